From an optimization exercise on the open Yosys and OpenROAD flow, aimed at small area; shortcuts taken in it are not production practice. RTL that was checked went through simulation tests only; none was proved equivalent to the original. Order is by start time. A run may have started before the one above it ended, and the first run may already hold edits. Some runs may be left out. An edit can pass the tests and still lose a function that they never use. Only the layout flow was run in runs 4 to 8, 10, 13 and 15; the RTL was not checked for function there.

<file path="design/flow/config.mk">
export PLATFORM = sky130hd
export DESIGN_NAME = seg_led_top
export DESIGN_NICKNAME = seg_led_top
export VERILOG_FILES = /design/flow/design.v
export SDC_FILE = /design/flow/constraint.sdc
export NUM_CORES = 4
export LEC_CHECK = 0
export CAP_MARGIN = 20
export CORE_MARGIN = 2
export CORE_UTILIZATION = 40
export SLEW_MARGIN = 20
</file>
<file path="design/flow/constraint.sdc">
create_clock -name core_clock -period 20.0 [get_ports {sys_clk}]
set_input_delay 4.0000 -clock core_clock [delete_from_list [all_inputs] [get_ports {sys_clk}]]
set_output_delay 4.0000 -clock core_clock [all_outputs]
set_load 0.01 [all_outputs]
</file>
<file path="design/flow/design.v">
module key_debounce(
    input clk,
    input rst_n,
    input key,
    output reg key_filtered
);
    parameter CNT_MAX = 20'd40;    
    reg [19:0] cnt;
    reg key_d0;
    reg key_d1;
    always @(posedge clk or negedge rst_n) begin
        if (!rst_n) begin
            key_d0 <= 1'b1;
            key_d1 <= 1'b1;
        end
        else begin
            key_d0 <= key;
            key_d1 <= key_d0;
        end
    end
    always @(posedge clk or negedge rst_n) begin
        if (!rst_n) begin
            cnt <= 20'd0;
        end
        else begin
            if (key_d1 != key_d0) begin  
                cnt <= CNT_MAX;
            end
            else begin   
                if (cnt > 20'd0) begin
                    cnt <= cnt - 1'b1;
                end
                else begin
                    cnt <= 20'd0;
                end
            end
        end
    end
    always @(posedge clk or negedge rst_n) begin
        if (!rst_n) begin
            key_filtered <= 1'b1;
        end
        else if (cnt == 20'd1) begin
            key_filtered <= key_d1;
        end
        else begin
            key_filtered <= key_filtered;
        end
    end
endmodule
module batch_debounce(
    input clk,
    input rst_n,
    input [3:0] keys,
    output [3:0] neg_keys_filtered
);
    reg [3:0] keys_filter_d0;
    wire [3:0] keys_filtered;
    assign neg_keys_filtered = (~keys_filtered) & keys_filter_d0;
    always @(posedge clk or negedge rst_n) begin
        if (!rst_n) begin
            keys_filter_d0 <= 4'b1111;
        end
        else begin
            keys_filter_d0 <= keys_filtered;
        end
    end
    key_debounce u_key_debounce1(
        .clk(clk), 
        .rst_n(rst_n),
        .key(keys[0]),
        .key_filtered(keys_filtered[0])
    );
    key_debounce u_key_debounce2(
        .clk(clk), 
        .rst_n(rst_n),
        .key(keys[1]),
        .key_filtered(keys_filtered[1])
    );
    key_debounce u_key_debounce3(
        .clk(clk), 
        .rst_n(rst_n),
        .key(keys[2]),
        .key_filtered(keys_filtered[2])
    );
    key_debounce u_key_debounce4(
        .clk(clk), 
        .rst_n(rst_n),
        .key(keys[3]),
        .key_filtered(keys_filtered[3])
    );
endmodule
module cnt2time(
    input clk,
    input rst_n,
    input [19:0] cnt_i,
    output reg [19:0] data
);
    reg [5:0] seconds;
    reg [5:0] minutes;
    reg [5:0] hours;
    always @(posedge clk or negedge rst_n) begin
        if (!rst_n) begin
            data <= 20'b0;
        end
        else begin
            seconds = cnt_i % 60;
            minutes = cnt_i / 60 % 60;
            hours = cnt_i / 3600 % 24;
            data <= hours * 10000 + minutes * 100 + seconds;
        end
    end
endmodule
module cntalm2time(
    input clk,
    input rst_n,
    input [19:0] cnt_i,
    output reg [19:0] data
);
    reg [5:0] seconds;
    reg [5:0] minutes;
    reg [5:0] hours;
    always @(posedge clk or negedge rst_n) begin
        if (!rst_n) begin
            data <= 20'b0;
        end
        else begin
            seconds = cnt_i % 60;
            minutes = cnt_i / 60 % 60;
            hours = cnt_i / 3600 % 25;
            data <= hours * 10000 + minutes * 100 + seconds;
        end
    end
endmodule
module alarm(
    input clk,
    input rst_n,
    input [2:0] sys_status,
    input [19:0] offset,
    input [3:0] neg_keys_filtered,
    input [19:0] cnt_i,  
    output reg [19:0] cnt_alm,
    output reg reach_alarm_time
);
    parameter S_ALARMTUNING = 3'd5;
    parameter K_CONFIRM = 4'b1000;
    parameter OFFSET_INIT = 20'h7ffff;   
    localparam ALARM_OFF = 20'd86_400;    
    localparam SEC_PER_DAY = 20'd86400;  
    reg [19:0] abs_offset;
    reg [19:0] cnt_tmp;
    always @(posedge clk or negedge rst_n) begin
        if (!rst_n) begin
            abs_offset <= 20'b0;
        end
        else begin
            if (sys_status == S_ALARMTUNING) begin
                if (offset < OFFSET_INIT) begin  
                    abs_offset <= OFFSET_INIT - offset;
                end
                else begin   
                    abs_offset <= offset - OFFSET_INIT;
                end
            end
        end
    end
    always @(posedge clk or negedge rst_n) begin
        if (!rst_n) begin
            cnt_alm <= ALARM_OFF;
        end
        else begin
            if (sys_status == S_ALARMTUNING) begin
                if (offset < OFFSET_INIT) begin  
                    if (cnt_tmp < abs_offset) begin
                        cnt_alm <= ALARM_OFF;
                    end
                    else begin
                        cnt_alm <= cnt_tmp - abs_offset;
                    end
                end
                else begin   
                    if (cnt_tmp + abs_offset > SEC_PER_DAY) begin
                        cnt_alm <= ALARM_OFF;
                    end
                    else begin
                        cnt_alm <= cnt_tmp + abs_offset;
                    end
                end
            end
            else begin
                cnt_alm <= cnt_tmp;
            end
        end
    end
    always @(posedge clk or negedge rst_n) begin
        if (!rst_n) begin
            cnt_tmp <= ALARM_OFF;
        end
        else begin
            if (sys_status == S_ALARMTUNING && neg_keys_filtered == K_CONFIRM) begin
                cnt_tmp <= cnt_alm;
            end
        end
    end
    always @(posedge clk or negedge rst_n) begin
        if (!rst_n) begin
            reach_alarm_time <= 20'b0;
        end
        else begin
            if (cnt_i == cnt_alm) begin
                reach_alarm_time <= 20'b1;
            end
            else begin
                reach_alarm_time <= 20'b0;
            end
        end
    end
endmodule
module count(
    input clk,
    input rst_n,
    input [2:0] sys_status,
    input [19:0] offset,
    input [3:0] neg_keys_filtered,
    output [19:0] data,
    output reg [5:0] point,
    output reg en,
    output reg sign,
    output [19:0] alarm_data,
    output reach_alarm_time
    );
    parameter MAX_NUM = 26'd500;  
    parameter S_INIT = 3'd0;
    parameter S_NORM = 3'd1;
    parameter S_TUNESEL = 3'd2;
    parameter S_TUNING  = 3'd3;
    parameter S_TUNEALARM = 3'd4;
    parameter S_ALARMTUNING = 3'd5;
    parameter S_ALARMING = 3'd6;
    parameter K_CONFIRM = 4'b1000;
    parameter OFFSET_INIT = 20'h7ffff;   
    localparam SEC_PER_DAY = 20'd86400;  
    localparam RUNNING  = 1'b1;
    localparam STOPPING = 1'b0;
    reg [19:0] cnt_i;
    reg [25:0] cnt_100ms;
    reg cnt_100ms_flag;
    reg run;
    reg [19:0] abs_offset;
    reg [19:0] cnt_j;
    wire [19:0] cnt_alm;
    always @(posedge clk or negedge rst_n) begin
        if (!rst_n) begin
            run <= STOPPING;
        end
        else begin
            case (sys_status)
                S_INIT:        run <= STOPPING;
                S_NORM:        run <= RUNNING;
                S_TUNESEL:     run <= STOPPING;
                S_TUNING:      run <= STOPPING;
                S_TUNEALARM:   run <= RUNNING;
                S_ALARMTUNING: run <= RUNNING;
                S_ALARMING:    run <= RUNNING;
                default:       run <= run;
            endcase
        end
    end
    always @(posedge clk or negedge rst_n) begin
        if (!rst_n) begin
            cnt_100ms <= 26'b0;
            cnt_100ms_flag <= 1'b0;
        end
        else if (cnt_100ms < MAX_NUM - 1'b1) begin
            cnt_100ms <= cnt_100ms + 1'b1;
            cnt_100ms_flag <= 1'b0;
        end
        else begin
            cnt_100ms <= 26'b0;
            cnt_100ms_flag <= 1'b1;
        end
    end
    always @(posedge clk or negedge rst_n) begin
        if (!rst_n) begin
            abs_offset <= 20'b0;
        end
        else begin
            if (sys_status == S_TUNING) begin
                if (offset < OFFSET_INIT) begin  
                    abs_offset <= OFFSET_INIT - offset;
                end
                else begin   
                    abs_offset <= offset - OFFSET_INIT;
                end
            end
        end
    end
    always @(posedge clk or negedge rst_n) begin
        if (!rst_n) begin
            cnt_i <= 20'b0;
        end
        else begin
            if (cnt_100ms_flag) begin
                if (cnt_i < SEC_PER_DAY) begin
                    if (run == 1'b1) begin
                        cnt_i <= cnt_i + 1'b1;
                    end
                    else begin
                        cnt_i <= cnt_i;
                    end
                end
                else begin
                    cnt_i <= 20'b0;
                end
            end
            if (sys_status == S_TUNING && neg_keys_filtered == K_CONFIRM) begin
                cnt_i <= cnt_j;
            end
        end
    end
    always @(posedge clk or negedge rst_n) begin
        if (!rst_n) begin
            cnt_j <= 20'b0;
        end
        else begin
            if (sys_status == S_TUNING) begin
                if (offset < OFFSET_INIT) begin  
                    if (cnt_i < abs_offset) begin
                        cnt_j <= cnt_j;
                    end
                    else begin
                        cnt_j <= cnt_i - abs_offset;
                    end
                end
                else begin   
                    if (cnt_i + abs_offset > SEC_PER_DAY) begin
                        cnt_j <= cnt_j;
                    end
                    else begin
                        cnt_j <= cnt_i + abs_offset;
                    end
                end
            end
            else begin
                cnt_j <= cnt_i;
            end
        end
    end
    cnt2time u_cnt2time (
        .clk(clk),
        .rst_n(rst_n), 
        .cnt_i(cnt_j),
        .data(data)
    );
    alarm #(
        .S_ALARMTUNING(S_ALARMTUNING),
        .K_CONFIRM(K_CONFIRM),
        .OFFSET_INIT(OFFSET_INIT)
    ) u_alarm (
        .clk(clk),
        .rst_n(rst_n),
        .sys_status (sys_status),
        .offset (offset),
        .neg_keys_filtered (neg_keys_filtered),
        .cnt_i(cnt_j),
        .cnt_alm (cnt_alm),
        .reach_alarm_time (reach_alarm_time)
    );
    cntalm2time u_cntalm2time (
        .clk(clk),
        .rst_n(rst_n), 
        .cnt_i(cnt_alm),
        .data(alarm_data)
    );
    always @(posedge clk or negedge rst_n) begin
        if (!rst_n) begin
            point <= 6'b010100;
            en <= 1'b0;
            sign <= 1'b0;
        end
        else begin
            point <= 6'b010100;
            en <= 1'b1;
            sign <= 1'b0;
        end
    end
endmodule
module tune_offset(
    input clk,
    input rst_n,
    input [2:0] sys_status,
    input [1:0] tune_status,
    input [3:0] neg_keys_filtered,
    output reg [19:0] offset
);
    parameter S_TUNING  = 3'd3;
    parameter S_ALARMTUNING = 3'd5;
    parameter T_NONE = 2'd0;
    parameter T_HOUR = 2'd3;
    parameter T_MINUTE = 2'd2;
    parameter T_SECOND = 2'd1;
    parameter MV_LEFT  = 4'b0010;
    parameter MV_RIGHT = 4'b0100;
    parameter OFFSET_INIT = 20'h7ffff;
    always @(posedge clk or negedge rst_n) begin
        if (!rst_n) begin
            offset <= OFFSET_INIT;
        end
        else begin
            if (sys_status == S_TUNING || sys_status == S_ALARMTUNING) begin
                case (tune_status)
                    T_HOUR: begin
                        if (neg_keys_filtered == MV_LEFT) begin
                            if (offset < 3600) begin
                                offset <= offset;
                            end
                            else begin
                                offset <= offset - 3600;
                            end
                        end
                        else if (neg_keys_filtered == MV_RIGHT) begin
                            if (offset > 20'hfffff - 3600) begin
                                offset <= offset;
                            end
                            else begin
                                offset <= offset + 3600;
                            end
                        end
                    end
                    T_MINUTE: begin
                        if (neg_keys_filtered == MV_LEFT) begin
                            if (offset < 60) begin
                                offset <= offset;
                            end
                            else begin
                                offset <= offset - 60;
                            end
                        end
                        else if (neg_keys_filtered == MV_RIGHT) begin
                            if (offset > 20'hfffff - 60) begin
                                offset <= offset;
                            end
                            else begin
                                offset <= offset + 60;
                            end
                        end
                    end
                    T_SECOND: begin
                        if (neg_keys_filtered == MV_LEFT) begin
                            if (offset < 1) begin
                                offset <= offset;
                            end
                            else begin
                                offset <= offset - 1;
                            end
                        end
                        else if (neg_keys_filtered == MV_RIGHT) begin
                            if (offset > 20'hfffff - 1) begin
                                offset <= offset;
                            end
                            else begin
                                offset <= offset + 1;
                            end
                        end
                    end
                    default: begin
                        offset <= OFFSET_INIT;
                    end
                endcase
            end
            else begin
                offset <= OFFSET_INIT;
            end
        end
    end
endmodule
module sys_status_mgr(
    input clk,
    input rst_n, 
    input [3:0] neg_keys_filtered,
    input reach_alarm_time,
    output reg [2:0] sys_status
);
    parameter S_INIT = 3'd0;
    parameter S_NORM = 3'd1;
    parameter S_TUNESEL = 3'd2;
    parameter S_TUNING  = 3'd3;
    parameter S_TUNEALARM = 3'd4;
    parameter S_ALARMTUNING = 3'd5;
    parameter S_ALARMING = 3'd6;
    parameter K_CONFIRM = 4'b1000;
    parameter K_CANCEL  = 4'b0001;
    always @(posedge clk or negedge rst_n) begin
        if (!rst_n) begin
            sys_status <= 3'd0;
        end
        else begin
            case (sys_status)
                S_INIT: begin
                    if (neg_keys_filtered == 4'b0000) begin
                        sys_status <= S_NORM;
                    end
                    else begin
                        sys_status <= sys_status;
                    end
                end
                S_NORM: begin
                    if (neg_keys_filtered == 4'b1000) begin
                        sys_status <= S_TUNESEL;
                    end
                    else if (neg_keys_filtered == 4'b0001) begin
                        sys_status <= S_TUNEALARM;
                    end
                    else if (reach_alarm_time == 1'b1) begin
                        sys_status <= S_ALARMING;
                    end
                    else begin
                        sys_status <= sys_status;
                    end
                end
                S_TUNESEL: begin
                    if (neg_keys_filtered == K_CANCEL) begin
                        sys_status <= S_NORM;
                    end
                    else if (neg_keys_filtered == K_CONFIRM) begin
                        sys_status <= S_TUNING;
                    end
                    else begin
                        sys_status <= sys_status;
                    end
                end
                S_TUNING: begin
                    if (neg_keys_filtered == K_CANCEL) begin
                        sys_status <= S_TUNESEL;
                    end
                    else if (neg_keys_filtered == K_CONFIRM) begin
                        sys_status <= S_TUNESEL;
                    end
                    else begin
                        sys_status <= sys_status;
                    end
                end
                S_TUNEALARM: begin
                    if (neg_keys_filtered == K_CONFIRM) begin
                        sys_status <= S_ALARMTUNING;
                    end
                    else if (neg_keys_filtered == K_CANCEL) begin
                        sys_status <= S_NORM;
                    end
                    else begin
                        sys_status <= sys_status;
                    end
                end
                S_ALARMTUNING: begin
                    if (neg_keys_filtered == K_CANCEL) begin
                        sys_status <= S_TUNEALARM;
                    end
                    else if (neg_keys_filtered == K_CONFIRM) begin
                        sys_status <= S_TUNEALARM;
                    end
                    else begin
                        sys_status <= sys_status;
                    end
                end
                S_ALARMING: begin
                    if (|neg_keys_filtered) begin
                        sys_status <= S_NORM;
                    end
                    else begin
                        sys_status <= sys_status;
                    end
                end
                default: sys_status <= S_NORM;
            endcase
        end
    end
endmodule
module tune_status_mgr(
    input clk,
    input rst_n,
    input [3:0] neg_keys_filtered,
    input [2:0] sys_status,
    output reg [1:0] tune_status
);
    parameter T_NONE = 2'd0;
    parameter T_HOUR = 2'd3;
    parameter T_MINUTE = 2'd2;
    parameter T_SECOND = 2'd1;
    parameter S_TUNESEL = 3'd2;
    parameter S_TUNING = 3'd3;
    parameter S_TUNEALARM = 3'd4;
    parameter S_ALARMTUNING = 3'd5;
    parameter MV_LEFT = 4'b0010;
    parameter MV_RIGHT = 4'b0100;
    always @(posedge clk or negedge rst_n) begin
        if (!rst_n) begin
            tune_status <= T_NONE;
        end
        else if (sys_status == S_TUNESEL || sys_status == S_TUNEALARM) begin
            case (tune_status)
                T_NONE: tune_status <= T_SECOND;
                T_SECOND: begin
                    if (neg_keys_filtered == MV_LEFT) begin
                        tune_status <= T_MINUTE;
                    end
                    else if (neg_keys_filtered == MV_RIGHT) begin
                        tune_status <= T_HOUR;
                    end
                    else begin
                        tune_status <= tune_status;
                    end
                end
                T_MINUTE: begin
                    if (neg_keys_filtered == MV_LEFT) begin
                        tune_status <= T_HOUR;
                    end
                    else if (neg_keys_filtered == MV_RIGHT) begin
                        tune_status <= T_SECOND;
                    end
                    else begin
                        tune_status <= tune_status;
                    end
                end
                T_HOUR: begin
                    if (neg_keys_filtered == MV_LEFT) begin
                        tune_status <= T_SECOND;
                    end
                    else if (neg_keys_filtered == MV_RIGHT) begin
                        tune_status <= T_MINUTE;
                    end
                    else begin
                        tune_status <= tune_status;
                    end
                end
                default: tune_status <= T_NONE;
            endcase
        end
        else if (sys_status == S_TUNING || sys_status == S_ALARMTUNING) begin
            tune_status <= tune_status;
        end
        else begin
            tune_status <= T_NONE;
        end
    end
endmodule
module binary2bcd(
    input wire sys_clk,
    input wire sys_rst_n,
    input wire [19:0] data,
    output reg [23:0] bcd_data
    );
    parameter CNT_SHIFT_NUM = 7'd20;
    reg [6:0] cnt_shift;
    reg [43:0] data_shift;
    reg shift_flag;
    always @(posedge sys_clk or negedge sys_rst_n) begin
        if (!sys_rst_n) begin
            cnt_shift <= 7'd0;
        end
        else if ((cnt_shift == CNT_SHIFT_NUM + 1) && (shift_flag)) begin
            cnt_shift <= 7'd0;
        end
        else if (shift_flag) begin
            cnt_shift <= cnt_shift + 1'b1;
        end
        else begin
            cnt_shift <= cnt_shift;
        end
    end
    always @(posedge sys_clk or negedge sys_rst_n) begin
        if (!sys_rst_n) begin
            data_shift <= 44'd0;
        end
        else if (cnt_shift == 7'd0) begin
            data_shift <= {24'b0, data};
        end
        else if ((cnt_shift <= CNT_SHIFT_NUM) && (!shift_flag)) begin
            data_shift[23:20] <= (data_shift[23:20] > 4)
            ? (data_shift[23:20] + 2'd3):(data_shift[23:20]);
            data_shift[27:24] <= (data_shift[27:24] > 4)
            ? (data_shift[27:24] + 2'd3):(data_shift[27:24]);
            data_shift[31:28] <= (data_shift[31:28] > 4)
            ? (data_shift[31:28] + 2'd3):(data_shift[31:28]);
            data_shift[35:32] <= (data_shift[35:32] > 4)
            ? (data_shift[35:32] + 2'd3):(data_shift[35:32]);
            data_shift[39:36] <= (data_shift[39:36] > 4)
            ? (data_shift[39:36] + 2'd3):(data_shift[39:36]);
            data_shift[43:40] <= (data_shift[43:40] > 4)
            ? (data_shift[43:40] + 2'd3):(data_shift[43:40]);
        end
        else if ((cnt_shift <= CNT_SHIFT_NUM) && (shift_flag)) begin
            data_shift <= data_shift << 1;
        end
        else begin
            data_shift <= data_shift;
        end
    end
    always @(posedge sys_clk or negedge sys_rst_n) begin
        if (!sys_rst_n) begin
            shift_flag <= 1'b0;
        end
        else begin
            shift_flag <= ~shift_flag;
        end
    end
    always @(posedge sys_clk or negedge sys_rst_n) begin
        if (!sys_rst_n) begin
            bcd_data <= 24'd0;
        end
        else if (cnt_shift == CNT_SHIFT_NUM + 1) begin
            bcd_data <= data_shift[43:20];
        end
        else begin
            bcd_data <= bcd_data;
        end
    end
endmodule
module seg_data_sel(
    input clk,
    input rst_n,
    input [2:0] sys_status,
    input [19:0] data,
    input [19:0] alarm_data,
    output reg [19:0] seg_data
);
    parameter S_TUNEALARM = 3'd4;
    parameter S_ALARMTUNING = 3'd5;
    always @(posedge clk or negedge rst_n) begin
        if (!rst_n) begin
            seg_data <= 20'd0;
        end
        else begin
            case (sys_status)
                S_TUNEALARM:    seg_data <= alarm_data;
                S_ALARMTUNING:  seg_data <= alarm_data;
                default: seg_data <= data;
            endcase
        end
    end
endmodule
module seg_led(
    input clk,
    input rst_n,
    input [19:0] data,
    input [5:0] point,
    input en,
    input sign,
    output reg [5:0] seg_sel,
    output reg [7:0] seg_led
    );
    localparam MAX_NUM = 4;  
    reg [23:0] bcd_data_t;
    reg [15:0] cnt_1ms;
    reg cnt_1ms_flag;
    reg [2:0] cnt_sel;
    reg [3:0] bcd_data_disp;
    reg dot_disp;
    wire [23:0] bcd_data;
    always @(posedge clk or negedge rst_n) begin
        if (!rst_n) begin
            bcd_data_t <= 24'b0;
        end
        else begin
            if (bcd_data[23:20] || point[5]) begin   
                bcd_data_t <= bcd_data;
            end
            else if (bcd_data[19:16] || point[4]) begin  
                bcd_data_t[19:0] <= bcd_data[19:0];
                if (sign) begin
                    bcd_data_t[23:20] <= 4'd11;
                end
                else begin
                    bcd_data_t[23:20] <= 4'd10;
                end
            end
            else if (bcd_data[15:12] || point[3]) begin  
                bcd_data_t[15:0] <= bcd_data[15:0];
                bcd_data_t[23:20] <= 4'd10;
                if (sign) begin
                    bcd_data_t[19:16] <= 4'd11;
                end
                else begin
                    bcd_data_t[19:16] <= 4'd10;
                end
            end
            else if (bcd_data[11:8] || point[2]) begin  
                bcd_data_t[11:0] <= bcd_data[11:0];
                bcd_data_t[23:16] <= {2{4'd10}};
                if (sign) begin
                    bcd_data_t[15:12] <= 4'd11;
                end
                else begin
                    bcd_data_t[15:12] <= 4'd10;
                end
            end
            else if (bcd_data[7:4] || point[1]) begin  
                bcd_data_t[7:0] <= bcd_data[7:0];
                bcd_data_t[23:12] <= {3{4'd10}};
                if (sign) begin
                    bcd_data_t[11:8] <= 4'd11;
                end
                else begin
                    bcd_data_t[11:8] <= 4'd10;
                end
            end
            else begin
                bcd_data_t[3:0] <= bcd_data[3:0];
                bcd_data_t[23:8] <= {4{4'd10}};
                if (sign) begin
                    bcd_data_t[7:4] <= 4'd11;
                end
                else begin
                    bcd_data_t[7:4] <= 4'd10;
                end
            end
        end
    end
    always @(posedge clk or negedge rst_n) begin
        if (!rst_n) begin
            cnt_1ms <= 13'b0;
            cnt_1ms_flag <= 1'b0;
        end
        else if (cnt_1ms < MAX_NUM - 1'b1) begin
            cnt_1ms <= cnt_1ms + 1;
            cnt_1ms_flag <= 1'b0;
        end
        else begin
            cnt_1ms <= 13'b0;
            cnt_1ms_flag <= 1'b1;
        end
    end
    always @(posedge clk or negedge rst_n) begin
        if (!rst_n) begin
            cnt_sel <= 3'b0;
        end
        else if (cnt_1ms_flag) begin
            if (cnt_sel < 3'd5) begin
                cnt_sel <= cnt_sel + 1'b1;
            end
            else begin
                cnt_sel <= 3'b0;
            end
        end
        else begin
            cnt_sel <= cnt_sel;
        end
    end
    always @(posedge clk or negedge rst_n) begin
        if (!rst_n) begin
            seg_sel <= 6'b111111;
            bcd_data_disp <= 4'b0;
            dot_disp <= 1'b1;
        end
        else begin
            if (en) begin
                case (cnt_sel)
                    3'd0 : begin
                        seg_sel <= 6'b111110;
                        bcd_data_disp <= bcd_data_t[3:0];
                        dot_disp <= ~point[0];
                    end
                    3'd1 : begin
                        seg_sel <= 6'b111101;
                        bcd_data_disp <= bcd_data_t[7:4];
                        dot_disp <= ~point[1];
                    end
                    3'd2 : begin
                        seg_sel <= 6'b111011;
                        bcd_data_disp <= bcd_data_t[11:8];
                        dot_disp <= ~point[2];
                    end
                    3'd3 : begin
                        seg_sel <= 6'b110111;
                        bcd_data_disp <= bcd_data_t[15:12];
                        dot_disp <= ~point[3];
                    end
                    3'd4 : begin
                        seg_sel <= 6'b101111;
                        bcd_data_disp <= bcd_data_t[19:16];
                        dot_disp <= ~point[4];
                    end
                    3'd5 : begin
                        seg_sel <= 6'b011111;
                        bcd_data_disp <= bcd_data_t[23:20];
                        dot_disp <= ~point[5];
                    end
                    default : begin
                        seg_sel <= 6'b111111;
                        bcd_data_disp <= 4'b0;
                        dot_disp <= 1;
                    end
                endcase 
            end
            else begin   
                seg_sel <= 6'b111111;
                bcd_data_disp <= 4'b0;
                dot_disp <= 1;
            end
        end
    end
    always @(posedge clk or negedge rst_n) begin
        if (!rst_n) begin
            seg_led <= 8'hff;
        end
        else begin
            case (bcd_data_disp)
                4'd0 : seg_led <= {dot_disp,7'b1000000};
                4'd1 : seg_led <= {dot_disp,7'b1111001};
                4'd2 : seg_led <= {dot_disp,7'b0100100};
                4'd3 : seg_led <= {dot_disp,7'b0110000};
                4'd4 : seg_led <= {dot_disp,7'b0011001};
                4'd5 : seg_led <= {dot_disp,7'b0010010};
                4'd6 : seg_led <= {dot_disp,7'b0000010};
                4'd7 : seg_led <= {dot_disp,7'b1111000};
                4'd8 : seg_led <= {dot_disp,7'b0000000};
                4'd9 : seg_led <= {dot_disp,7'b0010000};
                4'd10: seg_led <= {dot_disp,7'b1000000};   
                4'd11: seg_led <= 8'b10111111;   
                default : seg_led <= 8'hff;
            endcase
        end
    end
    binary2bcd u_binary2bcd (
        .sys_clk (clk),
        .sys_rst_n (rst_n),
        .data (data),
        .bcd_data (bcd_data)
    );
endmodule
module led_ctrl (
    input clk,
    input rst_n,
    input [2:0] sys_status,
    input [1:0] tune_status,
    output reg [3:0] leds
);
    parameter S_INIT = 3'd0;
    parameter S_NORM = 3'd1;
    parameter S_TUNESEL = 3'd2;
    parameter S_TUNING  = 3'd3;
    parameter S_TUNEALARM = 3'd4;
    parameter S_ALARMTUNING = 3'd5;
    parameter S_ALARMING = 3'd6;
    parameter T_NONE = 2'd0;
    parameter T_HOUR = 2'd3;
    parameter T_MINUTE = 2'd2;
    parameter T_SECOND = 2'd1;
    localparam MAX_NUM = 26'd500 >> 3;  
    reg [25:0] cnt;
    reg cnt_flag;
    always @(posedge clk or negedge rst_n) begin
        if (!rst_n) begin
            cnt <= 26'b0;
            cnt_flag <= 1'b0;
        end
        else if (cnt < MAX_NUM - 1'b1) begin
            cnt <= cnt + 1'b1;
        end
        else begin
            cnt <= 26'b0;
            cnt_flag <= ~cnt_flag;
        end
    end
    always @(posedge clk or negedge rst_n) begin
        if (!rst_n) begin
            leds <= 4'b0001;
        end
        else begin
            case (sys_status)
                S_INIT: leds <= 4'b0001;
                S_NORM: leds <= 4'b0010;
                S_TUNESEL: begin
                    case (tune_status)
                        T_SECOND: leds <= 4'b1100;
                        T_MINUTE: leds <= 4'b1010;
                        T_HOUR:   leds <= 4'b1001;
                        default:  leds <= 4'b1000;
                    endcase
                end
                S_TUNING: leds <= 4'b1111;
                S_TUNEALARM: begin
                    case (tune_status)
                        T_SECOND: leds <= 4'b1100;
                        T_MINUTE: leds <= 4'b1010;
                        T_HOUR:   leds <= 4'b1001;
                        default:  leds <= 4'b1000;
                    endcase
                end
                S_ALARMTUNING: leds <= 4'b1111;
                S_ALARMING: begin
                    if (cnt_flag) begin
                        leds <= 4'b1100;
                    end
                    else begin
                        leds <= 4'b0011;
                    end
                end
                default: leds <= leds;
            endcase
        end
    end
endmodule
module seg_led_top(
    input sys_clk,
    input sys_rst_n,
    input [3:0] keys,
    output [3:0] leds,
    output [5:0] seg_sel,
    output [7:0] seg_led
);
    wire [19:0] data;
    wire [5:0] point;
    wire en;
    wire sign;
    wire [19:0] alarm_data;
    wire reach_alarm_time;
    wire [19:0] seg_data;
    wire [3:0] neg_keys_filtered;
    wire [2:0] sys_status;
    wire [1:0] tune_status;
    wire [19:0] offset;
    parameter MAX_NUM = 26'd500;  
    parameter OFFSET_INIT = 20'h7ffff;   
    parameter S_INIT = 3'd0;
    parameter S_NORM = 3'd1;
    parameter S_TUNESEL = 3'd2;
    parameter S_TUNING  = 3'd3; 
    parameter S_TUNEALARM = 3'd4;
    parameter S_ALARMTUNING = 3'd5;
    parameter S_ALARMING = 3'd6;
    parameter T_NONE = 2'd0;
    parameter T_HOUR = 2'd3;
    parameter T_MINUTE = 2'd2;
    parameter T_SECOND = 2'd1;
    parameter MV_LEFT  = 4'b0010;
    parameter MV_RIGHT = 4'b0100;
    parameter K_CONFIRM = 4'b1000;
    parameter K_CANCEL  = 4'b0001;
    count #(
        .MAX_NUM(MAX_NUM),
        .S_INIT(S_INIT),
        .S_NORM(S_NORM),
        .S_TUNESEL(S_TUNESEL),
        .S_TUNING(S_TUNING),
        .OFFSET_INIT(OFFSET_INIT)
    ) u_count (
        .clk (sys_clk),
        .rst_n (sys_rst_n),
        .sys_status (sys_status),
        .offset (offset),
        .neg_keys_filtered (neg_keys_filtered),
        .data (data),
        .point (point),
        .en (en),
        .sign (sign),
        .alarm_data (alarm_data),
        .reach_alarm_time (reach_alarm_time)
    );
    tune_offset #(
        .S_TUNING(S_TUNING),
        .T_NONE(T_NONE),
        .T_HOUR(T_HOUR),
        .T_MINUTE(T_MINUTE), 
        .T_SECOND(T_SECOND),
        .MV_LEFT(MV_LEFT),
        .MV_RIGHT(MV_RIGHT),
        .OFFSET_INIT(OFFSET_INIT)
    ) u_tune_offset (
        .clk (sys_clk),
        .rst_n (sys_rst_n),
        .neg_keys_filtered (neg_keys_filtered),
        .sys_status (sys_status),
        .tune_status (tune_status),
        .offset (offset)
    );
    seg_data_sel #(
        .S_TUNEALARM(S_TUNEALARM),
        .S_ALARMTUNING(S_ALARMTUNING)
    ) u_seg_data_sel (
        .clk (sys_clk),
        .rst_n (sys_rst_n),
        .sys_status (sys_status),
        .data (data),
        .alarm_data (alarm_data),
        .seg_data (seg_data)
    );
    seg_led u_seg_led (
        .clk (sys_clk),
        .rst_n (sys_rst_n),
        .data (seg_data),
        .point (point),
        .en (en),
        .sign (sign),
        .seg_sel (seg_sel),
        .seg_led (seg_led)
    );
    batch_debounce u_batch_debounce (
        .clk (sys_clk),
        .rst_n (sys_rst_n),
        .keys (keys),
        .neg_keys_filtered(neg_keys_filtered)
    );
    sys_status_mgr #(
        .S_INIT(S_INIT),
        .S_NORM(S_NORM),
        .S_TUNESEL(S_TUNESEL),
        .S_TUNING(S_TUNING),
        .K_CONFIRM(K_CONFIRM),
        .K_CANCEL(K_CANCEL)
    ) u_sys_status_mgr (
        .clk (sys_clk),
        .rst_n (sys_rst_n),
        .neg_keys_filtered (neg_keys_filtered),
        .reach_alarm_time (reach_alarm_time),
        .sys_status(sys_status)
    );
    tune_status_mgr #(
        .T_NONE(T_NONE),
        .T_HOUR(T_HOUR),
        .T_MINUTE(T_MINUTE), 
        .T_SECOND(T_SECOND),
        .S_TUNESEL(S_TUNESEL),
        .S_TUNING(S_TUNING),
        .MV_LEFT(MV_LEFT),
        .MV_RIGHT(MV_RIGHT)
    ) u_tune_status_mgr (
        .clk (sys_clk),
        .rst_n (sys_rst_n),
        .neg_keys_filtered (neg_keys_filtered),
        .sys_status (sys_status),
        .tune_status (tune_status)
    );
    led_ctrl #(
        .S_INIT(S_INIT),
        .S_NORM(S_NORM),
        .S_TUNESEL(S_TUNESEL),
        .S_TUNING(S_TUNING),
        .T_NONE(T_NONE),
        .T_HOUR(T_HOUR),
        .T_MINUTE(T_MINUTE), 
        .T_SECOND(T_SECOND)
    ) u_led_ctrl (
        .clk (sys_clk),
        .rst_n (sys_rst_n),
        .sys_status (sys_status),
        .tune_status (tune_status),
        .leds (leds)
    );
endmodule
</file>
<file path="design/flow/run.sh">
#!/bin/bash
# synth_recipe.tcl (not shown) runs the flow's synth.tcl, then flattens the netlist and writes it again
# the make line also repeats each setting of config.mk as NAME=value (left out here)
make -C /OpenROAD-flow-scripts/flow DESIGN_CONFIG=/design/flow/config.mk WORK_HOME=/design/flow/orfs CLKGATE_MAP_FILE= SYNTH_SCRIPT=/design/flow/synth_recipe.tcl finish
</file>
==> run summary, run 1 <==
Static timing analysis puts the maximum clock frequency at 70.4 MHz. After layout, the worst path uses 71.0% of the clock period. At the end of routability-driven placement, the weighted congestion stood at 0.903. In the routed design, unresolved DRC markers number 0.

The number of cell instances on the worst register-to-register path is 51. The number of antenna violations at the first check in global routing was 0. Setup violations remaining at the end of the flow were counted as 0. The critical path class is register to register. The largest fanout of any net on the critical path was 21.

Between clock sinks in the finished design, the worst skew comes to 0.0295 ns. CTS built an H-tree with a depth of 2. Once the clock tree was built, the setup fixing pass inserted 0 buffers.

The HPWL after detailed placement is 69400 um. For the total inserted antenna cells, the log shows 0. The number of fill cells in the layout was 9331; the via count of the first global-routing pass was 30.6k. After clock tree synthesis, the clock-pin slew on the worst setup and hold paths is 0.07 ns. In this run the tightest slew margin relative to its limit is 34.1%. The detailed router placed 32.1k vias in this run. The path with the worst hold slack has its endpoint at u_batch_debounce.u_key_debounce1.key_d1. Counting distinct cell types in the post-synthesis netlist gives 126.

The total of flip-flops plus latches after synthesis works out to 501. The setup slack after layout was 5.80 ns. Data on the critical path is required at its endpoint by 20.47 ns. The minimum clock period came out at 14.20 ns. The routed design has 94900 um of wire. The detail route stage leaves a number of antenna-violating nets equal to 0. The share of cells above drive strength 1 is 8.35%, and the count of max-cap constraint violations is 0.

Most frequently used flop master after synthesis: dfrtp_1. The worst setup slack after placement came out at 5.87 ns. The post-cts hold buffer count was 0; the CTS buffer count was 55. The area added between synthesis and finish is 8.91%. The worst hold path begins at u_batch_debounce.u_key_debounce1.key_d0. The tree is rooted in a clkbuf_16. The clock latency at the later pin of the worst-skew pair is 0.63 ns, and the buffering stage count on the worst path with inverters included is 6. The cell count after synthesis came out at 4500.

The mean routed wirelength per cell works out to 16.5 um. Counting flops with an async set or reset pin after synthesis yields a share of 100%. The run gives 0 ns as the total negative setup slack.

TritonCTS built the clock tree. STA classifies the critical path endpoint as a register. The floorplan has 113 rows. The first global-routing pass estimated 159000 um of wire. For this configuration, the core starts out at a cell density of 40.4%. The cell depth of the worst min-delay path is 0, and the overall die width is 314 um. The largest single stage delay on the critical path is 0.71 ns.

After the last flow step, the layout net total stands at 4755. The slowest stage of the critical path is the or4_1 cell. The number of hold violations in the final report is 0, and the post-synthesis average cell area is 8.54 um^2. STA classifies the critical path startpoint as a register.

For the count of clock tree sinks, the log shows 501. The actual slew at the worst max-slew pin is 0.989 ns. Summing every instance area after synthesis gives 0.0384 mm^2. Before antenna repair, the detailed router went through 6 iterations.

Data arrival time of the critical path: 14.66 ns. Final max-slew violation count: 0. The largest net degree at the start of global routing was 141; the height of the die was 314 um. The cell family contributing the most delay on the critical path is compound AO/OA/AOI/OAI gates. The launching point of the worst reg2reg path was u_count.cnt_j[14].

The total routing resource utilization after global routing was 19.2%. Setup repair after global routing left no endpoint under its margin. The sequential-to-total area share from yosys stat came out at 32.8%. The worst min-delay path category is register to register. The tools report the endpoint of the most critical register-to-register path as u_count.u_cnt2time.data[18]. The number of buffers added on ports works out to 23. The area enclosed by the die boundary was 0.0985 mm^2; the count of flip-flops with a built-in enable after synthesis was 0. The region available for standard cell placement spans 0.0952 mm^2.

The per-cell via count in the routed design is 5.56. Post-CTS repair changed the size of 0 cells. The flow ran to the end and the layout has no timing, DRC or antenna violations. The total global routing overflow is 0, and the count of synthesis-stage warnings from yosys is 13. For flop-to-flop paths, the worst setup slack is 5.80 ns.

The count of routing violations after the opening detailed-route iteration was 2256. In this run the deepest clock path goes through 3 buffers. During I/O placement, the number of pins put on the boundary was 24.
==> cell families (layout without fill, tap and decap cells) <==
family                     after synthesis  in the layout  share of synthesized area [%]
DFF                                    501            501                           32.8
muxes                                  145            145                           4.06
AOI/OAI and AO/OA                     1241           1241                           21.4
other                                    2             51                         0.0196
adders and majority gates              305            305                           10.4
buffers and inverters                  461            415                           4.70
xor gates and xnor gates               348            348                           7.97
and+or+nand+nor                       1497           1497                           18.6
==> state kept, by name (all words and copies together) (netlist names), 24 cells and up <==
| name | flops |
|---|---|
| u_seg_led.bcd_data_t | 24 |
| u_seg_led.u_binary2bcd.data_shift | 44 |
| u_count.cnt_100ms | 26 |
| u_seg_led.u_binary2bcd.bcd_data | 24 |
| u_led_ctrl.cnt | 26 |
==> cells in the mapped netlist, types with 41 or more instances <==
| library cell | instances | area share, % |
|---|---|---|
| a21o_1 | 70 | 1.4 |
| a21oi_1 | 293 | 3.8 |
| a31oi_1 | 46 | 0.75 |
| and2_1 | 43 | 0.70 |
| and3_1 | 50 | 0.81 |
| clkbuf_1 | 158 | 1.5 |
| dfrtp_1 | 440 | 29 |
| dfstp_2 | 61 | 4.2 |
| ha_1 | 264 | 8.6 |
| inv_1 | 245 | 2.4 |
| mux2_2 | 74 | 2.2 |
| mux2i_1 | 68 | 1.8 |
| nand2_1 | 464 | 4.5 |
| nand3_1 | 104 | 1.4 |
| nand4_1 | 41 | 0.67 |
| nor2_1 | 401 | 3.9 |
| nor3_1 | 114 | 1.5 |
| nor4_1 | 55 | 0.90 |
| o21ai_0 | 325 | 4.2 |
| o21bai_1 | 77 | 1.5 |
| xnor2_1 | 252 | 5.7 |
| xor2_1 | 95 | 2.2 |
==> layout by cell type (no fill, tap or decap), drive strengths merged, types with 50 or more instances in the layout <==
cell,n
a21o,70
a21oi,299
and3,50
clkbuf,72
conb,51
dfrtp,440
dfstp,61
ha,264
inv,251
mux2,75
mux2i,70
nand2,465
nand3,106
nor2,402
nor3,117
nor4,58
o21ai,344
o21bai,77
xnor2,252
xor2,95
==> worst max-delay path by stage <==
| stage | startpoint | end | slack, ns | depth (start not counted) |
|---|---|---|---|---|
| floorplan | u_count.cnt_j[13] | u_count.u_cnt2time.data[18] | 8.53 | 53 |
| global placement | u_count.cnt_j[14] | u_count.u_cnt2time.data[18] | 6.22 | 51 |
| detailed placement | u_count.cnt_j[14] | u_count.u_cnt2time.data[18] | 5.87 | 51 |
| CTS | u_count.cnt_j[14] | u_count.u_cnt2time.data[19] | 5.87 | 50 |
| global route | u_count.cnt_j[14] | u_count.u_cnt2time.data[18] | 4.38 | 47 |
| finish | u_count.cnt_j[14] | u_count.u_cnt2time.data[18] | 5.80 | 51 |
==> through the flow <==
| stage | instance area (um^2) | hold WS [ns] | cells | utilization, % |
|---|---|---|---|---|
| after floorplan | 38600 | 0.350 | 4549 | - |
| after global placement | 39900 | 0.356 | 5665 | 41.9 |
| after detailed placement | 39900 | 0.360 | 5665 | 41.9 |
| after CTS | 41800 | 0.365 | 5768 | 44.0 |
| after global routing | 41800 | 0.376 | 5768 | 44.0 |
| final | 41800 | 0.369 | 5768 | 44.0 |
==> cell type report <==
class                   instances  area, um^2  area share, %
inverters                     253         952           2.28
clock inverters                31         395          0.945
multi-input cells            3587       24200           57.9
repair buffers                 59         518           1.24
well taps                    1265        1580           3.78
flip-flops and latches        501       12600           30.1
clock buffers                  72        1560           3.74
==> routing by layer <==
metal	up-vias	share of wire (%)	track usage, %
met2	638	47	31.7
met3	144	3.8	2.08
met4	0	3.2	6.57
met1	15361	46	26.3
li1	15912	-	-
met5	-	0	0
Power of run 1 is not shown: default switching activity piles up to over one toggle a cycle in this logic, so the estimate is an artifact.
==> inputs of run 2 (changes only) <==
==> design/flow/design.v (replaced) <==
module key_debounce(
    input clk,
    input rst_n,
    input key,
    output reg ev
);
    localparam [5:0] S40 = 6'b101000;
    localparam [5:0] S1  = 6'b100000;
    reg key_d0;
    reg key_d1;
    reg key_filtered;
    reg [5:0] lfsr;
    wire hit = (lfsr == S1);
    always @(posedge clk or negedge rst_n) begin
        if (!rst_n) begin
            key_d0 <= 1'b1;
            key_d1 <= 1'b1;
            key_filtered <= 1'b1;
            lfsr <= 6'd0;
            ev <= 1'b0;
        end
        else begin
            key_d0 <= key;
            key_d1 <= key_d0;
            lfsr <= (key_d1 != key_d0) ? S40 : {lfsr[4:0], lfsr[5] ^ lfsr[4]};
            if (hit)
                key_filtered <= key_d1;
            ev <= hit & key_filtered & ~key_d1;
        end
    end
endmodule
module seg_led_top(
    input sys_clk,
    input sys_rst_n,
    input [3:0] keys,
    output reg [3:0] leds,
    output reg [5:0] seg_sel,
    output reg [7:0] seg_led
);
    localparam [2:0] S_INIT        = 3'd0;
    localparam [2:0] S_NORM        = 3'd1;
    localparam [2:0] S_TUNESEL     = 3'd2;
    localparam [2:0] S_TUNING      = 3'd3;
    localparam [2:0] S_TUNEALARM   = 3'd4;
    localparam [2:0] S_ALARMTUNING = 3'd5;
    localparam [2:0] S_ALARMING    = 3'd6;
    localparam [1:0] T_NONE   = 2'd0;
    localparam [1:0] T_SECOND = 2'd1;
    localparam [1:0] T_MINUTE = 2'd2;
    localparam [1:0] T_HOUR   = 2'd3;
    localparam [16:0] MIDNIGHT = {5'd24, 6'd0, 6'd0};    
    wire clk = sys_clk;
    wire rst_n = sys_rst_n;
    function [19:0] fadd;
        input [19:0] a;
        input [19:0] b;
        reg [6:0] s;
        reg [6:0] m;
        reg c1, c2;
        begin
            s = {1'b0, a[5:0]} + {1'b0, b[5:0]};
            c1 = (s >= 7'd60);
            if (c1) s = s - 7'd60;
            m = {1'b0, a[11:6]} + {1'b0, b[11:6]} + {6'd0, c1};
            c2 = (m >= 7'd60);
            if (c2) m = m - 7'd60;
            fadd = {a[19:12] + b[19:12] + {7'd0, c2}, m[5:0], s[5:0]};
        end
    endfunction
    function [19:0] fsub;
        input [19:0] a;
        input [19:0] b;
        reg [6:0] s;
        reg [6:0] m;
        reg b1, b2;
        begin
            s = {1'b0, a[5:0]} - {1'b0, b[5:0]};
            b1 = s[6];
            if (b1) s = s + 7'd60;
            m = {1'b0, a[11:6]} - {1'b0, b[11:6]} - {6'd0, b1};
            b2 = m[6];
            if (b2) m = m + 7'd60;
            fsub = {a[19:12] - b[19:12] - {7'd0, b2}, m[5:0], s[5:0]};
        end
    endfunction
    function [16:0] finc;
        input [16:0] a;
        reg cs, cm;
        begin
            cs = (a[5:0] == 6'd59);
            cm = cs & (a[11:6] == 6'd59);
            finc[5:0]   = cs ? 6'd0 : a[5:0] + 6'd1;
            finc[11:6]  = cs ? (cm ? 6'd0 : a[11:6] + 6'd1) : a[11:6];
            finc[16:12] = cm ? a[16:12] + 5'd1 : a[16:12];
        end
    endfunction
    wire [3:0] ev;
    key_debounce u_key0 (.clk(clk), .rst_n(rst_n), .key(keys[0]), .ev(ev[0]));
    key_debounce u_key1 (.clk(clk), .rst_n(rst_n), .key(keys[1]), .ev(ev[1]));
    key_debounce u_key2 (.clk(clk), .rst_n(rst_n), .key(keys[2]), .ev(ev[2]));
    key_debounce u_key3 (.clk(clk), .rst_n(rst_n), .key(keys[3]), .ev(ev[3]));
    wire k_cancel  = (ev == 4'b0001);
    wire k_left    = (ev == 4'b0010);
    wire k_right   = (ev == 4'b0100);
    wire k_confirm = (ev == 4'b1000);
    wire k_any     = |ev;
    reg [2:0] st;
    reg [2:0] st_nx;
    reg [1:0] tune;
    reg run;
    reg reach;
    always @(*) begin
        st_nx = st;
        case (st)
            S_INIT:        if (!k_any) st_nx = S_NORM;
            S_NORM:        if (k_confirm) st_nx = S_TUNESEL;
                           else if (k_cancel) st_nx = S_TUNEALARM;
                           else if (reach) st_nx = S_ALARMING;
            S_TUNESEL:     if (k_cancel) st_nx = S_NORM;
                           else if (k_confirm) st_nx = S_TUNING;
            S_TUNING:      if (k_cancel | k_confirm) st_nx = S_TUNESEL;
            S_TUNEALARM:   if (k_confirm) st_nx = S_ALARMTUNING;
                           else if (k_cancel) st_nx = S_NORM;
            S_ALARMTUNING: if (k_cancel | k_confirm) st_nx = S_TUNEALARM;
            S_ALARMING:    if (k_any) st_nx = S_NORM;
            default:       st_nx = S_NORM;
        endcase
    end
    wire in_tuning = (st == S_TUNING);
    wire in_atuning = (st == S_ALARMTUNING);
    always @(posedge clk or negedge rst_n) begin
        if (!rst_n) begin
            st <= S_INIT;
            tune <= T_NONE;
            run <= 1'b0;
        end
        else begin
            st <= st_nx;
            if (st == S_TUNESEL || st == S_TUNEALARM) begin
                case (tune)
                    T_NONE:   tune <= T_SECOND;
                    T_SECOND: if (k_left) tune <= T_MINUTE; else if (k_right) tune <= T_HOUR;
                    T_MINUTE: if (k_left) tune <= T_HOUR;   else if (k_right) tune <= T_SECOND;
                    default:  if (k_left) tune <= T_SECOND; else if (k_right) tune <= T_MINUTE;
                endcase
            end
            else if (!(in_tuning || in_atuning))
                tune <= T_NONE;
            case (st)
                S_INIT, S_TUNESEL, S_TUNING: run <= 1'b0;
                S_NORM, S_TUNEALARM, S_ALARMTUNING, S_ALARMING: run <= 1'b1;
                default: run <= run;
            endcase
        end
    end
    reg [1:0] c4;
    reg [3:0] c11;
    reg [6:0] c125;
    reg [4:0] l31;
    reg blink;
    reg en;
    localparam [4:0] L30 = 5'b10000;    
    wire tick = (c4 == 2'd0) && (c125 == 7'd0);            
    wire p43  = (c4 == 2'd3) && (c11 == 4'd10);            
    wire p0   = (c4 == 2'd0) && (c11 == 4'd0) && en;       
    always @(posedge clk or negedge rst_n) begin
        if (!rst_n) begin
            c4 <= 2'd0;
            c11 <= 4'd0;
            c125 <= 7'd0;
            l31 <= 5'b00001;
            blink <= 1'b0;
            en <= 1'b0;
        end
        else begin
            c4 <= c4 + 2'd1;
            c11 <= (c11 == 4'd10) ? 4'd0 : c11 + 4'd1;
            c125 <= (c125 == 7'd124) ? 7'd0 : c125 + 7'd1;
            l31 <= {l31[3:0], l31[4] ^ l31[2]};
            if (c4[0] && l31 == L30)
                blink <= ~blink;
            en <= 1'b1;
        end
    end
    reg e_neg;
    reg [19:0] e_mag;
    reg [19:0] k_val;
    reg [19:0] sat_l;
    reg [19:0] sat_r;
    always @(*) begin
        case (tune)
            T_HOUR: begin
                k_val = {8'd1, 6'd0, 6'd0};
                sat_l = {8'd144, 6'd38, 6'd8};
                sat_r = {8'd144, 6'd38, 6'd9};
            end
            T_MINUTE: begin
                k_val = {8'd0, 6'd1, 6'd0};
                sat_l = {8'd145, 6'd37, 6'd8};
                sat_r = {8'd145, 6'd37, 6'd9};
            end
            default: begin
                k_val = {8'd0, 6'd0, 6'd1};
                sat_l = {8'd145, 6'd38, 6'd7};
                sat_r = {8'd145, 6'd38, 6'd8};
            end
        endcase
    end
    wire away = k_right ? ~e_neg : e_neg;
    wire mag_ge_k = (e_mag >= k_val);
    wire [19:0] mag_add = fadd(e_mag, k_val);
    wire [19:0] mag_sub = fsub(e_mag, k_val);
    wire [19:0] mag_neg = fsub(k_val, e_mag);
    wire hold_l = e_neg & (e_mag >= sat_l);
    wire hold_r = ~e_neg & (e_mag >= sat_r);
    always @(posedge clk or negedge rst_n) begin
        if (!rst_n) begin
            e_neg <= 1'b0;
            e_mag <= 20'd0;
        end
        else if ((in_tuning || in_atuning) && tune != T_NONE) begin
            if ((k_left && !hold_l) || (k_right && !hold_r)) begin
                if (away) begin
                    e_mag <= mag_add;
                end
                else if (mag_ge_k) begin
                    e_mag <= mag_sub;
                    if (mag_sub == 20'd0) e_neg <= 1'b0;
                end
                else begin
                    e_mag <= mag_neg;
                    e_neg <= ~e_neg;
                end
            end
        end
        else begin
            e_neg <= 1'b0;
            e_mag <= 20'd0;
        end
    end
    reg [17:0] abs_c;
    reg [17:0] abs_a;
    wire [17:0] mag_clamp = {|e_mag[19:17], e_mag[16:0]};
    always @(posedge clk or negedge rst_n) begin
        if (!rst_n) begin
            abs_c <= 18'd0;
            abs_a <= 18'd0;
        end
        else begin
            if (in_tuning) abs_c <= mag_clamp;
            if (in_atuning) abs_a <= mag_clamp;
        end
    end
    reg [16:0] cnt_i;
    reg [16:0] cnt_j;
    reg [16:0] cnt_tmp;
    reg [16:0] cnt_alm;
    wire [19:0] ti = {3'd0, cnt_i};
    wire [19:0] ac = {3'd0, abs_c[16:0]};
    wire [19:0] j_add = fadd(ti, ac);
    wire [19:0] j_sub = fsub(ti, ac);
    wire j_add_bad = abs_c[17] | (j_add > {3'd0, MIDNIGHT});
    wire j_sub_bad = abs_c[17] | (ti < ac);
    wire [19:0] ta = {3'd0, cnt_tmp};
    wire [19:0] aa = {3'd0, abs_a[16:0]};
    wire [19:0] a_add = fadd(ta, aa);
    wire [19:0] a_sub = fsub(ta, aa);
    wire a_add_bad = abs_a[17] | (a_add > {3'd0, MIDNIGHT});
    wire a_sub_bad = abs_a[17] | (ta < aa);
    always @(posedge clk or negedge rst_n) begin
        if (!rst_n) begin
            cnt_i <= 17'd0;
            cnt_j <= 17'd0;
            cnt_tmp <= MIDNIGHT;
            cnt_alm <= MIDNIGHT;
            reach <= 1'b0;
        end
        else begin
            if (tick) begin
                if (cnt_i != MIDNIGHT) begin
                    if (run) cnt_i <= finc(cnt_i);
                end
                else
                    cnt_i <= 17'd0;
            end
            if (in_tuning && k_confirm)
                cnt_i <= cnt_j;
            if (in_tuning) begin
                if (e_neg) begin
                    if (!j_sub_bad) cnt_j <= j_sub[16:0];
                end
                else begin
                    if (!j_add_bad) cnt_j <= j_add[16:0];
                end
            end
            else
                cnt_j <= cnt_i;
            if (in_atuning) begin
                if (e_neg)
                    cnt_alm <= a_sub_bad ? MIDNIGHT : a_sub[16:0];
                else
                    cnt_alm <= a_add_bad ? MIDNIGHT : a_add[16:0];
            end
            else
                cnt_alm <= cnt_tmp;
            if (in_atuning && k_confirm)
                cnt_tmp <= cnt_alm;
            reach <= (cnt_j == cnt_alm);
        end
    end
    reg [16:0] samp;
    reg [16:0] disp;
    wire alarm_next = (st_nx == S_TUNEALARM) || (st_nx == S_ALARMTUNING);
    wire [16:0] v = alarm_next ? cnt_alm : ((cnt_j == MIDNIGHT) ? 17'd0 : cnt_j);
    wire sel_s = ~seg_sel[0] | ~seg_sel[1];
    wire sel_m = ~seg_sel[2] | ~seg_sel[3];
    wire sel_h = ~seg_sel[4] | ~seg_sel[5];
    wire sel_tens = ~seg_sel[1] | ~seg_sel[3] | ~seg_sel[5];
    wire [5:0] fld = sel_s ? disp[5:0] : sel_m ? disp[11:6] : sel_h ? {1'b0, disp[16:12]} : 6'd0;
    wire [3:0] digit = sel_tens ? fld / 6'd10 : fld % 6'd10;
    wire dot = seg_sel[2] & seg_sel[4];
    reg [6:0] pat;
    always @(*) begin
        case (digit)
            4'd0: pat = 7'b1000000;
            4'd1: pat = 7'b1111001;
            4'd2: pat = 7'b0100100;
            4'd3: pat = 7'b0110000;
            4'd4: pat = 7'b0011001;
            4'd5: pat = 7'b0010010;
            4'd6: pat = 7'b0000010;
            4'd7: pat = 7'b1111000;
            4'd8: pat = 7'b0000000;
            default: pat = 7'b0010000;
        endcase
    end
    always @(posedge clk or negedge rst_n) begin
        if (!rst_n) begin
            samp <= 17'd0;
            disp <= 17'd0;
            seg_sel <= 6'b111111;
            seg_led <= 8'hff;
        end
        else begin
            if (p43) begin
                samp <= v;
                disp <= samp;
            end
            if (c4 == 2'd1)
                seg_sel <= {seg_sel[4:0], seg_sel[5] & ~(&seg_sel[4:0])};
            if (!p0)
                seg_led <= {dot, pat};
        end
    end
    always @(posedge clk or negedge rst_n) begin
        if (!rst_n) begin
            leds <= 4'b0001;
        end
        else begin
            case (st)
                S_INIT: leds <= 4'b0001;
                S_NORM: leds <= 4'b0010;
                S_TUNESEL, S_TUNEALARM: begin
                    case (tune)
                        T_SECOND: leds <= 4'b1100;
                        T_MINUTE: leds <= 4'b1010;
                        T_HOUR:   leds <= 4'b1001;
                        default:  leds <= 4'b1000;
                    endcase
                end
                S_TUNING, S_ALARMTUNING: leds <= 4'b1111;
                S_ALARMING: leds <= blink ? 4'b1100 : 4'b0011;
                default: leds <= leds;
            endcase
        end
    end
endmodule
==> run summary, run 2 <==
The detailed-placement wirelength estimate was 35700 um (was 69400 um); the count of unresolved DRC violations after routing was 0 (unchanged). The CTS buffer count came out at 29 (was 55). TritonCTS built the clock tree.

The total routing resource utilization after global routing is 20.4% (was 19.2%). The run gives 107 (was 141) as the largest net degree at the start of global routing. The run gives 0.0479 mm^2 (was 0.0985 mm^2) as the area enclosed by the die boundary.

The weighted congestion reported at the end of routability-driven placement is 0.897 (was 0.903), and the share of cells above drive strength 1 is 9.48% (was 8.35%). Worst-case hold path end point: u_key2.key_d1 (was u_batch_debounce.u_key_debounce1.key_d1). The tools report the count of different cell masters after synthesis as 98 (was 126).

Actual slew at the worst max-slew pin: 0.944 ns (was 0.989 ns). The family of cells with the greatest summed delay on the critical path was adder cells (was compound AO/OA/AOI/OAI gates). The height of the die is 219 um (was 314 um). The most frequently used flop master after synthesis is dfrtp_1 (unchanged). The largest area contributor in the netlist was dfrtp_1 (unchanged). Initial core utilization: 40.6% (was 40.4%).

The flow ran to the end and the layout has no timing, DRC or antenna violations. Minimum clock period: 7.56 ns (was 14.20 ns). For the post-cts repair resize count, the log shows 0 (unchanged). The mean routed wirelength per cell was 18.1 um (was 16.5 um); the total length of routed wires was 48200 um (was 94900 um).

The flip-flop count of the largest register, all copies and words added was 20 (was 44). The slowest stage cell on the critical path is o31ai_4 (was or4_1). The final max-slew violation count came out at 0 (unchanged). The setup clock skew after layout is 0.0189 ns (was 0.0295 ns). Number of fill cells in the layout: 4458 (was 9331). Via count of the first global-routing pass: 14.4k (was 30.6k).

The tools report the post-layout instance count excluding filler cells as 2667 (was 5768). The count of pins on the block boundary is 24 (unchanged), and the per-cell via count in the routed design is 5.60 (was 5.56). Top flop regs: e_mag (20), abs_a (18), abs_c (18) (was u_seg_led.u_binary2bcd.data_shift (44), u_count.cnt_100ms (26), u_led_ctrl.cnt (26)).

Top cells by area in the synthesized netlist: dfrtp_1, ha_1, dfstp_2, xnor2_1, o21ai_0 (was dfrtp_1, ha_1, xnor2_1, nand2_1, o21ai_0). The final clock period utilization by the worst path is 37.8% (was 71.0%), and the buffering stage count on the worst path with inverters included is 2 (was 6). The tools report the count of clock tree sinks as 244 (was 501). The logs give 0 ns (unchanged) for the total negative setup slack and 5 (was 6) for the first-pass iteration count of the detailed router. The tools report the clock latency at the later pin of the worst-skew pair as 0.57 ns (was 0.63 ns).

The count of final setup violators was 0 (unchanged). The number of placed instances, taps included came out at 2613 (was 5665). The register area came out at 0.00615 mm^2 (was 0.0126 mm^2).

The tools report the count of max-cap constraint violations as 0 (unchanged). The longest individual stage delay on the worst path came out at 0.51 ns (was 0.71 ns). For the sequential-to-total area share from yosys stat, the log shows 33.3% (was 32.8%).

The cell at the root of the clock tree is clkbuf_16 (unchanged). For the total inserted antenna cells, the log shows 0 (unchanged). Commonest non-fill, non-tap cells in the layout: dfrtp_1, ha_1, nand2_1, inv_1, nor2_1 (was nand2_1, dfrtp_1, nor2_1, o21ai_0, a21oi_1). The number of antenna violations at the first check in global routing was 2 (was 0). The area occupied by multi-input gates was 0.0114 mm^2 (was 0.0242 mm^2). Setup repair after global routing left no endpoint under its margin.

The critical path class is register to register (unchanged). The run gives 2054 (was 4500) as the synthesized netlist cell count. The number of buffers added on ports works out to 23 (unchanged). The netlist area before placement was 0.0185 mm^2 (was 0.0384 mm^2). Category of the worst setup path launch point: a register (unchanged). The post-layout net count was 2255 (was 4755); the critical path data required time was 20.42 ns (was 20.47 ns). The endpoint of the most critical register-to-register path is cnt_j[1] (was u_count.u_cnt2time.data[18]). Overall die width: 219 um (was 314 um). The tools report the launching point of the worst reg2reg path as cnt_i[2] (was u_count.cnt_j[14]). The total global routing overflow is 0 (unchanged). The post-synthesis average cell area came out at 8.99 um^2 (was 8.54 um^2). The run gives 0 (unchanged) as the number of setup buffers added after CTS. The largest fanout of any net on the critical path came out at 15 (was 21). The remaining number of nets flagged by the antenna check after routing is 0 (unchanged), and the count of flip-flops with a built-in enable after synthesis is 0 (unchanged). For the total number of vias, the log shows 14.9k (was 32.1k). The wire length of the first global-routing pass is 78200 um (was 159000 um), and the relative max-transition margin is 36.6% (was 34.1%). The register name with the most flops is e_mag (was u_seg_led.u_binary2bcd.data_shift).

Share of flip-flops with an asynchronous set or reset: 100% (unchanged). The data arrival time of the critical path is 7.98 ns (was 14.66 ns). The most common library cell in the layout ignoring fill and taps was dfrtp_1 (was nand2_1).

The number of hold violations in the final report was 0 (unchanged). The worst min-delay path category was register to register (unchanged). Reg-to-reg setup timing slack: 12.44 ns (was 5.80 ns). The kind of end point of the critical path is a register (unchanged). Top cell types by occurrence after synthesis: dfrtp_1, ha_1, nand2_1 (was nand2_1, dfrtp_1, nor2_1). The number of cell instances on the worst register-to-register path is 28 (was 51), and the count of routing violations after the opening detailed-route iteration is 1014 (was 2256). The logs give 1 (was 2) for the depth of the CTS H-tree and 132 MHz (was 70.4 MHz) for the maximum achievable frequency. The share of Yosys cell area claimed by the top area cell type is 28.7% (about the same). The area added between synthesis and finish was 9.43% (was 8.91%). The beginning of the worst hold path is u_key2.key_d0 (was u_batch_debounce.u_key_debounce1.key_d0). The post-cts hold buffer count is 0 (unchanged), and the row count is 78 (was 113). The most common cell in the synthesized netlist was dfrtp_1 (was nand2_1). The tools report the number of buffers on the longest clock path as 3 (unchanged). The CTS clock-pin slew for the worst setup and hold paths is 0.06 ns (was 0.07 ns), and the count of synthesis-stage warnings from yosys is 2 (was 13). The total of flip-flops plus latches after synthesis was 244 (was 501); the total core area was 0.0455 mm^2 (was 0.0952 mm^2). The cell depth of the worst min-delay path was 0 (unchanged).
[run 2: cell types whose count changed after synthesis, sizes merged, moves of 55 or more]
cell    delta
nor2     -249
xnor2    -164
nand3     -61
ha        -84
dfrtp    -228
inv       -80
a21o      -57
o21ai    -206
nor3      -79
o21bai    -59
a21oi    -169
nand2    -288
xor2      -55
clkbuf    -93
[run 2: layout make-up]
type / count / share of cell area [%]
Clock buffer: 39 / 4.03
Inverter: 169 / 3.14
Tap cell: 600 / 3.72
Clock inverter: 15 / 0.588
Sequential cell: 244 / 30.4
Multi-Input combinational cell: 1558 / 56.2
Timing Repair Buffer: 42 / 1.89
[run 2: routing by layer]
metal | vias to the layer above | wire length, um | track usage [%]
li1 | 7221 | - | -
met1 | 7294 | 22400 | 28.1
met2 | 323 | 22400 | 33.2
met3 | 94 | 2000 | 2.81
met4 | 2 | 1460 | 5.83
met5 | - | 18 | 0
[run 2: worst max path at each step]
stage / startpoint / end / slack, ns / cells past startpoint
after floorplan: cnt_i[2] / cnt_j[10] / 13.67 / 29
after global placement: cnt_i[2] / cnt_j[4] / 12.86 / 27
after detailed placement: cnt_i[2] / cnt_j[1] / 12.53 / 28
after CTS: cnt_i[2] / cnt_j[1] / 12.50 / 28
after global routing: cnt_i[2] / cnt_j[15] / 11.89 / 28
final: cnt_i[2] / cnt_j[1] / 12.44 / 28
[run 2: metrics by stage]
stage	util (%)	worst slack (ns)	hold slack (ns)	area (um^2)
after floorplan	-	13.67	0.347	18500
after global placement	42.4	12.86	0.359	19300
after detailed placement	42.4	12.53	0.361	19300
after CTS	44.4	12.50	0.372	20200
after global routing	44.4	11.89	0.375	20200
final	44.4	12.44	0.370	20200
[run 2: logic make-up (layout without fill, tap and decap cells)]
group	after synthesis	after routing	synth area share, %
AOI/OAI and AO/OA	502	502	17.7
DFF	244	244	33.3
xor gates and xnor gates	128	128	6.11
buffers and inverters	252	265	5.35
muxes	107	107	6.15
and+or+nand+nor	615	615	16.5
other	1	1	0.0203
adders and majority gates	205	205	14.9
Power of run 2 is not shown: the default activity estimate is doubtful for this run.
==> inputs of run 3 (changes only) <==
==> design/flow/design.v (replaced) <==
module key_debounce(
    input clk,
    input rst_n,
    input key,
    output reg ev
);
    localparam [5:0] S40 = 6'b101000;
    localparam [5:0] S1  = 6'b100000;
    reg key_d0;
    reg key_d1;
    reg key_filtered;
    reg [5:0] lfsr;
    wire hit = (lfsr == S1);
    always @(posedge clk or negedge rst_n) begin
        if (!rst_n) begin
            key_d0 <= 1'b1;
            key_d1 <= 1'b1;
            key_filtered <= 1'b1;
            lfsr <= 6'd0;
            ev <= 1'b0;
        end
        else begin
            key_d0 <= key;
            key_d1 <= key_d0;
            lfsr <= (key_d1 != key_d0) ? S40 : {lfsr[4:0], lfsr[5] ^ lfsr[4]};
            if (hit)
                key_filtered <= key_d1;
            ev <= hit & key_filtered & ~key_d1;
        end
    end
endmodule
module cnt2time(
    input clk,
    input rst_n,
    input in_tuning,
    input in_atuning,
    input [8:0] eh,
    input [5:0] em,
    input [5:0] es,
    output reg [17:0] abs_c,
    output reg [17:0] abs_a
);
    wire hi = ~eh[8] & (|eh[7:5]);
    wire lo = eh[8] & ~(&eh[7:5]);
    wire [5:0] hc = hi ? 6'd31 : lo ? 6'd32 : eh[5:0];
    wire [17:0] ec = {hc, em, es};
    always @(posedge clk or negedge rst_n) begin
        if (!rst_n) begin
            abs_c <= 18'd0;
            abs_a <= 18'd0;
        end
        else begin
            if (in_tuning) abs_c <= ec;
            if (in_atuning) abs_a <= ec;
        end
    end
endmodule
module alarm(
    input [16:0] x,
    input [17:0] a,
    input sub,
    output [16:0] r,
    output bad
);
    wire [4:0] xh = x[16:12];
    wire [5:0] xm = x[11:6];
    wire [5:0] xs = x[5:0];
    wire [7:0] ah = {{2{a[17]}}, a[17:12]};
    wire [5:0] am = a[11:6];
    wire [5:0] as = a[5:0];
    reg [6:0] s7;
    reg [6:0] m7;
    reg c1, c2;
    reg [7:0] rh;
    always @(*) begin
        if (!sub) begin
            s7 = {1'b0, xs} + {1'b0, as};
            c1 = (s7 >= 7'd60);
            if (c1) s7 = s7 - 7'd60;
            m7 = {1'b0, xm} + {1'b0, am} + {6'd0, c1};
            c2 = (m7 >= 7'd60);
            if (c2) m7 = m7 - 7'd60;
            rh = {3'd0, xh} + ah + {7'd0, c2};
        end
        else begin
            s7 = {1'b0, xs} - {1'b0, as};
            c1 = s7[6];
            if (c1) s7 = s7 + 7'd60;
            m7 = {1'b0, xm} - {1'b0, am} - {6'd0, c1};
            c2 = m7[6];
            if (c2) m7 = m7 + 7'd60;
            rh = {3'd0, xh} - ah - {7'd0, c2};
        end
    end
    assign r = {rh[4:0], m7[5:0], s7[5:0]};
    assign bad = rh[7] | (rh > 8'd24) | ((rh == 8'd24) & (|{m7[5:0], s7[5:0]}));
endmodule
module count(
    input clk,
    input rst_n,
    input tick,              
    input run,
    input in_tuning,
    input in_atuning,
    input k_confirm,
    input e_neg,             
    input [17:0] abs_c,      
    input [17:0] abs_a,      
    output reg [16:0] cnt_j,
    output reg [16:0] cnt_alm,
    output reg reach
);
    localparam [16:0] MIDNIGHT = {5'd24, 6'd0, 6'd0};
    reg [16:0] cnt_i;
    reg [16:0] cnt_tmp;
    wire [16:0] x = in_tuning ? cnt_i : cnt_tmp;
    wire [17:0] a = in_tuning ? abs_c : abs_a;
    wire [16:0] r;
    wire bad;
    alarm u_add (.x(x), .a(a), .sub(e_neg ^ a[17]), .r(r), .bad(bad));
    wire cs = (cnt_i[5:0] == 6'd59);
    wire cm = cs & (cnt_i[11:6] == 6'd59);
    wire [16:0] cnt_inc = {cm ? cnt_i[16:12] + 5'd1 : cnt_i[16:12],
                           cs ? (cm ? 6'd0 : cnt_i[11:6] + 6'd1) : cnt_i[11:6],
                           cs ? 6'd0 : cnt_i[5:0] + 6'd1};
    wire at_mid = (cnt_i[16:12] == 5'd24);
    always @(posedge clk or negedge rst_n) begin
        if (!rst_n) begin
            cnt_i <= 17'd0;
            cnt_j <= 17'd0;
            cnt_tmp <= MIDNIGHT;
            cnt_alm <= MIDNIGHT;
            reach <= 1'b0;
        end
        else begin
            if (in_tuning && k_confirm)
                cnt_i <= cnt_j;
            else if (tick) begin
                if (at_mid)
                    cnt_i <= 17'd0;
                else if (run)
                    cnt_i <= cnt_inc;
            end
            if (!in_tuning)
                cnt_j <= cnt_i;
            else if (!bad)
                cnt_j <= r;
            if (!in_atuning)
                cnt_alm <= cnt_tmp;
            else
                cnt_alm <= bad ? MIDNIGHT : r;
            if (in_atuning && k_confirm)
                cnt_tmp <= cnt_alm;
            reach <= (cnt_j == cnt_alm);
        end
    end
endmodule
module tune_offset(
    input clk,
    input rst_n,
    input active,            
    input [1:0] tune,        
    input k_left,
    input k_right,
    output reg [8:0] eh,
    output reg [5:0] em,
    output reg [5:0] es
);
    wire [20:0] e = {eh, em, es};
    reg [20:0] lim_l;
    reg [20:0] lim_r;
    always @(*) begin
        case (tune)
            2'd3: begin
                lim_l = {9'h16f, 6'd21, 6'd52};    
                lim_r = {9'd144, 6'd38, 6'd9};     
            end
            2'd2: begin
                lim_l = {9'h16e, 6'd22, 6'd52};    
                lim_r = {9'd145, 6'd37, 6'd9};     
            end
            default: begin
                lim_l = {9'h16e, 6'd21, 6'd53};    
                lim_r = {9'd145, 6'd38, 6'd8};     
            end
        endcase
    end
    wire hold_l = ({~e[20], e[19:0]} <= {~lim_l[20], lim_l[19:0]});
    wire hold_r = ({~e[20], e[19:0]} >= {~lim_r[20], lim_r[19:0]});
    wire step = (k_left & ~hold_l) | (k_right & ~hold_r);
    wire up = k_right;
    wire s_step = (tune == 2'd1);
    wire s_wrap = up ? (es == 6'd59) : (es == 6'd0);
    wire m_step = (tune == 2'd2) | (s_step & s_wrap);
    wire m_wrap = up ? (em == 6'd59) : (em == 6'd0);
    wire h_step = (tune == 2'd3) | (m_step & m_wrap);
    always @(posedge clk or negedge rst_n) begin
        if (!rst_n) begin
            eh <= 9'd0;
            em <= 6'd0;
            es <= 6'd0;
        end
        else if (!active || tune == 2'd0) begin
            eh <= 9'd0;
            em <= 6'd0;
            es <= 6'd0;
        end
        else if (step) begin
            if (s_step)
                es <= s_wrap ? (up ? 6'd0 : 6'd59) : (up ? es + 6'd1 : es - 6'd1);
            if (m_step)
                em <= m_wrap ? (up ? 6'd0 : 6'd59) : (up ? em + 6'd1 : em - 6'd1);
            if (h_step)
                eh <= up ? eh + 9'd1 : eh - 9'd1;
        end
    end
endmodule
module sys_status_mgr(
    input clk,
    input rst_n,
    input [3:0] ev,
    input reach,
    output reg [2:0] st,
    output reg [2:0] st_nx,
    output reg [1:0] tune,
    output reg run
);
    localparam [2:0] S_INIT        = 3'd0;
    localparam [2:0] S_NORM        = 3'd1;
    localparam [2:0] S_TUNESEL     = 3'd2;
    localparam [2:0] S_TUNING      = 3'd3;
    localparam [2:0] S_TUNEALARM   = 3'd4;
    localparam [2:0] S_ALARMTUNING = 3'd5;
    localparam [2:0] S_ALARMING    = 3'd6;
    wire k_cancel  = (ev == 4'b0001);
    wire k_left    = (ev == 4'b0010);
    wire k_right   = (ev == 4'b0100);
    wire k_confirm = (ev == 4'b1000);
    wire k_any     = |ev;
    always @(*) begin
        st_nx = st;
        case (st)
            S_INIT:        if (!k_any) st_nx = S_NORM;
            S_NORM:        if (k_confirm) st_nx = S_TUNESEL;
                           else if (k_cancel) st_nx = S_TUNEALARM;
                           else if (reach) st_nx = S_ALARMING;
            S_TUNESEL:     if (k_cancel) st_nx = S_NORM;
                           else if (k_confirm) st_nx = S_TUNING;
            S_TUNING:      if (k_cancel | k_confirm) st_nx = S_TUNESEL;
            S_TUNEALARM:   if (k_confirm) st_nx = S_ALARMTUNING;
                           else if (k_cancel) st_nx = S_NORM;
            S_ALARMTUNING: if (k_cancel | k_confirm) st_nx = S_TUNEALARM;
            S_ALARMING:    if (k_any) st_nx = S_NORM;
            default:       st_nx = S_NORM;
        endcase
    end
    always @(posedge clk or negedge rst_n) begin
        if (!rst_n) begin
            st <= S_INIT;
            tune <= 2'd0;
            run <= 1'b0;
        end
        else begin
            st <= st_nx;
            if (st == S_TUNESEL || st == S_TUNEALARM) begin
                case (tune)
                    2'd0: tune <= 2'd1;
                    2'd1: if (k_left) tune <= 2'd2; else if (k_right) tune <= 2'd3;
                    2'd2: if (k_left) tune <= 2'd3; else if (k_right) tune <= 2'd1;
                    default: if (k_left) tune <= 2'd1; else if (k_right) tune <= 2'd2;
                endcase
            end
            else if (!(st == S_TUNING || st == S_ALARMTUNING))
                tune <= 2'd0;
            case (st)
                S_INIT, S_TUNESEL, S_TUNING: run <= 1'b0;
                S_NORM, S_TUNEALARM, S_ALARMTUNING, S_ALARMING: run <= 1'b1;
                default: run <= run;
            endcase
        end
    end
endmodule
module binary2bcd(
    input clk,
    input rst_n,
    output tick,             
    output p43,              
    output p0,               
    output rot,              
    output reg blink         
);
    localparam [4:0] L30 = 5'b10000;    
    reg [1:0] c4;
    reg [3:0] c11;
    reg [6:0] c125;
    reg [4:0] l31;
    reg en;
    assign tick = (c4 == 2'd0) && (c125 == 7'd0);
    assign p43  = (c4 == 2'd3) && (c11 == 4'd10);
    assign p0   = (c4 == 2'd0) && (c11 == 4'd0) && en;
    assign rot  = (c4 == 2'd1);
    always @(posedge clk or negedge rst_n) begin
        if (!rst_n) begin
            c4 <= 2'd0;
            c11 <= 4'd0;
            c125 <= 7'd0;
            l31 <= 5'b00001;
            blink <= 1'b0;
            en <= 1'b0;
        end
        else begin
            c4 <= c4 + 2'd1;
            c11 <= (c11 == 4'd10) ? 4'd0 : c11 + 4'd1;
            c125 <= (c125 == 7'd124) ? 7'd0 : c125 + 7'd1;
            l31 <= {l31[3:0], l31[4] ^ l31[2]};
            if (c4[0] && l31 == L30)
                blink <= ~blink;
            en <= 1'b1;
        end
    end
endmodule
module seg_led(
    input clk,
    input rst_n,
    input p43,
    input p0,
    input rot,
    input alarm_next,
    input [16:0] cnt_j,
    input [16:0] cnt_alm,
    output reg [5:0] seg_sel,
    output reg [7:0] seg_led
);
    reg [16:0] samp;
    reg [16:0] disp;
    wire [4:0] jh = (cnt_j[16:12] == 5'd24) ? 5'd0 : cnt_j[16:12];
    wire [16:0] v = alarm_next ? cnt_alm : {jh, cnt_j[11:0]};
    wire sel_s = ~seg_sel[0] | ~seg_sel[1];
    wire sel_m = ~seg_sel[2] | ~seg_sel[3];
    wire sel_h = ~seg_sel[4] | ~seg_sel[5];
    wire sel_tens = ~seg_sel[1] | ~seg_sel[3] | ~seg_sel[5];
    wire [5:0] fld = sel_s ? disp[5:0] : sel_m ? disp[11:6] : sel_h ? {1'b0, disp[16:12]} : 6'd0;
    wire [3:0] digit = sel_tens ? fld / 6'd10 : fld % 6'd10;
    wire dot = seg_sel[2] & seg_sel[4];
    reg [6:0] pat;
    always @(*) begin
        case (digit)
            4'd0: pat = 7'b1000000;
            4'd1: pat = 7'b1111001;
            4'd2: pat = 7'b0100100;
            4'd3: pat = 7'b0110000;
            4'd4: pat = 7'b0011001;
            4'd5: pat = 7'b0010010;
            4'd6: pat = 7'b0000010;
            4'd7: pat = 7'b1111000;
            4'd8: pat = 7'b0000000;
            default: pat = 7'b0010000;
        endcase
    end
    always @(posedge clk or negedge rst_n) begin
        if (!rst_n) begin
            samp <= 17'd0;
            disp <= 17'd0;
            seg_sel <= 6'b111111;
            seg_led <= 8'hff;
        end
        else begin
            if (p43) begin
                samp <= v;
                disp <= samp;
            end
            if (rot)
                seg_sel <= {seg_sel[4:0], seg_sel[5] & ~(&seg_sel[4:0])};
            if (!p0)
                seg_led <= {dot, pat};
        end
    end
endmodule
module led_ctrl(
    input clk,
    input rst_n,
    input [2:0] st,
    input [1:0] tune,
    input blink,
    output reg [3:0] leds
);
    always @(posedge clk or negedge rst_n) begin
        if (!rst_n) begin
            leds <= 4'b0001;
        end
        else begin
            case (st)
                3'd0: leds <= 4'b0001;
                3'd1: leds <= 4'b0010;
                3'd2, 3'd4: begin
                    case (tune)
                        2'd1: leds <= 4'b1100;
                        2'd2: leds <= 4'b1010;
                        2'd3: leds <= 4'b1001;
                        default: leds <= 4'b1000;
                    endcase
                end
                3'd3, 3'd5: leds <= 4'b1111;
                3'd6: leds <= blink ? 4'b1100 : 4'b0011;
                default: leds <= leds;
            endcase
        end
    end
endmodule
module seg_led_top(
    input sys_clk,
    input sys_rst_n,
    input [3:0] keys,
    output [3:0] leds,
    output [5:0] seg_sel,
    output [7:0] seg_led
);
    wire clk = sys_clk;
    wire rst_n = sys_rst_n;
    wire [3:0] ev;
    key_debounce u_key0 (.clk(clk), .rst_n(rst_n), .key(keys[0]), .ev(ev[0]));
    key_debounce u_key1 (.clk(clk), .rst_n(rst_n), .key(keys[1]), .ev(ev[1]));
    key_debounce u_key2 (.clk(clk), .rst_n(rst_n), .key(keys[2]), .ev(ev[2]));
    key_debounce u_key3 (.clk(clk), .rst_n(rst_n), .key(keys[3]), .ev(ev[3]));
    wire k_left    = (ev == 4'b0010);
    wire k_right   = (ev == 4'b0100);
    wire k_confirm = (ev == 4'b1000);
    wire [2:0] st;
    wire [2:0] st_nx;
    wire [1:0] tune;
    wire run;
    wire reach;
    sys_status_mgr u_status (
        .clk(clk), .rst_n(rst_n), .ev(ev), .reach(reach),
        .st(st), .st_nx(st_nx), .tune(tune), .run(run)
    );
    wire in_tuning  = (st == 3'd3);
    wire in_atuning = (st == 3'd5);
    wire tick, p43, p0, rot, blink;
    binary2bcd u_time_base (
        .clk(clk), .rst_n(rst_n),
        .tick(tick), .p43(p43), .p0(p0), .rot(rot), .blink(blink)
    );
    wire [8:0] eh;
    wire [5:0] em;
    wire [5:0] es;
    tune_offset u_offset (
        .clk(clk), .rst_n(rst_n), .active(in_tuning | in_atuning), .tune(tune),
        .k_left(k_left), .k_right(k_right),
        .eh(eh), .em(em), .es(es)
    );
    wire [17:0] abs_c;
    wire [17:0] abs_a;
    cnt2time u_offsets (
        .clk(clk), .rst_n(rst_n), .in_tuning(in_tuning), .in_atuning(in_atuning),
        .eh(eh), .em(em), .es(es),
        .abs_c(abs_c), .abs_a(abs_a)
    );
    wire [16:0] cnt_j;
    wire [16:0] cnt_alm;
    count u_count (
        .clk(clk), .rst_n(rst_n), .tick(tick), .run(run),
        .in_tuning(in_tuning), .in_atuning(in_atuning), .k_confirm(k_confirm),
        .e_neg(eh[8]), .abs_c(abs_c), .abs_a(abs_a),
        .cnt_j(cnt_j), .cnt_alm(cnt_alm), .reach(reach)
    );
    seg_led u_display (
        .clk(clk), .rst_n(rst_n), .p43(p43), .p0(p0), .rot(rot),
        .alarm_next(st_nx == 3'd4 || st_nx == 3'd5),
        .cnt_j(cnt_j), .cnt_alm(cnt_alm),
        .seg_sel(seg_sel), .seg_led(seg_led)
    );
    led_ctrl u_leds (
        .clk(clk), .rst_n(rst_n), .st(st), .tune(tune), .blink(blink),
        .leds(leds)
    );
endmodule
==> run summary, run 3 <==
The height of the die was 201 um (was 219 um). The tools report the launching point of the worst reg2reg path as u_status.st[0] (was cnt_i[2]). The per-cell via count in the routed design is 5.50 (was 5.60).

The run finished with no timing, DRC or antenna violations. The logs give 0.0448 ns (was 0.0189 ns) for the setup clock skew after layout and 36.6% (about the same) for the relative max-transition margin. The run gives 28 (was 29) as the CTS buffer count. The weighted congestion reported at the end of routability-driven placement came out at 0.853 (was 0.897). For the total global routing overflow, the log shows 0 (unchanged). The post-layout net count came out at 1786 (was 2255).

Most frequently used flop master after synthesis: dfrtp_1 (unchanged). The tools report the count of routing violations after the opening detailed-route iteration as 881 (was 1014). The count of unresolved DRC violations after routing came out at 0 (unchanged). Slowest stage cell on the critical path: dfrtp_1 (was o31ai_4). The largest net degree at the start of global routing is 132 (was 107).

The count of max-cap constraint violations was 0 (unchanged). The final clock period utilization by the worst path was 44.5% (was 37.8%). The run gives 12.2k (was 14.9k) as the total number of vias. Setup repair after global routing left no endpoint under its margin. The critical path data required time came out at 20.42 ns (about the same).

The initial core utilization came out at 40.3% (was 40.6%). Share of flip-flops with an asynchronous set or reset: 100% (unchanged). The count of flip-flops with a built-in enable after synthesis is 0 (unchanged), and the post-cts hold buffer count is 0 (unchanged).

The minimum clock period was 8.90 ns (was 7.56 ns); the count of synthesis-stage warnings from yosys was 9 (was 2). Sequential-to-total area share from yosys stat: 39.7% (was 33.3%). Depth of the CTS H-tree: 1 (unchanged). Top flop regs: u_offsets.abs_a (18), u_offsets.abs_c (18) (was e_mag (20), abs_a (18), abs_c (18)). The tools report the cell at the root of the clock tree as clkbuf_16 (unchanged). The maximum achievable frequency came out at 112 MHz (was 132 MHz). The longest individual stage delay on the worst path is 0.72 ns (was 0.51 ns), and the post-layout instance count excluding filler cells is 2225 (was 2667). The via count of the first global-routing pass came out at 12.0k (was 14.4k).

The most common library cell in the layout ignoring fill and taps was nand2_1 (was dfrtp_1). The run gives 19.1% (was 20.4%) as the total routing resource utilization after global routing. Count of final setup violators: 0 (unchanged). The clock latency at the later pin of the worst-skew pair was 0.57 ns (about the same). The largest fanout of any net on the critical path was 49 (was 15); the total of flip-flops plus latches after synthesis was 244 (unchanged). The number of buffers added on ports is 23 (unchanged). The tools report the detailed-placement wirelength estimate as 27700 um (was 35700 um). The data arrival time of the critical path is 9.32 ns (was 7.98 ns), and the count of pins on the block boundary is 24 (unchanged).

The run gives 0 (unchanged) as the number of hold violations in the final report. The tools report the category of the worst setup path launch point as a register (unchanged). The area of all placed cells without fillers was 0.0171 mm^2 (was 0.0202 mm^2); the share of Yosys cell area claimed by the top area cell type was 34.3% (was 28.7%).

For the final max-slew violation count, the log shows 0 (unchanged). TritonCTS built the clock tree. The endpoint of the most critical register-to-register path was u_count.cnt_j[11] (was cnt_j[1]). The total negative setup slack is 0 ns (unchanged), and the area added between synthesis and finish is 10.9% (was 9.43%). Cell depth of the worst min-delay path: 0 (unchanged). Kind of end point of the critical path: a register (unchanged). Number of buffers on the longest clock path: 3 (unchanged). The overall die width came out at 201 um (was 219 um). For the placed instance area, the log shows 0.0161 mm^2 (was 0.0193 mm^2). Count of different cell masters after synthesis: 99 (was 98). The tools report the reg-to-reg setup timing slack as 11.10 ns (was 12.44 ns). The tools report the area enclosed by the die boundary as 0.0403 mm^2 (was 0.0479 mm^2).

The tools report the number of setup buffers added after CTS as 0 (unchanged). The post-synthesis average cell area came out at 9.16 um^2 (was 8.99 um^2). The number of placed instances, taps included was 2171 (was 2613). The share of cells above drive strength 1 was 12.0% (was 9.48%); the number of cell instances on the worst register-to-register path was 30 (was 28). The actual slew at the worst max-slew pin was 0.951 ns (was 0.944 ns); the remaining number of nets flagged by the antenna check after routing was 0 (unchanged).

The tools report the beginning of the worst hold path as u_key0.key_d0 (was u_key2.key_d0). The worst min-delay path category was register to register (unchanged). Most common cell in the synthesized netlist: nand2_1 (was dfrtp_1). The count of clock tree sinks was 244 (unchanged); the CTS clock-pin slew for the worst setup and hold paths was 0.06 ns (about the same).

The tools report the first-pass iteration count of the detailed router as 7 (was 5). Top cell types by occurrence after synthesis: nand2_1, dfrtp_1, nor2_1 (was dfrtp_1, ha_1, nand2_1). Top cells by area in the synthesized netlist: dfrtp_1, ha_1, nand2_1, dfstp_2, mux2_2 (was dfrtp_1, ha_1, dfstp_2, xnor2_1, o21ai_0). The row count is 72 (was 78).

The number of antenna violations at the first check in global routing was 0 (was 2). Commonest non-fill, non-tap cells in the layout: nand2_1, dfrtp_1, nor2_1, o21ai_0, inv_1 (was dfrtp_1, ha_1, nand2_1, inv_1, nor2_1). The post-cts repair resize count is 0 (unchanged). The largest area contributor in the netlist is dfrtp_1 (unchanged). The tools report the worst-case hold path end point as u_key0.key_d1 (was u_key2.key_d1). The wire length of the first global-routing pass was 63700 um (was 78200 um); the synthesized netlist cell count was 1689 (was 2054). For the total core area, the log shows 0.0384 mm^2 (was 0.0455 mm^2).

The critical path class was register to register (unchanged). The tools report the total length of routed wires as 38500 um (was 48200 um). The tools report the netlist area before placement as 0.0155 mm^2 (was 0.0185 mm^2).

The mean routed wirelength per cell is 17.3 um (was 18.1 um). The total inserted antenna cells is 0 (unchanged).
## run 3: cell families (layout without fill, tap and decap cells)
kind of cell    count (synthesis)  in the layout  synth area share [%]
fa+ha+maj                      96             96                  8.33
buf+inv                       163            181                  4.30
simple gates                  642            642                  20.5
mux                            96             96                  6.74
other cells                     1              1                0.0242
compound gates                385            385                  16.6
flops                         244            244                  39.7
xor+xnor                       62             62                  3.69
## run 3: how the worst max path moves through the flow
stage	endpoint	depth (start not counted)	startpoint	slack [ns]
3_5_place_dp	u_count.cnt_j[4]	30	u_status.st[0]	11.25
2_1_floorplan	u_count.cnt_j[10]	35	u_status.st[2]	12.42
3_3_place_gp	u_count.cnt_j[4]	30	u_status.st[0]	11.52
4_1_cts	u_count.cnt_j[11]	30	u_status.st[0]	11.15
6_report	u_count.cnt_j[11]	30	u_status.st[0]	11.10
5_1_grt	u_count.cnt_j[4]	30	u_status.st[0]	10.36
## run 3: per-stage QoR
| step | worst slack (ns) | hold WS, ns | utilization [%] |
|---|---|---|---|
| floorplan | 12.42 | 0.347 | - |
| global placement | 11.52 | 0.360 | 42.0 |
| detailed placement | 11.25 | 0.361 | 42.0 |
| CTS | 11.15 | 0.373 | 44.6 |
| global route | 10.36 | 0.377 | 44.7 |
| finish | 11.10 | 0.371 | 44.7 |
## run 3: area by class of cell
cell class,count,area [um^2]
tap,518,648
inverter,92,345
clock buffer,40,806
sequential,244,6150
multi-input combinational,1282,8670
timing repair buffer,37,364
fill,3793,21200
clock inverter,12,165
## run 3: worst max-delay path: cells and delay by family (launching register included)
family / cells / cell delay, ns
compound gates: 11 / 3.01
xor+xnor: 1 / 0.11
simple gates: 11 / 2.58
fa+ha+maj: 5 / 1.68
buf+inv: 2 / 0.61
flops: 1 / 0.72
## run 3: metal layers
metal  wire (um)  GRT usage (%)
met2       18100           31.4
met4         732           4.23
met3        1580           2.42
met5           0              0
met1       18100           27.0
Power of run 3 is not shown: the default activity estimate is doubtful for this run.
==> inputs of run 4 (changes only) <==
--- a/design/flow/design.v
+++ b/design/flow/design.v
@@ -62,38 +62,19 @@
     output [16:0] r,
     output bad
 );
-    wire [4:0] xh = x[16:12];
-    wire [5:0] xm = x[11:6];
-    wire [5:0] xs = x[5:0];
-    wire [7:0] ah = {{2{a[17]}}, a[17:12]};
-    wire [5:0] am = a[11:6];
-    wire [5:0] as = a[5:0];
-    reg [6:0] s7;
-    reg [6:0] m7;
-    reg c1, c2;
-    reg [7:0] rh;
-    always @(*) begin
-        if (!sub) begin
-            s7 = {1'b0, xs} + {1'b0, as};
-            c1 = (s7 >= 7'd60);
-            if (c1) s7 = s7 - 7'd60;
-            m7 = {1'b0, xm} + {1'b0, am} + {6'd0, c1};
-            c2 = (m7 >= 7'd60);
-            if (c2) m7 = m7 - 7'd60;
-            rh = {3'd0, xh} + ah + {7'd0, c2};
-        end
-        else begin
-            s7 = {1'b0, xs} - {1'b0, as};
-            c1 = s7[6];
-            if (c1) s7 = s7 + 7'd60;
-            m7 = {1'b0, xm} - {1'b0, am} - {6'd0, c1};
-            c2 = m7[6];
-            if (c2) m7 = m7 + 7'd60;
-            rh = {3'd0, xh} - ah - {7'd0, c2};
-        end
-    end
-    assign r = {rh[4:0], m7[5:0], s7[5:0]};
-    assign bad = rh[7] | (rh > 8'd24) | ((rh == 8'd24) & (|{m7[5:0], s7[5:0]}));
+    wire [6:0] ts = {1'b0, x[5:0]} + {1'b0, a[5:0] ^ {6{sub}}} + {6'd0, sub};
+    wire add_ovf_s = ts[6] | (&ts[5:2]);
+    wire fix_s = sub ? ~ts[6] : add_ovf_s;
+    wire cin_m = sub ? ts[6] : add_ovf_s;
+    wire [3:0] us = ts[5:2] + (fix_s ? {sub, sub, sub, 1'b1} : 4'd0);
+    wire [6:0] tm = {1'b0, x[11:6]} + {1'b0, a[11:6] ^ {6{sub}}} + {6'd0, cin_m};
+    wire add_ovf_m = tm[6] | (&tm[5:2]);
+    wire fix_m = sub ? ~tm[6] : add_ovf_m;
+    wire cin_h = sub ? tm[6] : add_ovf_m;
+    wire [3:0] um = tm[5:2] + (fix_m ? {sub, sub, sub, 1'b1} : 4'd0);
+    wire [7:0] rh = {3'd0, x[16:12]} + ({{2{a[17]}}, a[17:12]} ^ {8{sub}}) + {7'd0, cin_h};
+    assign r = {rh[4:0], um, tm[1:0], us, ts[1:0]};
+    assign bad = rh[7] | (rh[6:0] > 7'd24) | ((rh[6:0] == 7'd24) & (|{um, tm[1:0], us, ts[1:0]}));
 endmodule
 module count(
     input clk,
@@ -113,8 +94,8 @@
     localparam [16:0] MIDNIGHT = {5'd24, 6'd0, 6'd0};
     reg [16:0] cnt_i;
     reg [16:0] cnt_tmp;
-    wire [16:0] x = in_tuning ? cnt_i : cnt_tmp;
-    wire [17:0] a = in_tuning ? abs_c : abs_a;
+    wire [16:0] x = ({17{in_tuning}} & cnt_i) | ({17{in_atuning}} & cnt_tmp);
+    wire [17:0] a = ({18{in_tuning}} & abs_c) | ({18{in_atuning}} & abs_a);
     wire [16:0] r;
     wire bad;
     alarm u_add (.x(x), .a(a), .sub(e_neg ^ a[17]), .r(r), .bad(bad));
@@ -166,27 +147,29 @@
     output reg [5:0] em,
     output reg [5:0] es
 );
-    wire [20:0] e = {eh, em, es};
-    reg [20:0] lim_l;
-    reg [20:0] lim_r;
+    wire [11:0] ms = {em, es};
+    wire h_m146 = (eh == 9'h16e);    
+    wire h_m145 = (eh == 9'h16f);    
+    wire h_144  = (eh == 9'd144);
+    wire h_145  = (eh == 9'd145);
+    reg hold_l;
+    reg hold_r;
     always @(*) begin
         case (tune)
             2'd3: begin
-                lim_l = {9'h16f, 6'd21, 6'd52};    
-                lim_r = {9'd144, 6'd38, 6'd9};     
+                hold_l = h_m146 | (h_m145 & (ms <= {6'd21, 6'd52}));    
+                hold_r = h_145 | (h_144 & (ms >= {6'd38, 6'd9}));       
             end
             2'd2: begin
-                lim_l = {9'h16e, 6'd22, 6'd52};    
-                lim_r = {9'd145, 6'd37, 6'd9};     
+                hold_l = h_m146 & (ms <= {6'd22, 6'd52});               
+                hold_r = h_145 & (ms >= {6'd37, 6'd9});                 
             end
             default: begin
-                lim_l = {9'h16e, 6'd21, 6'd53};    
-                lim_r = {9'd145, 6'd38, 6'd8};     
+                hold_l = h_m146 & (ms <= {6'd21, 6'd53});               
+                hold_r = h_145 & (ms >= {6'd38, 6'd8});                 
             end
         endcase
     end
-    wire hold_l = ({~e[20], e[19:0]} <= {~lim_l[20], lim_l[19:0]});
-    wire hold_r = ({~e[20], e[19:0]} >= {~lim_r[20], lim_r[19:0]});
     wire step = (k_left & ~hold_l) | (k_right & ~hold_r);
     wire up = k_right;
     wire s_step = (tune == 2'd1);
@@ -194,6 +177,9 @@
     wire m_step = (tune == 2'd2) | (s_step & s_wrap);
     wire m_wrap = up ? (em == 6'd59) : (em == 6'd0);
     wire h_step = (tune == 2'd3) | (m_step & m_wrap);
+    wire [5:0] es_n = s_wrap ? {~up, ~up, ~up, 1'b0, ~up, ~up} : es + {{5{~up}}, 1'b1};
+    wire [5:0] em_n = m_wrap ? {~up, ~up, ~up, 1'b0, ~up, ~up} : em + {{5{~up}}, 1'b1};
+    wire [8:0] eh_n = eh + {{8{~up}}, 1'b1};
     always @(posedge clk or negedge rst_n) begin
         if (!rst_n) begin
             eh <= 9'd0;
@@ -206,12 +192,9 @@
             es <= 6'd0;
         end
         else if (step) begin
-            if (s_step)
-                es <= s_wrap ? (up ? 6'd0 : 6'd59) : (up ? es + 6'd1 : es - 6'd1);
-            if (m_step)
-                em <= m_wrap ? (up ? 6'd0 : 6'd59) : (up ? em + 6'd1 : em - 6'd1);
-            if (h_step)
-                eh <= up ? eh + 9'd1 : eh - 9'd1;
+            if (s_step) es <= es_n;
+            if (m_step) em <= em_n;
+            if (h_step) eh <= eh_n;
         end
     end
 endmodule
@@ -289,33 +272,34 @@
     output rot,              
     output reg blink         
 );
-    localparam [4:0] L30 = 5'b10000;    
+    localparam [3:0] C11_LAST  = 4'b0111;       
+    localparam [6:0] C125_LAST = 7'b1110000;    
+    localparam [4:0] L30       = 5'b10000;      
     reg [1:0] c4;
     reg [3:0] c11;
     reg [6:0] c125;
     reg [4:0] l31;
-    reg en;
-    assign tick = (c4 == 2'd0) && (c125 == 7'd0);
-    assign p43  = (c4 == 2'd3) && (c11 == 4'd10);
-    assign p0   = (c4 == 2'd0) && (c11 == 4'd0) && en;
+    wire c11_last = (c11 == C11_LAST);
+    wire c125_last = (c125 == C125_LAST);
+    assign tick = (c4 == 2'd0) && (c125 == 7'd1);
+    assign p43  = (c4 == 2'd3) && c11_last;
+    assign p0   = (c4 == 2'd0) && (c11 == 4'd1);
     assign rot  = (c4 == 2'd1);
     always @(posedge clk or negedge rst_n) begin
         if (!rst_n) begin
             c4 <= 2'd0;
-            c11 <= 4'd0;
-            c125 <= 7'd0;
+            c11 <= 4'd1;
+            c125 <= 7'd1;
             l31 <= 5'b00001;
             blink <= 1'b0;
-            en <= 1'b0;
         end
         else begin
             c4 <= c4 + 2'd1;
-            c11 <= (c11 == 4'd10) ? 4'd0 : c11 + 4'd1;
-            c125 <= (c125 == 7'd124) ? 7'd0 : c125 + 7'd1;
+            c11 <= c11_last ? 4'd1 : {c11[2:0], c11[3] ^ c11[2]};
+            c125 <= c125_last ? 7'd1 : {c125[5:0], c125[6] ^ c125[5]};
             l31 <= {l31[3:0], l31[4] ^ l31[2]};
             if (c4[0] && l31 == L30)
                 blink <= ~blink;
-            en <= 1'b1;
         end
     end
 endmodule
@@ -329,22 +313,24 @@
     input [16:0] cnt_j,
     input [16:0] cnt_alm,
     output reg [5:0] seg_sel,
-    output reg [7:0] seg_led
+    output [7:0] seg_led
 );
     reg [16:0] samp;
     reg [16:0] disp;
+    reg [3:0] dig;
+    reg dot;
     wire [4:0] jh = (cnt_j[16:12] == 5'd24) ? 5'd0 : cnt_j[16:12];
     wire [16:0] v = alarm_next ? cnt_alm : {jh, cnt_j[11:0]};
     wire sel_s = ~seg_sel[0] | ~seg_sel[1];
     wire sel_m = ~seg_sel[2] | ~seg_sel[3];
     wire sel_h = ~seg_sel[4] | ~seg_sel[5];
     wire sel_tens = ~seg_sel[1] | ~seg_sel[3] | ~seg_sel[5];
-    wire [5:0] fld = sel_s ? disp[5:0] : sel_m ? disp[11:6] : sel_h ? {1'b0, disp[16:12]} : 6'd0;
+    wire [5:0] fld = ({6{sel_s}} & disp[5:0]) | ({6{sel_m}} & disp[11:6]) | ({6{sel_h}} & {1'b0, disp[16:12]});
     wire [3:0] digit = sel_tens ? fld / 6'd10 : fld % 6'd10;
-    wire dot = seg_sel[2] & seg_sel[4];
+    wire started = ~(&seg_sel);      
     reg [6:0] pat;
     always @(*) begin
-        case (digit)
+        case (dig)
             4'd0: pat = 7'b1000000;
             4'd1: pat = 7'b1111001;
             4'd2: pat = 7'b0100100;
@@ -354,15 +340,18 @@
             4'd6: pat = 7'b0000010;
             4'd7: pat = 7'b1111000;
             4'd8: pat = 7'b0000000;
-            default: pat = 7'b0010000;
+            4'd9: pat = 7'b0010000;
+            default: pat = 7'b1111111;
         endcase
     end
+    assign seg_led = {dot, pat};
     always @(posedge clk or negedge rst_n) begin
         if (!rst_n) begin
             samp <= 17'd0;
             disp <= 17'd0;
             seg_sel <= 6'b111111;
-            seg_led <= 8'hff;
+            dig <= 4'hf;
+            dot <= 1'b1;
         end
         else begin
             if (p43) begin
@@ -370,9 +359,11 @@
                 disp <= samp;
             end
             if (rot)
-                seg_sel <= {seg_sel[4:0], seg_sel[5] & ~(&seg_sel[4:0])};
-            if (!p0)
-                seg_led <= {dot, pat};
+                seg_sel <= {seg_sel[4:0], seg_sel[5] & started};
+            if (!(p0 && started)) begin
+                dig <= digit;
+                dot <= seg_sel[2] & seg_sel[4];
+            end
         end
     end
 endmodule
--- a/design/flow/config.mk
+++ b/design/flow/config.mk
@@ -8,4 +8,5 @@
 export CAP_MARGIN = 20
 export CORE_MARGIN = 2
 export CORE_UTILIZATION = 40
+export CTS_BUF_LIST = sky130_fd_sc_hd__clkbuf_4
 export SLEW_MARGIN = 20
==> run summary, run 4 <==
Post-layout net count: 1497 (was 1786). The logs give 7 (unchanged) for the first-pass iteration count of the detailed router and 0.0150 mm^2 (was 0.0171 mm^2) for the area of all placed cells without fillers. The logs give 3 (unchanged) for the number of buffers on the longest clock path and 10.4k (was 12.2k) for the total number of vias.

The tools report the number of hold violations in the final report as 0 (unchanged). Top flop regs: u_offsets.abs_a (18), u_offsets.abs_c (18) (unchanged). For the weighted congestion reported at the end of routability-driven placement, the log shows 0.861 (was 0.853). The logs give 240 (was 244) for the count of clock tree sinks and 87 (was 99) for the count of different cell masters after synthesis.

The count of final setup violators came out at 0 (unchanged). The length of routed wiring on met1 was 14800 um (was 18100 um). Top cell types by occurrence after synthesis: dfrtp_1, nand2_1, o21ai_0 (was nand2_1, dfrtp_1, nor2_1).

Maximum achievable frequency: 117 MHz (was 112 MHz). The most common cell in the synthesized netlist was dfrtp_1 (was nand2_1). The area enclosed by the die boundary is 0.0351 mm^2 (was 0.0403 mm^2), and the per-cell via count in the routed design is 5.41 (was 5.50). The synthesized netlist cell count came out at 1385 (was 1689). The tools report the row count as 67 (was 72).

The count of flip-flops with a built-in enable after synthesis is 0 (unchanged). The count of max-cap constraint violations came out at 0 (unchanged). TritonCTS built the clock tree. The number of placed instances, taps included was 1800 (was 2171).

Longest individual stage delay on the worst path: 0.86 ns (was 0.72 ns). The total negative setup slack is 0 ns (unchanged). The run gives 724 (was 881) as the count of routing violations after the opening detailed-route iteration. The run gives 0 (unchanged) as the count of unresolved DRC violations after routing. The placed instance area came out at 0.0141 mm^2 (was 0.0161 mm^2). The mean routed wirelength per cell is 16.6 um (was 17.3 um). The tools report the total length of routed wires as 32000 um (was 38500 um). The final worst hold slack is 0.370 ns (was 0.371 ns). The length of routed met3 wiring was 1600 um (was 1580 um); the data arrival time of the critical path was 9.20 ns (was 9.32 ns). The total of flip-flops plus latches after synthesis was 240 (was 244); the minimum clock period was 8.58 ns (was 8.90 ns). The actual slew at the worst max-slew pin is 0.996 ns (was 0.951 ns). The logs give 24 (unchanged) for the count of pins on the block boundary and 0 (unchanged) for the number of setup buffers added after CTS.

The share of Yosys cell area claimed by the top area cell type came out at 38.9% (was 34.3%). Top cells by area in the synthesized netlist: dfrtp_1, dfstp_2, ha_1, nand2_1, mux2_2 (was dfrtp_1, ha_1, nand2_1, dfstp_2, mux2_2). For the critical path data required time, the log shows 20.61 ns (was 20.42 ns). The number of antenna violations at the first check in global routing was 1 (was 0). The total core area was 0.0333 mm^2 (was 0.0384 mm^2); the height of the die was 187 um (was 201 um). The tools report the kind of end point of the critical path as a register (unchanged). The tools report the wire length on met2 as 14900 um (was 18100 um).

The top layer used by detailed routing is met4 (unchanged). Worst min-delay path category: register to register (unchanged). Commonest non-fill, non-tap cells in the layout: dfrtp_1, nand2_1, clkbuf_4, o21ai_0, a21oi_1 (was nand2_1, dfrtp_1, nor2_1, o21ai_0, inv_1). The largest area contributor in the netlist was dfrtp_1 (unchanged). The post-layout instance count excluding filler cells is 1929 (was 2225). The sequential-to-total area share from yosys stat came out at 44.9% (was 39.7%).

The count of synthesis-stage warnings from yosys was 8 (was 9). Setup repair after global routing left no endpoint under its margin. The post-cts hold buffer count was 0 (unchanged); the CTS buffer count was 70 (was 28).

The tools report the depth of the CTS H-tree as 3 (was 1). The total routing resource utilization after global routing was 18.7% (was 19.1%). The overall die width works out to 187 um (was 201 um). Cell at the root of the clock tree: clkbuf_4 (was clkbuf_16). Total global routing overflow: 0 (unchanged).

Via count of the first global-routing pass: 10.2k (was 12.0k). Category of the worst setup path launch point: a register (unchanged). The clock latency at the later pin of the worst-skew pair was 0.71 ns (was 0.57 ns); the share of flip-flops with an asynchronous set or reset was 100% (unchanged). Number of buffers added on ports: 23 (unchanged). Counting stages on the worst path, the most repeated cell is fa_1. The tools report the wire length of the first global-routing pass as 53400 um (was 63700 um).

The most common library cell in the layout ignoring fill and taps was dfrtp_1 (was nand2_1). The run gives 0 (unchanged) as the final max-slew violation count. The largest fanout of any net on the critical path is 27 (was 49), and the relative max-transition margin is 33.2% (was 36.6%). The logs give 98 (was 132) for the largest net degree at the start of global routing and 0.0135 mm^2 (was 0.0155 mm^2) for the netlist area before placement. The area added between synthesis and finish works out to 11.9% (was 10.9%).

The slowest stage cell on the critical path is dfrtp_1 (unchanged). For the detailed-placement wirelength estimate, the log shows 22400 um (was 27700 um). The number of cell instances on the worst register-to-register path was 28 (was 30). The critical path class is register to register (unchanged). The initial core utilization came out at 40.4% (was 40.3%).

The final clock period utilization by the worst path is 42.9% (was 44.5%), and the setup clock skew after layout is 0.0576 ns (was 0.0448 ns). The cell depth of the worst min-delay path came out at 0 (unchanged). The share of cells above drive strength 1 works out to 15.9% (was 12.0%). CTS clock-pin slew for the worst setup and hold paths: 0.06 ns (about the same). The post-cts repair resize count came out at 0 (unchanged). The remaining number of nets flagged by the antenna check after routing came out at 0 (unchanged). The post-synthesis average cell area works out to 9.71 um^2 (was 9.16 um^2). The most frequently used flop master after synthesis was dfrtp_1 (unchanged).

The flow ran to the end and the layout has no timing, DRC or antenna violations.
[run 4: changes by cell type after synthesis, moves of 10 or more]
cell	before	now
inv_1	90	56
nor2_1	113	70
a21oi_1	89	72
a22oi_1	7	21
xor2_1	30	20
ha_1	83	56
a22o_1	2	24
nand2_1	263	186
xnor2_1	30	50
mux2_2	61	46
[run 4: logic make-up (layout without fill, tap and decap cells)]
logic type                 count (synthesis)  count (layout)  synth area share [%]
xor gates and xnor gates                  71              71                  4.73
and+or+nand+nor                          444             444                  16.3
other                                      0               1                     0
muxes                                     75              75                  6.01
DFF                                      240             240                  44.9
buffers and inverters                    124             219                  3.71
adders and majority gates                 67              67                  6.77
AOI/OAI and AO/OA                        364             364                  17.6
[run 4: worst paths after layout]
| check | startpoint | to | slack [ns] |
|---|---|---|---|
| worst max-delay path | u_status.st[2] | u_count.cnt_alm[3] | 11.42 |
| worst min-delay path | u_time_base.c125[1] | u_time_base.c125[2] | 0.37 |
| worst max register to register | u_status.st[2] | u_count.cnt_alm[3] | 11.42 |
| worst min register to register | u_time_base.c125[1] | u_time_base.c125[2] | 0.37 |
| max in group asynchronous | sys_rst_n | u_display.disp[2] | 15.39 |
| min in group asynchronous | sys_rst_n | u_time_base.c125[2] | 3.34 |
[run 4: final cells by class]
class                           count  area [um^2]
Fill cell                        3243        18200
Multi-Input combinational cell   1021         6930
Sequential cell                   240         6040
Clock buffer                      105          788
Tap cell                          448          561
Timing Repair Buffer               35          327
Inverter                           57          214
Clock inverter                     22          183
Antenna cell                        1         2.50
[run 4: worst max-delay path, delay by kind of cell (launching register included)]
kind                     cells  cell delay, ns
AO/OA/AOI/OAI                9            1.76
XOR/XNOR                     1            0.33
adder cells (fa/ha/maj)      5            2.10
flip-flops                   1            0.86
AND/OR/NAND/NOR             13            3.46
[run 4: routing by layer]
layer,vias up,GRT usage (%)
met1,5085,25.5
met2,250,29.4
met5,-,0
met3,51,3.92
met4,0,6.81
li1,5057,-
[run 4: per-stage QoR]
step	util [%]	worst slack, ns
final	45.2	11.42
after global routing	45.2	10.72
after CTS	45.2	11.41
after detailed placement	42.2	11.48
after global placement	42.2	11.64
after floorplan	-	12.59
Power of run 4 is not shown: the default activity estimate is doubtful for this run.
==> inputs of run 5 (changes only) <==
--- a/design/flow/config.mk
+++ b/design/flow/config.mk
@@ -8,5 +8,6 @@
 export CAP_MARGIN = 20
 export CORE_MARGIN = 2
 export CORE_UTILIZATION = 40
-export CTS_BUF_LIST = sky130_fd_sc_hd__clkbuf_4
+export CTS_BUF_LIST = sky130_fd_sc_hd__clkbuf_2 sky130_fd_sc_hd__clkbuf_4 sky130_fd_sc_hd__clkbuf_8
+export CTS_CLUSTER_SIZE = 40
 export SLEW_MARGIN = 20
==> run summary, run 5 <==
CTS clock-pin slew for the worst setup and hold paths: 0.06 ns (about the same). The actual slew at the worst max-slew pin was 0.987 ns (was 0.996 ns); the area added between synthesis and finish was 11.7% (was 11.9%). The area enclosed by the die boundary is 0.0351 mm^2 (unchanged). For the count of routing violations after the opening detailed-route iteration, the log shows 739 (was 724).

The relative max-transition margin came out at 33.7% (was 33.2%). Top cell types by occurrence after synthesis: dfrtp_1, nand2_1, o21ai_0 (unchanged). The post-cts repair resize count is 0 (unchanged).

Count of unresolved DRC violations after routing: 0 (unchanged). The tools report the number of hold violations in the final report as 0 (unchanged). The minimum clock period works out to 8.64 ns (was 8.58 ns).

Family of cells with the greatest summed delay on the critical path: simple AND/OR/NAND/NOR gates (unchanged). The post-cts hold buffer count was 0 (unchanged); the post-synthesis average cell area was 9.71 um^2 (unchanged). The via count of the first global-routing pass was 9967 (was 10.2k).

The logs give 116 MHz (was 117 MHz) for the maximum achievable frequency and 3 (unchanged) for the number of buffers on the longest clock path. The remaining number of nets flagged by the antenna check after routing was 0 (unchanged). The run finished with no timing, DRC or antenna violations.

Mean routed wirelength per cell: 17.0 um (was 16.6 um). The instance count on the critical path is 28 (unchanged), and the height of the die is 187 um (unchanged). The post-layout net count came out at 1469 (was 1497). The worst setup path endpoint is u_count.cnt_alm[8] (was u_count.cnt_alm[3]). The data arrival time of the critical path is 9.14 ns (was 9.20 ns). TritonCTS built the clock tree. The area of all placed cells without fillers is 0.0150 mm^2 (about the same).

The depth of the CTS H-tree was 2 (was 3); the total routing resource utilization after global routing was 18.5% (was 18.7%). For the critical path data required time, the log shows 20.50 ns (was 20.61 ns). The tools report the final design utilization as 45.1% (was 45.2%).

The worst min-delay path category is register to register (unchanged). The most frequently used flop master after synthesis was dfrtp_1 (unchanged). Most frequent cell on the critical path: fa_1 (unchanged). The launching point of the worst reg2reg path is u_status.st[2] (unchanged). For the wire length of the first global-routing pass, the log shows 53200 um (was 53400 um). The total length of routed wires came out at 32000 um (about the same). The number of buffers added on ports was 23 (unchanged); the final worst hold slack was 0.368 ns (was 0.370 ns). The most common cell in the synthesized netlist was dfrtp_1 (unchanged).

The largest net degree at the start of global routing was 98 (unchanged). The total of flip-flops plus latches after synthesis was 240 (unchanged). Top flop regs: u_offsets.abs_a (18), u_offsets.abs_c (18) (unchanged).

The logs give 0.0333 mm^2 (unchanged) for the total core area and 0.0135 mm^2 (unchanged) for the netlist area before placement. The detailed-placement wirelength estimate is 22400 um (unchanged). Critical path class: register to register (unchanged). The largest fanout of any net on the critical path works out to 27 (unchanged). The number of fill cells in the layout came out at 3227 (was 3243). The kind of end point of the critical path is a register (unchanged). Category of the worst setup path launch point: a register (unchanged). Synthesized netlist cell count: 1385 (unchanged). For the row count, the log shows 67 (unchanged). The reg-to-reg setup timing slack was 11.36 ns (was 11.42 ns). The final clock period utilization by the worst path was 43.2% (was 42.9%); the total inserted antenna cells was 0 (was 1). The per-cell via count in the routed design was 5.44 (was 5.41); the longest individual stage delay on the worst path was 0.87 ns (was 0.86 ns). The buffering stage count on the worst path with inverters included is 0 (unchanged), and the clock latency at the later pin of the worst-skew pair is 0.60 ns (was 0.71 ns). Count of synthesis-stage warnings from yosys: 8 (unchanged). Slowest stage cell on the critical path: dfrtp_1 (unchanged). The tools report the number of antenna violations at the first check in global routing as 0 (was 1). The share of cells above drive strength 1 is 13.8% (was 15.9%), and the number of cell instances on the worst register-to-register path is 28 (unchanged). For the number of setup buffers added after CTS, the log shows 0 (unchanged). The count of max-cap constraint violations was 0 (unchanged). The tools report the first element of the critical path as u_status.st[2] (unchanged).

The tools report the cell at the root of the clock tree as clkbuf_8 (was clkbuf_4). The total global routing overflow is 0 (unchanged), and the share of flip-flops with an asynchronous set or reset is 100% (unchanged). Setup repair after global routing left no endpoint under its margin. The logs give 44.9% (unchanged) for the sequential-to-total area share from yosys stat and 24 (unchanged) for the count of pins on the block boundary. The logs give 240 (unchanged) for the count of clock tree sinks and 5 (was 7) for the first-pass iteration count of the detailed router.

The CTS buffer count came out at 42 (was 70). Largest area contributor in the netlist: dfrtp_1 (unchanged). Commonest non-fill, non-tap cells in the layout: dfrtp_1, nand2_1, o21ai_0, a21oi_1, nor2_1 (was dfrtp_1, nand2_1, clkbuf_4, o21ai_0, a21oi_1).

The total number of vias came out at 10.2k (was 10.4k). The endpoint of the most critical register-to-register path was u_count.cnt_alm[8] (was u_count.cnt_alm[3]). The count of flip-flops with a built-in enable after synthesis is 0 (unchanged), and the setup clock skew after layout is 0.0455 ns (was 0.0576 ns). Top cells by area in the synthesized netlist: dfrtp_1, dfstp_2, ha_1, nand2_1, mux2_2 (unchanged). The overall die width is 187 um (unchanged).

The most common library cell in the layout ignoring fill and taps was dfrtp_1 (unchanged). The weighted congestion reported at the end of routability-driven placement came out at 0.861 (unchanged). The placed instance area was 0.0141 mm^2 (unchanged); the total negative setup slack was 0 ns (unchanged). The logs give 0 (unchanged) for the final max-slew violation count and 40.4% (unchanged) for the initial core utilization. Count of final setup violators: 0 (unchanged).

The share of Yosys cell area claimed by the top area cell type was 38.9% (unchanged); the count of different cell masters after synthesis was 87 (unchanged).
## run 5: how the worst min path moves through the flow
stage,start,end,slack (ns),cells after the start
floorplan,u_time_base.l31[3],u_time_base.l31[4],0.35,0
global placement,u_time_base.l31[1],u_time_base.l31[2],0.36,0
detailed placement,u_time_base.l31[3],u_time_base.l31[4],0.36,0
CTS,u_key3.key_d0,u_key3.key_d1,0.37,0
global route,u_key1.key_d0,u_key1.key_d1,0.38,0
finish,u_key0.key_d0,u_key0.key_d1,0.37,0
## run 5: area by class of cell
cell class / instances / area (um^2) / share of cell area (%)
sequential: 240 / 6040 / 40.2
multi-input combinational: 1021 / 6930 / 46.1
clock inverter: 6 / 83.8 / 0.558
tap: 448 / 561 / 3.73
inverter: 57 / 214 / 1.42
clock buffer: 70 / 870 / 5.79
timing repair buffer: 35 / 327 / 2.17
## run 5: per-stage QoR
stage               instances  setup slack [ns]
floorplan                1385             12.59
global placement         1800             11.64
detailed placement       1800             11.48
CTS                      1876             11.38
global route             1877             10.71
finish                   1877             11.36
## run 5: cells by family (layout without fill, tap and decap cells)
logic type                 after synthesis  count (layout)  synth area share, %
and+or+nand+nor                        444             444                 16.3
xor gates and xnor gates                71              71                 4.73
DFF                                    240             240                 44.9
AOI/OAI and AO/OA                      364             364                 17.6
adders and majority gates               67              67                 6.77
muxes                                   75              75                 6.01
buffers and inverters                  124             168                 3.71
## run 5: routing by layer
metal	GRT usage [%]	up-vias	share of wire, %
li1	-	4951	-
met1	26.2	5005	48
met2	29.3	195	46
met3	2.83	51	4.1
met4	5.60	0	2.2
met5	0	-	0
Power of run 5 is not shown: the default activity estimate is doubtful for this run.
==> inputs of run 6 (changes only) <==
--- a/design/flow/config.mk
+++ b/design/flow/config.mk
@@ -8,6 +8,7 @@
 export CAP_MARGIN = 20
 export CORE_MARGIN = 2
 export CORE_UTILIZATION = 40
-export CTS_BUF_LIST = sky130_fd_sc_hd__clkbuf_2 sky130_fd_sc_hd__clkbuf_4 sky130_fd_sc_hd__clkbuf_8
-export CTS_CLUSTER_SIZE = 40
+export CTS_BUF_LIST = sky130_fd_sc_hd__clkbuf_8 sky130_fd_sc_hd__clkbuf_16
+export CTS_CLUSTER_DIAMETER = 70
+export CTS_CLUSTER_SIZE = 16
 export SLEW_MARGIN = 20
==> run summary, run 6 <==
The cell depth of the worst min-delay path came out at 0 (unchanged). The per-cell via count in the routed design works out to 5.49 (was 5.44). The number of cell instances on the worst register-to-register path was 28 (unchanged). The most frequently used flop master after synthesis is dfrtp_1 (unchanged). The actual slew at the worst max-slew pin works out to 0.985 ns (was 0.987 ns).

For the register area, the log shows 0.00604 mm^2 (unchanged). Share of cells above drive strength 1: 10.9% (was 13.8%). The area enclosed by the die boundary is 0.0351 mm^2 (unchanged). The critical path data required time was 20.45 ns (was 20.50 ns). The kind of end point of the critical path was a register (unchanged). For the number of hold violations in the final report, the log shows 0 (unchanged).

The number of placed instances, taps included is 1800 (unchanged), and the synthesized netlist cell count is 1385 (unchanged). CTS clock-pin slew for the worst setup and hold paths: 0.08 ns (was 0.06 ns). The final max-slew violation count was 0 (unchanged). The setup clock skew after layout came out at 0.0324 ns (was 0.0455 ns). Commonest non-fill, non-tap cells in the layout: dfrtp_1, nand2_1, o21ai_0, a21oi_1, nor2_1 (unchanged).

Category of the worst setup path launch point: a register (unchanged). The number of buffers added on ports was 23 (unchanged); the placed instance area was 0.0141 mm^2 (unchanged). The post-synthesis average cell area is 9.71 um^2 (unchanged). The largest fanout of any net on the critical path is 27 (unchanged), and the CTS buffer count is 21 (was 42). Remaining number of nets flagged by the antenna check after routing: 0 (unchanged).

The height of the die was 187 um (unchanged); the via count of the first global-routing pass was 9746 (was 9967). Beginning of the worst hold path: u_key0.key_d0 (unchanged). The clock latency at the later pin of the worst-skew pair was 0.52 ns (was 0.60 ns); the area added between synthesis and finish was 9.53% (was 11.7%). TritonCTS built the clock tree.

The run gives 240 (unchanged) as the count of clock tree sinks. The run gives 40.4% (unchanged) as the initial core utilization. The run gives 8 (unchanged) as the count of synthesis-stage warnings from yosys. The flow ran to the end and the layout has no timing, DRC or antenna violations. For the sequential-to-total area share from yosys stat, the log shows 44.9% (unchanged). The tools report the total routing resource utilization after global routing as 18.1% (was 18.5%).

For the netlist area before placement, the log shows 0.0135 mm^2 (unchanged). For the weighted congestion reported at the end of routability-driven placement, the log shows 0.861 (unchanged). The row count is 67 (unchanged). The logs give 0 (unchanged) for the post-cts repair resize count and 0 (unchanged) for the total inserted antenna cells.

The maximum achievable frequency came out at 116 MHz (about the same). The most common library cell in the layout ignoring fill and taps is dfrtp_1 (unchanged). The wire length of the first global-routing pass was 52400 um (was 53200 um). The reg-to-reg setup timing slack is 11.40 ns (was 11.36 ns), and the overall die width is 187 um (unchanged). The longest individual stage delay on the worst path is 0.86 ns (was 0.87 ns). The largest net degree at the start of global routing came out at 98 (unchanged). The relative max-transition margin was 33.9% (was 33.7%).

The run gives 3 (unchanged) as the number of buffers on the longest clock path. The total core area is 0.0333 mm^2 (unchanged). The tools report the detailed-placement wirelength estimate as 22400 um (unchanged). The share of flip-flops with an asynchronous set or reset came out at 100% (unchanged).

The most frequent cell on the critical path is fa_1 (unchanged). The data arrival time of the critical path is 9.04 ns (was 9.14 ns), and the number of antenna violations at the first check in global routing is 0 (unchanged). The total negative setup slack is 0 ns (unchanged). For the setup slack after layout, the log shows 11.40 ns (was 11.36 ns).

The total of flip-flops plus latches after synthesis came out at 240 (unchanged). The worst min-delay path category is register to register (unchanged). The slowest stage cell on the critical path is dfrtp_1 (unchanged). The final clock period utilization by the worst path came out at 43.0% (was 43.2%).

The tools report the launching point of the worst reg2reg path as u_status.st[2] (unchanged). Mean routed wirelength per cell: 17.1 um (was 17.0 um). First element of the critical path: u_status.st[2] (unchanged). For the post-cts hold buffer count, the log shows 0 (unchanged).

Cell at the root of the clock tree: clkbuf_16 (was clkbuf_8). The share of Yosys cell area claimed by the top area cell type works out to 38.9% (unchanged). The logs give 10.1k (was 10.2k) for the total number of vias and 1839 (was 1877) for the post-layout instance count excluding filler cells. The count of final setup violators is 0 (unchanged), and the count of flip-flops with a built-in enable after synthesis is 0 (unchanged). The tools report the total global routing overflow as 0 (unchanged).

Top flop regs: u_offsets.abs_a (18), u_offsets.abs_c (18) (unchanged). The largest area contributor in the netlist is dfrtp_1 (unchanged). The count of different cell masters after synthesis was 87 (unchanged); the post-layout net count was 1448 (was 1469).

The number of setup buffers added after CTS was 0 (unchanged); the area occupied by multi-input gates was 0.00693 mm^2 (unchanged). The critical path class is register to register (unchanged). The count of unresolved DRC violations after routing is 0 (unchanged), and the first-pass iteration count of the detailed router is 5 (unchanged). The minimum clock period came out at 8.60 ns (was 8.64 ns). Top cells by area in the synthesized netlist: dfrtp_1, dfstp_2, ha_1, nand2_1, mux2_2 (unchanged).

The total length of routed wires is 31400 um (was 32000 um). The most common cell in the synthesized netlist is dfrtp_1 (unchanged). The number of fill cells in the layout is 3213 (was 3227).

The depth of the CTS H-tree is 1 (was 2). The endpoint of the most critical register-to-register path is u_count.cnt_alm[11] (was u_count.cnt_alm[8]). Top cell types by occurrence after synthesis: dfrtp_1, nand2_1, o21ai_0 (unchanged). The count of pins on the block boundary was 24 (unchanged).

The count of routing violations after the opening detailed-route iteration came out at 702 (was 739). Setup repair after global routing left no endpoint under its margin. For the count of max-cap constraint violations, the log shows 0 (unchanged). Worst setup slack after placement: 11.48 ns (unchanged).

The area of all placed cells without fillers was 0.0147 mm^2 (was 0.0150 mm^2). The tools report the worst-case hold path end point as u_key0.key_d1 (unchanged).
-- run 6: cell types whose count changed in the layout (fill, tap and decap cells not counted) --
cell / delta
clkinv_2: -1
clkbuf_16: +21
clkbuf_8: -52
bufinv_16: -1
inv_12: -1
clkinvlp_4: +1
inv_6: +2
clkbuf_4: -15
inv_8: -1
inv_1: +8
clkinv_8: +1
-- run 6: worst max-delay path by stage --
| stage | end | slack [ns] |
|---|---|---|
| 2_1_floorplan | u_count.cnt_j[1] | 12.59 |
| 3_3_place_gp | u_count.cnt_alm[8] | 11.64 |
| 3_5_place_dp | u_count.cnt_alm[0] | 11.48 |
| 4_1_cts | u_count.cnt_alm[12] | 11.39 |
| 5_1_grt | u_count.cnt_alm[12] | 10.69 |
| 6_report | u_count.cnt_alm[11] | 11.40 |
-- run 6: kinds of logic (layout without fill, tap and decap cells) --
group,after synthesis,after routing,share of synthesized area [%]
simple gates,444,444,16.3
compound gates,364,364,17.6
flops,240,240,44.9
buf+inv,124,130,3.71
mux,75,75,6.01
xor+xnor,71,71,4.73
fa+ha+maj,67,67,6.77
-- run 6: cell type report --
cell class                      count  area share [%]
Clock buffer                       24            3.85
Timing Repair Buffer               35            2.22
Tap cell                          448            3.81
Clock inverter                     14           0.629
Sequential cell                   240            41.0
Multi-Input combinational cell   1021            47.0
Inverter                           57            1.45
-- run 6: through the flow --
stage | hold slack [ns] | util (%)
finish | 0.368 | 44.3
global route | 0.376 | 44.3
CTS | 0.371 | 44.2
detailed placement | 0.360 | 42.2
global placement | 0.356 | 42.2
floorplan | 0.347 | -
-- run 6: metal layers --
metal | wire [um] | track usage [%] | part of all wire [%] | vias up
li1 | - | - | - | 4909
met1 | 14700 | 25.9 | 47 | 4926
met2 | 14400 | 28.9 | 46 | 221
met3 | 1510 | 2.70 | 4.8 | 37
met4 | 732 | 4.45 | 2.3 | 0
met5 | 0 | 0 | 0 | -
-- run 6: worst max-delay path: cells and delay by family (launching register included) --
kind / cells / cell delay, ns
xor gates and xnor gates: 1 / 0.33
AOI/OAI and AO/OA: 9 / 1.75
adders and majority gates: 5 / 2.09
DFF: 1 / 0.86
and+or+nand+nor: 13 / 3.48
Power of run 6 is not shown: the default activity estimate is doubtful for this run.
==> inputs of run 7 (changes only) <==
--- a/design/flow/config.mk
+++ b/design/flow/config.mk
@@ -8,7 +8,7 @@
 export CAP_MARGIN = 20
 export CORE_MARGIN = 2
 export CORE_UTILIZATION = 40
-export CTS_BUF_LIST = sky130_fd_sc_hd__clkbuf_8 sky130_fd_sc_hd__clkbuf_16
-export CTS_CLUSTER_DIAMETER = 70
-export CTS_CLUSTER_SIZE = 16
+export CTS_BUF_LIST = sky130_fd_sc_hd__clkbuf_16
+export CTS_CLUSTER_DIAMETER = 90
+export CTS_CLUSTER_SIZE = 20
 export SLEW_MARGIN = 20
==> run summary, run 7 <==
The number of hold violations in the final report is 0 (unchanged), and the row count is 67 (unchanged). Cell at the root of the clock tree: clkbuf_16 (unchanged). The number of antenna violations at the first check in global routing is 0 (unchanged), and the total global routing overflow is 0 (unchanged). Top cell types by occurrence after synthesis: dfrtp_1, nand2_1, o21ai_0 (unchanged). The number of buffers added on ports is 23 (unchanged). The tools report the count of different cell masters after synthesis as 87 (unchanged). For the synthesized netlist cell count, the log shows 1385 (unchanged).

The largest area contributor in the netlist is dfrtp_1 (unchanged). The CTS clock-pin slew for the worst setup and hold paths is 0.09 ns (was 0.08 ns). The run gives 0.0333 mm^2 (unchanged) as the total core area. The run gives 0 (unchanged) as the count of unresolved DRC violations after routing.

The height of the die is 187 um (unchanged). The beginning of the worst hold path was u_key1.key_d0 (was u_key0.key_d0). The wire length on met2 was 14600 um (was 14400 um). The count of clock tree sinks came out at 240 (unchanged). The detailed-placement wirelength estimate was 22400 um (unchanged).

The area added between synthesis and finish is 8.22% (was 9.53%), and the post-synthesis average cell area is 9.71 um^2 (unchanged). TritonCTS built the clock tree. The most frequently used flop master after synthesis was dfrtp_1 (unchanged). The netlist area before placement is 0.0135 mm^2 (unchanged), and the depth of the CTS H-tree is 1 (unchanged). The run gives 5 (unchanged) as the first-pass iteration count of the detailed router.

Most common cell in the synthesized netlist: dfrtp_1 (unchanged). The overall die width came out at 187 um (unchanged). The largest net degree at the start of global routing was 98 (unchanged); the count of pins on the block boundary was 24 (unchanged). The tools report the kind of end point of the critical path as a register (unchanged).

The sequential-to-total area share from yosys stat came out at 44.9% (unchanged). Setup repair after global routing left no endpoint under its margin. The top layer used by detailed routing is met4 (unchanged). For the count of final setup violators, the log shows 0 (unchanged). The run gives 0.0204 ns (was 0.0324 ns) as the setup clock skew after layout. The logs give 16 (was 21) for the CTS buffer count and 0.0351 mm^2 (unchanged) for the area enclosed by the die boundary. The total number of vias is 10.1k (about the same), and the minimum clock period is 8.61 ns (was 8.60 ns).

The critical path data required time was 20.44 ns (was 20.45 ns). The category of the worst setup path launch point is a register (unchanged). The share of cells above drive strength 1 works out to 10.1% (was 10.9%). The first element of the critical path is u_status.st[2] (unchanged). The most common library cell in the layout ignoring fill and taps was dfrtp_1 (unchanged). Launching point of the worst reg2reg path: u_status.st[2] (unchanged). The post-cts hold buffer count came out at 0 (unchanged).

The largest fanout of any net on the critical path works out to 27 (unchanged). The worst min-delay path category is register to register (unchanged). The longest individual stage delay on the worst path came out at 0.88 ns (was 0.86 ns).

The number of buffers on the longest clock path is 3 (unchanged), and the per-cell via count in the routed design is 5.53 (was 5.49). The logs give 0 ns (unchanged) for the total negative setup slack and 33.8% (was 33.9%) for the relative max-transition margin. The count of routing violations after the opening detailed-route iteration is 692 (was 702). The length of routed met3 wiring came out at 1480 um (was 1510 um). The weighted congestion reported at the end of routability-driven placement came out at 0.861 (unchanged).

The count of flip-flops with a built-in enable after synthesis works out to 0 (unchanged). Total of flip-flops plus latches after synthesis: 240 (unchanged). The run gives 14700 um (about the same) as the length of routed wiring on met1. The final clock period utilization by the worst path works out to 43.1% (was 43.0%).

The tools report the initial core utilization as 40.4% (unchanged). The actual slew at the worst max-slew pin was 0.986 ns (was 0.985 ns). The total inserted antenna cells is 0 (unchanged), and the wire length of the first global-routing pass is 52200 um (was 52400 um). The remaining number of nets flagged by the antenna check after routing is 0 (unchanged). For the count of max-cap constraint violations, the log shows 0 (unchanged).

Post-cts repair resize count: 0 (unchanged). For the via count of the first global-routing pass, the log shows 9743 (was 9746). The total length of routed wires is 31500 um (was 31400 um).

Commonest non-fill, non-tap cells in the layout: dfrtp_1, nand2_1, o21ai_0, a21oi_1, nor2_1 (unchanged). Number of setup buffers added after CTS: 0 (unchanged). The critical path class is register to register (unchanged).

For the final max-slew violation count, the log shows 0 (unchanged). Top cells by area in the synthesized netlist: dfrtp_1, dfstp_2, ha_1, nand2_1, mux2_2 (unchanged). The count of synthesis-stage warnings from yosys came out at 8 (unchanged).

The mean routed wirelength per cell is 17.2 um (was 17.1 um), and the data arrival time of the critical path is 9.05 ns (was 9.04 ns). The tools report the maximum achievable frequency as 116 MHz (about the same). The flow ran to the end and the layout has no timing, DRC or antenna violations. The most frequent cell on the critical path is fa_1 (unchanged). Post-layout net count: 1443 (was 1448). Top flop regs: u_offsets.abs_a (18), u_offsets.abs_c (18) (unchanged).

The clock latency at the later pin of the worst-skew pair was 0.51 ns (was 0.52 ns); the share of Yosys cell area claimed by the top area cell type was 38.9% (unchanged). For the total routing resource utilization after global routing, the log shows 18.0% (was 18.1%). The share of flip-flops with an asynchronous set or reset is 100% (unchanged).

The slowest stage cell on the critical path was dfrtp_1 (unchanged). The tools report the number of fill cells in the layout as 3244 (was 3213).
## run 7: cell counts after synthesis
No cell type changed its count.
## run 7: layer usage
layer	up-vias	track usage [%]
met5	-	0
met4	0	4.42
met3	36	2.70
met2	211	29.1
met1	4977	25.5
li1	4885	-
## run 7: final timing paths
check	endpoint	slack, ns	cells after the start
max	u_count.cnt_alm[11]	11.39	28
min	u_key1.key_d1	0.36	0
max reg2reg	u_count.cnt_alm[11]	11.39	28
min reg2reg	u_key1.key_d1	0.36	0
max in group asynchronous	u_key3.lfsr[2]	15.21	2
min in group asynchronous	u_display.samp[15]	3.52	1
## run 7: logic make-up (layout without fill, tap and decap cells)
| logic type | Yosys count | after routing | share of synthesized area (%) |
|---|---|---|---|
| adder cells (fa/ha/maj) | 67 | 67 | 6.77 |
| multiplexers | 75 | 75 | 6.01 |
| flip-flops | 240 | 240 | 44.9 |
| AND/OR/NAND/NOR | 444 | 444 | 16.3 |
| AO/OA/AOI/OAI | 364 | 364 | 17.6 |
| XOR/XNOR | 71 | 71 | 4.73 |
| buffers and inverters | 124 | 120 | 3.71 |
## run 7: layout make-up
cell class	count	area, um^2	share of cell area (%)
Timing Repair Buffer	35	327	2.24
Sequential cell	240	6040	41.5
Tap cell	448	561	3.85
Multi-Input combinational cell	1021	6930	47.6
Inverter	57	214	1.47
Clock inverter	11	58.8	0.404
Clock buffer	17	425	2.92
## run 7: metrics by stage
stage          instance area [um^2]  hold WS, ns  setup WS (ns)  cells  util (%)
2_1_floorplan                 13500        0.347          12.59   1385         -
3_3_place_gp                  14100        0.356          11.64   1800      42.2
3_5_place_dp                  14100        0.360          11.48   1800      42.2
4_1_cts                       14500        0.363          11.40   1828      43.7
5_1_grt                       14600        0.366          10.72   1829      43.7
6_report                      14600        0.364          11.39   1829      43.7
## run 7: worst max-delay path: cells and delay by family, from the launching register on
kind,cells,cell delay [ns]
simple gates,13,3.49
fa+ha+maj,5,2.09
compound gates,9,1.75
flops,1,0.88
xor+xnor,1,0.33
Power of run 7 is not shown: the default activity estimate is doubtful for this run.
==> inputs of run 8 (changes only) <==
--- a/design/flow/config.mk
+++ b/design/flow/config.mk
@@ -9,6 +9,6 @@
 export CORE_MARGIN = 2
 export CORE_UTILIZATION = 40
 export CTS_BUF_LIST = sky130_fd_sc_hd__clkbuf_16
-export CTS_CLUSTER_DIAMETER = 90
-export CTS_CLUSTER_SIZE = 20
+export CTS_CLUSTER_DIAMETER = 100
+export CTS_CLUSTER_SIZE = 24
 export SLEW_MARGIN = 20
==> run summary, run 8 <==
The number of setup buffers added after CTS was 0 (unchanged). The most frequently used flop master after synthesis is dfrtp_1 (unchanged). The critical path data required time was 20.42 ns (was 20.44 ns). Commonest non-fill, non-tap cells in the layout: dfrtp_1, nand2_1, o21ai_0, a21oi_1, nor2_1 (unchanged). The minimum clock period is 8.60 ns (was 8.61 ns), and the count of routing violations after the opening detailed-route iteration is 716 (was 692). The total of flip-flops plus latches after synthesis is 240 (unchanged), and the count of final setup violators is 0 (unchanged). Top cell types by occurrence after synthesis: dfrtp_1, nand2_1, o21ai_0 (unchanged). The critical path class is register to register (unchanged). The post-cts hold buffer count was 0 (unchanged). TritonCTS built the clock tree. Overall die width: 187 um (unchanged).

The run gives 9660 (was 9743) as the via count of the first global-routing pass. The tools report the post-layout instance count excluding filler cells as 1825 (was 1829). The share of flip-flops with an asynchronous set or reset works out to 100% (unchanged). The relative max-transition margin was 35.2% (was 33.8%); the total length of routed wires was 31300 um (was 31500 um). The largest net degree at the start of global routing was 98 (unchanged). The mean routed wirelength per cell works out to 17.2 um (about the same). The area added between synthesis and finish is 7.80% (was 8.22%), and the count of clock tree sinks is 240 (unchanged). Post-synthesis average cell area: 9.71 um^2 (unchanged). The category of the worst setup path launch point is a register (unchanged). The run finished with no timing, DRC or antenna violations.

The tools report the remaining number of nets flagged by the antenna check after routing as 0 (unchanged). Cell at the root of the clock tree: clkbuf_16 (unchanged). The height of the die came out at 187 um (unchanged). The clock latency at the later pin of the worst-skew pair is 0.50 ns (was 0.51 ns), and the total negative setup slack is 0 ns (unchanged).

The tools report the CTS buffer count as 14 (was 16). The count of max-cap constraint violations was 0 (unchanged); the count of flip-flops with a built-in enable after synthesis was 0 (unchanged). The run gives 10.0k (was 10.1k) as the total number of vias. The most common cell in the synthesized netlist was dfrtp_1 (unchanged). The longest individual stage delay on the worst path is 0.87 ns (was 0.88 ns). The number of buffers added on ports is 23 (unchanged). Per-cell via count in the routed design: 5.49 (was 5.53). The count of different cell masters after synthesis was 87 (unchanged); the CTS clock-pin slew for the worst setup and hold paths was 0.10 ns (was 0.09 ns). The post-layout net count is 1441 (was 1443). The data arrival time of the critical path is 9.02 ns (was 9.05 ns), and the first-pass iteration count of the detailed router is 5 (unchanged). The final clock period utilization by the worst path is 43.0% (was 43.1%). The logs give 0.00693 mm^2 (unchanged) for the area occupied by multi-input gates and 52100 um (was 52200 um) for the wire length of the first global-routing pass. The tools report the kind of end point of the critical path as a register (unchanged). The tools report the total routing resource utilization after global routing as 18.0% (about the same). For the count of synthesis-stage warnings from yosys, the log shows 8 (unchanged).

The share of Yosys cell area claimed by the top area cell type is 38.9% (unchanged), and the final max-slew violation count is 0 (unchanged). The run gives 44.9% (unchanged) as the sequential-to-total area share from yosys stat. The tools report the row count as 67 (unchanged).

The count of pins on the block boundary is 24 (unchanged), and the register area is 0.00604 mm^2 (unchanged). The tools report the depth of the CTS H-tree as 1 (unchanged). Actual slew at the worst max-slew pin: 0.966 ns (was 0.986 ns).

Worst min-delay path category: register to register (unchanged). The share of cells above drive strength 1 came out at 10.1% (about the same). Most frequent cell on the critical path: fa_1 (unchanged). The tools report the weighted congestion reported at the end of routability-driven placement as 0.861 (unchanged). The largest area contributor in the netlist was dfrtp_1 (unchanged).

The total global routing overflow came out at 0 (unchanged). The tools report the initial core utilization as 40.4% (unchanged). Setup repair after global routing left no endpoint under its margin. The logs give 0 (unchanged) for the count of unresolved DRC violations after routing and 3 (unchanged) for the number of buffers on the longest clock path.

The tools report the number of hold violations in the final report as 0 (unchanged). The detailed-placement wirelength estimate was 22400 um (unchanged); the number of antenna violations at the first check in global routing was 0 (unchanged). The setup clock skew after layout is 0.0314 ns (was 0.0204 ns), and the largest fanout of any net on the critical path is 27 (unchanged). The tools report the total core area as 0.0333 mm^2 (unchanged).

The number of fill cells in the layout was 3241 (was 3244); the synthesized netlist cell count was 1385 (unchanged). The run gives 0 (unchanged) as the post-cts repair resize count. Most common library cell in the layout ignoring fill and taps: dfrtp_1 (unchanged). The maximum achievable frequency was 116 MHz (about the same); the area enclosed by the die boundary was 0.0351 mm^2 (unchanged). Top cells by area in the synthesized netlist: dfrtp_1, dfstp_2, ha_1, nand2_1, mux2_2 (unchanged). The netlist area before placement was 0.0135 mm^2 (unchanged); the total inserted antenna cells was 0 (unchanged).

The slowest stage cell on the critical path is dfrtp_1 (unchanged). The number of placed instances, taps included was 1800 (unchanged). Top flop regs: u_offsets.abs_a (18), u_offsets.abs_c (18) (unchanged).
-- run 8: per-layer routing --
metal	GRT usage [%]	up-vias	share of wire, %
met3	2.38	35	4.7
met1	25.8	4911	47
met2	28.9	193	46
li1	-	4876	-
met4	4.66	0	2.6
met5	0	-	0
-- run 8: cell type report --
class	instances	share of cell area, %
clock buffer	15	2.59
tap	448	3.87
timing repair buffer	35	2.25
inverter	57	1.48
clock inverter	9	0.354
multi-input combinational	1021	47.8
sequential	240	41.7
-- run 8: kinds of logic (layout without fill, tap and decap cells) --
group,Yosys count,after routing,share of synthesized area [%]
and+or+nand+nor,444,444,16.3
AOI/OAI and AO/OA,364,364,17.6
DFF,240,240,44.9
buffers and inverters,124,116,3.71
muxes,75,75,6.01
xor gates and xnor gates,71,71,4.73
adders and majority gates,67,67,6.77
-- run 8: critical path: cells and delay by family, from the launching register on --
kind | cells | cell delay (ns)
and+or+nand+nor | 13 | 3.45
adders and majority gates | 5 | 2.09
AOI/OAI and AO/OA | 9 | 1.75
DFF | 1 | 0.87
xor gates and xnor gates | 1 | 0.33
-- run 8: through the flow --
step | worst slack (ns) | utilization [%] | hold slack, ns | instance area, um^2
3_5_place_dp | 11.48 | 42.2 | 0.360 | 14100
4_1_cts | 11.40 | 43.5 | 0.370 | 14500
2_1_floorplan | 12.59 | - | 0.347 | 13500
5_1_grt | 10.71 | 43.6 | 0.371 | 14500
3_3_place_gp | 11.64 | 42.2 | 0.356 | 14100
6_report | 11.40 | 43.6 | 0.369 | 14500
-- run 8: worst paths after layout --
kind | start | cells past startpoint | endpoint | slack [ns]
setup / recovery | u_status.st[2] | 28 | u_count.cnt_alm[13] | 11.40
hold / removal | u_key0.key_d0 | 0 | u_key0.key_d1 | 0.37
setup reg to reg | u_status.st[2] | 28 | u_count.cnt_alm[13] | 11.40
hold reg to reg | u_key0.key_d0 | 0 | u_key0.key_d1 | 0.37
max in group asynchronous | sys_rst_n | 2 | u_offsets.abs_a[0] | 15.21
min in group asynchronous | sys_rst_n | 1 | u_time_base.c125[2] | 3.51
Power of run 8 is not shown: the default activity estimate is doubtful for this run.
==> inputs of run 9 (changes only) <==
--- a/design/flow/design.v
+++ b/design/flow/design.v
@@ -11,18 +11,18 @@
     reg key_filtered;
     reg [5:0] lfsr;
     wire hit = (lfsr == S1);
+    always @(posedge clk)
+        lfsr <= (key_d1 != key_d0) ? S40 : {lfsr[4:0], lfsr[5] ^ lfsr[4]};
     always @(posedge clk or negedge rst_n) begin
         if (!rst_n) begin
             key_d0 <= 1'b1;
             key_d1 <= 1'b1;
             key_filtered <= 1'b1;
-            lfsr <= 6'd0;
             ev <= 1'b0;
         end
         else begin
             key_d0 <= key;
             key_d1 <= key_d0;
-            lfsr <= (key_d1 != key_d0) ? S40 : {lfsr[4:0], lfsr[5] ^ lfsr[4]};
             if (hit)
                 key_filtered <= key_d1;
             ev <= hit & key_filtered & ~key_d1;
@@ -111,7 +111,6 @@
             cnt_j <= 17'd0;
             cnt_tmp <= MIDNIGHT;
             cnt_alm <= MIDNIGHT;
-            reach <= 1'b0;
         end
         else begin
             if (in_tuning && k_confirm)
@@ -132,9 +131,10 @@
                 cnt_alm <= bad ? MIDNIGHT : r;
             if (in_atuning && k_confirm)
                 cnt_tmp <= cnt_alm;
-            reach <= (cnt_j == cnt_alm);
         end
     end
+    always @(posedge clk)
+        reach <= (cnt_j == cnt_alm);
 endmodule
 module tune_offset(
     input clk,
@@ -180,13 +180,8 @@
     wire [5:0] es_n = s_wrap ? {~up, ~up, ~up, 1'b0, ~up, ~up} : es + {{5{~up}}, 1'b1};
     wire [5:0] em_n = m_wrap ? {~up, ~up, ~up, 1'b0, ~up, ~up} : em + {{5{~up}}, 1'b1};
     wire [8:0] eh_n = eh + {{8{~up}}, 1'b1};
-    always @(posedge clk or negedge rst_n) begin
-        if (!rst_n) begin
-            eh <= 9'd0;
-            em <= 6'd0;
-            es <= 6'd0;
-        end
-        else if (!active || tune == 2'd0) begin
+    always @(posedge clk) begin
+        if (!active || tune == 2'd0) begin
             eh <= 9'd0;
             em <= 6'd0;
             es <= 6'd0;
@@ -240,11 +235,18 @@
     always @(posedge clk or negedge rst_n) begin
         if (!rst_n) begin
             st <= S_INIT;
-            tune <= 2'd0;
             run <= 1'b0;
         end
         else begin
             st <= st_nx;
+            case (st)
+                S_INIT, S_TUNESEL, S_TUNING: run <= 1'b0;
+                S_NORM, S_TUNEALARM, S_ALARMTUNING, S_ALARMING: run <= 1'b1;
+                default: run <= run;
+            endcase
+        end
+    end
+    always @(posedge clk) begin
             if (st == S_TUNESEL || st == S_TUNEALARM) begin
                 case (tune)
                     2'd0: tune <= 2'd1;
@@ -255,12 +257,6 @@
             end
             else if (!(st == S_TUNING || st == S_ALARMTUNING))
                 tune <= 2'd0;
-            case (st)
-                S_INIT, S_TUNESEL, S_TUNING: run <= 1'b0;
-                S_NORM, S_TUNEALARM, S_ALARMTUNING, S_ALARMING: run <= 1'b1;
-                default: run <= run;
-            endcase
-        end
     end
 endmodule
 module binary2bcd(
@@ -312,22 +308,24 @@
     input alarm_next,
     input [16:0] cnt_j,
     input [16:0] cnt_alm,
-    output reg [5:0] seg_sel,
+    output [5:0] seg_sel,
     output [7:0] seg_led
 );
+    reg [2:0] cs;
+    assign seg_sel = {cs != 3'd5, cs != 3'd4, cs != 3'd3, cs != 3'd2, cs != 3'd1, cs != 3'd0};
     reg [16:0] samp;
     reg [16:0] disp;
     reg [3:0] dig;
     reg dot;
     wire [4:0] jh = (cnt_j[16:12] == 5'd24) ? 5'd0 : cnt_j[16:12];
     wire [16:0] v = alarm_next ? cnt_alm : {jh, cnt_j[11:0]};
-    wire sel_s = ~seg_sel[0] | ~seg_sel[1];
-    wire sel_m = ~seg_sel[2] | ~seg_sel[3];
-    wire sel_h = ~seg_sel[4] | ~seg_sel[5];
-    wire sel_tens = ~seg_sel[1] | ~seg_sel[3] | ~seg_sel[5];
+    wire sel_s = ~cs[2] & ~cs[1];
+    wire sel_m = ~cs[2] & cs[1];
+    wire sel_h = cs[2] & ~cs[1];
+    wire sel_tens = cs[0];
     wire [5:0] fld = ({6{sel_s}} & disp[5:0]) | ({6{sel_m}} & disp[11:6]) | ({6{sel_h}} & {1'b0, disp[16:12]});
     wire [3:0] digit = sel_tens ? fld / 6'd10 : fld % 6'd10;
-    wire started = ~(&seg_sel);      
+    wire started = ~(&cs);           
     reg [6:0] pat;
     always @(*) begin
         case (dig)
@@ -349,7 +347,7 @@
         if (!rst_n) begin
             samp <= 17'd0;
             disp <= 17'd0;
-            seg_sel <= 6'b111111;
+            cs <= 3'd7;
             dig <= 4'hf;
             dot <= 1'b1;
         end
@@ -359,10 +357,10 @@
                 disp <= samp;
             end
             if (rot)
-                seg_sel <= {seg_sel[4:0], seg_sel[5] & started};
+                cs <= (cs[2] & cs[0]) ? 3'd0 : cs + 3'd1;
             if (!(p0 && started)) begin
                 dig <= digit;
-                dot <= seg_sel[2] & seg_sel[4];
+                dot <= ~(cs == 3'd2 || cs == 3'd4);
             end
         end
     end
==> run summary, run 9 <==
The largest fanout of any net on the critical path was 22 (was 27). The post-cts hold buffer count is 0 (unchanged). For the maximum achievable frequency, the log shows 115 MHz (was 116 MHz).

Top cells by area in the synthesized netlist: dfrtp_1, dfxtp_1, ha_1, dfstp_2, nand2_1 (was dfrtp_1, dfstp_2, ha_1, nand2_1, mux2_2). The run finished with no timing, DRC or antenna violations. The area added between synthesis and finish works out to 7.54% (was 7.80%). For the count of unresolved DRC violations after routing, the log shows 0 (unchanged).

The tools report the data arrival time of the critical path as 9.15 ns (was 9.02 ns). The tools report the CTS buffer count as 14 (unchanged). The total routing resource utilization after global routing is 18.3% (was 18.0%). The tools report the wire length of the first global-routing pass as 53000 um (was 52100 um). The setup slack after layout came out at 11.27 ns (was 11.40 ns).

The most common cell in the synthesized netlist was nand2_1 (was dfrtp_1). The tools report the row count as 67 (unchanged). The logs give 0 (unchanged) for the number of antenna violations at the first check in global routing and 10.3k (was 10.0k) for the total number of vias.

The run gives 0 (unchanged) as the post-cts repair resize count. The number of buffers added on ports is 23 (unchanged), and the number of placed instances, taps included is 1826 (was 1800). Count of synthesis-stage warnings from yosys: 8 (unchanged).

The tools report the count of routing violations after the opening detailed-route iteration as 689 (was 716). The most common library cell in the layout ignoring fill and taps is nand2_1 (was dfrtp_1). The actual slew at the worst max-slew pin works out to 1.00 ns (was 0.966 ns).

Category of the worst setup path launch point: a register (unchanged). The total inserted antenna cells is 0 (unchanged), and the global-route track usage on met1 is 25.7% (was 25.8%). Most frequently used flop master after synthesis: dfrtp_1 (unchanged).

The synthesized netlist cell count was 1417 (was 1385). The worst min-delay path category was register to register (unchanged). Setup repair after global routing left no endpoint under its margin. The tools report the post-layout instance count excluding filler cells as 1850 (was 1825). The critical path data required time came out at 20.42 ns (about the same).

The area enclosed by the die boundary came out at 0.0352 mm^2 (was 0.0351 mm^2). Area occupied by multi-input gates: 0.00725 mm^2 (was 0.00693 mm^2). The number of buffers on the longest clock path is 3 (unchanged), and the count of clock tree sinks is 237 (was 240).

The run gives 2.34% (was 2.38%) as the met3 routing resource usage after global routing. TritonCTS built the clock tree. The share of cells above drive strength 1 was 9.42% (was 10.1%); the total of flip-flops plus latches after synthesis was 237 (was 240).

Count of pins on the block boundary: 24 (unchanged). The run gives 0.51 ns (was 0.50 ns) as the clock latency at the later pin of the worst-skew pair. Share of Yosys cell area claimed by the top area cell type: 29.9% (was 38.9%). The post-layout net count is 1472 (was 1441). The tools report the via count of the first global-routing pass as 9898 (was 9660).

The run gives 23000 um (was 22400 um) as the detailed-placement wirelength estimate. The layer carrying the most global-route usage was met2 (unchanged). The sequential-to-total area share from yosys stat was 42.6% (was 44.9%); the final clock period utilization by the worst path was 43.7% (was 43.0%).

Count of max-cap constraint violations: 0 (unchanged). The cell at the root of the clock tree was clkbuf_16 (unchanged). The tools report the relative max-transition margin as 33.3% (was 35.2%). For the number of fill cells in the layout, the log shows 3307 (was 3241).

For the netlist area before placement, the log shows 0.0135 mm^2 (about the same). The kind of end point of the critical path is a register (unchanged). The total length of routed wires is 32100 um (was 31300 um). For the worst setup slack after placement, the log shows 11.35 ns (was 11.48 ns). The critical path class was register to register (unchanged). The remaining number of nets flagged by the antenna check after routing was 0 (unchanged); the setup clock skew after layout was 0.0362 ns (was 0.0314 ns).

The per-cell via count in the routed design was 5.54 (was 5.49). The logs give 0 ns (unchanged) for the total negative setup slack and 0 (unchanged) for the total global routing overflow. The largest area contributor in the netlist is dfrtp_1 (unchanged). The tools report the depth of the CTS H-tree as 1 (unchanged).

Top cell types by occurrence after synthesis: nand2_1, dfrtp_1, o21ai_0 (was dfrtp_1, nand2_1, o21ai_0). The tools report the count of final setup violators as 0 (unchanged). CTS clock-pin slew for the worst setup and hold paths: 0.10 ns (about the same). The height of the die is 188 um (was 187 um). The final max-slew violation count was 0 (unchanged). Commonest non-fill, non-tap cells in the layout: nand2_1, dfrtp_1, o21ai_0, nor2_1, a21oi_1 (was dfrtp_1, nand2_1, o21ai_0, a21oi_1, nor2_1).

Register area: 0.00575 mm^2 (was 0.00604 mm^2). Top flop regs: u_offsets.abs_a (18), u_offsets.abs_c (18) (unchanged). The minimum clock period works out to 8.73 ns (was 8.60 ns). The post-synthesis average cell area was 9.52 um^2 (was 9.71 um^2); the overall die width was 188 um (was 187 um). The largest net degree at the start of global routing is 109 (was 98).

For the weighted congestion reported at the end of routability-driven placement, the log shows 0.846 (was 0.861). Number of hold violations in the final report: 0 (unchanged). The number of setup buffers added after CTS was 0 (unchanged).

The global-route met2 utilization was 29.2% (was 28.9%). The share of flip-flops with an asynchronous set or reset was 79.7% (was 100%). The run gives 43.5% (was 43.6%) as the final design utilization. The tools report the count of different cell masters after synthesis as 95 (was 87). The run gives 5 (unchanged) as the first-pass iteration count of the detailed router. The total core area is 0.0334 mm^2 (was 0.0333 mm^2). The mean routed wirelength per cell is 17.4 um (was 17.2 um), and the count of flip-flops with a built-in enable after synthesis is 2 (was 0). Initial core utilization: 40.4% (about the same).
-- run 9: cell count changes after synthesis, moves of 7 or more --
cell | before | now
nand3_1 | 32 | 25
o311a_1 | 0 | 9
nor2_1 | 70 | 81
o21ai_1 | 12 | 2
o31ai_1 | 6 | 13
dfrtp_1 | 209 | 161
and3b_1 | 0 | 7
dfxtp_1 | 0 | 46
-- run 9: cell families (layout without fill, tap and decap cells) --
family,count (synthesis),after routing,synth area share (%)
xor+xnor,78,78,5.17
buf+inv,129,114,3.80
flops,237,237,42.6
simple gates,459,459,16.9
compound gates,367,367,18.3
mux,75,75,5.98
fa+ha+maj,72,72,7.24
-- run 9: path summary, 6_finish.rpt --
path                       slack (ns)                 end           start  cells past startpoint
setup / recovery                11.27   u_count.cnt_j[14]  u_status.st[0]                     25
hold / removal                   0.37       u_key0.key_d1   u_key0.key_d0                      0
setup reg to reg                11.27   u_count.cnt_j[14]  u_status.st[0]                     25
hold reg to reg                  0.37       u_key0.key_d1   u_key0.key_d0                      0
max in group asynchronous       15.22  u_count.cnt_tmp[9]       sys_rst_n                      2
min in group asynchronous        3.55   u_count.cnt_i[11]       sys_rst_n                      1
-- run 9: area by class of cell --
| class | instances | share of cell area, % |
|---|---|---|
| multi-input cells | 1051 | 50.0 |
| clock inverters | 10 | 0.440 |
| clock buffers | 14 | 2.42 |
| inverters | 57 | 1.48 |
| repair buffers | 33 | 2.16 |
| well taps | 448 | 3.87 |
| flip-flops and latches | 237 | 39.6 |
-- run 9: per-layer routing --
metal  wire length (um)  vias to the layer above  share of wire, %
met5                  0                        -                 0
met4               1030                        0               3.2
met3               1470                       49               4.6
met2              14500                      233                45
met1              15100                     4967                47
li1                   -                     5005                 -
-- run 9: stage by stage --
stage          cell area (um^2)  hold slack [ns]
3_3_place_gp              14100            0.356
3_5_place_dp              14100            0.361
2_1_floorplan             13500            0.347
6_report                  14500            0.369
4_1_cts                   14500            0.374
5_1_grt                   14500            0.377
-- run 9: critical path, cell delays in order (launching register included) --
cell	delay, ns
dfrtp_1	0.79
nand4b_1	0.22
and3_4	0.25
nor2_2	0.73
xnor2_1	0.16
ha_1	0.37
nor2b_1	0.17
o31ai_1	0.38
a21boi_0	0.37
a41oi_1	0.20
fa_1	0.48
nor2b_4	0.13
o211ai_1	0.09
and3_1	0.16
a311oi_1	0.62
nor4_1	0.14
nand2b_1	0.20
fa_1	0.40
fa_1	0.52
or4_1	0.44
nor4_1	0.27
and2_2	0.26
or4b_1	0.45
a2bb2oi_1	0.40
o22ai_1	0.16
o31ai_1	0.26
Power of run 9 is not shown: the default activity estimate is doubtful for this run.
==> inputs of run 10 (changes only) <==
--- a/design/flow/design.v
+++ b/design/flow/design.v
@@ -11,18 +11,18 @@
     reg key_filtered;
     reg [5:0] lfsr;
     wire hit = (lfsr == S1);
-    always @(posedge clk)
-        lfsr <= (key_d1 != key_d0) ? S40 : {lfsr[4:0], lfsr[5] ^ lfsr[4]};
     always @(posedge clk or negedge rst_n) begin
         if (!rst_n) begin
             key_d0 <= 1'b1;
             key_d1 <= 1'b1;
             key_filtered <= 1'b1;
+            lfsr <= 6'd0;
             ev <= 1'b0;
         end
         else begin
             key_d0 <= key;
             key_d1 <= key_d0;
+            lfsr <= (key_d1 != key_d0) ? S40 : {lfsr[4:0], lfsr[5] ^ lfsr[4]};
             if (hit)
                 key_filtered <= key_d1;
             ev <= hit & key_filtered & ~key_d1;
@@ -111,6 +111,7 @@
             cnt_j <= 17'd0;
             cnt_tmp <= MIDNIGHT;
             cnt_alm <= MIDNIGHT;
+            reach <= 1'b0;
         end
         else begin
             if (in_tuning && k_confirm)
@@ -131,10 +132,9 @@
                 cnt_alm <= bad ? MIDNIGHT : r;
             if (in_atuning && k_confirm)
                 cnt_tmp <= cnt_alm;
+            reach <= (cnt_j == cnt_alm);
         end
     end
-    always @(posedge clk)
-        reach <= (cnt_j == cnt_alm);
 endmodule
 module tune_offset(
     input clk,
@@ -180,8 +180,13 @@
     wire [5:0] es_n = s_wrap ? {~up, ~up, ~up, 1'b0, ~up, ~up} : es + {{5{~up}}, 1'b1};
     wire [5:0] em_n = m_wrap ? {~up, ~up, ~up, 1'b0, ~up, ~up} : em + {{5{~up}}, 1'b1};
     wire [8:0] eh_n = eh + {{8{~up}}, 1'b1};
-    always @(posedge clk) begin
-        if (!active || tune == 2'd0) begin
+    always @(posedge clk or negedge rst_n) begin
+        if (!rst_n) begin
+            eh <= 9'd0;
+            em <= 6'd0;
+            es <= 6'd0;
+        end
+        else if (!active || tune == 2'd0) begin
             eh <= 9'd0;
             em <= 6'd0;
             es <= 6'd0;
@@ -235,18 +240,11 @@
     always @(posedge clk or negedge rst_n) begin
         if (!rst_n) begin
             st <= S_INIT;
+            tune <= 2'd0;
             run <= 1'b0;
         end
         else begin
             st <= st_nx;
-            case (st)
-                S_INIT, S_TUNESEL, S_TUNING: run <= 1'b0;
-                S_NORM, S_TUNEALARM, S_ALARMTUNING, S_ALARMING: run <= 1'b1;
-                default: run <= run;
-            endcase
-        end
-    end
-    always @(posedge clk) begin
             if (st == S_TUNESEL || st == S_TUNEALARM) begin
                 case (tune)
                     2'd0: tune <= 2'd1;
@@ -257,6 +255,12 @@
             end
             else if (!(st == S_TUNING || st == S_ALARMTUNING))
                 tune <= 2'd0;
+            case (st)
+                S_INIT, S_TUNESEL, S_TUNING: run <= 1'b0;
+                S_NORM, S_TUNEALARM, S_ALARMTUNING, S_ALARMING: run <= 1'b1;
+                default: run <= run;
+            endcase
+        end
     end
 endmodule
 module binary2bcd(
==> run summary, run 10 <==
The flow ran to the end and the layout has no timing, DRC or antenna violations. Sequential-to-total area share from yosys stat: 44.6% (was 42.6%). Weighted congestion reported at the end of routability-driven placement: 0.872 (was 0.846). The combinational family with the most area after synthesis is compound AO/OA/AOI/OAI gates (unchanged). The tools report the CTS buffer count as 13 (was 14). The setup clock skew after layout was 0.0205 ns (was 0.0362 ns). For the total global routing overflow, the log shows 0 (unchanged). The total negative setup slack was 0 ns (unchanged); the first-pass iteration count of the detailed router was 5 (unchanged). Most common cell in the synthesized netlist: dfrtp_1 (was nand2_1).

The category of the worst setup path launch point was a register (unchanged). The minimum clock period was 8.88 ns (was 8.73 ns). The total inserted antenna cells was 0 (unchanged); the buffering stage count on the worst path with inverters included was 2 (was 0). Top cell types by occurrence after synthesis: dfrtp_1, nand2_1, o21ai_0 (was nand2_1, dfrtp_1, o21ai_0). The number of setup buffers added after CTS came out at 0 (unchanged).

Launching point of the worst reg2reg path: u_status.st[2] (was u_status.st[0]). The count of routing violations after the opening detailed-route iteration was 618 (was 689). The slowest stage cell on the critical path is dfrtp_1 (unchanged). The most common library cell in the layout ignoring fill and taps is dfrtp_1 (was nand2_1). The number of fill cells in the layout was 3191 (was 3307); the critical path data required time was 20.42 ns (about the same). TritonCTS built the clock tree. The run gives 0 (unchanged) as the count of max-cap constraint violations. The cell at the root of the clock tree is clkbuf_16 (unchanged). Most frequently used flop master after synthesis: dfrtp_1 (unchanged).

Top cells by area in the synthesized netlist: dfrtp_1, ha_1, dfstp_2, nand2_1, o21ai_0 (was dfrtp_1, dfxtp_1, ha_1, dfstp_2, nand2_1). The share of Yosys cell area claimed by the top area cell type is 39.1% (was 29.9%). For the count of pins on the block boundary, the log shows 24 (unchanged). The longest individual stage delay on the worst path works out to 0.84 ns (was 0.79 ns). The logs give 11.12 ns (was 11.27 ns) for the reg-to-reg setup timing slack and 100 (was 109) for the largest net degree at the start of global routing. The height of the die was 187 um (was 188 um). The number of antenna violations at the first check in global routing is 0 (unchanged). The endpoint of the most critical register-to-register path was u_count.cnt_alm[14] (was u_count.cnt_j[14]). The post-layout net count is 1447 (was 1472), and the count of synthesis-stage warnings from yosys is 8 (unchanged).

The largest area contributor in the netlist was dfrtp_1 (unchanged). The area added between synthesis and finish works out to 7.24% (was 7.54%). The wire length of the first global-routing pass is 51100 um (was 53000 um), and the count of final setup violators is 0 (unchanged). The share of flip-flops with an asynchronous set or reset is 100% (was 79.7%). The CTS clock-pin slew for the worst setup and hold paths was 0.10 ns (about the same). The final max-slew violation count was 0 (unchanged); the count of clock tree sinks was 237 (unchanged).

The family of cells with the greatest summed delay on the critical path is compound AO/OA/AOI/OAI gates (was simple AND/OR/NAND/NOR gates). Top flop regs: u_offsets.abs_a (18), u_offsets.abs_c (18) (unchanged). Commonest non-fill, non-tap cells in the layout: dfrtp_1, nand2_1, o21ai_0, a21oi_1, nor2_1 (was nand2_1, dfrtp_1, o21ai_0, nor2_1, a21oi_1). The logs give 30700 um (was 32100 um) for the total length of routed wires and 1 (unchanged) for the depth of the CTS H-tree. The tools report the total number of vias as 9840 (was 10.3k). The total of flip-flops plus latches after synthesis is 237 (unchanged). The count of unresolved DRC violations after routing is 0 (unchanged).

The run gives 0.0134 mm^2 (was 0.0135 mm^2) as the netlist area before placement. The synthesized netlist cell count is 1387 (was 1417), and the adder-cell area share of the yosys netlist is 7.37% (was 7.24%). Setup repair after global routing left no endpoint under its margin.

The data arrival time of the critical path was 9.30 ns (was 9.15 ns); the largest fanout of any net on the critical path was 63 (was 22). The post-synthesis average cell area was 9.65 um^2 (was 9.52 um^2). The first element of the critical path was u_status.st[2] (was u_status.st[0]).

The post-cts hold buffer count was 0 (unchanged); the final worst hold slack was 0.375 ns (was 0.369 ns). The multiplexer fraction of the synthesized cell area came out at 6.29% (was 5.98%). The initial core utilization was 40.9% (was 40.4%); the number of hold violations in the final report was 0 (unchanged).

The number of cell instances on the worst register-to-register path was 30 (was 25). For the row count, the log shows 66 (was 67). The detailed-placement wirelength estimate was 22100 um (was 23000 um). The post-cts repair resize count was 0 (unchanged).

The register area was 0.00597 mm^2 (was 0.00575 mm^2). The worst min-delay path category is register to register (unchanged). The tools report the via count of the first global-routing pass as 9467 (was 9898). The per-cell via count in the routed design came out at 5.42 (was 5.54). The number of buffers added on ports is 23 (unchanged), and the clock latency at the later pin of the worst-skew pair is 0.49 ns (was 0.51 ns). The mean routed wirelength per cell was 16.9 um (was 17.4 um). The maximum achievable frequency is 113 MHz (was 115 MHz), and the area occupied by multi-input gates is 0.00694 mm^2 (was 0.00725 mm^2).

Actual slew at the worst max-slew pin: 1.11 ns (was 1.00 ns). The count of flip-flops with a built-in enable after synthesis is 0 (was 2), and the fraction of synthesized cell area in xor and xnor cells is 5.22% (was 5.17%). The remaining number of nets flagged by the antenna check after routing is 0 (unchanged). The count of different cell masters after synthesis came out at 83 (was 95).

The run gives 3 (unchanged) as the number of buffers on the longest clock path. Critical path class: register to register (unchanged). The total routing resource utilization after global routing was 17.6% (was 18.3%).

The share of cells above drive strength 1 is 8.87% (was 9.42%). The simple-gate portion of the synthesized area works out to 15.7% (was 16.9%). Worst setup path endpoint: u_count.cnt_alm[14] (was u_count.cnt_j[14]).

Total core area: 0.0327 mm^2 (was 0.0334 mm^2). The kind of end point of the critical path is a register (unchanged). The instance count on the critical path is 30 (was 25), and the overall die width is 187 um (was 188 um). Share of the synthesized area in compound gates (AO/OA/AOI/OAI): 17.3% (was 18.3%). The final clock period utilization by the worst path works out to 44.4% (was 43.7%).

The tools report the relative max-transition margin as 25.1% (was 33.3%). Area enclosed by the die boundary: 0.0349 mm^2 (was 0.0352 mm^2).
## run 10: changes by cell type after synthesis, sizes merged, moves of 6 or more
cell    previous run  this run
o21ai            111       121
o211ai            12         3
o311a              9         1
dfrtp            161       209
dfxtp             46         0
and3b              7         0
a21oi             70        87
buf               19        10
a211oi             9         3
## run 10: logic make-up (layout without fill, tap and decap cells)
kind of cell / after synthesis / in the layout
AOI/OAI and AO/OA: 361 / 361
adders and majority gates: 73 / 73
xor gates and xnor gates: 75 / 75
and+or+nand+nor: 438 / 438
DFF: 237 / 237
buffers and inverters: 124 / 112
muxes: 79 / 79
## run 10: per-stage QoR
stage	cells	util, %	cell area [um^2]	setup slack [ns]
final	1817	43.9	14300	11.12
after floorplan	1387	-	13400	12.75
after detailed placement	1796	42.8	14000	11.23
after global placement	1796	42.8	14000	11.49
after global routing	1817	43.9	14300	10.53
after CTS	1817	43.9	14300	11.18
## run 10: per-layer routing
| metal | vias up | global-route usage, % | wire length, um |
|---|---|---|---|
| met1 | 4794 | 24.9 | 14700 |
| met3 | 37 | 1.86 | 941 |
| li1 | 4845 | - | - |
| met5 | - | 0 | 0 |
| met2 | 164 | 29.1 | 14400 |
| met4 | 0 | 4.52 | 754 |
## run 10: worst min-delay path by stage
stage | to | from | cells after the start
2_1_floorplan | u_time_base.l31[4] | u_time_base.l31[3] | 0
3_3_place_gp | u_time_base.l31[4] | u_time_base.l31[3] | 0
3_5_place_dp | u_time_base.l31[2] | u_time_base.l31[1] | 0
4_1_cts | u_time_base.l31[2] | u_time_base.l31[1] | 0
5_1_grt | u_key2.key_d1 | u_key2.key_d0 | 0
6_report | u_key1.key_d1 | u_key1.key_d0 | 0
## run 10: worst register-to-register path, delay by kind of cell (launching register included)
kind,cells,cell delay [ns]
fa+ha+maj,4,1.53
flops,1,0.84
compound gates,13,3.16
buf+inv,2,0.62
xor+xnor,1,0.19
simple gates,10,2.50
## run 10: layout make-up
cell class / count / area share [%]
multi-input cells: 1026 / 48.3
clock inverters: 8 / 0.218
flip-flops and latches: 237 / 41.6
well taps: 442 / 3.85
inverters: 56 / 1.47
repair buffers: 35 / 2.27
clock buffers: 13 / 2.27
Power of run 10 is not shown: the default activity estimate is doubtful for this run.
==> inputs of run 11 (changes only) <==
==> design/flow/design.v: back to that of run 9 <==
--- a/design/flow/config.mk
+++ b/design/flow/config.mk
@@ -7,7 +7,7 @@
 export LEC_CHECK = 0
 export CAP_MARGIN = 20
 export CORE_MARGIN = 2
-export CORE_UTILIZATION = 40
+export CORE_UTILIZATION = 60
 export CTS_BUF_LIST = sky130_fd_sc_hd__clkbuf_16
 export CTS_CLUSTER_DIAMETER = 100
 export CTS_CLUSTER_SIZE = 24
==> run summary, run 11 <==
The most common cell in the synthesized netlist is nand2_1 (was dfrtp_1). The worst-case hold path end point was u_time_base.l31[4] (was u_key1.key_d1). The category of the worst setup path launch point is a register (unchanged). The number of cell instances on the worst register-to-register path was 25 (was 30). The tools report the critical path data required time as 20.43 ns (was 20.42 ns). The most frequently used flop master after synthesis is dfrtp_1 (unchanged). The share of cells above drive strength 1 is 9.42% (was 8.87%), and the overall die width is 154 um (was 187 um). The CTS clock-pin slew for the worst setup and hold paths came out at 0.10 ns (about the same). Commonest non-fill, non-tap cells in the layout: nand2_1, dfrtp_1, o21ai_0, nor2_1, a21oi_1 (was dfrtp_1, nand2_1, o21ai_0, a21oi_1, nor2_1). The share of flip-flops with an asynchronous set or reset was 79.7% (was 100%); the via count of the first global-routing pass was 9774 (was 9467). The cell depth of the worst min-delay path came out at 0 (unchanged).

The run gives 51300 um (was 51100 um) as the wire length of the first global-routing pass. The count of flip-flops with a built-in enable after synthesis was 2 (was 0); the maximum achievable frequency was 112 MHz (was 113 MHz). The count of pins on the block boundary was 24 (unchanged). The height of the die is 154 um (was 187 um).

The initial core utilization is 61.4% (was 40.9%). The final max-slew violation count is 0 (unchanged), and the count of synthesis-stage warnings from yosys is 8 (unchanged). The tools report the first-pass iteration count of the detailed router as 5 (unchanged). The final design utilization is 65.2% (was 43.9%).

The count of final setup violators was 0 (unchanged); the minimum clock period was 8.89 ns (was 8.88 ns). The share of the synthesized area in compound gates (AO/OA/AOI/OAI) was 18.3% (was 17.3%). Most common library cell in the layout ignoring fill and taps: nand2_1 (was dfrtp_1).

Worst min-delay path category: register to register (unchanged). For the count of unresolved DRC violations after routing, the log shows 0 (unchanged). The relative max-transition margin is 27.9% (was 25.1%), and the actual slew at the worst max-slew pin is 1.08 ns (was 1.11 ns). The tools report the data arrival time of the critical path as 9.32 ns (was 9.30 ns).

CTS buffer count: 14 (was 13). The logs give 22000 um (was 22100 um) for the detailed-placement wirelength estimate and 0 (unchanged) for the number of hold violations in the final report. The logs give 95 (was 83) for the count of different cell masters after synthesis and 10.2k (was 9840) for the total number of vias. Total of flip-flops plus latches after synthesis: 237 (unchanged). The weighted congestion reported at the end of routability-driven placement is 0.860 (was 0.872).

Top cells by area in the synthesized netlist: dfrtp_1, dfxtp_1, ha_1, dfstp_2, nand2_1 (was dfrtp_1, ha_1, dfstp_2, nand2_1, o21ai_0). The synthesized netlist cell count is 1417 (was 1387). TritonCTS built the clock tree.

The total inserted antenna cells is 0 (unchanged). Adder-cell area share of the yosys netlist: 7.24% (was 7.37%). The post-synthesis average cell area is 9.52 um^2 (was 9.65 um^2). For the register area, the log shows 0.00575 mm^2 (was 0.00597 mm^2).

The worst setup slack after placement is 11.30 ns (was 11.23 ns). The fraction of synthesized cell area in xor and xnor cells is 5.17% (was 5.22%). The area added between synthesis and finish was 6.19% (was 7.24%). The area enclosed by the die boundary is 0.0237 mm^2 (was 0.0349 mm^2).

The largest area contributor in the netlist is dfrtp_1 (unchanged). The critical path class is register to register (unchanged). Row count: 54 (was 66). The per-cell via count in the routed design is 6.07 (was 5.42). The logs give 1472 (was 1447) for the post-layout net count and 11.11 ns (was 11.12 ns) for the setup slack after layout. Post-cts hold buffer count: 0 (unchanged). The post-cts repair resize count was 0 (unchanged); the setup clock skew after layout was 0.0184 ns (was 0.0205 ns).

The run gives 0.0135 mm^2 (was 0.0134 mm^2) as the netlist area before placement. The depth of the CTS H-tree was 1 (unchanged); the number of buffers added on ports was 23 (unchanged). Top cell types by occurrence after synthesis: nand2_1, dfrtp_1, o21ai_0 (was dfrtp_1, nand2_1, o21ai_0). The remaining number of nets flagged by the antenna check after routing was 0 (unchanged).

The first element of the critical path was u_status.st[2] (unchanged). The run finished with no timing, DRC or antenna violations. The count of routing violations after the opening detailed-route iteration is 865 (was 618). Setup repair after global routing left no endpoint under its margin. The sequential-to-total area share from yosys stat was 42.6% (was 44.6%). The total negative setup slack was 0 ns (unchanged).

The cell at the root of the clock tree is clkbuf_16 (unchanged). Top flop regs: u_offsets.abs_a (18), u_offsets.abs_c (18) (unchanged). The total routing resource utilization after global routing is 26.6% (was 17.6%). The clock latency at the later pin of the worst-skew pair was 0.49 ns (about the same); the share of Yosys cell area claimed by the top area cell type was 29.9% (was 39.1%). Total length of routed wires: 30700 um (about the same). The simple-gate portion of the synthesized area is 16.9% (was 15.7%), and the reg-to-reg setup timing slack is 11.11 ns (was 11.12 ns).

The kind of end point of the critical path was a register (unchanged). The total global routing overflow was 0 (unchanged); the multiplexer fraction of the synthesized cell area was 5.98% (was 6.29%). The endpoint of the most critical register-to-register path is u_count.cnt_alm[14] (unchanged).

The largest fanout of any net on the critical path works out to 49 (was 63). The tools report the beginning of the worst hold path as u_time_base.l31[3] (was u_key1.key_d0). The count of clock tree sinks was 237 (unchanged).

Number of fill cells in the layout: 1810 (was 3191). Area occupied by multi-input gates: 0.00725 mm^2 (was 0.00694 mm^2). The final clock period utilization by the worst path was 44.5% (was 44.4%). Combinational family with the most area after synthesis: compound AO/OA/AOI/OAI gates (unchanged).

The run gives 0 (unchanged) as the number of antenna violations at the first check in global routing. The number of buffers on the longest clock path was 3 (unchanged). Count of max-cap constraint violations: 0 (unchanged).

Launching point of the worst reg2reg path: u_status.st[2] (unchanged). The largest net degree at the start of global routing came out at 122 (was 100). Mean routed wirelength per cell: 18.3 um (was 16.9 um). For the total core area, the log shows 0.0220 mm^2 (was 0.0327 mm^2). Number of setup buffers added after CTS: 0 (unchanged).
run 11: cell count changes after synthesis, sizes merged, moves of 6 or more:
cell,change
a211oi,+6
a21oi,-17
and3b,+7
buf,+9
dfrtp,-48
dfxtp,+46
o211ai,+9
o21ai,-10
o311a,+8
run 11: per-stage QoR:
| step | cell area (um^2) | std cells | hold slack [ns] |
|---|---|---|---|
| 4_1_cts | 14300 | 1682 | 0.379 |
| 5_1_grt | 14300 | 1682 | 0.385 |
| 3_5_place_dp | 13900 | 1658 | 0.361 |
| 6_report | 14300 | 1682 | 0.372 |
| 2_1_floorplan | 13500 | 1417 | 0.347 |
| 3_3_place_gp | 13900 | 1658 | 0.362 |
run 11: cells by family (layout without fill, tap and decap cells):
logic type	after synthesis	in the layout
muxes	75	75
buffers and inverters	129	114
xor gates and xnor gates	78	78
adders and majority gates	72	72
DFF	237	237
and+or+nand+nor	459	459
AOI/OAI and AO/OA	367	367
run 11: layout make-up:
type,instances,area share (%)
repair buffers,33,2.16
multi-input cells,1051,50.6
well taps,280,2.45
inverters,57,1.49
clock buffers,16,2.80
flip-flops and latches,237,40.1
clock inverters,8,0.350
run 11: how the worst max path moves through the flow:
stage | to | slack [ns] | cells past startpoint
floorplan | u_count.cnt_j[0] | 12.56 | 28
global placement | u_count.cnt_alm[14] | 11.52 | 25
detailed placement | u_count.cnt_alm[14] | 11.30 | 25
CTS | u_count.cnt_alm[14] | 11.29 | 25
global route | u_count.cnt_alm[12] | 10.54 | 25
finish | u_count.cnt_alm[14] | 11.11 | 25
run 11: metal layers:
metal  GRT usage, %  wire (um)  vias up
li1               -          -     5000
met1           38.5      14300     4936
met4           6.85        776        0
met3           2.71       1430       50
met2           43.2      14200      224
met5              0          0        -
run 11: worst max-delay path, cell delays in order, from the launching register on:
cell and delay (ns):
dfrtp_1 0.73, clkinv_1 0.47, nor2_4 0.19, buf_4 0.47, a22oi_1 0.20, xnor2_1 0.17
ha_1 0.37, nor2b_1 0.17, o31ai_1 0.39, a21boi_0 0.39, a41oi_1 0.22, fa_1 0.48
nor2b_4 0.13, o211ai_1 0.09, and3_1 0.16, a311oi_1 0.64, nor4_1 0.14, nand2b_1 0.20
fa_1 0.41, fa_1 0.41, a21o_1 0.19, a21oi_1 0.18, xor2_1 0.46, nor2_1 0.35
a211oi_2 0.95, a22o_1 0.25
Power of run 11 is not shown: the default activity estimate is doubtful for this run.
==> inputs of run 12 (changes only) <==
--- a/design/flow/design.v
+++ b/design/flow/design.v
@@ -148,10 +148,12 @@
     output reg [5:0] es
 );
     wire [11:0] ms = {em, es};
-    wire h_m146 = (eh == 9'h16e);    
-    wire h_m145 = (eh == 9'h16f);    
-    wire h_144  = (eh == 9'd144);
-    wire h_145  = (eh == 9'd145);
+    wire h_neg_end = eh[8] & ~eh[7] & ~eh[4];    
+    wire h_pos_end = ~eh[8] & eh[7] & eh[4];     
+    wire h_m146 = h_neg_end & ~eh[0];
+    wire h_m145 = h_neg_end & eh[0];
+    wire h_144  = h_pos_end & ~eh[0];
+    wire h_145  = h_pos_end & eh[0];
     reg hold_l;
     reg hold_r;
     always @(*) begin
@@ -170,27 +172,28 @@
             end
         endcase
     end
-    wire step = (k_left & ~hold_l) | (k_right & ~hold_r);
     wire up = k_right;
-    wire s_step = (tune == 2'd1);
+    wire go = (k_left & ~hold_l) | (k_right & ~hold_r);
+    wire clr = ~active | (tune == 2'd0);
+    wire [5:0] ts = es ^ {6{~up}};
+    wire [5:0] tm = em ^ {6{~up}};
+    wire [8:0] th = eh ^ {9{~up}};
+    wire [5:0] fs = {&ts[4:0], &ts[3:0], &ts[2:0], &ts[1:0], ts[0], 1'b1};
+    wire [5:0] fm = {&tm[4:0], &tm[3:0], &tm[2:0], &tm[1:0], tm[0], 1'b1};
+    wire [8:0] fh = {&th[7:0], &th[6:0], &th[5:0], &th[4:0], &th[3:0], &th[2:0], &th[1:0], th[0], 1'b1};
     wire s_wrap = up ? (es == 6'd59) : (es == 6'd0);
-    wire m_step = (tune == 2'd2) | (s_step & s_wrap);
     wire m_wrap = up ? (em == 6'd59) : (em == 6'd0);
+    wire [5:0] wrap_val = {~up, ~up, ~up, 1'b0, ~up, ~up};
+    wire s_step = (tune == 2'd1);
+    wire m_step = (tune == 2'd2) | (s_step & s_wrap);
     wire h_step = (tune == 2'd3) | (m_step & m_wrap);
-    wire [5:0] es_n = s_wrap ? {~up, ~up, ~up, 1'b0, ~up, ~up} : es + {{5{~up}}, 1'b1};
-    wire [5:0] em_n = m_wrap ? {~up, ~up, ~up, 1'b0, ~up, ~up} : em + {{5{~up}}, 1'b1};
-    wire [8:0] eh_n = eh + {{8{~up}}, 1'b1};
     always @(posedge clk) begin
-        if (!active || tune == 2'd0) begin
-            eh <= 9'd0;
-            em <= 6'd0;
-            es <= 6'd0;
-        end
-        else if (step) begin
-            if (s_step) es <= es_n;
-            if (m_step) em <= em_n;
-            if (h_step) eh <= eh_n;
-        end
+        if (clr) es <= 6'd0;
+        else if (go & s_step) es <= s_wrap ? wrap_val : es ^ fs;
+        if (clr) em <= 6'd0;
+        else if (go & m_step) em <= m_wrap ? wrap_val : em ^ fm;
+        if (clr) eh <= 9'd0;
+        else if (go & h_step) eh <= eh ^ fh;
     end
 endmodule
 module sys_status_mgr(
--- a/design/flow/config.mk
+++ b/design/flow/config.mk
@@ -7,7 +7,7 @@
 export LEC_CHECK = 0
 export CAP_MARGIN = 20
 export CORE_MARGIN = 2
-export CORE_UTILIZATION = 60
+export CORE_UTILIZATION = 40
 export CTS_BUF_LIST = sky130_fd_sc_hd__clkbuf_16
 export CTS_CLUSTER_DIAMETER = 100
 export CTS_CLUSTER_SIZE = 24
==> run summary, run 12 <==
For the total inserted antenna cells, the log shows 0 (unchanged). Per-cell via count in the routed design: 5.49 (was 6.07). The detailed-placement wirelength estimate came out at 20700 um (was 22000 um). Minimum clock period: 9.12 ns (was 8.89 ns). Top cells by area in the synthesized netlist: dfrtp_1, dfxtp_1, nand2_1, dfstp_2, ha_1 (was dfrtp_1, dfxtp_1, ha_1, dfstp_2, nand2_1).

The CTS clock-pin slew for the worst setup and hold paths was 0.09 ns (was 0.10 ns); the share of cells above drive strength 1 was 9.41% (was 9.42%). The overall die width was 183 um (was 154 um). The tools report the maximum achievable frequency as 110 MHz (was 112 MHz).

The run gives 9.53 ns (was 9.32 ns) as the data arrival time of the critical path. The first-pass iteration count of the detailed router was 7 (was 5); the global-route track usage on met1 was 25.4% (was 38.5%). The most frequent cell on the critical path is fa_1 (unchanged).

The longest individual stage delay on the worst path works out to 0.87 ns (was 0.95 ns). TritonCTS built the clock tree. Layer carrying the most global-route usage: met2 (unchanged). The total negative setup slack was 0 ns (unchanged); the reg-to-reg setup timing slack was 10.88 ns (was 11.11 ns). The count of unresolved DRC violations after routing came out at 0 (unchanged). The number of buffers added on ports was 23 (unchanged); the count of final setup violators was 0 (unchanged). The logs give 29400 um (was 30700 um) for the total length of routed wires and 658 (was 865) for the count of routing violations after the opening detailed-route iteration. The total global routing overflow was 0 (unchanged). The netlist area before placement was 0.0129 mm^2 (was 0.0135 mm^2); the setup clock skew after layout was 0.0280 ns (was 0.0184 ns). The run gives 0 (unchanged) as the post-cts hold buffer count. Share of Yosys cell area claimed by the top area cell type: 31.3% (was 29.9%). Top flop regs: u_offsets.abs_a (18), u_offsets.abs_c (18) (unchanged). The run gives 0.0316 mm^2 (was 0.0220 mm^2) as the total core area. The largest area contributor in the netlist was dfrtp_1 (unchanged). The area added between synthesis and finish came out at 6.95% (was 6.19%).

The count of pins on the block boundary is 24 (unchanged). The logs give 8 (unchanged) for the count of synthesis-stage warnings from yosys and 9175 (was 9774) for the via count of the first global-routing pass. Remaining number of nets flagged by the antenna check after routing: 0 (unchanged). The sequential-to-total area share from yosys stat was 44.7% (was 42.6%); the initial core utilization was 40.7% (was 61.4%).

The post-layout net count was 1403 (was 1472). Setup repair after global routing left no endpoint under its margin. The count of different cell masters after synthesis is 87 (was 95). The buffering stage count on the worst path with inverters included was 1 (was 2); the area enclosed by the die boundary was 0.0336 mm^2 (was 0.0237 mm^2).

The count of max-cap constraint violations is 0 (unchanged). Category of the worst setup path launch point: a register (unchanged). The clock latency at the later pin of the worst-skew pair came out at 0.49 ns (about the same). The most common library cell in the layout ignoring fill and taps was nand2_1 (unchanged). The actual slew at the worst max-slew pin was 1.06 ns (was 1.08 ns); the number of antenna violations at the first check in global routing was 0 (unchanged).

For the row count, the log shows 65 (was 54). The mean routed wirelength per cell works out to 16.8 um (was 18.3 um). The logs give 20.41 ns (was 20.43 ns) for the critical path data required time and 1.75% (was 2.71%) for the met3 routing resource usage after global routing. The wire length of the first global-routing pass is 49200 um (was 51300 um), and the share of flip-flops with an asynchronous set or reset is 79.7% (unchanged). The height of the die came out at 183 um (was 154 um). The number of fill cells in the layout came out at 3153 (was 1810).

The worst min-delay path category is register to register (unchanged). The largest net degree at the start of global routing was 117 (was 122); the number of hold violations in the final report was 0 (unchanged). Critical path class: register to register (unchanged). The tools report the kind of end point of the critical path as a register (unchanged). Depth of the CTS H-tree: 1 (unchanged). The final max-slew violation count is 0 (unchanged), and the CTS buffer count is 13 (was 14). The post-cts repair resize count was 0 (unchanged); the count of clock tree sinks was 237 (unchanged). The largest fanout of any net on the critical path is 30 (was 49). The total routing resource utilization after global routing is 18.0% (was 26.6%), and the global-route met2 utilization is 29.4% (was 43.2%). The relative max-transition margin is 28.6% (was 27.9%). The synthesized netlist cell count is 1366 (was 1417), and the count of flip-flops with a built-in enable after synthesis is 2 (unchanged). The flow ran to the end and the layout has no timing, DRC or antenna violations. The cell at the root of the clock tree was clkbuf_16 (unchanged). Commonest non-fill, non-tap cells in the layout: nand2_1, dfrtp_1, o21ai_0, nor2_1, a21oi_1 (unchanged). Final clock period utilization by the worst path: 45.6% (was 44.5%). The most frequently used flop master after synthesis was dfrtp_1 (unchanged). For the total number of vias, the log shows 9615 (was 10.2k). Total of flip-flops plus latches after synthesis: 237 (unchanged). The family of cells with the greatest summed delay on the critical path was simple AND/OR/NAND/NOR gates (was compound AO/OA/AOI/OAI gates). The slowest stage cell on the critical path was dfrtp_1 (was a211oi_2).

The number of buffers on the longest clock path came out at 3 (unchanged). The run gives 0.375 ns (was 0.372 ns) as the final worst hold slack. The tools report the number of setup buffers added after CTS as 0 (unchanged). Top cell types by occurrence after synthesis: nand2_1, dfrtp_1, o21ai_0 (unchanged). Weighted congestion reported at the end of routability-driven placement: 0.874 (was 0.860).

The most common cell in the synthesized netlist was nand2_1 (unchanged). The post-synthesis average cell area was 9.42 um^2 (was 9.52 um^2).
==> run 12: worst register-to-register path: cells and delay by family (launching register included) <==
kind | cells | cell delay, ns
DFF | 1 | 0.87
AOI/OAI and AO/OA | 7 | 1.22
adders and majority gates | 5 | 2.08
and+or+nand+nor | 15 | 4.39
xor gates and xnor gates | 1 | 0.21
buffers and inverters | 1 | 0.29
==> run 12: per-stage QoR <==
step	instance area [um^2]	setup slack [ns]	util, %	cells
finish	13800	10.88	43.5	1751
detailed placement	13400	10.90	42.4	1730
CTS	13800	10.91	43.5	1751
global placement	13400	11.12	42.4	1730
floorplan	12900	11.87	-	1366
global route	13800	10.24	43.5	1751
==> run 12: cell families after synthesis <==
family,synth area share (%)
compound gates,15.9
xor+xnor,5.13
fa+ha+maj,5.74
buf+inv,3.49
flops,44.7
mux,6.00
simple gates,19.1
==> run 12: metal layers <==
layer	routed length, um	vias up
li1	-	4757
met1	14000	4646
met2	13600	174
met3	958	38
met4	803	0
met5	0	-
==> run 12: final cells by class <==
class / count / area (um^2) / share of cell area (%)
multi-input cells: 1016 / 6690 / 48.6
clock inverters: 8 / 31.3 / 0.227
well taps: 402 / 503 / 3.66
clock buffers: 13 / 325 / 2.36
flip-flops and latches: 237 / 5750 / 41.8
repair buffers: 33 / 309 / 2.25
inverters: 42 / 158 / 1.15
==> run 12: final timing paths <==
check | start | end | cells after the start
setup / recovery | u_status.st[0] | u_count.cnt_alm[10] | 29
hold / removal | u_key2.key_d0 | u_key2.key_d1 | 0
setup reg to reg | u_status.st[0] | u_count.cnt_alm[10] | 29
hold reg to reg | u_key2.key_d0 | u_key2.key_d1 | 0
max in group asynchronous | sys_rst_n | u_offsets.abs_c[15] | 2
min in group asynchronous | sys_rst_n | u_display.samp[12] | 1
Power of run 12 is not shown: the default activity estimate is doubtful for this run.
==> inputs of run 13 (changes only) <==
--- a/design/flow/design.v
+++ b/design/flow/design.v
@@ -206,13 +206,13 @@
     output reg [1:0] tune,
     output reg run
 );
-    localparam [2:0] S_INIT        = 3'd0;
-    localparam [2:0] S_NORM        = 3'd1;
-    localparam [2:0] S_TUNESEL     = 3'd2;
-    localparam [2:0] S_TUNING      = 3'd3;
-    localparam [2:0] S_TUNEALARM   = 3'd4;
-    localparam [2:0] S_ALARMTUNING = 3'd5;
-    localparam [2:0] S_ALARMING    = 3'd6;
+    localparam [2:0] S_INIT        = 3'b000;
+    localparam [2:0] S_NORM        = 3'b011;
+    localparam [2:0] S_TUNESEL     = 3'b010;
+    localparam [2:0] S_TUNING      = 3'b001;
+    localparam [2:0] S_TUNEALARM   = 3'b110;
+    localparam [2:0] S_ALARMTUNING = 3'b101;
+    localparam [2:0] S_ALARMING    = 3'b111;
     wire k_cancel  = (ev == 4'b0001);
     wire k_left    = (ev == 4'b0010);
     wire k_right   = (ev == 4'b0100);
@@ -232,7 +232,7 @@
                            else if (k_cancel) st_nx = S_NORM;
             S_ALARMTUNING: if (k_cancel | k_confirm) st_nx = S_TUNEALARM;
             S_ALARMING:    if (k_any) st_nx = S_NORM;
-            default:       st_nx = S_NORM;
+            default:       st_nx = S_NORM;    
         endcase
     end
     always @(posedge clk or negedge rst_n) begin
@@ -242,15 +242,11 @@
         end
         else begin
             st <= st_nx;
-            case (st)
-                S_INIT, S_TUNESEL, S_TUNING: run <= 1'b0;
-                S_NORM, S_TUNEALARM, S_ALARMTUNING, S_ALARMING: run <= 1'b1;
-                default: run <= run;
-            endcase
+            run <= st[2] | (st[1] & st[0]);
         end
     end
     always @(posedge clk) begin
-            if (st == S_TUNESEL || st == S_TUNEALARM) begin
+            if (st[1] & ~st[0]) begin
                 case (tune)
                     2'd0: tune <= 2'd1;
                     2'd1: if (k_left) tune <= 2'd2; else if (k_right) tune <= 2'd3;
@@ -258,7 +254,7 @@
                     default: if (k_left) tune <= 2'd1; else if (k_right) tune <= 2'd2;
                 endcase
             end
-            else if (!(st == S_TUNING || st == S_ALARMTUNING))
+            else if (!(~st[1] & st[0]))
                 tune <= 2'd0;
     end
 endmodule
@@ -382,9 +378,9 @@
         end
         else begin
             case (st)
-                3'd0: leds <= 4'b0001;
-                3'd1: leds <= 4'b0010;
-                3'd2, 3'd4: begin
+                3'b000: leds <= 4'b0001;
+                3'b011: leds <= 4'b0010;
+                3'b010, 3'b110: begin
                     case (tune)
                         2'd1: leds <= 4'b1100;
                         2'd2: leds <= 4'b1010;
@@ -392,9 +388,9 @@
                         default: leds <= 4'b1000;
                     endcase
                 end
-                3'd3, 3'd5: leds <= 4'b1111;
-                3'd6: leds <= blink ? 4'b1100 : 4'b0011;
-                default: leds <= leds;
+                3'b001, 3'b101: leds <= 4'b1111;
+                3'b111: leds <= blink ? 4'b1100 : 4'b0011;
+                default: leds <= 4'b0010;    
             endcase
         end
     end
@@ -426,8 +422,8 @@
         .clk(clk), .rst_n(rst_n), .ev(ev), .reach(reach),
         .st(st), .st_nx(st_nx), .tune(tune), .run(run)
     );
-    wire in_tuning  = (st == 3'd3);
-    wire in_atuning = (st == 3'd5);
+    wire in_tuning  = ~st[2] & ~st[1] & st[0];
+    wire in_atuning = st[2] & ~st[1] & st[0];
     wire tick, p43, p0, rot, blink;
     binary2bcd u_time_base (
         .clk(clk), .rst_n(rst_n),
@@ -437,7 +433,7 @@
     wire [5:0] em;
     wire [5:0] es;
     tune_offset u_offset (
-        .clk(clk), .rst_n(rst_n), .active(in_tuning | in_atuning), .tune(tune),
+        .clk(clk), .rst_n(rst_n), .active(~st[1] & st[0]), .tune(tune),
         .k_left(k_left), .k_right(k_right),
         .eh(eh), .em(em), .es(es)
     );
@@ -458,7 +454,7 @@
     );
     seg_led u_display (
         .clk(clk), .rst_n(rst_n), .p43(p43), .p0(p0), .rot(rot),
-        .alarm_next(st_nx == 3'd4 || st_nx == 3'd5),
+        .alarm_next(st_nx[2] & (st_nx[1] ^ st_nx[0])),
         .cnt_j(cnt_j), .cnt_alm(cnt_alm),
         .seg_sel(seg_sel), .seg_led(seg_led)
     );
==> run summary, run 13 <==
The run finished with no timing, DRC or antenna violations. The most frequently used flop master after synthesis was dfrtp_1 (unchanged). The count of flip-flops with a built-in enable after synthesis is 2 (unchanged). Setup repair after global routing left no endpoint under its margin. The count of clock tree sinks was 237 (unchanged). The first element of the critical path is u_status.st[2] (was u_status.st[0]).

The count of unresolved DRC violations after routing came out at 0 (unchanged). Worst min-delay path category: register to register (unchanged). The category of the worst setup path launch point is a register (unchanged). The run gives 65 (unchanged) as the row count. The total global routing overflow was 0 (unchanged). For the post-cts hold buffer count, the log shows 0 (unchanged). The total number of vias is 9376 (was 9615). The kind of end point of the critical path is a register (unchanged).

The depth of the CTS H-tree is 1 (unchanged). The run gives 0.0334 mm^2 (was 0.0336 mm^2) as the area enclosed by the die boundary. For the count of max-cap constraint violations, the log shows 0 (unchanged). The beginning of the worst hold path is u_time_base.c125[1] (was u_key2.key_d0).

The total negative setup slack came out at 0 ns (unchanged). The tools report the relative max-transition margin as 37.8% (was 28.6%). The weighted congestion reported at the end of routability-driven placement was 0.825 (was 0.874); the first-pass iteration count of the detailed router was 5 (was 7).

The share of Yosys cell area claimed by the top area cell type was 31.5% (was 31.3%); the via count of the first global-routing pass was 9061 (was 9175). The logs give 122 MHz (was 110 MHz) for the maximum achievable frequency and 17.1% (was 18.0%) for the total routing resource utilization after global routing. The critical path class is register to register (unchanged). The run gives 0.0151 ns (was 0.0280 ns) as the setup clock skew after layout. The most common library cell in the layout ignoring fill and taps is nand2_1 (unchanged). For the data arrival time of the critical path, the log shows 8.65 ns (was 9.53 ns). Top cell types by occurrence after synthesis: nand2_1, dfrtp_1, nor2_1 (was nand2_1, dfrtp_1, o21ai_0). The sequential-to-total area share from yosys stat was 44.9% (was 44.7%); the final max-slew violation count was 0 (unchanged). Top cells by area in the synthesized netlist: dfrtp_1, dfxtp_1, nand2_1, dfstp_2, mux2i_1 (was dfrtp_1, dfxtp_1, nand2_1, dfstp_2, ha_1). The run gives 8 (unchanged) as the count of synthesis-stage warnings from yosys. The run gives 0.0128 mm^2 (was 0.0129 mm^2) as the netlist area before placement. The area added between synthesis and finish was 7.47% (was 6.95%); the largest net degree at the start of global routing was 119 (was 117). The remaining number of nets flagged by the antenna check after routing came out at 0 (unchanged). The tools report the count of final setup violators as 0 (unchanged).

The post-layout net count came out at 1411 (was 1403). The most frequent cell on the critical path was fa_1 (unchanged). Largest area contributor in the netlist: dfrtp_1 (unchanged). The final clock period utilization by the worst path works out to 41.1% (was 45.6%). The largest fanout of any net on the critical path is 47 (was 30).

The tools report the CTS buffer count as 13 (unchanged). Height of the die: 183 um (about the same). The tools report the final worst hold slack as 0.370 ns (was 0.375 ns). The minimum clock period is 8.22 ns (was 9.12 ns), and the count of pins on the block boundary is 24 (unchanged). The share of cells above drive strength 1 came out at 8.54% (was 9.41%). The clock latency at the later pin of the worst-skew pair was 0.50 ns (was 0.49 ns). The run gives 1372 (was 1366) as the synthesized netlist cell count. The tools report the number of hold violations in the final report as 0 (unchanged). For the number of antenna violations at the first check in global routing, the log shows 0 (unchanged). Number of buffers added on ports: 23 (unchanged). Most common cell in the synthesized netlist: nand2_1 (unchanged). Top flop regs: u_offsets.abs_a (18), u_offsets.abs_c (18) (unchanged). The per-cell via count in the routed design works out to 5.33 (was 5.49). TritonCTS built the clock tree.

The mean routed wirelength per cell was 16.0 um (was 16.8 um). The total length of routed wires is 28100 um (was 29400 um), and the number of setup buffers added after CTS is 0 (unchanged). Post-cts repair resize count: 0 (unchanged). The number of buffers on the longest clock path is 3 (unchanged), and the longest individual stage delay on the worst path is 0.57 ns (was 0.87 ns). The tools report the total inserted antenna cells as 0 (unchanged). The post-synthesis average cell area was 9.32 um^2 (was 9.42 um^2). The cell at the root of the clock tree is clkbuf_16 (unchanged). Initial core utilization: 40.5% (was 40.7%). The count of routing violations after the opening detailed-route iteration came out at 703 (was 658). Slowest stage cell on the critical path: buf_4 (was dfrtp_1). Count of different cell masters after synthesis: 73 (was 87). The critical path data required time was 20.43 ns (was 20.41 ns); the actual slew at the worst max-slew pin was 0.919 ns (was 1.06 ns). The share of flip-flops with an asynchronous set or reset is 79.7% (unchanged), and the CTS clock-pin slew for the worst setup and hold paths is 0.10 ns (was 0.09 ns).

Commonest non-fill, non-tap cells in the layout: nand2_1, dfrtp_1, nor2_1, o21ai_0, a21oi_1 (was nand2_1, dfrtp_1, o21ai_0, nor2_1, a21oi_1). The overall die width works out to 183 um (about the same). The tools report the detailed-placement wirelength estimate as 19800 um (was 20700 um).

The total core area is 0.0316 mm^2 (about the same), and the total of flip-flops plus latches after synthesis is 237 (unchanged). The tools report the launching point of the worst reg2reg path as u_status.st[2] (was u_status.st[0]). The wire length of the first global-routing pass was 47100 um (was 49200 um).
==> run 13: cell count changes in the layout (fill, tap and decap cells not counted), sizes merged, moves of 5 or more <==
cell   delta
a21oi     -5
a22o     -21
a22oi    -16
and2      -6
mux2i    +39
nand2    +17
nand3    +10
nand4     -8
nor2     +16
nor4      +7
o21ai     -5
==> run 13: cell type report <==
type / count / area (um^2)
Tap cell: 402 / 503
Clock inverter: 9 / 40.0
Inverter: 43 / 161
Multi-Input combinational cell: 1019 / 6610
Fill cell: 3138 / 17800
Timing Repair Buffer: 37 / 359
Sequential cell: 237 / 5750
Clock buffer: 13 / 325
==> run 13: final timing paths <==
kind | endpoint | slack [ns] | cells after the start
min in group asynchronous | u_display.disp[5] | 3.64 | 1
max in group asynchronous | u_offsets.abs_c[12] | 14.88 | 2
worst min register to register | u_time_base.c125[2] | 0.37 | 0
worst max-delay path | u_count.cnt_j[1] | 11.78 | 34
worst max register to register | u_count.cnt_j[1] | 11.78 | 34
worst min-delay path | u_time_base.c125[2] | 0.37 | 0
==> run 13: metal layers <==
layer	global-route usage, %	wire length [um]	share of wire (%)
met5	0	0	0
met4	3.62	475	1.7
met3	1.83	900	3.2
met2	29.0	13200	47
met1	23.8	13500	48
==> run 13: cells by family after synthesis <==
kind of cell	Yosys count	share of synthesized area [%]
simple gates	510	18.6
compound gates	265	12.5
flops	237	44.9
buf+inv	116	3.58
mux	114	9.35
xor+xnor	76	5.32
fa+ha+maj	54	5.69
==> run 13: worst max-delay path, delay by kind of cell, from the launching register on <==
family | cells | cell delay (ns)
adder cells (fa/ha/maj) | 5 | 2.08
multiplexers | 2 | 0.65
AO/OA/AOI/OAI | 6 | 0.95
AND/OR/NAND/NOR | 13 | 2.21
buffers and inverters | 5 | 1.33
flip-flops | 1 | 0.35
XOR/XNOR | 3 | 0.54
==> run 13: metrics by stage <==
| step | cell area (um^2) | util (%) | cells | setup WS [ns] |
|---|---|---|---|---|
| floorplan | 12800 | - | 1372 | 12.57 |
| global placement | 13400 | 42.3 | 1737 | 11.99 |
| detailed placement | 13400 | 42.3 | 1737 | 11.71 |
| CTS | 13700 | 43.5 | 1759 | 11.64 |
| global route | 13700 | 43.6 | 1760 | 11.21 |
| finish | 13700 | 43.6 | 1760 | 11.78 |
Power of run 13 is not shown: the default activity estimate is doubtful for this run.
==> inputs of run 14 (changes only) <==
==> design/flow/design.v: back to that of run 12 <==
--- a/design/flow/config.mk
+++ b/design/flow/config.mk
@@ -5,10 +5,10 @@
 export SDC_FILE = /design/flow/constraint.sdc
 export NUM_CORES = 4
 export LEC_CHECK = 0
-export CAP_MARGIN = 20
+export CAP_MARGIN = 0
 export CORE_MARGIN = 2
 export CORE_UTILIZATION = 40
 export CTS_BUF_LIST = sky130_fd_sc_hd__clkbuf_16
 export CTS_CLUSTER_DIAMETER = 100
 export CTS_CLUSTER_SIZE = 24
-export SLEW_MARGIN = 20
+export SLEW_MARGIN = 0
==> run summary, run 14 <==
Total length of routed wires: 29400 um (was 28100 um). The share of the synthesized area in compound gates (AO/OA/AOI/OAI) was 15.9% (was 12.5%). The post-cts hold buffer count is 0 (unchanged), and the simple-gate portion of the synthesized area is 19.1% (was 18.6%). The category of the worst setup path launch point was a register (unchanged). The tools report the depth of the CTS H-tree as 1 (unchanged). Reg-to-reg setup timing slack: 10.88 ns (was 11.78 ns). Worst-case hold path end point: u_key2.key_d1 (was u_time_base.c125[2]). Final clock period utilization by the worst path: 45.6% (was 41.1%). The run gives 0 (unchanged) as the final max-slew violation count. The weighted congestion reported at the end of routability-driven placement was 0.874 (was 0.825). The total of flip-flops plus latches after synthesis was 237 (unchanged); the count of unresolved DRC violations after routing was 0 (unchanged).

The relative max-transition margin was 28.6% (was 37.8%); the data arrival time of the critical path was 9.53 ns (was 8.65 ns). The run gives 0 (unchanged) as the total global routing overflow. The largest net degree at the start of global routing came out at 117 (was 119). The number of antenna violations at the first check in global routing came out at 0 (unchanged). The share of cells above drive strength 1 was 9.41% (was 8.54%). The count of max-cap constraint violations was 0 (unchanged). Cell depth of the worst min-delay path: 0 (unchanged). The run gives 0 (unchanged) as the remaining number of nets flagged by the antenna check after routing.

Most frequently used flop master after synthesis: dfrtp_1 (unchanged). The tools report the cell at the root of the clock tree as clkbuf_16 (unchanged). Synthesized netlist cell count: 1366 (was 1372).

The critical path class was register to register (unchanged). The share of flip-flops with an asynchronous set or reset works out to 79.7% (unchanged). The count of synthesis-stage warnings from yosys is 8 (unchanged), and the area added between synthesis and finish is 6.95% (was 7.47%). The count of clock tree sinks was 237 (unchanged); the first-pass iteration count of the detailed router was 7 (was 5).

The via count of the first global-routing pass came out at 9175 (was 9061). Top cells by area in the synthesized netlist: dfrtp_1, dfxtp_1, nand2_1, dfstp_2, ha_1 (was dfrtp_1, dfxtp_1, nand2_1, dfstp_2, mux2i_1). For the total routing resource utilization after global routing, the log shows 18.0% (was 17.1%).

Top flop regs: u_offsets.abs_a (18), u_offsets.abs_c (18) (unchanged). The mean routed wirelength per cell works out to 16.8 um (was 16.0 um). The largest area contributor in the netlist is dfrtp_1 (unchanged).

Commonest non-fill, non-tap cells in the layout: nand2_1, dfrtp_1, o21ai_0, nor2_1, a21oi_1 (was nand2_1, dfrtp_1, nor2_1, o21ai_0, a21oi_1). The adder-cell area share of the yosys netlist works out to 5.74% (was 5.69%). The final design utilization is 43.5% (was 43.6%). The family of cells with the greatest summed delay on the critical path was simple AND/OR/NAND/NOR gates (unchanged). The total core area was 0.0316 mm^2 (about the same); the CTS buffer count was 13 (unchanged).

The longest individual stage delay on the worst path is 0.87 ns (was 0.57 ns), and the largest fanout of any net on the critical path is 30 (was 47). The count of routing violations after the opening detailed-route iteration is 658 (was 703). The count of flip-flops with a built-in enable after synthesis was 2 (unchanged); the buffering stage count on the worst path with inverters included was 1 (was 5).

The kind of end point of the critical path is a register (unchanged). The count of different cell masters after synthesis is 87 (was 73). The overall die width works out to 183 um (about the same). The multiplexer fraction of the synthesized cell area came out at 6.00% (was 9.35%).

The tools report the number of setup buffers added after CTS as 0 (unchanged). The fraction of synthesized cell area in xor and xnor cells was 5.13% (was 5.32%). The run gives 20.41 ns (was 20.43 ns) as the critical path data required time.

The minimum clock period was 9.12 ns (was 8.22 ns). The flow ran to the end and the layout has no timing, DRC or antenna violations. The per-cell via count in the routed design is 5.49 (was 5.33). Setup clock skew after layout: 0.0280 ns (was 0.0151 ns). The height of the die was 183 um (about the same); the count of pins on the block boundary was 24 (unchanged).

The tools report the endpoint of the most critical register-to-register path as u_count.cnt_alm[10] (was u_count.cnt_j[1]). The initial core utilization came out at 40.7% (was 40.5%). The wire length of the first global-routing pass came out at 49200 um (was 47100 um). The post-synthesis average cell area is 9.42 um^2 (was 9.32 um^2).

Setup repair after global routing left no endpoint under its margin. Total number of vias: 9615 (was 9376). The number of buffers added on ports is 23 (unchanged), and the final worst hold slack is 0.375 ns (was 0.370 ns). The slowest stage cell on the critical path is dfrtp_1 (was buf_4). The area enclosed by the die boundary was 0.0336 mm^2 (was 0.0334 mm^2); the CTS clock-pin slew for the worst setup and hold paths was 0.09 ns (was 0.10 ns). The number of cell instances on the worst register-to-register path was 29 (was 34); the clock latency at the later pin of the worst-skew pair was 0.49 ns (was 0.50 ns). The number of buffers on the longest clock path was 3 (unchanged); the actual slew at the worst max-slew pin was 1.06 ns (was 0.919 ns). The row count was 65 (unchanged). For the post-cts repair resize count, the log shows 0 (unchanged). The number of placed instances, taps included is 1730 (was 1737), and the detailed-placement wirelength estimate is 20700 um (was 19800 um).

The most frequent cell on the critical path was fa_1 (unchanged). Worst min-delay path category: register to register (unchanged). The run gives 0 (unchanged) as the total inserted antenna cells.

The beginning of the worst hold path was u_key2.key_d0 (was u_time_base.c125[1]). The number of hold violations in the final report was 0 (unchanged); the share of Yosys cell area claimed by the top area cell type was 31.3% (was 31.5%). Most common cell in the synthesized netlist: nand2_1 (unchanged). The tools report the post-layout net count as 1403 (was 1411). Top cell types by occurrence after synthesis: nand2_1, dfrtp_1, o21ai_0 (was nand2_1, dfrtp_1, nor2_1). TritonCTS built the clock tree. The sequential-to-total area share from yosys stat came out at 44.7% (was 44.9%). Netlist area before placement: 0.0129 mm^2 (was 0.0128 mm^2). The total negative setup slack came out at 0 ns (unchanged). The most common library cell in the layout ignoring fill and taps was nand2_1 (unchanged). The combinational family with the most area after synthesis is simple AND/OR/NAND/NOR gates (unchanged).

The logs give 1751 (was 1760) for the post-layout instance count excluding filler cells and 0 (unchanged) for the count of final setup violators. Launching point of the worst reg2reg path: u_status.st[0] (was u_status.st[2]). The maximum achievable frequency is 110 MHz (was 122 MHz).
## run 14: cell families (layout without fill, tap and decap cells)
group,after synthesis,count (layout)
AO/OA/AOI/OAI,324,324
XOR/XNOR,73,73
adder cells (fa/ha/maj),55,55
buffers and inverters,113,96
flip-flops,237,237
multiplexers,72,72
AND/OR/NAND/NOR,492,492
## run 14: layer usage
| metal | up-vias | GRT usage [%] | share of wire, % |
|---|---|---|---|
| met2 | 174 | 29.4 | 46 |
| li1 | 4757 | - | - |
| met5 | - | 0 | 0 |
| met1 | 4646 | 25.4 | 48 |
| met4 | 0 | 5.25 | 2.7 |
| met3 | 38 | 1.75 | 3.3 |
## run 14: layout make-up
class / instances / area, um^2
Timing Repair Buffer: 33 / 309
Inverter: 42 / 158
Clock buffer: 13 / 325
Fill cell: 3153 / 17900
Sequential cell: 237 / 5750
Clock inverter: 8 / 31.3
Tap cell: 402 / 503
Multi-Input combinational cell: 1016 / 6690
## run 14: worst max-delay path by stage
stage                              start             endpoint  slack, ns  depth (start not counted)
final                     u_status.st[0]  u_count.cnt_alm[10]      10.88                         29
after global routing      u_status.st[0]   u_count.cnt_alm[6]      10.24                         29
after CTS                 u_status.st[0]  u_count.cnt_alm[10]      10.91                         29
after detailed placement  u_status.st[0]  u_count.cnt_alm[10]      10.90                         29
after global placement    u_status.st[0]   u_count.cnt_alm[6]      11.12                         29
after floorplan           u_status.st[2]     u_count.cnt_j[1]      11.87                         32
## run 14: per-stage QoR
stage	setup WS [ns]	area, um^2
6_report	10.88	13800
5_1_grt	10.24	13800
4_1_cts	10.91	13800
3_5_place_dp	10.90	13400
3_3_place_gp	11.12	13400
2_1_floorplan	11.87	12900
Power of run 14 is not shown: the default activity estimate is doubtful for this run.
==> inputs of run 15 (changes only) <==
--- a/design/flow/design.v
+++ b/design/flow/design.v
@@ -29,32 +29,6 @@
         end
     end
 endmodule
-module cnt2time(
-    input clk,
-    input rst_n,
-    input in_tuning,
-    input in_atuning,
-    input [8:0] eh,
-    input [5:0] em,
-    input [5:0] es,
-    output reg [17:0] abs_c,
-    output reg [17:0] abs_a
-);
-    wire hi = ~eh[8] & (|eh[7:5]);
-    wire lo = eh[8] & ~(&eh[7:5]);
-    wire [5:0] hc = hi ? 6'd31 : lo ? 6'd32 : eh[5:0];
-    wire [17:0] ec = {hc, em, es};
-    always @(posedge clk or negedge rst_n) begin
-        if (!rst_n) begin
-            abs_c <= 18'd0;
-            abs_a <= 18'd0;
-        end
-        else begin
-            if (in_tuning) abs_c <= ec;
-            if (in_atuning) abs_a <= ec;
-        end
-    end
-endmodule
 module alarm(
     input [16:0] x,
     input [17:0] a,
@@ -85,8 +59,7 @@
     input in_atuning,
     input k_confirm,
     input e_neg,             
-    input [17:0] abs_c,      
-    input [17:0] abs_a,      
+    input [17:0] a,          
     output reg [16:0] cnt_j,
     output reg [16:0] cnt_alm,
     output reg reach
@@ -95,7 +68,6 @@
     reg [16:0] cnt_i;
     reg [16:0] cnt_tmp;
     wire [16:0] x = ({17{in_tuning}} & cnt_i) | ({17{in_atuning}} & cnt_tmp);
-    wire [17:0] a = ({18{in_tuning}} & abs_c) | ({18{in_atuning}} & abs_a);
     wire [16:0] r;
     wire bad;
     alarm u_add (.x(x), .a(a), .sub(e_neg ^ a[17]), .r(r), .bad(bad));
@@ -139,14 +111,48 @@
 module tune_offset(
     input clk,
     input rst_n,
-    input active,            
+    input in_tuning,
+    input in_atuning,
     input [1:0] tune,        
     input k_left,
     input k_right,
-    output reg [8:0] eh,
-    output reg [5:0] em,
-    output reg [5:0] es
+    output e_neg,            
+    output [17:0] a          
 );
+    localparam [1:0] D_NONE = 2'd0;
+    localparam [1:0] D_UP = 2'd1;
+    localparam [1:0] D_DOWN = 2'd2;
+    localparam [1:0] D_CLEAR = 2'd3;
+    reg [20:0] pc;
+    reg [20:0] pa;
+    reg [1:0] dl;
+    wire [20:0] p = in_tuning ? pc : pa;
+    wire [8:0] ph = p[20:12];
+    wire [5:0] pm = p[11:6];
+    wire [5:0] ps = p[5:0];
+    wire dup = dl[0];
+    wire dstep = dl[0] ^ dl[1];
+    wire [5:0] ts = ps ^ {6{~dup}};
+    wire [5:0] tm = pm ^ {6{~dup}};
+    wire [8:0] th = ph ^ {9{~dup}};
+    wire [5:0] fs = {&ts[4:0], &ts[3:0], &ts[2:0], &ts[1:0], ts[0], 1'b1};
+    wire [5:0] fm = {&tm[4:0], &tm[3:0], &tm[2:0], &tm[1:0], tm[0], 1'b1};
+    wire [8:0] fh = {&th[7:0], &th[6:0], &th[5:0], &th[4:0], &th[3:0], &th[2:0], &th[1:0], th[0], 1'b1};
+    wire s_wrap = dup ? (ps == 6'd59) : (ps == 6'd0);
+    wire m_wrap = dup ? (pm == 6'd59) : (pm == 6'd0);
+    wire [5:0] wrap_val = {~dup, ~dup, ~dup, 1'b0, ~dup, ~dup};
+    wire s_step = dstep & (tune == 2'd1);
+    wire m_step = dstep & ((tune == 2'd2) | ((tune == 2'd1) & s_wrap));
+    wire h_step = dstep & ((tune == 2'd3) | (((tune == 2'd2) | ((tune == 2'd1) & s_wrap)) & m_wrap));
+    wire [5:0] es_s = s_step ? (s_wrap ? wrap_val : ps ^ fs) : ps;
+    wire [5:0] em_s = m_step ? (m_wrap ? wrap_val : pm ^ fm) : pm;
+    wire [8:0] eh_s = h_step ? ph ^ fh : ph;
+    wire clear = (dl == D_CLEAR);
+    wire [8:0] eh = clear ? 9'd0 : eh_s;
+    wire [5:0] em = clear ? 6'd0 : em_s;
+    wire [5:0] es = clear ? 6'd0 : es_s;
+    wire [20:0] e = {eh, em, es};
+    assign e_neg = eh[8];
     wire [11:0] ms = {em, es};
     wire h_neg_end = eh[8] & ~eh[7] & ~eh[4];    
     wire h_pos_end = ~eh[8] & eh[7] & eh[4];     
@@ -172,29 +178,31 @@
             end
         endcase
     end
-    wire up = k_right;
-    wire go = (k_left & ~hold_l) | (k_right & ~hold_r);
+    wire active = in_tuning | in_atuning;
     wire clr = ~active | (tune == 2'd0);
-    wire [5:0] ts = es ^ {6{~up}};
-    wire [5:0] tm = em ^ {6{~up}};
-    wire [8:0] th = eh ^ {9{~up}};
-    wire [5:0] fs = {&ts[4:0], &ts[3:0], &ts[2:0], &ts[1:0], ts[0], 1'b1};
-    wire [5:0] fm = {&tm[4:0], &tm[3:0], &tm[2:0], &tm[1:0], tm[0], 1'b1};
-    wire [8:0] fh = {&th[7:0], &th[6:0], &th[5:0], &th[4:0], &th[3:0], &th[2:0], &th[1:0], th[0], 1'b1};
-    wire s_wrap = up ? (es == 6'd59) : (es == 6'd0);
-    wire m_wrap = up ? (em == 6'd59) : (em == 6'd0);
-    wire [5:0] wrap_val = {~up, ~up, ~up, 1'b0, ~up, ~up};
-    wire s_step = (tune == 2'd1);
-    wire m_step = (tune == 2'd2) | (s_step & s_wrap);
-    wire h_step = (tune == 2'd3) | (m_step & m_wrap);
     always @(posedge clk) begin
-        if (clr) es <= 6'd0;
-        else if (go & s_step) es <= s_wrap ? wrap_val : es ^ fs;
-        if (clr) em <= 6'd0;
-        else if (go & m_step) em <= m_wrap ? wrap_val : em ^ fm;
-        if (clr) eh <= 9'd0;
-        else if (go & h_step) eh <= eh ^ fh;
+        if (clr)
+            dl <= D_CLEAR;
+        else if (k_right & ~hold_r)
+            dl <= D_UP;
+        else if (k_left & ~hold_l)
+            dl <= D_DOWN;
+        else
+            dl <= D_NONE;
     end
+    always @(posedge clk or negedge rst_n) begin
+        if (!rst_n) begin
+            pc <= 21'd0;
+            pa <= 21'd0;
+        end
+        else begin
+            if (in_tuning) pc <= e;
+            if (in_atuning) pa <= e;
+        end
+    end
+    wire hi = ~ph[8] & (|ph[7:5]);
+    wire lo = ph[8] & ~(&ph[7:5]);
+    assign a = {hi ? 6'd31 : lo ? 6'd32 : ph[5:0], pm, ps};
 endmodule
 module sys_status_mgr(
     input clk,
@@ -433,27 +441,19 @@
         .clk(clk), .rst_n(rst_n),
         .tick(tick), .p43(p43), .p0(p0), .rot(rot), .blink(blink)
     );
-    wire [8:0] eh;
-    wire [5:0] em;
-    wire [5:0] es;
+    wire e_neg;
+    wire [17:0] a;
     tune_offset u_offset (
-        .clk(clk), .rst_n(rst_n), .active(in_tuning | in_atuning), .tune(tune),
-        .k_left(k_left), .k_right(k_right),
-        .eh(eh), .em(em), .es(es)
-    );
-    wire [17:0] abs_c;
-    wire [17:0] abs_a;
-    cnt2time u_offsets (
         .clk(clk), .rst_n(rst_n), .in_tuning(in_tuning), .in_atuning(in_atuning),
-        .eh(eh), .em(em), .es(es),
-        .abs_c(abs_c), .abs_a(abs_a)
+        .tune(tune), .k_left(k_left), .k_right(k_right),
+        .e_neg(e_neg), .a(a)
     );
     wire [16:0] cnt_j;
     wire [16:0] cnt_alm;
     count u_count (
         .clk(clk), .rst_n(rst_n), .tick(tick), .run(run),
         .in_tuning(in_tuning), .in_atuning(in_atuning), .k_confirm(k_confirm),
-        .e_neg(eh[8]), .abs_c(abs_c), .abs_a(abs_a),
+        .e_neg(e_neg), .a(a),
         .cnt_j(cnt_j), .cnt_alm(cnt_alm), .reach(reach)
     );
     seg_led u_display (
--- a/design/flow/config.mk
+++ b/design/flow/config.mk
@@ -5,10 +5,10 @@
 export SDC_FILE = /design/flow/constraint.sdc
 export NUM_CORES = 4
 export LEC_CHECK = 0
-export CAP_MARGIN = 0
+export CAP_MARGIN = 20
 export CORE_MARGIN = 2
 export CORE_UTILIZATION = 40
 export CTS_BUF_LIST = sky130_fd_sc_hd__clkbuf_16
 export CTS_CLUSTER_DIAMETER = 100
 export CTS_CLUSTER_SIZE = 24
-export SLEW_MARGIN = 0
+export SLEW_MARGIN = 20
==> run summary, run 15 <==
The flow ran to the end and the layout has no timing, DRC or antenna violations. The largest net degree at the start of global routing is 92 (was 117), and the post-layout instance count excluding filler cells is 1899 (was 1751). The clock latency at the later pin of the worst-skew pair is 0.51 ns (was 0.49 ns). Worst min-delay path category: register to register (unchanged). Share of cells above drive strength 1: 9.72% (was 9.41%). For the number of setup buffers added after CTS, the log shows 0 (unchanged).

Top flop regs: u_offset.pa (21), u_offset.pc (21) (was u_offsets.abs_a (18), u_offsets.abs_c (18)). The run gives 20.45 ns (was 20.41 ns) as the critical path data required time. The post-cts repair resize count is 0 (unchanged). The reg-to-reg setup timing slack is 9.23 ns (was 10.88 ns), and the total global routing overflow is 0 (unchanged). The count of different cell masters after synthesis was 97 (was 87).

The logs give 32.6% (was 29.4%) for the global-route met2 utilization and 40.4% (was 44.7%) for the sequential-to-total area share from yosys stat. The tools report the depth of the CTS H-tree as 1 (unchanged). The final worst hold slack is 0.376 ns (was 0.375 ns), and the area enclosed by the die boundary is 0.0356 mm^2 (was 0.0336 mm^2). The share of flip-flops with an asynchronous set or reset was 87.1% (was 79.7%). Top cells by area in the synthesized netlist: dfrtp_1, dfstp_2, nand2_1, o21ai_0, ha_1 (was dfrtp_1, dfxtp_1, nand2_1, dfstp_2, ha_1).

The global-route track usage on met1 is 27.3% (was 25.4%). The tools report the post-layout net count as 1505 (was 1403). The logs give 10.5k (was 9175) for the via count of the first global-routing pass and 40.7% (about the same) for the initial core utilization. Launching point of the worst reg2reg path: u_status.st[2] (was u_status.st[0]). The worst-case hold path end point was u_key3.key_d1 (was u_key2.key_d1). The tools report the count of clock tree sinks as 224 (was 237).

The beginning of the worst hold path is u_key3.key_d0 (was u_key2.key_d0). Most frequent cell on the critical path: fa_1 (unchanged). The number of antenna violations at the first check in global routing is 0 (unchanged), and the post-synthesis average cell area is 9.24 um^2 (was 9.42 um^2). Count of synthesis-stage warnings from yosys: 7 (was 8). The height of the die was 189 um (was 183 um); the total of flip-flops plus latches after synthesis was 224 (was 237). The maximum achievable frequency is 92.8 MHz (was 110 MHz), and the synthesized netlist cell count is 1476 (was 1366).

The total routing resource utilization after global routing is 19.5% (was 18.0%), and the total number of vias is 10.9k (was 9615). The first-pass iteration count of the detailed router is 7 (unchanged), and the met3 routing resource usage after global routing is 1.73% (was 1.75%). Count of unresolved DRC violations after routing: 0 (unchanged). The tools report the detailed-placement wirelength estimate as 24700 um (was 20700 um). The number of hold violations in the final report was 0 (unchanged). The slowest stage cell on the critical path was dfrtp_1 (unchanged). Critical path class: register to register (unchanged). The largest fanout of any net on the critical path is 55 (was 30).

Top cell types by occurrence after synthesis: nand2_1, dfrtp_1, o21ai_0 (unchanged). The kind of end point of the critical path is a register (unchanged). The layer carrying the most global-route usage is met2 (unchanged). The most common library cell in the layout ignoring fill and taps was nand2_1 (unchanged).

Cell at the root of the clock tree: clkbuf_16 (unchanged). The count of max-cap constraint violations came out at 0 (unchanged). Commonest non-fill, non-tap cells in the layout: nand2_1, dfrtp_1, o21ai_0, a21oi_1, nor2_1 (was nand2_1, dfrtp_1, o21ai_0, nor2_1, a21oi_1).

The count of final setup violators is 0 (unchanged), and the longest individual stage delay on the worst path is 0.65 ns (was 0.87 ns). The tools report the count of routing violations after the opening detailed-route iteration as 699 (was 658). For the row count, the log shows 67 (was 65). The count of flip-flops with a built-in enable after synthesis works out to 2 (unchanged). Endpoint of the most critical register-to-register path: u_count.cnt_alm[1] (was u_count.cnt_alm[10]). Number of buffers on the longest clock path: 3 (unchanged).

The number of placed instances, taps included came out at 1877 (was 1730). The CTS clock-pin slew for the worst setup and hold paths works out to 0.10 ns (was 0.09 ns). The overall die width was 189 um (was 183 um). TritonCTS built the clock tree. The total inserted antenna cells was 0 (unchanged). The most frequently used flop master after synthesis was dfrtp_1 (unchanged). The run gives 0.0335 mm^2 (was 0.0316 mm^2) as the total core area.

The largest area contributor in the netlist was dfrtp_1 (unchanged). The CTS buffer count is 13 (unchanged). Final max-slew violation count: 0 (unchanged). The relative max-transition margin came out at 40.6% (was 28.6%).

The logs give 11.22 ns (was 9.53 ns) for the data arrival time of the critical path and 57000 um (was 49200 um) for the wire length of the first global-routing pass. The final clock period utilization by the worst path was 53.9% (was 45.6%). The most common cell in the synthesized netlist is nand2_1 (unchanged). The actual slew at the worst max-slew pin is 0.879 ns (was 1.06 ns), and the number of buffers added on ports is 23 (unchanged).

The run gives 0 (unchanged) as the post-cts hold buffer count. The category of the worst setup path launch point was a register (unchanged). The number of cell instances on the worst register-to-register path is 37 (was 29).

Setup repair after global routing left no endpoint under its margin. Per-cell via count in the routed design: 5.75 (was 5.49). The mean routed wirelength per cell is 18.1 um (was 16.8 um), and the total length of routed wires is 34300 um (was 29400 um). The setup clock skew after layout is 0.0341 ns (was 0.0280 ns), and the area added between synthesis and finish is 6.81% (was 6.95%). Total negative setup slack: 0 ns (unchanged). The share of Yosys cell area claimed by the top area cell type came out at 30.6% (was 31.3%).

The cell depth of the worst min-delay path is 0 (unchanged). The netlist area before placement came out at 0.0136 mm^2 (was 0.0129 mm^2). The run gives 0.863 (was 0.874) as the weighted congestion reported at the end of routability-driven placement. The minimum clock period is 10.77 ns (was 9.12 ns), and the count of pins on the block boundary is 24 (unchanged). The remaining number of nets flagged by the antenna check after routing came out at 0 (unchanged).
## run 15: per-layer routing
metal | up-vias | routed length (um)
li1 | 5272 | -
met1 | 5370 | 16100
met2 | 233 | 16100
met3 | 41 | 1310
met4 | 0 | 711
met5 | - | 0
## run 15: layout make-up
class | count | area [um^2]
Inverter | 43 | 161
Clock buffer | 13 | 325
Fill cell | 3272 | 19000
Tap cell | 448 | 561
Multi-Input combinational cell | 1124 | 7610
Clock inverter | 9 | 52.6
Timing Repair Buffer | 38 | 347
Sequential cell | 224 | 5520
## run 15: worst max-delay path by stage
| stage | from | endpoint | slack, ns | cells after the start |
|---|---|---|---|---|
| 2_1_floorplan | u_offset.pa[0] | u_count.cnt_alm[12] | 11.37 | 38 |
| 3_3_place_gp | u_status.st[0] | u_count.cnt_alm[2] | 9.68 | 37 |
| 3_5_place_dp | u_status.st[2] | u_count.cnt_alm[8] | 9.39 | 37 |
| 4_1_cts | u_status.st[2] | u_count.cnt_alm[8] | 9.35 | 37 |
| 5_1_grt | u_status.st[2] | u_count.cnt_alm[9] | 8.48 | 37 |
| 6_report | u_status.st[2] | u_count.cnt_alm[1] | 9.23 | 37 |
## run 15: metrics by stage
step / setup WS, ns / instance area, um^2 / util, %
floorplan: 11.37 / 13600 / -
global placement: 9.68 / 14200 / 42.3
detailed placement: 9.39 / 14200 / 42.3
CTS: 9.35 / 14600 / 43.4
global route: 8.48 / 14600 / 43.4
finish: 9.23 / 14600 / 43.4
## run 15: cell families after synthesis
| kind of cell | synth area share, % |
|---|---|
| AOI/OAI and AO/OA | 19.2 |
| xor gates and xnor gates | 4.37 |
| adders and majority gates | 5.50 |
| buffers and inverters | 3.93 |
| DFF | 40.4 |
| muxes | 7.95 |
| and+or+nand+nor | 18.7 |
## run 15: worst max-delay path: cells and delay by family, from the launching register on
kind / cells / cell delay [ns]
buf+inv: 3 / 1.14
simple gates: 15 / 3.53
fa+ha+maj: 5 / 2.09
compound gates: 12 / 2.78
flops: 1 / 0.65
xor+xnor: 2 / 0.44
Power of run 15 is not shown: the default activity estimate is doubtful for this run.
==> inputs of run 16 (changes only) <==
--- a/design/flow/design.v
+++ b/design/flow/design.v
@@ -29,6 +29,27 @@
         end
     end
 endmodule
+module cnt2time(
+    input clk,
+    input rst_n,
+    input in_tuning,
+    input in_atuning,
+    input started,
+    input [8:0] eh,
+    input [5:0] em,
+    input [5:0] es,
+    output reg [17:0] abs_c,
+    output reg [17:0] abs_a
+);
+    wire hi = ~eh[8] & (|eh[7:5]);
+    wire lo = eh[8] & ~(&eh[7:5]);
+    wire [5:0] hc = hi ? 6'd31 : lo ? 6'd32 : eh[5:0];
+    wire [17:0] ec = {hc, em, es};
+    always @(posedge clk) begin
+        if (in_tuning | ~started) abs_c <= ec;
+        if (in_atuning | ~started) abs_a <= ec;
+    end
+endmodule
 module alarm(
     input [16:0] x,
     input [17:0] a,
@@ -59,7 +80,9 @@
     input in_atuning,
     input k_confirm,
     input e_neg,             
-    input [17:0] a,          
+    input [17:0] abs_c,      
+    input [17:0] abs_a,      
+    input started,           
     output reg [16:0] cnt_j,
     output reg [16:0] cnt_alm,
     output reg reach
@@ -68,6 +91,7 @@
     reg [16:0] cnt_i;
     reg [16:0] cnt_tmp;
     wire [16:0] x = ({17{in_tuning}} & cnt_i) | ({17{in_atuning}} & cnt_tmp);
+    wire [17:0] a = ({18{in_tuning}} & abs_c) | ({18{in_atuning}} & abs_a);
     wire [16:0] r;
     wire bad;
     alarm u_add (.x(x), .a(a), .sub(e_neg ^ a[17]), .r(r), .bad(bad));
@@ -82,7 +106,6 @@
             cnt_i <= 17'd0;
             cnt_j <= 17'd0;
             cnt_tmp <= MIDNIGHT;
-            cnt_alm <= MIDNIGHT;
         end
         else begin
             if (in_tuning && k_confirm)
@@ -97,62 +120,29 @@
                 cnt_j <= cnt_i;
             else if (!bad)
                 cnt_j <= r;
-            if (!in_atuning)
-                cnt_alm <= cnt_tmp;
-            else
-                cnt_alm <= bad ? MIDNIGHT : r;
             if (in_atuning && k_confirm)
                 cnt_tmp <= cnt_alm;
         end
     end
-    always @(posedge clk)
-        reach <= (cnt_j == cnt_alm);
+    always @(posedge clk) begin
+        if (!in_atuning)
+            cnt_alm <= cnt_tmp;
+        else
+            cnt_alm <= bad ? MIDNIGHT : r;
+        reach <= started & (cnt_j == cnt_alm);
+    end
 endmodule
 module tune_offset(
     input clk,
     input rst_n,
-    input in_tuning,
-    input in_atuning,
+    input active,            
     input [1:0] tune,        
     input k_left,
     input k_right,
-    output e_neg,            
-    output [17:0] a          
+    output reg [8:0] eh,
+    output reg [5:0] em,
+    output reg [5:0] es
 );
-    localparam [1:0] D_NONE = 2'd0;
-    localparam [1:0] D_UP = 2'd1;
-    localparam [1:0] D_DOWN = 2'd2;
-    localparam [1:0] D_CLEAR = 2'd3;
-    reg [20:0] pc;
-    reg [20:0] pa;
-    reg [1:0] dl;
-    wire [20:0] p = in_tuning ? pc : pa;
-    wire [8:0] ph = p[20:12];
-    wire [5:0] pm = p[11:6];
-    wire [5:0] ps = p[5:0];
-    wire dup = dl[0];
-    wire dstep = dl[0] ^ dl[1];
-    wire [5:0] ts = ps ^ {6{~dup}};
-    wire [5:0] tm = pm ^ {6{~dup}};
-    wire [8:0] th = ph ^ {9{~dup}};
-    wire [5:0] fs = {&ts[4:0], &ts[3:0], &ts[2:0], &ts[1:0], ts[0], 1'b1};
-    wire [5:0] fm = {&tm[4:0], &tm[3:0], &tm[2:0], &tm[1:0], tm[0], 1'b1};
-    wire [8:0] fh = {&th[7:0], &th[6:0], &th[5:0], &th[4:0], &th[3:0], &th[2:0], &th[1:0], th[0], 1'b1};
-    wire s_wrap = dup ? (ps == 6'd59) : (ps == 6'd0);
-    wire m_wrap = dup ? (pm == 6'd59) : (pm == 6'd0);
-    wire [5:0] wrap_val = {~dup, ~dup, ~dup, 1'b0, ~dup, ~dup};
-    wire s_step = dstep & (tune == 2'd1);
-    wire m_step = dstep & ((tune == 2'd2) | ((tune == 2'd1) & s_wrap));
-    wire h_step = dstep & ((tune == 2'd3) | (((tune == 2'd2) | ((tune == 2'd1) & s_wrap)) & m_wrap));
-    wire [5:0] es_s = s_step ? (s_wrap ? wrap_val : ps ^ fs) : ps;
-    wire [5:0] em_s = m_step ? (m_wrap ? wrap_val : pm ^ fm) : pm;
-    wire [8:0] eh_s = h_step ? ph ^ fh : ph;
-    wire clear = (dl == D_CLEAR);
-    wire [8:0] eh = clear ? 9'd0 : eh_s;
-    wire [5:0] em = clear ? 6'd0 : em_s;
-    wire [5:0] es = clear ? 6'd0 : es_s;
-    wire [20:0] e = {eh, em, es};
-    assign e_neg = eh[8];
     wire [11:0] ms = {em, es};
     wire h_neg_end = eh[8] & ~eh[7] & ~eh[4];    
     wire h_pos_end = ~eh[8] & eh[7] & eh[4];     
@@ -178,31 +168,29 @@
             end
         endcase
     end
-    wire active = in_tuning | in_atuning;
+    wire up = k_right;
+    wire go = (k_left & ~hold_l) | (k_right & ~hold_r);
     wire clr = ~active | (tune == 2'd0);
+    wire [5:0] ts = es ^ {6{~up}};
+    wire [5:0] tm = em ^ {6{~up}};
+    wire [8:0] th = eh ^ {9{~up}};
+    wire [5:0] fs = {&ts[4:0], &ts[3:0], &ts[2:0], &ts[1:0], ts[0], 1'b1};
+    wire [5:0] fm = {&tm[4:0], &tm[3:0], &tm[2:0], &tm[1:0], tm[0], 1'b1};
+    wire [8:0] fh = {&th[7:0], &th[6:0], &th[5:0], &th[4:0], &th[3:0], &th[2:0], &th[1:0], th[0], 1'b1};
+    wire s_wrap = up ? (es == 6'd59) : (es == 6'd0);
+    wire m_wrap = up ? (em == 6'd59) : (em == 6'd0);
+    wire [5:0] wrap_val = {~up, ~up, ~up, 1'b0, ~up, ~up};
+    wire s_step = (tune == 2'd1);
+    wire m_step = (tune == 2'd2) | (s_step & s_wrap);
+    wire h_step = (tune == 2'd3) | (m_step & m_wrap);
     always @(posedge clk) begin
-        if (clr)
-            dl <= D_CLEAR;
-        else if (k_right & ~hold_r)
-            dl <= D_UP;
-        else if (k_left & ~hold_l)
-            dl <= D_DOWN;
-        else
-            dl <= D_NONE;
-    end
-    always @(posedge clk or negedge rst_n) begin
-        if (!rst_n) begin
-            pc <= 21'd0;
-            pa <= 21'd0;
-        end
-        else begin
-            if (in_tuning) pc <= e;
-            if (in_atuning) pa <= e;
-        end
+        if (clr) es <= 6'd0;
+        else if (go & s_step) es <= s_wrap ? wrap_val : es ^ fs;
+        if (clr) em <= 6'd0;
+        else if (go & m_step) em <= m_wrap ? wrap_val : em ^ fm;
+        if (clr) eh <= 9'd0;
+        else if (go & h_step) eh <= eh ^ fh;
     end
-    wire hi = ~ph[8] & (|ph[7:5]);
-    wire lo = ph[8] & ~(&ph[7:5]);
-    assign a = {hi ? 6'd31 : lo ? 6'd32 : ph[5:0], pm, ps};
 endmodule
 module sys_status_mgr(
     input clk,
@@ -214,13 +202,13 @@
     output reg [1:0] tune,
     output reg run
 );
-    localparam [2:0] S_INIT        = 3'd0;
-    localparam [2:0] S_NORM        = 3'd1;
-    localparam [2:0] S_TUNESEL     = 3'd2;
-    localparam [2:0] S_TUNING      = 3'd3;
-    localparam [2:0] S_TUNEALARM   = 3'd4;
-    localparam [2:0] S_ALARMTUNING = 3'd5;
-    localparam [2:0] S_ALARMING    = 3'd6;
+    localparam [2:0] S_INIT        = 3'b000;
+    localparam [2:0] S_NORM        = 3'b011;
+    localparam [2:0] S_TUNESEL     = 3'b010;
+    localparam [2:0] S_TUNING      = 3'b001;
+    localparam [2:0] S_TUNEALARM   = 3'b110;
+    localparam [2:0] S_ALARMTUNING = 3'b101;
+    localparam [2:0] S_ALARMING    = 3'b111;
     wire k_cancel  = (ev == 4'b0001);
     wire k_left    = (ev == 4'b0010);
     wire k_right   = (ev == 4'b0100);
@@ -240,7 +228,7 @@
                            else if (k_cancel) st_nx = S_NORM;
             S_ALARMTUNING: if (k_cancel | k_confirm) st_nx = S_TUNEALARM;
             S_ALARMING:    if (k_any) st_nx = S_NORM;
-            default:       st_nx = S_NORM;
+            default:       st_nx = S_NORM;    
         endcase
     end
     always @(posedge clk or negedge rst_n) begin
@@ -250,15 +238,11 @@
         end
         else begin
             st <= st_nx;
-            case (st)
-                S_INIT, S_TUNESEL, S_TUNING: run <= 1'b0;
-                S_NORM, S_TUNEALARM, S_ALARMTUNING, S_ALARMING: run <= 1'b1;
-                default: run <= run;
-            endcase
+            run <= st[2] | (st[1] & st[0]);
         end
     end
     always @(posedge clk) begin
-            if (st == S_TUNESEL || st == S_TUNEALARM) begin
+            if (st[1] & ~st[0]) begin
                 case (tune)
                     2'd0: tune <= 2'd1;
                     2'd1: if (k_left) tune <= 2'd2; else if (k_right) tune <= 2'd3;
@@ -266,7 +250,7 @@
                     default: if (k_left) tune <= 2'd1; else if (k_right) tune <= 2'd2;
                 endcase
             end
-            else if (!(st == S_TUNING || st == S_ALARMTUNING))
+            else if (!(~st[1] & st[0]))
                 tune <= 2'd0;
     end
 endmodule
@@ -320,7 +304,8 @@
     input [16:0] cnt_j,
     input [16:0] cnt_alm,
     output [5:0] seg_sel,
-    output [7:0] seg_led
+    output [7:0] seg_led,
+    output started           
 );
     reg [2:0] cs;
     assign seg_sel = {cs != 3'd5, cs != 3'd4, cs != 3'd3, cs != 3'd2, cs != 3'd1, cs != 3'd0};
@@ -336,7 +321,7 @@
     wire sel_tens = cs[0];
     wire [5:0] fld = ({6{sel_s}} & disp[5:0]) | ({6{sel_m}} & disp[11:6]) | ({6{sel_h}} & {1'b0, disp[16:12]});
     wire [3:0] digit = sel_tens ? fld / 6'd10 : fld % 6'd10;
-    wire started = ~(&cs);           
+    assign started = ~(&cs);         
     reg [6:0] pat;
     always @(*) begin
         case (dig)
@@ -354,19 +339,19 @@
         endcase
     end
     assign seg_led = {dot, pat};
+    always @(posedge clk) begin
+        if (p43 | ~started) begin
+            samp <= v;
+            disp <= samp;
+        end
+    end
     always @(posedge clk or negedge rst_n) begin
         if (!rst_n) begin
-            samp <= 17'd0;
-            disp <= 17'd0;
             cs <= 3'd7;
             dig <= 4'hf;
             dot <= 1'b1;
         end
         else begin
-            if (p43) begin
-                samp <= v;
-                disp <= samp;
-            end
             if (rot)
                 cs <= (cs[2] & cs[0]) ? 3'd0 : cs + 3'd1;
             if (!(p0 && started)) begin
@@ -390,9 +375,9 @@
         end
         else begin
             case (st)
-                3'd0: leds <= 4'b0001;
-                3'd1: leds <= 4'b0010;
-                3'd2, 3'd4: begin
+                3'b000: leds <= 4'b0001;
+                3'b011: leds <= 4'b0010;
+                3'b010, 3'b110: begin
                     case (tune)
                         2'd1: leds <= 4'b1100;
                         2'd2: leds <= 4'b1010;
@@ -400,9 +385,9 @@
                         default: leds <= 4'b1000;
                     endcase
                 end
-                3'd3, 3'd5: leds <= 4'b1111;
-                3'd6: leds <= blink ? 4'b1100 : 4'b0011;
-                default: leds <= leds;
+                3'b001, 3'b101: leds <= 4'b1111;
+                3'b111: leds <= blink ? 4'b1100 : 4'b0011;
+                default: leds <= 4'b0010;    
             endcase
         end
     end
@@ -434,33 +419,42 @@
         .clk(clk), .rst_n(rst_n), .ev(ev), .reach(reach),
         .st(st), .st_nx(st_nx), .tune(tune), .run(run)
     );
-    wire in_tuning  = (st == 3'd3);
-    wire in_atuning = (st == 3'd5);
+    wire in_tuning  = ~st[2] & ~st[1] & st[0];
+    wire in_atuning = st[2] & ~st[1] & st[0];
     wire tick, p43, p0, rot, blink;
     binary2bcd u_time_base (
         .clk(clk), .rst_n(rst_n),
         .tick(tick), .p43(p43), .p0(p0), .rot(rot), .blink(blink)
     );
-    wire e_neg;
-    wire [17:0] a;
+    wire [8:0] eh;
+    wire [5:0] em;
+    wire [5:0] es;
     tune_offset u_offset (
+        .clk(clk), .rst_n(rst_n), .active(~st[1] & st[0]), .tune(tune),
+        .k_left(k_left), .k_right(k_right),
+        .eh(eh), .em(em), .es(es)
+    );
+    wire started;
+    wire [17:0] abs_c;
+    wire [17:0] abs_a;
+    cnt2time u_offsets (
         .clk(clk), .rst_n(rst_n), .in_tuning(in_tuning), .in_atuning(in_atuning),
-        .tune(tune), .k_left(k_left), .k_right(k_right),
-        .e_neg(e_neg), .a(a)
+        .started(started), .eh(eh), .em(em), .es(es),
+        .abs_c(abs_c), .abs_a(abs_a)
     );
     wire [16:0] cnt_j;
     wire [16:0] cnt_alm;
     count u_count (
         .clk(clk), .rst_n(rst_n), .tick(tick), .run(run),
         .in_tuning(in_tuning), .in_atuning(in_atuning), .k_confirm(k_confirm),
-        .e_neg(e_neg), .a(a),
+        .e_neg(eh[8]), .abs_c(abs_c), .abs_a(abs_a), .started(started),
         .cnt_j(cnt_j), .cnt_alm(cnt_alm), .reach(reach)
     );
     seg_led u_display (
         .clk(clk), .rst_n(rst_n), .p43(p43), .p0(p0), .rot(rot),
-        .alarm_next(st_nx == 3'd4 || st_nx == 3'd5),
+        .alarm_next(st_nx[2] & (st_nx[1] ^ st_nx[0])),
         .cnt_j(cnt_j), .cnt_alm(cnt_alm),
-        .seg_sel(seg_sel), .seg_led(seg_led)
+        .seg_sel(seg_sel), .seg_led(seg_led), .started(started)
     );
     led_ctrl u_leds (
         .clk(clk), .rst_n(rst_n), .st(st), .tune(tune), .blink(blink),
==> run summary, run 16 <==
The run finished with no timing, DRC or antenna violations. The area added between synthesis and finish is 7.43% (was 6.81%), and the largest fanout of any net on the critical path is 38 (was 55). The final max-slew violation count was 0 (unchanged); the count of final setup violators was 0 (unchanged). The minimum clock period is 7.78 ns (was 10.77 ns), and the maximum achievable frequency is 129 MHz (was 92.8 MHz).

The run gives 8581 (was 10.5k) as the via count of the first global-routing pass. Critical path class: register to register (unchanged). The count of max-cap constraint violations was 0 (unchanged); the weighted congestion reported at the end of routability-driven placement was 0.841 (was 0.863). The count of flip-flops with a built-in enable after synthesis is 72 (was 2).

The share of the synthesized area in compound gates (AO/OA/AOI/OAI) came out at 15.8% (was 19.2%). The depth of the CTS H-tree came out at 1 (unchanged). The data arrival time of the critical path came out at 8.14 ns (was 11.22 ns). Largest area contributor in the netlist: edfxtp_1 (was dfrtp_1). The run gives 13 (unchanged) as the CTS buffer count. The per-cell via count in the routed design was 5.56 (was 5.75); the total inserted antenna cells was 0 (unchanged). The longest individual stage delay on the worst path was 0.57 ns (was 0.65 ns). The combinational family with the most area after synthesis is simple AND/OR/NAND/NOR gates (was compound AO/OA/AOI/OAI gates).

The number of antenna violations at the first check in global routing came out at 0 (unchanged). For the total negative setup slack, the log shows 0 ns (unchanged). The most frequently used flop master after synthesis is dfrtp_1 (unchanged). The run gives 0 (unchanged) as the post-cts repair resize count. The slowest stage cell on the critical path was a211o_1 (was dfrtp_1). The multiplexer fraction of the synthesized cell area came out at 4.52% (was 7.95%).

The total of flip-flops plus latches after synthesis is 237 (was 224), and the initial core utilization is 40.7% (about the same). The count of different cell masters after synthesis is 86 (was 97), and the row count is 64 (was 67). The total routing resource utilization after global routing was 17.0% (was 19.5%).

Most common cell in the synthesized netlist: nand2_1 (unchanged). The mean routed wirelength per cell is 17.1 um (was 18.1 um), and the share of Yosys cell area claimed by the top area cell type is 17.4% (was 30.6%). The largest net degree at the start of global routing was 62 (was 92). The total length of routed wires came out at 27600 um (was 34300 um).

Remaining number of nets flagged by the antenna check after routing: 0 (unchanged). The logs give 0 (unchanged) for the number of hold violations in the final report and 5 (was 7) for the first-pass iteration count of the detailed router. The tools report the cell at the root of the clock tree as clkbuf_16 (unchanged). Commonest non-fill, non-tap cells in the layout: nand2_1, o21ai_0, nor2_1, dfrtp_1, edfxtp_1 (was nand2_1, dfrtp_1, o21ai_0, a21oi_1, nor2_1). The share of flip-flops with an asynchronous set or reset was 43.0% (was 87.1%); the share of cells above drive strength 1 was 10.2% (was 9.72%).

Netlist area before placement: 0.0124 mm^2 (was 0.0136 mm^2). The category of the worst setup path launch point was a register (unchanged). The area enclosed by the die boundary was 0.0325 mm^2 (was 0.0356 mm^2); the detailed-placement wirelength estimate was 19900 um (was 24700 um). The count of pins on the block boundary came out at 24 (unchanged). TritonCTS built the clock tree.

The number of buffers on the longest clock path is 3 (unchanged), and the critical path data required time is 20.36 ns (was 20.45 ns). Number of setup buffers added after CTS: 0 (unchanged). Setup repair after global routing left no endpoint under its margin. The count of routing violations after the opening detailed-route iteration is 587 (was 699). The sequential-to-total area share from yosys stat is 48.3% (was 40.4%). The kind of end point of the critical path is a register (unchanged). The total core area is 0.0306 mm^2 (was 0.0335 mm^2), and the count of unresolved DRC violations after routing is 0 (unchanged). The number of buffers added on ports was 23 (unchanged). The worst min-delay path category was register to register (unchanged). The simple-gate portion of the synthesized area works out to 16.5% (was 18.7%). Top cell types by occurrence after synthesis: nand2_1, o21ai_0, nor2_1 (was nand2_1, dfrtp_1, o21ai_0). The wire length of the first global-routing pass was 46200 um (was 57000 um). The post-layout net count is 1265 (was 1505). The tools report the number of fill cells in the layout as 2925 (was 3272). Top cells by area in the synthesized netlist: edfxtp_1, dfrtp_1, dfxtp_1, dfstp_2, ha_1 (was dfrtp_1, dfstp_2, nand2_1, o21ai_0, ha_1). For the count of synthesis-stage warnings from yosys, the log shows 8 (was 7). The clock latency at the later pin of the worst-skew pair was 0.48 ns (was 0.51 ns).

The actual slew at the worst max-slew pin came out at 0.913 ns (was 0.879 ns). Most frequent cell on the critical path: fa_1 (unchanged). The CTS clock-pin slew for the worst setup and hold paths came out at 0.09 ns (was 0.10 ns). Top flop regs: u_offsets.abs_a (18), u_offsets.abs_c (18) (was u_offset.pa (21), u_offset.pc (21)). The fraction of synthesized cell area in xor and xnor cells was 5.79% (was 4.37%). The count of clock tree sinks came out at 237 (was 224). The most common library cell in the layout ignoring fill and taps was nand2_1 (unchanged). The relative max-transition margin is 39.2% (was 40.6%). Synthesized netlist cell count: 1219 (was 1476). The final clock period utilization by the worst path came out at 38.9% (was 53.9%). The adder-cell area share of the yosys netlist came out at 5.85% (was 5.50%).

For the total global routing overflow, the log shows 0 (unchanged). The setup clock skew after layout is 0.0168 ns (was 0.0341 ns). The post-cts hold buffer count is 0 (unchanged), and the overall die width is 180 um (was 189 um). The height of the die was 180 um (was 189 um). The post-synthesis average cell area is 10.2 um^2 (was 9.24 um^2), and the total number of vias is 8940 (was 10.9k).
run 16: cell families after synthesis:
kind of cell,after synthesis
and+or+nand+nor,394
AOI/OAI and AO/OA,302
DFF,237
buffers and inverters,102
xor gates and xnor gates,79
adders and majority gates,54
muxes,51
run 16: final cells by class:
type,instances,area (um^2),share of cell area (%)
Clock inverter,8,31.3,0.234
Tap cell,396,495,3.71
Clock buffer,13,325,2.43
Inverter,39,146,1.10
Sequential cell,237,6010,45.0
Multi-Input combinational cell,880,6050,45.3
Timing Repair Buffer,34,310,2.32
run 16: layer usage:
layer  global-route usage [%]  vias to the layer above  routed length [um]
li1                         -                     4360                   -
met1                     24.2                     4343               12900
met2                     28.0                      195               12900
met3                     1.68                       42                1080
met4                     4.10                        0                 663
met5                        0                        -                   0
run 16: metrics by stage:
step | area (um^2) | setup WS [ns] | instances | hold slack [ns] | utilization, %
CTS | 13400 | 12.34 | 1607 | 0.378 | 43.7
global route | 13400 | 11.65 | 1607 | 0.381 | 43.7
floorplan | 12400 | 12.64 | 1219 | 0.347 | -
detailed placement | 13000 | 12.38 | 1586 | 0.364 | 42.5
finish | 13400 | 12.22 | 1607 | 0.376 | 43.7
global placement | 13000 | 12.58 | 1586 | 0.357 | 42.5
run 16: path summary, 6_finish.rpt:
path                       depth (start not counted)  slack [ns]            from                 end
max reg2reg                                       29       12.22  u_status.st[2]    u_count.cnt_j[6]
max in group asynchronous                          2       15.29       sys_rst_n   u_count.cnt_j[13]
min in group asynchronous                          1        3.51       sys_rst_n  u_count.cnt_tmp[3]
min reg2reg                                        0        0.38   u_key2.key_d0       u_key2.key_d1
min                                                0        0.38   u_key2.key_d0       u_key2.key_d1
max                                               29       12.22  u_status.st[2]    u_count.cnt_j[6]
run 16: worst max-delay path, delay by kind of cell (launching register included):
family                   cells  cell delay, ns
buffers and inverters        1            0.38
AO/OA/AOI/OAI                9            1.96
AND/OR/NAND/NOR             12            2.84
adder cells (fa/ha/maj)      5            1.61
flip-flops                   1            0.54
XOR/XNOR                     2            0.32
Power of run 16 is not shown: the default activity estimate is doubtful for this run.
==> inputs of run 17 (changes only) <==
--- a/design/flow/config.mk
+++ b/design/flow/config.mk
@@ -11,4 +11,6 @@
 export CTS_BUF_LIST = sky130_fd_sc_hd__clkbuf_16
 export CTS_CLUSTER_DIAMETER = 100
 export CTS_CLUSTER_SIZE = 24
+export GPL_ROUTABILITY_DRIVEN = 0
+export GPL_TIMING_DRIVEN = 0
 export SLEW_MARGIN = 20
==> run summary, run 17 <==
The run finished with no timing, DRC or antenna violations. The post-layout net count is 1318 (was 1265). The sequential-to-total area share from yosys stat is 48.3% (unchanged).

The count of synthesis-stage warnings from yosys came out at 8 (unchanged). The slowest stage cell on the critical path was clkbuf_1 (was a211o_1). The logs give 0.0325 mm^2 (unchanged) for the area enclosed by the die boundary and 70 (was 62) for the largest net degree at the start of global routing. The most common library cell in the layout ignoring fill and taps is nand2_1 (unchanged). The first-pass iteration count of the detailed router was 5 (unchanged). The critical path class was register to register (unchanged). The setup clock skew after layout is 0.0160 ns (was 0.0168 ns). For the wire length of the first global-routing pass, the log shows 48100 um (was 46200 um). The number of buffers on the longest clock path was 3 (unchanged); the total core area was 0.0306 mm^2 (unchanged). The adder-cell area share of the yosys netlist was 5.85% (unchanged).

The most frequently used flop master after synthesis is dfrtp_1 (unchanged). Setup repair after global routing left no endpoint under its margin. The total length of routed wires was 29700 um (was 27600 um); the overall die width was 180 um (unchanged). Share of flip-flops with an asynchronous set or reset: 43.0% (unchanged). The register area was 0.00601 mm^2 (unchanged); the detailed-placement wirelength estimate was 21800 um (was 19900 um). The most frequent cell on the critical path was fa_1 (unchanged).

Clock latency at the later pin of the worst-skew pair: 0.49 ns (was 0.48 ns). The largest area contributor in the netlist was edfxtp_1 (unchanged). Minimum clock period: 8.55 ns (was 7.78 ns). The cell at the root of the clock tree was clkbuf_16 (unchanged). The actual slew at the worst max-slew pin was 0.973 ns (was 0.913 ns). The count of unresolved DRC violations after routing is 0 (unchanged). The post-cts repair resize count was 0 (unchanged). The longest individual stage delay on the worst path was 0.59 ns (was 0.57 ns); the final max-slew violation count was 0 (unchanged). The count of flip-flops with a built-in enable after synthesis was 72 (unchanged); the total of flip-flops plus latches after synthesis was 237 (unchanged).

Height of the die: 180 um (unchanged). The total global routing overflow was 0 (unchanged). The multiplexer fraction of the synthesized cell area came out at 4.52% (unchanged).

The total number of vias was 9177 (was 8940); the count of pins on the block boundary was 24 (unchanged). The area occupied by multi-input gates was 0.00604 mm^2 (was 0.00605 mm^2). The mean routed wirelength per cell works out to 17.9 um (was 17.1 um).

The depth of the CTS H-tree was 1 (unchanged). Top cell types by occurrence after synthesis: nand2_1, o21ai_0, nor2_1 (unchanged). Final clock period utilization by the worst path: 42.7% (was 38.9%).

The number of hold violations in the final report is 0 (unchanged). The run gives 34.2% (was 39.2%) as the relative max-transition margin. The number of buffers added on ports was 23 (unchanged).

The CTS buffer count came out at 13 (unchanged). The total negative setup slack is 0 ns (unchanged), and the CTS clock-pin slew for the worst setup and hold paths is 0.10 ns (was 0.09 ns). Post-synthesis average cell area: 10.2 um^2 (unchanged). The critical path data required time is 20.38 ns (was 20.36 ns), and the count of max-cap constraint violations is 0 (unchanged). The data arrival time of the critical path was 8.93 ns (was 8.14 ns); the share of Yosys cell area claimed by the top area cell type was 17.4% (unchanged). Top cells by area in the synthesized netlist: edfxtp_1, dfrtp_1, dfxtp_1, dfstp_2, ha_1 (unchanged).

The netlist area before placement is 0.0124 mm^2 (unchanged). The category of the worst setup path launch point was a register (unchanged). The logs give 86 (unchanged) for the count of different cell masters after synthesis and 0 (unchanged) for the count of final setup violators.

Top flop regs: u_offsets.abs_a (18), u_offsets.abs_c (18) (unchanged). The combinational family with the most area after synthesis was simple AND/OR/NAND/NOR gates (unchanged). Per-cell via count in the routed design: 5.52 (was 5.56).

The kind of end point of the critical path is a register (unchanged). The number of setup buffers added after CTS is 0 (unchanged), and the fraction of synthesized cell area in xor and xnor cells is 5.79% (unchanged). Initial core utilization: 40.7% (unchanged).

The share of cells above drive strength 1 was 9.80% (was 10.2%). The worst min-delay path category was register to register (unchanged). The post-cts hold buffer count is 0 (unchanged). For the total routing resource utilization after global routing, the log shows 18.2% (was 17.0%). The tools report the reg-to-reg setup timing slack as 11.45 ns (was 12.22 ns). The run gives 1219 (unchanged) as the synthesized netlist cell count.

The run gives 0 (unchanged) as the total inserted antenna cells. For the count of clock tree sinks, the log shows 237 (unchanged). The logs give 117 MHz (was 129 MHz) for the maximum achievable frequency and 0 (unchanged) for the number of antenna violations at the first check in global routing. TritonCTS built the clock tree. The largest fanout of any net on the critical path is 10 (was 38).

The share of the synthesized area in compound gates (AO/OA/AOI/OAI) is 15.8% (unchanged), and the remaining number of nets flagged by the antenna check after routing is 0 (unchanged). The count of routing violations after the opening detailed-route iteration is 614 (was 587), and the simple-gate portion of the synthesized area is 16.5% (unchanged). For the via count of the first global-routing pass, the log shows 9030 (was 8581). The number of fill cells in the layout is 2929 (was 2925). The run gives 64 (unchanged) as the row count. Commonest non-fill, non-tap cells in the layout: nand2_1, o21ai_0, nor2_1, dfrtp_1, edfxtp_1 (unchanged).

The most common cell in the synthesized netlist is nand2_1 (unchanged). The area added between synthesis and finish was 9.05% (was 7.43%).
run 17: cell counts after synthesis:
No cell type changed its count.
run 17: path summary, 6_finish.rpt:
kind                                     start             endpoint  cells past startpoint
worst max-delay path            u_status.st[2]     u_count.cnt_j[8]                     32
worst min-delay path             u_key3.key_d0        u_key3.key_d1                      0
worst max register to register  u_status.st[2]     u_count.cnt_j[8]                     32
worst min register to register   u_key3.key_d0        u_key3.key_d1                      0
max in group asynchronous            sys_rst_n        u_key1.key_d0                      2
min in group asynchronous            sys_rst_n  u_count.cnt_tmp[12]                      1
run 17: routing by layer:
layer  share of wire [%]  track usage (%)
met5                   0                0
met4                 2.8             5.65
met3                 4.6             2.20
met2                  47             30.4
met1                  46             24.7
run 17: critical path, delay by kind of cell, from the launching register on:
kind | cells | cell delay (ns)
fa+ha+maj | 5 | 1.98
buf+inv | 3 | 1.31
xor+xnor | 4 | 1.13
flops | 1 | 0.43
simple gates | 12 | 1.77
compound gates | 7 | 1.52
mux | 1 | 0.28
run 17: area by class of cell:
class	count	area share [%]
clock buffer	13	2.40
clock inverter	9	0.295
buffer	63	1.89
multi-input combinational	880	44.5
tap	396	3.65
inverter	39	1.08
sequential	237	44.3
timing repair buffer	24	1.91
run 17: cells by family (layout without fill, tap and decap cells):
kind of cell / Yosys count / count (layout)
compound gates: 302 / 302
xor+xnor: 79 / 79
fa+ha+maj: 54 / 54
buf+inv: 102 / 148
flops: 237 / 237
mux: 51 / 51
simple gates: 394 / 394
run 17: per-stage QoR:
step / instances / utilization [%] / cell area, um^2 / hold WS, ns / worst slack, ns
2_1_floorplan: 1219 / - / 12400 / 0.347 / 12.64
3_3_place_gp: 1638 / 43.0 / 13200 / 0.355 / 10.81
3_5_place_dp: 1639 / 43.2 / 13200 / 0.365 / 11.47
4_1_cts: 1661 / 44.4 / 13600 / 0.378 / 11.43
5_1_grt: 1661 / 44.4 / 13600 / 0.382 / 10.88
6_report: 1661 / 44.4 / 13600 / 0.373 / 11.45
Power of run 17 is not shown: the default activity estimate is doubtful for this run.
==> inputs of run 18 (changes only) <==
--- a/design/flow/config.mk
+++ b/design/flow/config.mk
@@ -8,9 +8,7 @@
 export CAP_MARGIN = 20
 export CORE_MARGIN = 2
 export CORE_UTILIZATION = 40
-export CTS_BUF_LIST = sky130_fd_sc_hd__clkbuf_16
+export CTS_BUF_LIST = sky130_fd_sc_hd__clkbuf_8 sky130_fd_sc_hd__clkbuf_16
 export CTS_CLUSTER_DIAMETER = 100
-export CTS_CLUSTER_SIZE = 24
-export GPL_ROUTABILITY_DRIVEN = 0
-export GPL_TIMING_DRIVEN = 0
+export CTS_CLUSTER_SIZE = 28
 export SLEW_MARGIN = 20
==> run summary, run 18 <==
The CTS buffer count was 12 (was 13); the count of different cell masters after synthesis was 86 (unchanged). Multiplexer fraction of the synthesized cell area: 4.52% (unchanged). Largest fanout of any net on the critical path: 38 (was 10). The tools report the kind of end point of the critical path as a register (unchanged).

The reg-to-reg setup timing slack was 12.23 ns (was 11.45 ns); the post-cts hold buffer count was 0 (unchanged). The height of the die works out to 180 um (unchanged). The critical path class was register to register (unchanged). The run gives 3 (unchanged) as the number of buffers on the longest clock path. The final clock period utilization by the worst path is 38.8% (was 42.7%), and the count of final setup violators is 0 (unchanged).

Most common library cell in the layout ignoring fill and taps: nand2_1 (unchanged). Category of the worst setup path launch point: a register (unchanged). Top cells by area in the synthesized netlist: edfxtp_1, dfrtp_1, dfxtp_1, dfstp_2, ha_1 (unchanged).

Top cell types by occurrence after synthesis: nand2_1, o21ai_0, nor2_1 (unchanged). The length of routed met3 wiring came out at 1020 um (was 1370 um). The share of cells above drive strength 1 is 10.3% (was 9.80%), and the area added between synthesis and finish is 7.66% (was 9.05%).

The logs give 17.0% (was 18.2%) for the total routing resource utilization after global routing and 0.0325 mm^2 (unchanged) for the area enclosed by the die boundary. For the count of unresolved DRC violations after routing, the log shows 0 (unchanged). The instance count on the critical path came out at 29 (was 32). The most frequently used flop master after synthesis was dfrtp_1 (unchanged). The cell depth of the worst min-delay path was 0 (unchanged); the wire length on met2 was 12800 um (was 13900 um). The combinational family with the most area after synthesis is simple AND/OR/NAND/NOR gates (unchanged). The count of pins on the block boundary is 24 (unchanged), and the weighted congestion reported at the end of routability-driven placement is 0.841. The mean routed wirelength per cell was 17.1 um (was 17.9 um); the relative max-transition margin was 39.0% (was 34.2%). The longest individual stage delay on the worst path was 0.56 ns (was 0.59 ns). TritonCTS built the clock tree. The run gives 43.8% (was 44.4%) as the final design utilization. The adder-cell area share of the yosys netlist was 5.85% (unchanged); the via count of the first global-routing pass was 8563 (was 9030). For the count of synthesis-stage warnings from yosys, the log shows 8 (unchanged). The CTS clock-pin slew for the worst setup and hold paths is 0.11 ns (was 0.10 ns). The post-cts repair resize count is 0 (unchanged). The beginning of the worst hold path was u_key2.key_d0 (was u_key3.key_d0).

The depth of the CTS H-tree is 1 (unchanged). Setup repair after global routing left no endpoint under its margin. Per-cell via count in the routed design: 5.58 (was 5.52).

The most common cell in the synthesized netlist was nand2_1 (unchanged). The tools report the post-layout net count as 1264 (was 1318). The logs give 0.0306 mm^2 (unchanged) for the total core area and 0 (unchanged) for the final max-slew violation count. The maximum achievable frequency was 129 MHz (was 117 MHz). Family of cells with the greatest summed delay on the critical path: simple AND/OR/NAND/NOR gates (was adder cells).

The slowest stage cell on the critical path is a211o_1 (was clkbuf_1). The logs give 1219 (unchanged) for the synthesized netlist cell count and 0 (unchanged) for the number of setup buffers added after CTS. The number of buffers added on ports works out to 23 (unchanged).

The share of flip-flops with an asynchronous set or reset works out to 43.0% (unchanged). The run gives 0 (unchanged) as the number of antenna violations at the first check in global routing. The buffering stage count on the worst path with inverters included was 1 (was 3). The clock latency at the later pin of the worst-skew pair was 0.48 ns (was 0.49 ns); the actual slew at the worst max-slew pin was 0.915 ns (was 0.973 ns). The setup clock skew after layout is 0.0175 ns (was 0.0160 ns). The share of Yosys cell area claimed by the top area cell type works out to 17.4% (unchanged). The largest area contributor in the netlist is edfxtp_1 (unchanged).

The data arrival time of the critical path is 8.14 ns (was 8.93 ns), and the initial core utilization is 40.7% (unchanged). The run finished with no timing, DRC or antenna violations. Commonest non-fill, non-tap cells in the layout: nand2_1, o21ai_0, nor2_1, dfrtp_1, edfxtp_1 (unchanged). Remaining number of nets flagged by the antenna check after routing: 0 (unchanged). Top flop regs: u_offsets.abs_a (18), u_offsets.abs_c (18) (unchanged). The logs give 48.3% (unchanged) for the sequential-to-total area share from yosys stat and 27500 um (was 29700 um) for the total length of routed wires.

The fraction of synthesized cell area in xor and xnor cells is 5.79% (unchanged), and the minimum clock period is 7.77 ns (was 8.55 ns). First-pass iteration count of the detailed router: 5 (unchanged). The first element of the critical path was u_status.st[2] (unchanged). The overall die width is 180 um (unchanged), and the count of clock tree sinks is 237 (unchanged). The netlist area before placement is 0.0124 mm^2 (unchanged), and the length of routed wiring on met1 is 12900 um (was 13600 um).

The count of max-cap constraint violations is 0 (unchanged). The number of fill cells in the layout was 2921 (was 2929); the total of flip-flops plus latches after synthesis was 237 (unchanged). The number of cell instances on the worst register-to-register path is 29 (was 32), and the post-synthesis average cell area is 10.2 um^2 (unchanged). The number of hold violations in the final report is 0 (unchanged), and the total number of vias is 8962 (was 9177). The critical path data required time came out at 20.37 ns (was 20.38 ns). The most frequent cell on the critical path is fa_1 (unchanged). The count of routing violations after the opening detailed-route iteration was 608 (was 614). The total inserted antenna cells is 0 (unchanged). The launching point of the worst reg2reg path is u_status.st[2] (unchanged). The detailed-placement wirelength estimate was 19900 um (was 21800 um).

The tools report the worst setup path endpoint as u_count.cnt_j[6] (was u_count.cnt_j[8]). The count of flip-flops with a built-in enable after synthesis is 72 (unchanged), and the simple-gate portion of the synthesized area is 16.5% (unchanged). The worst min-delay path category was register to register (unchanged). The run gives 45900 um (was 48100 um) as the wire length of the first global-routing pass. The top layer used by detailed routing was met4 (unchanged). The total negative setup slack is 0 ns (unchanged), and the share of the synthesized area in compound gates (AO/OA/AOI/OAI) is 15.8% (unchanged). The total global routing overflow was 0 (unchanged); the row count was 64 (unchanged). The largest net degree at the start of global routing is 62 (was 70). The tools report the endpoint of the most critical register-to-register path as u_count.cnt_j[6] (was u_count.cnt_j[8]). The tools report the cell at the root of the clock tree as clkbuf_16 (unchanged).
[run 18: cells by family after synthesis]
kind of cell             after synthesis
AND/OR/NAND/NOR                      394
AO/OA/AOI/OAI                        302
flip-flops                           237
buffers and inverters                102
XOR/XNOR                              79
adder cells (fa/ha/maj)               54
multiplexers                          51
[run 18: worst reg2reg max path: cells and delay by family, from the launching register on]
family,cells,cell delay (ns)
AOI/OAI and AO/OA,9,1.96
xor gates and xnor gates,2,0.32
adders and majority gates,5,1.61
buffers and inverters,1,0.38
DFF,1,0.54
and+or+nand+nor,12,2.85
[run 18: metrics by stage]
stage	setup slack (ns)	area (um^2)	hold WS (ns)	instances
detailed placement	12.38	13000	0.364	1586
global route	11.67	13400	0.390	1606
global placement	12.58	13000	0.357	1586
floorplan	12.64	12400	0.347	1219
finish	12.23	13400	0.376	1606
CTS	12.35	13400	0.379	1606
[run 18: worst min path at each step]
| stage | slack [ns] | end |
|---|---|---|
| 2_1_floorplan | 0.35 | u_time_base.l31[4] |
| 3_3_place_gp | 0.36 | u_time_base.l31[2] |
| 3_5_place_dp | 0.36 | u_key2.key_d1 |
| 4_1_cts | 0.38 | u_key2.key_d1 |
| 5_1_grt | 0.39 | u_key2.key_d1 |
| 6_report | 0.38 | u_key2.key_d1 |
[run 18: final cells by class]
class / count / area, um^2 / share of cell area, %
Timing Repair Buffer: 34 / 310 / 2.32
Tap cell: 396 / 495 / 3.70
Inverter: 39 / 146 / 1.09
Clock inverter: 6 / 35.0 / 0.262
Multi-Input combinational cell: 880 / 6050 / 45.2
Clock buffer: 14 / 350 / 2.62
Sequential cell: 237 / 6010 / 44.9
[run 18: routing by layer]
metal / track usage (%) / up-vias
met5: 0 / -
met4: 4.74 / 0
met3: 1.90 / 48
met2: 27.7 / 193
met1: 23.9 / 4361
li1: - / 4360
Power of run 18 is not shown: the default activity estimate is doubtful for this run.
==> inputs of run 19 (changes only) <==
--- a/design/flow/config.mk
+++ b/design/flow/config.mk
@@ -8,7 +8,7 @@
 export CAP_MARGIN = 20
 export CORE_MARGIN = 2
 export CORE_UTILIZATION = 40
-export CTS_BUF_LIST = sky130_fd_sc_hd__clkbuf_8 sky130_fd_sc_hd__clkbuf_16
-export CTS_CLUSTER_DIAMETER = 100
-export CTS_CLUSTER_SIZE = 28
+export CTS_BUF_LIST = sky130_fd_sc_hd__clkbuf_16
+export CTS_CLUSTER_DIAMETER = 110
+export CTS_CLUSTER_SIZE = 30
 export SLEW_MARGIN = 20
==> run summary, run 19 <==
The total number of vias came out at 8907 (was 8962). The reg-to-reg setup timing slack is 12.26 ns (was 12.23 ns), and the count of pins on the block boundary is 24 (unchanged). The tools report the category of the worst setup path launch point as a register (unchanged). The CTS buffer count was 11 (was 12). Setup repair after global routing left no endpoint under its margin. For the largest net degree at the start of global routing, the log shows 62 (unchanged).

For the total inserted antenna cells, the log shows 0 (unchanged). The total global routing overflow is 0 (unchanged). The launching point of the worst reg2reg path is u_status.st[2] (unchanged).

Largest area contributor in the netlist: edfxtp_1 (unchanged). The logs give 8.12 ns (was 8.14 ns) for the data arrival time of the critical path and 27400 um (was 27500 um) for the total length of routed wires. The per-cell via count in the routed design works out to 5.56 (was 5.58). The total of flip-flops plus latches after synthesis works out to 237 (unchanged). The number of buffers on the longest clock path is 3 (unchanged). The most common library cell in the layout ignoring fill and taps was nand2_1 (unchanged). The run gives 1060 um (was 1020 um) as the length of routed met3 wiring.

Most common cell in the synthesized netlist: nand2_1 (unchanged). Count of unresolved DRC violations after routing: 0 (unchanged). The tools report the weighted congestion reported at the end of routability-driven placement as 0.841 (unchanged).

Commonest non-fill, non-tap cells in the layout: nand2_1, o21ai_0, nor2_1, dfrtp_1, edfxtp_1 (unchanged). The number of setup buffers added after CTS was 0 (unchanged). TritonCTS built the clock tree. For the post-layout net count, the log shows 1263 (was 1264).

The logs give 1586 (unchanged) for the number of placed instances, taps included and 237 (unchanged) for the count of clock tree sinks. The number of buffers added on ports came out at 23 (unchanged). Kind of end point of the critical path: a register (unchanged). The synthesized netlist cell count was 1219 (unchanged). The most frequent cell on the critical path was fa_1 (unchanged). The count of synthesis-stage warnings from yosys is 8 (unchanged). For the sequential-to-total area share from yosys stat, the log shows 48.3% (unchanged). The mean routed wirelength per cell was 17.1 um (about the same). Top cell types by occurrence after synthesis: nand2_1, o21ai_0, nor2_1 (unchanged). Initial core utilization: 40.7% (unchanged). For the number of hold violations in the final report, the log shows 0 (unchanged). The area of all placed cells without fillers came out at 0.0133 mm^2 (was 0.0134 mm^2). The detailed-placement wirelength estimate came out at 19900 um (unchanged). Critical path class: register to register (unchanged). Height of the die: 180 um (unchanged).

The total core area came out at 0.0306 mm^2 (unchanged). The total routing resource utilization after global routing is 16.9% (was 17.0%). Most frequently used flop master after synthesis: dfrtp_1 (unchanged).

The remaining number of nets flagged by the antenna check after routing was 0 (unchanged); the CTS clock-pin slew for the worst setup and hold paths was 0.12 ns (was 0.11 ns). The tools report the netlist area before placement as 0.0124 mm^2 (unchanged). The top layer used by detailed routing was met4 (unchanged).

The tools report the count of routing violations after the opening detailed-route iteration as 639 (was 608). Largest fanout of any net on the critical path: 38 (unchanged). The final clock period utilization by the worst path was 38.7% (was 38.8%). Family of cells with the greatest summed delay on the critical path: simple AND/OR/NAND/NOR gates (unchanged). For the relative max-transition margin, the log shows 39.2% (was 39.0%).

The post-layout instance count excluding filler cells was 1603 (was 1606); the via count of the first global-routing pass was 8564 (was 8563). The logs give 45800 um (was 45900 um) for the wire length of the first global-routing pass and 0 ns (unchanged) for the total negative setup slack. The wire length on met2 is 12600 um (was 12800 um). The count of max-cap constraint violations is 0 (unchanged), and the number of antenna violations at the first check in global routing is 0 (unchanged). The tools report the maximum achievable frequency as 129 MHz (about the same). The run finished with no timing, DRC or antenna violations.

The first element of the critical path was u_status.st[2] (unchanged). The area added between synthesis and finish is 6.97% (was 7.66%). The final max-slew violation count is 0 (unchanged), and the share of cells above drive strength 1 is 10.1% (was 10.3%). The tools report the count of different cell masters after synthesis as 86 (unchanged). The buffering stage count on the worst path with inverters included was 1 (unchanged).

The length of routed wiring on met1 is 12900 um (about the same), and the first-pass iteration count of the detailed router is 5 (unchanged). The tools report the endpoint of the most critical register-to-register path as u_count.cnt_j[6] (unchanged). The longest individual stage delay on the worst path came out at 0.56 ns (about the same).

The worst min-delay path category is register to register (unchanged). The placed instance area is 0.0130 mm^2 (unchanged), and the count of flip-flops with a built-in enable after synthesis is 72 (unchanged). The number of fill cells in the layout was 2918 (was 2921).

The instance count on the critical path is 29 (unchanged), and the overall die width is 180 um (unchanged). The share of flip-flops with an asynchronous set or reset came out at 43.0% (unchanged). The run gives 0 (unchanged) as the post-cts repair resize count. Count of final setup violators: 0 (unchanged).

The post-cts hold buffer count came out at 0 (unchanged). The depth of the CTS H-tree is 1 (unchanged). The number of cell instances on the worst register-to-register path was 29 (unchanged). The tools report the cell at the root of the clock tree as clkbuf_16 (unchanged). The slowest stage cell on the critical path was a211o_1 (unchanged). The row count came out at 64 (unchanged).

Post-synthesis average cell area: 10.2 um^2 (unchanged). The minimum clock period works out to 7.74 ns (was 7.77 ns). Setup clock skew after layout: 0.0197 ns (was 0.0175 ns). Top cells by area in the synthesized netlist: edfxtp_1, dfrtp_1, dfxtp_1, dfstp_2, ha_1 (unchanged).

Clock latency at the later pin of the worst-skew pair: 0.48 ns (about the same). The area enclosed by the die boundary was 0.0325 mm^2 (unchanged); the share of Yosys cell area claimed by the top area cell type was 17.4% (unchanged). Actual slew at the worst max-slew pin: 0.912 ns (was 0.915 ns). Top flop regs: u_offsets.abs_a (18), u_offsets.abs_c (18) (unchanged). For the critical path data required time, the log shows 20.38 ns (was 20.37 ns).

Worst setup path endpoint: u_count.cnt_j[6] (unchanged).
[run 19: per-layer routing]
layer | track usage (%) | vias to the layer above
met3 | 2.00 | 52
met2 | 27.5 | 201
met1 | 23.7 | 4297
li1 | - | 4357
met5 | 0 | -
met4 | 5.10 | 0
[run 19: metrics by stage]
step | hold WS [ns] | setup WS (ns) | utilization (%)
after detailed placement | 0.364 | 12.38 | 42.5
after global placement | 0.357 | 12.58 | 42.5
after global routing | 0.391 | 11.68 | 43.5
after floorplan | 0.347 | 12.64 | -
final | 0.377 | 12.26 | 43.5
after CTS | 0.380 | 12.36 | 43.5
[run 19: worst min-delay path by stage]
stage	start	end	cells after the start	slack, ns
floorplan	u_time_base.l31[3]	u_time_base.l31[4]	0	0.35
global placement	u_time_base.l31[1]	u_time_base.l31[2]	0	0.36
detailed placement	u_key2.key_d0	u_key2.key_d1	0	0.36
CTS	u_key2.key_d0	u_key2.key_d1	0	0.38
global route	u_key1.key_d0	u_key1.key_d1	0	0.39
finish	u_time_base.l31[1]	u_time_base.l31[2]	0	0.38
[run 19: logic make-up after synthesis]
family / share of synthesized area (%)
muxes: 4.52
AOI/OAI and AO/OA: 15.8
buffers and inverters: 3.24
and+or+nand+nor: 16.5
xor gates and xnor gates: 5.79
adders and majority gates: 5.85
DFF: 48.3
[run 19: layout make-up]
| cell class | count | area, um^2 | share of cell area (%) |
|---|---|---|---|
| repair buffers | 34 | 310 | 2.33 |
| clock inverters | 6 | 23.8 | 0.179 |
| well taps | 396 | 495 | 3.72 |
| flip-flops and latches | 237 | 6010 | 45.1 |
| inverters | 39 | 146 | 1.10 |
| clock buffers | 11 | 275 | 2.07 |
| multi-input cells | 880 | 6050 | 45.4 |
[run 19: worst register-to-register path, delay by kind of cell, from the launching register on]
family,cells,cell delay [ns]
AND/OR/NAND/NOR,12,2.85
AO/OA/AOI/OAI,9,1.97
adder cells (fa/ha/maj),5,1.61
flip-flops,1,0.54
buffers and inverters,1,0.37
XOR/XNOR,2,0.32
Power of run 19 is not shown: the default activity estimate is doubtful for this run.
==> inputs of run 20 (changes only) <==
--- a/design/flow/design.v
+++ b/design/flow/design.v
@@ -4,13 +4,13 @@
     input key,
     output reg ev
 );
-    localparam [5:0] S40 = 6'b101000;
-    localparam [5:0] S1  = 6'b100000;
+    localparam [5:0] S40 = 6'b010001;
+    localparam [5:0] S1  = 6'b000001;
     reg key_d0;
     reg key_d1;
     reg key_filtered;
     reg [5:0] lfsr;
-    wire hit = (lfsr == S1);
+    wire hit = ~(lfsr[5] | lfsr[4] | lfsr[3] | lfsr[1]);
     always @(posedge clk)
         lfsr <= (key_d1 != key_d0) ? S40 : {lfsr[4:0], lfsr[5] ^ lfsr[4]};
     always @(posedge clk or negedge rst_n) begin
@@ -57,17 +57,55 @@
     output [16:0] r,
     output bad
 );
-    wire [6:0] ts = {1'b0, x[5:0]} + {1'b0, a[5:0] ^ {6{sub}}} + {6'd0, sub};
+    function [6:0] add6;
+        input [5:0] p;
+        input [5:0] q;
+        input c;
+        integer i;
+        reg cc;
+        begin
+            cc = c;
+            for (i = 0; i < 6; i = i + 1) begin
+                add6[i] = p[i] ^ q[i] ^ cc;
+                cc = (p[i] & q[i]) | (cc & (p[i] ^ q[i]));
+            end
+            add6[6] = cc;
+        end
+    endfunction
+    function [7:0] add8;
+        input [7:0] p;
+        input [7:0] q;
+        input c;
+        integer i;
+        reg cc;
+        begin
+            cc = c;
+            for (i = 0; i < 8; i = i + 1) begin
+                add8[i] = p[i] ^ q[i] ^ cc;
+                cc = (p[i] & q[i]) | (cc & (p[i] ^ q[i]));
+            end
+        end
+    endfunction
+    function [3:0] step4;
+        input [3:0] p;
+        input dn;
+        reg [3:0] t;
+        begin
+            t = p ^ {4{dn}};
+            step4 = p ^ {&t[2:0], &t[1:0], t[0], 1'b1};
+        end
+    endfunction
+    wire [6:0] ts = add6(x[5:0], a[5:0] ^ {6{sub}}, sub);
     wire add_ovf_s = ts[6] | (&ts[5:2]);
     wire fix_s = sub ? ~ts[6] : add_ovf_s;
     wire cin_m = sub ? ts[6] : add_ovf_s;
-    wire [3:0] us = ts[5:2] + (fix_s ? {sub, sub, sub, 1'b1} : 4'd0);
-    wire [6:0] tm = {1'b0, x[11:6]} + {1'b0, a[11:6] ^ {6{sub}}} + {6'd0, cin_m};
+    wire [3:0] us = fix_s ? step4(ts[5:2], sub) : ts[5:2];
+    wire [6:0] tm = add6(x[11:6], a[11:6] ^ {6{sub}}, cin_m);
     wire add_ovf_m = tm[6] | (&tm[5:2]);
     wire fix_m = sub ? ~tm[6] : add_ovf_m;
     wire cin_h = sub ? tm[6] : add_ovf_m;
-    wire [3:0] um = tm[5:2] + (fix_m ? {sub, sub, sub, 1'b1} : 4'd0);
-    wire [7:0] rh = {3'd0, x[16:12]} + ({{2{a[17]}}, a[17:12]} ^ {8{sub}}) + {7'd0, cin_h};
+    wire [3:0] um = fix_m ? step4(tm[5:2], sub) : tm[5:2];
+    wire [7:0] rh = add8({3'd0, x[16:12]}, {{2{a[17]}}, a[17:12]} ^ {8{sub}}, cin_h);
     assign r = {rh[4:0], um, tm[1:0], us, ts[1:0]};
     assign bad = rh[7] | (rh[6:0] > 7'd24) | ((rh[6:0] == 7'd24) & (|{um, tm[1:0], us, ts[1:0]}));
 endmodule
@@ -95,12 +133,12 @@
     wire [16:0] r;
     wire bad;
     alarm u_add (.x(x), .a(a), .sub(e_neg ^ a[17]), .r(r), .bad(bad));
-    wire cs = (cnt_i[5:0] == 6'd59);
-    wire cm = cs & (cnt_i[11:6] == 6'd59);
+    wire cs = &{cnt_i[5:3], cnt_i[1:0]};
+    wire cm = cs & (&{cnt_i[11:9], cnt_i[7:6]});
     wire [16:0] cnt_inc = {cm ? cnt_i[16:12] + 5'd1 : cnt_i[16:12],
                            cs ? (cm ? 6'd0 : cnt_i[11:6] + 6'd1) : cnt_i[11:6],
                            cs ? 6'd0 : cnt_i[5:0] + 6'd1};
-    wire at_mid = (cnt_i[16:12] == 5'd24);
+    wire at_mid = cnt_i[16] & cnt_i[15];
     always @(posedge clk or negedge rst_n) begin
         if (!rst_n) begin
             cnt_i <= 17'd0;
@@ -313,7 +351,7 @@
     reg [16:0] disp;
     reg [3:0] dig;
     reg dot;
-    wire [4:0] jh = (cnt_j[16:12] == 5'd24) ? 5'd0 : cnt_j[16:12];
+    wire [4:0] jh = {cnt_j[16] & ~cnt_j[15], cnt_j[15] & ~cnt_j[16], cnt_j[14:12]};
     wire [16:0] v = alarm_next ? cnt_alm : {jh, cnt_j[11:0]};
     wire sel_s = ~cs[2] & ~cs[1];
     wire sel_m = ~cs[2] & cs[1];
--- a/design/flow/config.mk
+++ b/design/flow/config.mk
@@ -9,6 +9,6 @@
 export CORE_MARGIN = 2
 export CORE_UTILIZATION = 40
 export CTS_BUF_LIST = sky130_fd_sc_hd__clkbuf_16
-export CTS_CLUSTER_DIAMETER = 110
-export CTS_CLUSTER_SIZE = 30
+export CTS_CLUSTER_DIAMETER = 100
+export CTS_CLUSTER_SIZE = 24
 export SLEW_MARGIN = 20
==> run summary, run 20 <==
The number of buffers added on ports was 23 (unchanged). For the count of unresolved DRC violations after routing, the log shows 0 (unchanged). The count of different cell masters after synthesis is 84 (was 86), and the post-synthesis average cell area is 10.2 um^2 (about the same).

The clock latency at the later pin of the worst-skew pair came out at 0.49 ns (was 0.48 ns). The number of buffers on the longest clock path came out at 3 (unchanged). The total length of routed wires came out at 27400 um (about the same). Most common library cell in the layout ignoring fill and taps: nand2_1 (unchanged). The total core area is 0.0305 mm^2 (was 0.0306 mm^2), and the remaining number of nets flagged by the antenna check after routing is 0 (unchanged).

The number of hold violations in the final report is 0 (unchanged), and the count of max-cap constraint violations is 0 (unchanged). The run gives 40.6% (was 40.7%) as the initial core utilization. Total number of vias: 8748 (was 8907). TritonCTS built the clock tree. The wire length of the first global-routing pass was 45000 um (was 45800 um). The minimum clock period was 10.83 ns (was 7.74 ns); the CTS clock-pin slew for the worst setup and hold paths was 0.10 ns (was 0.12 ns). Per-cell via count in the routed design: 5.48 (was 5.56). The critical path class was register to register (unchanged).

For the post-layout net count, the log shows 1242 (was 1263). Count of final setup violators: 0 (unchanged). The largest fanout of any net on the critical path came out at 27 (was 38).

The most frequently used flop master after synthesis was dfrtp_1 (unchanged). Setup repair after global routing left no endpoint under its margin. The area added between synthesis and finish was 7.14% (was 6.97%); the row count was 64 (unchanged).

The actual slew at the worst max-slew pin was 0.910 ns (was 0.912 ns). The area enclosed by the die boundary was 0.0324 mm^2 (was 0.0325 mm^2). The total negative setup slack is 0 ns (unchanged), and the setup clock skew after layout is 0.0200 ns (was 0.0197 ns).

The tools report the via count of the first global-routing pass as 8224 (was 8564). The largest net degree at the start of global routing was 56 (was 62); the count of flip-flops with a built-in enable after synthesis was 72 (unchanged). The synthesized netlist cell count came out at 1218 (was 1219). For the sequential-to-total area share from yosys stat, the log shows 48.5% (was 48.3%).

For the number of setup buffers added after CTS, the log shows 0 (unchanged). Total of flip-flops plus latches after synthesis: 237 (unchanged). Commonest non-fill, non-tap cells in the layout: nand2_1, nor2_1, dfrtp_1, edfxtp_1, o21ai_0 (was nand2_1, o21ai_0, nor2_1, dfrtp_1, edfxtp_1). The slowest stage cell on the critical path is or4_1 (was a211o_1).

The total inserted antenna cells was 0 (unchanged). CTS buffer count: 13 (was 11). The tools report the count of clock tree sinks as 237 (unchanged). The logs give 24 (unchanged) for the count of pins on the block boundary and 9 (was 8) for the count of synthesis-stage warnings from yosys. The run gives 0 (unchanged) as the final max-slew violation count.

The post-cts repair resize count was 0 (unchanged). The cell at the root of the clock tree is clkbuf_16 (unchanged). The maximum achievable frequency was 92.3 MHz (was 129 MHz); the weighted congestion reported at the end of routability-driven placement was 0.879 (was 0.841). The depth of the CTS H-tree came out at 1 (unchanged). The critical path data required time was 20.37 ns (was 20.38 ns); the relative max-transition margin was 39.2% (about the same). For the number of fill cells in the layout, the log shows 2925 (was 2918). The mean routed wirelength per cell works out to 17.2 um (was 17.1 um). The share of cells above drive strength 1 works out to 10.0% (was 10.1%). Total global routing overflow: 0 (unchanged). Top flop regs: u_offsets.abs_a (18), u_offsets.abs_c (18) (unchanged). The data arrival time of the critical path is 11.20 ns (was 8.12 ns). The tools report the kind of end point of the critical path as a register (unchanged). Most common cell in the synthesized netlist: nand2_1 (unchanged). The final clock period utilization by the worst path came out at 54.2% (was 38.7%).

The category of the worst setup path launch point is a register (unchanged). Height of the die: 180 um (about the same). The share of Yosys cell area claimed by the top area cell type came out at 17.5% (was 17.4%).

The netlist area before placement came out at 0.0124 mm^2 (about the same). The longest individual stage delay on the worst path is 0.70 ns (was 0.56 ns). The share of flip-flops with an asynchronous set or reset is 43.0% (unchanged). The largest area contributor in the netlist was edfxtp_1 (unchanged). The number of antenna violations at the first check in global routing was 0 (unchanged); the overall die width was 180 um (about the same).

Top cells by area in the synthesized netlist: edfxtp_1, dfrtp_1, dfxtp_1, dfstp_2, mux2_2 (was edfxtp_1, dfrtp_1, dfxtp_1, dfstp_2, ha_1). The most frequent cell on the critical path is fa_1 (unchanged). Worst min-delay path category: register to register (unchanged).

For the post-cts hold buffer count, the log shows 0 (unchanged). Top cell types by occurrence after synthesis: nand2_1, nor2_1, dfrtp_1 (was nand2_1, o21ai_0, nor2_1). The run finished with no timing, DRC or antenna violations. The tools report the detailed-placement wirelength estimate as 19900 um (about the same). The count of routing violations after the opening detailed-route iteration came out at 582 (was 639). The first-pass iteration count of the detailed router is 5 (unchanged), and the total routing resource utilization after global routing is 16.8% (was 16.9%).
-- run 20: through the flow --
step | util, % | setup WS (ns) | instance area (um^2) | hold slack (ns) | std cells
final | 43.5 | 9.17 | 13300 | 0.365 | 1596
after global routing | 43.5 | 8.48 | 13300 | 0.361 | 1596
after CTS | 43.5 | 9.24 | 13300 | 0.371 | 1596
after detailed placement | 42.3 | 9.24 | 12900 | 0.362 | 1574
after global placement | 42.3 | 9.46 | 12900 | 0.353 | 1574
after floorplan | - | 9.79 | 12400 | 0.347 | 1218
-- run 20: kinds of logic (layout without fill, tap and decap cells) --
logic type	Yosys count	in the layout	synth area share, %
AOI/OAI and AO/OA	251	251	12.9
buffers and inverters	113	95	3.64
and+or+nand+nor	424	424	17.6
adders and majority gates	43	43	5.32
DFF	237	237	48.5
xor gates and xnor gates	66	66	4.67
muxes	84	84	7.32
-- run 20: critical path: cells and delay by family, from the launching register on --
kind	cells	cell delay, ns
simple gates	11	2.27
buf+inv	8	1.05
compound gates	4	0.74
flops	1	0.35
mux	1	0.48
fa+ha+maj	16	5.56
xor+xnor	1	0.23
-- run 20: final cells by class --
| cell class | count | area [um^2] | share of cell area, % |
|---|---|---|---|
| flip-flops and latches | 237 | 6010 | 45.3 |
| clock inverters | 9 | 38.8 | 0.292 |
| multi-input cells | 868 | 5940 | 44.8 |
| clock buffers | 13 | 325 | 2.45 |
| inverters | 40 | 150 | 1.13 |
| well taps | 396 | 495 | 3.74 |
| repair buffers | 33 | 303 | 2.28 |
-- run 20: metal layers --
layer	track usage, %	part of all wire, %
met4	4.10	2.3
met2	27.9	47
met5	0	0
met3	1.80	3.2
met1	23.5	47
-- run 20: worst paths after layout --
kind                            slack (ns)                   to      startpoint  depth (start not counted)
worst min register to register        0.36        u_key1.key_d1   u_key1.key_d0                          0
worst max-delay path                  9.17     u_count.cnt_j[8]  u_status.st[2]                         41
min in group asynchronous             3.57  u_time_base.c125[5]       sys_rst_n                          1
worst max register to register        9.17     u_count.cnt_j[8]  u_status.st[2]                         41
worst min-delay path                  0.36        u_key1.key_d1   u_key1.key_d0                          0
max in group asynchronous            15.29       u_status.st[2]       sys_rst_n                          2
Power of run 20 is not shown: the default activity estimate is doubtful for this run.
==> inputs of run 21 (changes only) <==
--- a/design/flow/config.mk
+++ b/design/flow/config.mk
@@ -9,6 +9,6 @@
 export CORE_MARGIN = 2
 export CORE_UTILIZATION = 40
 export CTS_BUF_LIST = sky130_fd_sc_hd__clkbuf_16
-export CTS_CLUSTER_DIAMETER = 100
-export CTS_CLUSTER_SIZE = 24
+export CTS_CLUSTER_DIAMETER = 110
+export CTS_CLUSTER_SIZE = 30
 export SLEW_MARGIN = 20
==> run summary, run 21 <==
The weighted congestion reported at the end of routability-driven placement is 0.879 (unchanged), and the area added between synthesis and finish is 6.60% (was 7.14%). The most frequent cell on the critical path is fa_1 (unchanged). The wire length of the first global-routing pass is 44800 um (was 45000 um), and the share of Yosys cell area claimed by the top area cell type is 17.5% (unchanged).

The tools report the depth of the CTS H-tree as 1 (unchanged). The logs give 9 (unchanged) for the count of synthesis-stage warnings from yosys and 24 (unchanged) for the count of pins on the block boundary. The run gives 91.8 MHz (was 92.3 MHz) as the maximum achievable frequency. Count of flip-flops with a built-in enable after synthesis: 72 (unchanged). The share of cells above drive strength 1 came out at 9.79% (was 10.0%). Commonest non-fill, non-tap cells in the layout: nand2_1, nor2_1, dfrtp_1, edfxtp_1, o21ai_0 (unchanged). The count of different cell masters after synthesis is 84 (unchanged), and the height of the die is 180 um (unchanged). The count of max-cap constraint violations was 0 (unchanged). The number of buffers added on ports came out at 23 (unchanged). The actual slew at the worst max-slew pin was 0.921 ns (was 0.910 ns); the adder-cell area share of the yosys netlist was 5.32% (unchanged). The count of final setup violators was 0 (unchanged). The logs give 0 (unchanged) for the final max-slew violation count and 16.7% (was 16.8%) for the total routing resource utilization after global routing. The run gives 0 (unchanged) as the total global routing overflow. The worst min-delay path category was register to register (unchanged).

Netlist area before placement: 0.0124 mm^2 (unchanged). The area enclosed by the die boundary was 0.0324 mm^2 (unchanged); the CTS clock-pin slew for the worst setup and hold paths was 0.12 ns (was 0.10 ns). The initial core utilization came out at 40.6% (unchanged).

The logs give 1240 (was 1242) for the post-layout net count and 0.00601 mm^2 (unchanged) for the register area. The multiplexer fraction of the synthesized cell area came out at 7.32% (unchanged). Most common cell in the synthesized netlist: nand2_1 (unchanged). For the first-pass iteration count of the detailed router, the log shows 5 (unchanged). The per-cell via count in the routed design was 5.47 (was 5.48). The total number of vias is 8703 (was 8748). The tools report the category of the worst setup path launch point as a register (unchanged).

The share of flip-flops with an asynchronous set or reset was 43.0% (unchanged); the post-cts repair resize count was 0 (unchanged). The tools report the number of hold violations in the final report as 0 (unchanged). For the critical path data required time, the log shows 20.35 ns (was 20.37 ns). The flow ran to the end and the layout has no timing, DRC or antenna violations. The most common library cell in the layout ignoring fill and taps is nand2_1 (unchanged). The slowest stage cell on the critical path is dfrtp_1 (was or4_1). The run gives 8157 (was 8224) as the via count of the first global-routing pass. The kind of end point of the critical path is a register (unchanged).

The remaining number of nets flagged by the antenna check after routing came out at 0 (unchanged). Top cell types by occurrence after synthesis: nand2_1, nor2_1, dfrtp_1 (unchanged). Largest area contributor in the netlist: edfxtp_1 (unchanged).

The total of flip-flops plus latches after synthesis is 237 (unchanged), and the minimum clock period is 10.89 ns (was 10.83 ns). The tools report the first element of the critical path as u_status.st[0] (was u_status.st[2]). The combinational family with the most area after synthesis is simple AND/OR/NAND/NOR gates (unchanged). The post-synthesis average cell area was 10.2 um^2 (unchanged). The total inserted antenna cells is 0 (unchanged). The tools report the CTS buffer count as 11 (was 13). The longest individual stage delay on the worst path is 0.72 ns (was 0.70 ns), and the count of clock tree sinks is 237 (unchanged). For the synthesized netlist cell count, the log shows 1218 (unchanged). The row count is 64 (unchanged). Beginning of the worst hold path: u_key0.key_d0 (was u_key1.key_d0). The count of unresolved DRC violations after routing was 0 (unchanged); the number of fill cells in the layout was 2920 (was 2925). The tools report the launching point of the worst reg2reg path as u_status.st[0] (was u_status.st[2]). Top flop regs: u_offsets.abs_a (18), u_offsets.abs_c (18) (unchanged).

The logs give 38.4% (was 39.2%) for the relative max-transition margin and 11.24 ns (was 11.20 ns) for the data arrival time of the critical path. Setup repair after global routing left no endpoint under its margin. Top cells by area in the synthesized netlist: edfxtp_1, dfrtp_1, dfxtp_1, dfstp_2, mux2_2 (unchanged).

The tools report the cell at the root of the clock tree as clkbuf_16 (unchanged). The run gives 0.49 ns (about the same) as the clock latency at the later pin of the worst-skew pair. The number of setup buffers added after CTS came out at 0 (unchanged). The most frequently used flop master after synthesis was dfrtp_1 (unchanged).

Overall die width: 180 um (unchanged). The simple-gate portion of the synthesized area is 17.6% (unchanged), and the sequential-to-total area share from yosys stat is 48.5% (unchanged). The number of antenna violations at the first check in global routing came out at 0 (unchanged). The largest net degree at the start of global routing came out at 56 (unchanged). TritonCTS built the clock tree. The final clock period utilization by the worst path is 54.4% (was 54.2%), and the mean routed wirelength per cell is 17.1 um (was 17.2 um).

For the total negative setup slack, the log shows 0 ns (unchanged). The fraction of synthesized cell area in xor and xnor cells was 4.67% (unchanged); the count of routing violations after the opening detailed-route iteration was 532 (was 582). The tools report the total length of routed wires as 27200 um (was 27400 um). The share of the synthesized area in compound gates (AO/OA/AOI/OAI) came out at 12.9% (unchanged). Critical path class: register to register (unchanged). The largest fanout of any net on the critical path came out at 37 (was 27). Setup clock skew after layout: 0.0209 ns (was 0.0200 ns).

The tools report the post-cts hold buffer count as 0 (unchanged). The total core area was 0.0305 mm^2 (unchanged); the detailed-placement wirelength estimate was 19900 um (unchanged). The tools report the area occupied by multi-input gates as 0.00594 mm^2 (unchanged).

The number of buffers on the longest clock path was 3 (unchanged).
[run 21: cells by family after synthesis]
| kind of cell | after synthesis |
|---|---|
| buf+inv | 113 |
| simple gates | 424 |
| compound gates | 251 |
| flops | 237 |
| mux | 84 |
| xor+xnor | 66 |
| fa+ha+maj | 43 |
[run 21: worst paths after layout]
kind	slack [ns]	depth (start not counted)	to
max in group asynchronous	15.31	2	u_status.st[2]
hold / removal	0.37	0	u_key0.key_d1
setup reg to reg	9.11	40	u_count.cnt_j[8]
min in group asynchronous	3.57	1	u_time_base.c125[3]
setup / recovery	9.11	40	u_count.cnt_j[8]
hold reg to reg	0.37	0	u_key0.key_d1
[run 21: area by class of cell]
cell class,instances,share of cell area [%]
Timing Repair Buffer,33,2.29
Tap cell,396,3.75
Sequential cell,237,45.5
Inverter,40,1.14
Clock buffer,11,2.09
Clock inverter,6,0.171
Multi-Input combinational cell,868,45.0
[run 21: per-layer routing]
layer  share of wire, %  track usage, %
met3                3.2            1.82
met4                2.3            4.03
met1                 47            23.4
met5                  0               0
met2                 48            27.9
[run 21: critical path, delay by kind of cell, from the launching register on]
family / cells / cell delay [ns]
xor+xnor: 1 / 0.24
flops: 1 / 0.72
fa+ha+maj: 16 / 5.57
simple gates: 12 / 2.81
compound gates: 4 / 0.74
buf+inv: 7 / 0.63
[run 21: stage by stage]
| step | setup slack [ns] | hold WS (ns) | utilization, % | instances | area (um^2) |
|---|---|---|---|---|---|
| after floorplan | 9.79 | 0.347 | - | 1218 | 12400 |
| after global placement | 9.46 | 0.353 | 42.3 | 1574 | 12900 |
| after detailed placement | 9.24 | 0.362 | 42.3 | 1574 | 12900 |
| after CTS | 9.20 | 0.370 | 43.2 | 1591 | 13200 |
| after global routing | 8.45 | 0.387 | 43.2 | 1591 | 13200 |
| final | 9.11 | 0.365 | 43.2 | 1591 | 13200 |
Power of run 21 is not shown: the default activity estimate is doubtful for this run.
==> inputs of run 22 (changes only) <==
--- a/design/flow/design.v
+++ b/design/flow/design.v
@@ -143,7 +143,6 @@
         if (!rst_n) begin
             cnt_i <= 17'd0;
             cnt_j <= 17'd0;
-            cnt_tmp <= MIDNIGHT;
         end
         else begin
             if (in_tuning && k_confirm)
@@ -158,11 +157,15 @@
                 cnt_j <= cnt_i;
             else if (!bad)
                 cnt_j <= r;
-            if (in_atuning && k_confirm)
-                cnt_tmp <= cnt_alm;
         end
     end
     always @(posedge clk) begin
+        if (~started)
+            cnt_tmp <= MIDNIGHT;
+        else if (in_atuning && k_confirm)
+            cnt_tmp <= cnt_alm;
+    end
+    always @(posedge clk) begin
         if (!in_atuning)
             cnt_alm <= cnt_tmp;
         else
==> run summary, run 22 <==
The flow ran to the end and the layout has no timing, DRC or antenna violations. The mean routed wirelength per cell is 17.4 um (was 17.1 um). The tools report the total routing resource utilization after global routing as 17.9% (was 16.7%). For the count of routing violations after the opening detailed-route iteration, the log shows 630 (was 532). The cell at the root of the clock tree is clkbuf_16 (unchanged). The most frequent cell on the critical path is fa_1 (unchanged). The run gives 0.938 (was 0.879) as the weighted congestion reported at the end of routability-driven placement. The area added between synthesis and finish is 7.51% (was 6.60%). Slowest stage cell on the critical path: dfrtp_1 (unchanged). For the first-pass iteration count of the detailed router, the log shows 5 (unchanged).

Commonest non-fill, non-tap cells in the layout: nand2_1, dfxtp_1, o21ai_0, edfxtp_1, nor2_1 (was nand2_1, nor2_1, dfrtp_1, edfxtp_1, o21ai_0). For the netlist area before placement, the log shows 0.0121 mm^2 (was 0.0124 mm^2). The tools report the category of the worst setup path launch point as a register (unchanged).

The most common library cell in the layout ignoring fill and taps was nand2_1 (unchanged). The tools report the final max-slew violation count as 0 (unchanged). The height of the die is 178 um (was 180 um). TritonCTS built the clock tree. The length of routed wiring on met1 is 12900 um (was 12800 um), and the maximum achievable frequency is 85.9 MHz (was 91.8 MHz). Synthesized netlist cell count: 1213 (was 1218).

For the row count, the log shows 63 (was 64). The cell depth of the worst min-delay path works out to 0 (unchanged). Kind of end point of the critical path: a register (unchanged). Top cell types by occurrence after synthesis: nand2_1, dfxtp_1, o21ai_0 (was nand2_1, nor2_1, dfrtp_1). Top flop regs: u_offsets.abs_a (18), u_offsets.abs_c (18) (unchanged). The total global routing overflow is 0 (unchanged). For the CTS buffer count, the log shows 12 (was 11).

The number of hold violations in the final report is 0 (unchanged). Via count of the first global-routing pass: 8328 (was 8157). The clock latency at the later pin of the worst-skew pair was 0.50 ns (was 0.49 ns); the post-synthesis average cell area was 9.97 um^2 (was 10.2 um^2). The most common cell in the synthesized netlist was nand2_1 (unchanged). Top cells by area in the synthesized netlist: edfxtp_1, dfxtp_1, dfrtp_1, dfstp_2, nand2_1 (was edfxtp_1, dfrtp_1, dfxtp_1, dfstp_2, mux2_2).

The count of flip-flops with a built-in enable after synthesis works out to 72 (unchanged). Detailed-placement wirelength estimate: 19700 um (was 19900 um). The top layer used by detailed routing was met4 (unchanged). The overall die width is 178 um (was 180 um), and the share of cells above drive strength 1 is 9.20% (was 9.79%).

The post-cts repair resize count is 0 (unchanged), and the largest fanout of any net on the critical path is 18 (was 37). Number of cell instances on the worst register-to-register path: 39 (was 40). The CTS clock-pin slew for the worst setup and hold paths is 0.12 ns (about the same), and the count of unresolved DRC violations after routing is 0 (unchanged). The logs give 71 (was 56) for the largest net degree at the start of global routing and 0 (unchanged) for the post-cts hold buffer count.

The total core area is 0.0297 mm^2 (was 0.0305 mm^2). The tools report the wire length on met2 as 12900 um (about the same). The tools report the area enclosed by the die boundary as 0.0316 mm^2 (was 0.0324 mm^2). For the initial core utilization, the log shows 40.7% (was 40.6%).

Endpoint of the most critical register-to-register path: u_count.cnt_j[2] (was u_count.cnt_j[8]). The tools report the remaining number of nets flagged by the antenna check after routing as 0 (unchanged). The run gives 27600 um (was 27200 um) as the total length of routed wires. The most frequently used flop master after synthesis is dfxtp_1 (was dfrtp_1).

The count of synthesis-stage warnings from yosys came out at 9 (unchanged). The run gives 43.7% (was 43.2%) as the final design utilization. The length of routed met3 wiring is 1060 um (was 860 um). The number of buffers added on ports was 23 (unchanged); the post-layout instance count excluding filler cells was 1586 (was 1591).

The total of flip-flops plus latches after synthesis works out to 237 (unchanged). The placed instance area was 0.0126 mm^2 (was 0.0129 mm^2); the number of setup buffers added after CTS was 0 (unchanged). The total negative setup slack is 0 ns (unchanged), and the actual slew at the worst max-slew pin is 0.960 ns (was 0.921 ns).

Total number of vias: 8794 (was 8703). The beginning of the worst hold path was u_key0.key_d0 (unchanged). The minimum clock period was 11.64 ns (was 10.89 ns).

The wire length of the first global-routing pass is 45200 um (was 44800 um). The number of buffers on the longest clock path came out at 3 (unchanged). The final clock period utilization by the worst path was 58.2% (was 54.4%). For the area of all placed cells without fillers, the log shows 0.0130 mm^2 (was 0.0132 mm^2). Critical path class: register to register (unchanged). For the count of clock tree sinks, the log shows 237 (unchanged).

The worst min-delay path category was register to register (unchanged). The per-cell via count in the routed design was 5.54 (was 5.47); the post-layout net count was 1239 (was 1240). The sequential-to-total area share from yosys stat is 49.0% (was 48.5%), and the count of pins on the block boundary is 24 (unchanged). The critical path data required time is 20.38 ns (was 20.35 ns). The logs give 0 (unchanged) for the total inserted antenna cells and 36.0% (was 38.4%) for the relative max-transition margin. The run gives 8.36 ns (was 9.11 ns) as the reg-to-reg setup timing slack. The largest area contributor in the netlist was edfxtp_1 (unchanged).

The tools report the worst-case hold path end point as u_key0.key_d1 (unchanged). The run gives 0 (unchanged) as the count of final setup violators. Share of Yosys cell area claimed by the top area cell type: 17.9% (was 17.5%).

For the number of antenna violations at the first check in global routing, the log shows 0 (unchanged). The share of flip-flops with an asynchronous set or reset is 35.9% (was 43.0%). Launching point of the worst reg2reg path: u_status.st[0] (unchanged). The longest individual stage delay on the worst path is 0.65 ns (was 0.72 ns).

Setup repair after global routing left no endpoint under its margin. The logs give 1 (unchanged) for the depth of the CTS H-tree and 0 (unchanged) for the count of max-cap constraint violations. The count of different cell masters after synthesis came out at 79 (was 84).

For the data arrival time of the critical path, the log shows 12.03 ns (was 11.24 ns). The run gives 0.0446 ns (was 0.0209 ns) as the setup clock skew after layout. The number of placed instances, taps included was 1566 (was 1574).
==> run 22: cell types whose count changed in the layout (fill, tap and decap cells not counted), sizes merged, moves of 17 or more <==
| cell | before | now |
|---|---|---|
| nand2 | 121 | 141 |
| dfxtp | 63 | 80 |
| mux2i | 35 | 7 |
| a22oi | 12 | 36 |
| mux2 | 49 | 25 |
| nor2 | 97 | 71 |
==> run 22: metal layers <==
layer | vias up | global-route usage, %
met5 | - | 0
met4 | 0 | 5.05
met3 | 43 | 1.99
met2 | 186 | 29.2
met1 | 4261 | 25.2
li1 | 4304 | -
==> run 22: cells by family (layout without fill, tap and decap cells) <==
kind of cell	after synthesis	count (layout)	synth area share, %
AO/OA/AOI/OAI	304	304	16.7
buffers and inverters	119	102	3.92
XOR/XNOR	65	65	4.71
adder cells (fa/ha/maj)	43	43	5.44
flip-flops	237	237	49.0
multiplexers	32	32	2.91
AND/OR/NAND/NOR	413	413	17.3
==> run 22: critical path, delay by kind of cell (launching register included) <==
| family | cells | cell delay [ns] |
|---|---|---|
| fa+ha+maj | 16 | 5.68 |
| compound gates | 6 | 1.75 |
| simple gates | 9 | 2.68 |
| buf+inv | 8 | 0.77 |
| flops | 1 | 0.65 |
==> run 22: worst max-delay path by stage <==
stage / to / from / cells past startpoint / slack, ns
after global routing: u_count.cnt_j[2] / u_status.st[0] / 39 / 7.79
after floorplan: u_count.cnt_j[11] / u_status.st[1] / 43 / 10.29
after CTS: u_count.cnt_j[2] / u_status.st[0] / 39 / 8.47
final: u_count.cnt_j[2] / u_status.st[0] / 39 / 8.36
after global placement: u_count.cnt_j[9] / u_status.st[0] / 39 / 8.96
after detailed placement: u_count.cnt_j[5] / u_status.st[0] / 39 / 8.54
==> run 22: cell type report <==
cell class / count / area, um^2
well taps: 390 / 488
fillers: 2840 / 16700
repair buffers: 37 / 333
inverters: 45 / 169
clock buffers: 13 / 325
clock inverters: 7 / 55.1
flip-flops and latches: 237 / 5920
multi-input cells: 857 / 5710
==> run 22: metrics by stage <==
stage | worst slack (ns) | hold slack [ns]
floorplan | 10.29 | 0.347
global placement | 8.96 | 0.354
detailed placement | 8.54 | 0.360
CTS | 8.47 | 0.380
global route | 7.79 | 0.386
finish | 8.36 | 0.377
Power of run 22 is not shown: the default activity estimate is doubtful for this run.
==> inputs of run 23 (changes only) <==
--- a/design/flow/design.v
+++ b/design/flow/design.v
@@ -196,8 +196,8 @@
     always @(*) begin
         case (tune)
             2'd3: begin
-                hold_l = h_m146 | (h_m145 & (ms <= {6'd21, 6'd52}));    
-                hold_r = h_145 | (h_144 & (ms >= {6'd38, 6'd9}));       
+                hold_l = h_neg_end;                                     
+                hold_r = h_145;                                         
             end
             2'd2: begin
                 hold_l = h_m146 & (ms <= {6'd22, 6'd52});               
@@ -211,7 +211,7 @@
     end
     wire up = k_right;
     wire go = (k_left & ~hold_l) | (k_right & ~hold_r);
-    wire clr = ~active | (tune == 2'd0);
+    wire clr = ~active;      
     wire [5:0] ts = es ^ {6{~up}};
     wire [5:0] tm = em ^ {6{~up}};
     wire [8:0] th = eh ^ {9{~up}};
==> run summary, run 23 <==
For the count of routing violations after the opening detailed-route iteration, the log shows 676 (was 630). Critical path class: register to register (unchanged). The mean routed wirelength per cell was 17.3 um (was 17.4 um); the total routing resource utilization after global routing was 17.4% (was 17.9%). The cell at the root of the clock tree was clkbuf_16 (unchanged).

The count of final setup violators was 0 (unchanged). The run gives 1249 (was 1239) as the post-layout net count. For the total number of vias, the log shows 8826 (was 8794). The tools report the kind of end point of the critical path as a register (unchanged). The number of fill cells in the layout was 2875 (was 2840); the post-synthesis average cell area was 9.91 um^2 (was 9.97 um^2).

The netlist area before placement is 0.0121 mm^2 (about the same), and the largest fanout of any net on the critical path is 38 (was 18). The most common cell in the synthesized netlist was nand2_1 (unchanged). The post-cts repair resize count was 0 (unchanged). Top flop regs: u_offsets.abs_a (18), u_offsets.abs_c (18) (unchanged). The most frequent cell on the critical path was fa_1 (unchanged). The number of buffers added on ports works out to 23 (unchanged).

The per-cell via count in the routed design was 5.54 (about the same); the synthesized netlist cell count was 1225 (was 1213). The height of the die came out at 178 um (about the same). Actual slew at the worst max-slew pin: 1.06 ns (was 0.960 ns). The category of the worst setup path launch point is a register (unchanged).

The remaining number of nets flagged by the antenna check after routing was 0 (unchanged); the area added between synthesis and finish was 6.62% (was 7.51%). The share of cells above drive strength 1 works out to 9.05% (was 9.20%). The family of cells with the greatest summed delay on the critical path is adder cells (unchanged). The critical path data required time is 20.38 ns (about the same). TritonCTS built the clock tree. Detailed-placement wirelength estimate: 19300 um (was 19700 um).

Top cell types by occurrence after synthesis: nand2_1, nor2_1, a21oi_1 (was nand2_1, dfxtp_1, o21ai_0). The count of unresolved DRC violations after routing is 0 (unchanged), and the number of setup buffers added after CTS is 0 (unchanged). Depth of the CTS H-tree: 1 (unchanged).

The tools report the row count as 63 (unchanged). The run gives 0 (unchanged) as the total inserted antenna cells. The total global routing overflow was 0 (unchanged). The slowest stage cell on the critical path was or4_1 (was dfrtp_1).

The tools report the area enclosed by the die boundary as 0.0318 mm^2 (was 0.0316 mm^2). The data arrival time of the critical path is 11.74 ns (was 12.03 ns). The buffering stage count on the worst path with inverters included is 8 (unchanged), and the maximum achievable frequency is 88.0 MHz (was 85.9 MHz).

The overall die width works out to 178 um (about the same). Count of flip-flops with a built-in enable after synthesis: 72 (unchanged). The total core area was 0.0298 mm^2 (was 0.0297 mm^2); the final max-slew violation count was 0 (unchanged).

Largest area contributor in the netlist: edfxtp_1 (unchanged). The count of max-cap constraint violations is 0 (unchanged), and the CTS buffer count is 11 (was 12). The minimum clock period was 11.37 ns (was 11.64 ns).

For the total negative setup slack, the log shows 0 ns (unchanged). The number of buffers on the longest clock path was 3 (unchanged). Top cells by area in the synthesized netlist: edfxtp_1, dfxtp_1, dfrtp_1, dfstp_2, nand2_1 (unchanged). The run gives 237 (unchanged) as the count of clock tree sinks.

The run finished with no timing, DRC or antenna violations. The CTS clock-pin slew for the worst setup and hold paths came out at 0.11 ns (was 0.12 ns). The count of pins on the block boundary was 24 (unchanged). Register area: 0.00592 mm^2 (unchanged). The final clock period utilization by the worst path is 56.8% (was 58.2%), and the sequential-to-total area share from yosys stat is 48.7% (was 49.0%). The worst min-delay path category is register to register (unchanged).

The run gives 29.2% (was 36.0%) as the relative max-transition margin. The first-pass iteration count of the detailed router was 5 (unchanged). The longest individual stage delay on the worst path works out to 0.90 ns (was 0.65 ns). For the area occupied by multi-input gates, the log shows 0.00576 mm^2 (was 0.00571 mm^2).

The count of synthesis-stage warnings from yosys was 9 (unchanged). For the total length of routed wires, the log shows 27500 um (was 27600 um). The clock latency at the later pin of the worst-skew pair was 0.48 ns (was 0.50 ns). The setup clock skew after layout was 0.0170 ns (was 0.0446 ns). The total of flip-flops plus latches after synthesis was 237 (unchanged); the wire length of the first global-routing pass was 44400 um (was 45200 um). For the weighted congestion reported at the end of routability-driven placement, the log shows 0.818 (was 0.938). Setup repair after global routing left no endpoint under its margin. The share of flip-flops with an asynchronous set or reset was 35.9% (unchanged). The tools report the number of hold violations in the final report as 0 (unchanged). Most frequently used flop master after synthesis: dfxtp_1 (unchanged). The most common library cell in the layout ignoring fill and taps is nand2_1 (unchanged). The tools report the initial core utilization as 40.8% (was 40.7%). The run gives 0 (unchanged) as the post-cts hold buffer count. The share of Yosys cell area claimed by the top area cell type is 17.8% (was 17.9%), and the via count of the first global-routing pass is 8239 (was 8328). Commonest non-fill, non-tap cells in the layout: nand2_1, nor2_1, a21oi_1, dfxtp_1, edfxtp_1 (was nand2_1, dfxtp_1, o21ai_0, edfxtp_1, nor2_1). The number of antenna violations at the first check in global routing was 0 (unchanged); the count of different cell masters after synthesis was 84 (was 79).

The largest net degree at the start of global routing is 72 (was 71).
## run 23: final cells by class
type	instances	area share [%]
flip-flops and latches	237	45.7
multi-input cells	873	44.5
well taps	390	3.77
repair buffers	36	2.51
clock buffers	11	2.13
inverters	41	1.19
clock inverters	6	0.184
## run 23: stage by stage
step | std cells | hold slack [ns] | cell area, um^2 | utilization (%) | worst slack [ns]
after global routing | 1594 | 0.383 | 12900 | 43.5 | 8.05
after global placement | 1577 | 0.354 | 12700 | 42.5 | 8.88
after floorplan | 1225 | 0.347 | 12100 | - | 10.06
after detailed placement | 1577 | 0.358 | 12700 | 42.5 | 8.71
after CTS | 1594 | 0.380 | 12900 | 43.5 | 8.68
final | 1594 | 0.379 | 12900 | 43.5 | 8.63
## run 23: path summary, 6_finish.rpt
| kind | endpoint | cells after the start | slack, ns | from |
|---|---|---|---|---|
| min in group asynchronous | u_count.cnt_j[8] | 1 | 3.36 | sys_rst_n |
| hold reg to reg | u_key1.key_d1 | 0 | 0.38 | u_key1.key_d0 |
| hold / removal | u_key1.key_d1 | 0 | 0.38 | u_key1.key_d0 |
| max in group asynchronous | u_key0.ev | 2 | 15.47 | sys_rst_n |
| setup reg to reg | u_count.cnt_alm[15] | 37 | 8.63 | u_status.st[1] |
| setup / recovery | u_count.cnt_alm[15] | 37 | 8.63 | u_status.st[1] |
## run 23: layer usage
metal	track usage [%]	routed length, um	vias up
li1	-	-	4311
met1	25.0	13100	4242
met2	27.9	12500	236
met3	2.20	1300	37
met4	4.20	582	0
met5	0	0	-
## run 23: cell families after synthesis
| kind of cell | synth area share, % |
|---|---|
| XOR/XNOR | 4.54 |
| buffers and inverters | 3.87 |
| adder cells (fa/ha/maj) | 5.42 |
| AND/OR/NAND/NOR | 16.8 |
| AO/OA/AOI/OAI | 15.8 |
| flip-flops | 48.7 |
| multiplexers | 4.86 |
Power of run 23 is not shown: the default activity estimate is doubtful for this run.
==> inputs of run 24 (changes only) <==
--- a/design/flow/config.mk
+++ b/design/flow/config.mk
@@ -7,7 +7,7 @@
 export LEC_CHECK = 0
 export CAP_MARGIN = 20
 export CORE_MARGIN = 2
-export CORE_UTILIZATION = 40
+export CORE_UTILIZATION = 55
 export CTS_BUF_LIST = sky130_fd_sc_hd__clkbuf_16
 export CTS_CLUSTER_DIAMETER = 110
 export CTS_CLUSTER_SIZE = 30
==> run summary, run 24 <==
The tools report the number of antenna violations at the first check in global routing as 0 (unchanged). The count of flip-flops with a built-in enable after synthesis is 72 (unchanged), and the clock latency at the later pin of the worst-skew pair is 0.49 ns (was 0.48 ns). Per-cell via count in the routed design: 5.97 (was 5.54).

Setup repair after global routing left no endpoint under its margin. The final design utilization is 58.8% (was 43.5%), and the final clock period utilization by the worst path is 58.6% (was 56.8%). The tools report the area enclosed by the die boundary as 0.0233 mm^2 (was 0.0318 mm^2). The post-cts hold buffer count was 0 (unchanged). The mean routed wirelength per cell is 18.7 um (was 17.3 um), and the sequential-to-total area share from yosys stat is 48.7% (unchanged).

The total of flip-flops plus latches after synthesis was 237 (unchanged). Most frequently used flop master after synthesis: dfxtp_1 (unchanged). The logs give 0.0121 mm^2 (unchanged) for the netlist area before placement and 65 (was 72) for the largest net degree at the start of global routing. The total core area is 0.0218 mm^2 (was 0.0298 mm^2).

The number of buffers on the longest clock path is 3 (unchanged). Top flop regs: u_offsets.abs_a (18), u_offsets.abs_c (18) (unchanged). TritonCTS built the clock tree. The first-pass iteration count of the detailed router came out at 6 (was 5). The most common cell in the synthesized netlist is nand2_1 (unchanged). The count of unresolved DRC violations after routing was 0 (unchanged); the setup slack after layout was 8.28 ns (was 8.63 ns).

The count of different cell masters after synthesis is 84 (unchanged). The tools report the setup clock skew after layout as 0.0250 ns (was 0.0170 ns). The count of pins on the block boundary is 24 (unchanged), and the total negative setup slack is 0 ns (unchanged). The overall die width was 153 um (was 178 um).

The tools report the synthesized netlist cell count as 1225 (unchanged). The worst min-delay path category is register to register (unchanged). The critical path class was register to register (unchanged). The cell depth of the worst min-delay path was 0 (unchanged).

The share of flip-flops with an asynchronous set or reset was 35.9% (unchanged); the area added between synthesis and finish was 5.37% (was 6.62%). The logs give 11 (unchanged) for the CTS buffer count and 1 (unchanged) for the depth of the CTS H-tree. For the row count, the log shows 54 (was 63). The critical path data required time was 20.38 ns (about the same); the data arrival time of the critical path was 12.10 ns (was 11.74 ns). The detailed-placement wirelength estimate was 19800 um (was 19300 um). Commonest non-fill, non-tap cells in the layout: nand2_1, nor2_1, a21oi_1, dfxtp_1, edfxtp_1 (unchanged). The count of synthesis-stage warnings from yosys was 9 (unchanged). The number of hold violations in the final report is 0 (unchanged), and the wire length of the first global-routing pass is 46000 um (was 44400 um).

The number of buffers added on ports is 23 (unchanged), and the via count of the first global-routing pass is 8508 (was 8239). The post-layout net count was 1247 (was 1249); the number of setup buffers added after CTS was 0 (unchanged). For the final max-slew violation count, the log shows 0 (unchanged). Share of Yosys cell area claimed by the top area cell type: 17.8% (unchanged). The remaining number of nets flagged by the antenna check after routing was 0 (unchanged); the share of cells above drive strength 1 was 8.90% (was 9.05%).

Number of cell instances on the worst register-to-register path: 36 (was 37). The worst setup slack after placement is 8.38 ns (was 8.71 ns). The run finished with no timing, DRC or antenna violations.

The total routing resource utilization after global routing is 24.1% (was 17.4%), and the count of final setup violators is 0 (unchanged). The slowest stage cell on the critical path is or4_1 (unchanged). The total number of vias is 8854 (was 8826), and the count of clock tree sinks is 237 (unchanged). Largest fanout of any net on the critical path: 28 (was 38).

Largest area contributor in the netlist: edfxtp_1 (unchanged). For the total global routing overflow, the log shows 0 (unchanged). Top cell types by occurrence after synthesis: nand2_1, nor2_1, a21oi_1 (unchanged).

For the initial core utilization, the log shows 55.8% (was 40.8%). The longest individual stage delay on the worst path was 0.89 ns (was 0.90 ns). The most frequent cell on the critical path was fa_1 (unchanged).

The minimum clock period was 11.72 ns (was 11.37 ns); the post-cts repair resize count was 0 (unchanged). The relative max-transition margin was 29.2% (about the same); the height of the die was 153 um (was 178 um). The most common library cell in the layout ignoring fill and taps was nand2_1 (unchanged). The kind of end point of the critical path is a register (unchanged). The CTS clock-pin slew for the worst setup and hold paths works out to 0.12 ns (was 0.11 ns).

The actual slew at the worst max-slew pin is 1.06 ns (about the same), and the weighted congestion reported at the end of routability-driven placement is 0.885 (was 0.818). Top cells by area in the synthesized netlist: edfxtp_1, dfxtp_1, dfrtp_1, dfstp_2, nand2_1 (unchanged). Post-synthesis average cell area: 9.91 um^2 (unchanged).

The tools report the cell at the root of the clock tree as clkbuf_16 (unchanged). The total length of routed wires is 27700 um (was 27500 um), and the maximum achievable frequency is 85.4 MHz (was 88.0 MHz). The count of max-cap constraint violations is 0 (unchanged).

The category of the worst setup path launch point was a register (unchanged). Total inserted antenna cells: 0 (unchanged). Count of routing violations after the opening detailed-route iteration: 839 (was 676).
## run 24: kinds of logic after synthesis
group	count (synthesis)	share of synthesized area, %
buf+inv	115	3.87
compound gates	301	15.8
flops	237	48.7
mux	54	4.86
fa+ha+maj	43	5.42
xor+xnor	63	4.54
simple gates	412	16.8
## run 24: worst paths after layout
check	end	from	slack (ns)
min in group asynchronous	u_count.cnt_i[9]	sys_rst_n	3.39
min	u_key2.key_d1	u_key2.key_d0	0.38
max in group asynchronous	u_time_base.l31[4]	sys_rst_n	15.45
min reg2reg	u_key2.key_d1	u_key2.key_d0	0.38
max reg2reg	u_count.cnt_alm[16]	u_status.st[1]	8.28
max	u_count.cnt_alm[16]	u_status.st[1]	8.28
## run 24: layout make-up
cell class	count	area [um^2]
clock buffer	11	275
clock inverter	6	23.8
fill	1911	8960
inverter	41	154
multi-input combinational	873	5760
sequential	237	5920
tap	280	350
timing repair buffer	34	310
## run 24: through the flow
| step | std cells | cell area (um^2) | hold slack [ns] |
|---|---|---|---|
| after floorplan | 1225 | 12100 | 0.347 |
| after global placement | 1465 | 12500 | 0.353 |
| after detailed placement | 1465 | 12500 | 0.364 |
| after CTS | 1482 | 12800 | 0.380 |
| after global routing | 1482 | 12800 | 0.383 |
| final | 1482 | 12800 | 0.377 |
## run 24: routing by layer
layer / part of all wire [%] / wire length (um) / global-route usage [%]
met5: 0 / 0 / 0
met4: 2.4 / 677 / 6.70
met3: 4.3 / 1180 / 2.47
met2: 47 / 13000 / 38.4
met1: 47 / 12900 / 35.3
## run 24: worst max-delay path, delay by kind of cell (launching register included)
kind,cells,cell delay [ns]
adders and majority gates,16,5.65
and+or+nand+nor,8,3.60
AOI/OAI and AO/OA,5,1.03
buffers and inverters,7,0.76
DFF,1,0.54
Power of run 24 is not shown: the default activity estimate is doubtful for this run.
==> inputs of run 25 (changes only) <==
--- a/design/flow/config.mk
+++ b/design/flow/config.mk
@@ -7,7 +7,7 @@
 export LEC_CHECK = 0
 export CAP_MARGIN = 20
 export CORE_MARGIN = 2
-export CORE_UTILIZATION = 55
+export CORE_UTILIZATION = 30
 export CTS_BUF_LIST = sky130_fd_sc_hd__clkbuf_16
 export CTS_CLUSTER_DIAMETER = 110
 export CTS_CLUSTER_SIZE = 30
==> run summary, run 25 <==
The CTS buffer count is 11 (unchanged), and the post-synthesis average cell area is 9.91 um^2 (unchanged). The overall die width was 205 um (was 153 um); the count of flip-flops with a built-in enable after synthesis was 72 (unchanged). The total global routing overflow is 0 (unchanged). The remaining number of nets flagged by the antenna check after routing is 0 (unchanged). The total number of vias is 8857 (was 8854), and the post-cts hold buffer count is 0 (unchanged). Top cells by area in the synthesized netlist: edfxtp_1, dfxtp_1, dfrtp_1, dfstp_2, nand2_1 (unchanged).

The count of final setup violators was 0 (unchanged); the minimum clock period was 11.22 ns (was 11.72 ns). The critical path class was register to register (unchanged). The number of buffers on the longest clock path came out at 3 (unchanged). The final design utilization is 32.9% (was 58.8%). Top flop regs: u_offsets.abs_a (18), u_offsets.abs_c (18) (unchanged). The run gives 0 (unchanged) as the count of unresolved DRC violations after routing. The cell depth of the worst min-delay path is 0 (unchanged).

The logs give 8319 (was 8508) for the via count of the first global-routing pass and 89.1 MHz (was 85.4 MHz) for the maximum achievable frequency. Most frequently used flop master after synthesis: dfxtp_1 (unchanged). The largest fanout of any net on the critical path works out to 28 (unchanged). The run gives 0.0121 mm^2 (unchanged) as the netlist area before placement.

The detailed-placement wirelength estimate was 20400 um (was 19800 um). The run gives 9 (unchanged) as the count of synthesis-stage warnings from yosys. The tools report the endpoint of the most critical register-to-register path as u_count.cnt_alm[16] (unchanged). The number of cell instances on the worst register-to-register path is 35 (was 36).

Setup repair after global routing left no endpoint under its margin. For the total negative setup slack, the log shows 0 ns (unchanged). The total of flip-flops plus latches after synthesis came out at 237 (unchanged).

TritonCTS built the clock tree. The CTS clock-pin slew for the worst setup and hold paths was 0.11 ns (was 0.12 ns). The data arrival time of the critical path is 11.60 ns (was 12.10 ns), and the final clock period utilization by the worst path is 56.1% (was 58.6%).

The tools report the area occupied by multi-input gates as 0.00576 mm^2 (unchanged). The tools report the setup clock skew after layout as 0.0159 ns (was 0.0250 ns). The logs give 24 (unchanged) for the count of pins on the block boundary and 13.6% (was 24.1%) for the total routing resource utilization after global routing. The tools report the sequential-to-total area share from yosys stat as 48.7% (unchanged). The tools report the cell at the root of the clock tree as clkbuf_16 (unchanged).

Height of the die: 205 um (was 153 um). The most common cell in the synthesized netlist is nand2_1 (unchanged). Most common library cell in the layout ignoring fill and taps: nand2_1 (unchanged). The run gives 8.78 ns (was 8.28 ns) as the reg-to-reg setup timing slack. The logs give 0.0421 mm^2 (was 0.0233 mm^2) for the area enclosed by the die boundary and 0.0131 mm^2 (was 0.0128 mm^2) for the area of all placed cells without fillers. The count of different cell masters after synthesis is 84 (unchanged).

Total inserted antenna cells: 0 (unchanged). The longest individual stage delay on the worst path is 0.86 ns (was 0.89 ns). The largest area contributor in the netlist was edfxtp_1 (unchanged). Worst-case hold path end point: u_key3.key_d1 (was u_key2.key_d1).

The mean routed wirelength per cell came out at 16.4 um (was 18.7 um). The number of fill cells in the layout is 4082 (was 1911). The number of setup buffers added after CTS was 0 (unchanged); the relative max-transition margin was 34.3% (was 29.2%). The slowest stage cell on the critical path is or4_1 (unchanged). The register area was 0.00592 mm^2 (unchanged). The tools report the post-cts repair resize count as 0 (unchanged). The total core area was 0.0398 mm^2 (was 0.0218 mm^2); the post-layout net count was 1249 (was 1247).

Count of routing violations after the opening detailed-route iteration: 795 (was 839). The share of Yosys cell area claimed by the top area cell type came out at 17.8% (unchanged). The area added between synthesis and finish was 8.01% (was 5.37%). The first element of the critical path is u_status.st[1] (unchanged). The launching point of the worst reg2reg path was u_status.st[1] (unchanged).

The tools report the initial core utilization as 30.5% (was 55.8%). For the wire length of the first global-routing pass, the log shows 45800 um (was 46000 um). For the count of clock tree sinks, the log shows 237 (unchanged). The synthesized netlist cell count is 1225 (unchanged). The clock latency at the later pin of the worst-skew pair came out at 0.49 ns (about the same).

The count of max-cap constraint violations is 0 (unchanged). The run gives 8.91 ns (was 8.38 ns) as the worst setup slack after placement. Depth of the CTS H-tree: 1 (unchanged). Share of cells above drive strength 1: 9.05% (was 8.90%). The total length of routed wires came out at 28300 um (was 27700 um). The logs give 0 (unchanged) for the number of hold violations in the final report and 0.894 (was 0.885) for the weighted congestion reported at the end of routability-driven placement. The row count came out at 73 (was 54). The largest net degree at the start of global routing was 73 (was 65).

The run finished with no timing, DRC or antenna violations. The first-pass iteration count of the detailed router was 7 (was 6); the placed instance area was 0.0128 mm^2 (was 0.0125 mm^2). The number of buffers added on ports is 23 (unchanged).

The number of antenna violations at the first check in global routing was 1 (was 0). The final max-slew violation count was 0 (unchanged). The critical path data required time was 20.38 ns (about the same); the setup slack after layout was 8.78 ns (was 8.28 ns). The share of flip-flops with an asynchronous set or reset came out at 35.9% (unchanged).

The per-cell via count in the routed design was 5.12 (was 5.97). The worst min-delay path category is register to register (unchanged). The tools report the beginning of the worst hold path as u_key3.key_d0 (was u_key2.key_d0). Commonest non-fill, non-tap cells in the layout: nand2_1, nor2_1, a21oi_1, dfxtp_1, edfxtp_1 (unchanged). The category of the worst setup path launch point is a register (unchanged).

Most frequent cell on the critical path: fa_1 (unchanged). Top cell types by occurrence after synthesis: nand2_1, nor2_1, a21oi_1 (unchanged). The actual slew at the worst max-slew pin was 0.975 ns (was 1.06 ns). Kind of end point of the critical path: a register (unchanged).
==> run 25: cell counts after synthesis <==
No cell type changed its count.
==> run 25: cell families (layout without fill, tap and decap cells) <==
kind of cell	Yosys count	in the layout	synth area share, %
AO/OA/AOI/OAI	301	301	15.8
XOR/XNOR	63	63	4.54
adder cells (fa/ha/maj)	43	43	5.42
buffers and inverters	115	94	3.87
flip-flops	237	237	48.7
multiplexers	54	54	4.86
AND/OR/NAND/NOR	412	412	16.8
==> run 25: per-layer routing <==
layer	vias to the layer above	routed length [um]	share of wire [%]	track usage (%)
met2	225	12900	45	21.6
li1	4299	-	-	-
met1	4295	13100	46	19.1
met4	0	782	2.8	4.14
met3	38	1560	5.5	2.09
met5	-	0	0	0
==> run 25: layout make-up <==
cell class | instances | area share (%)
Sequential cell | 237 | 45.1
Multi-Input combinational cell | 873 | 43.9
Tap cell | 525 | 5.01
Timing Repair Buffer | 36 | 2.48
Clock buffer | 11 | 2.10
Inverter | 41 | 1.17
Clock inverter | 6 | 0.181
==> run 25: stage by stage <==
step / instances / hold slack (ns)
3_5_place_dp: 1712 / 0.365
2_1_floorplan: 1225 / 0.347
5_1_grt: 1729 / 0.385
6_report: 1729 / 0.379
3_3_place_gp: 1712 / 0.356
4_1_cts: 1729 / 0.382
==> run 25: worst max-delay path: cells and delay by family, from the launching register on <==
| family | cells | cell delay [ns] |
|---|---|---|
| AND/OR/NAND/NOR | 8 | 3.30 |
| adder cells (fa/ha/maj) | 16 | 5.70 |
| buffers and inverters | 6 | 0.40 |
| flip-flops | 1 | 0.54 |
| AO/OA/AOI/OAI | 4 | 0.93 |
| XOR/XNOR | 1 | 0.22 |
==> run 25: how the worst max path moves through the flow <==
stage,end,slack [ns],depth (start not counted)
CTS,u_count.cnt_alm[16],8.85,37
global placement,u_count.cnt_alm[16],9.08,37
finish,u_count.cnt_alm[16],8.78,35
global route,u_count.cnt_alm[15],8.20,39
floorplan,u_count.cnt_j[14],10.06,39
detailed placement,u_count.cnt_alm[16],8.91,37
Power of run 25 is not shown: the default activity estimate is doubtful for this run.

## static timing again, ports no longer ideal
No port has a modelled driver above. Below, the same layouts with a new extraction and two added sets of constraints. Step 1 (the two cells are an assumption about what drives the block):
set clk [get_ports {sys_clk}]
set_driving_cell -lib_cell sky130_fd_sc_hd__clkbuf_16 $clk
set_driving_cell -lib_cell sky130_fd_sc_hd__buf_2 [delete_from_list [all_inputs] $clk]
Step 2 moves the port delays by t, midway between the first and last clock arrival at a register: inputs arrive t later, outputs are due t later. That takes back most of the time a late clock gives input paths. a / b / c = ideal / step 1 / step 2; a / b = the first two.
| run | t, ns | setup slack, ns | worst hold slack (ns) | worst slew at a driven data input, ns |
|---|---|---|---|---|
| run 1 | 0.678 | 5.802 / 5.802 / 5.802 | 0.369 / 0.369 / 0.369 | 0.05 |
| run 2 | 0.610 | 12.437 / 12.437 / 12.437 | 0.370 / 0.370 / 0.370 | 0.05 |
| run 3 | 0.603 | 11.098 / 11.098 / 11.098 | 0.371 / 0.371 / 0.371 | 0.05 |
| run 4 | 0.731 | 11.417 / 11.417 / 11.417 | 0.370 / 0.370 / 0.370 | 0.05 |
| run 5 | 0.626 | 11.358 / 11.358 / 11.358 | 0.368 / 0.368 / 0.368 | 0.05 |
| run 6 | 0.560 | 11.404 / 11.404 / 11.404 | 0.368 / 0.368 / 0.368 | 0.05 |
| run 7 | 0.553 | 11.389 / 11.389 / 11.389 | 0.364 / 0.364 / 0.364 | 0.05 |
| run 8 | 0.545 | 11.404 / 11.404 / 11.404 | 0.369 / 0.369 / 0.369 | 0.05 |
| run 9 | 0.544 | 11.267 / 11.267 / 11.267 | 0.369 / 0.369 / 0.369 | 0.04 |
| run 10 | 0.526 | 11.120 / 11.120 / 11.120 | 0.375 / 0.375 / 0.375 | 0.05 |
| run 11 | 0.530 | 11.108 / 11.108 / 11.108 | 0.372 / 0.372 / 0.372 | 0.06 |
| run 12 | 0.526 | 10.879 / 10.879 / 10.879 | 0.375 / 0.375 / 0.375 | 0.04 |
| run 13 | 0.538 | 11.777 / 11.777 / 11.777 | 0.370 / 0.370 / 0.370 | 0.04 |
| run 14 | 0.526 | 10.879 / 10.879 / 10.879 | 0.375 / 0.375 / 0.375 | 0.04 |
| run 15 | 0.538 | 9.229 / 9.229 / 9.229 | 0.376 / 0.376 / 0.376 | 0.05 |
| run 16 | 0.513 | 12.220 / 12.220 / 12.220 | 0.376 / 0.376 / 0.376 | 0.04 |
| run 17 | 0.532 | 11.453 / 11.453 / 11.453 | 0.373 / 0.373 / 0.373 | 0.05 |
| run 18 | 0.515 | 12.234 / 12.234 / 12.234 | 0.376 / 0.376 / 0.376 | 0.04 |
| run 19 | 0.514 | 12.261 / 12.261 / 12.261 | 0.377 / 0.377 / 0.377 | 0.04 |
| run 20 | 0.531 | 9.168 / 9.168 / 9.168 | 0.365 / 0.365 / 0.365 | 0.04 |
| run 21 | 0.525 | 9.111 / 9.111 / 9.111 | 0.365 / 0.365 / 0.365 | 0.04 |
| run 22 | 0.528 | 8.357 / 8.357 / 8.357 | 0.377 / 0.377 / 0.377 | 0.04 |
| run 23 | 0.520 | 8.635 / 8.635 / 8.635 | 0.379 / 0.379 / 0.379 | 0.04 |
| run 24 | 0.520 | 8.284 / 8.284 / 8.284 | 0.377 / 0.377 / 0.377 | 0.03 |
| run 25 | 0.532 | 8.781 / 8.781 / 8.781 | 0.379 / 0.379 / 0.379 | 0.03 |
After both steps setup and hold are still met in every run listed.
